What follows belongs to an exercise in optimizing a design on an open flow for small area and a short achievable clock period; a production flow would make more cautious choices. Where RTL was checked, it was by simulation tests only, not by an equivalence proof against the original. Order is by start time. A run may have started before the one above it ended, and the first run may already hold edits. Some runs may be left out. An edit can pass the tests and still lose a function that they never use. No functional check of the RTL was part of runs 1 to 6, 9, 10, 14 to 20, 23, 25, 27, 30, 31, 37 and 38.

===== flow/run.sh =====
#!/bin/bash
# synth_recipe.tcl (not shown) runs the flow's synth.tcl, then flattens the netlist and writes it again
# the make line also repeats each setting of config.mk as NAME=value (left out here)
make -C /OpenROAD-flow-scripts/flow DESIGN_CONFIG=/design/flow/config.mk WORK_HOME=/design/flow/orfs CLKGATE_MAP_FILE= SYNTH_SCRIPT=/design/flow/synth_recipe.tcl finish

===== flow/config.mk =====
export PLATFORM = sky130hd
export DESIGN_NAME = compute_array
export DESIGN_NICKNAME = compute_array
export VERILOG_FILES = /design/flow/design.v
export SDC_FILE = /design/flow/constraint.sdc
export NUM_CORES = 4
export LEC_CHECK = 0
export CAP_MARGIN = 20
export CORE_MARGIN = 2
export CORE_UTILIZATION = 40
export SLEW_MARGIN = 20

===== flow/constraint.sdc =====
create_clock -name core_clock -period 16.0 [get_ports {clk}]
set_input_delay 3.2000 -clock core_clock [delete_from_list [all_inputs] [get_ports {clk}]]
set_output_delay 3.2000 -clock core_clock [all_outputs]
set_load 0.01 [all_outputs]

===== flow/design.v =====
module mux2 (
input in0, in1,
input s,
output out
);
assign out = s ? in1 : in0;
endmodule 
module mux2x16 (
input [15:0] in0, in1,
input s,
output [15:0] out
);
mux2 m0(in0[0], in1[0], s, out[0]);
mux2 m1(in0[1], in1[1], s, out[1]);
mux2 m2(in0[2], in1[2], s, out[2]);
mux2 m3(in0[3], in1[3], s, out[3]);
mux2 m4(in0[4], in1[4], s, out[4]);
mux2 m5(in0[5], in1[5], s, out[5]);
mux2 m6(in0[6], in1[6], s, out[6]);
mux2 m7(in0[7], in1[7], s, out[7]);
mux2 m8(in0[8], in1[8], s, out[8]);
mux2 m9(in0[9], in1[9], s, out[9]);
mux2 m10(in0[10], in1[10], s, out[10]);
mux2 m11(in0[11], in1[11], s, out[11]);
mux2 m12(in0[12], in1[12], s, out[12]);
mux2 m13(in0[13], in1[13], s, out[13]);
mux2 m14(in0[14], in1[14], s, out[14]);
mux2 m15(in0[15], in1[15], s, out[15]);
endmodule 
module mux4x16 (
input [15:0] in0, in1, in2, in3,
input [1:0] s,
output [15:0] out
);
wire [15:0] muxOut0, muxOut1;
mux2x16 m0(in0, in1, s[0], muxOut0);
mux2x16 m1(in2, in3, s[0], muxOut1);
mux2x16 m2(muxOut0, muxOut1, s[1], out);
endmodule 
module mux8x16 (
input [15:0] in0, in1, in2, in3, in4, in5, in6, in7,
input [2:0] s,
output [15:0] out
);
wire [15:0] muxOut0, muxOut1;
mux4x16 m0(in0, in1, in2, in3, s[1:0], muxOut0);
mux4x16 m1(in4, in5, in6, in7, s[1:0], muxOut1);
mux2x16 m2(muxOut0, muxOut1, s[2], out);
endmodule 
module reg16 (
input enable, clear, clk,
input [15:0] dataIn,
output [15:0] dataOut
);
reg [15:0] regValue;
assign dataOut = regValue;
always @(posedge clk)
if (~clear) begin
  regValue <= 16'b0;
end else if (enable) begin
  regValue <= dataIn;
end
endmodule 
module adder (
input [15:0] a, b,
output [15:0] out
);
assign out = a+b;
endmodule 
module multiplier (
input [15:0] a, b,
output [15:0] out
);
wire signed [15:0] signed_a, signed_b;
assign signed_a = a;
assign signed_b = b;
assign out = signed_a*signed_b;
endmodule 
module accumulator (
input enable, clear, clk,
input [15:0] dataIn,
output [15:0] dataOut
);
wire [15:0] regOut, adderOut;
assign dataOut = adderOut;
adder a0(dataIn, regOut, adderOut);
reg16 r0(enable, clear, clk, adderOut, regOut);
endmodule
module lessThan(
input minMode,
input [15:0] a, b,
output [15:0] out
);
reg [15:0] compareOut;
wire signed [15:0] signed_a, signed_b;
assign signed_a = a;
assign signed_b = b;
assign out = minMode ? compareOut : {15'b0, a < b};
always@* begin
    if(signed_a < signed_b) begin
        compareOut <= a;
    end else begin
        compareOut <= b;
    end
end
endmodule
module greaterThan(
input maxMode,
input [15:0] a, b,
output [15:0] out
);
reg [15:0] compareOut;
wire signed [15:0] signed_a, signed_b;
assign signed_a = a;
assign signed_b = b;
assign out = maxMode ? compareOut : {15'b0, a < b};
always@* begin
    if(signed_a > signed_b) begin
        compareOut <= a;
    end else begin
        compareOut <= b;
    end
end
endmodule
module equalTo(
input [15:0] a, b,
output [15:0] out
);
wire signed [15:0] signed_a, signed_b;
assign signed_a = a;
assign signed_b = b;
assign out[15:1] = 15'b0;
assign out[0] = a == b;
endmodule
module computationTile (
input clk, clear,
input [3:0] opcode,
input [15:0] input0, input1_wire,
output [15:0] cellOut
);
wire accumulatorEnable, readCell;
wire [15:0] additionOut, multiplicationOut, accumulatorOut, lessThanWire, greaterThanWire, equalToWire, orWire, andWire, notWire, simpleMuxOut, accumulatorMuxOut, regOut, input1;
reg prepareCache;
wire cacheOperand;
assign readCell = opcode[3] & ~opcode[2] & ~opcode[1] & ~opcode[0];
assign cellOut = readCell ? regOut : simpleMuxOut;
assign accumulatorEnable = (opcode[3] & opcode[2] & opcode[1] & opcode[0]) & ~clear;
assign andWire = input0 & input1;
assign orWire = input0 | input1;
assign notWire = ~input0;
assign input1 = cacheOperand ? regOut : input1_wire;
multiplier x0(input0, input1, multiplicationOut);
adder p0(input0, input1, additionOut);
accumulator a0(accumulatorEnable, accumulatorEnable, clk, multiplicationOut, accumulatorOut);
lessThan l0(opcode[3], input0, input1, lessThanWire);
greaterThan g0(opcode[3], input0, input1, greaterThanWire);
equalTo e0(input0, input1, equalToWire);
mux2x16 m1(multiplicationOut, accumulatorOut, opcode[3], accumulatorMuxOut);
mux8x16 m0(notWire, andWire, orWire, additionOut, lessThanWire, greaterThanWire, equalToWire, accumulatorMuxOut, opcode[2:0], simpleMuxOut);
reg16 r0(~readCell, ~clear, clk, simpleMuxOut, regOut);
assign cacheOperand = ~clear & (opcode != 8) & (opcode != 15) & prepareCache;
always@(posedge clk)begin
    if(clear == 1)begin
        prepareCache <= 0;
    end else if(opcode == 8)begin
        prepareCache <= 0;
    end else begin
        prepareCache <= 1;
    end
end
endmodule
module compute_array (
    input clk, clear,
    input [3:0] tile_opcode,
    input [63:0] value_a, value_b,
    output [63:0] wire_out
);
    parameter WORD_BITS = 16;
    parameter TILES = 4;
    generate
        genvar i;
        for(i = 0; i < TILES; i = i+1) begin: ctl
            computationTile tile_i(clk, clear, tile_opcode,
                value_a[WORD_BITS*(i+1)-1:WORD_BITS*i],
                value_b[WORD_BITS*(i+1)-1:WORD_BITS*i],
                wire_out[WORD_BITS*(i+1)-1:WORD_BITS*i]
            );
        end
    endgenerate
endmodule

==> metrics.csv, run 1 <==
metric,value,unit
arrival,12.23,ns
async_flop_share,0,
max_slew_margin,0.212,
regToRegSetupSlack,7.40,ns
status,"complete, no violations",
num_vias,31100,
seq_area_frac_synth,0.0770,
drc,0,
slowest_delay,0.65,ns
cp-end-kind,output port,
fmax,64.8,MHz
die_h,294,um
routed_wirelength,123000,um
die_w,294,um
tightest_slew,1.18,ns
period_minus_slack,15.43,ns
grt_max_degree,98,
rsz0062_at_grt,no,
layout.nets,5413,
synth.most_common_cell,inv_1,
clock_latency,0.50,ns
drt_iter0_drc,2587,
num_rows,106,
synth_area_leaders,"fa_1 (19%), ha_1 (19%), inv_1 (7.8%), dfxtp_1 (7.7%), nor2_1 (5.7%)",
clk_path_buf_depth,2,
path_max_fanout,34,
ctsRootBufferMaster,clkbuf_16,
hold_violations,0,
synth_area,33500,sq um
synth_area_per_cell,7.68,sq um
path_clk_slew,0.07,ns
tns,0,ns
yosysTopAreaCell,fa_1,
drv_cap,0,
grt_overflow_total,0,
hold_class,reg2reg,
r2r-start,ctl[2].tile_i.prepareCache,
slowest_stage,or4b_1,
cts-buffers-inserted,17,
clkSinkCount,129,
cts_tree,done,
place_hpwl,96100,um
synth-main-ff-cell,dfxtp_1,
dieArea,86200,sq um
grt.total_usage,0.286,
syn_nets,5319,
pin_count,198,
utilization,0.447,
syn_inst,4365,
r2r_end,ctl[2].tile_i.r0.regValue[15],
synth_top_area_share,0.193,
ant_nets,0,
layout-drive-gt1-share,0.0456,
worstSetupPathType,in2out,
worst_slack,0.570,ns
first_global_vias,30700,
endpoint,wire_out[47],
ys_types,86,
first_pass_iters,6,
core_area,83300,sq um
timing.critical_path.mode_cell,fa_1,
synth_warnings,4,
start_util,0.403,
area_growth,11.1,%
setup_viol,0,
worstSetupStartpoint,tile_opcode[1],
synth-edff-count,0,
pre_cts_ws,0.499,ns
min-delay-start,ctl[3].tile_i.r0.regValue[11],
reg2reg_depth,31,
skew,0.0193,ns
htreeDepth,4,
critPathLaunchType,input port,
cts_hold_buf,0,
antenna_found_initial,0,
gp_congestion,0.959,
final.period_utilization,0.964,
critPathRequiredTime,12.80,ns
antenna_cells,0,
post_drt_wl_per_cell,22.2,um
port_buffers,197,
ys_seq_elements,129,
synthTopCellsByCount,"inv_1 (697), nor2_1 (506), ha_1 (496)",
slew_viol_final,0,
via_per_inst,5.59,
grt_pass1_wl,188000,um
## kinds of logic (layout without fill, tap and decap cells)
group | after synthesis | in the layout | share of synthesized area
AO/OA/AOI/OAI | 826 | 826 | 0.155
XOR/XNOR | 241 | 241 | 0.0685
adder cells (fa/ha/maj) | 820 | 820 | 0.378
buffers and inverters | 907 | 1014 | 0.103
flip-flops | 129 | 129 | 0.0770
multiplexers | 142 | 142 | 0.0470
AND/OR/NAND/NOR | 1300 | 1300 | 0.171
## worst max-delay path, delay by kind of cell
family	cells	cell delay, ns
buffers and inverters	8	1.32
AOI/OAI and AO/OA	7	1.69
and+or+nand+nor	5	1.15
muxes	2	0.66
xor gates and xnor gates	2	0.50
adders and majority gates	8	3.65
## how the worst min path moves through the flow
stage	to	slack [ns]	cells past startpoint
detailed placement	ctl[3].tile_i.r0.regValue[11]	0.53	2
floorplan	ctl[3].tile_i.r0.regValue[11]	0.51	2
finish	ctl[3].tile_i.r0.regValue[11]	0.54	2
CTS	ctl[3].tile_i.r0.regValue[11]	0.54	2
global placement	ctl[3].tile_i.r0.regValue[11]	0.53	2
global route	ctl[3].tile_i.r0.regValue[11]	0.57	2
## cell type report
type | count | area [sq um]
fill | 8543 | 46000
multi-input combinational | 3329 | 27500
inverter | 715 | 2680
sequential | 129 | 2580
timing repair buffer | 267 | 2530
tap | 1080 | 1350
clock buffer | 20 | 447
clock inverter | 12 | 136
## cells in the final DEF (no fill, tap or decap), drive strengths merged, types with 129 or more instances in the layout
cell type	netlist	routed
o21ai	191	191
dfxtp	129	129
xnor2	172	172
nand2	482	482
clkdlybuf4s50	0	192
inv	703	704
fa	324	324
a21oi	259	259
ha	496	496
nor2	507	507
## metal layers
| layer | routed length, um | part of all wire | vias to the layer above | GRT usage |
|---|---|---|---|---|
| li1 | - | - | 14500 | - |
| met1 | 54600 | 0.44 | 15100 | 0.390 |
| met2 | 55400 | 0.45 | 1255 | 0.461 |
| met3 | 8060 | 0.065 | 229 | 0.0328 |
| met4 | 5100 | 0.041 | 0 | 0.113 |
| met5 | 0 | 0 | - | 0 |
## flip-flops by register name (all words and copies together), names as in the netlist
register                   cells
ctl.tile_i.a0.r0.regValue     64
ctl.tile_i.r0.regValue        64
ctl.tile_i.prepareCache        1
## per-stage QoR
stage                     hold slack [ns]  instance area (sq um)  instances
after global placement              0.527                  36600       5512
after detailed placement            0.527                  36600       5512
after CTS                           0.542                  37200       5544
after global routing                0.572                  37300       5552
final                               0.541                  37300       5552
after floorplan                     0.507                  33500       4365
## what timing repair did
item,in CTS,in global routing
setup endpoints to repair,0,3
gates resized for setup,0,0
setup buffers,0,8
hold endpoints to repair,0,0
Power of run 1 is not shown: the default activity estimate is doubtful for this run.
==> run 2, diff against run 1 <==
==> flow/design.v (replaced) <==
module computationTile (
input clk, clear,
input [3:0] opcode,
input cache_ok, mac_last,
input [15:0] input0, input1_wire,
output [15:0] cellOut
);
reg [15:0] R;
wire mac = opcode == 4'd15;
wire cacheOperand = ~clear & (opcode != 4'd8) & ~mac & cache_ok;
wire [15:0] x = input0;
wire [15:0] y = cacheOperand ? R : input1_wire;
wire isadd = opcode[2:0] == 3'd3;
wire [15:0] xg = x & {16{~isadd}};
wire y0a = y[0] | isadd;
wire [15:0] z = ({16{isadd}} & y) | ({16{mac & mac_last}} & R);
wire [15:0] ca = {x[15] ^ opcode[3], x[14:0]};
wire [15:0] cb = {y[15] ^ opcode[3], y[14:0]};
wire [15:0] prod;
wire lt, eq;
wire p1;
wire p2;
wire p3;
wire p4;
wire p5;
wire p6;
wire p7;
wire p8;
wire p9;
wire p10;
wire p11;
wire p12;
wire p13;
wire p14;
wire p15;
wire p16;
wire p17;
wire p18;
wire p19;
wire p20;
wire p21;
wire p22;
wire p23;
wire p24;
wire p25;
wire p26;
wire p27;
wire p28;
wire p29;
wire p30;
wire p31;
wire p32;
wire p33;
wire p34;
wire p35;
wire p36;
wire p37;
wire p38;
wire p39;
wire p40;
wire p41;
wire p42;
wire p43;
wire p44;
wire p45;
wire p46;
wire p47;
wire p48;
wire p49;
wire p50;
wire p51;
wire p52;
wire p53;
wire p54;
wire p55;
wire p56;
wire p57;
wire p58;
wire p59;
wire p60;
wire p61;
wire p62;
wire p63;
wire p64;
wire p65;
wire p66;
wire p67;
wire p68;
wire p69;
wire p70;
wire p71;
wire p72;
wire p73;
wire p74;
wire p75;
wire p76;
wire p77;
wire p78;
wire p79;
wire p80;
wire p81;
wire p82;
wire p83;
wire p84;
wire p85;
wire p86;
wire p87;
wire p88;
wire p89;
wire p90;
wire p91;
wire p92;
wire p93;
wire p94;
wire p95;
wire p96;
wire p97;
wire p98;
wire p99;
wire p100;
wire p101;
wire p102;
wire p103;
wire p104;
wire p105;
wire p106;
wire p107;
wire p108;
wire p109;
wire p110;
wire p111;
wire p112;
wire p113;
wire p114;
wire p115;
wire p116;
wire p117;
wire p118;
wire p119;
wire p120;
wire p121;
wire p122;
wire p123;
wire p124;
wire p125;
wire p126;
wire p127;
wire p128;
wire p129;
wire p130;
wire p131;
wire p132;
wire p133;
wire p134;
wire p135;
wire p136;
wire p137;
wire p138;
wire p139;
wire p140;
wire p141;
wire p142;
wire p143;
wire p144;
wire p145;
wire p146;
wire p147;
wire p148;
wire p149;
wire p150;
wire p151;
wire p152;
wire s153;
wire c154;
wire s155;
wire c156;
wire s157;
wire c158;
wire s159;
wire c160;
wire s161;
wire c162;
wire s163;
wire c164;
wire s165;
wire c166;
wire s167;
wire c168;
wire s169;
wire c170;
wire s171;
wire c172;
wire s173;
wire c174;
wire s175;
wire c176;
wire s177;
wire c178;
wire s179;
wire c180;
wire s181;
wire c182;
wire s183;
wire c184;
wire s185;
wire c186;
wire s187;
wire c188;
wire s189;
wire c190;
wire s191;
wire c192;
wire s193;
wire c194;
wire s195;
wire c196;
wire s197;
wire c198;
wire s199;
wire c200;
wire s201;
wire c202;
wire s203;
wire c204;
wire s205;
wire c206;
wire s207;
wire c208;
wire s209;
wire c210;
wire s211;
wire c212;
wire s213;
wire c214;
wire s215;
wire c216;
wire s217;
wire c218;
wire s219;
wire c220;
wire s221;
wire c222;
wire s223;
wire c224;
wire s225;
wire c226;
wire s227;
wire c228;
wire s229;
wire c230;
wire s231;
wire c232;
wire s233;
wire c234;
wire s235;
wire c236;
wire s237;
wire c238;
wire s239;
wire c240;
wire s241;
wire c242;
wire s243;
wire c244;
wire s245;
wire c246;
wire s247;
wire c248;
wire s249;
wire c250;
wire s251;
wire c252;
wire s253;
wire c254;
wire s255;
wire c256;
wire s257;
wire c258;
wire s259;
wire c260;
wire s261;
wire c262;
wire s263;
wire c264;
wire s265;
wire c266;
wire s267;
wire c268;
wire s269;
wire c270;
wire s271;
wire c272;
wire s273;
wire c274;
wire s275;
wire c276;
wire s277;
wire c278;
wire s279;
wire c280;
wire s281;
wire c282;
wire s283;
wire c284;
wire s285;
wire c286;
wire s287;
wire c288;
wire s289;
wire c290;
wire s291;
wire c292;
wire s293;
wire c294;
wire s295;
wire c296;
wire s297;
wire c298;
wire s299;
wire c300;
wire s301;
wire c302;
wire s303;
wire c304;
wire s305;
wire c306;
wire s307;
wire c308;
wire s309;
wire c310;
wire s311;
wire c312;
wire s313;
wire c314;
wire s315;
wire c316;
wire s317;
wire c318;
wire s319;
wire c320;
wire s321;
wire c322;
wire s323;
wire c324;
wire s325;
wire c326;
wire s327;
wire c328;
wire s329;
wire c330;
wire s331;
wire c332;
wire s333;
wire c334;
wire s335;
wire c336;
wire s337;
wire c338;
wire s339;
wire c340;
wire s341;
wire c342;
wire s343;
wire c344;
wire s345;
wire c346;
wire s347;
wire c348;
wire s349;
wire c350;
wire s351;
wire c352;
wire s353;
wire c354;
wire s355;
wire c356;
wire s357;
wire c358;
wire s359;
wire c360;
wire s361;
wire c362;
wire s363;
wire c364;
wire s365;
wire c366;
wire s367;
wire c368;
wire s369;
wire c370;
wire s371;
wire c372;
wire s373;
wire c374;
wire s375;
wire c376;
wire s377;
wire c378;
wire s379;
wire c380;
wire s381;
wire c382;
wire s383;
wire c384;
wire s385;
wire c386;
wire s387;
wire c388;
wire s389;
wire c390;
wire s391;
wire c392;
wire g393;
wire t394;
wire g395;
wire t396;
wire g397;
wire t398;
wire g399;
wire t400;
wire g401;
wire t402;
wire g403;
wire t404;
wire g405;
wire t406;
wire g407;
wire t408;
wire g409;
wire t410;
wire g411;
wire t412;
wire g413;
wire t414;
wire g415;
wire t416;
wire g417;
wire t418;
wire g419;
wire t420;
wire g421;
wire t422;
wire g423;
wire t424;
wire G425;
wire P426;
wire G427;
wire P428;
wire G429;
wire P430;
wire G431;
wire P432;
wire G433;
wire P434;
wire G435;
wire P436;
wire G437;
wire P438;
wire G439;
wire P440;
wire G441;
wire P442;
wire G443;
wire P444;
wire G445;
wire P446;
wire G447;
wire P448;
wire G449;
wire P450;
wire G451;
wire P452;
wire G453;
wire P454;
wire G455;
wire P456;
wire G457;
wire P458;
wire G459;
wire P460;
wire G461;
wire P462;
wire G463;
wire P464;
wire G465;
wire P466;
wire G467;
wire P468;
wire G469;
wire P470;
wire G471;
wire P472;
wire G473;
wire P474;
wire G475;
wire P476;
wire G477;
wire P478;
wire G479;
wire P480;
wire G481;
wire P482;
wire G483;
wire P484;
wire G485;
wire P486;
wire G487;
wire P488;
wire l489;
wire e490;
wire l491;
wire e492;
wire l493;
wire e494;
wire l495;
wire e496;
wire l497;
wire e498;
wire l499;
wire e500;
wire l501;
wire e502;
wire l503;
wire e504;
wire l505;
wire e506;
wire l507;
wire e508;
wire l509;
wire e510;
wire l511;
wire e512;
wire l513;
wire e514;
wire l515;
wire e516;
wire l517;
wire e518;
wire l519;
wire e520;
wire l521;
wire e522;
wire l523;
wire e524;
wire l525;
wire e526;
wire l527;
wire e528;
wire l529;
wire e530;
wire l531;
wire e532;
wire l533;
wire e534;
wire l535;
wire e536;
wire l537;
wire e538;
wire l539;
wire e540;
wire l541;
wire e542;
wire l543;
wire e544;
wire l545;
wire e546;
wire l547;
wire e548;
wire l549;
wire e550;
assign p1 = (x[0] & y0a);
assign p2 = z[0];
assign p3 = (x[1] & y0a);
assign p4 = (xg[0] & y[1]);
assign p5 = z[1];
assign p6 = (x[2] & y0a);
assign p7 = (xg[1] & y[1]);
assign p8 = (xg[0] & y[2]);
assign p9 = z[2];
assign p10 = (x[3] & y0a);
assign p11 = (xg[2] & y[1]);
assign p12 = (xg[1] & y[2]);
assign p13 = (xg[0] & y[3]);
assign p14 = z[3];
assign p15 = (x[4] & y0a);
assign p16 = (xg[3] & y[1]);
assign p17 = (xg[2] & y[2]);
assign p18 = (xg[1] & y[3]);
assign p19 = (xg[0] & y[4]);
assign p20 = z[4];
assign p21 = (x[5] & y0a);
assign p22 = (xg[4] & y[1]);
assign p23 = (xg[3] & y[2]);
assign p24 = (xg[2] & y[3]);
assign p25 = (xg[1] & y[4]);
assign p26 = (xg[0] & y[5]);
assign p27 = z[5];
assign p28 = (x[6] & y0a);
assign p29 = (xg[5] & y[1]);
assign p30 = (xg[4] & y[2]);
assign p31 = (xg[3] & y[3]);
assign p32 = (xg[2] & y[4]);
assign p33 = (xg[1] & y[5]);
assign p34 = (xg[0] & y[6]);
assign p35 = z[6];
assign p36 = (x[7] & y0a);
assign p37 = (xg[6] & y[1]);
assign p38 = (xg[5] & y[2]);
assign p39 = (xg[4] & y[3]);
assign p40 = (xg[3] & y[4]);
assign p41 = (xg[2] & y[5]);
assign p42 = (xg[1] & y[6]);
assign p43 = (xg[0] & y[7]);
assign p44 = z[7];
assign p45 = (x[8] & y0a);
assign p46 = (xg[7] & y[1]);
assign p47 = (xg[6] & y[2]);
assign p48 = (xg[5] & y[3]);
assign p49 = (xg[4] & y[4]);
assign p50 = (xg[3] & y[5]);
assign p51 = (xg[2] & y[6]);
assign p52 = (xg[1] & y[7]);
assign p53 = (xg[0] & y[8]);
assign p54 = z[8];
assign p55 = (x[9] & y0a);
assign p56 = (xg[8] & y[1]);
assign p57 = (xg[7] & y[2]);
assign p58 = (xg[6] & y[3]);
assign p59 = (xg[5] & y[4]);
assign p60 = (xg[4] & y[5]);
assign p61 = (xg[3] & y[6]);
assign p62 = (xg[2] & y[7]);
assign p63 = (xg[1] & y[8]);
assign p64 = (xg[0] & y[9]);
assign p65 = z[9];
assign p66 = (x[10] & y0a);
assign p67 = (xg[9] & y[1]);
assign p68 = (xg[8] & y[2]);
assign p69 = (xg[7] & y[3]);
assign p70 = (xg[6] & y[4]);
assign p71 = (xg[5] & y[5]);
assign p72 = (xg[4] & y[6]);
assign p73 = (xg[3] & y[7]);
assign p74 = (xg[2] & y[8]);
assign p75 = (xg[1] & y[9]);
assign p76 = (xg[0] & y[10]);
assign p77 = z[10];
assign p78 = (x[11] & y0a);
assign p79 = (xg[10] & y[1]);
assign p80 = (xg[9] & y[2]);
assign p81 = (xg[8] & y[3]);
assign p82 = (xg[7] & y[4]);
assign p83 = (xg[6] & y[5]);
assign p84 = (xg[5] & y[6]);
assign p85 = (xg[4] & y[7]);
assign p86 = (xg[3] & y[8]);
assign p87 = (xg[2] & y[9]);
assign p88 = (xg[1] & y[10]);
assign p89 = (xg[0] & y[11]);
assign p90 = z[11];
assign p91 = (x[12] & y0a);
assign p92 = (xg[11] & y[1]);
assign p93 = (xg[10] & y[2]);
assign p94 = (xg[9] & y[3]);
assign p95 = (xg[8] & y[4]);
assign p96 = (xg[7] & y[5]);
assign p97 = (xg[6] & y[6]);
assign p98 = (xg[5] & y[7]);
assign p99 = (xg[4] & y[8]);
assign p100 = (xg[3] & y[9]);
assign p101 = (xg[2] & y[10]);
assign p102 = (xg[1] & y[11]);
assign p103 = (xg[0] & y[12]);
assign p104 = z[12];
assign p105 = (x[13] & y0a);
assign p106 = (xg[12] & y[1]);
assign p107 = (xg[11] & y[2]);
assign p108 = (xg[10] & y[3]);
assign p109 = (xg[9] & y[4]);
assign p110 = (xg[8] & y[5]);
assign p111 = (xg[7] & y[6]);
assign p112 = (xg[6] & y[7]);
assign p113 = (xg[5] & y[8]);
assign p114 = (xg[4] & y[9]);
assign p115 = (xg[3] & y[10]);
assign p116 = (xg[2] & y[11]);
assign p117 = (xg[1] & y[12]);
assign p118 = (xg[0] & y[13]);
assign p119 = z[13];
assign p120 = (x[14] & y0a);
assign p121 = (xg[13] & y[1]);
assign p122 = (xg[12] & y[2]);
assign p123 = (xg[11] & y[3]);
assign p124 = (xg[10] & y[4]);
assign p125 = (xg[9] & y[5]);
assign p126 = (xg[8] & y[6]);
assign p127 = (xg[7] & y[7]);
assign p128 = (xg[6] & y[8]);
assign p129 = (xg[5] & y[9]);
assign p130 = (xg[4] & y[10]);
assign p131 = (xg[3] & y[11]);
assign p132 = (xg[2] & y[12]);
assign p133 = (xg[1] & y[13]);
assign p134 = (xg[0] & y[14]);
assign p135 = z[14];
assign p136 = (x[15] & y0a);
assign p137 = (xg[14] & y[1]);
assign p138 = (xg[13] & y[2]);
assign p139 = (xg[12] & y[3]);
assign p140 = (xg[11] & y[4]);
assign p141 = (xg[10] & y[5]);
assign p142 = (xg[9] & y[6]);
assign p143 = (xg[8] & y[7]);
assign p144 = (xg[7] & y[8]);
assign p145 = (xg[6] & y[9]);
assign p146 = (xg[5] & y[10]);
assign p147 = (xg[4] & y[11]);
assign p148 = (xg[3] & y[12]);
assign p149 = (xg[2] & y[13]);
assign p150 = (xg[1] & y[14]);
assign p151 = (xg[0] & y[15]);
assign p152 = z[15];
assign s153 = p91 ^ p92;
assign c154 = p91 & p92;
assign s155 = p105 ^ p106 ^ p107;
assign c156 = (p105 & p106) | (p105 & p107) | (p106 & p107);
assign s157 = p108 ^ p109;
assign c158 = p108 & p109;
assign s159 = p120 ^ p121 ^ p122;
assign c160 = (p120 & p121) | (p120 & p122) | (p121 & p122);
assign s161 = p123 ^ p124 ^ p125;
assign c162 = (p123 & p124) | (p123 & p125) | (p124 & p125);
assign s163 = p126 ^ p127;
assign c164 = p126 & p127;
assign s165 = p136 ^ p137 ^ p138;
assign c166 = (p136 & p137) | (p136 & p138) | (p137 & p138);
assign s167 = p139 ^ p140 ^ p141;
assign c168 = (p139 & p140) | (p139 & p141) | (p140 & p141);
assign s169 = p142 ^ p143 ^ p144;
assign c170 = (p142 & p143) | (p142 & p144) | (p143 & p144);
assign s171 = p145 ^ p146;
assign c172 = p145 & p146;
assign s173 = p45 ^ p46;
assign c174 = p45 & p46;
assign s175 = p55 ^ p56 ^ p57;
assign c176 = (p55 & p56) | (p55 & p57) | (p56 & p57);
assign s177 = p58 ^ p59;
assign c178 = p58 & p59;
assign s179 = p66 ^ p67 ^ p68;
assign c180 = (p66 & p67) | (p66 & p68) | (p67 & p68);
assign s181 = p69 ^ p70 ^ p71;
assign c182 = (p69 & p70) | (p69 & p71) | (p70 & p71);
assign s183 = p72 ^ p73;
assign c184 = p72 & p73;
assign s185 = p78 ^ p79 ^ p80;
assign c186 = (p78 & p79) | (p78 & p80) | (p79 & p80);
assign s187 = p81 ^ p82 ^ p83;
assign c188 = (p81 & p82) | (p81 & p83) | (p82 & p83);
assign s189 = p84 ^ p85 ^ p86;
assign c190 = (p84 & p85) | (p84 & p86) | (p85 & p86);
assign s191 = p87 ^ p88;
assign c192 = p87 & p88;
assign s193 = p93 ^ p94 ^ p95;
assign c194 = (p93 & p94) | (p93 & p95) | (p94 & p95);
assign s195 = p96 ^ p97 ^ p98;
assign c196 = (p96 & p97) | (p96 & p98) | (p97 & p98);
assign s197 = p99 ^ p100 ^ p101;
assign c198 = (p99 & p100) | (p99 & p101) | (p100 & p101);
assign s199 = p102 ^ p103 ^ p104;
assign c200 = (p102 & p103) | (p102 & p104) | (p103 & p104);
assign s201 = p110 ^ p111 ^ p112;
assign c202 = (p110 & p111) | (p110 & p112) | (p111 & p112);
assign s203 = p113 ^ p114 ^ p115;
assign c204 = (p113 & p114) | (p113 & p115) | (p114 & p115);
assign s205 = p116 ^ p117 ^ p118;
assign c206 = (p116 & p117) | (p116 & p118) | (p117 & p118);
assign s207 = p119 ^ s155 ^ s157;
assign c208 = (p119 & s155) | (p119 & s157) | (s155 & s157);
assign s209 = p128 ^ p129 ^ p130;
assign c210 = (p128 & p129) | (p128 & p130) | (p129 & p130);
assign s211 = p131 ^ p132 ^ p133;
assign c212 = (p131 & p132) | (p131 & p133) | (p132 & p133);
assign s213 = p134 ^ p135 ^ s159;
assign c214 = (p134 & p135) | (p134 & s159) | (p135 & s159);
assign s215 = s161 ^ s163 ^ c156;
assign c216 = (s161 & s163) | (s161 & c156) | (s163 & c156);
assign s217 = p147 ^ p148 ^ p149;
assign c218 = (p147 & p148) | (p147 & p149) | (p148 & p149);
assign s219 = p150 ^ p151 ^ p152;
assign c220 = (p150 & p151) | (p150 & p152) | (p151 & p152);
assign s221 = s165 ^ s167 ^ s169;
assign c222 = (s165 & s167) | (s165 & s169) | (s167 & s169);
assign s223 = s171 ^ c160 ^ c162;
assign c224 = (s171 & c160) | (s171 & c162) | (c160 & c162);
assign s225 = p21 ^ p22;
assign c226 = p21 & p22;
assign s227 = p28 ^ p29 ^ p30;
assign c228 = (p28 & p29) | (p28 & p30) | (p29 & p30);
assign s229 = p31 ^ p32;
assign c230 = p31 & p32;
assign s231 = p36 ^ p37 ^ p38;
assign c232 = (p36 & p37) | (p36 & p38) | (p37 & p38);
assign s233 = p39 ^ p40 ^ p41;
assign c234 = (p39 & p40) | (p39 & p41) | (p40 & p41);
assign s235 = p42 ^ p43;
assign c236 = p42 & p43;
assign s237 = p47 ^ p48 ^ p49;
assign c238 = (p47 & p48) | (p47 & p49) | (p48 & p49);
assign s239 = p50 ^ p51 ^ p52;
assign c240 = (p50 & p51) | (p50 & p52) | (p51 & p52);
assign s241 = p53 ^ p54 ^ s173;
assign c242 = (p53 & p54) | (p53 & s173) | (p54 & s173);
assign s243 = p60 ^ p61 ^ p62;
assign c244 = (p60 & p61) | (p60 & p62) | (p61 & p62);
assign s245 = p63 ^ p64 ^ p65;
assign c246 = (p63 & p64) | (p63 & p65) | (p64 & p65);
assign s247 = s175 ^ s177 ^ c174;
assign c248 = (s175 & s177) | (s175 & c174) | (s177 & c174);
assign s249 = p74 ^ p75 ^ p76;
assign c250 = (p74 & p75) | (p74 & p76) | (p75 & p76);
assign s251 = p77 ^ s179 ^ s181;
assign c252 = (p77 & s179) | (p77 & s181) | (s179 & s181);
assign s253 = s183 ^ c176 ^ c178;
assign c254 = (s183 & c176) | (s183 & c178) | (c176 & c178);
assign s255 = p89 ^ p90 ^ s185;
assign c256 = (p89 & p90) | (p89 & s185) | (p90 & s185);
assign s257 = s187 ^ s189 ^ s191;
assign c258 = (s187 & s189) | (s187 & s191) | (s189 & s191);
assign s259 = c180 ^ c182 ^ c184;
assign c260 = (c180 & c182) | (c180 & c184) | (c182 & c184);
assign s261 = s153 ^ s193 ^ s195;
assign c262 = (s153 & s193) | (s153 & s195) | (s193 & s195);
assign s263 = s197 ^ s199 ^ c186;
assign c264 = (s197 & s199) | (s197 & c186) | (s199 & c186);
assign s265 = c188 ^ c190 ^ c192;
assign c266 = (c188 & c190) | (c188 & c192) | (c190 & c192);
assign s267 = c154 ^ s201 ^ s203;
assign c268 = (c154 & s201) | (c154 & s203) | (s201 & s203);
assign s269 = s205 ^ s207 ^ c194;
assign c270 = (s205 & s207) | (s205 & c194) | (s207 & c194);
assign s271 = c196 ^ c198 ^ c200;
assign c272 = (c196 & c198) | (c196 & c200) | (c198 & c200);
assign s273 = c158 ^ s209 ^ s211;
assign c274 = (c158 & s209) | (c158 & s211) | (s209 & s211);
assign s275 = s213 ^ s215 ^ c202;
assign c276 = (s213 & s215) | (s213 & c202) | (s215 & c202);
assign s277 = c204 ^ c206 ^ c208;
assign c278 = (c204 & c206) | (c204 & c208) | (c206 & c208);
assign s279 = c164 ^ s217 ^ s219;
assign c280 = (c164 & s217) | (c164 & s219) | (s217 & s219);
assign s281 = s221 ^ s223 ^ c210;
assign c282 = (s221 & s223) | (s221 & c210) | (s223 & c210);
assign s283 = c212 ^ c214 ^ c216;
assign c284 = (c212 & c214) | (c212 & c216) | (c214 & c216);
assign s285 = p10 ^ p11;
assign c286 = p10 & p11;
assign s287 = p15 ^ p16 ^ p17;
assign c288 = (p15 & p16) | (p15 & p17) | (p16 & p17);
assign s289 = p18 ^ p19;
assign c290 = p18 & p19;
assign s291 = p23 ^ p24 ^ p25;
assign c292 = (p23 & p24) | (p23 & p25) | (p24 & p25);
assign s293 = p26 ^ p27 ^ s225;
assign c294 = (p26 & p27) | (p26 & s225) | (p27 & s225);
assign s295 = p33 ^ p34 ^ p35;
assign c296 = (p33 & p34) | (p33 & p35) | (p34 & p35);
assign s297 = s227 ^ s229 ^ c226;
assign c298 = (s227 & s229) | (s227 & c226) | (s229 & c226);
assign s299 = p44 ^ s231 ^ s233;
assign c300 = (p44 & s231) | (p44 & s233) | (s231 & s233);
assign s301 = s235 ^ c228 ^ c230;
assign c302 = (s235 & c228) | (s235 & c230) | (c228 & c230);
assign s303 = s237 ^ s239 ^ s241;
assign c304 = (s237 & s239) | (s237 & s241) | (s239 & s241);
assign s305 = c232 ^ c234 ^ c236;
assign c306 = (c232 & c234) | (c232 & c236) | (c234 & c236);
assign s307 = s243 ^ s245 ^ s247;
assign c308 = (s243 & s245) | (s243 & s247) | (s245 & s247);
assign s309 = c238 ^ c240 ^ c242;
assign c310 = (c238 & c240) | (c238 & c242) | (c240 & c242);
assign s311 = s249 ^ s251 ^ s253;
assign c312 = (s249 & s251) | (s249 & s253) | (s251 & s253);
assign s313 = c244 ^ c246 ^ c248;
assign c314 = (c244 & c246) | (c244 & c248) | (c246 & c248);
assign s315 = s255 ^ s257 ^ s259;
assign c316 = (s255 & s257) | (s255 & s259) | (s257 & s259);
assign s317 = c250 ^ c252 ^ c254;
assign c318 = (c250 & c252) | (c250 & c254) | (c252 & c254);
assign s319 = s261 ^ s263 ^ s265;
assign c320 = (s261 & s263) | (s261 & s265) | (s263 & s265);
assign s321 = c256 ^ c258 ^ c260;
assign c322 = (c256 & c258) | (c256 & c260) | (c258 & c260);
assign s323 = s267 ^ s269 ^ s271;
assign c324 = (s267 & s269) | (s267 & s271) | (s269 & s271);
assign s325 = c262 ^ c264 ^ c266;
assign c326 = (c262 & c264) | (c262 & c266) | (c264 & c266);
assign s327 = s273 ^ s275 ^ s277;
assign c328 = (s273 & s275) | (s273 & s277) | (s275 & s277);
assign s329 = c268 ^ c270 ^ c272;
assign c330 = (c268 & c270) | (c268 & c272) | (c270 & c272);
assign s331 = s279 ^ s281 ^ s283;
assign c332 = (s279 & s281) | (s279 & s283) | (s281 & s283);
assign s333 = c274 ^ c276 ^ c278;
assign c334 = (c274 & c276) | (c274 & c278) | (c276 & c278);
assign s335 = p6 ^ p7;
assign c336 = p6 & p7;
assign s337 = p12 ^ p13 ^ p14;
assign c338 = (p12 & p13) | (p12 & p14) | (p13 & p14);
assign s339 = p20 ^ s287 ^ s289;
assign c340 = (p20 & s287) | (p20 & s289) | (s287 & s289);
assign s341 = s291 ^ s293 ^ c288;
assign c342 = (s291 & s293) | (s291 & c288) | (s293 & c288);
assign s343 = s295 ^ s297 ^ c292;
assign c344 = (s295 & s297) | (s295 & c292) | (s297 & c292);
assign s345 = s299 ^ s301 ^ c296;
assign c346 = (s299 & s301) | (s299 & c296) | (s301 & c296);
assign s347 = s303 ^ s305 ^ c300;
assign c348 = (s303 & s305) | (s303 & c300) | (s305 & c300);
assign s349 = s307 ^ s309 ^ c304;
assign c350 = (s307 & s309) | (s307 & c304) | (s309 & c304);
assign s351 = s311 ^ s313 ^ c308;
assign c352 = (s311 & s313) | (s311 & c308) | (s313 & c308);
assign s353 = s315 ^ s317 ^ c312;
assign c354 = (s315 & s317) | (s315 & c312) | (s317 & c312);
assign s355 = s319 ^ s321 ^ c316;
assign c356 = (s319 & s321) | (s319 & c316) | (s321 & c316);
assign s357 = s323 ^ s325 ^ c320;
assign c358 = (s323 & s325) | (s323 & c320) | (s325 & c320);
assign s359 = s327 ^ s329 ^ c324;
assign c360 = (s327 & s329) | (s327 & c324) | (s329 & c324);
assign s361 = s331 ^ s333 ^ c328;
assign c362 = (s331 & s333) | (s331 & c328) | (s333 & c328);
assign s363 = p3 ^ p4;
assign c364 = p3 & p4;
assign s365 = p8 ^ p9 ^ s335;
assign c366 = (p8 & p9) | (p8 & s335) | (p9 & s335);
assign s367 = s285 ^ s337 ^ c336;
assign c368 = (s285 & s337) | (s285 & c336) | (s337 & c336);
assign s369 = c286 ^ s339 ^ c338;
assign c370 = (c286 & s339) | (c286 & c338) | (s339 & c338);
assign s371 = c290 ^ s341 ^ c340;
assign c372 = (c290 & s341) | (c290 & c340) | (s341 & c340);
assign s373 = c294 ^ s343 ^ c342;
assign c374 = (c294 & s343) | (c294 & c342) | (s343 & c342);
assign s375 = c298 ^ s345 ^ c344;
assign c376 = (c298 & s345) | (c298 & c344) | (s345 & c344);
assign s377 = c302 ^ s347 ^ c346;
assign c378 = (c302 & s347) | (c302 & c346) | (s347 & c346);
assign s379 = c306 ^ s349 ^ c348;
assign c380 = (c306 & s349) | (c306 & c348) | (s349 & c348);
assign s381 = c310 ^ s351 ^ c350;
assign c382 = (c310 & s351) | (c310 & c350) | (s351 & c350);
assign s383 = c314 ^ s353 ^ c352;
assign c384 = (c314 & s353) | (c314 & c352) | (s353 & c352);
assign s385 = c318 ^ s355 ^ c354;
assign c386 = (c318 & s355) | (c318 & c354) | (s355 & c354);
assign s387 = c322 ^ s357 ^ c356;
assign c388 = (c322 & s357) | (c322 & c356) | (s357 & c356);
assign s389 = c326 ^ s359 ^ c358;
assign c390 = (c326 & s359) | (c326 & c358) | (s359 & c358);
assign s391 = c330 ^ s361 ^ c360;
assign c392 = (c330 & s361) | (c330 & c360) | (s361 & c360);
assign g393 = p1 & p2;
assign t394 = p1 ^ p2;
assign g395 = p5 & s363;
assign t396 = p5 ^ s363;
assign g397 = s365 & c364;
assign t398 = s365 ^ c364;
assign g399 = s367 & c366;
assign t400 = s367 ^ c366;
assign g401 = s369 & c368;
assign t402 = s369 ^ c368;
assign g403 = s371 & c370;
assign t404 = s371 ^ c370;
assign g405 = s373 & c372;
assign t406 = s373 ^ c372;
assign g407 = s375 & c374;
assign t408 = s375 ^ c374;
assign g409 = s377 & c376;
assign t410 = s377 ^ c376;
assign g411 = s379 & c378;
assign t412 = s379 ^ c378;
assign g413 = s381 & c380;
assign t414 = s381 ^ c380;
assign g415 = s383 & c382;
assign t416 = s383 ^ c382;
assign g417 = s385 & c384;
assign t418 = s385 ^ c384;
assign g419 = s387 & c386;
assign t420 = s387 ^ c386;
assign g421 = s389 & c388;
assign t422 = s389 ^ c388;
assign g423 = s391 & c390;
assign t424 = s391 ^ c390;
assign G425 = g395 | (t396 & g393);
assign P426 = t396 & t394;
assign G427 = g399 | (t400 & g397);
assign P428 = t400 & t398;
assign G429 = g403 | (t404 & g401);
assign P430 = t404 & t402;
assign G431 = g407 | (t408 & g405);
assign P432 = t408 & t406;
assign G433 = g411 | (t412 & g409);
assign P434 = t412 & t410;
assign G435 = g415 | (t416 & g413);
assign P436 = t416 & t414;
assign G437 = g419 | (t420 & g417);
assign P438 = t420 & t418;
assign G439 = g423 | (t424 & g421);
assign P440 = t424 & t422;
assign G441 = g397 | (t398 & G425);
assign P442 = t398 & P426;
assign G443 = G427 | (P428 & G425);
assign P444 = P428 & P426;
assign G445 = g405 | (t406 & G429);
assign P446 = t406 & P430;
assign G447 = G431 | (P432 & G429);
assign P448 = P432 & P430;
assign G449 = g413 | (t414 & G433);
assign P450 = t414 & P434;
assign G451 = G435 | (P436 & G433);
assign P452 = P436 & P434;
assign G453 = g421 | (t422 & G437);
assign P454 = t422 & P438;
assign G455 = G439 | (P440 & G437);
assign P456 = P440 & P438;
assign G457 = g401 | (t402 & G443);
assign P458 = t402 & P444;
assign G459 = G429 | (P430 & G443);
assign P460 = P430 & P444;
assign G461 = G445 | (P446 & G443);
assign P462 = P446 & P444;
assign G463 = G447 | (P448 & G443);
assign P464 = P448 & P444;
assign G465 = g417 | (t418 & G451);
assign P466 = t418 & P452;
assign G467 = G437 | (P438 & G451);
assign P468 = P438 & P452;
assign G469 = G453 | (P454 & G451);
assign P470 = P454 & P452;
assign G471 = G455 | (P456 & G451);
assign P472 = P456 & P452;
assign G473 = g409 | (t410 & G463);
assign P474 = t410 & P464;
assign G475 = G433 | (P434 & G463);
assign P476 = P434 & P464;
assign G477 = G449 | (P450 & G463);
assign P478 = P450 & P464;
assign G479 = G451 | (P452 & G463);
assign P480 = P452 & P464;
assign G481 = G465 | (P466 & G463);
assign P482 = P466 & P464;
assign G483 = G467 | (P468 & G463);
assign P484 = P468 & P464;
assign G485 = G469 | (P470 & G463);
assign P486 = P470 & P464;
assign G487 = G471 | (P472 & G463);
assign P488 = P472 & P464;
assign prod[0] = t394;
assign prod[1] = t396 ^ g393;
assign prod[2] = t398 ^ G425;
assign prod[3] = t400 ^ G441;
assign prod[4] = t402 ^ G443;
assign prod[5] = t404 ^ G457;
assign prod[6] = t406 ^ G459;
assign prod[7] = t408 ^ G461;
assign prod[8] = t410 ^ G463;
assign prod[9] = t412 ^ G473;
assign prod[10] = t414 ^ G475;
assign prod[11] = t416 ^ G477;
assign prod[12] = t418 ^ G479;
assign prod[13] = t420 ^ G481;
assign prod[14] = t422 ^ G483;
assign prod[15] = t424 ^ G485;
assign l489 = ~ca[0] & cb[0];
assign e490 = ~(ca[0] ^ cb[0]);
assign l491 = ~ca[1] & cb[1];
assign e492 = ~(ca[1] ^ cb[1]);
assign l493 = ~ca[2] & cb[2];
assign e494 = ~(ca[2] ^ cb[2]);
assign l495 = ~ca[3] & cb[3];
assign e496 = ~(ca[3] ^ cb[3]);
assign l497 = ~ca[4] & cb[4];
assign e498 = ~(ca[4] ^ cb[4]);
assign l499 = ~ca[5] & cb[5];
assign e500 = ~(ca[5] ^ cb[5]);
assign l501 = ~ca[6] & cb[6];
assign e502 = ~(ca[6] ^ cb[6]);
assign l503 = ~ca[7] & cb[7];
assign e504 = ~(ca[7] ^ cb[7]);
assign l505 = ~ca[8] & cb[8];
assign e506 = ~(ca[8] ^ cb[8]);
assign l507 = ~ca[9] & cb[9];
assign e508 = ~(ca[9] ^ cb[9]);
assign l509 = ~ca[10] & cb[10];
assign e510 = ~(ca[10] ^ cb[10]);
assign l511 = ~ca[11] & cb[11];
assign e512 = ~(ca[11] ^ cb[11]);
assign l513 = ~ca[12] & cb[12];
assign e514 = ~(ca[12] ^ cb[12]);
assign l515 = ~ca[13] & cb[13];
assign e516 = ~(ca[13] ^ cb[13]);
assign l517 = ~ca[14] & cb[14];
assign e518 = ~(ca[14] ^ cb[14]);
assign l519 = ~ca[15] & cb[15];
assign e520 = ~(ca[15] ^ cb[15]);
assign l521 = l491 | (e492 & l489);
assign e522 = e492 & e490;
assign l523 = l495 | (e496 & l493);
assign e524 = e496 & e494;
assign l525 = l499 | (e500 & l497);
assign e526 = e500 & e498;
assign l527 = l503 | (e504 & l501);
assign e528 = e504 & e502;
assign l529 = l507 | (e508 & l505);
assign e530 = e508 & e506;
assign l531 = l511 | (e512 & l509);
assign e532 = e512 & e510;
assign l533 = l515 | (e516 & l513);
assign e534 = e516 & e514;
assign l535 = l519 | (e520 & l517);
assign e536 = e520 & e518;
assign l537 = l523 | (e524 & l521);
assign e538 = e524 & e522;
assign l539 = l527 | (e528 & l525);
assign e540 = e528 & e526;
assign l541 = l531 | (e532 & l529);
assign e542 = e532 & e530;
assign l543 = l535 | (e536 & l533);
assign e544 = e536 & e534;
assign l545 = l539 | (e540 & l537);
assign e546 = e540 & e538;
assign l547 = l543 | (e544 & l541);
assign e548 = e544 & e542;
assign l549 = l547 | (e548 & l545);
assign e550 = e548 & e546;
assign lt = l549;
assign eq = e550;
reg [15:0] g;
always @* begin
    case (opcode[2:0])
    3'd0: g = opcode[3] ? R : ~x;
    3'd1: g = x & y;
    3'd2: g = x | y;
    3'd4: g = opcode[3] ? (lt ? x : y) : {15'b0, lt};
    3'd5: g = opcode[3] ? (lt ? y : x) : {15'b0, lt};
    3'd6: g = {15'b0, eq};
    default: g = 16'd0;
    endcase
end
wire [15:0] f = (opcode[1:0] == 2'd3) ? prod : g;
assign cellOut = f;
always @(posedge clk)
    R <= clear ? 16'd0 : f;
endmodule
module compute_array (
    input clk, clear,
    input [3:0] tile_opcode,
    input [63:0] value_a, value_b,
    output [63:0] wire_out
);
    parameter WORD_BITS = 16;
    parameter TILES = 4;
    reg cache_ok, mac_last;
    always @(posedge clk) begin
        cache_ok <= ~clear & (tile_opcode != 4'd8);
        mac_last <= ~clear & (tile_opcode == 4'd15);
    end
    generate
        genvar i;
        for(i = 0; i < TILES; i = i+1) begin: ctl
            computationTile tile_i(clk, clear, tile_opcode, cache_ok, mac_last,
                value_a[WORD_BITS*(i+1)-1:WORD_BITS*i],
                value_b[WORD_BITS*(i+1)-1:WORD_BITS*i],
                wire_out[WORD_BITS*(i+1)-1:WORD_BITS*i]
            );
        end
    endgenerate
endmodule
==> metrics.csv, run 2 <==
metric,value,unit,change
status,"complete, no violations",,
nFillCells,6584,,-23%
multi_input_area,21900,sq um,-20%
synth-edff-count,0,,unchanged
cts_hold_buf,0,,unchanged
grt_pass1_wl,146000,um,-23%
antenna_cells,0,,unchanged
synth-main-ff-cell,dfxtp_1,,
ys_types,79,,-8.1%
slowest_delay,0.62,ns,-0.03 ns
antenna_found_initial,3,,+3
tns,0,ns,unchanged
port_buffers,197,,unchanged
dp.cells,4267,,-23%
synth_top_area_share,0.291,,+0.0980
first_pass_iters,5,,-1
fmax,67.7,MHz,+4.4%
grt_max_degree,105,,+7.1%
htreeDepth,3,,-1
layout-drive-gt1-share,0.0382,,-0.00740
clock_latency,0.41,ns,-0.09 ns
core_area,64500,sq um,-23%
pre_cts_ws,1.34,ns,+0.836 ns
final_cell_mix,"inv_1 (541), nor2_1 (456), fa_1 (380)",,
hold_violations,0,,unchanged
syn_inst,3363,,-23%
hold_class,reg2reg,,
worst_slack,1.22,ns,+0.653 ns
gp_congestion,0.933,,-2.6%
die_h,259,um,-12%
layout.nets,4233,,-22%
cts-buffers-inserted,9,,-8
place_hpwl,72600,um,-25%
synth_area_per_cell,7.76,sq um,+1.0%
critPathRequiredTime,12.80,ns,about the same
worstSetupPathType,in2out,,
syn_nets,4173,,-22%
slowest_stage,or4b_1,,
synth_area,26100,sq um,-22%
period_minus_slack,14.78,ns,-0.653 ns
clkSinkCount,66,,-49%
post_cts_resize_count,0,,unchanged
skew,0.0202,ns,+0.000999 ns
yosysTopAreaCell,fa_1,,
crit_chain,buf_6 > or4b_1 > nand3_4 > nand2_1 > nand2_1 > clkinv_1 > nor2_1 > fa_1 > fa_1 > inv_1 > fa_1 > inv_1 > fa_1 > fa_1 > ha_1 > o21a_1 > o21a_1 > o21ai_0 > a31oi_1 > nor2_1 > xor3_1 > nor3_1 > a311o_1 > clkdlybuf4s50_1,,
routed_wirelength,95200,um,-23%
largest_reg_flops,64,,
postCtsSetupBuffers,0,,unchanged
drt_iter0_drc,2426,,-6.2%
grt.total_usage,0.285,,-0.00116
via_per_inst,5.63,,+0.59%
area_growth,11.2,%,
dieArea,67300,sq um,-22%
synth.most_common_cell,inv_1,,
ctsRootBufferMaster,clkbuf_16,,
path_clk_slew,0.07,ns,about the same
cp-end-kind,output port,,
path_max_fanout,83,,+140%
final.period_utilization,0.924,,-0.0408
post_drt_wl_per_cell,22.2,um,+0.17%
max_slew_margin,0.259,,+0.0468
tightest_slew,1.08,ns,-0.0968 ns
seq_area_frac_synth,0.0506,,-0.0264
synth_area_leaders,"fa_1 (29%), ha_1 (14%), inv_1 (7.8%), nor2_1 (6.6%), dfxtp_1 (5.1%)",,
drv_cap,0,,unchanged
reg.largest.list,"ctl.tile_i.R x64, cache_ok x1, mac_last x1",,
grt_overflow_total,0,,unchanged
num_vias,24100,,-22%
async_flop_share,0,,unchanged
num_rows,93,,-12%
final_common_cell,inv_1,,
regArea,1320,sq um,-49%
clk_path_buf_depth,2,,unchanged
start_util,0.405,,+0.00230
regMostFlops,ctl.tile_i.R,,
critPathLaunchType,input port,,
ys_seq_elements,66,,-49%
slew_viol_final,0,,unchanged
die_w,259,um,-12%
timing.critical_path.mode_cell,fa_1,,
pin_count,198,,unchanged
rsz0062_at_grt,no,,
finalNonFillerCells,4283,,-23%
cts_tree,done,,
synthTopCellsByCount,"inv_1 (541), nor2_1 (456), fa_1 (380)",,
synth_warnings,2,,-2
arrival,11.58,ns,-0.65 ns
setup_viol,0,,unchanged
drc,0,,unchanged
ant_nets,0,,unchanged
first_global_vias,23700,,-23%
-- run 2: cell count changes in the layout (fill, tap and decap cells not counted), moves of 63 or more --
cell / delta
inv_1: -156
nand3_1: +83
ha_1: -200
a21oi_1: -81
o21ai_0: -66
dfxtp_1: -63
nand2_1: -188
-- run 2: logic make-up after synthesis --
family / Yosys count / share of synthesized area
AO/OA/AOI/OAI: 581 / 0.145
XOR/XNOR: 156 / 0.0555
adder cells (fa/ha/maj): 676 / 0.433
buffers and inverters: 758 / 0.111
flip-flops: 66 / 0.0506
multiplexers: 71 / 0.0281
AND/OR/NAND/NOR: 1055 / 0.176
-- run 2: path summary, 6_finish.rpt --
path / start / end / slack (ns) / cells after the start
max: tile_opcode[3] / wire_out[15] / 1.22 / 24
min: ctl[3].tile_i.R[0] / ctl[3].tile_i.R[0] / 0.85 / 5
max reg2reg: cache_ok / ctl[1].tile_i.R[15] / 8.15 / 25
min reg2reg: ctl[3].tile_i.R[0] / ctl[3].tile_i.R[0] / 0.85 / 5
-- run 2: per-layer routing --
metal	global-route usage	vias up	part of all wire
met3	0.0474	158	0.090
met4	0.0950	6	0.032
met5	0	-	0.00042
met2	0.450	1170	0.46
met1	0.395	11800	0.42
li1	-	10900	-
-- run 2: metrics by stage --
stage                util  hold slack (ns)  cell area, sq um
floorplan               -            0.779             26100
global placement    0.446            0.832             28700
detailed placement  0.446            0.837             28700
CTS                 0.451            0.853             29000
global route        0.451            0.951             29000
finish              0.451            0.851             29000
-- run 2: final cells by class --
| cell class | instances | area share |
|---|---|---|
| multi-input combinational | 2539 | 0.755 |
| timing repair buffer | 236 | 0.0785 |
| inverter | 571 | 0.0738 |
| sequential | 66 | 0.0455 |
| tap | 855 | 0.0368 |
| clock buffer | 14 | 0.00909 |
| clock inverter | 2 | 0.00121 |
-- run 2: critical path: cells and delay by family --
family	cells	cell delay [ns]
XOR/XNOR	1	0.48
AND/OR/NAND/NOR	7	2.35
AO/OA/AOI/OAI	5	1.03
buffers and inverters	5	1.65
adder cells (fa/ha/maj)	6	2.78
Power of run 2 is not shown: the default activity estimate is doubtful for this run.
==> run 3, diff against run 2 <==
--- a/flow/design.v
+++ b/flow/design.v
@@ -443,131 +443,82 @@
 wire g423;
 wire t424;
 wire G425;
-wire P426;
+wire G426;
 wire G427;
-wire P428;
+wire G428;
 wire G429;
-wire P430;
+wire G430;
 wire G431;
-wire P432;
+wire G432;
 wire G433;
-wire P434;
+wire G434;
 wire G435;
-wire P436;
+wire G436;
 wire G437;
-wire P438;
+wire G438;
 wire G439;
-wire P440;
-wire G441;
-wire P442;
-wire G443;
-wire P444;
-wire G445;
-wire P446;
-wire G447;
-wire P448;
-wire G449;
-wire P450;
-wire G451;
-wire P452;
-wire G453;
-wire P454;
-wire G455;
-wire P456;
-wire G457;
-wire P458;
-wire G459;
-wire P460;
-wire G461;
-wire P462;
-wire G463;
-wire P464;
-wire G465;
-wire P466;
-wire G467;
-wire P468;
-wire G469;
-wire P470;
-wire G471;
-wire P472;
-wire G473;
-wire P474;
-wire G475;
-wire P476;
-wire G477;
-wire P478;
-wire G479;
-wire P480;
-wire G481;
-wire P482;
-wire G483;
-wire P484;
-wire G485;
-wire P486;
-wire G487;
-wire P488;
-wire l489;
-wire e490;
-wire l491;
-wire e492;
-wire l493;
-wire e494;
-wire l495;
-wire e496;
-wire l497;
-wire e498;
-wire l499;
-wire e500;
-wire l501;
-wire e502;
-wire l503;
-wire e504;
-wire l505;
-wire e506;
-wire l507;
-wire e508;
-wire l509;
-wire e510;
-wire l511;
-wire e512;
-wire l513;
-wire e514;
-wire l515;
-wire e516;
-wire l517;
-wire e518;
-wire l519;
-wire e520;
-wire l521;
-wire e522;
-wire l523;
-wire e524;
-wire l525;
-wire e526;
-wire l527;
-wire e528;
-wire l529;
-wire e530;
-wire l531;
-wire e532;
-wire l533;
-wire e534;
-wire l535;
-wire e536;
-wire l537;
-wire e538;
-wire l539;
-wire e540;
-wire l541;
-wire e542;
-wire l543;
-wire e544;
-wire l545;
-wire e546;
-wire l547;
-wire e548;
-wire l549;
-wire e550;
+wire l440;
+wire e441;
+wire l442;
+wire e443;
+wire l444;
+wire e445;
+wire l446;
+wire e447;
+wire l448;
+wire e449;
+wire l450;
+wire e451;
+wire l452;
+wire e453;
+wire l454;
+wire e455;
+wire l456;
+wire e457;
+wire l458;
+wire e459;
+wire l460;
+wire e461;
+wire l462;
+wire e463;
+wire l464;
+wire e465;
+wire l466;
+wire e467;
+wire l468;
+wire e469;
+wire l470;
+wire e471;
+wire l472;
+wire e473;
+wire l474;
+wire e475;
+wire l476;
+wire e477;
+wire l478;
+wire e479;
+wire l480;
+wire e481;
+wire l482;
+wire e483;
+wire l484;
+wire e485;
+wire l486;
+wire e487;
+wire l488;
+wire e489;
+wire l490;
+wire e491;
+wire l492;
+wire e493;
+wire l494;
+wire e495;
+wire l496;
+wire e497;
+wire l498;
+wire e499;
+wire l500;
+wire e501;
 assign p1 = (x[0] & y0a);
 assign p2 = z[0];
 assign p3 = (x[1] & y0a);
@@ -993,149 +944,100 @@
 assign g423 = s391 & c390;
 assign t424 = s391 ^ c390;
 assign G425 = g395 | (t396 & g393);
-assign P426 = t396 & t394;
-assign G427 = g399 | (t400 & g397);
-assign P428 = t400 & t398;
-assign G429 = g403 | (t404 & g401);
-assign P430 = t404 & t402;
-assign G431 = g407 | (t408 & g405);
-assign P432 = t408 & t406;
-assign G433 = g411 | (t412 & g409);
-assign P434 = t412 & t410;
-assign G435 = g415 | (t416 & g413);
-assign P436 = t416 & t414;
-assign G437 = g419 | (t420 & g417);
-assign P438 = t420 & t418;
-assign G439 = g423 | (t424 & g421);
-assign P440 = t424 & t422;
-assign G441 = g397 | (t398 & G425);
-assign P442 = t398 & P426;
-assign G443 = G427 | (P428 & G425);
-assign P444 = P428 & P426;
-assign G445 = g405 | (t406 & G429);
-assign P446 = t406 & P430;
-assign G447 = G431 | (P432 & G429);
-assign P448 = P432 & P430;
-assign G449 = g413 | (t414 & G433);
-assign P450 = t414 & P434;
-assign G451 = G435 | (P436 & G433);
-assign P452 = P436 & P434;
-assign G453 = g421 | (t422 & G437);
-assign P454 = t422 & P438;
-assign G455 = G439 | (P440 & G437);
-assign P456 = P440 & P438;
-assign G457 = g401 | (t402 & G443);
-assign P458 = t402 & P444;
-assign G459 = G429 | (P430 & G443);
-assign P460 = P430 & P444;
-assign G461 = G445 | (P446 & G443);
-assign P462 = P446 & P444;
-assign G463 = G447 | (P448 & G443);
-assign P464 = P448 & P444;
-assign G465 = g417 | (t418 & G451);
-assign P466 = t418 & P452;
-assign G467 = G437 | (P438 & G451);
-assign P468 = P438 & P452;
-assign G469 = G453 | (P454 & G451);
-assign P470 = P454 & P452;
-assign G471 = G455 | (P456 & G451);
-assign P472 = P456 & P452;
-assign G473 = g409 | (t410 & G463);
-assign P474 = t410 & P464;
-assign G475 = G433 | (P434 & G463);
-assign P476 = P434 & P464;
-assign G477 = G449 | (P450 & G463);
-assign P478 = P450 & P464;
-assign G479 = G451 | (P452 & G463);
-assign P480 = P452 & P464;
-assign G481 = G465 | (P466 & G463);
-assign P482 = P466 & P464;
-assign G483 = G467 | (P468 & G463);
-assign P484 = P468 & P464;
-assign G485 = G469 | (P470 & G463);
-assign P486 = P470 & P464;
-assign G487 = G471 | (P472 & G463);
-assign P488 = P472 & P464;
+assign G426 = g397 | (t398 & G425);
+assign G427 = g399 | (t400 & G426);
+assign G428 = g401 | (t402 & G427);
+assign G429 = g403 | (t404 & G428);
+assign G430 = g405 | (t406 & G429);
+assign G431 = g407 | (t408 & G430);
+assign G432 = g409 | (t410 & G431);
+assign G433 = g411 | (t412 & G432);
+assign G434 = g413 | (t414 & G433);
+assign G435 = g415 | (t416 & G434);
+assign G436 = g417 | (t418 & G435);
+assign G437 = g419 | (t420 & G436);
+assign G438 = g421 | (t422 & G437);
+assign G439 = g423 | (t424 & G438);
 assign prod[0] = t394;
 assign prod[1] = t396 ^ g393;
 assign prod[2] = t398 ^ G425;
-assign prod[3] = t400 ^ G441;
-assign prod[4] = t402 ^ G443;
-assign prod[5] = t404 ^ G457;
-assign prod[6] = t406 ^ G459;
-assign prod[7] = t408 ^ G461;
-assign prod[8] = t410 ^ G463;
-assign prod[9] = t412 ^ G473;
-assign prod[10] = t414 ^ G475;
-assign prod[11] = t416 ^ G477;
-assign prod[12] = t418 ^ G479;
-assign prod[13] = t420 ^ G481;
-assign prod[14] = t422 ^ G483;
-assign prod[15] = t424 ^ G485;
-assign l489 = ~ca[0] & cb[0];
-assign e490 = ~(ca[0] ^ cb[0]);
-assign l491 = ~ca[1] & cb[1];
-assign e492 = ~(ca[1] ^ cb[1]);
-assign l493 = ~ca[2] & cb[2];
-assign e494 = ~(ca[2] ^ cb[2]);
-assign l495 = ~ca[3] & cb[3];
-assign e496 = ~(ca[3] ^ cb[3]);
-assign l497 = ~ca[4] & cb[4];
-assign e498 = ~(ca[4] ^ cb[4]);
-assign l499 = ~ca[5] & cb[5];
-assign e500 = ~(ca[5] ^ cb[5]);
-assign l501 = ~ca[6] & cb[6];
-assign e502 = ~(ca[6] ^ cb[6]);
-assign l503 = ~ca[7] & cb[7];
-assign e504 = ~(ca[7] ^ cb[7]);
-assign l505 = ~ca[8] & cb[8];
-assign e506 = ~(ca[8] ^ cb[8]);
-assign l507 = ~ca[9] & cb[9];
-assign e508 = ~(ca[9] ^ cb[9]);
-assign l509 = ~ca[10] & cb[10];
-assign e510 = ~(ca[10] ^ cb[10]);
-assign l511 = ~ca[11] & cb[11];
-assign e512 = ~(ca[11] ^ cb[11]);
-assign l513 = ~ca[12] & cb[12];
-assign e514 = ~(ca[12] ^ cb[12]);
-assign l515 = ~ca[13] & cb[13];
-assign e516 = ~(ca[13] ^ cb[13]);
-assign l517 = ~ca[14] & cb[14];
-assign e518 = ~(ca[14] ^ cb[14]);
-assign l519 = ~ca[15] & cb[15];
-assign e520 = ~(ca[15] ^ cb[15]);
-assign l521 = l491 | (e492 & l489);
-assign e522 = e492 & e490;
-assign l523 = l495 | (e496 & l493);
-assign e524 = e496 & e494;
-assign l525 = l499 | (e500 & l497);
-assign e526 = e500 & e498;
-assign l527 = l503 | (e504 & l501);
-assign e528 = e504 & e502;
-assign l529 = l507 | (e508 & l505);
-assign e530 = e508 & e506;
-assign l531 = l511 | (e512 & l509);
-assign e532 = e512 & e510;
-assign l533 = l515 | (e516 & l513);
-assign e534 = e516 & e514;
-assign l535 = l519 | (e520 & l517);
-assign e536 = e520 & e518;
-assign l537 = l523 | (e524 & l521);
-assign e538 = e524 & e522;
-assign l539 = l527 | (e528 & l525);
-assign e540 = e528 & e526;
-assign l541 = l531 | (e532 & l529);
-assign e542 = e532 & e530;
-assign l543 = l535 | (e536 & l533);
-assign e544 = e536 & e534;
-assign l545 = l539 | (e540 & l537);
-assign e546 = e540 & e538;
-assign l547 = l543 | (e544 & l541);
-assign e548 = e544 & e542;
-assign l549 = l547 | (e548 & l545);
-assign e550 = e548 & e546;
-assign lt = l549;
-assign eq = e550;
+assign prod[3] = t400 ^ G426;
+assign prod[4] = t402 ^ G427;
+assign prod[5] = t404 ^ G428;
+assign prod[6] = t406 ^ G429;
+assign prod[7] = t408 ^ G430;
+assign prod[8] = t410 ^ G431;
+assign prod[9] = t412 ^ G432;
+assign prod[10] = t414 ^ G433;
+assign prod[11] = t416 ^ G434;
+assign prod[12] = t418 ^ G435;
+assign prod[13] = t420 ^ G436;
+assign prod[14] = t422 ^ G437;
+assign prod[15] = t424 ^ G438;
+assign l440 = ~ca[0] & cb[0];
+assign e441 = ~(ca[0] ^ cb[0]);
+assign l442 = ~ca[1] & cb[1];
+assign e443 = ~(ca[1] ^ cb[1]);
+assign l444 = ~ca[2] & cb[2];
+assign e445 = ~(ca[2] ^ cb[2]);
+assign l446 = ~ca[3] & cb[3];
+assign e447 = ~(ca[3] ^ cb[3]);
+assign l448 = ~ca[4] & cb[4];
+assign e449 = ~(ca[4] ^ cb[4]);
+assign l450 = ~ca[5] & cb[5];
+assign e451 = ~(ca[5] ^ cb[5]);
+assign l452 = ~ca[6] & cb[6];
+assign e453 = ~(ca[6] ^ cb[6]);
+assign l454 = ~ca[7] & cb[7];
+assign e455 = ~(ca[7] ^ cb[7]);
+assign l456 = ~ca[8] & cb[8];
+assign e457 = ~(ca[8] ^ cb[8]);
+assign l458 = ~ca[9] & cb[9];
+assign e459 = ~(ca[9] ^ cb[9]);
+assign l460 = ~ca[10] & cb[10];
+assign e461 = ~(ca[10] ^ cb[10]);
+assign l462 = ~ca[11] & cb[11];
+assign e463 = ~(ca[11] ^ cb[11]);
+assign l464 = ~ca[12] & cb[12];
+assign e465 = ~(ca[12] ^ cb[12]);
+assign l466 = ~ca[13] & cb[13];
+assign e467 = ~(ca[13] ^ cb[13]);
+assign l468 = ~ca[14] & cb[14];
+assign e469 = ~(ca[14] ^ cb[14]);
+assign l470 = ~ca[15] & cb[15];
+assign e471 = ~(ca[15] ^ cb[15]);
+assign l472 = l442 | (e443 & l440);
+assign e473 = e443 & e441;
+assign l474 = l446 | (e447 & l444);
+assign e475 = e447 & e445;
+assign l476 = l450 | (e451 & l448);
+assign e477 = e451 & e449;
+assign l478 = l454 | (e455 & l452);
+assign e479 = e455 & e453;
+assign l480 = l458 | (e459 & l456);
+assign e481 = e459 & e457;
+assign l482 = l462 | (e463 & l460);
+assign e483 = e463 & e461;
+assign l484 = l466 | (e467 & l464);
+assign e485 = e467 & e465;
+assign l486 = l470 | (e471 & l468);
+assign e487 = e471 & e469;
+assign l488 = l474 | (e475 & l472);
+assign e489 = e475 & e473;
+assign l490 = l478 | (e479 & l476);
+assign e491 = e479 & e477;
+assign l492 = l482 | (e483 & l480);
+assign e493 = e483 & e481;
+assign l494 = l486 | (e487 & l484);
+assign e495 = e487 & e485;
+assign l496 = l490 | (e491 & l488);
+assign e497 = e491 & e489;
+assign l498 = l494 | (e495 & l492);
+assign e499 = e495 & e493;
+assign l500 = l498 | (e499 & l496);
+assign e501 = e499 & e497;
+assign lt = l500;
+assign eq = e501;
 reg [15:0] g;
 always @* begin
     case (opcode[2:0])
==> metrics.csv, run 3 <==
metric,value,unit,change
arrival,12.52,ns,+0.94 ns
layout-drive-gt1-share,0.109,,+0.0710
hold_violations,0,,unchanged
grt_util_met2,0.473,,+0.0230
max_slew_margin,0.277,,+0.0174
start_util,0.403,,-0.00205
path_max_fanout,7,,-92%
htreeDepth,3,,unchanged
drv_cap,0,,unchanged
final_cell_mix,"inv_1 (495), nor2_1 (423), fa_1 (389)",,
path_clk_slew,0.07,ns,about the same
num_vias,24600,,+2.1%
pin_count,198,,unchanged
antenna_cells,0,,unchanged
grt_use_met3,0.0405,,-0.00682
synth_top_area_share,0.325,,+0.0341
reg.largest.list,"ctl.tile_i.R x64, cache_ok x1, mac_last x1",,
slowest_delay,0.54,ns,-0.08 ns
slowest_stage,or4b_4,,
antenna_found_initial,3,,unchanged
seq_area_frac_synth,0.0511,,+0.000534
num_rows,93,,unchanged
cts_hold_buf,0,,unchanged
final.period_utilization,0.982,,+0.0588
final_common_cell,inv_1,,
synth_warnings,2,,unchanged
slew_viol_final,0,,unchanged
routed_wirelength,96300,um,+1.2%
grt_overflow_total,0,,unchanged
grt_util_met1,0.398,,+0.00353
grt_max_degree,73,,-30%
critPathLaunchType,input port,,
port_buffers,197,,unchanged
area_growth,19.1,%,
ys_types,72,,-8.9%
post_drt_wl_per_cell,21.6,um,-2.9%
via_per_inst,5.51,,-2.0%
ys_seq_elements,66,,unchanged
place_hpwl,76100,um,+4.8%
core_area,64100,sq um,-0.54%
skew,0.0175,ns,-0.00278 ns
dieArea,66600,sq um,-1.0%
clk_path_buf_depth,2,,unchanged
async_flop_share,0,,unchanged
first_pass_iters,6,,+1
synth-main-ff-cell,dfxtp_1,,
ctsRootBufferMaster,clkbuf_16,,
top_usage_layer,met2,,
die_w,258,um,-0.52%
synth_area_per_cell,7.81,sq um,+0.57%
clkSinkCount,66,,unchanged
synth_area_leaders,"fa_1 (33%), ha_1 (12%), inv_1 (7.2%), nor2_1 (6.2%), dfxtp_1 (5.1%)",,
largest_reg_flops,64,,unchanged
tns,0,ns,unchanged
worstSetupPathType,in2out,,
synthTopCellsByCount,"inv_1 (496), nor2_1 (427), fa_1 (420)",,
rsz0062_at_grt,no,,
finalNonFillerCells,4463,,+4.2%
timing.critical_path.mode_cell,fa_2,,
dp.cells,4437,,+4.0%
syn_inst,3309,,-1.6%
gp_congestion,0.980,,+5.0%
synth_area,25800,sq um,-1.0%
clock_latency,0.41,ns,about the same
critPathRequiredTime,12.80,ns,about the same
die_h,258,um,-0.52%
cts-buffers-inserted,9,,unchanged
grt_pass1_wl,148000,um,+1.9%
layout.nets,4398,,+3.9%
status,"complete, no violations",,
fmax,63.6,MHz,-6.0%
regMostFlops,ctl.tile_i.R,,
cts_tree,done,,
utilization,0.480,,+0.0292
whs,0.853,ns,+0.00179 ns
synth-edff-count,0,,unchanged
drt_iter0_drc,2129,,-12%
synth.most_common_cell,inv_1,,
yosysTopAreaCell,fa_1,,
drc,0,,unchanged
ant_nets,0,,unchanged
hold_class,reg2reg,,
cp-end-kind,output port,,
period_minus_slack,15.72,ns,+0.941 ns
syn_nets,4104,,-1.7%
tightest_slew,1.09,ns,+0.00486 ns
first_global_vias,24600,,+3.8%
grt.total_usage,0.292,,+0.00706
setup_viol,0,,unchanged
[run 3: cell types whose count changed after synthesis, sizes merged, moves of 42 or more]
| cell | before | now |
|---|---|---|
| a22oi | 21 | 103 |
| ha | 296 | 241 |
| inv | 559 | 503 |
| nand2 | 299 | 357 |
| nand3 | 110 | 61 |
| nor2b | 65 | 3 |
| o211ai | 5 | 47 |
| o21ai | 126 | 231 |
[run 3: critical path: cells and delay by family]
kind,cells,cell delay (ns)
adders and majority gates,14,5.83
xor gates and xnor gates,8,1.41
and+or+nand+nor,4,0.83
buffers and inverters,5,0.61
muxes,1,0.32
AOI/OAI and AO/OA,1,0.30
[run 3: cells by family (layout without fill, tap and decap cells)]
group           count (synthesis)  in the layout  share of synthesized area
simple gates                 1014           1014                      0.166
mux                            68             68                     0.0288
fa+ha+maj                     661            661                      0.442
buf+inv                       699            998                      0.104
compound gates                689            689                      0.163
flops                          66             66                     0.0511
xor+xnor                      112            112                     0.0447
[run 3: final timing paths]
path	from	end	slack (ns)	cells after the start
max	tile_opcode[2]	wire_out[63]	0.28	33
min	ctl[3].tile_i.R[13]	ctl[3].tile_i.R[13]	0.85	4
max reg2reg	cache_ok	ctl[0].tile_i.R[15]	6.80	29
min reg2reg	ctl[3].tile_i.R[13]	ctl[3].tile_i.R[13]	0.85	4
[run 3: metal layers]
metal	vias up	wire length, um
met4	6	3520
met1	12200	41100
met5	-	34
li1	11200	-
met2	1024	44600
met3	176	7000
[run 3: what timing repair did]
action | CTS | global route
setup buffers | 4 | 5
pin swaps | 9 | 30
cloned | 1 | 0
gates resized for setup | 40 | 30
setup endpoints to repair | 4 | 4
[run 3: final cells by class]
| cell class | count | area (sq um) |
|---|---|---|
| Fill cell | 6415 | 33400 |
| Multi-Input combinational cell | 2544 | 22000 |
| Timing Repair Buffer | 469 | 4120 |
| Inverter | 513 | 1930 |
| Sequential cell | 66 | 1320 |
| Tap cell | 855 | 1070 |
| Clock buffer | 11 | 253 |
| Clock inverter | 5 | 52.6 |
[run 3: per-stage QoR]
stage	worst slack (ns)	cell area, sq um
2_1_floorplan	0.00142	25900
5_1_grt	0.000131	30800
3_3_place_gp	-0.787	30200
4_1_cts	0.00312	30600
6_report	0.282	30800
3_5_place_dp	-0.871	30200
Power of run 3 is not shown: the default activity estimate is doubtful for this run.
==> run 4, diff against run 3 <==
==> flow/design.v: back to that of run 2 <==
--- a/flow/config.mk
+++ b/flow/config.mk
@@ -8,4 +8,5 @@
 export CAP_MARGIN = 20
 export CORE_MARGIN = 2
 export CORE_UTILIZATION = 40
+export SETUP_SLACK_MARGIN = 2
 export SLEW_MARGIN = 20
==> metrics.csv, run 4 <==
metric,value,unit,change
status,"complete, no violations",,
reg.largest.list,"ctl.tile_i.R x64, cache_ok x1, mac_last x1",,
cts_tree,done,,
setup_viol,0,,unchanged
post_drt_wl_per_cell,22.5,um,+4.3%
path_max_fanout,28,,+21
start_util,0.405,,+0.00205
layout-drive-gt1-share,0.0554,,-0.0538
tns,0,ns,unchanged
syn_inst,3363,,+1.6%
slowest_stage,or4b_4,,
dieArea,67300,sq um,+1.0%
synth_warnings,2,,unchanged
critPathRequiredTime,12.80,ns,about the same
clock_latency,0.41,ns,about the same
synth_top_area_share,0.291,,-0.0341
clkSinkCount,66,,unchanged
via_per_inst,5.62,,+1.9%
synth_area_per_cell,7.76,sq um,-0.57%
synth_area_leaders,"fa_1 (29%), ha_1 (14%), inv_1 (7.8%), nor2_1 (6.6%), dfxtp_1 (5.1%)",,
first_global_vias,23800,,-3.2%
tightest_slew,1.09,ns,+0.00632 ns
arrival,10.48,ns,-2.04 ns
drt_iter0_drc,2314,,+8.7%
skew,0.0213,ns,+0.00384 ns
synth.area.mux_share,0.0281,,-0.000684
die_w,259,um,+0.52%
slowest_delay,0.64,ns,+0.10 ns
rsz0062_at_grt,yes,,
yosys.area_share.simple,0.176,,+0.00986
critPathLaunchType,input port,,
antenna_found_initial,2,,-1
layout.nets,4268,,-3.0%
routed_wirelength,97200,um,+0.93%
area_growth,13.2,%,
htreeDepth,3,,unchanged
slew_viol_final,0,,unchanged
first_pass_iters,6,,unchanged
grt_overflow_total,0,,unchanged
period_minus_slack,13.68,ns,-2.04 ns
drc,0,,unchanged
hold_class,reg2reg,,
ctsRootBufferMaster,clkbuf_16,,
cp-end-kind,output port,,
ys_types,79,,+9.7%
synthXorXnorAreaFrac,0.0555,,+0.0109
seq_area_frac_synth,0.0506,,-0.000534
num_vias,24300,,-1.4%
cts_hold_buf,0,,unchanged
grt_pass1_wl,146000,um,-1.5%
num_rows,93,,unchanged
syn_nets,4173,,+1.7%
synthTopCellsByCount,"inv_1 (541), nor2_1 (456), fa_1 (380)",,
worstSetupPathType,in2out,,
path_clk_slew,0.07,ns,about the same
pin_count,198,,unchanged
synth_top_family_by_area,adder cells,,
synth_compound_area_frac,0.145,,-0.0176
drv_cap,0,,unchanged
place_hpwl,72600,um,-4.6%
largest_reg_flops,64,,unchanged
clk_path_buf_depth,2,,unchanged
regMostFlops,ctl.tile_i.R,,
synthAdderAreaFrac,0.433,,-0.00893
regToRegSetupSlack,8.81,ns,+2.01 ns
synth-main-ff-cell,dfxtp_1,,
utilization,0.458,,-0.0213
final_common_cell,inv_1,,
crit_buf_inv,9,,+4
yosysTopAreaCell,fa_1,,
core_area,64500,sq um,+0.54%
grt.total_usage,0.286,,-0.00568
die_h,259,um,+0.52%
final_cell_mix,"inv_1 (538), nor2_1 (455), fa_1 (380)",,
grt_max_degree,105,,+44%
crit_family,adder cells,,
synth.most_common_cell,inv_1,,
synth-edff-count,0,,unchanged
port_buffers,197,,unchanged
async_flop_share,0,,unchanged
cts-buffers-inserted,9,,unchanged
ys_seq_elements,66,,unchanged
final.period_utilization,0.855,,-0.127
synth_area,26100,sq um,+1.1%
max_slew_margin,0.252,,-0.0250
hold_violations,0,,unchanged
gp_congestion,0.933,,-4.8%
fmax,73.1,MHz,+15%
ant_nets,0,,unchanged
## run 4: changes by cell type in the layout (fill, tap and decap cells not counted), sizes merged, moves of 38 or more
cell,before,now
nand2,357,299
inv,504,556
nor2b,3,65
o211ai,47,5
ha,241,296
buf,279,75
a22oi,103,21
o21ai,231,126
a221oi,3,41
nand3,61,111
fa,420,380
## run 4: path summary, 6_finish.rpt
check / startpoint / endpoint / cells after the start
worst max-delay path: tile_opcode[0] / wire_out[63] / 30
worst min-delay path: ctl[3].tile_i.R[0] / ctl[3].tile_i.R[0] / 5
worst max register to register: cache_ok / ctl[0].tile_i.R[15] / 24
worst min register to register: ctl[3].tile_i.R[0] / ctl[3].tile_i.R[0] / 5
## run 4: worst reg2reg max path: stages, from the launching register on
cell,delay [ns]
dfxtp_1,0.34
nor2b_2,0.45
nand3_4,0.16
buf_4,0.22
nand2_1,0.08
nand2_1,0.25
inv_1,0.50
nor3_1,0.14
fa_1,0.56
inv_1,0.05
fa_1,0.59
fa_1,0.45
fa_1,0.50
fa_1,0.51
fa_1,0.42
xnor2_1,0.21
xnor2_1,0.16
xnor2_1,0.10
xnor2_1,0.26
xnor2_1,0.17
xnor2_1,0.15
xnor2_1,0.16
nor3_1,0.07
a311o_1,0.39
nor2b_1,0.18
## run 4: what timing repair did
action                                  CTS  global route
cloned                                    1             3
setup buffers                             9            22
endpoints found under the setup margin   15            12
pin swaps                                 3             6
resized for setup                        13            41
## run 4: stage by stage
stage	cells	worst slack, ns	instance area, sq um	hold slack [ns]
after floorplan	3363	2.88	26100	0.779
after global placement	4267	1.53	28700	0.832
after detailed placement	4267	1.34	28700	0.837
after CTS	4293	2.00	29200	0.853
after global routing	4318	1.96	29600	0.951
final	4319	2.32	29600	0.876
## run 4: cells by family after synthesis
| group | count (synthesis) |
|---|---|
| adders and majority gates | 676 |
| xor gates and xnor gates | 156 |
| DFF | 66 |
| and+or+nand+nor | 1055 |
| AOI/OAI and AO/OA | 581 |
| muxes | 71 |
| buffers and inverters | 758 |
## run 4: final cells by class
type	count	area [sq um]
clock buffer	14	264
antenna	1	2.50
multi-input combinational	2541	22000
fill	6547	34900
tap	855	1070
clock inverter	2	35.0
sequential	66	1320
timing repair buffer	269	2650
inverter	571	2160
## run 4: metal layers
| metal | global-route usage | wire length (um) | part of all wire |
|---|---|---|---|
| met5 | 0 | 30 | 0.00031 |
| met4 | 0.0985 | 3440 | 0.035 |
| met3 | 0.0500 | 8760 | 0.090 |
| met2 | 0.451 | 44100 | 0.45 |
| met1 | 0.395 | 40900 | 0.42 |
Power of run 4 is not shown: the default activity estimate is doubtful for this run.
==> run 5, diff against run 4 <==
--- a/flow/config.mk
+++ b/flow/config.mk
@@ -8,5 +8,5 @@
 export CAP_MARGIN = 20
 export CORE_MARGIN = 2
 export CORE_UTILIZATION = 40
-export SETUP_SLACK_MARGIN = 2
+export SETUP_SLACK_MARGIN = 4
 export SLEW_MARGIN = 20
==> metrics.csv, run 5 <==
metric,value,unit,change
largest_reg_flops,64,,unchanged
yosys.area_share.simple,0.176,,unchanged
timing.critical_path.mode_cell,fa_1,,
period_minus_slack,12.82,ns,-0.864 ns
synth_compound_area_frac,0.145,,unchanged
skew,0.0169,ns,-0.00444 ns
antenna_found_initial,3,,+1
dieArea,67300,sq um,unchanged
max_slew_margin,0.231,,-0.0207
ant_nets,0,,unchanged
path_clk_slew,0.07,ns,about the same
grt_overflow_total,0,,unchanged
final.period_utilization,0.801,,-0.0540
synthTopCellsByCount,"inv_1 (541), nor2_1 (456), fa_1 (380)",,
place_hpwl,72400,um,-0.21%
whs,0.908,ns,+0.0314 ns
cts_hold_buf,0,,unchanged
synth-edff-count,0,,unchanged
seq_area_frac_synth,0.0506,,unchanged
synthAdderAreaFrac,0.433,,unchanged
synth-main-ff-cell,dfxtp_1,,
synthXorXnorAreaFrac,0.0555,,unchanged
synth_area,26100,sq um,unchanged
layout-drive-gt1-share,0.153,,+0.0978
first_pass_iters,6,,unchanged
port_buffers,197,,unchanged
rsz0062_at_grt,yes,,
layout.nets,4394,,+3.0%
core_area,64500,sq um,unchanged
path_max_fanout,9,,-68%
tightest_slew,1.15,ns,+0.0622 ns
fmax,78.0,MHz,+6.7%
setup_viol,0,,unchanged
place_area,29100,sq um,+1.4%
synth_area_leaders,"fa_1 (29%), ha_1 (14%), inv_1 (7.8%), nor2_1 (6.6%), dfxtp_1 (5.1%)",,
drv_cap,0,,unchanged
routed_wirelength,101000,um,+4.1%
syn_nets,4173,,unchanged
grt.total_usage,0.299,,+0.0131
critPathRequiredTime,12.80,ns,about the same
fin_area,32200,sq um,+8.8%
synth_area_per_cell,7.76,sq um,unchanged
synth.most_common_cell,inv_1,,
hold_violations,0,,unchanged
num_vias,25000,,+3.2%
clk_path_buf_depth,2,,unchanged
drc,0,,unchanged
tns,0,ns,unchanged
cts_tree,done,,
cp-end-kind,output port,,
arrival,9.62,ns,-0.86 ns
reg.largest.list,"ctl.tile_i.R x64, cache_ok x1, mac_last x1",,
ys_types,79,,unchanged
clock_latency,0.40,ns,about the same
yosysTopAreaCell,fa_1,,
worstSetupPathType,in2out,,
slew_viol_final,0,,unchanged
syn_inst,3363,,unchanged
final_common_cell,inv_1,,
die_h,259,um,unchanged
die_w,259,um,unchanged
start_util,0.405,,unchanged
slowest_delay,0.55,ns,-0.09 ns
pin_count,198,,unchanged
final_cell_mix,"inv_1 (514), nor2_1 (441), fa_1 (368)",,
area_growth,23.2,%,
via_per_inst,5.63,,+0.24%
gp_congestion,0.943,,+1.1%
status,"complete, no violations",,
num_rows,93,,unchanged
post_drt_wl_per_cell,22.8,um,+1.1%
grt_max_degree,69,,-34%
critPathLaunchType,input port,,
htreeDepth,3,,unchanged
synth_warnings,2,,unchanged
first_global_vias,25200,,+5.6%
ctsRootBufferMaster,clkbuf_16,,
synth.area.mux_share,0.0281,,unchanged
slowest_stage,or4b_4,,
grt_pass1_wl,153000,um,+5.0%
crit_buf_inv,10,,+1
async_flop_share,0,,unchanged
synth_top_family_by_area,adder cells,,
hold_class,reg2reg,,
crit_family,adder cells,,
synth_top_area_share,0.291,,unchanged
clkSinkCount,66,,unchanged
cts-buffers-inserted,9,,unchanged
drt_iter0_drc,2229,,-3.7%
regMostFlops,ctl.tile_i.R,,
ys_seq_elements,66,,unchanged
## run 5: worst paths after layout
| check | startpoint | end | slack (ns) | cells past startpoint |
|---|---|---|---|---|
| hold reg to reg | ctl[2].tile_i.R[1] | ctl[2].tile_i.R[1] | 0.91 | 3 |
| setup / recovery | tile_opcode[0] | wire_out[63] | 3.18 | 28 |
| hold / removal | ctl[2].tile_i.R[1] | ctl[2].tile_i.R[1] | 0.91 | 3 |
| setup reg to reg | cache_ok | ctl[1].tile_i.R[15] | 9.37 | 26 |
## run 5: final cells by class
class / instances / area [sq um]
repair buffers: 395 / 3810
fillers: 6392 / 32300
inverters: 571 / 2230
diodes: 2 / 5.00
clock buffers: 13 / 270
well taps: 855 / 1070
multi-input cells: 2541 / 23400
flip-flops and latches: 66 / 1320
clock inverters: 2 / 35.0
## run 5: worst register-to-register path, cell delays in order (launching register included)
cell and delay (ns):
dfxtp_1 0.38, nand2b_4 0.09, nor3_4 0.18, buf_4 0.15, buf_4 0.14, buf_8 0.18
mux2_4 0.39, clkinv_4 0.13, nor2_1 0.08, fa_1 0.48, inv_1 0.06, fa_1 0.56
fa_1 0.43, fa_1 0.52, fa_1 0.43, fa_2 0.37, xnor2_2 0.15, xnor2_1 0.13
xnor2_1 0.19, xnor2_1 0.15, xnor2_1 0.15, xnor2_1 0.14, xnor3_1 0.28, xnor2_2 0.15
xnor2_1 0.14, o21ai_2 0.17, nor2b_1 0.28
## run 5: repair_timing
action / in CTS / in global routing
gates cloned: 6 / 1
setup endpoints to repair: 57 / 43
setup buffers: 106 / 51
pin swaps: 97 / 113
endpoints found under the hold margin: 0 / 0
resized for setup: 284 / 162
## run 5: kinds of logic (layout without fill, tap and decap cells)
group	after synthesis	in the layout
and+or+nand+nor	1055	1057
buffers and inverters	758	981
adders and majority gates	676	676
AOI/OAI and AO/OA	581	581
xor gates and xnor gates	156	156
muxes	71	71
DFF	66	66
other	0	2
## run 5: through the flow
stage | util | setup WS, ns | instances
after floorplan | - | 3.64 | 3363
after global placement | 0.452 | 1.84 | 4264
after detailed placement | 0.452 | 1.73 | 4264
after CTS | 0.483 | 3.09 | 4391
after global routing | 0.499 | 2.96 | 4444
final | 0.499 | 3.18 | 4445
## run 5: metal layers
| layer | up-vias | track usage | wire, um |
|---|---|---|---|
| met3 | 219 | 0.0554 | 9020 |
| met5 | - | 0 | 26 |
| met2 | 1273 | 0.479 | 46200 |
| met1 | 12300 | 0.404 | 42400 |
| li1 | 11300 | - | - |
| met4 | 4 | 0.106 | 3570 |
Power of run 5 is not shown: the default activity estimate is doubtful for this run.
==> run 6, diff against run 5 <==
--- a/flow/design.v
+++ b/flow/design.v
@@ -7,12 +7,20 @@
 );
 reg [15:0] R;
 wire mac = opcode == 4'd15;
-wire cacheOperand = ~clear & (opcode != 4'd8) & ~mac & cache_ok;
+wire read = opcode == 4'd8;
+wire arith = opcode[1:0] == 2'd3;           
+wire isadd = opcode[2:0] == 3'd3;           
+wire flagop = ~opcode[3] & (opcode[2:0] == 3'd4 | opcode[2:0] == 3'd5)
+            | opcode[2:0] == 3'd6;           
+wire eqop = opcode[2:0] == 3'd6;
+wire minop = opcode == 4'd12;
+wire maxop = opcode == 4'd13;
+wire cacheOperand = ~clear & ~read & ~mac & cache_ok;
 wire [15:0] x = input0;
-wire [15:0] y = cacheOperand ? R : input1_wire;
-wire isadd = opcode[2:0] == 3'd3;
-wire [15:0] xg = x & {16{~isadd}};
-wire y0a = y[0] | isadd;
+wire [15:0] y = (cacheOperand | read) ? R : input1_wire;
+wire rowsel = arith & ~isadd;
+wire [15:0] xg = x & {16{rowsel}};
+wire y0a = (y[0] | isadd) & arith;
 wire [15:0] z = ({16{isadd}} & y) | ({16{mac & mac_last}} & R);
 wire [15:0] ca = {x[15] ^ opcode[3], x[14:0]};
 wire [15:0] cb = {y[15] ^ opcode[3], y[14:0]};
@@ -1136,19 +1144,14 @@
 assign e550 = e548 & e546;
 assign lt = l549;
 assign eq = e550;
-reg [15:0] g;
-always @* begin
-    case (opcode[2:0])
-    3'd0: g = opcode[3] ? R : ~x;
-    3'd1: g = x & y;
-    3'd2: g = x | y;
-    3'd4: g = opcode[3] ? (lt ? x : y) : {15'b0, lt};
-    3'd5: g = opcode[3] ? (lt ? y : x) : {15'b0, lt};
-    3'd6: g = {15'b0, eq};
-    default: g = 16'd0;
-    endcase
-end
-wire [15:0] f = (opcode[1:0] == 2'd3) ? prod : g;
+wire t_and = opcode[2:0] == 3'd1;
+wire t_x = opcode[2:0] == 3'd2 | (minop & lt) | (maxop & ~lt);
+wire t_y = opcode[2:0] == 3'd2 | (minop & ~lt) | (maxop & lt) | read;
+wire t_nx = opcode == 4'd0;
+wire [15:0] g = (x & y & {16{t_and}}) | (x & {16{t_x}}) | (y & {16{t_y}})
+              | (~x & {16{t_nx}});
+wire bit0 = flagop & (eqop ? eq : lt);
+wire [15:0] f = prod | g | {15'b0, bit0};
 assign cellOut = f;
 always @(posedge clk)
     R <= clear ? 16'd0 : f;
--- a/flow/config.mk
+++ b/flow/config.mk
@@ -8,5 +8,5 @@
 export CAP_MARGIN = 20
 export CORE_MARGIN = 2
 export CORE_UTILIZATION = 40
-export SETUP_SLACK_MARGIN = 4
+export SETUP_SLACK_MARGIN = 2
 export SLEW_MARGIN = 20
==> metrics.csv, run 6 <==
metric,value,unit,change
port_buffers,197,,unchanged
ys_seq_elements,66,,unchanged
place_hpwl,66700,um,-7.9%
timing.critical_path.mode_cell,xnor2_1,,
regMostFlops,ctl.tile_i.R,,
first_pass_iters,6,,unchanged
final_cell_mix,"inv_1 (525), nor2_1 (387), fa_1 (380)",,
synth_compound_area_frac,0.109,,-0.0360
synthXorXnorAreaFrac,0.0601,,+0.00451
syn_inst,2832,,-16%
arrival,10.56,ns,+0.94 ns
hold_class,reg2reg,,
min-delay-start,ctl[2].tile_i.R[15],,
layout.nets,3741,,-15%
synth_area,23200,sq um,-11%
htreeDepth,3,,unchanged
clk_path_buf_depth,2,,unchanged
critPathRequiredTime,12.80,ns,about the same
hold_end,ctl[2].tile_i.R[15],,
synthAdderAreaFrac,0.455,,+0.0218
cts_hold_buf,0,,unchanged
r2r-start,cache_ok,,
yosysTopAreaCell,fa_1,,
regArea,1320,sq um,unchanged
slowest_delay,0.57,ns,+0.02 ns
nFillCells,5731,,-10%
pin_count,198,,unchanged
cp.depth,23,,-18%
multi_input_area,19600,sq um,-17%
grt_pass1_wl,131000,um,-15%
crit_family,adder cells,,
layout-drive-gt1-share,0.0441,,-0.109
cts-buffers-inserted,9,,unchanged
synth-main-ff-cell,dfxtp_1,,
slew_viol_final,0,,unchanged
gp_congestion,0.972,,+3.0%
synth_area_leaders,"fa_1 (33%), ha_1 (13%), inv_1 (8.5%), nor2_1 (6.3%), dfxtp_1 (5.7%)",,
cts_tree,done,,
fmax,72.7,MHz,-6.9%
die_h,245,um,-5.6%
ant_nets,0,,unchanged
status,"complete, no violations",,
synth-edff-count,0,,unchanged
first_global_vias,22300,,-12%
crit_chain,clkbuf_4 > buf_4 > nand3_1 > buf_4 > nor3_1 > fa_1 > fa_1 > inv_1 > fa_1 > fa_1 > fa_1 > fa_1 > xnor2_1 > xnor2_1 > xnor2_1 > xnor2_1 > xnor2_1 > xnor2_1 > xnor2_1 > xnor2_2 > xnor3_1 > nand2_1 > clkdlybuf4s50_1,,
synth_top_area_share,0.328,,+0.0364
critPathLaunchType,input port,,
routed_wirelength,85200,um,-16%
pre_cts_ws,0.715,ns,-1.02 ns
cp-end-kind,output port,,
whs,0.778,ns,-0.130 ns
r2r_end,ctl[1].tile_i.R[15],,
die_w,245,um,-5.6%
final_common_cell,inv_1,,
ctsRootBufferMaster,clkbuf_16,,
synth.area.mux_share,0.0366,,+0.00852
max_slew_margin,0.297,,+0.0657
regToRegSetupSlack,8.73,ns,-0.64 ns
skew,0.0188,ns,+0.00191 ns
ys_types,65,,-18%
dieArea,60000,sq um,-11%
drc,0,,unchanged
grt.total_usage,0.287,,-0.0123
syn_nets,3582,,-14%
holdPathStages,3,,unchanged
post_drt_wl_per_cell,22.7,um,-0.45%
setup_viol,0,,unchanged
yosys.area_share.simple,0.175,,-0.000449
path_clk_slew,0.06,ns,about the same
antenna_cells,0,,-2
synth_warnings,2,,unchanged
period_minus_slack,13.76,ns,+0.943 ns
grt_overflow_total,0,,unchanged
worstSetupPathType,in2out,,
antenna_found_initial,3,,unchanged
path_max_fanout,20,,+11
seq_area_frac_synth,0.0569,,+0.00632
via_per_inst,5.58,,-0.91%
largest_reg_flops,64,,unchanged
area_growth,14.9,%,
clkSinkCount,66,,unchanged
crit_buf_inv,5,,-5
synth_top_family_by_area,adder cells,,
final.period_utilization,0.860,,+0.0590
rsz0062_at_grt,yes,,
core_area,57500,sq um,-11%
drt_iter0_drc,1963,,-12%
hold_violations,0,,unchanged
tns,0,ns,unchanged
grt_max_degree,79,,+14%
num_rows,88,,-5.4%
synth.most_common_cell,inv_1,,
synthTopCellsByCount,"inv_1 (525), nor2_1 (388), fa_1 (380)",,
slowest_stage,fa_1,,
synth_area_per_cell,8.20,sq um,+5.6%
async_flop_share,0,,unchanged
drv_cap,0,,unchanged
reg.largest.list,"ctl.tile_i.R x64, cache_ok x1, mac_last x1",,
tightest_slew,1.05,ns,-0.104 ns
clock_latency,0.40,ns,about the same
start_util,0.404,,-0.00121
worst_slack,2.24,ns,-0.943 ns
reg2reg_depth,23,,-12%
num_vias,21000,,-16%
run 6: changes by cell type after synthesis, moves of 18 or more:
cell / previous run / this run
a221oi_1: 41 / 19
and3_1: 3 / 22
o22a_1: 31 / 0
and2_1: 4 / 55
nor2_1: 456 / 388
o211ai_1: 5 / 31
ha_1: 296 / 236
a21oi_1: 178 / 82
clkbuf_1: 157 / 97
o21ai_0: 124 / 66
a211oi_1: 41 / 15
a22oi_1: 21 / 39
nor3_1: 61 / 28
nand2_1: 291 / 200
run 6: worst max-delay path by stage:
stage / startpoint / to / slack, ns
2_1_floorplan: tile_opcode[3] / wire_out[47] / 2.87
3_3_place_gp: tile_opcode[3] / wire_out[31] / 0.86
3_5_place_dp: tile_opcode[3] / wire_out[31] / 0.71
4_1_cts: tile_opcode[0] / wire_out[31] / 2.00
5_1_grt: clear / wire_out[63] / 1.99
6_report: tile_opcode[2] / wire_out[63] / 2.24
run 6: area by class of cell:
type	count	area share
clock inverter	5	0.00479
clock buffer	10	0.00859
inverter	528	0.0743
tap	765	0.0359
timing repair buffer	259	0.0932
multi-input combinational	2127	0.734
sequential	66	0.0496
run 6: logic make-up after synthesis:
family,Yosys count
xor gates and xnor gates,145
AOI/OAI and AO/OA,373
muxes,83
adders and majority gates,616
buffers and inverters,640
and+or+nand+nor,909
DFF,66
run 6: routing by layer:
metal | vias up | share of wire | GRT usage
met5 | - | 0.00043 | 0
met4 | 6 | 0.040 | 0.114
met3 | 194 | 0.083 | 0.0473
met2 | 1037 | 0.46 | 0.460
met1 | 10400 | 0.42 | 0.386
li1 | 9316 | - | -
run 6: stage by stage:
stage                     utilization  cells  instance area (sq um)
after global placement          0.454   3740                  26100
after global routing            0.464   3760                  26700
final                           0.464   3760                  26700
after detailed placement        0.454   3740                  26100
after floorplan                     -   2832                  23200
after CTS                       0.463   3757                  26600
run 6: repair_timing:
action / 4_1_cts / 5_1_grt
setup endpoints to repair: 21 / 5
buffers inserted: 1 / 3
cloned: 1 / 0
hold endpoints to repair: 0 / 0
gates resized for setup: 36 / 20
pin swaps: 1 / 2
run 6: worst min-delay path, cell delays in order, from the launching register on:
cell and delay (ns):
dfxtp_1 0.35, mux2_2 0.17, a221oi_1 0.09, a21oi_1 0.13
Power of run 6 is not shown: the default activity estimate is doubtful for this run.
==> run 7, diff against run 6 <==
--- a/flow/design.v
+++ b/flow/design.v
@@ -1,3 +1,17 @@
+module adder (
+input [15:0] a, b,
+output [15:0] out
+);
+assign out = a+b;
+endmodule
+module fullAdder (input a, b, c, output s, co);
+assign s = a ^ b ^ c;
+assign co = (a & b) | (a & c) | (b & c);
+endmodule
+module halfAdder (input a, b, output s, co);
+assign s = a ^ b;
+assign co = a & b;
+endmodule
 module computationTile (
 input clk, clear,
 input [3:0] opcode,
@@ -728,246 +742,126 @@
 assign p150 = (xg[1] & y[14]);
 assign p151 = (xg[0] & y[15]);
 assign p152 = z[15];
-assign s153 = p91 ^ p92;
-assign c154 = p91 & p92;
-assign s155 = p105 ^ p106 ^ p107;
-assign c156 = (p105 & p106) | (p105 & p107) | (p106 & p107);
-assign s157 = p108 ^ p109;
-assign c158 = p108 & p109;
-assign s159 = p120 ^ p121 ^ p122;
-assign c160 = (p120 & p121) | (p120 & p122) | (p121 & p122);
-assign s161 = p123 ^ p124 ^ p125;
-assign c162 = (p123 & p124) | (p123 & p125) | (p124 & p125);
-assign s163 = p126 ^ p127;
-assign c164 = p126 & p127;
-assign s165 = p136 ^ p137 ^ p138;
-assign c166 = (p136 & p137) | (p136 & p138) | (p137 & p138);
-assign s167 = p139 ^ p140 ^ p141;
-assign c168 = (p139 & p140) | (p139 & p141) | (p140 & p141);
-assign s169 = p142 ^ p143 ^ p144;
-assign c170 = (p142 & p143) | (p142 & p144) | (p143 & p144);
-assign s171 = p145 ^ p146;
-assign c172 = p145 & p146;
-assign s173 = p45 ^ p46;
-assign c174 = p45 & p46;
-assign s175 = p55 ^ p56 ^ p57;
-assign c176 = (p55 & p56) | (p55 & p57) | (p56 & p57);
-assign s177 = p58 ^ p59;
-assign c178 = p58 & p59;
-assign s179 = p66 ^ p67 ^ p68;
-assign c180 = (p66 & p67) | (p66 & p68) | (p67 & p68);
-assign s181 = p69 ^ p70 ^ p71;
-assign c182 = (p69 & p70) | (p69 & p71) | (p70 & p71);
-assign s183 = p72 ^ p73;
-assign c184 = p72 & p73;
-assign s185 = p78 ^ p79 ^ p80;
-assign c186 = (p78 & p79) | (p78 & p80) | (p79 & p80);
-assign s187 = p81 ^ p82 ^ p83;
-assign c188 = (p81 & p82) | (p81 & p83) | (p82 & p83);
-assign s189 = p84 ^ p85 ^ p86;
-assign c190 = (p84 & p85) | (p84 & p86) | (p85 & p86);
-assign s191 = p87 ^ p88;
-assign c192 = p87 & p88;
-assign s193 = p93 ^ p94 ^ p95;
-assign c194 = (p93 & p94) | (p93 & p95) | (p94 & p95);
-assign s195 = p96 ^ p97 ^ p98;
-assign c196 = (p96 & p97) | (p96 & p98) | (p97 & p98);
-assign s197 = p99 ^ p100 ^ p101;
-assign c198 = (p99 & p100) | (p99 & p101) | (p100 & p101);
-assign s199 = p102 ^ p103 ^ p104;
-assign c200 = (p102 & p103) | (p102 & p104) | (p103 & p104);
-assign s201 = p110 ^ p111 ^ p112;
-assign c202 = (p110 & p111) | (p110 & p112) | (p111 & p112);
-assign s203 = p113 ^ p114 ^ p115;
-assign c204 = (p113 & p114) | (p113 & p115) | (p114 & p115);
-assign s205 = p116 ^ p117 ^ p118;
-assign c206 = (p116 & p117) | (p116 & p118) | (p117 & p118);
-assign s207 = p119 ^ s155 ^ s157;
-assign c208 = (p119 & s155) | (p119 & s157) | (s155 & s157);
-assign s209 = p128 ^ p129 ^ p130;
-assign c210 = (p128 & p129) | (p128 & p130) | (p129 & p130);
-assign s211 = p131 ^ p132 ^ p133;
-assign c212 = (p131 & p132) | (p131 & p133) | (p132 & p133);
-assign s213 = p134 ^ p135 ^ s159;
-assign c214 = (p134 & p135) | (p134 & s159) | (p135 & s159);
-assign s215 = s161 ^ s163 ^ c156;
-assign c216 = (s161 & s163) | (s161 & c156) | (s163 & c156);
-assign s217 = p147 ^ p148 ^ p149;
-assign c218 = (p147 & p148) | (p147 & p149) | (p148 & p149);
-assign s219 = p150 ^ p151 ^ p152;
-assign c220 = (p150 & p151) | (p150 & p152) | (p151 & p152);
-assign s221 = s165 ^ s167 ^ s169;
-assign c222 = (s165 & s167) | (s165 & s169) | (s167 & s169);
-assign s223 = s171 ^ c160 ^ c162;
-assign c224 = (s171 & c160) | (s171 & c162) | (c160 & c162);
-assign s225 = p21 ^ p22;
-assign c226 = p21 & p22;
-assign s227 = p28 ^ p29 ^ p30;
-assign c228 = (p28 & p29) | (p28 & p30) | (p29 & p30);
-assign s229 = p31 ^ p32;
-assign c230 = p31 & p32;
-assign s231 = p36 ^ p37 ^ p38;
-assign c232 = (p36 & p37) | (p36 & p38) | (p37 & p38);
-assign s233 = p39 ^ p40 ^ p41;
-assign c234 = (p39 & p40) | (p39 & p41) | (p40 & p41);
-assign s235 = p42 ^ p43;
-assign c236 = p42 & p43;
-assign s237 = p47 ^ p48 ^ p49;
-assign c238 = (p47 & p48) | (p47 & p49) | (p48 & p49);
-assign s239 = p50 ^ p51 ^ p52;
-assign c240 = (p50 & p51) | (p50 & p52) | (p51 & p52);
-assign s241 = p53 ^ p54 ^ s173;
-assign c242 = (p53 & p54) | (p53 & s173) | (p54 & s173);
-assign s243 = p60 ^ p61 ^ p62;
-assign c244 = (p60 & p61) | (p60 & p62) | (p61 & p62);
-assign s245 = p63 ^ p64 ^ p65;
-assign c246 = (p63 & p64) | (p63 & p65) | (p64 & p65);
-assign s247 = s175 ^ s177 ^ c174;
-assign c248 = (s175 & s177) | (s175 & c174) | (s177 & c174);
-assign s249 = p74 ^ p75 ^ p76;
-assign c250 = (p74 & p75) | (p74 & p76) | (p75 & p76);
-assign s251 = p77 ^ s179 ^ s181;
-assign c252 = (p77 & s179) | (p77 & s181) | (s179 & s181);
-assign s253 = s183 ^ c176 ^ c178;
-assign c254 = (s183 & c176) | (s183 & c178) | (c176 & c178);
-assign s255 = p89 ^ p90 ^ s185;
-assign c256 = (p89 & p90) | (p89 & s185) | (p90 & s185);
-assign s257 = s187 ^ s189 ^ s191;
-assign c258 = (s187 & s189) | (s187 & s191) | (s189 & s191);
-assign s259 = c180 ^ c182 ^ c184;
-assign c260 = (c180 & c182) | (c180 & c184) | (c182 & c184);
-assign s261 = s153 ^ s193 ^ s195;
-assign c262 = (s153 & s193) | (s153 & s195) | (s193 & s195);
-assign s263 = s197 ^ s199 ^ c186;
-assign c264 = (s197 & s199) | (s197 & c186) | (s199 & c186);
-assign s265 = c188 ^ c190 ^ c192;
-assign c266 = (c188 & c190) | (c188 & c192) | (c190 & c192);
-assign s267 = c154 ^ s201 ^ s203;
-assign c268 = (c154 & s201) | (c154 & s203) | (s201 & s203);
-assign s269 = s205 ^ s207 ^ c194;
-assign c270 = (s205 & s207) | (s205 & c194) | (s207 & c194);
-assign s271 = c196 ^ c198 ^ c200;
-assign c272 = (c196 & c198) | (c196 & c200) | (c198 & c200);
-assign s273 = c158 ^ s209 ^ s211;
-assign c274 = (c158 & s209) | (c158 & s211) | (s209 & s211);
-assign s275 = s213 ^ s215 ^ c202;
-assign c276 = (s213 & s215) | (s213 & c202) | (s215 & c202);
-assign s277 = c204 ^ c206 ^ c208;
-assign c278 = (c204 & c206) | (c204 & c208) | (c206 & c208);
-assign s279 = c164 ^ s217 ^ s219;
-assign c280 = (c164 & s217) | (c164 & s219) | (s217 & s219);
-assign s281 = s221 ^ s223 ^ c210;
-assign c282 = (s221 & s223) | (s221 & c210) | (s223 & c210);
-assign s283 = c212 ^ c214 ^ c216;
-assign c284 = (c212 & c214) | (c212 & c216) | (c214 & c216);
-assign s285 = p10 ^ p11;
-assign c286 = p10 & p11;
-assign s287 = p15 ^ p16 ^ p17;
-assign c288 = (p15 & p16) | (p15 & p17) | (p16 & p17);
-assign s289 = p18 ^ p19;
-assign c290 = p18 & p19;
-assign s291 = p23 ^ p24 ^ p25;
-assign c292 = (p23 & p24) | (p23 & p25) | (p24 & p25);
-assign s293 = p26 ^ p27 ^ s225;
-assign c294 = (p26 & p27) | (p26 & s225) | (p27 & s225);
-assign s295 = p33 ^ p34 ^ p35;
-assign c296 = (p33 & p34) | (p33 & p35) | (p34 & p35);
-assign s297 = s227 ^ s229 ^ c226;
-assign c298 = (s227 & s229) | (s227 & c226) | (s229 & c226);
-assign s299 = p44 ^ s231 ^ s233;
-assign c300 = (p44 & s231) | (p44 & s233) | (s231 & s233);
-assign s301 = s235 ^ c228 ^ c230;
-assign c302 = (s235 & c228) | (s235 & c230) | (c228 & c230);
-assign s303 = s237 ^ s239 ^ s241;
-assign c304 = (s237 & s239) | (s237 & s241) | (s239 & s241);
-assign s305 = c232 ^ c234 ^ c236;
-assign c306 = (c232 & c234) | (c232 & c236) | (c234 & c236);
-assign s307 = s243 ^ s245 ^ s247;
-assign c308 = (s243 & s245) | (s243 & s247) | (s245 & s247);
-assign s309 = c238 ^ c240 ^ c242;
-assign c310 = (c238 & c240) | (c238 & c242) | (c240 & c242);
-assign s311 = s249 ^ s251 ^ s253;
-assign c312 = (s249 & s251) | (s249 & s253) | (s251 & s253);
-assign s313 = c244 ^ c246 ^ c248;
-assign c314 = (c244 & c246) | (c244 & c248) | (c246 & c248);
-assign s315 = s255 ^ s257 ^ s259;
-assign c316 = (s255 & s257) | (s255 & s259) | (s257 & s259);
-assign s317 = c250 ^ c252 ^ c254;
-assign c318 = (c250 & c252) | (c250 & c254) | (c252 & c254);
-assign s319 = s261 ^ s263 ^ s265;
-assign c320 = (s261 & s263) | (s261 & s265) | (s263 & s265);
-assign s321 = c256 ^ c258 ^ c260;
-assign c322 = (c256 & c258) | (c256 & c260) | (c258 & c260);
-assign s323 = s267 ^ s269 ^ s271;
-assign c324 = (s267 & s269) | (s267 & s271) | (s269 & s271);
-assign s325 = c262 ^ c264 ^ c266;
-assign c326 = (c262 & c264) | (c262 & c266) | (c264 & c266);
-assign s327 = s273 ^ s275 ^ s277;
-assign c328 = (s273 & s275) | (s273 & s277) | (s275 & s277);
-assign s329 = c268 ^ c270 ^ c272;
-assign c330 = (c268 & c270) | (c268 & c272) | (c270 & c272);
-assign s331 = s279 ^ s281 ^ s283;
-assign c332 = (s279 & s281) | (s279 & s283) | (s281 & s283);
-assign s333 = c274 ^ c276 ^ c278;
-assign c334 = (c274 & c276) | (c274 & c278) | (c276 & c278);
-assign s335 = p6 ^ p7;
-assign c336 = p6 & p7;
-assign s337 = p12 ^ p13 ^ p14;
-assign c338 = (p12 & p13) | (p12 & p14) | (p13 & p14);
-assign s339 = p20 ^ s287 ^ s289;
-assign c340 = (p20 & s287) | (p20 & s289) | (s287 & s289);
-assign s341 = s291 ^ s293 ^ c288;
-assign c342 = (s291 & s293) | (s291 & c288) | (s293 & c288);
-assign s343 = s295 ^ s297 ^ c292;
-assign c344 = (s295 & s297) | (s295 & c292) | (s297 & c292);
-assign s345 = s299 ^ s301 ^ c296;
-assign c346 = (s299 & s301) | (s299 & c296) | (s301 & c296);
-assign s347 = s303 ^ s305 ^ c300;
-assign c348 = (s303 & s305) | (s303 & c300) | (s305 & c300);
-assign s349 = s307 ^ s309 ^ c304;
-assign c350 = (s307 & s309) | (s307 & c304) | (s309 & c304);
-assign s351 = s311 ^ s313 ^ c308;
-assign c352 = (s311 & s313) | (s311 & c308) | (s313 & c308);
-assign s353 = s315 ^ s317 ^ c312;
-assign c354 = (s315 & s317) | (s315 & c312) | (s317 & c312);
-assign s355 = s319 ^ s321 ^ c316;
-assign c356 = (s319 & s321) | (s319 & c316) | (s321 & c316);
-assign s357 = s323 ^ s325 ^ c320;
-assign c358 = (s323 & s325) | (s323 & c320) | (s325 & c320);
-assign s359 = s327 ^ s329 ^ c324;
-assign c360 = (s327 & s329) | (s327 & c324) | (s329 & c324);
-assign s361 = s331 ^ s333 ^ c328;
-assign c362 = (s331 & s333) | (s331 & c328) | (s333 & c328);
-assign s363 = p3 ^ p4;
-assign c364 = p3 & p4;
-assign s365 = p8 ^ p9 ^ s335;
-assign c366 = (p8 & p9) | (p8 & s335) | (p9 & s335);
-assign s367 = s285 ^ s337 ^ c336;
-assign c368 = (s285 & s337) | (s285 & c336) | (s337 & c336);
-assign s369 = c286 ^ s339 ^ c338;
-assign c370 = (c286 & s339) | (c286 & c338) | (s339 & c338);
-assign s371 = c290 ^ s341 ^ c340;
-assign c372 = (c290 & s341) | (c290 & c340) | (s341 & c340);
-assign s373 = c294 ^ s343 ^ c342;
-assign c374 = (c294 & s343) | (c294 & c342) | (s343 & c342);
-assign s375 = c298 ^ s345 ^ c344;
-assign c376 = (c298 & s345) | (c298 & c344) | (s345 & c344);
-assign s377 = c302 ^ s347 ^ c346;
-assign c378 = (c302 & s347) | (c302 & c346) | (s347 & c346);
-assign s379 = c306 ^ s349 ^ c348;
-assign c380 = (c306 & s349) | (c306 & c348) | (s349 & c348);
-assign s381 = c310 ^ s351 ^ c350;
-assign c382 = (c310 & s351) | (c310 & c350) | (s351 & c350);
-assign s383 = c314 ^ s353 ^ c352;
-assign c384 = (c314 & s353) | (c314 & c352) | (s353 & c352);
-assign s385 = c318 ^ s355 ^ c354;
-assign c386 = (c318 & s355) | (c318 & c354) | (s355 & c354);
-assign s387 = c322 ^ s357 ^ c356;
-assign c388 = (c322 & s357) | (c322 & c356) | (s357 & c356);
-assign s389 = c326 ^ s359 ^ c358;
-assign c390 = (c326 & s359) | (c326 & c358) | (s359 & c358);
-assign s391 = c330 ^ s361 ^ c360;
-assign c392 = (c330 & s361) | (c330 & c360) | (s361 & c360);
+halfAdder us153(p91, p92, s153, c154);
+fullAdder us155(p105, p106, p107, s155, c156);
+halfAdder us157(p108, p109, s157, c158);
+fullAdder us159(p120, p121, p122, s159, c160);
+fullAdder us161(p123, p124, p125, s161, c162);
+halfAdder us163(p126, p127, s163, c164);
+fullAdder us165(p136, p137, p138, s165, c166);
+fullAdder us167(p139, p140, p141, s167, c168);
+fullAdder us169(p142, p143, p144, s169, c170);
+halfAdder us171(p145, p146, s171, c172);
+halfAdder us173(p45, p46, s173, c174);
+fullAdder us175(p55, p56, p57, s175, c176);
+halfAdder us177(p58, p59, s177, c178);
+fullAdder us179(p66, p67, p68, s179, c180);
+fullAdder us181(p69, p70, p71, s181, c182);
+halfAdder us183(p72, p73, s183, c184);
+fullAdder us185(p78, p79, p80, s185, c186);
+fullAdder us187(p81, p82, p83, s187, c188);
+fullAdder us189(p84, p85, p86, s189, c190);
+halfAdder us191(p87, p88, s191, c192);
+fullAdder us193(p93, p94, p95, s193, c194);
+fullAdder us195(p96, p97, p98, s195, c196);
+fullAdder us197(p99, p100, p101, s197, c198);
+fullAdder us199(p102, p103, p104, s199, c200);
+fullAdder us201(p110, p111, p112, s201, c202);
+fullAdder us203(p113, p114, p115, s203, c204);
+fullAdder us205(p116, p117, p118, s205, c206);
+fullAdder us207(p119, s155, s157, s207, c208);
+fullAdder us209(p128, p129, p130, s209, c210);
+fullAdder us211(p131, p132, p133, s211, c212);
+fullAdder us213(p134, p135, s159, s213, c214);
+fullAdder us215(s161, s163, c156, s215, c216);
+fullAdder us217(p147, p148, p149, s217, c218);
+fullAdder us219(p150, p151, p152, s219, c220);
+fullAdder us221(s165, s167, s169, s221, c222);
+fullAdder us223(s171, c160, c162, s223, c224);
+halfAdder us225(p21, p22, s225, c226);
+fullAdder us227(p28, p29, p30, s227, c228);
+halfAdder us229(p31, p32, s229, c230);
+fullAdder us231(p36, p37, p38, s231, c232);
+fullAdder us233(p39, p40, p41, s233, c234);
+halfAdder us235(p42, p43, s235, c236);
+fullAdder us237(p47, p48, p49, s237, c238);
+fullAdder us239(p50, p51, p52, s239, c240);
+fullAdder us241(p53, p54, s173, s241, c242);
+fullAdder us243(p60, p61, p62, s243, c244);
+fullAdder us245(p63, p64, p65, s245, c246);
+fullAdder us247(s175, s177, c174, s247, c248);
+fullAdder us249(p74, p75, p76, s249, c250);
+fullAdder us251(p77, s179, s181, s251, c252);
+fullAdder us253(s183, c176, c178, s253, c254);
+fullAdder us255(p89, p90, s185, s255, c256);
+fullAdder us257(s187, s189, s191, s257, c258);
+fullAdder us259(c180, c182, c184, s259, c260);
+fullAdder us261(s153, s193, s195, s261, c262);
+fullAdder us263(s197, s199, c186, s263, c264);
+fullAdder us265(c188, c190, c192, s265, c266);
+fullAdder us267(c154, s201, s203, s267, c268);
+fullAdder us269(s205, s207, c194, s269, c270);
+fullAdder us271(c196, c198, c200, s271, c272);
+fullAdder us273(c158, s209, s211, s273, c274);
+fullAdder us275(s213, s215, c202, s275, c276);
+fullAdder us277(c204, c206, c208, s277, c278);
+fullAdder us279(c164, s217, s219, s279, c280);
+fullAdder us281(s221, s223, c210, s281, c282);
+fullAdder us283(c212, c214, c216, s283, c284);
+halfAdder us285(p10, p11, s285, c286);
+fullAdder us287(p15, p16, p17, s287, c288);
+halfAdder us289(p18, p19, s289, c290);
+fullAdder us291(p23, p24, p25, s291, c292);
+fullAdder us293(p26, p27, s225, s293, c294);
+fullAdder us295(p33, p34, p35, s295, c296);
+fullAdder us297(s227, s229, c226, s297, c298);
+fullAdder us299(p44, s231, s233, s299, c300);
+fullAdder us301(s235, c228, c230, s301, c302);
+fullAdder us303(s237, s239, s241, s303, c304);
+fullAdder us305(c232, c234, c236, s305, c306);
+fullAdder us307(s243, s245, s247, s307, c308);
+fullAdder us309(c238, c240, c242, s309, c310);
+fullAdder us311(s249, s251, s253, s311, c312);
+fullAdder us313(c244, c246, c248, s313, c314);
+fullAdder us315(s255, s257, s259, s315, c316);
+fullAdder us317(c250, c252, c254, s317, c318);
+fullAdder us319(s261, s263, s265, s319, c320);
+fullAdder us321(c256, c258, c260, s321, c322);
+fullAdder us323(s267, s269, s271, s323, c324);
+fullAdder us325(c262, c264, c266, s325, c326);
+fullAdder us327(s273, s275, s277, s327, c328);
+fullAdder us329(c268, c270, c272, s329, c330);
+fullAdder us331(s279, s281, s283, s331, c332);
+fullAdder us333(c274, c276, c278, s333, c334);
+halfAdder us335(p6, p7, s335, c336);
+fullAdder us337(p12, p13, p14, s337, c338);
+fullAdder us339(p20, s287, s289, s339, c340);
+fullAdder us341(s291, s293, c288, s341, c342);
+fullAdder us343(s295, s297, c292, s343, c344);
+fullAdder us345(s299, s301, c296, s345, c346);
+fullAdder us347(s303, s305, c300, s347, c348);
+fullAdder us349(s307, s309, c304, s349, c350);
+fullAdder us351(s311, s313, c308, s351, c352);
+fullAdder us353(s315, s317, c312, s353, c354);
+fullAdder us355(s319, s321, c316, s355, c356);
+fullAdder us357(s323, s325, c320, s357, c358);
+fullAdder us359(s327, s329, c324, s359, c360);
+fullAdder us361(s331, s333, c328, s361, c362);
+halfAdder us363(p3, p4, s363, c364);
+fullAdder us365(p8, p9, s335, s365, c366);
+fullAdder us367(s285, s337, c336, s367, c368);
+fullAdder us369(c286, s339, c338, s369, c370);
+fullAdder us371(c290, s341, c340, s371, c372);
+fullAdder us373(c294, s343, c342, s373, c374);
+fullAdder us375(c298, s345, c344, s375, c376);
+fullAdder us377(c302, s347, c346, s377, c378);
+fullAdder us379(c306, s349, c348, s379, c380);
+fullAdder us381(c310, s351, c350, s381, c382);
+fullAdder us383(c314, s353, c352, s383, c384);
+fullAdder us385(c318, s355, c354, s385, c386);
+fullAdder us387(c322, s357, c356, s387, c388);
+fullAdder us389(c326, s359, c358, s389, c390);
+fullAdder us391(c330, s361, c360, s391, c392);
 assign g393 = p1 & p2;
 assign t394 = p1 ^ p2;
 assign g395 = p5 & s363;
--- a/flow/config.mk
+++ b/flow/config.mk
@@ -10,3 +10,5 @@
 export CORE_UTILIZATION = 40
 export SETUP_SLACK_MARGIN = 2
 export SLEW_MARGIN = 20
+export SYNTH_HIERARCHICAL = 1
+export SYNTH_MINIMUM_KEEP_SIZE = 0
==> metrics.csv, run 7 <==
metric,value,unit,change
layout-drive-gt1-share,0.0569,,+0.0128
final_common_cell,nor2_1,,
crit_chain,buf_2 > buf_8 > a31oi_1 > a311oi_4 > buf_6 > mux2_2 > and3_1 > fa_1 > fa_1 > fa_1 > fa_1 > fa_1 > ha_1 > nand2_1 > o21ai_0 > a21o_1 > a41o_1 > a41oi_1 > xnor2_1 > nand3_1 > clkdlybuf4s50_1,,
first_global_vias,21500,,-3.6%
synth-main-ff-cell,dfxtp_1,,
antenna_found_initial,1,,-2
synth-edff-count,0,,unchanged
reg.largest.list,"ctl.tile_i.R x64, cache_ok x1, mac_last x1",,
area_growth,14.0,%,
dieArea,59800,sq um,-0.27%
seq_area_frac_synth,0.0571,,+0.000154
grt_pass1_wl,124000,um,-5.5%
cts-buffers-inserted,9,,unchanged
post_drt_wl_per_cell,22.6,um,-0.11%
status,"complete, no violations",,
start_util,0.403,,-0.00109
antenna_cells,0,,unchanged
grt_overflow_total,0,,unchanged
crit_buf_inv,4,,-1
period_minus_slack,13.72,ns,-0.0404 ns
clkSinkCount,66,,unchanged
arrival,10.52,ns,-0.04 ns
via_per_inst,5.77,,+3.3%
first_pass_iters,6,,unchanged
yosysTopAreaCell,fa_1,,
ys_types,57,,-12%
crit_family,adder cells,,
synth_area_per_cell,8.84,sq um,+7.9%
pin_count,198,,unchanged
tns,0,ns,unchanged
syn_inst,2618,,-7.6%
slowest_delay,0.59,ns,+0.02 ns
drt_iter0_drc,1622,,-17%
synth.area.mux_share,0.0303,,-0.00633
synth_top_area_share,0.377,,+0.0493
grt.total_usage,0.269,,-0.0178
cp-end-kind,output port,,
num_vias,20300,,-3.2%
final.period_utilization,0.857,,-0.00253
synth.most_common_cell,nor2_1,,
tightest_slew,1.18,ns,+0.129 ns
synthTopCellsByCount,"nor2_1 (474), fa_1 (436), ha_1 (240)",,
clk_path_buf_depth,2,,unchanged
clock_latency,0.40,ns,about the same
ant_nets,0,,unchanged
synthAdderAreaFrac,0.507,,+0.0518
slew_viol_final,0,,unchanged
syn_nets,3428,,-4.3%
fmax,72.9,MHz,+0.29%
ys_seq_elements,66,,unchanged
hold_class,reg2reg,,
htreeDepth,3,,unchanged
synthXorXnorAreaFrac,0.0182,,-0.0419
drv_cap,0,,unchanged
worstSetupPathType,in2out,,
synth_top_family_by_area,adder cells,,
grt_max_degree,71,,-10%
skew,0.00779,ns,-0.0110 ns
regMostFlops,ctl.tile_i.R,,
setup_viol,0,,unchanged
synth_warnings,8,,+6
worst_slack,2.28,ns,+0.0404 ns
core_area,57500,sq um,unchanged
path_max_fanout,37,,+85%
synth_area,23100,sq um,-0.27%
num_rows,88,,unchanged
synth_area_leaders,"fa_1 (38%), ha_1 (13%), nor2_1 (7.7%), dfxtp_1 (5.7%), nand2_1 (3.7%)",,
pre_cts_ws,1.81,ns,+1.10 ns
path_clk_slew,0.08,ns,+0.02 ns
async_flop_share,0,,unchanged
slowest_stage,fa_1,,
gp_congestion,0.936,,-3.7%
port_buffers,197,,unchanged
nFillCells,5613,,-2.1%
critPathRequiredTime,12.80,ns,about the same
cts_tree,done,,
final_cell_mix,"nor2_1 (474), fa_1 (436), ha_1 (240)",,
max_slew_margin,0.211,,-0.0855
die_h,245,um,-0.13%
drc,0,,unchanged
fin_area,26400,sq um,-1.0%
critPathLaunchType,input port,,
place_area,26000,sq um,-0.37%
synth_compound_area_frac,0.132,,+0.0231
yosys.area_share.simple,0.206,,+0.0306
rsz0062_at_grt,yes,,
die_w,245,um,-0.13%
largest_reg_flops,64,,unchanged
ctsRootBufferMaster,clkbuf_16,,
layout.nets,3565,,-4.7%
routed_wirelength,79700,um,-6.4%
timing.critical_path.mode_cell,fa_1,,
place_hpwl,60800,um,-8.9%
hold_violations,0,,unchanged
-- run 7: worst paths after layout --
path / startpoint / to / slack, ns / cells after the start
max: tile_opcode[3] / wire_out[47] / 2.28 / 21
min: ctl[2].tile_i.R[0] / ctl[2].tile_i.R[0] / 0.80 / 4
max reg2reg: cache_ok / ctl[1].tile_i.R[9] / 9.27 / 22
min reg2reg: ctl[2].tile_i.R[0] / ctl[2].tile_i.R[0] / 0.80 / 4
-- run 7: metrics by stage --
step                hold WS (ns)  cells   util
floorplan                  0.707   2618      -
global placement           0.752   3507  0.453
detailed placement         0.785   3507  0.453
CTS                        0.804   3522  0.458
global route               0.879   3524  0.459
finish                     0.804   3524  0.459
-- run 7: per-layer routing --
metal	routed length (um)	up-vias	global-route usage	part of all wire
met4	3550	2	0.123	0.045
met3	5070	174	0.0396	0.064
met1	34100	10300	0.357	0.43
met5	9	-	0	0.00011
li1	-	9065	-	-
met2	37000	827	0.433	0.46
-- run 7: worst reg2reg max path, cell delays in order, from the launching register on --
cell	delay, ns
dfxtp_1	0.37
nand2b_1	0.11
nor2_1	0.07
a311oi_4	0.26
buf_4	0.40
mux2i_1	0.20
a21oi_2	0.59
and2_1	0.28
fa_1	0.44
fa_1	0.58
fa_1	0.47
fa_1	0.48
ha_1	0.32
o21a_1	0.12
nor2_1	0.03
a21oi_1	0.42
a21oi_1	0.24
fa_1	0.42
xnor2_1	0.14
a21oi_1	0.11
o211ai_1	0.09
a221o_2	0.34
nor2b_4	0.13
-- run 7: cell families (layout without fill, tap and decap cells) --
kind of cell | Yosys count | in the layout
buffers and inverters | 280 | 421
AO/OA/AOI/OAI | 444 | 444
flip-flops | 66 | 66
adder cells (fa/ha/maj) | 676 | 676
multiplexers | 68 | 68
AND/OR/NAND/NOR | 1036 | 1036
XOR/XNOR | 48 | 48
-- run 7: per-module statistics from Yosys (local to each module, per instance) --
module,times used,cell area (sq um),flops+latches,cells inside
fullAdder,420,20.0,0,1
computationTile,4,3480,16,533
halfAdder,60,12.5,0,1
compute_array,1,68.8,2,6
-- run 7: cell type report --
type,count,area [sq um],area share
repair buffers,254,2410,0.0912
multi-input cells,2272,20800,0.789
clock buffers,10,239,0.00906
clock inverters,5,78.8,0.00299
flip-flops and latches,66,1320,0.0501
inverters,152,571,0.0216
well taps,765,957,0.0363
-- run 7: timing repair --
| item | in CTS | in global routing |
|---|---|---|
| setup buffers | 0 | 2 |
| pin swaps | 0 | 1 |
| hold buffers | 0 | 0 |
| endpoints found under the setup margin | 7 | 19 |
| resized for setup | 2 | 10 |
Power of run 7 is not shown: the default activity estimate is doubtful for this run.
==> run 8, diff against run 7 <==
==> flow/flow/run.sh (new file) <==
#!/bin/bash
# The standard layout (standard.sh: standard synthesis, then ORFS to
# finish), with the port buffers made as sky130_fd_sc_hd__buf_1 cells in place
# of the delay buffers buffer_ports picks by default.
set -euo pipefail
bash standard.sh BUFFER_PORTS_ARGS="-buffer_cell sky130_fd_sc_hd__buf_1" finish > standard_flow.log 2>&1
==> flow/standard.sh (new file) <==
#!/bin/bash
# synth_recipe.tcl (not shown) runs the flow's synth.tcl, then flattens the netlist and writes it again
# the make line also repeats each setting of config.mk as NAME=value (left out here)
make -C /OpenROAD-flow-scripts/flow DESIGN_CONFIG=/design/flow/config.mk WORK_HOME=/design/flow/orfs CLKGATE_MAP_FILE= SYNTH_SCRIPT=/design/flow/synth_recipe.tcl "${@:-finish}"
removed: flow/run.sh
==> metrics.csv, run 8 <==
metric,value,unit,change
start_util,0.403,,unchanged
whs,0.796,ns,-0.00728 ns
slowest_stage,a311oi_4,,
cp-end-kind,output port,,
grt_max_degree,71,,unchanged
grt_pass1_wl,125000,um,+0.99%
port_buffers,197,,unchanged
area_growth,8.36,%,
synth-edff-count,0,,unchanged
largest_reg_flops,64,,unchanged
ys_types,57,,unchanged
synth.most_common_cell,nor2_1,,
synthTopCellsByCount,"nor2_1 (474), fa_1 (436), ha_1 (240)",,
seq_area_frac_synth,0.0571,,unchanged
tightest_slew,1.16,ns,-0.0170 ns
regMostFlops,ctl.tile_i.R,,
syn_inst,2618,,unchanged
crit_chain,clkbuf_4 > a31oi_1 > a311oi_4 > mux2i_1 > a21oi_1 > buf_4 > and2_1 > fa_1 > fa_1 > fa_1 > fa_1 > fa_1 > fa_1 > ha_1 > a21oi_1 > o21bai_1 > a41oi_1 > xnor2_1 > nand3_1 > buf_1,,
die_w,245,um,unchanged
layout-drive-gt1-share,0.0541,,-0.00280
final.period_utilization,0.853,,-0.00482
dieArea,59800,sq um,unchanged
rsz0062_at_grt,yes,,
grt.total_usage,0.270,,+0.000745
hold_class,reg2reg,,
clkSinkCount,66,,unchanged
critPathRequiredTime,12.80,ns,about the same
ant_nets,0,,unchanged
place_hpwl,59900,um,-1.4%
routed_wirelength,79100,um,-0.76%
grt_overflow_total,0,,unchanged
reg2reg_depth,19,,-14%
tns,0,ns,unchanged
synth_top_area_share,0.377,,unchanged
synth_area_per_cell,8.84,sq um,unchanged
arrival,10.44,ns,-0.08 ns
synth_area,23100,sq um,unchanged
yosysTopAreaCell,fa_1,,
layout.nets,3559,,-0.17%
holdPathStages,4,,unchanged
status,"complete, no violations",,
slowest_delay,0.91,ns,+0.32 ns
antenna_found_initial,6,,+5
dp.cells,3503,,-0.11%
final_cell_mix,"nor2_1 (474), fa_1 (436), ha_1 (240)",,
postCtsSetupBuffers,0,,unchanged
fmax,73.3,MHz,+0.56%
setup_viol,0,,unchanged
core_area,57500,sq um,unchanged
drv_cap,0,,unchanged
timing.critical_path.mode_cell,fa_1,,
gp_congestion,0.931,,-0.54%
reg.largest.list,"ctl.tile_i.R x64, cache_ok x1, mac_last x1",,
utilization,0.436,,-0.0227
die_h,245,um,unchanged
slew_viol_final,0,,unchanged
ctsRootBufferMaster,clkbuf_16,,
via_per_inst,5.81,,+0.74%
clk_path_buf_depth,2,,unchanged
ys_seq_elements,66,,unchanged
htreeDepth,3,,unchanged
cts_tree,done,,
critPathLaunchType,input port,,
finalNonFillerCells,3523,,-0.028%
syn_nets,3428,,unchanged
synth_area_leaders,"fa_1 (38%), ha_1 (13%), nor2_1 (7.7%), dfxtp_1 (5.7%), nand2_1 (3.7%)",,
clock_latency,0.40,ns,about the same
period_minus_slack,13.64,ns,-0.0770 ns
drt_iter0_drc,1743,,+7.5%
first_global_vias,21700,,+1.1%
cts-buffers-inserted,9,,unchanged
num_vias,20500,,+0.71%
final_common_cell,nor2_1,,
skew,0.0116,ns,+0.00382 ns
synth-main-ff-cell,dfxtp_1,,
hold_violations,0,,unchanged
first_pass_iters,5,,-1
max_slew_margin,0.222,,+0.0114
drc,0,,unchanged
synth_warnings,8,,unchanged
num_rows,88,,unchanged
async_flop_share,0,,unchanged
pin_count,198,,unchanged
post_drt_wl_per_cell,22.5,um,-0.73%
worstSetupPathType,in2out,,
path_clk_slew,0.07,ns,about the same
path_max_fanout,70,,+89%
## run 8: cell count changes in the layout (fill, tap and decap cells not counted), moves of 2 or more
cell	change
buf_4	-4
clkdlybuf4s50_1	-192
buf_1	+192
diode_2	+4
buf_6	-3
clkbuf_2	+3
bufinv_16	-2
## run 8: critical path, delay by kind of cell
family,cells,cell delay [ns]
compound gates,6,1.86
simple gates,2,0.33
xor+xnor,1,0.18
mux,1,0.35
fa+ha+maj,7,3.40
buf+inv,3,1.07
## run 8: kinds of logic after synthesis
kind of cell	Yosys count	synth area share
DFF	66	0.0571
muxes	68	0.0303
and+or+nand+nor	1036	0.206
buffers and inverters	280	0.0493
AOI/OAI and AO/OA	444	0.132
xor gates and xnor gates	48	0.0182
adders and majority gates	676	0.507
## run 8: final timing paths
check	start	end	slack [ns]
worst max-delay path	tile_opcode[0]	wire_out[47]	2.36
worst min-delay path	ctl[2].tile_i.R[0]	ctl[2].tile_i.R[0]	0.80
worst max register to register	cache_ok	ctl[2].tile_i.R[14]	9.03
worst min register to register	ctl[2].tile_i.R[0]	ctl[2].tile_i.R[0]	0.80
## run 8: stage by stage
stage	worst slack (ns)	instance area, sq um
2_1_floorplan	4.12	23100
6_report	2.36	25100
3_5_place_dp	2.27	24800
3_3_place_gp	2.42	24800
4_1_cts	2.25	25100
5_1_grt	1.92	25100
## run 8: final cells by class
cell class | instances | area, sq um
Fill cell | 5757 | 32400
Timing Repair Buffer | 248 | 1140
Sequential cell | 66 | 1320
Antenna cell | 4 | 10.0
Tap cell | 765 | 957
Inverter | 152 | 571
Clock buffer | 12 | 256
Clock inverter | 4 | 26.3
Multi-Input combinational cell | 2272 | 20800
## run 8: routing by layer
layer / global-route usage / part of all wire / up-vias
li1: - / - / 9051
met1: 0.356 / 0.42 / 10300
met2: 0.443 / 0.47 / 892
met3: 0.0419 / 0.072 / 182
met4: 0.109 / 0.038 / 4
met5: 0 / 0.00034 / -
## run 8: per-module statistics from Yosys (local to each module, per instance)
module,flip-flops and latches,copies in the design
fullAdder,0,420
halfAdder,0,60
compute_array,2,1
computationTile,16,4
## run 8: timing repair
item                       in CTS  in global routing
setup endpoints to repair       0                  7
hold endpoints to repair        0                  0
gates resized for setup         0                  1
hold buffers                    0                  0
Power of run 8 is not shown: the default activity estimate is doubtful for this run.
==> run 9, diff against run 8 <==
--- a/flow/design.v
+++ b/flow/design.v
@@ -1,3 +1,17 @@
+module mux2 (
+input in0, in1,
+input s,
+output out
+);
+assign out = s ? in1 : in0;
+endmodule
+module resultBit (
+input x, y, prod,
+input t_x, t_xy, t_y, t_nx,
+output f
+);
+assign f = prod | (x ? (t_x | (y & t_xy)) : (t_nx | (y & t_y)));
+endmodule
 module adder (
 input [15:0] a, b,
 output [15:0] out
@@ -1041,11 +1055,17 @@
 wire t_and = opcode[2:0] == 3'd1;
 wire t_x = opcode[2:0] == 3'd2 | (minop & lt) | (maxop & ~lt);
 wire t_y = opcode[2:0] == 3'd2 | (minop & ~lt) | (maxop & lt) | read;
+wire t_xy = t_and | t_y;
 wire t_nx = opcode == 4'd0;
-wire [15:0] g = (x & y & {16{t_and}}) | (x & {16{t_x}}) | (y & {16{t_y}})
-              | (~x & {16{t_nx}});
 wire bit0 = flagop & (eqop ? eq : lt);
-wire [15:0] f = prod | g | {15'b0, bit0};
+wire [15:0] f;
+resultBit rb0(x[0], y[0], prod[0] | bit0, t_x, t_xy, t_y, t_nx, f[0]);
+genvar i;
+generate
+    for (i = 1; i < 16; i = i + 1) begin: rbits
+        resultBit rb(x[i], y[i], prod[i], t_x, t_xy, t_y, t_nx, f[i]);
+    end
+endgenerate
 assign cellOut = f;
 always @(posedge clk)
     R <= clear ? 16'd0 : f;
--- a/flow/config.mk
+++ b/flow/config.mk
@@ -8,7 +8,7 @@
 export CAP_MARGIN = 20
 export CORE_MARGIN = 2
 export CORE_UTILIZATION = 40
-export SETUP_SLACK_MARGIN = 2
+export SETUP_SLACK_MARGIN = 2.5
 export SLEW_MARGIN = 20
 export SYNTH_HIERARCHICAL = 1
 export SYNTH_MINIMUM_KEEP_SIZE = 0
==> metrics.csv, run 9 <==
metric,value,unit,change
status,"complete, no violations",,
via_per_inst,5.54,,-4.7%
r2r_end,ctl[2].tile_i.R[15],,
critPathRequiredTime,12.80,ns,about the same
layout-drive-gt1-share,0.0687,,+0.0146
core_area,56200,sq um,-2.3%
ys_seq_elements,66,,unchanged
drc,0,,unchanged
final_common_cell,nor2_1,,
ys_types,55,,-3.5%
cts-buffers-inserted,9,,unchanged
first_pass_iters,5,,unchanged
yosysTopAreaCell,fa_1,,
synthTopCellsByCount,"nor2_1 (454), fa_1 (436), ha_1 (180)",,
ctsRootBufferMaster,clkbuf_16,,
regToRegSetupSlack,9.41,ns,+0.38 ns
path_max_fanout,27,,-61%
worstSetupStartpoint,tile_opcode[1],,
drt_iter0_drc,1132,,-35%
max_slew_margin,0.385,,+0.162
htreeDepth,3,,unchanged
synth-main-ff-cell,dfxtp_1,,
synth_area_leaders,"fa_1 (39%), ha_1 (10%), nor2_1 (7.5%), dfxtp_1 (5.8%), and2_1 (3.4%)",,
pre_cts_ws,2.42,ns,+0.153 ns
synth.most_common_cell,nor2_1,,
place_hpwl,54700,um,-8.7%
skew,0.0103,ns,-0.00128 ns
pin_count,198,,unchanged
critPathLaunchType,input port,,
r2r-start,cache_ok,,
endpoint,wire_out[63],,
num_rows,87,,-1.1%
grt_max_degree,48,,-32%
antenna_found_initial,6,,unchanged
regMostFlops,ctl.tile_i.R,,
gp_congestion,0.922,,-0.99%
setup_viol,0,,unchanged
hold_class,reg2reg,,
reg2reg_depth,17,,-2
grt_overflow_total,0,,unchanged
reg.largest.list,"ctl.tile_i.R x64, cache_ok x1, mac_last x1",,
ant_nets,0,,unchanged
arrival,9.91,ns,-0.53 ns
start_util,0.403,,about the same
first_global_vias,20000,,-7.7%
cts_tree,done,,
async_flop_share,0,,unchanged
layout.nets,3335,,-6.3%
worstSetupPathType,in2out,,
grt_pass1_wl,111000,um,-11%
tightest_slew,0.923,ns,-0.238 ns
port_buffers,197,,unchanged
tns,0,ns,unchanged
synth_area_per_cell,9.30,sq um,+5.2%
hold_violations,0,,unchanged
final_cell_mix,"nor2_1 (454), fa_1 (436), buf_1 (192)",,
clock_latency,0.40,ns,about the same
synth_area,22600,sq um,-2.3%
clk_path_buf_depth,2,,unchanged
routed_wirelength,69800,um,-12%
largest_reg_flops,64,,unchanged
post_drt_wl_per_cell,20.9,um,-7.2%
clkSinkCount,66,,unchanged
worst_slack,2.89,ns,+0.527 ns
period_minus_slack,13.11,ns,-0.527 ns
area_growth,8.16,%,
fmax,76.3,MHz,+4.0%
grt.total_usage,0.244,,-0.0261
seq_area_frac_synth,0.0584,,+0.00135
die_h,242,um,-1.1%
slew_viol_final,0,,unchanged
drv_cap,0,,unchanged
synth-edff-count,0,,unchanged
final.period_utilization,0.820,,-0.0330
synth_top_area_share,0.386,,+0.00893
cp-end-kind,output port,,
place_area,24100,sq um,-2.8%
fin_area,24500,sq um,-2.5%
rsz0062_at_grt,no,,
synth_warnings,8,,unchanged
syn_inst,2430,,-7.2%
die_w,242,um,-1.1%
num_vias,18500,,-9.4%
whs,0.798,ns,+0.00212 ns
dieArea,58400,sq um,-2.3%
path_clk_slew,0.07,ns,about the same
syn_nets,3180,,-7.2%
-- run 9: cell count changes after synthesis, sizes merged, moves of 20 or more --
cell	change
a211o	+64
and3	-76
nand2	-76
mux2	+124
a21oi	-64
and2	+64
ha	-60
nor3	-24
nor2b	+32
a221o	-28
a31oi	-40
clkbuf	-48
o211ai	-20
-- run 9: repair_timing --
item                                    CTS  global route
endpoints found under the setup margin    1             4
buffers inserted                          0             0
gates resized for setup                   1            14
hold buffers                              0             0
-- run 9: how the worst min path moves through the flow --
| stage | startpoint | to | depth (start not counted) |
|---|---|---|---|
| after floorplan | ctl[0].tile_i.R[15] | ctl[0].tile_i.R[15] | 4 |
| after global placement | ctl[3].tile_i.R[15] | ctl[3].tile_i.R[15] | 4 |
| after global routing | ctl[1].tile_i.R[15] | ctl[1].tile_i.R[15] | 4 |
| after CTS | ctl[1].tile_i.R[15] | ctl[1].tile_i.R[15] | 4 |
| after detailed placement | ctl[1].tile_i.R[15] | ctl[1].tile_i.R[15] | 4 |
| final | ctl[1].tile_i.R[15] | ctl[1].tile_i.R[15] | 4 |
-- run 9: per-module statistics from Yosys, one instance, submodules excluded --
module / flip-flops and latches / times used / cells
compute_array: 2 / 1 / 6
computationTile: 16 / 4 / 438
resultBit: 0 / 64 / 3
fullAdder: 0 / 420 / 1
halfAdder: 0 / 60 / 1
-- run 9: cell type report --
class                      instances  area [sq um]
sequential                        66          1320
timing repair buffer             236          1050
tap                              756           946
antenna                            3          7.51
clock buffer                      14           274
clock inverter                     2          10.0
inverter                         164           616
fill                            5562         31700
multi-input combinational       2108         20200
-- run 9: routing by layer --
layer,vias up,global-route usage,routed length [um]
met5,-,0,30
met4,4,0.106,2750
met3,145,0.0351,3630
met2,601,0.404,33200
met1,9448,0.318,30200
li1,8342,-,-
-- run 9: cells by family (layout without fill, tap and decap cells) --
family          Yosys count  count (layout)  synth area share
simple gates            932             932             0.191
buf+inv                 256             416            0.0505
fa+ha+maj               616             616             0.486
compound gates          324             324            0.0981
xor+xnor                 52              52            0.0201
other cells               0               3                 0
mux                     184             184            0.0963
flops                    66              66            0.0584
-- run 9: critical path, cell delays in order --
cell and delay [ns]:
clkbuf_4 0.31, buf_4 0.33, nand3_1 0.12, and2_2 0.27, o21ai_0 0.45, a31oi_4 0.33, and2_1 0.29, fa_1 0.51
fa_1 0.53, fa_1 0.60, fa_1 0.48, fa_1 0.55, fa_1 0.56, xor2_1 0.37, nor4_1 0.08, a2111oi_0 0.37
o211a_1 0.26, a211o_1 0.13, buf_1 0.16
-- run 9: per-stage QoR --
stage | instances | util
floorplan | 2430 | -
global placement | 3330 | 0.429
detailed placement | 3330 | 0.429
CTS | 3346 | 0.434
global route | 3349 | 0.435
finish | 3349 | 0.435
Power of run 9 is not shown: the default activity estimate is doubtful for this run.
==> run 10, diff against run 9 <==
--- a/flow/config.mk
+++ b/flow/config.mk
@@ -8,7 +8,7 @@
 export CAP_MARGIN = 20
 export CORE_MARGIN = 2
 export CORE_UTILIZATION = 40
-export SETUP_SLACK_MARGIN = 2.5
+export SETUP_SLACK_MARGIN = 3.5
 export SLEW_MARGIN = 20
 export SYNTH_HIERARCHICAL = 1
 export SYNTH_MINIMUM_KEEP_SIZE = 0
==> metrics.csv, run 10 <==
metric,value,unit,change
status,"complete, no violations",,
tightest_slew,0.880,ns,-0.0427 ns
grt_pass1_wl,112000,um,+0.84%
clkSinkCount,66,,unchanged
gp_congestion,0.922,,unchanged
die_w,242,um,unchanged
slowest_delay,0.57,ns,-0.03 ns
holdPathStages,4,,unchanged
grt_max_degree,48,,unchanged
slowest_stage,fa_1,,
synth_area_leaders,"fa_1 (39%), ha_1 (10%), nor2_1 (7.5%), dfxtp_1 (5.8%), and2_1 (3.4%)",,
multi_input_area,20500,sq um,+1.2%
place_hpwl,54700,um,unchanged
first_pass_iters,5,,unchanged
worstSetupPathType,in2out,,
port_buffers,197,,unchanged
num_rows,87,,unchanged
dieArea,58400,sq um,unchanged
final_common_cell,nor2_1,,
reg2reg_depth,19,,+2
layout-drive-gt1-share,0.105,,+0.0365
critPathLaunchType,input port,,
period_minus_slack,12.32,ns,-0.794 ns
largest_reg_flops,64,,unchanged
drc,0,,unchanged
final_cell_mix,"nor2_1 (454), fa_1 (435), buf_1 (189)",,
antenna_found_initial,5,,-1
max_slew_margin,0.413,,+0.0285
seq_area_frac_synth,0.0584,,unchanged
rsz0062_at_grt,no,,
arrival,9.12,ns,-0.79 ns
synth_warnings,8,,unchanged
ant_nets,0,,unchanged
syn_nets,3180,,unchanged
path_clk_slew,0.07,ns,about the same
via_per_inst,5.52,,-0.20%
critPathRequiredTime,12.80,ns,about the same
skew,0.00896,ns,-0.00137 ns
synth-edff-count,0,,unchanged
clk_path_buf_depth,2,,unchanged
drt_iter0_drc,1197,,+5.7%
htreeDepth,3,,unchanged
synth.most_common_cell,nor2_1,,
crit_chain,buf_12 > buf_12 > nor3b_1 > o21a_2 > o21ai_1 > a31oi_4 > buf_4 > and2_1 > fa_1 > fa_1 > fa_1 > fa_1 > fa_1 > ha_1 > a21o_1 > a21oi_1 > o211ai_1 > a2111o_1 > o211a_1 > a211o_1 > clkbuf_2,,
cp-end-kind,output port,,
cts_tree,done,,
grt.total_usage,0.246,,+0.00267
tns,0,ns,unchanged
reg.largest.list,"ctl.tile_i.R x64, cache_ok x1, mac_last x1",,
fmax,81.2,MHz,+6.4%
nFillCells,5507,,-0.99%
setup_viol,0,,unchanged
pin_count,198,,unchanged
synth_area_per_cell,9.30,sq um,unchanged
die_h,242,um,unchanged
slew_viol_final,0,,unchanged
final.period_utilization,0.770,,-0.0496
layout.nets,3407,,+2.2%
ctsRootBufferMaster,clkbuf_16,,
num_vias,18900,,+1.9%
synth_area,22600,sq um,unchanged
regToRegSetupSlack,9.76,ns,+0.35 ns
cts_hold_buf,0,,unchanged
path_max_fanout,28,,+3.7%
grt_overflow_total,0,,unchanged
regArea,1320,sq um,unchanged
hold_class,reg2reg,,
yosysTopAreaCell,fa_1,,
syn_inst,2430,,unchanged
core_area,56200,sq um,unchanged
area_growth,12.5,%,
cts-buffers-inserted,9,,unchanged
regMostFlops,ctl.tile_i.R,,
routed_wirelength,71300,um,+2.1%
ys_types,55,,unchanged
timing.critical_path.mode_cell,fa_1,,
first_global_vias,20200,,+0.71%
clock_latency,0.39,ns,about the same
post_drt_wl_per_cell,20.9,um,about the same
hold_violations,0,,unchanged
drv_cap,0,,unchanged
ys_seq_elements,66,,unchanged
start_util,0.403,,unchanged
synth-main-ff-cell,dfxtp_1,,
synthTopCellsByCount,"nor2_1 (454), fa_1 (436), ha_1 (180)",,
async_flop_share,0,,unchanged
synth_top_area_share,0.386,,unchanged
-- run 10: cell counts after synthesis --
No cell type changed its count.
-- run 10: worst paths after layout --
check | to | startpoint
hold / removal | ctl[1].tile_i.R[15] | ctl[1].tile_i.R[15]
setup reg to reg | ctl[3].tile_i.R[15] | cache_ok
setup / recovery | wire_out[31] | tile_opcode[1]
hold reg to reg | ctl[1].tile_i.R[15] | ctl[1].tile_i.R[15]
-- run 10: what timing repair did --
action	4_1_cts	5_1_grt
buffers inserted	21	48
pin swaps	7	15
gates cloned	0	3
setup endpoints to repair	25	14
resized for setup	44	57
-- run 10: area by class of cell --
type	count	area share
Clock inverter	2	0.000393
Inverter	164	0.0242
Tap cell	756	0.0372
Clock buffer	14	0.0108
Multi-Input combinational cell	2108	0.805
Sequential cell	66	0.0519
Antenna cell	3	0.000295
Timing Repair Buffer	308	0.0704
-- run 10: metrics by stage --
stage               utilization  cell area [sq um]  std cells  worst slack, ns  hold WS (ns)
finish                    0.453              25400       3421             3.68         0.797
global route              0.453              25400       3421             3.46         0.857
CTS                       0.442              24800       3367             3.48         0.802
detailed placement        0.429              24100       3330             2.42         0.783
global placement          0.429              24100       3330             2.66         0.767
floorplan                     -              22600       2430             4.32         0.784
-- run 10: Yosys stat by module (local to each module, per instance) --
module | area, sq um | cells | flip-flops and latches
computationTile | 2850 | 438 | 16
compute_array | 68.8 | 6 | 2
resultBit | 31.3 | 3 | 0
fullAdder | 20.0 | 1 | 0
halfAdder | 12.5 | 1 | 0
-- run 10: critical path, delay by kind of cell --
family                   cells  cell delay (ns)
AO/OA/AOI/OAI                9             2.10
adder cells (fa/ha/maj)      6             2.78
buffers and inverters        4             0.60
AND/OR/NAND/NOR              2             0.42
-- run 10: kinds of logic after synthesis --
family | synth area share
AOI/OAI and AO/OA | 0.0981
xor gates and xnor gates | 0.0201
muxes | 0.0963
adders and majority gates | 0.486
DFF | 0.0584
and+or+nand+nor | 0.191
buffers and inverters | 0.0505
-- run 10: routing by layer --
layer | vias to the layer above | share of wire | track usage | routed length, um
met5 | - | 0.00022 | 0 | 16
met4 | 2 | 0.041 | 0.113 | 2930
met3 | 150 | 0.056 | 0.0377 | 4030
met2 | 694 | 0.48 | 0.405 | 34000
met1 | 9567 | 0.43 | 0.320 | 30400
li1 | 8488 | - | - | -
Power of run 10 is not shown: the default activity estimate is doubtful for this run.
## Run 11: large edit since run 10, in outline
flow/design.v: 1096 -> 1124 lines; modules unchanged: 5
  cellMux2i: new, 3 lines
  cellNor2: new, 3 lines
  cellAnd2: new, 3 lines
  resultBit: edited, 7 -> 13 lines
  cellO21ai: new, 3 lines
  cellA21oi: new, 3 lines
  cellNand2: new, 3 lines
  prefixAdder: new, 213 lines, not shown
  lessThan: new, 18 lines
  compare16: new, 132 lines
  computationTile: edited, 1044 -> 685 lines, shown in part
==> module cellMux2i as of run 11 <==
module cellMux2i (input a0, a1, s, output y);
assign y = ~(s ? a1 : a0);
endmodule
==> module cellNor2 as of run 11 <==
module cellNor2 (input a, b, output y);
assign y = ~(a | b);
endmodule
==> module cellAnd2 as of run 11 <==
module cellAnd2 (input a, b, output y);
assign y = a & b;
endmodule
==> module resultBit as of run 11 <==
module resultBit (
input x, yn, prod_n,
input t_x_n, t_xy_n, t_y_n, t_nx_n,
input clear,
output f, d
);
wire p1, p0, gn;
cellO21ai o1(yn, t_xy_n, t_x_n, p1);      
cellO21ai o0(yn, t_y_n, t_nx_n, p0);      
cellMux2i m(p0, p1, x, gn);
cellNand2 n(prod_n, gn, f);
cellA21oi a(prod_n, gn, clear, d);
endmodule
==> module cellO21ai as of run 11 <==
module cellO21ai (input a1, a2, b1, output y);
assign y = ~((a1 | a2) & b1);
endmodule
==> module cellA21oi as of run 11 <==
module cellA21oi (input a1, a2, b1, output y);
assign y = ~((a1 & a2) | b1);
endmodule
==> module cellNand2 as of run 11 <==
module cellNand2 (input a, b, output y);
assign y = ~(a & b);
endmodule
==> module lessThan as of run 11 <==
module lessThan(
input minMode,
input [15:0] a, b,
output [15:0] out
);
reg [15:0] compareOut;
wire signed [15:0] signed_a, signed_b;
assign signed_a = a;
assign signed_b = b;
assign out = minMode ? compareOut : {15'b0, a < b};
always@* begin
    if(signed_a < signed_b) begin
        compareOut <= a;
    end else begin
        compareOut <= b;
    end
end
endmodule
==> module compare16 as of run 11 <==
module compare16 (
input [15:0] x, yn,
input s,
output lt, eq
);
wire gt1;
wire e2;
wire gt3;
wire e4;
wire gt5;
wire e6;
wire gt7;
wire e8;
wire gt9;
wire e10;
wire gt11;
wire e12;
wire gt13;
wire e14;
wire gt15;
wire e16;
wire gt17;
wire e18;
wire gt19;
wire e20;
wire gt21;
wire e22;
wire gt23;
wire e24;
wire gt25;
wire e26;
wire gt27;
wire e28;
wire gt29;
wire e30;
wire gt31;
wire e32;
wire gt33;
wire e34;
wire gt35;
wire e36;
wire gt37;
wire e38;
wire gt39;
wire e40;
wire gt41;
wire e42;
wire gt43;
wire e44;
wire gt45;
wire e46;
wire gt47;
wire e48;
wire gt49;
wire e50;
wire gt51;
wire e52;
wire gt53;
wire e54;
wire gt55;
wire e56;
wire gt57;
wire e58;
wire gt59;
wire e60;
wire gt61;
wire e62;
assign gt1 = x[0] & yn[0];
assign e2 = x[0] ^ yn[0];
assign gt3 = x[1] & yn[1];
assign e4 = x[1] ^ yn[1];
assign gt5 = x[2] & yn[2];
assign e6 = x[2] ^ yn[2];
assign gt7 = x[3] & yn[3];
assign e8 = x[3] ^ yn[3];
assign gt9 = x[4] & yn[4];
assign e10 = x[4] ^ yn[4];
assign gt11 = x[5] & yn[5];
assign e12 = x[5] ^ yn[5];
assign gt13 = x[6] & yn[6];
assign e14 = x[6] ^ yn[6];
assign gt15 = x[7] & yn[7];
assign e16 = x[7] ^ yn[7];
assign gt17 = x[8] & yn[8];
assign e18 = x[8] ^ yn[8];
assign gt19 = x[9] & yn[9];
assign e20 = x[9] ^ yn[9];
assign gt21 = x[10] & yn[10];
assign e22 = x[10] ^ yn[10];
assign gt23 = x[11] & yn[11];
assign e24 = x[11] ^ yn[11];
assign gt25 = x[12] & yn[12];
assign e26 = x[12] ^ yn[12];
assign gt27 = x[13] & yn[13];
assign e28 = x[13] ^ yn[13];
assign gt29 = x[14] & yn[14];
assign e30 = x[14] ^ yn[14];
assign gt31 = s ? (~x[15] & ~yn[15]) : (x[15] & yn[15]);
assign e32 = x[15] ^ yn[15];
assign gt33 = gt3 | (e4 & gt1);
assign e34 = e4 & e2;
assign gt35 = gt7 | (e8 & gt5);
assign e36 = e8 & e6;
assign gt37 = gt11 | (e12 & gt9);
assign e38 = e12 & e10;
assign gt39 = gt15 | (e16 & gt13);
assign e40 = e16 & e14;
assign gt41 = gt19 | (e20 & gt17);
assign e42 = e20 & e18;
assign gt43 = gt23 | (e24 & gt21);
assign e44 = e24 & e22;
assign gt45 = gt27 | (e28 & gt25);
assign e46 = e28 & e26;
assign gt47 = gt31 | (e32 & gt29);
assign e48 = e32 & e30;
assign gt49 = gt35 | (e36 & gt33);
assign e50 = e36 & e34;
assign gt51 = gt39 | (e40 & gt37);
assign e52 = e40 & e38;
assign gt53 = gt43 | (e44 & gt41);
assign e54 = e44 & e42;
assign gt55 = gt47 | (e48 & gt45);
assign e56 = e48 & e46;
assign gt57 = gt51 | (e52 & gt49);
assign e58 = e52 & e50;
assign gt59 = gt55 | (e56 & gt53);
assign e60 = e56 & e54;
assign gt61 = gt59 | (e60 & gt57);
assign e62 = e60 & e58;
assign lt = ~(gt61 | e62);
assign eq = e62;
endmodule
==> module computationTile, changes in run 11, first 98 of 1577 lines <==
@@ -6,6 +6,7 @@
 output [15:0] cellOut
 );
 reg [15:0] R;
+wire [15:0] x = input0;
 wire mac = opcode == 4'd15;
 wire read = opcode == 4'd8;
 wire arith = opcode[1:0] == 2'd3;           
@@ -15,1030 +16,670 @@
 wire eqop = opcode[2:0] == 3'd6;
 wire minop = opcode == 4'd12;
 wire maxop = opcode == 4'd13;
-wire cacheOperand = ~clear & ~read & ~mac & cache_ok;
-wire [15:0] x = input0;
-wire [15:0] y = (cacheOperand | read) ? R : input1_wire;
+wire cy = read | (cache_ok & ~clear & ~mac);
+wire [15:0] yn;
+genvar i;
+generate
+    for (i = 0; i < 16; i = i + 1) begin: opnd
+        cellMux2i ym(input1_wire[i], R[i], cy, yn[i]);
+    end
+endgenerate
 wire rowsel = arith & ~isadd;
-wire [15:0] xg = x & {16{rowsel}};
-wire y0a = (y[0] | isadd) & arith;
-wire [15:0] z = ({16{isadd}} & y) | ({16{mac & mac_last}} & R);
-wire [15:0] ca = {x[15] ^ opcode[3], x[14:0]};
-wire [15:0] cb = {y[15] ^ opcode[3], y[14:0]};
-wire [15:0] prod;
-wire lt, eq;
+wire y0a = (~yn[0] | isadd) & arith;
+wire [15:0] xgn = ~(x & {16{rowsel}});
+wire macm = mac & mac_last;
+wire [15:0] z = ({16{isadd}} & ~yn) | ({16{macm}} & R);
 wire p1;
-wire p2;
 wire p3;
-wire p4;
 wire p5;
-wire p6;
 wire p7;
-wire p8;
 wire p9;
-wire p10;
 wire p11;
-wire p12;
 wire p13;
-wire p14;
 wire p15;
-wire p16;
 wire p17;
-wire p18;
 wire p19;
-wire p20;
 wire p21;
-wire p22;
 wire p23;
-wire p24;
 wire p25;
-wire p26;
 wire p27;
-wire p28;
 wire p29;
-wire p30;
 wire p31;
-wire p32;
 wire p33;
-wire p34;
 wire p35;
-wire p36;
 wire p37;
-wire p38;
 wire p39;
-wire p40;
 wire p41;
-wire p42;
 wire p43;
-wire p44;
 wire p45;
-wire p46;
 wire p47;
-wire p48;
 wire p49;
-wire p50;
 wire p51;
-wire p52;
 wire p53;
-wire p54;
 wire p55;
-wire p56;
 wire p57;
-wire p58;
 wire p59;
-wire p60;
 wire p61;
-wire p62;
 wire p63;
==> flow/flow/run.sh (replaced) <==
#!/bin/bash
# The standard layout (standard.sh: standard synthesis, then ORFS to
# finish) with two changes:
# - the port buffers are sky130_fd_sc_hd__buf_1 cells in place of the delay
#   buffers buffer_ports picks by default;
# - before floorplanning, flow/downsize.tcl sets the combinational cells that
#   synthesis sized up back to drive strength 1 (repair sizes up again).
set -euo pipefail
here=$(pwd)
bash standard.sh synth > synth_flow.log 2>&1
bash standard.sh BUFFER_PORTS_ARGS="-buffer_cell sky130_fd_sc_hd__buf_1" \
    PRE_FLOORPLAN_TCL="$here/flow/downsize.tcl" finish > layout_flow.log 2>&1
==> flow/flow/downsize.tcl (new file) <==
# Before floorplanning: put every combinational cell that synthesis sized up
# back to its drive-strength-1 variant of the same function. The resizer's
# repair steps later size up again what slew, capacitance or timing need.
set db [ord::get_db]
set block [ord::get_db_block]
set n 0
foreach inst [$block getInsts] {
  set name [[$inst getMaster] getName]
  if { [regexp {^(sky130_fd_sc_hd__[a-z0-9]+)_([0-9]+)$} $name -> base drv] && $drv > 1 } {
    if { [string match "*__df*" $base] || [string match "*__sdf*" $base] || [string match "*__edf*" $base] } {
      continue
    }
    set master [$db findMaster ${base}_1]
    if { $master != "NULL" } {
      $inst swapMaster $master
      incr n
    }
  }
}
puts "downsize.tcl: $n instances set to drive strength 1"
--- a/flow/config.mk
+++ b/flow/config.mk
@@ -8,7 +8,7 @@
 export CAP_MARGIN = 20
 export CORE_MARGIN = 2
 export CORE_UTILIZATION = 40
-export SETUP_SLACK_MARGIN = 3.5
+export SETUP_SLACK_MARGIN = 4.5
 export SLEW_MARGIN = 20
 export SYNTH_HIERARCHICAL = 1
 export SYNTH_MINIMUM_KEEP_SIZE = 0
==> metrics.csv, run 11 <==
metric,value,unit,change
status,"complete, no violations",,
cts-buffers-inserted,9,,unchanged
reg.largest.list,"ctl.tile_i.R x64, cache_ok x1, mac_last x1",,
holdPathStages,4,,unchanged
tns,0,ns,unchanged
skew,0.0101,ns,+0.00110 ns
rsz0062_at_grt,yes,,
post_drt_wl_per_cell,22.9,um,+9.6%
ctsRootBufferMaster,clkbuf_16,,
clkSinkCount,66,,unchanged
port_buffers,197,,unchanged
setup_viol,0,,unchanged
largest_reg_flops,64,,unchanged
via_per_inst,5.75,,+4.1%
ant_nets,0,,unchanged
tightest_slew,0.836,ns,-0.0446 ns
core_area,51100,sq um,-9.0%
gp_congestion,0.897,,-2.7%
finalNonFillerCells,3373,,-1.4%
final_cell_mix,"nor2_1 (476), fa_1 (426), buf_4 (207)",,
clock_latency,0.40,ns,about the same
critPathLaunchType,input port,,
num_vias,19400,,+2.7%
routed_wirelength,77100,um,+8.1%
worst_slack,4.01,ns,+0.333 ns
die_h,231,um,-4.6%
slew_viol_final,0,,unchanged
grt_max_degree,39,,-19%
num_rows,83,,-4.6%
layout.nets,3439,,+0.94%
dieArea,53200,sq um,-9.0%
final_common_cell,nor2_1,,
first_global_vias,20800,,+3.0%
path_max_fanout,11,,-61%
pre_cts_ws,2.69,ns,+0.263 ns
grt.total_usage,0.291,,+0.0443
drt_iter0_drc,1490,,+24%
regToRegSetupSlack,9.77,ns,about the same
critPathRequiredTime,12.80,ns,about the same
antenna_found_initial,3,,-2
syn_nets,2972,,-6.5%
hold_end,ctl[3].tile_i.R[1],,
r2r-start,cache_ok,,
arrival,8.79,ns,-0.33 ns
final.period_utilization,0.749,,-0.0208
regMostFlops,ctl.tile_i.R,,
syn_inst,2218,,-8.7%
cts_hold_buf,0,,unchanged
hold_violations,0,,unchanged
nFillCells,4538,,-18%
start_util,0.402,,about the same
worstSetupPathType,in2out,,
dp.cells,3100,,-6.9%
layout-drive-gt1-share,0.237,,+0.132
max_slew_margin,0.441,,+0.0277
htreeDepth,3,,unchanged
grt_pass1_wl,118000,um,+5.4%
grt_overflow_total,0,,unchanged
cts_tree,done,,
die_w,231,um,-4.6%
r2r_end,ctl[3].tile_i.R[10],,
period_minus_slack,11.99,ns,-0.333 ns
reg2reg_depth,29,,+10
drc,0,,unchanged
clk_path_buf_depth,2,,unchanged
hold_class,reg2reg,,
first_pass_iters,7,,+2
fmax,83.4,MHz,+2.8%
place_hpwl,52700,um,-3.7%
synth_warnings,8,,unchanged
pin_count,198,,unchanged
path_clk_slew,0.07,ns,about the same
min-delay-start,ctl[3].tile_i.R[1],,
drv_cap,0,,unchanged
cp-end-kind,output port,,
run 11: cell count changes in the layout (fill, tap and decap cells not counted), sizes merged, moves of 64 or more:
cell   previous run  this run
inv             164        56
buf             302       473
mux2i            56       128
a21oi            56       120
mux2            128         0
and2            128        64
run 11: worst max path at each step:
stage                         startpoint           end  slack, ns  cells past startpoint
after floorplan           tile_opcode[1]  wire_out[15]       4.18                     18
after global placement    tile_opcode[0]  wire_out[60]       2.72                     21
after detailed placement  tile_opcode[0]  wire_out[28]       2.69                     22
after CTS                 tile_opcode[1]  wire_out[62]       4.02                     25
after global routing      tile_opcode[1]  wire_out[46]       3.87                     25
final                              clear  wire_out[31]       4.01                     21
run 11: routing by layer:
layer | vias to the layer above | wire (um) | track usage
met5 | - | 0 | 0
met4 | 0 | 2400 | 0.101
met1 | 9935 | 32000 | 0.383
met2 | 826 | 37600 | 0.489
li1 | 8481 | - | -
met3 | 160 | 5090 | 0.0430
run 11: per-stage QoR:
step           utilization  hold slack [ns]  area [sq um]
6_report             0.541            0.831         27600
2_1_floorplan            -            0.783         21400
4_1_cts              0.527            0.838         26900
5_1_grt              0.541            0.896         27600
3_3_place_gp         0.452            0.812         23100
3_5_place_dp         0.453            0.827         23100
run 11: critical path, cell delays in order:
cell and delay [ns]:
clkbuf_16 0.17, nor2b_4 0.18, a21oi_2 0.06, o21ai_4 0.16
buf_12 0.16, mux2i_4 0.28, a21oi_4 0.11, buf_4 0.17
and2_4 0.16, fa_1 0.46, fa_1 0.51, fa_1 0.44
fa_1 0.54, fa_1 0.45, fa_1 0.54, ha_4 0.23
a21o_1 0.19, a221oi_2 0.34, xnor2_1 0.18, nand2_1 0.08
buf_2 0.14
run 11: layout make-up:
cell class | instances | area (sq um) | share of cell area
repair buffers | 488 | 3820 | 0.138
inverters | 56 | 210 | 0.00760
clock inverters | 2 | 35.0 | 0.00127
clock buffers | 14 | 264 | 0.00955
flip-flops and latches | 66 | 1320 | 0.0478
diodes | 3 | 7.51 | 0.000272
well taps | 680 | 851 | 0.0308
multi-input cells | 2064 | 21100 | 0.764
run 11: timing repair:
item,4_1_cts,5_1_grt
pin swaps,153,88
buffers inserted,206,43
setup endpoints to repair,64,56
gates resized for setup,266,96
gates cloned,4,1
Power of run 11 is not shown: the default activity estimate is doubtful for this run.
==> run 12, diff against run 11 <==
--- a/flow/config.mk
+++ b/flow/config.mk
@@ -8,7 +8,7 @@
 export CAP_MARGIN = 20
 export CORE_MARGIN = 2
 export CORE_UTILIZATION = 40
-export SETUP_SLACK_MARGIN = 4.5
+export SETUP_SLACK_MARGIN = 3.5
 export SLEW_MARGIN = 20
 export SYNTH_HIERARCHICAL = 1
 export SYNTH_MINIMUM_KEEP_SIZE = 0
==> metrics.csv, run 12 <==
metric,value,unit,change
status,"complete, no violations",,
rsz0062_at_grt,yes,,
routed_wirelength,69000,um,-10%
skew,0.00614,ns,-0.00393 ns
layout-drive-gt1-share,0.0613,,-0.176
hold_violations,0,,unchanged
worst_slack,3.73,ns,-0.282 ns
nFillCells,4974,,+9.6%
finalNonFillerCells,3163,,-6.2%
syn_inst,2218,,unchanged
crit_family,adder cells,,
period_minus_slack,12.27,ns,+0.282 ns
post_drt_wl_per_cell,21.8,um,-4.5%
slowest_stage,fa_1,,
clkSinkCount,66,,unchanged
worstSetupPathType,in2out,,
die_h,231,um,unchanged
critPathLaunchType,input port,,
crit_chain,clkbuf_16 > nor2b_1 > a21oi_1 > o21ai_2 > buf_12 > mux2i_4 > a21oi_4 > buf_12 > and2_1 > fa_1 > fa_1 > fa_1 > fa_1 > fa_1 > ha_1 > a21o_1 > a21oi_2 > o21a_1 > o311ai_2 > a21oi_1 > xor2_1 > nand2_1 > buf_1,,
num_vias,18300,,-5.8%
dieArea,53200,sq um,unchanged
fmax,81.5,MHz,-2.3%
drt_iter0_drc,1630,,+9.4%
clk_path_buf_depth,2,,unchanged
cp-end-kind,output port,,
gp_congestion,0.942,,+5.1%
fin_area,23400,sq um,-15%
ant_nets,0,,unchanged
clock_latency,0.39,ns,about the same
place_hpwl,51400,um,-2.6%
tns,0,ns,unchanged
pre_cts_ws,2.19,ns,-0.497 ns
die_w,231,um,unchanged
slowest_delay,0.58,ns,+0.04 ns
first_pass_iters,6,,-1
antenna_found_initial,3,,unchanged
grt_overflow_total,0,,unchanged
final_cell_mix,"nor2_1 (518), fa_1 (435), buf_1 (192)",,
place_area,22500,sq um,-2.8%
grt_max_degree,71,,+82%
timing.critical_path.mode_cell,fa_1,,
path_clk_slew,0.07,ns,about the same
pin_count,198,,unchanged
cts_tree,done,,
cts-buffers-inserted,9,,unchanged
grt.total_usage,0.259,,-0.0314
hold_class,reg2reg,,
final_common_cell,nor2_1,,
dp.cells,3122,,+0.71%
layout.nets,3230,,-6.1%
synth_warnings,8,,unchanged
tightest_slew,0.940,ns,+0.104 ns
ctsRootBufferMaster,clkbuf_16,,
num_rows,83,,unchanged
drv_cap,0,,unchanged
core_area,51100,sq um,unchanged
syn_nets,2972,,unchanged
first_global_vias,19100,,-8.3%
largest_reg_flops,64,,unchanged
reg.largest.list,"ctl.tile_i.R x64, cache_ok x1, mac_last x1",,
critPathRequiredTime,12.80,ns,about the same
drc,0,,unchanged
crit_buf_inv,4,,unchanged
htreeDepth,3,,unchanged
final.period_utilization,0.767,,+0.0176
path_max_fanout,35,,+24
port_buffers,197,,unchanged
slew_viol_final,0,,unchanged
arrival,9.07,ns,+0.28 ns
start_util,0.402,,unchanged
via_per_inst,5.78,,+0.43%
max_slew_margin,0.356,,-0.0853
regMostFlops,ctl.tile_i.R,,
grt_pass1_wl,107000,um,-9.6%
setup_viol,0,,unchanged
==> run 12: cell type report <==
| type | count | area, sq um | area share |
|---|---|---|---|
| well taps | 680 | 851 | 0.0363 |
| multi-input cells | 2064 | 19200 | 0.821 |
| diodes | 2 | 5.00 | 0.000214 |
| repair buffers | 279 | 1510 | 0.0646 |
| inverters | 56 | 210 | 0.00898 |
| clock buffers | 14 | 264 | 0.0113 |
| clock inverters | 2 | 35.0 | 0.00150 |
| flip-flops and latches | 66 | 1320 | 0.0564 |
==> run 12: final timing paths <==
kind              slack, ns  cells after the start                from                  end
setup / recovery       3.73                     23               clear         wire_out[46]
hold / removal         0.82                      4  ctl[3].tile_i.R[1]   ctl[3].tile_i.R[1]
hold reg to reg        0.82                      4  ctl[3].tile_i.R[1]   ctl[3].tile_i.R[1]
setup reg to reg       9.82                     19            cache_ok  ctl[3].tile_i.R[14]
==> run 12: routing by layer <==
layer	part of all wire	track usage	vias to the layer above
met2	0.47	0.423	778
met3	0.073	0.0394	138
met4	0.032	0.0980	2
met1	0.42	0.349	9304
li1	-	-	8051
met5	0.00019	0	-
==> run 12: timing repair <==
action	in CTS	in global routing
gates resized for setup	40	42
pin swaps	2	8
hold buffers	0	0
endpoints found under the setup margin	35	20
cloned	0	1
setup buffers	7	15
==> run 12: stage by stage <==
stage	hold slack (ns)	utilization
6_report	0.817	0.458
4_1_cts	0.813	0.451
3_5_place_dp	0.801	0.440
5_1_grt	0.883	0.458
3_3_place_gp	0.794	0.440
2_1_floorplan	0.761	-
==> run 12: worst reg2reg max path, cell delays in order, from the launching register on <==
cell	delay [ns]
dfxtp_1	0.43
nor2b_2	0.19
a21oi_1	0.06
o21ai_2	0.17
buf_12	0.16
mux2i_1	0.79
nor2_1	0.18
fa_1	0.61
fa_1	0.45
fa_1	0.51
fa_1	0.60
fa_1	0.44
ha_1	0.35
nand2_1	0.16
o21a_1	0.17
o311ai_2	0.14
a21oi_1	0.18
xor2_1	0.26
buf_4	0.16
a21oi_1	0.05
Power of run 12 is not shown: the default activity estimate is doubtful for this run.
==> run 13, diff against run 12 <==
--- a/flow/config.mk
+++ b/flow/config.mk
@@ -8,7 +8,7 @@
 export CAP_MARGIN = 20
 export CORE_MARGIN = 2
 export CORE_UTILIZATION = 40
-export SETUP_SLACK_MARGIN = 3.5
+export SETUP_SLACK_MARGIN = 4.0
 export SLEW_MARGIN = 20
 export SYNTH_HIERARCHICAL = 1
 export SYNTH_MINIMUM_KEEP_SIZE = 0
==> metrics.csv, run 13 <==
metric,value,unit,change
first_global_vias,19600,,+2.6%
core_area,51100,sq um,unchanged
grt_overflow_total,0,,unchanged
num_rows,83,,unchanged
r2r-start,cache_ok,,
pin_count,198,,unchanged
htreeDepth,3,,unchanged
worstSetupStartpoint,tile_opcode[1],,
dieArea,53200,sq um,unchanged
cp-end-kind,output port,,
setup_viol,0,,unchanged
path_max_fanout,14,,-60%
nFillCells,4878,,-1.9%
clk_path_buf_depth,2,,unchanged
grt_max_degree,47,,-34%
syn_inst,2218,,unchanged
reg2reg_depth,21,,+2
final.period_utilization,0.744,,-0.0227
drv_cap,0,,unchanged
crit_chain,clkbuf_16 > nor2_4 > a21oi_2 > o21ai_4 > buf_6 > mux2i_4 > a21oi_4 > buf_12 > and2_4 > fa_1 > fa_1 > fa_1 > fa_1 > fa_1 > ha_4 > a21o_1 > a21oi_4 > o21a_1 > o311ai_4 > a21oi_2 > xor2_1 > nand2_1 > buf_1,,
syn_nets,2972,,unchanged
gp_congestion,0.941,,-0.14%
drc,0,,unchanged
synth_warnings,8,,unchanged
cts-buffers-inserted,9,,unchanged
critPathLaunchType,input port,,
die_w,231,um,unchanged
holdPathStages,4,,unchanged
worstSetupPathType,in2out,,
hold_class,reg2reg,,
slew_viol_final,0,,unchanged
critPathRequiredTime,12.80,ns,about the same
fmax,84.0,MHz,+3.1%
timing.critical_path.mode_cell,fa_1,,
hold_violations,0,,unchanged
crit_buf_inv,4,,unchanged
layout-drive-gt1-share,0.135,,+0.0735
pre_cts_ws,2.27,ns,+0.0844 ns
regArea,1320,sq um,unchanged
die_h,231,um,unchanged
port_buffers,197,,unchanged
ctsRootBufferMaster,clkbuf_16,,
arrival,8.71,ns,-0.36 ns
tns,0,ns,unchanged
crit_family,adder cells,,
max_slew_margin,0.374,,+0.0182
antenna_found_initial,0,,-3
start_util,0.402,,unchanged
slowest_stage,fa_1,,
clock_latency,0.39,ns,about the same
post_drt_wl_per_cell,22.1,um,+1.4%
clkSinkCount,66,,unchanged
path_clk_slew,0.06,ns,about the same
final_common_cell,nor2_1,,
cts_tree,done,,
largest_reg_flops,64,,unchanged
antenna_cells,0,,-2
slowest_delay,0.57,ns,about the same
rsz0062_at_grt,yes,,
regMostFlops,ctl.tile_i.R,,
layout.nets,3327,,+3.0%
period_minus_slack,11.91,ns,-0.364 ns
num_vias,18700,,+2.4%
final_cell_mix,"nor2_1 (506), fa_1 (435), buf_1 (191)",,
grt_pass1_wl,111000,um,+4.1%
first_pass_iters,6,,unchanged
drt_iter0_drc,1460,,-10%
worst_slack,4.09,ns,+0.364 ns
reg.largest.list,"ctl.tile_i.R x64, cache_ok x1, mac_last x1",,
via_per_inst,5.75,,-0.45%
skew,0.0124,ns,+0.00626 ns
cp.depth,23,,unchanged
routed_wirelength,72000,um,+4.4%
tightest_slew,0.938,ns,-0.00167 ns
min-delay-start,ctl[0].tile_i.R[1],,
place_hpwl,51500,um,+0.32%
grt.total_usage,0.270,,+0.0109
multi_input_area,20000,sq um,+4.3%
ant_nets,0,,unchanged
status,"complete, no violations",,
==> run 13: cell type report <==
cell class | instances | area share
multi-input combinational | 2065 | 0.797
timing repair buffer | 375 | 0.0978
sequential | 66 | 0.0526
tap | 680 | 0.0338
clock buffer | 13 | 0.0104
inverter | 56 | 0.00836
==> run 13: per-stage QoR <==
step / cells / hold WS, ns / utilization / instance area (sq um)
floorplan: 2218 / 0.783 / - / 21000
detailed placement: 3109 / 0.800 / 0.446 / 22800
global route: 3255 / 0.886 / 0.492 / 25100
global placement: 3109 / 0.767 / 0.446 / 22800
CTS: 3203 / 0.816 / 0.474 / 24200
finish: 3255 / 0.827 / 0.492 / 25100
==> run 13: worst paths after layout <==
check / end / slack, ns
min reg2reg: ctl[0].tile_i.R[1] / 0.83
max: wire_out[62] / 4.09
min: ctl[0].tile_i.R[1] / 0.83
max reg2reg: ctl[3].tile_i.R[14] / 10.16
==> run 13: worst reg2reg max path: cells and delay by family, from the launching register on <==
family | cells | cell delay, ns
and+or+nand+nor | 2 | 0.36
DFF | 1 | 0.44
AOI/OAI and AO/OA | 9 | 1.36
adders and majority gates | 6 | 2.82
muxes | 1 | 0.26
xor gates and xnor gates | 1 | 0.21
buffers and inverters | 2 | 0.29
==> run 13: routing by layer <==
metal,part of all wire,global-route usage
met5,0,0
met4,0.034,0.110
met3,0.064,0.0431
met2,0.47,0.439
met1,0.43,0.360
==> run 13: repair_timing <==
item,in CTS,in global routing
endpoints found under the setup margin,53,28
buffers inserted,80,47
pin swaps,16,69
gates cloned,1,5
hold endpoints to repair,0,0
hold buffers,0,0
resized for setup,93,92
Power of run 13 is not shown: the default activity estimate is doubtful for this run.
==> run 14: too many edits to list; what changed since run 13 <==
flow/design.v: 1124 -> 991 lines; modules unchanged: 14
  cellO22ai: new, 3 lines
  cellXor2: new, 3 lines
  compare16: edited, 132 -> 117 lines
  computationTile: edited, 685 -> 561 lines, shown in part
==> module cellO22ai as of run 14 <==
module cellO22ai (input a1, a2, b1, b2, output y);
assign y = ~((a1 | a2) & (b1 | b2));
endmodule
==> module cellXor2 as of run 14 <==
module cellXor2 (input a, b, output y);
assign y = a ^ b;
endmodule
==> module compare16 as of run 14 <==
module compare16 (
input [15:0] x, yn,
input s,
output lt, eq
);
wire gt1;
wire e2;
wire gt3;
wire e4;
wire gt5;
wire e6;
wire gt7;
wire e8;
wire gt9;
wire e10;
wire gt11;
wire e12;
wire gt13;
wire e14;
wire gt15;
wire e16;
wire gt17;
wire e18;
wire gt19;
wire e20;
wire gt21;
wire e22;
wire gt23;
wire e24;
wire gt25;
wire e26;
wire gt27;
wire e28;
wire gt29;
wire e30;
wire gt31;
wire e32;
wire gt33;
wire e34;
wire gt35;
wire e36;
wire gt37;
wire e38;
wire gt39;
wire e40;
wire gt41;
wire e42;
wire gt43;
wire e44;
wire gt45;
wire e46;
wire gt47;
wire e48;
wire gt49;
wire e50;
wire gt51;
wire e52;
wire gt53;
wire e54;
wire gt55;
wire e56;
wire gt57;
wire e58;
wire gt59;
wire e60;
wire gt61;
wire e62;
halfAdder h0(x[0], yn[0], e2, gt1);
halfAdder h1(x[1], yn[1], e4, gt3);
halfAdder h2(x[2], yn[2], e6, gt5);
halfAdder h3(x[3], yn[3], e8, gt7);
halfAdder h4(x[4], yn[4], e10, gt9);
halfAdder h5(x[5], yn[5], e12, gt11);
halfAdder h6(x[6], yn[6], e14, gt13);
halfAdder h7(x[7], yn[7], e16, gt15);
halfAdder h8(x[8], yn[8], e18, gt17);
halfAdder h9(x[9], yn[9], e20, gt19);
halfAdder h10(x[10], yn[10], e22, gt21);
halfAdder h11(x[11], yn[11], e24, gt23);
halfAdder h12(x[12], yn[12], e26, gt25);
halfAdder h13(x[13], yn[13], e28, gt27);
halfAdder h14(x[14], yn[14], e30, gt29);
assign gt31 = s ? (~x[15] & ~yn[15]) : (x[15] & yn[15]);
assign e32 = x[15] ^ yn[15];
cellA21oi agt33(e4, gt1, gt3, gt33);
cellNand2 ne34(e4, e2, e34);
cellA21oi agt35(e8, gt5, gt7, gt35);
cellNand2 ne36(e8, e6, e36);
cellA21oi agt37(e12, gt9, gt11, gt37);
cellNand2 ne38(e12, e10, e38);
cellA21oi agt39(e16, gt13, gt15, gt39);
cellNand2 ne40(e16, e14, e40);
cellA21oi agt41(e20, gt17, gt19, gt41);
cellNand2 ne42(e20, e18, e42);
cellA21oi agt43(e24, gt21, gt23, gt43);
cellNand2 ne44(e24, e22, e44);
cellA21oi agt45(e28, gt25, gt27, gt45);
cellNand2 ne46(e28, e26, e46);
cellA21oi agt47(e32, gt29, gt31, gt47);
cellNand2 ne48(e32, e30, e48);
cellO21ai ogt49(e36, gt33, gt35, gt49);
cellNor2 re50(e36, e34, e50);
cellO21ai ogt51(e40, gt37, gt39, gt51);
cellNor2 re52(e40, e38, e52);
cellO21ai ogt53(e44, gt41, gt43, gt53);
cellNor2 re54(e44, e42, e54);
cellO21ai ogt55(e48, gt45, gt47, gt55);
cellNor2 re56(e48, e46, e56);
cellA21oi agt57(e52, gt49, gt51, gt57);
cellNand2 ne58(e52, e50, e58);
cellA21oi agt59(e56, gt53, gt55, gt59);
cellNand2 ne60(e56, e54, e60);
cellO21ai ogt61(e60, gt57, gt59, gt61);
cellNor2 re62(e60, e58, e62);
assign lt = ~(gt61 | e62);
assign eq = e62;
endmodule
==> module computationTile, changes in run 14, first 102 of 1088 lines <==
@@ -25,644 +25,520 @@
     end
 endgenerate
 wire rowsel = arith & ~isadd;
-wire y0a = (~yn[0] | isadd) & arith;
-wire [15:0] xgn = ~(x & {16{rowsel}});
+wire [16:0] xe = {x, 1'b0};
+wire [7:0] one, two, neg, a1n, a2n, b1n, b2n, ng;
+genvar k;
+generate
+    for (k = 0; k < 8; k = k + 1) begin: benc
+        assign one[k] = xe[2*k+1] ^ xe[2*k];
+        assign two[k] = (xe[2*k+2] & ~xe[2*k+1] & ~xe[2*k])
+                      | (~xe[2*k+2] & xe[2*k+1] & xe[2*k]);
+        assign neg[k] = xe[2*k+2];
+        assign a1n[k] = ~(one[k] & arith);
+        assign a2n[k] = ~(two[k] & arith);
+        assign b1n[k] = ~(one[k] & rowsel);
+        assign b2n[k] = ~(two[k] & rowsel);
+        assign ng[k] = neg[k] & arith;
+    end
+endgenerate
+wire yp0n = yn[0] & ~isadd;                  
+wire r7b1 = (~b1n[7] & ~yn[1]) ^ (~a1n[7] & ng[7] & ~yp0n) | (~a2n[7] & ~yp0n);
 wire macm = mac & mac_last;
 wire [15:0] z = ({16{isadd}} & ~yn) | ({16{macm}} & R);
-wire p1;
+wire q1;
 wire p3;
-wire p5;
+wire q5;
 wire p7;
-wire p9;
+wire q9;
 wire p11;
-wire p13;
+wire q13;
 wire p15;
-wire p17;
+wire q17;
 wire p19;
-wire p21;
+wire q21;
 wire p23;
-wire p25;
+wire q25;
 wire p27;
-wire p29;
+wire q29;
 wire p31;
-wire p33;
+wire q33;
 wire p35;
-wire p37;
+wire q37;
 wire p39;
-wire p41;
+wire q41;
 wire p43;
-wire p45;
+wire q45;
 wire p47;
-wire p49;
+wire q49;
 wire p51;
-wire p53;
+wire q53;
 wire p55;
-wire p57;
+wire q57;
 wire p59;
-wire p61;
+wire q61;
 wire p63;
-wire p65;
+wire q65;
 wire p67;
-wire p69;
+wire q69;
 wire p71;
-wire p73;
+wire q73;
 wire p75;
-wire p77;
+wire q77;
 wire p79;
-wire p81;
+wire q81;
 wire p83;
-wire p85;
+wire q85;
 wire p87;
-wire p89;
+wire q89;
 wire p91;
-wire p93;
+wire q93;
 wire p95;
-wire p97;
+wire q97;
 wire p99;
-wire p101;
--- a/flow/config.mk
+++ b/flow/config.mk
@@ -8,7 +8,7 @@
 export CAP_MARGIN = 20
 export CORE_MARGIN = 2
 export CORE_UTILIZATION = 40
-export SETUP_SLACK_MARGIN = 4.0
+export SETUP_SLACK_MARGIN = 3.5
 export SLEW_MARGIN = 20
 export SYNTH_HIERARCHICAL = 1
 export SYNTH_MINIMUM_KEEP_SIZE = 0
==> metrics.csv, run 14 <==
metric,value,unit,change
status,"complete, no violations",,
drc,0,,unchanged
slew_viol_final,0,,unchanged
holdPathStages,4,,unchanged
regMostFlops,ctl.tile_i.R,,
critPathRequiredTime,12.80,ns,about the same
clock_latency,0.39,ns,about the same
antenna_found_initial,4,,+4
drt_iter0_drc,1688,,+16%
hold_violations,0,,unchanged
dieArea,51500,sq um,-3.2%
grt_overflow_total,0,,unchanged
grt_pass1_wl,108000,um,-2.6%
die_h,227,um,-1.6%
reg.largest.list,"ctl.tile_i.R x64, cache_ok x1, mac_last x1",,
tightest_slew,1.09,ns,+0.148 ns
cts_hold_buf,0,,unchanged
cp-end-kind,output port,,
drv_cap,0,,unchanged
max_slew_margin,0.276,,-0.0981
layout.nets,3083,,-7.3%
reg2reg_depth,19,,-9.5%
critPathLaunchType,input port,,
final_common_cell,xor2_1,,
fmax,81.6,MHz,-2.9%
path_max_fanout,46,,+32
largest_reg_flops,64,,unchanged
grt.total_usage,0.273,,+0.00345
arrival,9.06,ns,+0.35 ns
setup_viol,0,,unchanged
rsz0062_at_grt,no,,
grt_max_degree,47,,unchanged
via_per_inst,5.98,,+3.9%
start_util,0.405,,+0.00317
first_global_vias,19000,,-2.7%
synth_warnings,8,,unchanged
layout-drive-gt1-share,0.0612,,-0.0736
clk_path_buf_depth,2,,unchanged
ctsRootBufferMaster,clkbuf_16,,
syn_inst,2290,,+3.2%
pin_count,198,,unchanged
post_drt_wl_per_cell,22.1,um,about the same
path_clk_slew,0.06,ns,about the same
ant_nets,0,,unchanged
final.period_utilization,0.766,,+0.0221
num_rows,81,,-2.4%
port_buffers,197,,unchanged
first_pass_iters,6,,unchanged
clkSinkCount,66,,unchanged
core_area,49100,sq um,-4.0%
final_cell_mix,"xor2_1 (324), o22ai_1 (256), nand2_1 (255)",,
skew,0.0147,ns,+0.00226 ns
routed_wirelength,70900,um,-1.6%
tns,0,ns,unchanged
die_w,227,um,-1.6%
worstSetupPathType,in2out,,
cts-buffers-inserted,9,,unchanged
period_minus_slack,12.26,ns,+0.354 ns
hold_class,reg2reg,,
gp_congestion,0.977,,+3.9%
htreeDepth,3,,unchanged
syn_nets,2844,,-4.3%
num_vias,19100,,+2.2%
place_hpwl,53200,um,+3.2%
cts_tree,done,,
## run 14: path summary, 6_finish.rpt
| path | start | to | slack [ns] |
|---|---|---|---|
| worst max register to register | cache_ok | ctl[0].tile_i.R[15] | 10.14 |
| worst max-delay path | tile_opcode[2] | wire_out[30] | 3.74 |
| worst min-delay path | ctl[0].tile_i.R[3] | ctl[0].tile_i.R[3] | 0.87 |
| worst min register to register | ctl[0].tile_i.R[3] | ctl[0].tile_i.R[3] | 0.87 |
## run 14: per-layer routing
metal / share of wire / up-vias / global-route usage / wire length, um
met5: 0 / - / 0 / 0
met2: 0.46 / 775 / 0.439 / 32900
met1: 0.43 / 9384 / 0.363 / 30300
met3: 0.072 / 141 / 0.0447 / 5110
li1: - / 8833 / - / -
met4: 0.037 / 0 / 0.120 / 2610
## run 14: area by class of cell
| class | instances | area [sq um] |
|---|---|---|
| Antenna cell | 4 | 10.0 |
| Clock buffer | 13 | 250 |
| Clock inverter | 3 | 15.0 |
| Fill cell | 4974 | 26500 |
| Inverter | 56 | 210 |
| Multi-Input combinational cell | 2124 | 18600 |
| Sequential cell | 66 | 1320 |
| Tap cell | 664 | 831 |
| Timing Repair Buffer | 272 | 1360 |
## run 14: through the flow
stage | instances | utilization | hold slack [ns] | setup WS [ns] | area, sq um
finish | 3202 | 0.460 | 0.868 | 3.74 | 22600
global route | 3202 | 0.460 | 0.927 | 3.48 | 22600
CTS | 3181 | 0.453 | 0.859 | 3.49 | 22200
detailed placement | 3155 | 0.442 | 0.902 | 2.39 | 21700
global placement | 3155 | 0.442 | 0.849 | 2.60 | 21700
floorplan | 2290 | - | 0.800 | 3.67 | 19900
## run 14: what timing repair did
action                                  4_1_cts  5_1_grt
endpoints found under the setup margin       56       34
cloned                                        0        0
pin swaps                                     0        2
buffers inserted                             10       17
resized for setup                            53       46
## run 14: worst max-delay path, stage by stage
cell      delay [ns]
clkbuf_2        0.07
buf_4           0.42
and3_2          0.50
nand2_1         0.41
o22ai_1         0.28
xor2_1          0.21
fa_1            0.47
fa_1            0.58
fa_1            0.46
fa_1            0.49
ha_1            0.35
a21oi_1         0.33
o21a_1          0.22
o311ai_2        0.13
a21oi_1         0.22
xor2_1          0.30
nand2_1         0.21
buf_1           0.17
Power of run 14 is not shown: the default activity estimate is doubtful for this run.
==> run 15, diff against run 14 <==
--- a/flow/config.mk
+++ b/flow/config.mk
@@ -8,7 +8,7 @@
 export CAP_MARGIN = 20
 export CORE_MARGIN = 2
 export CORE_UTILIZATION = 40
-export SETUP_SLACK_MARGIN = 3.5
+export SETUP_SLACK_MARGIN = 4.5
 export SLEW_MARGIN = 20
 export SYNTH_HIERARCHICAL = 1
 export SYNTH_MINIMUM_KEEP_SIZE = 0
==> metrics.csv, run 15 <==
metric,value,unit,change
status,"complete, no violations",,
r2r-start,cache_ok,,
timing.critical_path.mode_cell,fa_1,,
slew_viol_final,0,,unchanged
drv_cap,0,,unchanged
first_pass_iters,6,,unchanged
skew,0.0150,ns,+0.000389 ns
crit_buf_inv,7,,+4
grt_overflow_total,0,,unchanged
period_minus_slack,11.70,ns,-0.564 ns
setup_viol,0,,unchanged
hold_class,reg2reg,,
synth_warnings,8,,unchanged
ant_nets,0,,unchanged
grt_pass1_wl,118000,um,+8.5%
critPathRequiredTime,12.80,ns,about the same
htreeDepth,3,,unchanged
dieArea,51500,sq um,unchanged
syn_inst,2290,,unchanged
path_max_fanout,7,,-85%
arrival,8.50,ns,-0.56 ns
tns,0,ns,unchanged
syn_nets,2844,,unchanged
routed_wirelength,78800,um,+11%
port_buffers,197,,unchanged
tightest_slew,1.05,ns,-0.0353 ns
gp_congestion,0.941,,-3.7%
num_vias,20900,,+9.5%
path_clk_slew,0.07,ns,about the same
pin_count,198,,unchanged
crit_chain,clkbuf_16 > buf_16 > nor2_4 > a21oi_2 > o2bb2ai_4 > buf_12 > buf_12 > buf_12 > mux2i_4 > buf_4 > o22ai_1 > xor2_1 > fa_1 > fa_1 > fa_1 > fa_1 > ha_4 > nand2_1 > nor2_1 > a221oi_4 > xnor2_1 > nand2_1 > buf_2,,
post_drt_wl_per_cell,22.7,um,+2.6%
max_slew_margin,0.299,,+0.0236
worstSetupPathType,in2out,,
die_w,227,um,unchanged
core_area,49100,sq um,unchanged
final.period_utilization,0.731,,-0.0353
slowest_delay,0.58,ns,about the same
die_h,227,um,unchanged
start_util,0.405,,unchanged
largest_reg_flops,64,,unchanged
cts-buffers-inserted,9,,unchanged
nFillCells,4426,,-11%
crit_family,adder cells,,
worstSetupStartpoint,tile_opcode[1],,
layout.nets,3352,,+8.7%
cts_tree,done,,
grt.total_usage,0.298,,+0.0243
place_hpwl,51700,um,-2.9%
first_global_vias,20800,,+9.1%
clock_latency,0.41,ns,+0.02 ns
ctsRootBufferMaster,clkbuf_16,,
cp-end-kind,output port,,
antenna_found_initial,2,,-2
fmax,85.5,MHz,+4.8%
reg.largest.list,"ctl.tile_i.R x64, cache_ok x1, mac_last x1",,
critPathLaunchType,input port,,
clkSinkCount,66,,unchanged
regMostFlops,ctl.tile_i.R,,
slowest_stage,fa_1,,
rsz0062_at_grt,yes,,
drc,0,,unchanged
cts_hold_buf,0,,unchanged
grt_max_degree,35,,-26%
min-delay-start,ctl[3].tile_i.R[0],,
layout-drive-gt1-share,0.229,,+0.168
drt_iter0_drc,1846,,+9.4%
final_common_cell,xor2_1,,
final_cell_mix,"xor2_1 (315), buf_4 (240), o22ai_1 (232)",,
via_per_inst,6.04,,+1.1%
hold_violations,0,,unchanged
clk_path_buf_depth,2,,unchanged
num_rows,81,,unchanged
-- run 15: per-stage QoR --
step / std cells / util / setup slack, ns / hold WS (ns) / cell area (sq um)
6_report: 3468 / 0.558 / 4.30 / 0.866 / 27400
5_1_grt: 3467 / 0.558 / 4.14 / 0.940 / 27400
4_1_cts: 3376 / 0.524 / 4.41 / 0.865 / 25700
3_5_place_dp: 3134 / 0.442 / 2.11 / 0.889 / 21700
3_3_place_gp: 3134 / 0.442 / 2.28 / 0.863 / 21700
2_1_floorplan: 2290 / - / 4.52 / 0.800 / 20100
-- run 15: area by class of cell --
type	instances	area [sq um]	share of cell area
multi-input combinational	2125	20400	0.745
timing repair buffer	540	4310	0.158
sequential	66	1320	0.0483
tap	664	831	0.0304
clock buffer	11	233	0.00850
inverter	56	210	0.00768
clock inverter	5	55.1	0.00201
antenna	1	2.50	0.0000914
-- run 15: final timing paths --
path | endpoint | slack [ns] | cells past startpoint
worst min register to register | ctl[3].tile_i.R[0] | 0.87 | 4
worst max register to register | ctl[2].tile_i.R[14] | 10.47 | 21
worst min-delay path | ctl[3].tile_i.R[0] | 0.87 | 4
worst max-delay path | wire_out[47] | 4.30 | 23
-- run 15: repair_timing --
action / CTS / global route
setup buffers: 210 / 89
gates resized for setup: 289 / 176
pin swaps: 106 / 139
endpoints found under the setup margin: 64 / 63
gates cloned: 16 / 2
-- run 15: tightest hold or removal path: cells and delay by family, from the launching register on --
kind | cells | cell delay, ns
DFF | 1 | 0.38
AOI/OAI and AO/OA | 2 | 0.24
muxes | 2 | 0.21
-- run 15: metal layers --
metal	share of wire	up-vias	GRT usage	wire length (um)
li1	-	9387	-	-
met1	0.41	10300	0.388	32000
met2	0.47	1068	0.486	37300
met3	0.080	205	0.0501	6330
met4	0.040	2	0.132	3150
met5	0.00019	-	0	15
Power of run 15 is not shown: the default activity estimate is doubtful for this run.
==> run 16, diff against run 15 <==
--- a/flow/config.mk
+++ b/flow/config.mk
@@ -7,8 +7,8 @@
 export LEC_CHECK = 0
 export CAP_MARGIN = 20
 export CORE_MARGIN = 2
-export CORE_UTILIZATION = 40
-export SETUP_SLACK_MARGIN = 4.5
+export CORE_UTILIZATION = 60
+export SETUP_SLACK_MARGIN = 3.5
 export SLEW_MARGIN = 20
 export SYNTH_HIERARCHICAL = 1
 export SYNTH_MINIMUM_KEEP_SIZE = 0
==> metrics.csv, run 16 <==
metric,value,unit,change
grt_max_degree,47,,+34%
num_vias,19400,,-7.4%
grt_use_met3,0.0644,,+0.0143
pin_count,198,,unchanged
arrival,9.03,ns,+0.53 ns
clk_path_buf_depth,2,,unchanged
top_usage_layer,met2,,
dieArea,34600,sq um,-33%
slew_viol_final,0,,unchanged
path_max_fanout,42,,+35
period_minus_slack,12.23,ns,+0.533 ns
regMostFlops,ctl.tile_i.R,,
routed_wirelength,64500,um,-18%
grt_overflow_total,0,,unchanged
path_clk_slew,0.07,ns,about the same
grt_util_met2,0.589,,+0.102
critPathLaunchType,input port,,
port_buffers,197,,unchanged
synth_warnings,8,,unchanged
grt_util_met1,0.507,,+0.119
max_slew_margin,0.270,,-0.0296
ctsRootBufferMaster,clkbuf_16,,
drv_cap,0,,unchanged
start_util,0.610,,+0.204
first_global_vias,18700,,-10%
setup_viol,0,,unchanged
worstSetupPathType,in2out,,
skew,0.00834,ns,-0.00670 ns
num_rows,66,,-19%
htreeDepth,3,,unchanged
drc,0,,unchanged
core_area,32600,sq um,-34%
hold_class,reg2reg,,
syn_inst,2290,,unchanged
die_h,186,um,-18%
syn_nets,2844,,unchanged
die_w,186,um,-18%
cp-end-kind,output port,,
nFillCells,2754,,-38%
status,"complete, no violations",,
final.period_utilization,0.764,,+0.0333
grt_pass1_wl,101000,um,-14%
post_drt_wl_per_cell,21.7,um,-4.6%
reg.largest.list,"ctl.tile_i.R x64, cache_ok x1, mac_last x1",,
final_cell_mix,"xor2_1 (324), nand2_1 (258), o22ai_1 (256)",,
cts_tree,done,,
place_hpwl,47000,um,-8.9%
first_pass_iters,6,,unchanged
final_common_cell,xor2_1,,
clkSinkCount,66,,unchanged
tightest_slew,1.10,ns,+0.0444 ns
via_per_inst,6.51,,+7.9%
antenna_found_initial,1,,-1
gp_congestion,0.932,,-0.92%
layout-drive-gt1-share,0.0600,,-0.169
fmax,81.8,MHz,-4.4%
tns,0,ns,unchanged
ant_nets,0,,unchanged
layout.nets,3084,,-8.0%
largest_reg_flops,64,,unchanged
drt_iter0_drc,1692,,-8.3%
clock_latency,0.38,ns,-0.03 ns
rsz0062_at_grt,no,,
hold_violations,0,,unchanged
grt.total_usage,0.376,,+0.0779
critPathRequiredTime,12.80,ns,about the same
cts-buffers-inserted,9,,unchanged
run 16: area by class of cell:
type | count | area [sq um] | share of cell area
multi-input cells | 2124 | 18600 | 0.833
repair buffers | 273 | 1370 | 0.0611
flip-flops and latches | 66 | 1320 | 0.0591
well taps | 442 | 553 | 0.0247
clock buffers | 14 | 274 | 0.0123
inverters | 56 | 210 | 0.00940
clock inverters | 2 | 10.0 | 0.000448
diodes | 2 | 5.00 | 0.000224
run 16: through the flow:
| step | utilization | worst slack (ns) | area [sq um] | hold WS (ns) | cells |
|---|---|---|---|---|---|
| 3_5_place_dp | 0.655 | 2.50 | 21400 | 0.882 | 2928 |
| 3_3_place_gp | 0.655 | 2.72 | 21400 | 0.870 | 2928 |
| 5_1_grt | 0.686 | 3.47 | 22400 | 0.932 | 2978 |
| 6_report | 0.686 | 3.77 | 22400 | 0.857 | 2979 |
| 4_1_cts | 0.670 | 3.49 | 21900 | 0.852 | 2944 |
| 2_1_floorplan | - | 3.67 | 19900 | 0.800 | 2290 |
run 16: worst paths after layout:
kind | startpoint | end | slack, ns | cells after the start
worst min-delay path | ctl[1].tile_i.R[0] | ctl[1].tile_i.R[0] | 0.86 | 4
worst min register to register | ctl[1].tile_i.R[0] | ctl[1].tile_i.R[0] | 0.86 | 4
worst max-delay path | tile_opcode[1] | wire_out[49] | 3.77 | 22
worst max register to register | cache_ok | ctl[2].tile_i.R[14] | 10.29 | 18
run 16: repair_timing:
action,in CTS,in global routing
setup endpoints to repair,64,38
hold endpoints to repair,0,0
resized for setup,48,51
hold buffers,0,0
setup buffers,0,33
run 16: routing by layer:
metal	routed length (um)	up-vias
met5	0	-
met3	5740	168
met4	2580	0
met2	29400	1012
li1	-	8848
met1	26800	9380
run 16: worst max-delay path, cell delays in order:
cell,delay [ns]
buf_6,0.26
buf_6,0.27
and2_4,0.30
nand2_1,0.10
o2bb2ai_2,0.14
buf_6,0.24
mux2i_1,0.46
inv_1,0.09
ha_1,0.19
mux2_1,0.29
a21oi_1,0.12
o21ai_1,0.09
a21oi_1,0.24
o21ai_1,0.12
nor2_1,0.27
o21a_1,0.15
o32a_1,0.83
o31a_1,0.88
o21ai_1,0.16
mux2i_1,0.27
nand2_1,0.15
buf_1,0.16
Power of run 16 is not shown: the default activity estimate is doubtful for this run.
==> run 17, diff against run 16 <==
--- a/flow/config.mk
+++ b/flow/config.mk
@@ -7,8 +7,8 @@
 export LEC_CHECK = 0
 export CAP_MARGIN = 20
 export CORE_MARGIN = 2
-export CORE_UTILIZATION = 60
-export SETUP_SLACK_MARGIN = 3.5
+export CORE_UTILIZATION = 40
+export SETUP_SLACK_MARGIN = 3.8
 export SLEW_MARGIN = 20
 export SYNTH_HIERARCHICAL = 1
 export SYNTH_MINIMUM_KEEP_SIZE = 0
==> metrics.csv, run 17 <==
metric,value,unit,change
multi_input_area,18700,sq um,+0.66%
worstSetupStartpoint,tile_opcode[1],,
rsz0062_at_grt,yes,,
layout-drive-gt1-share,0.0844,,+0.0244
via_per_inst,5.95,,-8.7%
reg.largest.list,"ctl.tile_i.R x64, cache_ok x1, mac_last x1",,
layout.nets,3120,,+1.2%
cts_tree,done,,
skew,0.0275,ns,+0.0192 ns
wl_met3,4070,um,-29%
slew_viol_final,0,,unchanged
clkSinkCount,66,,unchanged
hold_class,reg2reg,,
drc,0,,unchanged
die_w,227,um,+22%
reg2reg_depth,18,,unchanged
critPathRequiredTime,12.80,ns,about the same
antenna_found_initial,0,,-1
drv_cap,0,,unchanged
clock_latency,0.41,ns,+0.03 ns
nFillCells,4859,,+76%
period_minus_slack,12.04,ns,-0.192 ns
grt_max_degree,44,,-6.4%
highest_layer,met4,,
post_drt_wl_per_cell,21.1,um,-2.7%
syn_nets,2844,,unchanged
grt_pass1_wl,107000,um,+6.3%
port_buffers,197,,unchanged
drt_iter0_drc,1449,,-14%
r2r-start,cache_ok,,
path_max_fanout,38,,-9.5%
fmax,83.1,MHz,+1.6%
cp-end-kind,output port,,
start_util,0.405,,-0.204
clk_path_buf_depth,2,,unchanged
tightest_slew,1.07,ns,-0.0298 ns
final_common_cell,xor2_1,,
critPathLaunchType,input port,,
setup_viol,0,,unchanged
place_hpwl,50500,um,+7.4%
ant_nets,0,,unchanged
largest_reg_flops,64,,unchanged
holdPathStages,4,,unchanged
first_pass_iters,6,,unchanged
num_rows,81,,+23%
wl_met2,31900,um,+8.7%
tns,0,ns,unchanged
arrival,8.84,ns,-0.19 ns
first_global_vias,19200,,+2.7%
regMostFlops,ctl.tile_i.R,,
final_cell_mix,"xor2_1 (324), o22ai_1 (256), nand2_1 (248)",,
routed_wirelength,68200,um,+5.7%
grt.total_usage,0.266,,-0.110
max_slew_margin,0.289,,+0.0199
core_area,49100,sq um,+50%
cts-buffers-inserted,9,,unchanged
syn_inst,2290,,unchanged
htreeDepth,3,,unchanged
worstSetupPathType,in2out,,
synth_warnings,8,,unchanged
min-delay-start,ctl[0].tile_i.R[9],,
gp_congestion,0.932,,about the same
regArea,1320,sq um,unchanged
met1_length,30300,um,+13%
dieArea,51500,sq um,+49%
cts_hold_buf,0,,unchanged
path_clk_slew,0.07,ns,about the same
grt_overflow_total,0,,unchanged
hold_violations,0,,unchanged
pin_count,198,,unchanged
die_h,227,um,+22%
num_vias,19200,,-0.89%
ctsRootBufferMaster,clkbuf_16,,
final.period_utilization,0.752,,-0.0120
antenna_cells,0,,-2
status,"complete, no violations",,
run 17: area by class of cell:
type / count / area share
repair buffers: 309 / 0.0751
multi-input cells: 2124 / 0.810
well taps: 664 / 0.0359
clock buffers: 11 / 0.0105
clock inverters: 5 / 0.00232
inverters: 56 / 0.00908
flip-flops and latches: 66 / 0.0571
run 17: timing repair:
item / 4_1_cts / 5_1_grt
setup buffers: 29 / 34
cloned: 0 / 1
resized for setup: 82 / 67
pin swaps: 0 / 5
setup endpoints to repair: 64 / 49
run 17: worst max-delay path, stage by stage:
cell and delay [ns]:
clkbuf_8 0.20, buf_12 0.22, nor2_1 0.10, a21oi_1 0.08
o2bb2ai_2 0.21, buf_12 0.24, mux2i_1 0.64, inv_1 0.11
ha_1 0.20, mux2_1 0.28, a21oi_1 0.12, o21ai_1 0.12
a21oi_1 0.19, o21ai_1 0.09, nor2_1 0.26, o21a_1 0.16
o32a_1 0.79, o31a_1 0.90, o21ai_1 0.17, mux2i_1 0.25
nand2_1 0.09, buf_1 0.15
run 17: worst paths after layout:
check | slack (ns) | end
min reg2reg | 0.86 | ctl[0].tile_i.R[9]
max | 3.96 | wire_out[44]
min | 0.86 | ctl[0].tile_i.R[9]
max reg2reg | 10.22 | ctl[3].tile_i.R[15]
run 17: through the flow:
step	hold WS (ns)	utilization	instances	setup slack (ns)	instance area [sq um]
after floorplan	0.800	-	2290	4.14	19900
after global placement	0.861	0.442	3155	2.55	21700
after detailed placement	0.903	0.442	3155	2.41	21700
after CTS	0.880	0.460	3200	3.75	22600
after global routing	0.935	0.472	3235	3.77	23100
final	0.860	0.472	3235	3.96	23100
run 17: layer usage:
metal  global-route usage  vias up
li1                     -     8905
met1                0.364     9493
met2                0.431      727
met3               0.0319      111
met4               0.0985        0
met5                    0        -
Power of run 17 is not shown: the default activity estimate is doubtful for this run.
==> run 18, diff against run 17 <==
--- a/flow/design.v
+++ b/flow/design.v
@@ -432,7 +432,7 @@
 endgenerate
 wire rowsel = arith & ~isadd;
 wire [16:0] xe = {x, 1'b0};
-wire [7:0] one, two, neg, a1n, a2n, b1n, b2n, ng;
+wire [7:0] one, two, neg, on, tn, ng;
 genvar k;
 generate
     for (k = 0; k < 8; k = k + 1) begin: benc
@@ -440,17 +440,18 @@
         assign two[k] = (xe[2*k+2] & ~xe[2*k+1] & ~xe[2*k])
                       | (~xe[2*k+2] & xe[2*k+1] & xe[2*k]);
         assign neg[k] = xe[2*k+2];
-        assign a1n[k] = ~(one[k] & arith);
-        assign a2n[k] = ~(two[k] & arith);
-        assign b1n[k] = ~(one[k] & rowsel);
-        assign b2n[k] = ~(two[k] & rowsel);
-        assign ng[k] = neg[k] & arith;
+        if (k == 0) begin: d0
+            assign on[k] = ~(arith & (isadd | one[k]));
+        end else begin: dk
+            assign on[k] = ~(rowsel & one[k]);
+        end
+        assign tn[k] = ~(rowsel & two[k]);
+        assign ng[k] = rowsel & neg[k];
     end
 endgenerate
-wire yp0n = yn[0] & ~isadd;                  
-wire r7b1 = (~b1n[7] & ~yn[1]) ^ (~a1n[7] & ng[7] & ~yp0n) | (~a2n[7] & ~yp0n);
+wire r7b1 = (~on[7] & (~yn[1] ^ (ng[7] & ~yn[0]))) | (~tn[7] & ~yn[0]);
 wire macm = mac & mac_last;
-wire [15:0] z = ({16{isadd}} & ~yn) | ({16{macm}} & R);
+wire [15:0] z = ({16{isadd}} & x) | ({16{macm}} & R);
 wire q1;
 wire p3;
 wire q5;
@@ -732,180 +733,180 @@
 wire c488;
 wire s490;
 wire c491;
-cellNor2 u2(yp0n, a1n[0], q1);
+cellNor2 u2(yn[0], on[0], q1);
 cellXor2 u4(q1, ng[0], p3);
-cellO22ai u6(yn[1], b1n[0], yp0n, a2n[0], q5);
+cellO22ai u6(yn[1], on[0], yn[0], tn[0], q5);
 cellXor2 u8(q5, ng[0], p7);
-cellO22ai u10(yn[2], b1n[0], yn[1], b2n[0], q9);
+cellO22ai u10(yn[2], on[0], yn[1], tn[0], q9);
 cellXor2 u12(q9, ng[0], p11);
-cellO22ai u14(yn[3], b1n[0], yn[2], b2n[0], q13);
+cellO22ai u14(yn[3], on[0], yn[2], tn[0], q13);
 cellXor2 u16(q13, ng[0], p15);
-cellO22ai u18(yn[4], b1n[0], yn[3], b2n[0], q17);
+cellO22ai u18(yn[4], on[0], yn[3], tn[0], q17);
 cellXor2 u20(q17, ng[0], p19);
-cellO22ai u22(yn[5], b1n[0], yn[4], b2n[0], q21);
+cellO22ai u22(yn[5], on[0], yn[4], tn[0], q21);
 cellXor2 u24(q21, ng[0], p23);
-cellO22ai u26(yn[6], b1n[0], yn[5], b2n[0], q25);
+cellO22ai u26(yn[6], on[0], yn[5], tn[0], q25);
 cellXor2 u28(q25, ng[0], p27);
-cellO22ai u30(yn[7], b1n[0], yn[6], b2n[0], q29);
+cellO22ai u30(yn[7], on[0], yn[6], tn[0], q29);
 cellXor2 u32(q29, ng[0], p31);
-cellO22ai u34(yn[8], b1n[0], yn[7], b2n[0], q33);
+cellO22ai u34(yn[8], on[0], yn[7], tn[0], q33);
 cellXor2 u36(q33, ng[0], p35);
-cellO22ai u38(yn[9], b1n[0], yn[8], b2n[0], q37);
+cellO22ai u38(yn[9], on[0], yn[8], tn[0], q37);
 cellXor2 u40(q37, ng[0], p39);
-cellO22ai u42(yn[10], b1n[0], yn[9], b2n[0], q41);
+cellO22ai u42(yn[10], on[0], yn[9], tn[0], q41);
 cellXor2 u44(q41, ng[0], p43);
-cellO22ai u46(yn[11], b1n[0], yn[10], b2n[0], q45);
+cellO22ai u46(yn[11], on[0], yn[10], tn[0], q45);
 cellXor2 u48(q45, ng[0], p47);
-cellO22ai u50(yn[12], b1n[0], yn[11], b2n[0], q49);
+cellO22ai u50(yn[12], on[0], yn[11], tn[0], q49);
 cellXor2 u52(q49, ng[0], p51);
-cellO22ai u54(yn[13], b1n[0], yn[12], b2n[0], q53);
+cellO22ai u54(yn[13], on[0], yn[12], tn[0], q53);
 cellXor2 u56(q53, ng[0], p55);
-cellO22ai u58(yn[14], b1n[0], yn[13], b2n[0], q57);
+cellO22ai u58(yn[14], on[0], yn[13], tn[0], q57);
 cellXor2 u60(q57, ng[0], p59);
-cellO22ai u62(yn[15], b1n[0], yn[14], b2n[0], q61);
+cellO22ai u62(yn[15], on[0], yn[14], tn[0], q61);
 cellXor2 u64(q61, ng[0], p63);
-cellNor2 u66(yp0n, a1n[1], q65);
+cellNor2 u66(yn[0], on[1], q65);
 cellXor2 u68(q65, ng[1], p67);
-cellO22ai u70(yn[1], b1n[1], yp0n, a2n[1], q69);
+cellO22ai u70(yn[1], on[1], yn[0], tn[1], q69);
 cellXor2 u72(q69, ng[1], p71);
-cellO22ai u74(yn[2], b1n[1], yn[1], b2n[1], q73);
+cellO22ai u74(yn[2], on[1], yn[1], tn[1], q73);
 cellXor2 u76(q73, ng[1], p75);
-cellO22ai u78(yn[3], b1n[1], yn[2], b2n[1], q77);
+cellO22ai u78(yn[3], on[1], yn[2], tn[1], q77);
 cellXor2 u80(q77, ng[1], p79);
-cellO22ai u82(yn[4], b1n[1], yn[3], b2n[1], q81);
+cellO22ai u82(yn[4], on[1], yn[3], tn[1], q81);
 cellXor2 u84(q81, ng[1], p83);
-cellO22ai u86(yn[5], b1n[1], yn[4], b2n[1], q85);
+cellO22ai u86(yn[5], on[1], yn[4], tn[1], q85);
 cellXor2 u88(q85, ng[1], p87);
-cellO22ai u90(yn[6], b1n[1], yn[5], b2n[1], q89);
+cellO22ai u90(yn[6], on[1], yn[5], tn[1], q89);
 cellXor2 u92(q89, ng[1], p91);
-cellO22ai u94(yn[7], b1n[1], yn[6], b2n[1], q93);
+cellO22ai u94(yn[7], on[1], yn[6], tn[1], q93);
 cellXor2 u96(q93, ng[1], p95);
-cellO22ai u98(yn[8], b1n[1], yn[7], b2n[1], q97);
+cellO22ai u98(yn[8], on[1], yn[7], tn[1], q97);
 cellXor2 u100(q97, ng[1], p99);
-cellO22ai u102(yn[9], b1n[1], yn[8], b2n[1], q101);
+cellO22ai u102(yn[9], on[1], yn[8], tn[1], q101);
 cellXor2 u104(q101, ng[1], p103);
-cellO22ai u106(yn[10], b1n[1], yn[9], b2n[1], q105);
+cellO22ai u106(yn[10], on[1], yn[9], tn[1], q105);
 cellXor2 u108(q105, ng[1], p107);
-cellO22ai u110(yn[11], b1n[1], yn[10], b2n[1], q109);
+cellO22ai u110(yn[11], on[1], yn[10], tn[1], q109);
 cellXor2 u112(q109, ng[1], p111);
-cellO22ai u114(yn[12], b1n[1], yn[11], b2n[1], q113);
+cellO22ai u114(yn[12], on[1], yn[11], tn[1], q113);
 cellXor2 u116(q113, ng[1], p115);
-cellO22ai u118(yn[13], b1n[1], yn[12], b2n[1], q117);
+cellO22ai u118(yn[13], on[1], yn[12], tn[1], q117);
 cellXor2 u120(q117, ng[1], p119);
-cellNor2 u122(yp0n, a1n[2], q121);
+cellNor2 u122(yn[0], on[2], q121);
 cellXor2 u124(q121, ng[2], p123);
-cellO22ai u126(yn[1], b1n[2], yp0n, a2n[2], q125);
+cellO22ai u126(yn[1], on[2], yn[0], tn[2], q125);
 cellXor2 u128(q125, ng[2], p127);
-cellO22ai u130(yn[2], b1n[2], yn[1], b2n[2], q129);
+cellO22ai u130(yn[2], on[2], yn[1], tn[2], q129);
 cellXor2 u132(q129, ng[2], p131);
-cellO22ai u134(yn[3], b1n[2], yn[2], b2n[2], q133);
+cellO22ai u134(yn[3], on[2], yn[2], tn[2], q133);
 cellXor2 u136(q133, ng[2], p135);
-cellO22ai u138(yn[4], b1n[2], yn[3], b2n[2], q137);
+cellO22ai u138(yn[4], on[2], yn[3], tn[2], q137);
 cellXor2 u140(q137, ng[2], p139);
-cellO22ai u142(yn[5], b1n[2], yn[4], b2n[2], q141);
+cellO22ai u142(yn[5], on[2], yn[4], tn[2], q141);
 cellXor2 u144(q141, ng[2], p143);
-cellO22ai u146(yn[6], b1n[2], yn[5], b2n[2], q145);
+cellO22ai u146(yn[6], on[2], yn[5], tn[2], q145);
 cellXor2 u148(q145, ng[2], p147);
-cellO22ai u150(yn[7], b1n[2], yn[6], b2n[2], q149);
+cellO22ai u150(yn[7], on[2], yn[6], tn[2], q149);
 cellXor2 u152(q149, ng[2], p151);
-cellO22ai u154(yn[8], b1n[2], yn[7], b2n[2], q153);
+cellO22ai u154(yn[8], on[2], yn[7], tn[2], q153);
 cellXor2 u156(q153, ng[2], p155);
-cellO22ai u158(yn[9], b1n[2], yn[8], b2n[2], q157);
+cellO22ai u158(yn[9], on[2], yn[8], tn[2], q157);
 cellXor2 u160(q157, ng[2], p159);
-cellO22ai u162(yn[10], b1n[2], yn[9], b2n[2], q161);
+cellO22ai u162(yn[10], on[2], yn[9], tn[2], q161);
 cellXor2 u164(q161, ng[2], p163);
-cellO22ai u166(yn[11], b1n[2], yn[10], b2n[2], q165);
+cellO22ai u166(yn[11], on[2], yn[10], tn[2], q165);
 cellXor2 u168(q165, ng[2], p167);
-cellNor2 u170(yp0n, a1n[3], q169);
+cellNor2 u170(yn[0], on[3], q169);
 cellXor2 u172(q169, ng[3], p171);
-cellO22ai u174(yn[1], b1n[3], yp0n, a2n[3], q173);
+cellO22ai u174(yn[1], on[3], yn[0], tn[3], q173);
 cellXor2 u176(q173, ng[3], p175);
-cellO22ai u178(yn[2], b1n[3], yn[1], b2n[3], q177);
+cellO22ai u178(yn[2], on[3], yn[1], tn[3], q177);
 cellXor2 u180(q177, ng[3], p179);
-cellO22ai u182(yn[3], b1n[3], yn[2], b2n[3], q181);
+cellO22ai u182(yn[3], on[3], yn[2], tn[3], q181);
 cellXor2 u184(q181, ng[3], p183);
-cellO22ai u186(yn[4], b1n[3], yn[3], b2n[3], q185);
+cellO22ai u186(yn[4], on[3], yn[3], tn[3], q185);
 cellXor2 u188(q185, ng[3], p187);
-cellO22ai u190(yn[5], b1n[3], yn[4], b2n[3], q189);
+cellO22ai u190(yn[5], on[3], yn[4], tn[3], q189);
 cellXor2 u192(q189, ng[3], p191);
-cellO22ai u194(yn[6], b1n[3], yn[5], b2n[3], q193);
+cellO22ai u194(yn[6], on[3], yn[5], tn[3], q193);
 cellXor2 u196(q193, ng[3], p195);
-cellO22ai u198(yn[7], b1n[3], yn[6], b2n[3], q197);
+cellO22ai u198(yn[7], on[3], yn[6], tn[3], q197);
 cellXor2 u200(q197, ng[3], p199);
-cellO22ai u202(yn[8], b1n[3], yn[7], b2n[3], q201);
+cellO22ai u202(yn[8], on[3], yn[7], tn[3], q201);
 cellXor2 u204(q201, ng[3], p203);
-cellO22ai u206(yn[9], b1n[3], yn[8], b2n[3], q205);
+cellO22ai u206(yn[9], on[3], yn[8], tn[3], q205);
 cellXor2 u208(q205, ng[3], p207);
-cellNor2 u210(yp0n, a1n[4], q209);
+cellNor2 u210(yn[0], on[4], q209);
 cellXor2 u212(q209, ng[4], p211);
-cellO22ai u214(yn[1], b1n[4], yp0n, a2n[4], q213);
+cellO22ai u214(yn[1], on[4], yn[0], tn[4], q213);
 cellXor2 u216(q213, ng[4], p215);
-cellO22ai u218(yn[2], b1n[4], yn[1], b2n[4], q217);
+cellO22ai u218(yn[2], on[4], yn[1], tn[4], q217);
 cellXor2 u220(q217, ng[4], p219);
-cellO22ai u222(yn[3], b1n[4], yn[2], b2n[4], q221);
+cellO22ai u222(yn[3], on[4], yn[2], tn[4], q221);
 cellXor2 u224(q221, ng[4], p223);
-cellO22ai u226(yn[4], b1n[4], yn[3], b2n[4], q225);
+cellO22ai u226(yn[4], on[4], yn[3], tn[4], q225);
 cellXor2 u228(q225, ng[4], p227);
-cellO22ai u230(yn[5], b1n[4], yn[4], b2n[4], q229);
+cellO22ai u230(yn[5], on[4], yn[4], tn[4], q229);
 cellXor2 u232(q229, ng[4], p231);
-cellO22ai u234(yn[6], b1n[4], yn[5], b2n[4], q233);
+cellO22ai u234(yn[6], on[4], yn[5], tn[4], q233);
 cellXor2 u236(q233, ng[4], p235);
-cellO22ai u238(yn[7], b1n[4], yn[6], b2n[4], q237);
+cellO22ai u238(yn[7], on[4], yn[6], tn[4], q237);
 cellXor2 u240(q237, ng[4], p239);
-cellNor2 u242(yp0n, a1n[5], q241);
+cellNor2 u242(yn[0], on[5], q241);
 cellXor2 u244(q241, ng[5], p243);
-cellO22ai u246(yn[1], b1n[5], yp0n, a2n[5], q245);
+cellO22ai u246(yn[1], on[5], yn[0], tn[5], q245);
 cellXor2 u248(q245, ng[5], p247);
-cellO22ai u250(yn[2], b1n[5], yn[1], b2n[5], q249);
+cellO22ai u250(yn[2], on[5], yn[1], tn[5], q249);
 cellXor2 u252(q249, ng[5], p251);
-cellO22ai u254(yn[3], b1n[5], yn[2], b2n[5], q253);
+cellO22ai u254(yn[3], on[5], yn[2], tn[5], q253);
 cellXor2 u256(q253, ng[5], p255);
-cellO22ai u258(yn[4], b1n[5], yn[3], b2n[5], q257);
+cellO22ai u258(yn[4], on[5], yn[3], tn[5], q257);
 cellXor2 u260(q257, ng[5], p259);
-cellO22ai u262(yn[5], b1n[5], yn[4], b2n[5], q261);
+cellO22ai u262(yn[5], on[5], yn[4], tn[5], q261);
 cellXor2 u264(q261, ng[5], p263);
-cellNor2 u266(yp0n, a1n[6], q265);
+cellNor2 u266(yn[0], on[6], q265);
 cellXor2 u268(q265, ng[6], p267);
-cellO22ai u270(yn[1], b1n[6], yp0n, a2n[6], q269);
+cellO22ai u270(yn[1], on[6], yn[0], tn[6], q269);
 cellXor2 u272(q269, ng[6], p271);
-cellO22ai u274(yn[2], b1n[6], yn[1], b2n[6], q273);
+cellO22ai u274(yn[2], on[6], yn[1], tn[6], q273);
 cellXor2 u276(q273, ng[6], p275);
-cellO22ai u278(yn[3], b1n[6], yn[2], b2n[6], q277);
+cellO22ai u278(yn[3], on[6], yn[2], tn[6], q277);
 cellXor2 u280(q277, ng[6], p279);
-cellNor2 u282(yp0n, a1n[7], p281);
-halfAdder u285(p35, p91, s283, c284);
-halfAdder u288(p39, p95, s286, c287);
-fullAdder u291(p43, p99, p147, s289, c290);
-halfAdder u294(p187, p219, s292, c293);
-fullAdder u297(p47, p103, p151, s295, c296);
-halfAdder u300(p191, p223, s298, c299);
-fullAdder u303(p51, p107, p155, s301, c302);
-fullAdder u306(p195, p227, p251, s304, c305);
-halfAdder u309(p267, ng[6], s307, c308);
-fullAdder u312(p55, p111, p159, s310, c311);
-fullAdder u315(p199, p231, p255, s313, c314);
-halfAdder u318(p271, z[13], s316, c317);
-fullAdder u321(p59, p115, p163, s319, c320);
-fullAdder u324(p203, p235, p259, s322, c323);
-fullAdder u327(p275, p281, z[14], s325, c326);
-fullAdder u330(p63, p119, p167, s328, c329);
-fullAdder u333(p207, p239, p263, s331, c332);
-fullAdder u336(p279, r7b1, z[15], s334, c335);
-halfAdder u339(p19, p75, s337, c338);
-halfAdder u342(p23, p79, s340, c341);
-fullAdder u345(p27, p83, p131, s343, c344);
-halfAdder u348(p171, ng[3], s346, c347);
-fullAdder u351(p31, p87, p135, s349, c350);
-halfAdder u354(p175, z[7], s352, c353);
-fullAdder u357(p139, p179, p211, s355, c356);
-fullAdder u360(ng[4], z[8], s283, s358, c359);
-fullAdder u363(p143, p183, p215, s361, c362);
-fullAdder u366(z[9], s286, c284, s364, c365);
-fullAdder u369(p243, ng[5], z[10], s367, c368);
+cellNor2 u282(yn[0], on[7], p281);
+halfAdder u285(ng[4], z[8], s283, c284);
+halfAdder u288(z[9], p39, s286, c287);
+fullAdder u291(ng[5], z[10], p43, s289, c290);
+halfAdder u294(p99, p147, s292, c293);
+fullAdder u297(z[11], p47, p103, s295, c296);
+halfAdder u300(p151, p191, s298, c299);
+fullAdder u303(ng[6], z[12], p51, s301, c302);
+fullAdder u306(p107, p155, p195, s304, c305);
+halfAdder u309(p227, p251, s307, c308);
+fullAdder u312(z[13], p55, p111, s310, c311);
+fullAdder u315(p159, p199, p231, s313, c314);
+halfAdder u318(p255, p271, s316, c317);
+fullAdder u321(z[14], p59, p115, s319, c320);
+fullAdder u324(p163, p203, p235, s322, c323);
+fullAdder u327(p259, p275, p281, s325, c326);
+fullAdder u330(z[15], p63, p119, s328, c329);
+fullAdder u333(p167, p207, p239, s331, c332);
+fullAdder u336(p263, p279, r7b1, s334, c335);
+halfAdder u339(ng[2], z[4], s337, c338);
+halfAdder u342(z[5], p23, s340, c341);
+fullAdder u345(ng[3], z[6], p27, s343, c344);
+halfAdder u348(p83, p131, s346, c347);
+fullAdder u351(z[7], p31, p87, s349, c350);
+halfAdder u354(p135, p175, s352, c353);
+fullAdder u357(p35, p91, p139, s355, c356);
+fullAdder u360(p179, p211, s283, s358, c359);
+fullAdder u363(p95, p143, p183, s361, c362);
+fullAdder u366(p215, s286, c284, s364, c365);
+fullAdder u369(p187, p219, p243, s367, c368);
 fullAdder u372(s289, s292, c287, s370, c371);
-fullAdder u375(p247, z[11], s295, s373, c374);
+fullAdder u375(p223, p247, s295, s373, c374);
 fullAdder u378(s298, c290, c293, s376, c377);
-fullAdder u381(z[12], s301, s304, s379, c380);
+fullAdder u381(p267, s301, s304, s379, c380);
 fullAdder u384(s307, c296, c299, s382, c383);
 fullAdder u387(s310, s313, s316, s385, c386);
 fullAdder u390(c302, c305, c308, s388, c389);
@@ -913,11 +914,11 @@
 fullAdder u396(c311, c314, c317, s394, c395);
 fullAdder u399(s328, s331, s334, s397, c398);
 fullAdder u402(c320, c323, c326, s400, c401);
-halfAdder u405(p11, p67, s403, c404);
-halfAdder u408(p15, p71, s406, c407);
-fullAdder u411(p123, ng[2], z[4], s409, c410);
-fullAdder u414(p127, z[5], s340, s412, c413);
-fullAdder u417(z[6], s343, s346, s415, c416);
+halfAdder u405(ng[1], z[2], s403, c404);
+halfAdder u408(z[3], p15, s406, c407);
+fullAdder u411(p19, p75, p123, s409, c410);
+fullAdder u414(p79, p127, s340, s412, c413);
+fullAdder u417(p171, s343, s346, s415, c416);
 fullAdder u420(s349, s352, c344, s418, c419);
 fullAdder u423(s355, s358, c350, s421, c422);
 fullAdder u426(s361, s364, c356, s424, c425);
@@ -927,10 +928,10 @@
 fullAdder u438(s385, s388, c380, s436, c437);
 fullAdder u441(s391, s394, c386, s439, c440);
 fullAdder u444(s397, s400, c392, s442, c443);
-halfAdder u447(p3, ng[0], s445, c446);
-halfAdder u450(p7, z[1], s448, c449);
-fullAdder u453(ng[1], z[2], s403, s451, c452);
-fullAdder u456(z[3], s406, c404, s454, c455);
+halfAdder u447(ng[0], z[0], s445, c446);
+halfAdder u450(z[1], p7, s448, c449);
+fullAdder u453(p11, p67, s403, s451, c452);
+fullAdder u456(p71, s406, c404, s454, c455);
 fullAdder u459(s337, s409, c407, s457, c458);
 fullAdder u462(c338, s412, c410, s460, c461);
 fullAdder u465(c341, s415, c413, s463, c464);
@@ -944,7 +945,7 @@
 fullAdder u489(c389, s439, c437, s487, c488);
 fullAdder u492(c395, s442, c440, s490, c491);
 wire [15:0] prod_n;
-prefixAdder cpa({s490, s487, s484, s481, s478, s475, s472, s469, s466, s463, s460, s457, s454, s451, s448, z[0]}, {c488, c485, c482, c479, c476, c473, c470, c467, c464, c461, c458, c455, c452, c449, c446, s445}, prod_n);
+prefixAdder cpa({s490, s487, s484, s481, s478, s475, s472, s469, s466, s463, s460, s457, s454, s451, s448, p3}, {c488, c485, c482, c479, c476, c473, c470, c467, c464, c461, c458, c455, c452, c449, c446, s445}, prod_n);
 wire lt, eq;
 compare16 cmp(x, yn, opcode[3], lt, eq);
 wire t_and = opcode[2:0] == 3'd1;
--- a/flow/config.mk
+++ b/flow/config.mk
@@ -8,7 +8,7 @@
 export CAP_MARGIN = 20
 export CORE_MARGIN = 2
 export CORE_UTILIZATION = 40
-export SETUP_SLACK_MARGIN = 3.8
+export SETUP_SLACK_MARGIN = 3.5
 export SLEW_MARGIN = 20
 export SYNTH_HIERARCHICAL = 1
 export SYNTH_MINIMUM_KEEP_SIZE = 0
==> metrics.csv, run 18 <==
metric,value,unit,change
status,"complete, no violations",,
die_h,224,um,-1.1%
final_common_cell,xor2_1,,
clock_latency,0.39,ns,-0.02 ns
grt_pass1_wl,104000,um,-2.8%
grt_max_degree,52,,+18%
cts_hold_buf,0,,unchanged
cp-end-kind,output port,,
path_clk_slew,0.07,ns,about the same
r2r-start,cache_ok,,
regMostFlops,ctl.tile_i.R,,
pin_count,198,,unchanged
path_max_fanout,51,,+34%
worstSetupStartpoint,clear,,
reg2reg_depth,16,,-2
dieArea,50400,sq um,-2.2%
rsz0062_at_grt,yes,,
drt_iter0_drc,1336,,-7.8%
setup_viol,0,,unchanged
regToRegSetupSlack,10.22,ns,about the same
critPathRequiredTime,12.80,ns,about the same
hold_end,ctl[2].tile_i.R[8],,
clkSinkCount,66,,unchanged
reg.largest.list,"ctl.tile_i.R x64, cache_ok x1, mac_last x1",,
drv_cap,0,,unchanged
hold_violations,0,,unchanged
arrival,9.06,ns,+0.22 ns
holdPathStages,4,,unchanged
final.period_utilization,0.766,,+0.0138
place_hpwl,48500,um,-4.0%
gp_congestion,0.905,,-2.9%
cts_tree,done,,
htreeDepth,3,,unchanged
grt_util_met1,0.355,,-0.00890
antenna_found_initial,1,,+1
die_w,224,um,-1.1%
num_vias,18800,,-2.0%
via_per_inst,6.00,,+0.89%
largest_reg_flops,64,,unchanged
cts-buffers-inserted,9,,unchanged
num_rows,80,,-1.2%
ant_nets,0,,unchanged
post_drt_wl_per_cell,21.0,um,-0.47%
syn_nets,2784,,-2.1%
first_global_vias,18900,,-1.3%
tns,0,ns,unchanged
drc,0,,unchanged
routed_wirelength,65900,um,-3.3%
port_buffers,197,,unchanged
synth_warnings,8,,unchanged
final_cell_mix,"xor2_1 (324), o22ai_1 (256), fa_1 (240)",,
top_usage_layer,met2,,
period_minus_slack,12.26,ns,+0.220 ns
clk_path_buf_depth,2,,unchanged
finalNonFillerCells,3142,,-2.9%
first_pass_iters,6,,unchanged
r2r_end,ctl[2].tile_i.R[15],,
ctsRootBufferMaster,clkbuf_16,,
fmax,81.6,MHz,-1.8%
start_util,0.406,,+0.00112
core_area,47800,sq um,-2.5%
min-delay-start,ctl[2].tile_i.R[8],,
grt.total_usage,0.261,,-0.00459
grt_use_met3,0.0368,,+0.00496
worstSetupPathType,in2out,,
slew_viol_final,0,,unchanged
grt_util_met2,0.421,,-0.0106
grt_overflow_total,0,,unchanged
skew,0.0102,ns,-0.0173 ns
max_slew_margin,0.292,,+0.00255
layout-drive-gt1-share,0.0685,,-0.0159
hold_class,reg2reg,,
tightest_slew,1.06,ns,-0.00774 ns
syn_inst,2230,,-2.6%
layout.nets,3075,,-1.4%
dp.cells,3075,,-2.5%
critPathLaunchType,input port,,
[run 18: layout make-up]
class / count / area [sq um]
clock buffers: 12 / 256
fillers: 4665 / 25300
clock inverters: 4 / 97.6
multi-input cells: 2080 / 18200
repair buffers: 304 / 1620
inverters: 60 / 225
flip-flops and latches: 66 / 1320
diodes: 1 / 2.50
well taps: 615 / 769
[run 18: through the flow]
| step | cell area [sq um] | hold slack, ns | setup WS (ns) | util |
|---|---|---|---|---|
| 2_1_floorplan | 19400 | 0.780 | 3.96 | - |
| 3_3_place_gp | 21300 | 0.892 | 2.83 | 0.446 |
| 3_5_place_dp | 21300 | 0.918 | 2.80 | 0.446 |
| 4_1_cts | 22000 | 0.917 | 3.51 | 0.459 |
| 5_1_grt | 22500 | 0.909 | 3.40 | 0.470 |
| 6_report | 22500 | 0.860 | 3.74 | 0.470 |
[run 18: per-layer routing]
layer	routed length, um	share of wire
met5	0	0
met4	2200	0.033
met3	4220	0.064
met2	30400	0.46
met1	29200	0.44
[run 18: timing repair]
action,CTS,global route
setup buffers,13,37
setup endpoints to repair,25,22
gates resized for setup,32,35
endpoints found under the hold margin,0,0
pin swaps,1,0
[run 18: worst max-delay path by stage]
stage	depth (start not counted)	end	slack, ns
after CTS	21	wire_out[31]	3.51
after detailed placement	21	wire_out[62]	2.80
after floorplan	18	wire_out[14]	3.96
final	19	wire_out[47]	3.74
after global routing	21	wire_out[15]	3.40
after global placement	21	wire_out[14]	2.83
[run 18: worst max-delay path, cell delays in order]
cell and delay (ns):
clkbuf_4 0.24, buf_12 0.28, nor2b_1 0.18, a21oi_1 0.07, nor2_2 0.12, buf_4 0.41
mux2i_1 0.67, o22ai_1 0.19, xor2_1 0.19, fa_1 0.50, fa_1 0.52, fa_1 0.59
fa_1 0.45, ha_1 0.36, a21o_1 0.18, a221oi_1 0.44, xnor2_1 0.19, nand2_1 0.08
buf_1 0.14
Power of run 18 is not shown: the default activity estimate is doubtful for this run.
==> run 19, diff against run 18 <==
--- a/flow/config.mk
+++ b/flow/config.mk
@@ -8,7 +8,7 @@
 export CAP_MARGIN = 20
 export CORE_MARGIN = 2
 export CORE_UTILIZATION = 40
-export SETUP_SLACK_MARGIN = 3.5
+export SETUP_SLACK_MARGIN = 3.0
 export SLEW_MARGIN = 20
 export SYNTH_HIERARCHICAL = 1
 export SYNTH_MINIMUM_KEEP_SIZE = 0
==> metrics.csv, run 19 <==
metric,value,unit,change
place_hpwl,48500,um,unchanged
slowest_delay,0.65,ns,-0.02 ns
setup_viol,0,,unchanged
final_cell_mix,"xor2_1 (324), o22ai_1 (256), fa_1 (240)",,
fmax,79.0,MHz,-3.2%
layout.nets,3025,,-1.6%
num_vias,18500,,-1.9%
slew_viol_final,0,,unchanged
largest_reg_flops,64,,unchanged
cp-end-kind,output port,,
cts-buffers-inserted,9,,unchanged
path_max_fanout,51,,unchanged
timing.critical_path.mode_cell,fa_1,,
critPathRequiredTime,12.80,ns,about the same
drt_iter0_drc,1338,,+0.15%
htreeDepth,3,,unchanged
port_buffers,197,,unchanged
regMostFlops,ctl.tile_i.R,,
cts_hold_buf,0,,unchanged
dieArea,50400,sq um,unchanged
postCtsSetupBuffers,0,,-13
reg.largest.list,"ctl.tile_i.R x64, cache_ok x1, mac_last x1",,
slowest_stage,mux2i_2,,
synth_warnings,8,,unchanged
nFillCells,4707,,+0.90%
core_area,47800,sq um,unchanged
period_minus_slack,12.66,ns,+0.401 ns
max_slew_margin,0.290,,-0.00178
clk_path_buf_depth,2,,unchanged
met1_length,28700,um,-1.6%
via_per_inst,5.98,,-0.35%
hold_class,reg2reg,,
critPathLaunchType,input port,,
antenna_found_initial,1,,unchanged
start_util,0.406,,unchanged
syn_nets,2784,,unchanged
gp_congestion,0.905,,unchanged
first_global_vias,18800,,-0.85%
syn_inst,2230,,unchanged
drc,0,,unchanged
grt_pass1_wl,103000,um,-0.70%
hold_violations,0,,unchanged
wl_met3,4340,um,+2.8%
highest_layer,met4,,
first_pass_iters,7,,+1
grt_max_degree,52,,unchanged
clock_latency,0.39,ns,about the same
rsz0062_at_grt,yes,,
cts_tree,done,,
tns,0,ns,unchanged
routed_wirelength,65100,um,-1.3%
layout-drive-gt1-share,0.0420,,-0.0265
final.period_utilization,0.791,,+0.0251
worstSetupPathType,in2out,,
skew,0.0103,ns,+0.0000729 ns
status,"complete, no violations",,
wl_met2,29800,um,-1.8%
arrival,9.46,ns,+0.40 ns
grt.total_usage,0.259,,-0.00214
ctsRootBufferMaster,clkbuf_16,,
tightest_slew,1.06,ns,+0.000375 ns
die_h,224,um,unchanged
num_rows,80,,unchanged
clkSinkCount,66,,unchanged
ant_nets,0,,unchanged
path_clk_slew,0.07,ns,about the same
pin_count,198,,unchanged
grt_overflow_total,0,,unchanged
drv_cap,0,,unchanged
post_drt_wl_per_cell,21.0,um,+0.27%
crit_chain,clkbuf_4 > buf_6 > nor2b_1 > a21oi_1 > nor2_4 > buf_4 > mux2i_2 > o22ai_1 > xor2_1 > fa_1 > fa_1 > fa_1 > ha_1 > nand3_1 > a211oi_1 > nor2_1 > o311ai_1 > a21oi_1 > xor2_1 > nand2_1 > buf_1,,
final_common_cell,xor2_1,,
die_w,224,um,unchanged
run 19: worst max-delay path, delay by kind of cell:
family | cells | cell delay (ns)
AOI/OAI and AO/OA | 5 | 1.17
xor gates and xnor gates | 2 | 0.38
adders and majority gates | 4 | 1.92
buffers and inverters | 4 | 1.04
muxes | 1 | 0.65
and+or+nand+nor | 5 | 1.04
run 19: per-stage QoR:
step	std cells	setup WS, ns	util	area [sq um]	hold slack, ns
after floorplan	2230	3.96	-	19400	0.780
after global placement	3074	2.83	0.446	21300	0.892
after detailed placement	3075	2.80	0.446	21300	0.918
after CTS	3091	3.03	0.454	21700	0.942
after global routing	3092	2.93	0.456	21800	1.00
final	3092	3.34	0.456	21800	0.914
run 19: final timing paths:
path | slack, ns | depth (start not counted) | endpoint | from
hold / removal | 0.91 | 4 | ctl[0].tile_i.R[9] | ctl[0].tile_i.R[9]
setup / recovery | 3.34 | 21 | wire_out[62] | clear
hold reg to reg | 0.91 | 4 | ctl[0].tile_i.R[9] | ctl[0].tile_i.R[9]
setup reg to reg | 9.87 | 18 | ctl[3].tile_i.R[14] | cache_ok
run 19: cell type report:
type,count,area (sq um),share of cell area
flip-flops and latches,66,1320,0.0605
clock inverters,4,97.6,0.00447
multi-input cells,2080,18000,0.824
diodes,1,2.50,0.000115
clock buffers,12,256,0.0117
repair buffers,254,1180,0.0540
inverters,60,225,0.0103
well taps,615,769,0.0352
run 19: timing repair:
action | 4_1_cts | 5_1_grt
pin swaps | 0 | 0
endpoints found under the setup margin | 7 | 19
hold endpoints to repair | 0 | 0
gates resized for setup | 5 | 21
run 19: layer usage:
metal,global-route usage,up-vias
met2,0.417,746
met5,0,-
met3,0.0361,127
li1,-,8604
met1,0.354,9008
met4,0.0968,0
Power of run 19 is not shown: the default activity estimate is doubtful for this run.
==> run 20, diff against run 19 <==
--- a/flow/design.v
+++ b/flow/design.v
@@ -292,117 +292,132 @@
 input s,
 output lt, eq
 );
-wire gt1;
-wire e2;
-wire gt3;
-wire e4;
-wire gt5;
-wire e6;
-wire gt7;
-wire e8;
-wire gt9;
-wire e10;
-wire gt11;
-wire e12;
-wire gt13;
-wire e14;
-wire gt15;
-wire e16;
-wire gt17;
-wire e18;
-wire gt19;
-wire e20;
-wire gt21;
-wire e22;
-wire gt23;
-wire e24;
-wire gt25;
-wire e26;
-wire gt27;
-wire e28;
-wire gt29;
-wire e30;
-wire gt31;
-wire e32;
-wire gt33;
-wire e34;
-wire gt35;
-wire e36;
-wire gt37;
-wire e38;
-wire gt39;
-wire e40;
-wire gt41;
-wire e42;
-wire gt43;
-wire e44;
-wire gt45;
-wire e46;
-wire gt47;
-wire e48;
-wire gt49;
-wire e50;
-wire gt51;
-wire e52;
-wire gt53;
-wire e54;
-wire gt55;
-wire e56;
-wire gt57;
-wire e58;
-wire gt59;
-wire e60;
-wire gt61;
-wire e62;
-halfAdder h0(x[0], yn[0], e2, gt1);
-halfAdder h1(x[1], yn[1], e4, gt3);
-halfAdder h2(x[2], yn[2], e6, gt5);
-halfAdder h3(x[3], yn[3], e8, gt7);
-halfAdder h4(x[4], yn[4], e10, gt9);
-halfAdder h5(x[5], yn[5], e12, gt11);
-halfAdder h6(x[6], yn[6], e14, gt13);
-halfAdder h7(x[7], yn[7], e16, gt15);
-halfAdder h8(x[8], yn[8], e18, gt17);
-halfAdder h9(x[9], yn[9], e20, gt19);
-halfAdder h10(x[10], yn[10], e22, gt21);
-halfAdder h11(x[11], yn[11], e24, gt23);
-halfAdder h12(x[12], yn[12], e26, gt25);
-halfAdder h13(x[13], yn[13], e28, gt27);
-halfAdder h14(x[14], yn[14], e30, gt29);
-assign gt31 = s ? (~x[15] & ~yn[15]) : (x[15] & yn[15]);
-assign e32 = x[15] ^ yn[15];
-cellA21oi agt33(e4, gt1, gt3, gt33);
-cellNand2 ne34(e4, e2, e34);
-cellA21oi agt35(e8, gt5, gt7, gt35);
-cellNand2 ne36(e8, e6, e36);
-cellA21oi agt37(e12, gt9, gt11, gt37);
-cellNand2 ne38(e12, e10, e38);
-cellA21oi agt39(e16, gt13, gt15, gt39);
-cellNand2 ne40(e16, e14, e40);
-cellA21oi agt41(e20, gt17, gt19, gt41);
-cellNand2 ne42(e20, e18, e42);
-cellA21oi agt43(e24, gt21, gt23, gt43);
-cellNand2 ne44(e24, e22, e44);
-cellA21oi agt45(e28, gt25, gt27, gt45);
-cellNand2 ne46(e28, e26, e46);
-cellA21oi agt47(e32, gt29, gt31, gt47);
-cellNand2 ne48(e32, e30, e48);
-cellO21ai ogt49(e36, gt33, gt35, gt49);
-cellNor2 re50(e36, e34, e50);
-cellO21ai ogt51(e40, gt37, gt39, gt51);
-cellNor2 re52(e40, e38, e52);
-cellO21ai ogt53(e44, gt41, gt43, gt53);
-cellNor2 re54(e44, e42, e54);
-cellO21ai ogt55(e48, gt45, gt47, gt55);
-cellNor2 re56(e48, e46, e56);
-cellA21oi agt57(e52, gt49, gt51, gt57);
-cellNand2 ne58(e52, e50, e58);
-cellA21oi agt59(e56, gt53, gt55, gt59);
-cellNand2 ne60(e56, e54, e60);
-cellO21ai ogt61(e60, gt57, gt59, gt61);
-cellNor2 re62(e60, e58, e62);
-assign lt = ~(gt61 | e62);
-assign eq = e62;
+wire g1;
+wire l2;
+wire g3;
+wire l4;
+wire g5;
+wire l6;
+wire g7;
+wire l8;
+wire g9;
+wire l10;
+wire g11;
+wire l12;
+wire g13;
+wire l14;
+wire g15;
+wire l16;
+wire g17;
+wire l18;
+wire g19;
+wire l20;
+wire g21;
+wire l22;
+wire g23;
+wire l24;
+wire g25;
+wire l26;
+wire g27;
+wire l28;
+wire g29;
+wire l30;
+wire g31;
+wire l32;
+wire g33;
+wire l34;
+wire g35;
+wire l36;
+wire g37;
+wire l38;
+wire g39;
+wire l40;
+wire g41;
+wire l42;
+wire g43;
+wire l44;
+wire g45;
+wire l46;
+wire g47;
+wire l48;
+wire g49;
+wire l50;
+wire g51;
+wire l52;
+wire g53;
+wire l54;
+wire g55;
+wire l56;
+wire g57;
+wire l58;
+wire g59;
+wire l60;
+wire g61;
+wire l62;
+cellNand2 a0(x[0], yn[0], g1);
+cellNor2 b0(x[0], yn[0], l2);
+cellNand2 a1(x[1], yn[1], g3);
+cellNor2 b1(x[1], yn[1], l4);
+cellNand2 a2(x[2], yn[2], g5);
+cellNor2 b2(x[2], yn[2], l6);
+cellNand2 a3(x[3], yn[3], g7);
+cellNor2 b3(x[3], yn[3], l8);
+cellNand2 a4(x[4], yn[4], g9);
+cellNor2 b4(x[4], yn[4], l10);
+cellNand2 a5(x[5], yn[5], g11);
+cellNor2 b5(x[5], yn[5], l12);
+cellNand2 a6(x[6], yn[6], g13);
+cellNor2 b6(x[6], yn[6], l14);
+cellNand2 a7(x[7], yn[7], g15);
+cellNor2 b7(x[7], yn[7], l16);
+cellNand2 a8(x[8], yn[8], g17);
+cellNor2 b8(x[8], yn[8], l18);
+cellNand2 a9(x[9], yn[9], g19);
+cellNor2 b9(x[9], yn[9], l20);
+cellNand2 a10(x[10], yn[10], g21);
+cellNor2 b10(x[10], yn[10], l22);
+cellNand2 a11(x[11], yn[11], g23);
+cellNor2 b11(x[11], yn[11], l24);
+cellNand2 a12(x[12], yn[12], g25);
+cellNor2 b12(x[12], yn[12], l26);
+cellNand2 a13(x[13], yn[13], g27);
+cellNor2 b13(x[13], yn[13], l28);
+cellNand2 a14(x[14], yn[14], g29);
+cellNor2 b14(x[14], yn[14], l30);
+assign g31 = ~(s ? (~x[15] & ~yn[15]) : (x[15] & yn[15]));
+assign l32 = s ? (x[15] & yn[15]) : (~x[15] & ~yn[15]);
+cellO21ai og33(l4, g1, g3, g33);
+cellA21oi al34(g3, l2, l4, l34);
+cellO21ai og35(l8, g5, g7, g35);
+cellA21oi al36(g7, l6, l8, l36);
+cellO21ai og37(l12, g9, g11, g37);
+cellA21oi al38(g11, l10, l12, l38);
+cellO21ai og39(l16, g13, g15, g39);
+cellA21oi al40(g15, l14, l16, l40);
+cellO21ai og41(l20, g17, g19, g41);
+cellA21oi al42(g19, l18, l20, l42);
+cellO21ai og43(l24, g21, g23, g43);
+cellA21oi al44(g23, l22, l24, l44);
+cellO21ai og45(l28, g25, g27, g45);
+cellA21oi al46(g27, l26, l28, l46);
+cellO21ai og47(l32, g29, g31, g47);
+cellA21oi al48(g31, l30, l32, l48);
+cellA21oi ag49(l36, g33, g35, g49);
+cellO21ai ol50(g35, l34, l36, l50);
+cellA21oi ag51(l40, g37, g39, g51);
+cellO21ai ol52(g39, l38, l40, l52);
+cellA21oi ag53(l44, g41, g43, g53);
+cellO21ai ol54(g43, l42, l44, l54);
+cellA21oi ag55(l48, g45, g47, g55);
+cellO21ai ol56(g47, l46, l48, l56);
+cellO21ai og57(l52, g49, g51, g57);
+cellA21oi al58(g51, l50, l52, l58);
+cellO21ai og59(l56, g53, g55, g59);
+cellA21oi al60(g55, l54, l56, l60);
+cellA21oi ag61(l60, g57, g59, g61);
+cellO21ai ol62(g59, l58, l60, l62);
+assign lt = l62;
+assign eq = g61 & ~l62;
 endmodule
 module computationTile (
 input clk, clear,
--- a/flow/config.mk
+++ b/flow/config.mk
@@ -8,7 +8,7 @@
 export CAP_MARGIN = 20
 export CORE_MARGIN = 2
 export CORE_UTILIZATION = 40
-export SETUP_SLACK_MARGIN = 3.0
+export SETUP_SLACK_MARGIN = 3.5
 export SLEW_MARGIN = 20
 export SYNTH_HIERARCHICAL = 1
 export SYNTH_MINIMUM_KEEP_SIZE = 0
==> metrics.csv, run 20 <==
metric,value,unit,change
crit_chain,buf_4 > a21oi_1 > nor2_2 > buf_4 > mux2i_4 > buf_4 > o22ai_1 > xor2_1 > fa_1 > fa_1 > fa_1 > ha_1 > nand3_1 > a211oi_1 > nor2_1 > o311ai_1 > a21oi_1 > xor2_1 > nand2_1 > buf_1,,
ctsRootBufferMaster,clkbuf_16,,
path_max_fanout,42,,-18%
final_cell_mix,"xor2_1 (324), o22ai_1 (256), nand2_1 (251)",,
grt_overflow_total,0,,unchanged
arrival,9.10,ns,-0.36 ns
multi_input_area,17800,sq um,-0.81%
via_per_inst,6.00,,+0.31%
tightest_slew,1.13,ns,+0.0697 ns
hold_class,reg2reg,,
antenna_found_initial,3,,+2
core_area,47500,sq um,-0.63%
max_slew_margin,0.243,,-0.0474
place_hpwl,48400,um,-0.32%
path_clk_slew,0.08,ns,about the same
drv_cap,0,,unchanged
largest_reg_flops,64,,unchanged
grt.total_usage,0.264,,+0.00474
finalNonFillerCells,3171,,+2.6%
r2r-start,cache_ok,,
min-delay-start,ctl[3].tile_i.R[6],,
setup_viol,0,,unchanged
regMostFlops,ctl.tile_i.R,,
status,"complete, no violations",,
critPathLaunchType,input port,,
regArea,1320,sq um,unchanged
whs,0.878,ns,-0.0359 ns
dp.cells,3141,,+2.1%
die_w,223,um,-0.66%
cts-buffers-inserted,9,,unchanged
clk_path_buf_depth,2,,unchanged
nFillCells,4770,,+1.3%
post_drt_wl_per_cell,20.7,um,-1.7%
die_h,223,um,-0.66%
worstSetupPathType,in2out,,
tns,0,ns,unchanged
gp_congestion,0.932,,+3.0%
place_area,21100,sq um,-1.2%
num_vias,19000,,+2.9%
syn_inst,2294,,+2.9%
hold_violations,0,,unchanged
syn_nets,2780,,-0.14%
slowest_stage,fa_1,,
first_pass_iters,6,,-1
drc,0,,unchanged
slowest_delay,0.58,ns,-0.07 ns
rsz0062_at_grt,yes,,
fmax,81.3,MHz,+2.9%
pin_count,198,,unchanged
skew,0.0186,ns,+0.00831 ns
clkSinkCount,66,,unchanged
grt_max_degree,64,,+23%
clock_latency,0.40,ns,about the same
layout.nets,3034,,+0.30%
final.period_utilization,0.769,,-0.0222
cts_tree,done,,
fin_area,21700,sq um,-0.57%
reg.largest.list,"ctl.tile_i.R x64, cache_ok x1, mac_last x1",,
final_common_cell,xor2_1,,
worstSetupStartpoint,tile_opcode[3],,
drt_iter0_drc,1503,,+12%
slew_viol_final,0,,unchanged
grt_pass1_wl,104000,um,+1.2%
num_rows,80,,unchanged
first_global_vias,19000,,+1.1%
critPathRequiredTime,12.80,ns,about the same
layout-drive-gt1-share,0.0501,,+0.00813
period_minus_slack,12.30,ns,-0.356 ns
ant_nets,0,,unchanged
synth_warnings,8,,unchanged
cp-end-kind,output port,,
htreeDepth,3,,unchanged
start_util,0.404,,-0.00291
routed_wirelength,65600,um,+0.84%
port_buffers,197,,unchanged
dieArea,49700,sq um,-1.3%
[run 20: worst max-delay path, delay by kind of cell]
kind                       cells  cell delay [ns]
xor gates and xnor gates       2             0.43
buffers and inverters          4             1.13
AOI/OAI and AO/OA              5             1.41
adders and majority gates      4             1.93
muxes                          1             0.43
and+or+nand+nor                4             0.51
[run 20: stage by stage]
step | setup WS, ns | util
after floorplan | 3.93 | -
after global placement | 2.39 | 0.443
after detailed placement | 2.27 | 0.444
after CTS | 3.53 | 0.452
after global routing | 3.42 | 0.457
final | 3.70 | 0.457
[run 20: final timing paths]
path                                             to  slack [ns]  depth (start not counted)
worst max-delay path                   wire_out[62]        3.70                         20
worst min-delay path             ctl[3].tile_i.R[6]        0.88                          4
worst max register to register  ctl[3].tile_i.R[14]        9.94                         19
worst min register to register   ctl[3].tile_i.R[6]        0.88                          4
[run 20: final cells by class]
cell class | instances | share of cell area
clock inverters | 5 | 0.00277
diodes | 3 | 0.000346
repair buffers | 266 | 0.0583
inverters | 52 | 0.00899
multi-input cells | 2153 | 0.822
well taps | 615 | 0.0354
clock buffers | 11 | 0.0116
flip-flops and latches | 66 | 0.0609
[run 20: metal layers]
metal / track usage / share of wire
met1: 0.365 / 0.44
met3: 0.0340 / 0.068
met4: 0.0821 / 0.024
met2: 0.428 / 0.46
met5: 0 / 0.00020
[run 20: repair_timing]
action / 4_1_cts / 5_1_grt
cloned: 0 / 1
pin swaps: 0 / 2
setup endpoints to repair: 25 / 17
setup buffers: 0 / 10
hold endpoints to repair: 0 / 0
gates resized for setup: 20 / 26
hold buffers: 0 / 0
Power of run 20 is not shown: the default activity estimate is doubtful for this run.
==> run 21, diff against run 20 <==
--- a/flow/design.v
+++ b/flow/design.v
@@ -60,214 +60,176 @@
 input [15:0] a, b,
 output [15:0] sn
 );
-wire g1;
-wire t2;
-wire g3;
-wire t4;
-wire g5;
-wire t6;
-wire g7;
-wire t8;
-wire g9;
-wire t10;
-wire g11;
-wire t12;
-wire g13;
-wire t14;
-wire g15;
-wire t16;
-wire g17;
-wire t18;
-wire g19;
-wire t20;
-wire g21;
-wire t22;
-wire g23;
-wire t24;
-wire g25;
-wire t26;
-wire g27;
-wire t28;
-wire g29;
-wire t30;
-wire g31;
-wire t32;
-wire G33;
-wire P34;
-wire G35;
-wire P36;
-wire G37;
-wire P38;
-wire G39;
-wire P40;
-wire G41;
-wire P42;
-wire G43;
-wire P44;
-wire G45;
-wire P46;
-wire G47;
-wire P48;
-wire G49;
-wire P50;
-wire G51;
-wire P52;
-wire G53;
-wire P54;
-wire G55;
-wire P56;
-wire G57;
-wire P58;
-wire G59;
-wire P60;
-wire G61;
-wire P62;
-wire G63;
-wire P64;
-wire G65;
-wire P66;
-wire G67;
-wire P68;
-wire G69;
-wire P70;
-wire G71;
-wire P72;
-wire G73;
-wire P74;
-wire G75;
-wire P76;
-wire G77;
-wire P78;
-wire G79;
-wire P80;
-wire G81;
-wire P82;
-wire G83;
-wire P84;
-wire G85;
-wire P86;
-wire G87;
-wire P88;
-wire G89;
-wire P90;
-wire G91;
-wire P92;
-wire G93;
-wire P94;
-wire G95;
-wire P96;
-assign g1 = a[0] & b[0];
-assign t2 = a[0] ^ b[0];
-assign g3 = a[1] & b[1];
-assign t4 = a[1] ^ b[1];
-assign g5 = a[2] & b[2];
-assign t6 = a[2] ^ b[2];
-assign g7 = a[3] & b[3];
-assign t8 = a[3] ^ b[3];
-assign g9 = a[4] & b[4];
-assign t10 = a[4] ^ b[4];
-assign g11 = a[5] & b[5];
-assign t12 = a[5] ^ b[5];
-assign g13 = a[6] & b[6];
-assign t14 = a[6] ^ b[6];
-assign g15 = a[7] & b[7];
-assign t16 = a[7] ^ b[7];
-assign g17 = a[8] & b[8];
-assign t18 = a[8] ^ b[8];
-assign g19 = a[9] & b[9];
-assign t20 = a[9] ^ b[9];
-assign g21 = a[10] & b[10];
-assign t22 = a[10] ^ b[10];
-assign g23 = a[11] & b[11];
-assign t24 = a[11] ^ b[11];
-assign g25 = a[12] & b[12];
-assign t26 = a[12] ^ b[12];
-assign g27 = a[13] & b[13];
-assign t28 = a[13] ^ b[13];
-assign g29 = a[14] & b[14];
-assign t30 = a[14] ^ b[14];
-assign g31 = a[15] & b[15];
-assign t32 = a[15] ^ b[15];
-assign G33 = g3 | (t4 & g1);
-assign P34 = t4 & t2;
-assign G35 = g7 | (t8 & g5);
-assign P36 = t8 & t6;
-assign G37 = g11 | (t12 & g9);
-assign P38 = t12 & t10;
-assign G39 = g15 | (t16 & g13);
-assign P40 = t16 & t14;
-assign G41 = g19 | (t20 & g17);
-assign P42 = t20 & t18;
-assign G43 = g23 | (t24 & g21);
-assign P44 = t24 & t22;
-assign G45 = g27 | (t28 & g25);
-assign P46 = t28 & t26;
-assign G47 = g31 | (t32 & g29);
-assign P48 = t32 & t30;
-assign G49 = g5 | (t6 & G33);
-assign P50 = t6 & P34;
-assign G51 = G35 | (P36 & G33);
-assign P52 = P36 & P34;
-assign G53 = g13 | (t14 & G37);
-assign P54 = t14 & P38;
-assign G55 = G39 | (P40 & G37);
-assign P56 = P40 & P38;
-assign G57 = g21 | (t22 & G41);
-assign P58 = t22 & P42;
-assign G59 = G43 | (P44 & G41);
-assign P60 = P44 & P42;
-assign G61 = g29 | (t30 & G45);
-assign P62 = t30 & P46;
-assign G63 = G47 | (P48 & G45);
-assign P64 = P48 & P46;
-assign G65 = g9 | (t10 & G51);
-assign P66 = t10 & P52;
-assign G67 = G37 | (P38 & G51);
-assign P68 = P38 & P52;
-assign G69 = G53 | (P54 & G51);
-assign P70 = P54 & P52;
-assign G71 = G55 | (P56 & G51);
-assign P72 = P56 & P52;
-assign G73 = g25 | (t26 & G59);
-assign P74 = t26 & P60;
-assign G75 = G45 | (P46 & G59);
-assign P76 = P46 & P60;
-assign G77 = G61 | (P62 & G59);
-assign P78 = P62 & P60;
-assign G79 = G63 | (P64 & G59);
-assign P80 = P64 & P60;
-assign G81 = g17 | (t18 & G71);
-assign P82 = t18 & P72;
-assign G83 = G41 | (P42 & G71);
-assign P84 = P42 & P72;
-assign G85 = G57 | (P58 & G71);
-assign P86 = P58 & P72;
-assign G87 = G59 | (P60 & G71);
-assign P88 = P60 & P72;
-assign G89 = G73 | (P74 & G71);
-assign P90 = P74 & P72;
-assign G91 = G75 | (P76 & G71);
-assign P92 = P76 & P72;
-assign G93 = G77 | (P78 & G71);
-assign P94 = P78 & P72;
-assign G95 = G79 | (P80 & G71);
-assign P96 = P80 & P72;
-assign sn[0] = ~t2;
-assign sn[1] = ~(t4 ^ g1);
-assign sn[2] = ~(t6 ^ G33);
-assign sn[3] = ~(t8 ^ G49);
-assign sn[4] = ~(t10 ^ G51);
-assign sn[5] = ~(t12 ^ G65);
-assign sn[6] = ~(t14 ^ G67);
-assign sn[7] = ~(t16 ^ G69);
-assign sn[8] = ~(t18 ^ G71);
-assign sn[9] = ~(t20 ^ G81);
-assign sn[10] = ~(t22 ^ G83);
-assign sn[11] = ~(t24 ^ G85);
-assign sn[12] = ~(t26 ^ G87);
-assign sn[13] = ~(t28 ^ G89);
-assign sn[14] = ~(t30 ^ G91);
-assign sn[15] = ~(t32 ^ G93);
+wire g97;
+wire t98;
+wire g99;
+wire t100;
+wire g101;
+wire t102;
+wire g103;
+wire t104;
+wire g105;
+wire t106;
+wire g107;
+wire t108;
+wire g109;
+wire t110;
+wire g111;
+wire t112;
+wire g113;
+wire t114;
+wire g115;
+wire t116;
+wire g117;
+wire t118;
+wire g119;
+wire t120;
+wire g121;
+wire t122;
+wire g123;
+wire t124;
+wire g125;
+wire t126;
+wire g127;
+wire t128;
+wire G129;
+wire G131;
+wire P132;
+wire G133;
+wire P134;
+wire G135;
+wire P136;
+wire G137;
+wire P138;
+wire G139;
+wire P140;
+wire G141;
+wire P142;
+wire i145;
+wire G146;
+wire G149;
+wire i151;
+wire G152;
+wire i153;
+wire P154;
+wire G155;
+wire P156;
+wire i157;
+wire G158;
+wire i159;
+wire P160;
+wire G161;
+wire P162;
+wire i163;
+wire G164;
+wire i165;
+wire P166;
+wire G169;
+wire i171;
+wire G172;
+wire G175;
+wire G177;
+wire G179;
+wire P180;
+wire i181;
+wire G182;
+wire i183;
+wire P184;
+wire G185;
+wire P186;
+wire i189;
+wire G190;
+wire G191;
+wire G192;
+wire G193;
+wire G194;
+wire G195;
+wire G196;
+halfAdder h0(a[0], b[0], t98, g97);
+halfAdder h1(a[1], b[1], t100, g99);
+halfAdder h2(a[2], b[2], t102, g101);
+halfAdder h3(a[3], b[3], t104, g103);
+halfAdder h4(a[4], b[4], t106, g105);
+halfAdder h5(a[5], b[5], t108, g107);
+halfAdder h6(a[6], b[6], t110, g109);
+halfAdder h7(a[7], b[7], t112, g111);
+halfAdder h8(a[8], b[8], t114, g113);
+halfAdder h9(a[9], b[9], t116, g115);
+halfAdder h10(a[10], b[10], t118, g117);
+halfAdder h11(a[11], b[11], t120, g119);
+halfAdder h12(a[12], b[12], t122, g121);
+halfAdder h13(a[13], b[13], t124, g123);
+halfAdder h14(a[14], b[14], t126, g125);
+halfAdder h15(a[15], b[15], t128, g127);
+cellA21oi nG129(t100, g97, g99, G129);
+cellA21oi nG131(t104, g101, g103, G131);
+cellNand2 mP132(t104, t102, P132);
+cellA21oi nG133(t108, g105, g107, G133);
+cellNand2 mP134(t108, t106, P134);
+cellA21oi nG135(t112, g109, g111, G135);
+cellNand2 mP136(t112, t110, P136);
+cellA21oi nG137(t116, g113, g115, G137);
+cellNand2 mP138(t116, t114, P138);
+cellA21oi nG139(t120, g117, g119, G139);
+cellNand2 mP140(t120, t118, P140);
+cellA21oi nG141(t124, g121, g123, G141);
+cellNand2 mP142(t124, t122, P142);
+assign i145 = ~G129;
+cellA21oi nG146(t102, i145, g101, G146);
+cellO21ai nG149(P132, G129, G131, G149);
+assign i151 = ~G133;
+cellA21oi nG152(t110, i151, g109, G152);
+assign i153 = ~P134;
+cellNand2 mP154(t110, i153, P154);
+cellO21ai nG155(P136, G133, G135, G155);
+cellNor2 mP156(P136, P134, P156);
+assign i157 = ~G137;
+cellA21oi nG158(t118, i157, g117, G158);
+assign i159 = ~P138;
+cellNand2 mP160(t118, i159, P160);
+cellO21ai nG161(P140, G137, G139, G161);
+cellNor2 mP162(P140, P138, P162);
+assign i163 = ~G141;
+cellA21oi nG164(t126, i163, g125, G164);
+assign i165 = ~P142;
+cellNand2 mP166(t126, i165, P166);
+cellA21oi nG169(t106, G149, g105, G169);
+assign i171 = ~G149;
+cellO21ai nG172(P134, i171, G133, G172);
+cellO21ai nG175(P154, i171, G152, G175);
+cellA21oi nG177(P156, G149, G155, G177);
+cellA21oi nG179(t122, G161, g121, G179);
+cellNand2 mP180(t122, P162, P180);
+assign i181 = ~G161;
+cellO21ai nG182(P142, i181, G141, G182);
+assign i183 = ~P162;
+cellNor2 mP184(P142, i183, P184);
+cellO21ai nG185(P166, i181, G164, G185);
+cellNor2 mP186(P166, i183, P186);
+assign i189 = ~G177;
+cellA21oi nG190(t114, i189, g113, G190);
+cellO21ai nG191(P138, G177, G137, G191);
+cellO21ai nG192(P160, G177, G158, G192);
+cellA21oi nG193(P162, i189, G161, G193);
+cellO21ai nG194(P180, G177, G179, G194);
+cellA21oi nG195(P184, i189, G182, G195);
+cellA21oi nG196(P186, i189, G185, G196);
+assign sn[0] = ~t98;
+assign sn[1] = ~(t100 ^ g97);
+assign sn[2] = t102 ^ G129;
+assign sn[3] = t104 ^ G146;
+assign sn[4] = ~(t106 ^ G149);
+assign sn[5] = t108 ^ G169;
+assign sn[6] = ~(t110 ^ G172);
+assign sn[7] = ~(t112 ^ G175);
+assign sn[8] = t114 ^ G177;
+assign sn[9] = t116 ^ G190;
+assign sn[10] = ~(t118 ^ G191);
+assign sn[11] = ~(t120 ^ G192);
+assign sn[12] = t122 ^ G193;
+assign sn[13] = ~(t124 ^ G194);
+assign sn[14] = t126 ^ G195;
+assign sn[15] = t128 ^ G196;
 endmodule
 module lessThan(
 input minMode,
==> metrics.csv, run 21 <==
metric,value,unit,change
ctsRootBufferMaster,clkbuf_16,,
place_hpwl,49000,um,+1.3%
cts-buffers-inserted,9,,unchanged
critPathLaunchType,input port,,
pin_count,198,,unchanged
first_global_vias,19300,,+1.6%
clkSinkCount,66,,unchanged
slowest_stage,fa_1,,
clock_latency,0.40,ns,about the same
drc,0,,unchanged
cts_hold_buf,0,,unchanged
postCtsSetupBuffers,0,,unchanged
crit_chain,clkbuf_4 > nor2b_1 > a21oi_1 > nor2_4 > buf_4 > mux2i_2 > o22ai_1 > xor2_1 > fa_1 > fa_1 > fa_1 > fa_1 > ha_1 > a21oi_1 > inv_1 > a21oi_1 > o21ai_1 > a21oi_1 > xor2_1 > nand2_1 > buf_1,,
syn_inst,2338,,+1.9%
max_slew_margin,0.223,,-0.0194
antenna_found_initial,4,,+1
slowest_delay,0.58,ns,about the same
clk_path_buf_depth,2,,unchanged
cts_tree,done,,
layout.nets,3063,,+0.96%
drt_iter0_drc,1750,,+16%
gp_congestion,0.906,,-2.8%
final_cell_mix,"xor2_1 (340), nand2_1 (268), o22ai_1 (252)",,
skew,0.0164,ns,-0.00217 ns
num_vias,19400,,+2.0%
layout-drive-gt1-share,0.0459,,-0.00419
htreeDepth,3,,unchanged
slew_viol_final,0,,unchanged
cp-end-kind,output port,,
critPathRequiredTime,12.80,ns,about the same
rsz0062_at_grt,no,,
core_area,47400,sq um,-0.21%
num_rows,80,,unchanged
final.period_utilization,0.757,,-0.0123
tns,0,ns,unchanged
drv_cap,0,,unchanged
syn_nets,2816,,+1.3%
die_h,223,um,-0.21%
fin_area,21600,sq um,-0.46%
first_pass_iters,6,,unchanged
final_common_cell,xor2_1,,
path_max_fanout,28,,-33%
dieArea,49500,sq um,-0.41%
routed_wirelength,66800,um,+1.7%
hold_violations,0,,unchanged
hold_class,reg2reg,,
period_minus_slack,12.11,ns,-0.196 ns
ant_nets,0,,unchanged
die_w,223,um,-0.21%
fmax,82.6,MHz,+1.6%
setup_viol,0,,unchanged
arrival,8.91,ns,-0.19 ns
largest_reg_flops,64,,unchanged
worstSetupPathType,in2out,,
synth_warnings,8,,unchanged
path_clk_slew,0.07,ns,about the same
status,"complete, no violations",,
start_util,0.403,,-0.000836
grt_max_degree,44,,-31%
grt_pass1_wl,106000,um,+2.0%
post_drt_wl_per_cell,20.8,um,+0.59%
place_area,21000,sq um,-0.27%
regMostFlops,ctl.tile_i.R,,
tightest_slew,1.16,ns,+0.0299 ns
via_per_inst,6.05,,+0.90%
port_buffers,197,,unchanged
grt_overflow_total,0,,unchanged
reg.largest.list,"ctl.tile_i.R x64, cache_ok x1, mac_last x1",,
grt.total_usage,0.269,,+0.00564
## run 21: final cells by class
class                   count  area [sq um]
fillers                  4779         25800
multi-input cells        2188         17700
flip-flops and latches     66          1320
repair buffers            260          1230
well taps                 615           769
clock buffers              11           253
inverters                  60           225
clock inverters             5          85.1
diodes                      2          5.00
## run 21: per-layer routing
metal / part of all wire / vias to the layer above / global-route usage / routed length, um
met5: 0.00037 / - / 0 / 25
met4: 0.031 / 4 / 0.101 / 2080
met3: 0.072 / 114 / 0.0407 / 4830
met2: 0.46 / 799 / 0.431 / 30800
met1: 0.43 / 9536 / 0.368 / 29000
li1: - / 8952 / - / -
## run 21: worst paths after layout
check,from,endpoint,slack (ns),cells after the start
max,clear,wire_out[47],3.89,21
min,ctl[2].tile_i.R[13],ctl[2].tile_i.R[13],0.89,4
max reg2reg,cache_ok,ctl[2].tile_i.R[15],10.23,19
min reg2reg,ctl[2].tile_i.R[13],ctl[2].tile_i.R[13],0.89,4
## run 21: worst max-delay path: cells and delay by family
kind,cells,cell delay [ns]
adders and majority gates,5,2.39
buffers and inverters,4,0.84
AOI/OAI and AO/OA,6,0.80
and+or+nand+nor,3,0.69
muxes,1,0.53
xor gates and xnor gates,2,0.40
## run 21: per-stage QoR
step                      utilization  cells  setup slack (ns)  hold slack [ns]
after floorplan                     -   2338              4.01            0.795
after detailed placement        0.443   3189              3.12            0.932
after global routing            0.455   3207              3.50            0.958
after CTS                       0.451   3205              3.45            0.942
after global placement          0.443   3189              3.16            0.913
final                           0.455   3207              3.89            0.889
## run 21: timing repair
item	4_1_cts	5_1_grt
pin swaps	0	0
resized for setup	13	33
endpoints found under the setup margin	22	28
Power of run 21 is not shown: the default activity estimate is doubtful for this run.
==> run 22, diff against run 21 <==
--- a/flow/config.mk
+++ b/flow/config.mk
@@ -8,7 +8,7 @@
 export CAP_MARGIN = 20
 export CORE_MARGIN = 2
 export CORE_UTILIZATION = 40
-export SETUP_SLACK_MARGIN = 3.5
+export SETUP_SLACK_MARGIN = 3.9
 export SLEW_MARGIN = 20
 export SYNTH_HIERARCHICAL = 1
 export SYNTH_MINIMUM_KEEP_SIZE = 0
==> metrics.csv, run 22 <==
metric,value,unit,change
layout.nets,3107,,+1.4%
regArea,1320,sq um,unchanged
clk_path_buf_depth,2,,unchanged
worst_slack,4.19,ns,+0.297 ns
clock_latency,0.41,ns,about the same
critPathRequiredTime,12.80,ns,about the same
hold_violations,0,,unchanged
wl_met2,31300,um,+1.4%
critPathLaunchType,input port,,
min-delay-start,ctl[2].tile_i.R[13],,
gp_congestion,0.906,,unchanged
met1_length,29100,um,+0.43%
port_buffers,197,,unchanged
max_slew_margin,0.212,,-0.0111
clkSinkCount,66,,unchanged
first_global_vias,19400,,+0.47%
routed_wirelength,67400,um,+0.96%
post_drt_wl_per_cell,20.7,um,-0.40%
period_minus_slack,11.81,ns,-0.297 ns
fmax,84.7,MHz,+2.5%
final.period_utilization,0.738,,-0.0186
num_rows,80,,unchanged
antenna_found_initial,2,,-2
cp-end-kind,output port,,
arrival,8.61,ns,-0.30 ns
ant_nets,0,,unchanged
start_util,0.403,,unchanged
cts_tree,done,,
cts-buffers-inserted,9,,unchanged
tns,0,ns,unchanged
first_pass_iters,5,,-1
slew_viol_final,0,,unchanged
highest_layer,met4,,
dieArea,49500,sq um,unchanged
synth_warnings,8,,unchanged
drt_iter0_drc,1830,,+4.6%
hold_class,reg2reg,,
rsz0062_at_grt,yes,,
layout-drive-gt1-share,0.0668,,+0.0209
r2r-start,cache_ok,,
syn_nets,2816,,unchanged
syn_inst,2338,,unchanged
grt_pass1_wl,107000,um,+0.24%
final_cell_mix,"xor2_1 (340), nand2_1 (267), o22ai_1 (252)",,
core_area,47400,sq um,unchanged
path_max_fanout,28,,unchanged
status,"complete, no violations",,
pre_cts_ws,3.12,ns,unchanged
setup_viol,0,,unchanged
place_area,21000,sq um,unchanged
path_clk_slew,0.08,ns,about the same
place_hpwl,49000,um,unchanged
ctsRootBufferMaster,clkbuf_16,,
skew,0.0184,ns,+0.00204 ns
regMostFlops,ctl.tile_i.R,,
die_h,223,um,unchanged
htreeDepth,3,,unchanged
drv_cap,0,,unchanged
die_w,223,um,unchanged
worstSetupStartpoint,clear,,
via_per_inst,6.05,,about the same
num_vias,19700,,+1.4%
multi_input_area,17800,sq um,+0.69%
grt_max_degree,44,,unchanged
cts_hold_buf,0,,unchanged
holdPathStages,4,,unchanged
largest_reg_flops,64,,unchanged
grt.total_usage,0.270,,+0.000828
fin_area,22100,sq um,+2.4%
nFillCells,4757,,-0.46%
reg.largest.list,"ctl.tile_i.R x64, cache_ok x1, mac_last x1",,
final_common_cell,xor2_1,,
drc,0,,unchanged
worstSetupPathType,in2out,,
grt_overflow_total,0,,unchanged
reg2reg_depth,20,,+1
wl_met3,5030,um,+4.0%
pin_count,198,,unchanged
tightest_slew,1.17,ns,+0.0166 ns
==> run 22: cell count changes in the layout (fill, tap and decap cells not counted), sizes merged <==
| cell | delta |
|---|---|
| buf | +47 |
| clkbuf | -4 |
| nor2 | +1 |
==> run 22: final timing paths <==
| path | end | slack (ns) |
|---|---|---|
| setup reg to reg | ctl[0].tile_i.R[15] | 10.45 |
| hold reg to reg | ctl[2].tile_i.R[13] | 0.88 |
| setup / recovery | wire_out[63] | 4.19 |
| hold / removal | ctl[2].tile_i.R[13] | 0.88 |
==> run 22: area by class of cell <==
type	instances	share of cell area
Inverter	60	0.0102
Clock inverter	5	0.00385
Clock buffer	11	0.0114
Sequential cell	66	0.0597
Multi-Input combinational cell	2189	0.807
Tap cell	615	0.0348
Antenna cell	2	0.000226
Timing Repair Buffer	303	0.0731
==> run 22: per-stage QoR <==
| stage | cells | hold WS [ns] | utilization |
|---|---|---|---|
| after global routing | 3251 | 0.943 | 0.466 |
| after floorplan | 2338 | 0.795 | - |
| after CTS | 3210 | 0.885 | 0.456 |
| after detailed placement | 3189 | 0.932 | 0.443 |
| after global placement | 3189 | 0.913 | 0.443 |
| final | 3251 | 0.881 | 0.466 |
==> run 22: what timing repair did <==
| action | CTS | global route |
|---|---|---|
| buffers inserted | 5 | 38 |
| setup endpoints to repair | 32 | 27 |
| pin swaps | 1 | 1 |
| resized for setup | 43 | 39 |
| cloned | 0 | 1 |
==> run 22: layer usage <==
layer,global-route usage,vias to the layer above
met5,0,-
met4,0.101,0
met3,0.0407,110
met2,0.434,848
met1,0.368,9664
li1,-,9048
==> run 22: worst max-delay path: stages <==
cell and delay (ns):
buf_4 0.23, nor2b_1 0.20, a21oi_1 0.09, nor2_4 0.32, buf_6 0.29, mux2i_4 0.45
o22ai_1 0.15, xor2_1 0.18, fa_1 0.58, fa_1 0.45, fa_1 0.57, fa_1 0.42
ha_1 0.35, a21oi_1 0.21, inv_1 0.06, a21oi_1 0.12, o21ai_1 0.07, a21oi_1 0.16
xor2_1 0.21, nand2_1 0.09, buf_1 0.15
Power of run 22 is not shown: the default activity estimate is doubtful for this run.
==> run 23, diff against run 22 <==
--- a/flow/design.v
+++ b/flow/design.v
@@ -23,15 +23,13 @@
 module resultBit (
 input x, yn, prod_n,
 input t_x_n, t_xy_n, t_y_n, t_nx_n,
-input clear,
-output f, d
+output f
 );
 wire p1, p0, gn;
 cellO21ai o1(yn, t_xy_n, t_x_n, p1);      
 cellO21ai o0(yn, t_y_n, t_nx_n, p0);      
 cellMux2i m(p0, p1, x, gn);
 cellNand2 n(prod_n, gn, f);
-cellA21oi a(prod_n, gn, clear, d);
 endmodule
 module cellO21ai (input a1, a2, b1, output y);
 assign y = ~((a1 | a2) & b1);
@@ -385,6 +383,7 @@
 input clk, clear,
 input [3:0] opcode,
 input cache_ok, mac_last,
+input zeroed,
 input [15:0] input0, input1_wire,
 output [15:0] cellOut
 );
@@ -851,97 +850,96 @@
 cellO22ai u278(yn[3], on[6], yn[2], tn[6], q277);
 cellXor2 u280(q277, ng[6], p279);
 cellNor2 u282(yn[0], on[7], p281);
-halfAdder u285(ng[4], z[8], s283, c284);
-halfAdder u288(z[9], p39, s286, c287);
-fullAdder u291(ng[5], z[10], p43, s289, c290);
-halfAdder u294(p99, p147, s292, c293);
-fullAdder u297(z[11], p47, p103, s295, c296);
-halfAdder u300(p151, p191, s298, c299);
-fullAdder u303(ng[6], z[12], p51, s301, c302);
-fullAdder u306(p107, p155, p195, s304, c305);
-halfAdder u309(p227, p251, s307, c308);
-fullAdder u312(z[13], p55, p111, s310, c311);
-fullAdder u315(p159, p199, p231, s313, c314);
-halfAdder u318(p255, p271, s316, c317);
-fullAdder u321(z[14], p59, p115, s319, c320);
-fullAdder u324(p163, p203, p235, s322, c323);
-fullAdder u327(p259, p275, p281, s325, c326);
-fullAdder u330(z[15], p63, p119, s328, c329);
-fullAdder u333(p167, p207, p239, s331, c332);
-fullAdder u336(p263, p279, r7b1, s334, c335);
-halfAdder u339(ng[2], z[4], s337, c338);
-halfAdder u342(z[5], p23, s340, c341);
-fullAdder u345(ng[3], z[6], p27, s343, c344);
-halfAdder u348(p83, p131, s346, c347);
-fullAdder u351(z[7], p31, p87, s349, c350);
-halfAdder u354(p135, p175, s352, c353);
-fullAdder u357(p35, p91, p139, s355, c356);
-fullAdder u360(p179, p211, s283, s358, c359);
-fullAdder u363(p95, p143, p183, s361, c362);
-fullAdder u366(p215, s286, c284, s364, c365);
-fullAdder u369(p187, p219, p243, s367, c368);
-fullAdder u372(s289, s292, c287, s370, c371);
-fullAdder u375(p223, p247, s295, s373, c374);
-fullAdder u378(s298, c290, c293, s376, c377);
-fullAdder u381(p267, s301, s304, s379, c380);
-fullAdder u384(s307, c296, c299, s382, c383);
-fullAdder u387(s310, s313, s316, s385, c386);
-fullAdder u390(c302, c305, c308, s388, c389);
-fullAdder u393(s319, s322, s325, s391, c392);
-fullAdder u396(c311, c314, c317, s394, c395);
-fullAdder u399(s328, s331, s334, s397, c398);
-fullAdder u402(c320, c323, c326, s400, c401);
-halfAdder u405(ng[1], z[2], s403, c404);
-halfAdder u408(z[3], p15, s406, c407);
-fullAdder u411(p19, p75, p123, s409, c410);
-fullAdder u414(p79, p127, s340, s412, c413);
-fullAdder u417(p171, s343, s346, s415, c416);
-fullAdder u420(s349, s352, c344, s418, c419);
-fullAdder u423(s355, s358, c350, s421, c422);
-fullAdder u426(s361, s364, c356, s424, c425);
-fullAdder u429(s367, s370, c362, s427, c428);
-fullAdder u432(s373, s376, c368, s430, c431);
-fullAdder u435(s379, s382, c374, s433, c434);
-fullAdder u438(s385, s388, c380, s436, c437);
-fullAdder u441(s391, s394, c386, s439, c440);
-fullAdder u444(s397, s400, c392, s442, c443);
-halfAdder u447(ng[0], z[0], s445, c446);
-halfAdder u450(z[1], p7, s448, c449);
-fullAdder u453(p11, p67, s403, s451, c452);
-fullAdder u456(p71, s406, c404, s454, c455);
-fullAdder u459(s337, s409, c407, s457, c458);
-fullAdder u462(c338, s412, c410, s460, c461);
-fullAdder u465(c341, s415, c413, s463, c464);
-fullAdder u468(c347, s418, c416, s466, c467);
-fullAdder u471(c353, s421, c419, s469, c470);
-fullAdder u474(c359, s424, c422, s472, c473);
-fullAdder u477(c365, s427, c425, s475, c476);
-fullAdder u480(c371, s430, c428, s478, c479);
-fullAdder u483(c377, s433, c431, s481, c482);
-fullAdder u486(c383, s436, c434, s484, c485);
-fullAdder u489(c389, s439, c437, s487, c488);
-fullAdder u492(c395, s442, c440, s490, c491);
+halfAdder u285(ng[0], z[0], s283, c284);
+halfAdder u288(z[1], c284, s286, c287);
+fullAdder u291(ng[1], z[2], c287, s289, c290);
+halfAdder u294(p11, p67, s292, c293);
+fullAdder u297(z[3], p15, p71, s295, c296);
+halfAdder u300(c290, c293, s298, c299);
+fullAdder u303(ng[2], z[4], p19, s301, c302);
+fullAdder u306(p75, p123, c296, s304, c305);
+halfAdder u309(s301, c299, s307, c308);
+fullAdder u312(z[5], p23, p79, s310, c311);
+fullAdder u315(p127, c302, s310, s313, c314);
+halfAdder u318(c308, c305, s316, c317);
+fullAdder u321(ng[3], z[6], p27, s319, c320);
+fullAdder u324(p83, p131, p171, s322, c323);
+fullAdder u327(c311, s319, s322, s325, c326);
+halfAdder u330(c314, s325, s328, c329);
+fullAdder u333(z[7], p31, p87, s331, c332);
+fullAdder u336(p135, p175, c320, s334, c335);
+fullAdder u339(c323, s331, s334, s337, c338);
+halfAdder u342(c326, c329, s340, c341);
+fullAdder u345(ng[4], z[8], p35, s343, c344);
+fullAdder u348(p91, p139, p179, s346, c347);
+fullAdder u351(p211, c332, s343, s349, c350);
+fullAdder u354(s346, c335, s349, s352, c353);
+halfAdder u357(c338, s352, s355, c356);
+fullAdder u360(z[9], p39, p95, s358, c359);
+fullAdder u363(p143, p183, p215, s361, c362);
+fullAdder u366(c344, c347, s358, s364, c365);
+fullAdder u369(s361, c350, s364, s367, c368);
+halfAdder u372(c353, s367, s370, c371);
+fullAdder u375(ng[5], z[10], p43, s373, c374);
+fullAdder u378(p99, p147, p187, s376, c377);
+fullAdder u381(p219, p243, c359, s379, c380);
+fullAdder u384(c362, s373, s376, s382, c383);
+fullAdder u387(s379, c365, s382, s385, c386);
+halfAdder u390(c368, s385, s388, c389);
+fullAdder u393(z[11], p47, p103, s391, c392);
+fullAdder u396(p151, p191, p223, s394, c395);
+fullAdder u399(p247, c374, c377, s397, c398);
+fullAdder u402(s391, s394, c380, s400, c401);
+fullAdder u405(s397, c383, s400, s403, c404);
+halfAdder u408(c386, c389, s406, c407);
+fullAdder u411(ng[6], z[12], p51, s409, c410);
+fullAdder u414(p107, p155, p195, s412, c413);
+fullAdder u417(p227, p251, p267, s415, c416);
+fullAdder u420(c392, c395, s409, s418, c419);
+fullAdder u423(s412, s415, c398, s421, c422);
+fullAdder u426(s418, c401, s421, s424, c425);
+halfAdder u429(c404, s424, s427, c428);
+fullAdder u432(z[13], p55, p111, s430, c431);
+fullAdder u435(p159, p199, p231, s433, c434);
+fullAdder u438(p255, p271, c410, s436, c437);
+fullAdder u441(c413, c416, s430, s439, c440);
+fullAdder u444(s433, s436, c419, s442, c443);
+fullAdder u447(s439, c422, s442, s445, c446);
+halfAdder u450(c425, s445, s448, c449);
+fullAdder u453(z[14], p59, p115, s451, c452);
+fullAdder u456(p163, p203, p235, s454, c455);
+fullAdder u459(p259, p275, p281, s457, c458);
+fullAdder u462(c431, c434, s451, s460, c461);
+fullAdder u465(s454, s457, c437, s463, c464);
+fullAdder u468(c440, s460, c443, s466, c467);
+fullAdder u471(s463, s466, c446, s469, c470);
+fullAdder u474(z[15], p63, p119, s472, c473);
+fullAdder u477(p167, p207, p239, s475, c476);
+fullAdder u480(p263, p279, r7b1, s478, c479);
+fullAdder u483(c452, c455, c458, s481, c482);
+fullAdder u486(s472, s475, s478, s484, c485);
+fullAdder u489(c461, s481, s484, s487, c488);
+fullAdder u492(c464, s487, c467, s490, c491);
 wire [15:0] prod_n;
-prefixAdder cpa({s490, s487, s484, s481, s478, s475, s472, s469, s466, s463, s460, s457, s454, s451, s448, p3}, {c488, c485, c482, c479, c476, c473, c470, c467, c464, c461, c458, c455, c452, c449, c446, s445}, prod_n);
+prefixAdder cpa({s490, c449, c428, c407, s403, c371, c356, c341, s337, c317, s313, s304, s295, s289, s286, s283}, {c470, s469, s448, s427, s406, s388, s370, s355, s340, s328, s316, s307, s298, s292, p7, p3}, prod_n);
 wire lt, eq;
 compare16 cmp(x, yn, opcode[3], lt, eq);
 wire t_and = opcode[2:0] == 3'd1;
 wire t_x = opcode[2:0] == 3'd2 | (minop & lt) | (maxop & ~lt);
-wire t_y = opcode[2:0] == 3'd2 | (minop & ~lt) | (maxop & lt) | read;
+wire t_y = opcode[2:0] == 3'd2 | (minop & ~lt) | (maxop & lt) | (read & ~zeroed);
 wire t_xy = t_and | t_y;
 wire t_nx = opcode == 4'd0;
 wire bit0 = flagop & (eqop ? eq : lt);
 wire [15:0] pn = {prod_n[15:1], prod_n[0] & ~bit0};
-wire [15:0] f, d;
+wire [15:0] f;
 generate
     for (i = 0; i < 16; i = i + 1) begin: res
-        resultBit rb(x[i], yn[i], pn[i], ~t_x, ~t_xy, ~t_y, ~t_nx, clear,
-                     f[i], d[i]);
+        resultBit rb(x[i], yn[i], pn[i], ~t_x, ~t_xy, ~t_y, ~t_nx, f[i]);
     end
 endgenerate
 assign cellOut = f;
 always @(posedge clk)
-    R <= d;
+    R <= f;
 endmodule
 module compute_array (
     input clk, clear,
@@ -951,15 +949,16 @@
 );
     parameter WORD_BITS = 16;
     parameter TILES = 4;
-    reg cache_ok, mac_last;
+    reg cache_ok, mac_last, zeroed;
     always @(posedge clk) begin
         cache_ok <= ~clear & (tile_opcode != 4'd8);
         mac_last <= ~clear & (tile_opcode == 4'd15);
+        zeroed <= clear;
     end
     generate
         genvar i;
-        for(i = 0; i < TILES; i = i+1) begin: ctl
-            computationTile tile_i(clk, clear, tile_opcode, cache_ok, mac_last,
+        for(i = 0; i < TILES; i = i + 1) begin: ctl
+            computationTile tile_i(clk, clear, tile_opcode, cache_ok, mac_last, zeroed,
                 value_a[WORD_BITS*(i+1)-1:WORD_BITS*i],
                 value_b[WORD_BITS*(i+1)-1:WORD_BITS*i],
                 wire_out[WORD_BITS*(i+1)-1:WORD_BITS*i]
--- a/flow/config.mk
+++ b/flow/config.mk
@@ -8,7 +8,7 @@
 export CAP_MARGIN = 20
 export CORE_MARGIN = 2
 export CORE_UTILIZATION = 40
-export SETUP_SLACK_MARGIN = 3.9
+export SETUP_SLACK_MARGIN = 3.7
 export SLEW_MARGIN = 20
 export SYNTH_HIERARCHICAL = 1
 export SYNTH_MINIMUM_KEEP_SIZE = 0
==> metrics.csv, run 23 <==
metric,value,unit,change
status,"complete, no violations",,
post_drt_wl_per_cell,20.6,um,-0.49%
clock_latency,0.41,ns,about the same
path_max_fanout,30,,+7.1%
die_h,221,um,-0.83%
regToRegSetupSlack,10.54,ns,+0.09 ns
worstSetupPathType,in2out,,
hold_class,reg2reg,,
routed_wirelength,64800,um,-3.8%
cts_tree,done,,
synth_warnings,8,,unchanged
grt_max_degree,43,,-2.3%
slowest_delay,0.90,ns,+0.32 ns
critPathLaunchType,input port,,
ctsRootBufferMaster,clkbuf_16,,
holdPathStages,4,,unchanged
regMostFlops,ctl.tile_i.R,,
arrival,8.78,ns,+0.17 ns
crit_chain,clkbuf_4 > inv_1 > nor2_1 > buf_4 > and2_1 > xor2_1 > fa_1 > fa_1 > ha_1 > ha_1 > ha_1 > a21oi_1 > o21ai_1 > a21oi_1 > inv_1 > a21oi_1 > xor2_1 > nand2_1 > buf_1,,
drc,0,,unchanged
largest_reg_flops,64,,unchanged
min-delay-start,ctl[1].tile_i.R[12],,
num_rows,79,,-1.3%
syn_inst,2259,,-3.4%
slew_viol_final,0,,unchanged
fmax,83.5,MHz,-1.4%
critPathRequiredTime,12.80,ns,about the same
grt.total_usage,0.265,,-0.00496
skew,0.0176,ns,-0.000854 ns
final.period_utilization,0.749,,+0.0108
layout.nets,3006,,-3.3%
place_hpwl,47600,um,-2.9%
period_minus_slack,11.98,ns,+0.173 ns
clk_path_buf_depth,2,,unchanged
core_area,46500,sq um,-2.1%
layout-drive-gt1-share,0.0553,,-0.0115
pin_count,198,,unchanged
antenna_found_initial,2,,unchanged
num_vias,18700,,-5.1%
final_common_cell,xor2_1,,
dieArea,48700,sq um,-1.6%
ant_nets,0,,unchanged
setup_viol,0,,unchanged
clkSinkCount,67,,+1.5%
hold_violations,0,,unchanged
start_util,0.404,,+0.00167
r2r_end,ctl[3].tile_i.R[15],,
cp-end-kind,output port,,
via_per_inst,5.94,,-1.8%
path_clk_slew,0.07,ns,about the same
reg2reg_depth,19,,-5.0%
max_slew_margin,0.239,,+0.0263
drv_cap,0,,unchanged
slowest_stage,and2_1,,
syn_nets,2737,,-2.8%
first_global_vias,17900,,-7.3%
grt_pass1_wl,101000,um,-5.6%
r2r-start,cache_ok,,
port_buffers,197,,unchanged
first_pass_iters,6,,+1
cts-buffers-inserted,9,,unchanged
hold_end,ctl[1].tile_i.R[12],,
htreeDepth,3,,unchanged
tightest_slew,1.14,ns,-0.0361 ns
die_w,221,um,-0.83%
drt_iter0_drc,1440,,-21%
nFillCells,4553,,-4.3%
final_cell_mix,"xor2_1 (344), nand2_1 (260), o22ai_1 (252)",,
tns,0,ns,unchanged
rsz0062_at_grt,no,,
gp_congestion,0.889,,-1.8%
grt_overflow_total,0,,unchanged
==> run 23: final cells by class <==
| type | instances | area, sq um | area share |
|---|---|---|---|
| timing repair buffer | 282 | 1440 | 0.0666 |
| antenna | 2 | 5.00 | 0.000232 |
| sequential | 67 | 1340 | 0.0622 |
| tap | 607 | 759 | 0.0352 |
| inverter | 64 | 240 | 0.0111 |
| multi-input combinational | 2104 | 17500 | 0.809 |
| clock inverter | 5 | 100 | 0.00464 |
| clock buffer | 11 | 243 | 0.0112 |
==> run 23: metrics by stage <==
step                      hold WS [ns]  setup slack [ns]  instances  utilization  cell area, sq um
after CTS                        0.867              3.72       3113        0.455             21100
after floorplan                  0.793              3.82       2259            -             18800
after global placement           0.827              3.01       3097        0.445             20700
final                            0.826              4.02       3142        0.465             21600
after detailed placement         0.865              2.85       3097        0.445             20700
after global routing             0.861              3.72       3142        0.465             21600
==> run 23: worst max path at each step <==
stage | to | from | cells past startpoint
3_5_place_dp | wire_out[47] | tile_opcode[2] | 22
4_1_cts | wire_out[15] | tile_opcode[1] | 22
5_1_grt | wire_out[47] | tile_opcode[3] | 23
2_1_floorplan | wire_out[15] | tile_opcode[1] | 20
6_report | wire_out[44] | tile_opcode[2] | 19
3_3_place_gp | wire_out[47] | tile_opcode[2] | 22
==> run 23: what timing repair did <==
item / in CTS / in global routing
resized for setup: 29 / 32
endpoints found under the setup margin: 23 / 26
buffers inserted: 0 / 27
hold buffers: 0 / 0
==> run 23: critical path: cells and delay by family <==
family | cells | cell delay, ns
fa+ha+maj | 5 | 1.84
simple gates | 3 | 1.17
xor+xnor | 2 | 0.49
compound gates | 4 | 0.88
buf+inv | 5 | 1.16
==> run 23: per-layer routing <==
| layer | global-route usage | vias up | part of all wire |
|---|---|---|---|
| met5 | 0 | - | 0 |
| met4 | 0.0816 | 0 | 0.026 |
| met3 | 0.0403 | 101 | 0.072 |
| met2 | 0.435 | 808 | 0.47 |
| met1 | 0.359 | 9058 | 0.44 |
| li1 | - | 8705 | - |
Power of run 23 is not shown: the default activity estimate is doubtful for this run.
==> run 24, diff against run 23 <==
--- a/flow/design.v
+++ b/flow/design.v
@@ -850,78 +850,78 @@
 cellO22ai u278(yn[3], on[6], yn[2], tn[6], q277);
 cellXor2 u280(q277, ng[6], p279);
 cellNor2 u282(yn[0], on[7], p281);
-halfAdder u285(ng[0], z[0], s283, c284);
-halfAdder u288(z[1], c284, s286, c287);
-fullAdder u291(ng[1], z[2], c287, s289, c290);
-halfAdder u294(p11, p67, s292, c293);
-fullAdder u297(z[3], p15, p71, s295, c296);
-halfAdder u300(c290, c293, s298, c299);
-fullAdder u303(ng[2], z[4], p19, s301, c302);
-fullAdder u306(p75, p123, c296, s304, c305);
-halfAdder u309(s301, c299, s307, c308);
-fullAdder u312(z[5], p23, p79, s310, c311);
-fullAdder u315(p127, c302, s310, s313, c314);
-halfAdder u318(c308, c305, s316, c317);
-fullAdder u321(ng[3], z[6], p27, s319, c320);
-fullAdder u324(p83, p131, p171, s322, c323);
-fullAdder u327(c311, s319, s322, s325, c326);
-halfAdder u330(c314, s325, s328, c329);
-fullAdder u333(z[7], p31, p87, s331, c332);
-fullAdder u336(p135, p175, c320, s334, c335);
-fullAdder u339(c323, s331, s334, s337, c338);
-halfAdder u342(c326, c329, s340, c341);
-fullAdder u345(ng[4], z[8], p35, s343, c344);
-fullAdder u348(p91, p139, p179, s346, c347);
-fullAdder u351(p211, c332, s343, s349, c350);
-fullAdder u354(s346, c335, s349, s352, c353);
-halfAdder u357(c338, s352, s355, c356);
-fullAdder u360(z[9], p39, p95, s358, c359);
-fullAdder u363(p143, p183, p215, s361, c362);
-fullAdder u366(c344, c347, s358, s364, c365);
-fullAdder u369(s361, c350, s364, s367, c368);
-halfAdder u372(c353, s367, s370, c371);
-fullAdder u375(ng[5], z[10], p43, s373, c374);
-fullAdder u378(p99, p147, p187, s376, c377);
-fullAdder u381(p219, p243, c359, s379, c380);
-fullAdder u384(c362, s373, s376, s382, c383);
-fullAdder u387(s379, c365, s382, s385, c386);
-halfAdder u390(c368, s385, s388, c389);
-fullAdder u393(z[11], p47, p103, s391, c392);
-fullAdder u396(p151, p191, p223, s394, c395);
-fullAdder u399(p247, c374, c377, s397, c398);
-fullAdder u402(s391, s394, c380, s400, c401);
-fullAdder u405(s397, c383, s400, s403, c404);
-halfAdder u408(c386, c389, s406, c407);
-fullAdder u411(ng[6], z[12], p51, s409, c410);
-fullAdder u414(p107, p155, p195, s412, c413);
-fullAdder u417(p227, p251, p267, s415, c416);
-fullAdder u420(c392, c395, s409, s418, c419);
-fullAdder u423(s412, s415, c398, s421, c422);
-fullAdder u426(s418, c401, s421, s424, c425);
-halfAdder u429(c404, s424, s427, c428);
-fullAdder u432(z[13], p55, p111, s430, c431);
-fullAdder u435(p159, p199, p231, s433, c434);
-fullAdder u438(p255, p271, c410, s436, c437);
-fullAdder u441(c413, c416, s430, s439, c440);
-fullAdder u444(s433, s436, c419, s442, c443);
-fullAdder u447(s439, c422, s442, s445, c446);
-halfAdder u450(c425, s445, s448, c449);
-fullAdder u453(z[14], p59, p115, s451, c452);
-fullAdder u456(p163, p203, p235, s454, c455);
-fullAdder u459(p259, p275, p281, s457, c458);
-fullAdder u462(c431, c434, s451, s460, c461);
-fullAdder u465(s454, s457, c437, s463, c464);
-fullAdder u468(c440, s460, c443, s466, c467);
-fullAdder u471(s463, s466, c446, s469, c470);
-fullAdder u474(z[15], p63, p119, s472, c473);
-fullAdder u477(p167, p207, p239, s475, c476);
-fullAdder u480(p263, p279, r7b1, s478, c479);
-fullAdder u483(c452, c455, c458, s481, c482);
-fullAdder u486(s472, s475, s478, s484, c485);
-fullAdder u489(c461, s481, s484, s487, c488);
-fullAdder u492(c464, s487, c467, s490, c491);
+halfAdder u285(ng[4], z[8], s283, c284);
+halfAdder u288(z[9], p39, s286, c287);
+fullAdder u291(ng[5], z[10], p43, s289, c290);
+halfAdder u294(p99, p147, s292, c293);
+fullAdder u297(z[11], p47, p103, s295, c296);
+halfAdder u300(p151, p191, s298, c299);
+fullAdder u303(ng[6], z[12], p51, s301, c302);
+fullAdder u306(p107, p155, p195, s304, c305);
+halfAdder u309(p227, p251, s307, c308);
+fullAdder u312(z[13], p55, p111, s310, c311);
+fullAdder u315(p159, p199, p231, s313, c314);
+halfAdder u318(p255, p271, s316, c317);
+fullAdder u321(z[14], p59, p115, s319, c320);
+fullAdder u324(p163, p203, p235, s322, c323);
+fullAdder u327(p259, p275, p281, s325, c326);
+fullAdder u330(z[15], p63, p119, s328, c329);
+fullAdder u333(p167, p207, p239, s331, c332);
+fullAdder u336(p263, p279, r7b1, s334, c335);
+halfAdder u339(ng[2], z[4], s337, c338);
+halfAdder u342(z[5], p23, s340, c341);
+fullAdder u345(ng[3], z[6], p27, s343, c344);
+halfAdder u348(p83, p131, s346, c347);
+fullAdder u351(z[7], p31, p87, s349, c350);
+halfAdder u354(p135, p175, s352, c353);
+fullAdder u357(p35, p91, p139, s355, c356);
+fullAdder u360(p179, p211, s283, s358, c359);
+fullAdder u363(p95, p143, p183, s361, c362);
+fullAdder u366(p215, s286, c284, s364, c365);
+fullAdder u369(p187, p219, p243, s367, c368);
+fullAdder u372(s289, s292, c287, s370, c371);
+fullAdder u375(p223, p247, s295, s373, c374);
+fullAdder u378(s298, c290, c293, s376, c377);
+fullAdder u381(p267, s301, s304, s379, c380);
+fullAdder u384(s307, c296, c299, s382, c383);
+fullAdder u387(s310, s313, s316, s385, c386);
+fullAdder u390(c302, c305, c308, s388, c389);
+fullAdder u393(s319, s322, s325, s391, c392);
+fullAdder u396(c311, c314, c317, s394, c395);
+fullAdder u399(s328, s331, s334, s397, c398);
+fullAdder u402(c320, c323, c326, s400, c401);
+halfAdder u405(ng[1], z[2], s403, c404);
+halfAdder u408(z[3], p15, s406, c407);
+fullAdder u411(p19, p75, p123, s409, c410);
+fullAdder u414(p79, p127, s340, s412, c413);
+fullAdder u417(p171, s343, s346, s415, c416);
+fullAdder u420(s349, s352, c344, s418, c419);
+fullAdder u423(s355, s358, c350, s421, c422);
+fullAdder u426(s361, s364, c356, s424, c425);
+fullAdder u429(s367, s370, c362, s427, c428);
+fullAdder u432(s373, s376, c368, s430, c431);
+fullAdder u435(s379, s382, c374, s433, c434);
+fullAdder u438(s385, s388, c380, s436, c437);
+fullAdder u441(s391, s394, c386, s439, c440);
+fullAdder u444(s397, s400, c392, s442, c443);
+halfAdder u447(ng[0], z[0], s445, c446);
+halfAdder u450(z[1], p7, s448, c449);
+fullAdder u453(p11, p67, s403, s451, c452);
+fullAdder u456(p71, s406, c404, s454, c455);
+fullAdder u459(s337, s409, c407, s457, c458);
+fullAdder u462(c338, s412, c410, s460, c461);
+fullAdder u465(c341, s415, c413, s463, c464);
+fullAdder u468(c347, s418, c416, s466, c467);
+fullAdder u471(c353, s421, c419, s469, c470);
+fullAdder u474(c359, s424, c422, s472, c473);
+fullAdder u477(c365, s427, c425, s475, c476);
+fullAdder u480(c371, s430, c428, s478, c479);
+fullAdder u483(c377, s433, c431, s481, c482);
+fullAdder u486(c383, s436, c434, s484, c485);
+fullAdder u489(c389, s439, c437, s487, c488);
+fullAdder u492(c395, s442, c440, s490, c491);
 wire [15:0] prod_n;
-prefixAdder cpa({s490, c449, c428, c407, s403, c371, c356, c341, s337, c317, s313, s304, s295, s289, s286, s283}, {c470, s469, s448, s427, s406, s388, s370, s355, s340, s328, s316, s307, s298, s292, p7, p3}, prod_n);
+prefixAdder cpa({s490, s487, s484, s481, s478, s475, s472, s469, s466, s463, s460, s457, s454, s451, s448, p3}, {c488, c485, c482, c479, c476, c473, c470, c467, c464, c461, c458, c455, c452, c449, c446, s445}, prod_n);
 wire lt, eq;
 compare16 cmp(x, yn, opcode[3], lt, eq);
 wire t_and = opcode[2:0] == 3'd1;
==> metrics.csv, run 24 <==
metric,value,unit,change
status,"complete, no violations",,
dp.cells,3108,,+0.36%
finalNonFillerCells,3137,,-0.16%
r2r_end,ctl[2].tile_i.R[15],,
worstSetupStartpoint,tile_opcode[3],,
cp-end-kind,output port,,
final.period_utilization,0.750,,+0.000852
core_area,46500,sq um,unchanged
path_max_fanout,42,,+40%
num_vias,18700,,+0.091%
drt_iter0_drc,1433,,-0.49%
drv_cap,0,,unchanged
ant_nets,0,,unchanged
endpoint,wire_out[47],,
clkSinkCount,67,,unchanged
crit_chain,clkbuf_2 > buf_6 > nor2b_1 > a22oi_1 > o21ai_2 > buf_4 > mux2i_4 > o22ai_1 > xor2_1 > fa_1 > fa_1 > fa_1 > fa_1 > ha_1 > a21oi_1 > inv_1 > a21oi_1 > o21ai_1 > a21oi_1 > xor2_1 > nand2_1 > buf_1,,
regToRegSetupSlack,10.48,ns,-0.06 ns
whs,0.804,ns,-0.0224 ns
first_pass_iters,5,,-1
layout.nets,3001,,-0.17%
clk_path_buf_depth,2,,unchanged
cts-buffers-inserted,9,,unchanged
port_buffers,197,,unchanged
synth_warnings,8,,unchanged
die_w,221,um,unchanged
antenna_found_initial,2,,unchanged
cts_tree,done,,
clock_latency,0.40,ns,about the same
via_per_inst,5.96,,+0.25%
pin_count,198,,unchanged
slowest_stage,fa_1,,
ctsRootBufferMaster,clkbuf_16,,
final_cell_mix,"xor2_1 (344), nand2_1 (260), o22ai_1 (252)",,
regMostFlops,ctl.tile_i.R,,
skew,0.0133,ns,-0.00426 ns
first_global_vias,18500,,+3.3%
hold_class,reg2reg,,
grt_overflow_total,0,,unchanged
num_rows,79,,unchanged
dieArea,48700,sq um,unchanged
grt_pass1_wl,102000,um,+0.80%
htreeDepth,3,,unchanged
path_clk_slew,0.07,ns,about the same
grt_max_degree,43,,unchanged
tightest_slew,1.00,ns,-0.136 ns
routed_wirelength,64400,um,-0.67%
timing.critical_path.mode_cell,fa_1,,
utilization,0.461,,-0.00364
arrival,8.80,ns,+0.02 ns
post_drt_wl_per_cell,20.5,um,-0.52%
hold_violations,0,,unchanged
tns,0,ns,unchanged
r2r-start,cache_ok,,
slew_viol_final,0,,unchanged
setup_viol,0,,unchanged
critPathRequiredTime,12.80,ns,about the same
nFillCells,4625,,+1.6%
largest_reg_flops,64,,unchanged
die_h,221,um,unchanged
slowest_delay,0.58,ns,-0.32 ns
final_common_cell,xor2_1,,
period_minus_slack,12.00,ns,+0.0136 ns
reg2reg_depth,18,,-1
syn_inst,2259,,unchanged
cts_hold_buf,0,,unchanged
start_util,0.404,,unchanged
critPathLaunchType,input port,,
place_hpwl,47400,um,-0.31%
worstSetupPathType,in2out,,
gp_congestion,0.901,,+1.3%
max_slew_margin,0.330,,+0.0910
drc,0,,unchanged
layout-drive-gt1-share,0.0510,,-0.00424
fmax,83.4,MHz,-0.11%
rsz0062_at_grt,no,,
syn_nets,2737,,unchanged
grt.total_usage,0.266,,+0.000481
==> run 24: how the worst min path moves through the flow <==
stage                     slack (ns)  cells past startpoint                 from             endpoint
after floorplan                 0.79                      4  ctl[0].tile_i.R[14]  ctl[0].tile_i.R[14]
after global placement          0.85                      5   ctl[1].tile_i.R[9]   ctl[1].tile_i.R[9]
after detailed placement        0.83                      4   ctl[0].tile_i.R[5]   ctl[0].tile_i.R[5]
after CTS                       0.85                      4   ctl[0].tile_i.R[5]   ctl[0].tile_i.R[5]
after global routing            0.86                      4  ctl[0].tile_i.R[13]  ctl[0].tile_i.R[13]
final                           0.80                      4   ctl[0].tile_i.R[5]   ctl[0].tile_i.R[5]
==> run 24: critical path, delay by kind of cell <==
family | cells | cell delay, ns
adder cells (fa/ha/maj) | 5 | 2.39
AO/OA/AOI/OAI | 7 | 1.01
buffers and inverters | 5 | 0.97
multiplexers | 1 | 0.46
XOR/XNOR | 2 | 0.40
AND/OR/NAND/NOR | 2 | 0.34
==> run 24: metrics by stage <==
step | area, sq um | worst slack, ns
after detailed placement | 20700 | 3.48
final | 21400 | 4.00
after global routing | 21400 | 3.70
after global placement | 20700 | 3.57
after CTS | 21100 | 3.72
after floorplan | 18800 | 3.91
==> run 24: routing by layer <==
| layer | GRT usage | vias to the layer above | routed length, um | share of wire |
|---|---|---|---|---|
| li1 | - | 8696 | - | - |
| met4 | 0.0829 | 2 | 1680 | 0.026 |
| met2 | 0.427 | 768 | 29800 | 0.46 |
| met5 | 0 | - | 8 | 0.00012 |
| met3 | 0.0532 | 114 | 5120 | 0.079 |
| met1 | 0.359 | 9109 | 27800 | 0.43 |
==> run 24: layout make-up <==
class                           instances  area [sq um]  share of cell area
Tap cell                              607           759              0.0355
Antenna cell                            2          5.00            0.000234
Inverter                               64           240              0.0112
Multi-Input combinational cell       2104         17400               0.812
Timing Repair Buffer                  277          1360              0.0633
Sequential cell                        67          1340              0.0626
Clock buffer                           12           246              0.0115
Clock inverter                          4          73.8             0.00345
==> run 24: repair_timing <==
action                                  4_1_cts  5_1_grt
gates resized for setup                      14       34
buffers inserted                              0       11
endpoints found under the setup margin       16       22
Power of run 24 is not shown: the default activity estimate is doubtful for this run.
==> run 25, diff against run 24 <==
--- a/flow/design.v
+++ b/flow/design.v
@@ -14,6 +14,9 @@
 module cellO22ai (input a1, a2, b1, b2, output y);
 assign y = ~((a1 | a2) & (b1 | b2));
 endmodule
+module cellA22oi (input a1, a2, b1, b2, output y);
+assign y = ~((a1 & a2) | (b1 & b2));
+endmodule
 module cellXor2 (input a, b, output y);
 assign y = a ^ b;
 endmodule
@@ -403,7 +406,7 @@
 genvar i;
 generate
     for (i = 0; i < 16; i = i + 1) begin: opnd
-        cellMux2i ym(input1_wire[i], R[i], cy, yn[i]);
+        cellA22oi ym(cy, R[i], ~cy, input1_wire[i], yn[i]);
     end
 endgenerate
 wire rowsel = arith & ~isadd;
==> metrics.csv, run 25 <==
metric,value,unit,change
status,"complete, no violations",,
worstSetupStartpoint,tile_opcode[0],,
routed_wirelength,67200,um,+4.4%
grt_max_degree,47,,+9.3%
whs,0.746,ns,-0.0579 ns
drt_iter0_drc,1736,,+21%
core_area,46300,sq um,-0.43%
largest_reg_flops,64,,unchanged
period_minus_slack,12.03,ns,+0.0351 ns
port_buffers,197,,unchanged
die_w,220,um,-0.38%
tns,0,ns,unchanged
drc,0,,unchanged
hold_class,reg2reg,,
syn_inst,2263,,+0.18%
layout-drive-gt1-share,0.0813,,+0.0303
arrival,8.83,ns,+0.03 ns
post_drt_wl_per_cell,20.9,um,+2.0%
die_h,220,um,-0.38%
antenna_found_initial,5,,+3
clock_latency,0.39,ns,about the same
pin_count,198,,unchanged
path_clk_slew,0.07,ns,about the same
cts_tree,done,,
regMostFlops,ctl.tile_i.R,,
skew,0.0167,ns,+0.00337 ns
ant_nets,0,,unchanged
min-delay-start,ctl[2].tile_i.R[9],,
hold_violations,0,,unchanged
gp_congestion,0.918,,+1.9%
clk_path_buf_depth,2,,unchanged
clkSinkCount,67,,unchanged
cts_hold_buf,0,,unchanged
slew_viol_final,0,,unchanged
tightest_slew,1.07,ns,+0.0633 ns
path_max_fanout,30,,-29%
first_global_vias,18700,,+1.1%
first_pass_iters,6,,+1
setup_viol,0,,unchanged
grt_overflow_total,0,,unchanged
grt_pass1_wl,104000,um,+2.3%
num_rows,79,,unchanged
regToRegSetupSlack,10.29,ns,-0.19 ns
final_common_cell,xor2_1,,
final_cell_mix,"xor2_1 (344), nand2_1 (260), o22ai_1 (252)",,
cts-buffers-inserted,9,,unchanged
ctsRootBufferMaster,clkbuf_16,,
via_per_inst,6.00,,+0.65%
fmax,83.1,MHz,-0.29%
grt.total_usage,0.275,,+0.00973
num_vias,19200,,+2.9%
layout.nets,3069,,+2.3%
place_hpwl,48700,um,+2.6%
rsz0062_at_grt,yes,,
dieArea,48300,sq um,-0.76%
synth_warnings,8,,unchanged
max_slew_margin,0.289,,-0.0401
critPathLaunchType,input port,,
worst_slack,3.97,ns,-0.0351 ns
cp-end-kind,output port,,
drv_cap,0,,unchanged
syn_nets,2741,,+0.15%
pre_cts_ws,3.12,ns,-0.361 ns
worstSetupPathType,in2out,,
critPathRequiredTime,12.80,ns,about the same
start_util,0.403,,-0.00141
r2r-start,cache_ok,,
htreeDepth,3,,unchanged
final.period_utilization,0.752,,+0.00219
==> run 25: repair_timing <==
action / CTS / global route
setup buffers: 53 / 33
endpoints found under the setup margin: 30 / 32
gates resized for setup: 48 / 18
pin swaps: 21 / 11
==> run 25: layer usage <==
| layer | vias up | part of all wire | track usage | wire (um) |
|---|---|---|---|---|
| li1 | 8863 | - | - | - |
| met1 | 9364 | 0.44 | 0.383 | 29200 |
| met2 | 886 | 0.46 | 0.430 | 30800 |
| met3 | 121 | 0.078 | 0.0429 | 5270 |
| met4 | 2 | 0.028 | 0.104 | 1890 |
| met5 | - | 0.00018 | 0 | 12 |
==> run 25: path summary, 6_finish.rpt <==
path | depth (start not counted) | end
setup / recovery | 24 | wire_out[62]
setup reg to reg | 20 | ctl[3].tile_i.R[14]
hold / removal | 4 | ctl[2].tile_i.R[9]
hold reg to reg | 4 | ctl[2].tile_i.R[9]
==> run 25: per-stage QoR <==
stage               cell area, sq um  std cells  utilization
finish                         21800       3208        0.471
global route                   21800       3206        0.471
CTS                            21500       3170        0.464
detailed placement             20500       3101        0.443
global placement               20500       3099        0.443
floorplan                      18600       2263            -
==> run 25: worst max-delay path, cell delays in order <==
cell	delay, ns
buf_1	0.07
buf_4	0.23
inv_1	0.14
a32oi_1	0.10
o21ai_1	0.17
buf_6	0.26
clkinvlp_4	0.13
buf_4	0.17
a22oi_2	0.42
buf_4	0.29
o22ai_1	0.10
xor2_1	0.17
ha_1	0.35
fa_1	0.55
fa_1	0.43
ha_1	0.35
a21oi_1	0.15
o21ai_1	0.07
a21oi_1	0.52
inv_1	0.26
a21oi_1	0.22
xor2_1	0.21
nand2_1	0.10
buf_1	0.13
==> run 25: final cells by class <==
cell class | count | area (sq um)
Sequential cell | 67 | 1340
Inverter | 72 | 285
Multi-Input combinational cell | 2100 | 17200
Tap cell | 607 | 759
Clock buffer | 12 | 256
Fill cell | 4551 | 24500
Antenna cell | 5 | 12.5
Clock inverter | 4 | 72.6
Timing Repair Buffer | 341 | 1910
Power of run 25 is not shown: the default activity estimate is doubtful for this run.
==> run 26, diff against run 25 <==
--- a/flow/design.v
+++ b/flow/design.v
@@ -406,7 +406,7 @@
 genvar i;
 generate
     for (i = 0; i < 16; i = i + 1) begin: opnd
-        cellA22oi ym(cy, R[i], ~cy, input1_wire[i], yn[i]);
+        cellMux2i ym(input1_wire[i], R[i], cy, yn[i]);
     end
 endgenerate
 wire rowsel = arith & ~isadd;
--- a/flow/config.mk
+++ b/flow/config.mk
@@ -8,7 +8,7 @@
 export CAP_MARGIN = 20
 export CORE_MARGIN = 2
 export CORE_UTILIZATION = 40
-export SETUP_SLACK_MARGIN = 3.7
+export SETUP_SLACK_MARGIN = 4.0
 export SLEW_MARGIN = 20
 export SYNTH_HIERARCHICAL = 1
 export SYNTH_MINIMUM_KEEP_SIZE = 0
==> metrics.csv, run 26 <==
metric,value,unit,change
status,"complete, no violations",,
die_w,221,um,+0.38%
start_util,0.404,,+0.00141
drv_cap,0,,unchanged
multi_input_area,17600,sq um,+2.5%
via_per_inst,5.94,,-0.89%
top_usage_layer,met2,,
dieArea,48700,sq um,+0.77%
grt_util_met2,0.418,,-0.0123
gp_congestion,0.885,,-3.7%
grt_use_met3,0.0462,,+0.00326
clock_latency,0.39,ns,about the same
cts_tree,done,,
syn_inst,2259,,-0.18%
tightest_slew,1.01,ns,-0.0576 ns
grt_pass1_wl,99600,um,-4.2%
drc,0,,unchanged
path_max_fanout,11,,-63%
final.period_utilization,0.737,,-0.0145
regToRegSetupSlack,10.56,ns,+0.27 ns
ant_nets,0,,unchanged
clkSinkCount,67,,unchanged
layout-drive-gt1-share,0.0856,,+0.00428
synth_warnings,8,,unchanged
grt.total_usage,0.261,,-0.0140
htreeDepth,3,,unchanged
largest_reg_flops,64,,unchanged
num_vias,19000,,-1.4%
period_minus_slack,11.80,ns,-0.232 ns
drt_iter0_drc,1664,,-4.1%
grt_overflow_total,0,,unchanged
arrival,8.60,ns,-0.23 ns
port_buffers,197,,unchanged
grt_max_degree,43,,-8.5%
regArea,1340,sq um,unchanged
first_global_vias,18000,,-3.7%
cp-end-kind,output port,,
critPathLaunchType,input port,,
regMostFlops,ctl.tile_i.R,,
final_common_cell,xor2_1,,
rsz0062_at_grt,no,,
fmax,84.8,MHz,+2.0%
routed_wirelength,65700,um,-2.2%
die_h,221,um,+0.38%
clk_path_buf_depth,2,,unchanged
slew_viol_final,0,,unchanged
post_drt_wl_per_cell,20.6,um,-1.7%
grt_util_met1,0.363,,-0.0200
hold_class,reg2reg,,
num_rows,79,,unchanged
layout.nets,3057,,-0.39%
skew,0.0122,ns,-0.00455 ns
core_area,46500,sq um,+0.43%
path_clk_slew,0.07,ns,about the same
pin_count,198,,unchanged
worstSetupPathType,in2out,,
first_pass_iters,5,,-1
antenna_found_initial,4,,-1
tns,0,ns,unchanged
ctsRootBufferMaster,clkbuf_16,,
final_cell_mix,"xor2_1 (344), nand2_1 (255), o22ai_1 (252)",,
nFillCells,4587,,+0.79%
setup_viol,0,,unchanged
place_hpwl,47000,um,-3.4%
max_slew_margin,0.328,,+0.0384
critPathRequiredTime,12.80,ns,about the same
cts-buffers-inserted,9,,unchanged
hold_violations,0,,unchanged
syn_nets,2737,,-0.15%
-- run 26: cell count changes in the layout (fill, tap and decap cells not counted), moves of 5 or more --
cell,delta
buf_4,-19
nand2_2,+5
a22oi_2,-37
and2_1,-9
mux2i_1,+38
and2_2,+7
clkinvlp_4,-5
mux2i_2,+6
o21ai_2,+6
a22oi_1,-23
nand2_1,-5
mux2i_4,+22
o21ai_1,-7
-- run 26: worst paths after layout --
check	start	to	cells past startpoint
setup reg to reg	cache_ok	ctl[3].tile_i.R[14]	20
hold reg to reg	ctl[2].tile_i.R[10]	ctl[2].tile_i.R[10]	4
setup / recovery	tile_opcode[3]	wire_out[62]	24
hold / removal	ctl[2].tile_i.R[10]	ctl[2].tile_i.R[10]	4
-- run 26: cell type report --
cell class	instances	share of cell area
Antenna cell	2	0.000226
Clock buffer	13	0.0117
Timing Repair Buffer	330	0.0872
Sequential cell	67	0.0605
Tap cell	607	0.0343
Multi-Input combinational cell	2107	0.794
Inverter	64	0.0108
Clock inverter	2	0.00158
-- run 26: layer usage --
| metal | share of wire | wire length, um |
|---|---|---|
| met1 | 0.43 | 28500 |
| met3 | 0.076 | 4970 |
| met5 | 0.00041 | 27 |
| met2 | 0.46 | 30400 |
| met4 | 0.028 | 1850 |
-- run 26: repair_timing --
action | 4_1_cts | 5_1_grt
hold buffers | 0 | 0
gates cloned | 1 | 5
pin swaps | 2 | 4
endpoints found under the hold margin | 0 | 0
setup buffers | 8 | 60
endpoints found under the setup margin | 45 | 24
resized for setup | 57 | 62
-- run 26: stage by stage --
stage | worst slack [ns] | instances | util | cell area [sq um] | hold WS [ns]
after floorplan | 4.33 | 2259 | - | 18800 | 0.793
after global placement | 2.47 | 3101 | 0.445 | 20700 | 0.830
after detailed placement | 2.33 | 3101 | 0.445 | 20700 | 0.845
after CTS | 4.00 | 3125 | 0.459 | 21300 | 0.819
after global routing | 3.99 | 3191 | 0.477 | 22200 | 0.858
final | 4.20 | 3192 | 0.477 | 22200 | 0.804
-- run 26: critical path, cell delays in order --
cell      delay, ns
clkbuf_4       0.18
buf_12         0.17
nor2b_2        0.15
a22oi_1        0.27
o21ai_4        0.11
buf_12         0.16
buf_8          0.16
mux2i_4        0.19
buf_4          0.17
o22ai_1        0.15
xor2_1         0.23
fa_1           0.46
fa_1           0.49
fa_1           0.61
fa_1           0.48
ha_4           0.31
nand2_1        0.09
o21ai_2        0.25
inv_1          0.09
o21ai_1        0.14
a21oi_1        0.06
xor2_1         0.21
nand2_1        0.11
buf_1          0.14
Power of run 26 is not shown: the default activity estimate is doubtful for this run.
==> run 27, diff against run 26 <==
--- a/flow/design.v
+++ b/flow/design.v
@@ -401,7 +401,10 @@
 wire eqop = opcode[2:0] == 3'd6;
 wire minop = opcode == 4'd12;
 wire maxop = opcode == 4'd13;
-wire cy = read | (cache_ok & ~clear & ~mac);
+wire cy, cy_rn, cy_kn;
+assign cy_rn = ~read;
+assign cy_kn = ~(cache_ok & ~mac);
+cellO21ai cyg(cy_kn, clear, cy_rn, cy);
 wire [15:0] yn;
 genvar i;
 generate
--- a/flow/config.mk
+++ b/flow/config.mk
@@ -8,7 +8,7 @@
 export CAP_MARGIN = 20
 export CORE_MARGIN = 2
 export CORE_UTILIZATION = 40
-export SETUP_SLACK_MARGIN = 4.0
+export SETUP_SLACK_MARGIN = 3.7
 export SLEW_MARGIN = 20
 export SYNTH_HIERARCHICAL = 1
 export SYNTH_MINIMUM_KEEP_SIZE = 0
==> metrics.csv, run 27 <==
metric,value,unit,change
routed_wirelength,64300,um,-2.1%
slowest_delay,0.63,ns,+0.02 ns
tightest_slew,0.985,ns,-0.0232 ns
pre_cts_ws,2.21,ns,-0.115 ns
slowest_stage,fa_1,,
setup_viol,0,,unchanged
pin_count,198,,unchanged
htreeDepth,3,,unchanged
cts_hold_buf,0,,unchanged
hold_violations,0,,unchanged
hold_end,ctl[0].tile_i.R[12],,
crit_buf_inv,4,,-3
status,"complete, no violations",,
r2r-start,cache_ok,,
crit_family,adder cells,,
worst_slack,3.97,ns,-0.226 ns
fmax,83.2,MHz,-1.9%
finalNonFillerCells,3161,,-0.97%
gp_congestion,0.927,,+4.8%
final_common_cell,xor2_1,,
place_hpwl,47000,um,-0.10%
path_clk_slew,0.08,ns,about the same
ctsRootBufferMaster,clkbuf_16,,
dieArea,48600,sq um,-0.21%
final.period_utilization,0.752,,+0.0142
critPathRequiredTime,12.80,ns,about the same
max_slew_margin,0.343,,+0.0154
ant_nets,0,,unchanged
timing.critical_path.mode_cell,fa_1,,
antenna_found_initial,1,,-3
synth_warnings,8,,unchanged
skew,0.00946,ns,-0.00269 ns
layout.nets,3026,,-1.0%
syn_nets,2745,,+0.29%
core_area,46400,sq um,-0.21%
grt_max_degree,39,,-9.3%
dp.cells,3118,,+0.55%
cts-buffers-inserted,9,,unchanged
arrival,8.83,ns,+0.23 ns
regMostFlops,ctl.tile_i.R,,
syn_inst,2267,,+0.35%
drc,0,,unchanged
regToRegSetupSlack,10.52,ns,-0.04 ns
path_max_fanout,38,,+27
grt_overflow_total,0,,unchanged
min-delay-start,ctl[0].tile_i.R[12],,
clk_path_buf_depth,2,,unchanged
slew_viol_final,0,,unchanged
via_per_inst,5.94,,-0.12%
drt_iter0_drc,1606,,-3.5%
start_util,0.404,,about the same
num_vias,18800,,-1.1%
largest_reg_flops,64,,unchanged
critPathLaunchType,input port,,
clock_latency,0.39,ns,about the same
r2r_end,ctl[3].tile_i.R[15],,
grt.total_usage,0.265,,+0.00307
reg2reg_depth,18,,-10%
first_global_vias,18200,,+0.97%
grt_pass1_wl,101000,um,+1.5%
first_pass_iters,6,,+1
clkSinkCount,67,,unchanged
period_minus_slack,12.03,ns,+0.226 ns
layout-drive-gt1-share,0.0607,,-0.0248
die_w,220,um,-0.10%
tns,0,ns,unchanged
drv_cap,0,,unchanged
cp-end-kind,output port,,
rsz0062_at_grt,yes,,
worstSetupPathType,in2out,,
hold_class,reg2reg,,
cp.depth,21,,-13%
crit_chain,clkbuf_4 > nand2_1 > o21ai_0 > o21ai_2 > buf_4 > mux2i_4 > o22ai_1 > xor2_1 > fa_1 > fa_1 > fa_1 > fa_1 > ha_1 > a21oi_1 > inv_1 > a21oi_1 > o21ai_1 > a21oi_1 > xor2_1 > nand2_1 > buf_1,,
die_h,220,um,-0.10%
holdPathStages,4,,unchanged
post_drt_wl_per_cell,20.4,um,-1.2%
final_cell_mix,"xor2_1 (340), nand2_1 (280), o22ai_1 (252)",,
num_rows,79,,unchanged
port_buffers,197,,unchanged
cts_tree,done,,
run 27: metrics by stage:
stage               hold slack (ns)  utilization  instance area [sq um]
detailed placement            0.822        0.447                  20700
CTS                           0.823        0.457                  21200
global placement              0.803        0.447                  20700
floorplan                     0.793            -                  18700
finish                        0.815        0.465                  21600
global route                  0.874        0.465                  21600
run 27: area by class of cell:
type	count	area, sq um
tap	607	759
inverter	64	240
clock buffer	10	239
multi-input combinational	2117	17400
antenna	1	2.50
fill	4621	24800
clock inverter	6	88.8
timing repair buffer	289	1450
sequential	67	1340
run 27: layer usage:
metal / vias up / track usage / wire, um / share of wire
li1: 8705 / - / - / -
met1: 9182 / 0.365 / 28300 / 0.44
met2: 763 / 0.416 / 29400 / 0.46
met3: 113 / 0.0482 / 4840 / 0.075
met4: 0 / 0.0893 / 1880 / 0.029
met5: - / 0 / 0 / 0
run 27: worst register-to-register path, cell delays in order (launching register included):
cell	delay, ns
dfxtp_1	0.41
o21ai_0	0.13
o21ai_2	0.13
buf_4	0.41
mux2i_4	0.52
o22ai_1	0.16
xor2_1	0.27
fa_1	0.48
fa_1	0.52
fa_1	0.63
fa_1	0.44
ha_1	0.36
a21oi_1	0.21
inv_1	0.06
a21oi_1	0.11
o21ai_1	0.07
a21oi_1	0.15
xor2_1	0.21
nand2_1	0.09
run 27: timing repair:
item	4_1_cts	5_1_grt
gates cloned	0	1
resized for setup	23	32
setup buffers	0	25
endpoints found under the setup margin	26	26
pin swaps	0	1
run 27: worst max path at each step:
stage / startpoint / to / slack [ns]
final: tile_opcode[3] / wire_out[63] / 3.97
after global placement: tile_opcode[1] / wire_out[41] / 2.37
after CTS: tile_opcode[1] / wire_out[41] / 3.68
after floorplan: tile_opcode[1] / wire_out[15] / 3.92
after global routing: tile_opcode[3] / wire_out[30] / 3.69
after detailed placement: tile_opcode[1] / wire_out[41] / 2.21
Power of run 27 is not shown: the default activity estimate is doubtful for this run.
==> run 28, diff against run 27 <==
--- a/flow/design.v
+++ b/flow/design.v
@@ -401,10 +401,7 @@
 wire eqop = opcode[2:0] == 3'd6;
 wire minop = opcode == 4'd12;
 wire maxop = opcode == 4'd13;
-wire cy, cy_rn, cy_kn;
-assign cy_rn = ~read;
-assign cy_kn = ~(cache_ok & ~mac);
-cellO21ai cyg(cy_kn, clear, cy_rn, cy);
+wire cy = read | (cache_ok & ~clear & ~mac);
 wire [15:0] yn;
 genvar i;
 generate
--- a/flow/config.mk
+++ b/flow/config.mk
@@ -8,7 +8,8 @@
 export CAP_MARGIN = 20
 export CORE_MARGIN = 2
 export CORE_UTILIZATION = 40
-export SETUP_SLACK_MARGIN = 3.7
+export CTS_BUF_LIST = sky130_fd_sc_hd__clkbuf_8
+export SETUP_SLACK_MARGIN = 3.4
 export SLEW_MARGIN = 20
 export SYNTH_HIERARCHICAL = 1
 export SYNTH_MINIMUM_KEEP_SIZE = 0
==> metrics.csv, run 28 <==
metric,value,unit,change
status,"complete, no violations",,
post_cts_resize_count,0,,-100%
htreeDepth,3,,unchanged
start_util,0.404,,about the same
fmax,81.6,MHz,-1.9%
cts-buffers-inserted,9,,unchanged
nFillCells,4655,,+0.74%
drt_iter0_drc,1453,,-9.5%
arrival,9.06,ns,+0.23 ns
ant_nets,0,,unchanged
path_max_fanout,42,,+11%
port_buffers,197,,unchanged
regToRegSetupSlack,10.30,ns,-0.22 ns
num_rows,79,,unchanged
max_slew_margin,0.337,,-0.00642
path_clk_slew,0.09,ns,about the same
final.period_utilization,0.766,,+0.0148
first_global_vias,18500,,+1.8%
ctsRootBufferMaster,clkbuf_8,,
layout.nets,2990,,-1.2%
crit_buf_inv,5,,+1
slowest_delay,0.65,ns,+0.02 ns
layout-drive-gt1-share,0.0445,,-0.0162
final_common_cell,xor2_1,,
critPathRequiredTime,12.80,ns,about the same
syn_nets,2737,,-0.29%
multi_input_area,17300,sq um,-0.90%
postCtsSetupBuffers,0,,unchanged
tightest_slew,0.991,ns,+0.00649 ns
final_cell_mix,"xor2_1 (344), nand2_1 (260), o22ai_1 (252)",,
synth_warnings,8,,unchanged
rsz0062_at_grt,yes,,
via_per_inst,5.98,,+0.73%
worstSetupPathType,in2out,,
period_minus_slack,12.26,ns,+0.237 ns
min-delay-start,ctl[0].tile_i.R[7],,
dieArea,48700,sq um,+0.21%
cts_hold_buf,0,,unchanged
routed_wirelength,64200,um,-0.19%
hold_violations,0,,unchanged
cp-end-kind,output port,,
regArea,1340,sq um,unchanged
clkSinkCount,67,,unchanged
gp_congestion,0.901,,-2.9%
grt_overflow_total,0,,unchanged
die_h,221,um,+0.10%
critPathLaunchType,input port,,
tns,0,ns,unchanged
largest_reg_flops,64,,unchanged
grt.total_usage,0.265,,+0.000633
clock_latency,0.47,ns,+0.08 ns
antenna_found_initial,1,,unchanged
slowest_stage,mux2i_1,,
place_hpwl,47400,um,+1.0%
crit_family,adder cells,,
skew,0.0215,ns,+0.0120 ns
regMostFlops,ctl.tile_i.R,,
cts_tree,done,,
timing.critical_path.mode_cell,fa_1,,
setup_viol,0,,unchanged
first_pass_iters,5,,-1
hold_class,reg2reg,,
syn_inst,2259,,-0.35%
grt_pass1_wl,101000,um,+0.27%
slew_viol_final,0,,unchanged
die_w,221,um,+0.10%
r2r-start,cache_ok,,
core_area,46500,sq um,+0.21%
num_vias,18700,,-0.42%
crit_chain,clkbuf_2 > buf_4 > nor2b_1 > a22oi_1 > o21ai_2 > buf_4 > mux2i_1 > o22ai_1 > xor2_1 > fa_1 > fa_1 > fa_1 > fa_1 > ha_1 > a21oi_1 > inv_1 > a21oi_1 > o21ai_1 > a21oi_1 > xor2_1 > nand2_1 > buf_1,,
pin_count,198,,unchanged
drv_cap,0,,unchanged
worstSetupStartpoint,tile_opcode[3],,
drc,0,,unchanged
grt_max_degree,43,,+10%
post_drt_wl_per_cell,20.6,um,+0.96%
clk_path_buf_depth,2,,unchanged
run 28: layer usage:
metal  vias to the layer above  track usage  wire length (um)
li1                       8664            -                 -
met1                      9163        0.360             27700
met2                       740        0.425             29800
met3                       115       0.0525              5050
met4                         2       0.0822              1690
met5                         -            0                 8
run 28: per-stage QoR:
| step | instances | cell area (sq um) | utilization | setup WS (ns) | hold slack [ns] |
|---|---|---|---|---|---|
| 3_3_place_gp | 3107 | 20700 | 0.446 | 3.57 | 0.851 |
| 4_1_cts | 3124 | 21000 | 0.451 | 3.46 | 0.855 |
| 6_report | 3125 | 21100 | 0.454 | 3.74 | 0.847 |
| 3_5_place_dp | 3108 | 20700 | 0.447 | 3.48 | 0.831 |
| 5_1_grt | 3124 | 21100 | 0.454 | 3.34 | 0.908 |
| 2_1_floorplan | 2259 | 18800 | - | 3.91 | 0.793 |
run 28: tightest hold or removal path, delay by kind of cell, from the launching register on:
kind | cells | cell delay (ns)
AND/OR/NAND/NOR | 1 | 0.07
AO/OA/AOI/OAI | 1 | 0.14
flip-flops | 1 | 0.38
multiplexers | 2 | 0.23
run 28: area by class of cell:
cell class	count	share of cell area
inverter	64	0.0114
clock buffer	10	0.00652
multi-input combinational	2104	0.819
antenna	1	0.000119
timing repair buffer	266	0.0599
sequential	67	0.0636
tap	607	0.0360
clock inverter	6	0.00385
run 28: worst paths after layout:
check                                           end  depth (start not counted)
worst max-delay path                   wire_out[47]                         22
worst max register to register  ctl[2].tile_i.R[15]                         18
worst min register to register   ctl[0].tile_i.R[7]                          4
worst min-delay path             ctl[0].tile_i.R[7]                          4
Power of run 28 is not shown: the default activity estimate is doubtful for this run.
==> run 29, diff against run 28 <==
--- a/flow/config.mk
+++ b/flow/config.mk
@@ -9,7 +9,7 @@
 export CORE_MARGIN = 2
 export CORE_UTILIZATION = 40
 export CTS_BUF_LIST = sky130_fd_sc_hd__clkbuf_8
-export SETUP_SLACK_MARGIN = 3.4
+export SETUP_SLACK_MARGIN = 3.7
 export SLEW_MARGIN = 20
 export SYNTH_HIERARCHICAL = 1
 export SYNTH_MINIMUM_KEEP_SIZE = 0
==> metrics.csv, run 29 <==
metric,value,unit,change
critPathRequiredTime,12.80,ns,about the same
place_hpwl,47400,um,unchanged
cts_tree,done,,
layout.nets,3004,,+0.47%
num_vias,18600,,-0.21%
max_slew_margin,0.343,,+0.00584
clock_latency,0.47,ns,about the same
grt_pass1_wl,102000,um,+0.27%
pre_cts_ws,3.48,ns,unchanged
antenna_found_initial,1,,unchanged
ant_nets,0,,unchanged
cts-buffers-inserted,9,,unchanged
rsz0062_at_grt,no,,
worstSetupPathType,in2out,,
hold_class,reg2reg,,
routed_wirelength,64400,um,+0.25%
period_minus_slack,12.00,ns,-0.263 ns
die_h,221,um,unchanged
fmax,83.3,MHz,+2.2%
cp-end-kind,output port,,
worst_slack,4.00,ns,+0.263 ns
synth_warnings,8,,unchanged
syn_inst,2259,,unchanged
critPathLaunchType,input port,,
ctsRootBufferMaster,clkbuf_8,,
drv_cap,0,,unchanged
clkSinkCount,67,,unchanged
status,"complete, no violations",,
grt_overflow_total,0,,unchanged
start_util,0.404,,unchanged
slew_viol_final,0,,unchanged
first_global_vias,18500,,+0.032%
final_cell_mix,"xor2_1 (344), nand2_1 (260), o22ai_1 (252)",,
setup_viol,0,,unchanged
final_common_cell,xor2_1,,
grt.total_usage,0.266,,+0.000445
num_rows,79,,unchanged
drt_iter0_drc,1400,,-3.6%
cts_hold_buf,0,,unchanged
grt_max_degree,43,,unchanged
regMostFlops,ctl.tile_i.R,,
place_area,20700,sq um,unchanged
layout-drive-gt1-share,0.0522,,+0.00766
hold_violations,0,,unchanged
dieArea,48700,sq um,unchanged
htreeDepth,3,,unchanged
gp_congestion,0.901,,unchanged
syn_nets,2737,,unchanged
path_max_fanout,42,,unchanged
drc,0,,unchanged
skew,0.0200,ns,-0.00151 ns
tightest_slew,0.983,ns,-0.00874 ns
first_pass_iters,6,,+1
fin_area,21300,sq um,+1.1%
pin_count,198,,unchanged
post_drt_wl_per_cell,20.5,um,-0.20%
path_clk_slew,0.09,ns,about the same
die_w,221,um,unchanged
tns,0,ns,unchanged
clk_path_buf_depth,2,,unchanged
final.period_utilization,0.750,,-0.0164
via_per_inst,5.94,,-0.65%
arrival,8.80,ns,-0.26 ns
largest_reg_flops,64,,unchanged
port_buffers,197,,unchanged
core_area,46500,sq um,unchanged
==> run 29: cell type report <==
class / instances / area (sq um)
Fill cell: 4636 / 25100
Multi-Input combinational cell: 2104 / 17400
Timing Repair Buffer: 280 / 1380
Sequential cell: 67 / 1340
Tap cell: 607 / 759
Inverter: 64 / 240
Clock buffer: 10 / 138
Clock inverter: 6 / 81.3
Antenna cell: 1 / 2.50
==> run 29: worst paths after layout <==
kind / start / to / slack [ns] / cells past startpoint
worst min-delay path: ctl[0].tile_i.R[5] / ctl[0].tile_i.R[5] / 0.81 / 4
worst max-delay path: tile_opcode[3] / wire_out[47] / 4.00 / 22
worst max register to register: cache_ok / ctl[3].tile_i.R[14] / 10.46 / 18
worst min register to register: ctl[0].tile_i.R[5] / ctl[0].tile_i.R[5] / 0.81 / 4
==> run 29: metal layers <==
layer | global-route usage | vias to the layer above | wire [um]
met5 | 0 | - | 8
met3 | 0.0531 | 120 | 5020
li1 | - | 8689 | -
met1 | 0.360 | 9079 | 27800
met4 | 0.0818 | 2 | 1740
met2 | 0.427 | 755 | 29800
==> run 29: through the flow <==
step	util	std cells	hold slack [ns]
after global placement	0.446	3107	0.851
after floorplan	-	2259	0.793
after global routing	0.459	3138	0.871
after CTS	0.452	3124	0.855
after detailed placement	0.447	3108	0.831
final	0.459	3139	0.812
==> run 29: repair_timing <==
item,in CTS,in global routing
endpoints found under the hold margin,0,0
setup endpoints to repair,15,22
resized for setup,14,34
buffers inserted,0,14
==> run 29: critical path: stages <==
cell	delay [ns]
clkbuf_2	0.09
buf_6	0.27
nor2b_1	0.25
a22oi_1	0.11
o21ai_2	0.12
buf_4	0.40
mux2i_4	0.47
o22ai_1	0.15
xor2_1	0.20
fa_1	0.50
fa_1	0.53
fa_1	0.58
fa_1	0.43
ha_1	0.35
a21oi_1	0.22
inv_1	0.07
a21oi_1	0.15
o21ai_1	0.09
a21oi_1	0.17
xor2_1	0.20
nand2_1	0.09
buf_1	0.14
Power of run 29 is not shown: the default activity estimate is doubtful for this run.
==> run 30, diff against run 29 <==
--- a/flow/design.v
+++ b/flow/design.v
@@ -387,6 +387,7 @@
 input [3:0] opcode,
 input cache_ok, mac_last,
 input zeroed,
+input cy_in,
 input [15:0] input0, input1_wire,
 output [15:0] cellOut
 );
@@ -401,7 +402,7 @@
 wire eqop = opcode[2:0] == 3'd6;
 wire minop = opcode == 4'd12;
 wire maxop = opcode == 4'd13;
-wire cy = read | (cache_ok & ~clear & ~mac);
+wire cy = cy_in;
 wire [15:0] yn;
 genvar i;
 generate
@@ -958,10 +959,11 @@
         mac_last <= ~clear & (tile_opcode == 4'd15);
         zeroed <= clear;
     end
+    wire cy = (tile_opcode == 4'd8) | (cache_ok & ~clear & (tile_opcode != 4'd15));
     generate
         genvar i;
         for(i = 0; i < TILES; i = i + 1) begin: ctl
-            computationTile tile_i(clk, clear, tile_opcode, cache_ok, mac_last, zeroed,
+            computationTile tile_i(clk, clear, tile_opcode, cache_ok, mac_last, zeroed, cy,
                 value_a[WORD_BITS*(i+1)-1:WORD_BITS*i],
                 value_b[WORD_BITS*(i+1)-1:WORD_BITS*i],
                 wire_out[WORD_BITS*(i+1)-1:WORD_BITS*i]
--- a/flow/config.mk
+++ b/flow/config.mk
@@ -9,7 +9,7 @@
 export CORE_MARGIN = 2
 export CORE_UTILIZATION = 40
 export CTS_BUF_LIST = sky130_fd_sc_hd__clkbuf_8
-export SETUP_SLACK_MARGIN = 3.7
+export SETUP_SLACK_MARGIN = 4.0
 export SLEW_MARGIN = 20
 export SYNTH_HIERARCHICAL = 1
 export SYNTH_MINIMUM_KEEP_SIZE = 0
==> metrics.csv, run 30 <==
metric,value,unit,change
core_area,46400,sq um,-0.21%
start_util,0.403,,-0.00132
ant_nets,0,,unchanged
rsz0062_at_grt,yes,,
first_global_vias,18900,,+2.1%
holdPathStages,4,,unchanged
synth_warnings,8,,unchanged
final_cell_mix,"xor2_1 (339), nand2_1 (274), o22ai_1 (251)",,
syn_inst,2252,,-0.31%
multi_input_area,17800,sq um,+2.4%
regToRegSetupSlack,10.65,ns,+0.19 ns
cp-end-kind,output port,,
period_minus_slack,11.93,ns,-0.0724 ns
drv_cap,0,,unchanged
max_slew_margin,0.331,,-0.0115
status,"complete, no violations",,
place_hpwl,47200,um,-0.54%
setup_viol,0,,unchanged
cts-buffers-inserted,9,,unchanged
grt_max_degree,35,,-19%
via_per_inst,5.95,,+0.11%
clock_latency,0.46,ns,about the same
layout-drive-gt1-share,0.117,,+0.0648
timing.critical_path.mode_cell,fa_1,,
first_pass_iters,6,,unchanged
arrival,8.73,ns,-0.07 ns
htreeDepth,3,,unchanged
die_h,220,um,-0.27%
hold_class,reg2reg,,
final.period_utilization,0.745,,-0.00453
clk_path_buf_depth,2,,unchanged
antenna_found_initial,6,,+5
die_w,220,um,-0.27%
final_common_cell,xor2_1,,
grt.total_usage,0.277,,+0.0113
crit_chain,buf_4 > buf_12 > or3b_4 > nand2_4 > and3_4 > buf_16 > mux2i_4 > o22ai_1 > xor2_1 > fa_1 > fa_1 > fa_1 > fa_1 > ha_1 > a21oi_1 > o21ai_2 > a21oi_1 > o21ai_1 > xnor2_1 > nand2_1 > buf_1,,
reg2reg_depth,18,,unchanged
critPathRequiredTime,12.80,ns,about the same
regMostFlops,ctl.tile_i.R,,
ctsRootBufferMaster,clkbuf_8,,
hold_violations,0,,unchanged
slowest_stage,fa_1,,
grt_pass1_wl,105000,um,+2.9%
port_buffers,197,,unchanged
grt_overflow_total,0,,unchanged
slowest_delay,0.58,ns,about the same
gp_congestion,0.922,,+2.4%
largest_reg_flops,64,,unchanged
path_clk_slew,0.09,ns,about the same
regArea,1340,sq um,unchanged
num_rows,79,,unchanged
critPathLaunchType,input port,,
clkSinkCount,67,,unchanged
dieArea,48500,sq um,-0.53%
tightest_slew,1.00,ns,+0.0203 ns
slew_viol_final,0,,unchanged
skew,0.0259,ns,+0.00595 ns
post_drt_wl_per_cell,21.2,um,+3.4%
tns,0,ns,unchanged
cts_tree,done,,
layout.nets,3116,,+3.7%
num_vias,19300,,+3.8%
drt_iter0_drc,1667,,+19%
nFillCells,4427,,-4.5%
routed_wirelength,69000,um,+7.2%
syn_nets,2730,,-0.26%
worstSetupPathType,in2out,,
drc,0,,unchanged
path_max_fanout,13,,-69%
pin_count,198,,unchanged
fmax,83.8,MHz,+0.61%
## run 30: layer usage
metal	vias up	share of wire	track usage
met5	-	0.00032	0
met4	4	0.029	0.0872
met2	933	0.47	0.448
met3	145	0.085	0.0587
met1	9369	0.42	0.369
li1	8898	-	-
## run 30: layout make-up
cell class                 instances  area share
tap                              607      0.0332
clock inverter                     5    0.000929
multi-input combinational       2111       0.778
inverter                          60     0.00984
sequential                        67      0.0586
timing repair buffer             389       0.113
clock buffer                      11     0.00661
antenna                            4    0.000437
## run 30: final timing paths
check / endpoint / from
hold reg to reg: ctl[3].tile_i.R[12] / ctl[3].tile_i.R[12]
hold / removal: ctl[3].tile_i.R[12] / ctl[3].tile_i.R[12]
setup reg to reg: ctl[2].tile_i.R[13] / cache_ok
setup / recovery: wire_out[45] / tile_opcode[0]
## run 30: timing repair
| item | 4_1_cts | 5_1_grt |
|---|---|---|
| endpoints found under the setup margin | 48 | 22 |
| resized for setup | 75 | 95 |
| hold buffers | 0 | 0 |
| setup buffers | 64 | 62 |
| pin swaps | 7 | 45 |
| endpoints found under the hold margin | 0 | 0 |
| gates cloned | 4 | 3 |
## run 30: worst max-delay path: cells and delay by family
family | cells | cell delay [ns]
AOI/OAI and AO/OA | 5 | 0.72
adders and majority gates | 5 | 2.31
xor gates and xnor gates | 2 | 0.54
buffers and inverters | 4 | 0.65
and+or+nand+nor | 4 | 0.91
muxes | 1 | 0.34
## run 30: through the flow
stage          cells   util  setup WS, ns  hold WS (ns)  instance area (sq um)
2_1_floorplan   2252      -          4.16         0.793                  18700
3_3_place_gp    3101  0.445          2.76         0.806                  20600
3_5_place_dp    3101  0.445          2.65         0.847                  20600
4_1_cts         3185  0.471          4.00         0.805                  21900
5_1_grt         3253  0.494          3.88         0.843                  22900
6_report        3254  0.494          4.07         0.801                  22900
Power of run 30 is not shown: the default activity estimate is doubtful for this run.
==> run 31, diff against run 30 <==
--- a/flow/config.mk
+++ b/flow/config.mk
@@ -9,7 +9,7 @@
 export CORE_MARGIN = 2
 export CORE_UTILIZATION = 40
 export CTS_BUF_LIST = sky130_fd_sc_hd__clkbuf_8
-export SETUP_SLACK_MARGIN = 4.0
+export SETUP_SLACK_MARGIN = 3.7
 export SLEW_MARGIN = 20
 export SYNTH_HIERARCHICAL = 1
 export SYNTH_MINIMUM_KEEP_SIZE = 0
==> metrics.csv, run 31 <==
metric,value,unit,change
status,"complete, no violations",,
cts_tree,done,,
tightest_slew,0.972,ns,-0.0309 ns
ctsRootBufferMaster,clkbuf_8,,
slew_viol_final,0,,unchanged
via_per_inst,5.99,,+0.79%
syn_nets,2730,,unchanged
slowest_delay,0.63,ns,+0.05 ns
crit_chain,buf_1 > buf_6 > or3b_1 > nand2_2 > and3_4 > buf_4 > mux2i_2 > buf_4 > o22ai_1 > xor2_1 > fa_1 > fa_1 > fa_1 > fa_1 > ha_1 > a21oi_1 > inv_1 > a21oi_1 > o21ai_1 > a21oi_1 > xor2_1 > nand2_1 > buf_1,,
critPathRequiredTime,12.80,ns,about the same
cp-end-kind,output port,,
htreeDepth,3,,unchanged
syn_inst,2252,,unchanged
regMostFlops,ctl.tile_i.R,,
synth_warnings,8,,unchanged
antenna_found_initial,3,,-3
ant_nets,0,,unchanged
rsz0062_at_grt,yes,,
grt_overflow_total,0,,unchanged
drt_iter0_drc,1633,,-2.0%
start_util,0.403,,unchanged
pin_count,198,,unchanged
cts-buffers-inserted,9,,unchanged
die_h,220,um,unchanged
final_common_cell,xor2_1,,
place_area,20700,sq um,+0.11%
die_w,220,um,unchanged
port_buffers,197,,unchanged
max_slew_margin,0.351,,+0.0201
period_minus_slack,12.17,ns,+0.244 ns
fmax,82.2,MHz,-2.0%
hold_class,reg2reg,,
clkSinkCount,67,,unchanged
arrival,8.97,ns,+0.24 ns
place_hpwl,47600,um,+0.96%
fin_area,21500,sq um,-5.9%
tns,0,ns,unchanged
largest_reg_flops,64,,unchanged
crit_family,adder cells,,
dieArea,48500,sq um,unchanged
clk_path_buf_depth,2,,unchanged
crit_buf_inv,6,,+2
skew,0.0212,ns,-0.00471 ns
grt.total_usage,0.269,,-0.00778
layout-drive-gt1-share,0.0658,,-0.0511
cts_hold_buf,0,,unchanged
worstSetupPathType,in2out,,
final.period_utilization,0.761,,+0.0152
grt_max_degree,39,,+11%
core_area,46400,sq um,unchanged
setup_viol,0,,unchanged
layout.nets,3026,,-2.9%
hold_violations,0,,unchanged
path_max_fanout,34,,+21
grt_pass1_wl,101000,um,-3.0%
post_drt_wl_per_cell,20.9,um,-1.4%
drv_cap,0,,unchanged
num_vias,18900,,-2.1%
clock_latency,0.46,ns,about the same
drc,0,,unchanged
path_clk_slew,0.10,ns,about the same
timing.critical_path.mode_cell,fa_1,,
critPathLaunchType,input port,,
first_global_vias,18100,,-4.4%
final_cell_mix,"xor2_1 (340), nand2_1 (277), o22ai_1 (252)",,
slowest_stage,fa_1,,
num_rows,79,,unchanged
gp_congestion,0.897,,-2.7%
first_pass_iters,6,,unchanged
routed_wirelength,66100,um,-4.2%
## run 31: per-layer routing
metal  wire, um  track usage
met4       1970       0.0953
met2      29900        0.423
met1      29000        0.377
met5         13            0
met3       5230       0.0381
## run 31: through the flow
step                worst slack (ns)  hold WS [ns]  cells  utilization
detailed placement              2.71         0.722   3104        0.446
finish                          3.83         0.744   3161        0.465
global placement                2.88         0.705   3103        0.445
CTS                             3.70         0.757   3126        0.456
floorplan                       3.72         0.793   2252            -
global route                    3.56         0.793   3161        0.465
## run 31: repair_timing
| action | in CTS | in global routing |
|---|---|---|
| resized for setup | 41 | 26 |
| setup endpoints to repair | 33 | 25 |
| pin swaps | 1 | 3 |
| setup buffers | 5 | 32 |
| gates cloned | 2 | 1 |
## run 31: cell type report
type	instances	area [sq um]
inverters	60	225
clock inverters	5	22.5
fillers	4552	24800
flip-flops and latches	67	1340
well taps	607	759
multi-input cells	2110	17400
diodes	2	5.00
repair buffers	300	1620
clock buffers	10	138
## run 31: worst min-delay path, delay by kind of cell, from the launching register on
| family | cells | cell delay [ns] |
|---|---|---|
| flip-flops | 1 | 0.36 |
| AO/OA/AOI/OAI | 1 | 0.12 |
| AND/OR/NAND/NOR | 1 | 0.07 |
| multiplexers | 2 | 0.17 |
## run 31: final timing paths
check                                   startpoint                  end  slack [ns]  cells past startpoint
worst max register to register            cache_ok  ctl[1].tile_i.R[15]       10.49                     20
worst min-delay path            ctl[0].tile_i.R[7]   ctl[0].tile_i.R[7]        0.74                      4
worst max-delay path                tile_opcode[1]         wire_out[31]        3.83                     23
worst min register to register  ctl[0].tile_i.R[7]   ctl[0].tile_i.R[7]        0.74                      4
Power of run 31 is not shown: the default activity estimate is doubtful for this run.
==> run 32, diff against run 31 <==
--- a/flow/design.v
+++ b/flow/design.v
@@ -387,7 +387,6 @@
 input [3:0] opcode,
 input cache_ok, mac_last,
 input zeroed,
-input cy_in,
 input [15:0] input0, input1_wire,
 output [15:0] cellOut
 );
@@ -402,7 +401,7 @@
 wire eqop = opcode[2:0] == 3'd6;
 wire minop = opcode == 4'd12;
 wire maxop = opcode == 4'd13;
-wire cy = cy_in;
+wire cy = read | (cache_ok & ~clear & ~mac);
 wire [15:0] yn;
 genvar i;
 generate
@@ -959,11 +958,10 @@
         mac_last <= ~clear & (tile_opcode == 4'd15);
         zeroed <= clear;
     end
-    wire cy = (tile_opcode == 4'd8) | (cache_ok & ~clear & (tile_opcode != 4'd15));
     generate
         genvar i;
         for(i = 0; i < TILES; i = i + 1) begin: ctl
-            computationTile tile_i(clk, clear, tile_opcode, cache_ok, mac_last, zeroed, cy,
+            computationTile tile_i(clk, clear, tile_opcode, cache_ok, mac_last, zeroed,
                 value_a[WORD_BITS*(i+1)-1:WORD_BITS*i],
                 value_b[WORD_BITS*(i+1)-1:WORD_BITS*i],
                 wire_out[WORD_BITS*(i+1)-1:WORD_BITS*i]
--- a/flow/config.mk
+++ b/flow/config.mk
@@ -5,11 +5,11 @@
 export SDC_FILE = /design/flow/constraint.sdc
 export NUM_CORES = 4
 export LEC_CHECK = 0
-export CAP_MARGIN = 20
+export CAP_MARGIN = 0
 export CORE_MARGIN = 2
 export CORE_UTILIZATION = 40
 export CTS_BUF_LIST = sky130_fd_sc_hd__clkbuf_8
 export SETUP_SLACK_MARGIN = 3.7
-export SLEW_MARGIN = 20
+export SLEW_MARGIN = 0
 export SYNTH_HIERARCHICAL = 1
 export SYNTH_MINIMUM_KEEP_SIZE = 0
==> metrics.csv, run 32 <==
metric,value,unit,change
clock_latency,0.46,ns,about the same
period_minus_slack,12.01,ns,-0.160 ns
cp-end-kind,output port,,
slowest_stage,fa_1,,
fmax,83.3,MHz,+1.3%
largest_reg_flops,64,,unchanged
max_slew_margin,0.297,,-0.0543
grt_max_degree,43,,+10%
first_pass_iters,6,,unchanged
die_h,221,um,+0.27%
tns,0,ns,unchanged
regMostFlops,ctl.tile_i.R,,
start_util,0.404,,+0.00132
setup_viol,0,,unchanged
arrival,8.81,ns,-0.16 ns
port_buffers,197,,unchanged
critPathRequiredTime,12.80,ns,about the same
critPathLaunchType,input port,,
finalNonFillerCells,3131,,-0.95%
cts-buffers-inserted,9,,unchanged
first_global_vias,18600,,+2.9%
core_area,46500,sq um,+0.21%
post_drt_wl_per_cell,20.5,um,-1.8%
syn_inst,2259,,+0.31%
pin_count,198,,unchanged
skew,0.0255,ns,+0.00424 ns
crit_buf_inv,5,,-1
dieArea,48700,sq um,+0.53%
grt_overflow_total,0,,unchanged
path_clk_slew,0.09,ns,about the same
status,"complete, no violations",,
hold_violations,0,,unchanged
final.period_utilization,0.751,,-0.0100
nFillCells,4693,,+3.1%
worstSetupPathType,in2out,,
grt.total_usage,0.266,,-0.00345
rsz0062_at_grt,yes,,
ant_nets,0,,unchanged
via_per_inst,5.96,,-0.56%
layout.nets,2997,,-0.96%
slew_viol_final,0,,unchanged
grt_pass1_wl,101000,um,about the same
synth_warnings,8,,unchanged
cts_tree,done,,
ctsRootBufferMaster,clkbuf_8,,
routed_wirelength,64300,um,-2.7%
syn_nets,2737,,+0.26%
die_w,221,um,+0.27%
place_hpwl,47500,um,-0.23%
num_vias,18700,,-1.5%
timing.critical_path.mode_cell,fa_1,,
htreeDepth,3,,unchanged
drc,0,,unchanged
utilization,0.458,,-0.00702
drv_cap,0,,unchanged
worst_slack,3.99,ns,+0.160 ns
crit_family,adder cells,,
drt_iter0_drc,1372,,-16%
num_rows,79,,unchanged
dp.cells,3107,,+0.097%
gp_congestion,0.901,,+0.39%
path_max_fanout,42,,+24%
cts_hold_buf,0,,unchanged
hold_class,reg2reg,,
clk_path_buf_depth,2,,unchanged
final_cell_mix,"xor2_1 (344), nand2_1 (260), o22ai_1 (252)",,
layout-drive-gt1-share,0.0503,,-0.0155
tightest_slew,1.05,ns,+0.0787 ns
final_common_cell,xor2_1,,
antenna_found_initial,2,,-1
slowest_delay,0.58,ns,-0.05 ns
clkSinkCount,67,,unchanged
crit_chain,clkbuf_2 > buf_6 > nor2b_1 > a22oi_1 > o21ai_2 > buf_4 > mux2i_2 > o22ai_1 > xor2_1 > fa_1 > fa_1 > fa_1 > fa_1 > ha_1 > a21oi_1 > inv_1 > a21oi_1 > o21ai_1 > a21oi_1 > xor2_1 > nand2_1 > buf_1,,
pre_cts_ws,3.44,ns,+0.726 ns
## run 32: layout make-up
| cell class | instances | area, sq um | area share |
|---|---|---|---|
| clock buffer | 10 | 138 | 0.00647 |
| tap | 607 | 759 | 0.0357 |
| timing repair buffer | 273 | 1350 | 0.0633 |
| sequential | 67 | 1340 | 0.0631 |
| inverter | 64 | 240 | 0.0113 |
| multi-input combinational | 2104 | 17400 | 0.819 |
| clock inverter | 5 | 22.5 | 0.00106 |
| antenna | 1 | 2.50 | 0.000118 |
## run 32: through the flow
step / hold slack [ns] / instance area, sq um
finish: 0.820 / 21300
CTS: 0.881 / 20900
floorplan: 0.793 / 18800
global route: 0.853 / 21300
detailed placement: 0.866 / 20700
global placement: 0.851 / 20700
## run 32: repair_timing
action	4_1_cts	5_1_grt
resized for setup	14	40
setup buffers	0	8
hold endpoints to repair	0	0
endpoints found under the setup margin	14	23
## run 32: final timing paths
path / cells past startpoint / end / slack, ns / from
min reg2reg: 4 / ctl[3].tile_i.R[10] / 0.82 / ctl[3].tile_i.R[10]
max reg2reg: 18 / ctl[2].tile_i.R[15] / 10.47 / cache_ok
min: 4 / ctl[3].tile_i.R[10] / 0.82 / ctl[3].tile_i.R[10]
max: 22 / wire_out[47] / 3.99 / tile_opcode[3]
## run 32: tightest hold or removal path, cell delays in order (launching register included)
cell and delay [ns]:
dfxtp_1 0.39, mux2i_4 0.11, o21ai_1 0.12, mux2i_1 0.08
nand2_1 0.08
## run 32: metal layers
| metal | track usage | vias up | part of all wire |
|---|---|---|---|
| met1 | 0.360 | 9100 | 0.44 |
| met2 | 0.421 | 742 | 0.45 |
| met4 | 0.0964 | 2 | 0.030 |
| li1 | - | 8690 | - |
| met5 | 0 | - | 0.00020 |
| met3 | 0.0517 | 127 | 0.078 |
Power of run 32 is not shown: the default activity estimate is doubtful for this run.
==> run 33, diff against run 32 <==
--- a/flow/design.v
+++ b/flow/design.v
@@ -17,6 +17,9 @@
 module cellA22oi (input a1, a2, b1, b2, output y);
 assign y = ~((a1 & a2) | (b1 & b2));
 endmodule
+module cellXnor2 (input a, b, output y);
+assign y = ~(a ^ b);
+endmodule
 module cellXor2 (input a, b, output y);
 assign y = a ^ b;
 endmodule
@@ -91,7 +94,6 @@
 wire t124;
 wire g125;
 wire t126;
-wire g127;
 wire t128;
 wire G129;
 wire G131;
@@ -146,76 +148,91 @@
 wire G194;
 wire G195;
 wire G196;
-halfAdder h0(a[0], b[0], t98, g97);
-halfAdder h1(a[1], b[1], t100, g99);
-halfAdder h2(a[2], b[2], t102, g101);
-halfAdder h3(a[3], b[3], t104, g103);
-halfAdder h4(a[4], b[4], t106, g105);
-halfAdder h5(a[5], b[5], t108, g107);
-halfAdder h6(a[6], b[6], t110, g109);
-halfAdder h7(a[7], b[7], t112, g111);
-halfAdder h8(a[8], b[8], t114, g113);
-halfAdder h9(a[9], b[9], t116, g115);
-halfAdder h10(a[10], b[10], t118, g117);
-halfAdder h11(a[11], b[11], t120, g119);
-halfAdder h12(a[12], b[12], t122, g121);
-halfAdder h13(a[13], b[13], t124, g123);
-halfAdder h14(a[14], b[14], t126, g125);
-halfAdder h15(a[15], b[15], t128, g127);
-cellA21oi nG129(t100, g97, g99, G129);
-cellA21oi nG131(t104, g101, g103, G131);
-cellNand2 mP132(t104, t102, P132);
-cellA21oi nG133(t108, g105, g107, G133);
-cellNand2 mP134(t108, t106, P134);
-cellA21oi nG135(t112, g109, g111, G135);
-cellNand2 mP136(t112, t110, P136);
-cellA21oi nG137(t116, g113, g115, G137);
-cellNand2 mP138(t116, t114, P138);
-cellA21oi nG139(t120, g117, g119, G139);
-cellNand2 mP140(t120, t118, P140);
-cellA21oi nG141(t124, g121, g123, G141);
-cellNand2 mP142(t124, t122, P142);
+cellXnor2 h0(a[0], b[0], t98);
+cellNand2 k0(a[0], b[0], g97);
+cellXnor2 h1(a[1], b[1], t100);
+cellNand2 k1(a[1], b[1], g99);
+cellXnor2 h2(a[2], b[2], t102);
+cellNand2 k2(a[2], b[2], g101);
+cellXnor2 h3(a[3], b[3], t104);
+cellNand2 k3(a[3], b[3], g103);
+cellXnor2 h4(a[4], b[4], t106);
+cellNand2 k4(a[4], b[4], g105);
+cellXnor2 h5(a[5], b[5], t108);
+cellNand2 k5(a[5], b[5], g107);
+cellXnor2 h6(a[6], b[6], t110);
+cellNand2 k6(a[6], b[6], g109);
+cellXnor2 h7(a[7], b[7], t112);
+cellNand2 k7(a[7], b[7], g111);
+cellXnor2 h8(a[8], b[8], t114);
+cellNand2 k8(a[8], b[8], g113);
+cellXnor2 h9(a[9], b[9], t116);
+cellNand2 k9(a[9], b[9], g115);
+cellXnor2 h10(a[10], b[10], t118);
+cellNand2 k10(a[10], b[10], g117);
+cellXnor2 h11(a[11], b[11], t120);
+cellNand2 k11(a[11], b[11], g119);
+cellXnor2 h12(a[12], b[12], t122);
+cellNand2 k12(a[12], b[12], g121);
+cellXnor2 h13(a[13], b[13], t124);
+cellNand2 k13(a[13], b[13], g123);
+cellXnor2 h14(a[14], b[14], t126);
+cellNand2 k14(a[14], b[14], g125);
+cellXnor2 h15(a[15], b[15], t128);
+cellO21ai nG129(t100, g97, g99, G129);
+cellO21ai nG131(t104, g101, g103, G131);
+cellNor2 mP132(t104, t102, P132);
+cellO21ai nG133(t108, g105, g107, G133);
+cellNor2 mP134(t108, t106, P134);
+cellO21ai nG135(t112, g109, g111, G135);
+cellNor2 mP136(t112, t110, P136);
+cellO21ai nG137(t116, g113, g115, G137);
+cellNor2 mP138(t116, t114, P138);
+cellO21ai nG139(t120, g117, g119, G139);
+cellNor2 mP140(t120, t118, P140);
+cellO21ai nG141(t124, g121, g123, G141);
+cellNor2 mP142(t124, t122, P142);
 assign i145 = ~G129;
-cellA21oi nG146(t102, i145, g101, G146);
-cellO21ai nG149(P132, G129, G131, G149);
+cellO21ai nG146(t102, i145, g101, G146);
+cellA21oi nG149(P132, G129, G131, G149);
 assign i151 = ~G133;
-cellA21oi nG152(t110, i151, g109, G152);
+cellO21ai nG152(t110, i151, g109, G152);
 assign i153 = ~P134;
-cellNand2 mP154(t110, i153, P154);
-cellO21ai nG155(P136, G133, G135, G155);
-cellNor2 mP156(P136, P134, P156);
+cellNor2 mP154(t110, i153, P154);
+cellA21oi nG155(P136, G133, G135, G155);
+cellNand2 mP156(P136, P134, P156);
 assign i157 = ~G137;
-cellA21oi nG158(t118, i157, g117, G158);
+cellO21ai nG158(t118, i157, g117, G158);
 assign i159 = ~P138;
-cellNand2 mP160(t118, i159, P160);
-cellO21ai nG161(P140, G137, G139, G161);
-cellNor2 mP162(P140, P138, P162);
+cellNor2 mP160(t118, i159, P160);
+cellA21oi nG161(P140, G137, G139, G161);
+cellNand2 mP162(P140, P138, P162);
 assign i163 = ~G141;
-cellA21oi nG164(t126, i163, g125, G164);
+cellO21ai nG164(t126, i163, g125, G164);
 assign i165 = ~P142;
-cellNand2 mP166(t126, i165, P166);
-cellA21oi nG169(t106, G149, g105, G169);
+cellNor2 mP166(t126, i165, P166);
+cellO21ai nG169(t106, G149, g105, G169);
 assign i171 = ~G149;
-cellO21ai nG172(P134, i171, G133, G172);
-cellO21ai nG175(P154, i171, G152, G175);
-cellA21oi nG177(P156, G149, G155, G177);
-cellA21oi nG179(t122, G161, g121, G179);
-cellNand2 mP180(t122, P162, P180);
+cellA21oi nG172(P134, i171, G133, G172);
+cellA21oi nG175(P154, i171, G152, G175);
+cellO21ai nG177(P156, G149, G155, G177);
+cellO21ai nG179(t122, G161, g121, G179);
+cellNor2 mP180(t122, P162, P180);
 assign i181 = ~G161;
-cellO21ai nG182(P142, i181, G141, G182);
+cellA21oi nG182(P142, i181, G141, G182);
 assign i183 = ~P162;
-cellNor2 mP184(P142, i183, P184);
-cellO21ai nG185(P166, i181, G164, G185);
-cellNor2 mP186(P166, i183, P186);
+cellNand2 mP184(P142, i183, P184);
+cellA21oi nG185(P166, i181, G164, G185);
+cellNand2 mP186(P166, i183, P186);
 assign i189 = ~G177;
-cellA21oi nG190(t114, i189, g113, G190);
-cellO21ai nG191(P138, G177, G137, G191);
-cellO21ai nG192(P160, G177, G158, G192);
-cellA21oi nG193(P162, i189, G161, G193);
-cellO21ai nG194(P180, G177, G179, G194);
-cellA21oi nG195(P184, i189, G182, G195);
-cellA21oi nG196(P186, i189, G185, G196);
-assign sn[0] = ~t98;
+cellO21ai nG190(t114, i189, g113, G190);
+cellA21oi nG191(P138, G177, G137, G191);
+cellA21oi nG192(P160, G177, G158, G192);
+cellO21ai nG193(P162, i189, G161, G193);
+cellA21oi nG194(P180, G177, G179, G194);
+cellO21ai nG195(P184, i189, G182, G195);
+cellO21ai nG196(P186, i189, G185, G196);
+assign sn[0] = t98;
 assign sn[1] = ~(t100 ^ g97);
 assign sn[2] = t102 ^ G129;
 assign sn[3] = t104 ^ G146;
==> metrics.csv, run 33 <==
metric,value,unit,change
period_minus_slack,11.95,ns,-0.0588 ns
clk_path_buf_depth,2,,unchanged
drv_cap,0,,unchanged
final_common_cell,xor2_1,,
syn_nets,2733,,-0.15%
gp_congestion,0.891,,-1.1%
cts-buffers-inserted,9,,unchanged
max_slew_margin,0.169,,-0.128
via_per_inst,5.92,,-0.71%
num_rows,79,,unchanged
critPathLaunchType,input port,,
dieArea,48700,sq um,about the same
worstSetupPathType,in2out,,
die_h,221,um,about the same
drc,0,,unchanged
worst_slack,4.05,ns,+0.0588 ns
path_max_fanout,42,,unchanged
grt_overflow_total,0,,unchanged
start_util,0.404,,about the same
path_clk_slew,0.09,ns,about the same
status,"complete, no violations",,
core_area,46500,sq um,unchanged
layout-drive-gt1-share,0.0533,,+0.00297
skew,0.0105,ns,-0.0149 ns
antenna_found_initial,3,,+1
first_pass_iters,5,,-1
final_cell_mix,"xor2_1 (344), nand2_1 (296), o21ai_1 (260)",,
pre_cts_ws,3.23,ns,-0.204 ns
hold_class,reg2reg,,
cts_tree,done,,
grt_max_degree,43,,unchanged
cp-end-kind,output port,,
port_buffers,197,,unchanged
tns,0,ns,unchanged
routed_wirelength,64000,um,-0.54%
syn_inst,2319,,+2.7%
hold_violations,0,,unchanged
ant_nets,0,,unchanged
min-delay-start,ctl[1].tile_i.R[11],,
first_global_vias,18200,,-2.4%
clkSinkCount,67,,unchanged
rsz0062_at_grt,no,,
cts_hold_buf,0,,unchanged
ctsRootBufferMaster,clkbuf_8,,
tightest_slew,1.23,ns,+0.182 ns
r2r-start,cache_ok,,
htreeDepth,3,,unchanged
final.period_utilization,0.747,,-0.00367
fin_area,21400,sq um,+0.41%
pin_count,198,,unchanged
regMostFlops,ctl.tile_i.R,,
fmax,83.7,MHz,+0.49%
critPathRequiredTime,12.80,ns,about the same
slew_viol_final,0,,unchanged
die_w,221,um,about the same
worstSetupStartpoint,tile_opcode[3],,
largest_reg_flops,64,,unchanged
post_drt_wl_per_cell,20.0,um,-2.7%
arrival,8.75,ns,-0.06 ns
drt_iter0_drc,1592,,+16%
setup_viol,0,,unchanged
layout.nets,2998,,+0.033%
place_area,20700,sq um,-0.19%
clock_latency,0.44,ns,-0.02 ns
synth_warnings,8,,unchanged
place_hpwl,47200,um,-0.77%
num_vias,18900,,+1.5%
grt.total_usage,0.261,,-0.00500
grt_pass1_wl,100000,um,-1.4%
[run 33: changes by cell type in the layout (fill, tap and decap cells not counted), moves of 5 or more]
cell     previous run  this run
o21ai_1           228       260
xnor2_1            28        91
nand2_1           260       296
a21oi_1           137       106
nor2_1            150       174
inv_1              66        61
buf_4              71        83
ha_1              120        56
[run 33: routing by layer]
layer	vias to the layer above	track usage	wire (um)
met3	105	0.0434	4390
met4	2	0.0811	1720
met1	9255	0.364	28700
met2	754	0.412	29100
met5	-	0	13
li1	8821	-	-
[run 33: area by class of cell]
type	instances	area [sq um]
fillers	4637	25100
clock buffers	11	151
repair buffers	282	1400
diodes	4	10.0
clock inverters	5	76.3
flip-flops and latches	67	1340
inverters	60	225
multi-input cells	2164	17400
well taps	607	759
[run 33: worst max-delay path, cell delays in order]
cell	delay [ns]
clkbuf_2	0.09
buf_6	0.27
nor2b_1	0.22
a22oi_1	0.10
o21ai_2	0.15
buf_6	0.30
mux2i_4	0.49
o22ai_1	0.15
xor2_1	0.17
fa_1	0.53
fa_1	0.45
fa_1	0.60
fa_1	0.48
xnor2_1	0.31
nor2_1	0.12
a21oi_2	0.28
inv_1	0.09
a21oi_1	0.14
o21ai_1	0.09
xor2_1	0.18
nand2_1	0.11
buf_1	0.16
[run 33: worst paths after layout]
kind                                       endpoint  slack [ns]  depth (start not counted)
worst max-delay path                   wire_out[46]        4.05                         22
worst min-delay path            ctl[1].tile_i.R[11]        0.80                          4
worst max register to register  ctl[2].tile_i.R[14]       10.49                         18
worst min register to register  ctl[1].tile_i.R[11]        0.80                          4
[run 33: repair_timing]
action | in CTS | in global routing
pin swaps | 0 | 1
endpoints found under the hold margin | 0 | 0
gates resized for setup | 31 | 23
buffers inserted | 0 | 19
endpoints found under the setup margin | 18 | 31
[run 33: stage by stage]
stage          utilization  cells  hold slack, ns
3_5_place_dp         0.446   3161           0.864
2_1_floorplan            -   2319           0.793
3_3_place_gp         0.446   3161           0.831
5_1_grt              0.460   3198           0.858
6_report             0.460   3200           0.804
4_1_cts              0.454   3177           0.847
Power of run 33 is not shown: the default activity estimate is doubtful for this run.
==> run 34, diff against run 33 <==
--- a/flow/config.mk
+++ b/flow/config.mk
@@ -9,7 +9,7 @@
 export CORE_MARGIN = 2
 export CORE_UTILIZATION = 40
 export CTS_BUF_LIST = sky130_fd_sc_hd__clkbuf_8
-export SETUP_SLACK_MARGIN = 3.7
+export SETUP_SLACK_MARGIN = 3.9
 export SLEW_MARGIN = 0
 export SYNTH_HIERARCHICAL = 1
 export SYNTH_MINIMUM_KEEP_SIZE = 0
==> metrics.csv, run 34 <==
metric,value,unit,change
timing.critical_path.mode_cell,fa_1,,
hold_end,ctl[1].tile_i.R[11],,
core_area,46500,sq um,unchanged
clock_latency,0.44,ns,about the same
hold_violations,0,,unchanged
worstSetupPathType,in2out,,
grt_overflow_total,0,,unchanged
crit_chain,clkbuf_2 > buf_8 > nor2b_1 > a22oi_1 > o21ai_2 > buf_6 > mux2i_1 > buf_4 > o22ai_1 > xor2_1 > fa_1 > fa_1 > fa_1 > fa_1 > xnor2_2 > nor2_1 > a21oi_2 > inv_1 > a21oi_1 > o21ai_1 > xor2_1 > nand2_1 > buf_1,,
slowest_stage,fa_1,,
critPathRequiredTime,12.80,ns,about the same
num_vias,19100,,+0.85%
r2r-start,cache_ok,,
place_hpwl,47200,um,unchanged
dieArea,48700,sq um,unchanged
fmax,84.9,MHz,+1.5%
min-delay-start,ctl[1].tile_i.R[11],,
final.period_utilization,0.736,,-0.0109
grt.total_usage,0.262,,+0.000811
period_minus_slack,11.78,ns,-0.174 ns
setup_viol,0,,unchanged
grt_max_degree,43,,unchanged
antenna_found_initial,3,,unchanged
hold_class,reg2reg,,
path_clk_slew,0.09,ns,about the same
clk_path_buf_depth,2,,unchanged
cts_tree,done,,
slew_viol_final,0,,unchanged
ant_nets,0,,unchanged
die_w,221,um,unchanged
drc,0,,unchanged
critPathLaunchType,input port,,
largest_reg_flops,64,,unchanged
gp_congestion,0.891,,unchanged
tightest_slew,1.13,ns,-0.108 ns
first_pass_iters,5,,unchanged
port_buffers,197,,unchanged
status,"complete, no violations",,
slowest_delay,0.59,ns,about the same
syn_nets,2733,,unchanged
max_slew_margin,0.249,,+0.0804
arrival,8.58,ns,-0.17 ns
holdPathStages,4,,unchanged
layout-drive-gt1-share,0.0659,,+0.0126
skew,0.0121,ns,+0.00154 ns
r2r_end,ctl[2].tile_i.R[14],,
num_rows,79,,unchanged
first_global_vias,18200,,+0.34%
drv_cap,0,,unchanged
syn_inst,2319,,unchanged
htreeDepth,3,,unchanged
regMostFlops,ctl.tile_i.R,,
via_per_inst,5.93,,+0.25%
path_max_fanout,42,,unchanged
die_h,221,um,unchanged
finalNonFillerCells,3219,,+0.59%
tns,0,ns,unchanged
rsz0062_at_grt,no,,
layout.nets,3018,,+0.67%
post_drt_wl_per_cell,20.0,um,+0.11%
nFillCells,4611,,-0.56%
regToRegSetupSlack,10.63,ns,+0.14 ns
reg2reg_depth,19,,+1
clkSinkCount,67,,unchanged
final_cell_mix,"xor2_1 (344), nand2_1 (296), o21ai_1 (259)",,
start_util,0.404,,unchanged
drt_iter0_drc,1593,,+0.063%
routed_wirelength,64400,um,+0.70%
cts-buffers-inserted,9,,unchanged
utilization,0.466,,+0.00585
synth_warnings,8,,unchanged
pin_count,198,,unchanged
cp-end-kind,output port,,
ctsRootBufferMaster,clkbuf_8,,
grt_pass1_wl,100000,um,+0.31%
dp.cells,3161,,unchanged
final_common_cell,xor2_1,,
[run 34: through the flow]
| stage | setup slack, ns | hold WS [ns] | area, sq um |
|---|---|---|---|
| after global placement | 3.40 | 0.831 | 20700 |
| after CTS | 3.90 | 0.847 | 21200 |
| after detailed placement | 3.23 | 0.864 | 20700 |
| after floorplan | 4.06 | 0.793 | 18800 |
| final | 4.22 | 0.808 | 21600 |
| after global routing | 3.89 | 0.858 | 21600 |
[run 34: critical path, delay by kind of cell]
family / cells / cell delay [ns]
xor+xnor: 3 / 0.60
simple gates: 3 / 0.44
compound gates: 6 / 0.85
buf+inv: 6 / 1.12
mux: 1 / 0.23
fa+ha+maj: 4 / 2.09
[run 34: how the worst max path moves through the flow]
stage / start / to / slack (ns)
5_1_grt: tile_opcode[0] / wire_out[30] / 3.89
2_1_floorplan: tile_opcode[1] / wire_out[14] / 4.06
6_report: tile_opcode[3] / wire_out[46] / 4.22
3_3_place_gp: tile_opcode[3] / wire_out[15] / 3.40
4_1_cts: tile_opcode[3] / wire_out[30] / 3.90
3_5_place_dp: tile_opcode[3] / wire_out[14] / 3.23
[run 34: area by class of cell]
class | instances | area [sq um] | share of cell area
multi-input combinational | 2165 | 17500 | 0.809
timing repair buffer | 301 | 1580 | 0.0731
sequential | 67 | 1340 | 0.0620
tap | 607 | 759 | 0.0351
inverter | 60 | 225 | 0.0104
clock buffer | 11 | 151 | 0.00700
clock inverter | 5 | 76.3 | 0.00353
antenna | 3 | 7.51 | 0.000347
[run 34: routing by layer]
| layer | vias to the layer above | part of all wire | routed length [um] | GRT usage |
|---|---|---|---|---|
| li1 | 8849 | - | - | - |
| met1 | 9337 | 0.45 | 28800 | 0.364 |
| met2 | 804 | 0.46 | 29400 | 0.413 |
| met3 | 106 | 0.070 | 4480 | 0.0440 |
| met4 | 2 | 0.027 | 1750 | 0.0838 |
| met5 | - | 0.00020 | 13 | 0 |
[run 34: timing repair]
action,4_1_cts,5_1_grt
resized for setup,40,37
gates cloned,0,1
setup buffers,7,31
pin swaps,1,0
endpoints found under the setup margin,26,30
hold buffers,0,0
Power of run 34 is not shown: the default activity estimate is doubtful for this run.
==> run 35, diff against run 34 <==
==> flow/flow/run.sh (replaced) <==
#!/bin/bash
# The standard layout (standard.sh: standard synthesis, then ORFS to
# finish), with the port buffers made as sky130_fd_sc_hd__buf_1 cells in place
# of the delay buffers buffer_ports picks by default.
set -euo pipefail
bash standard.sh synth > synth_flow.log 2>&1
bash standard.sh BUFFER_PORTS_ARGS="-buffer_cell sky130_fd_sc_hd__buf_1" finish > layout_flow.log 2>&1
removed: flow/flow/downsize.tcl
==> metrics.csv, run 35 <==
metric,value,unit,change
layout.nets,3020,,+0.066%
antenna_found_initial,5,,+2
num_rows,80,,+1.3%
drv_cap,0,,unchanged
status,"complete, no violations",,
ys_types,42,,
start_util,0.405,,+0.000965
ys_seq_elements,67,,
syn_inst,2319,,unchanged
period_minus_slack,11.78,ns,+0.0000700 ns
fmax,84.9,MHz,about the same
tns,0,ns,unchanged
grt.total_usage,0.261,,about the same
path_max_fanout,22,,-48%
first_pass_iters,8,,+3
synth_area,19300,sq um,
seq_area_frac_synth,0.0694,,
grt_max_degree,39,,-9.3%
final_common_cell,xor2_1,,
arrival,8.58,ns,about the same
async_flop_share,0,,
skew,0.0239,ns,+0.0118 ns
worstSetupPathType,in2out,,
via_per_inst,5.93,,about the same
regArea,1340,sq um,unchanged
multi_input_area,18000,sq um,+2.7%
cts_tree,done,,
synth_warnings,8,,unchanged
synth_area_leaders,"fa_1 (23%), xor2_1 (16%), o22ai_1 (8.2%), dfxtp_1 (6.9%), o21ai_1 (6.7%)",,
dp.cells,3164,,+0.095%
hold_class,reg2reg,,
max_slew_margin,0.239,,-0.0103
clkSinkCount,67,,unchanged
synth_area_per_cell,8.34,sq um,
regMostFlops,ctl.tile_i.R,,
grt_pass1_wl,104000,um,+3.4%
tightest_slew,1.14,ns,+0.0118 ns
core_area,47700,sq um,+2.8%
path_clk_slew,0.11,ns,+0.02 ns
place_hpwl,47800,um,+1.5%
clk_path_buf_depth,2,,unchanged
gp_congestion,0.901,,+1.2%
ant_nets,0,,unchanged
grt_overflow_total,0,,unchanged
drt_iter0_drc,1437,,-9.8%
critPathLaunchType,input port,,
layout-drive-gt1-share,0.113,,+0.0471
critPathRequiredTime,12.80,ns,about the same
first_global_vias,18900,,+3.6%
clock_latency,0.47,ns,+0.03 ns
largest_reg_flops,64,,unchanged
syn_nets,2733,,unchanged
whs,0.806,ns,-0.00174 ns
num_vias,19100,,+0.23%
htreeDepth,3,,unchanged
cp-end-kind,output port,,
post_drt_wl_per_cell,20.5,um,+2.3%
yosysTopAreaCell,fa_1,,
synth-edff-count,0,,
ctsRootBufferMaster,clkbuf_8,,
hold_violations,0,,unchanged
slew_viol_final,0,,unchanged
dieArea,50100,sq um,+3.0%
synth.most_common_cell,xor2_1,,
cts-buffers-inserted,9,,unchanged
area_growth,14.6,%,
reg2reg_depth,19,,unchanged
rsz0062_at_grt,yes,,
finalNonFillerCells,3229,,+0.31%
final.period_utilization,0.736,,about the same
pin_count,198,,unchanged
synthTopCellsByCount,"xor2_1 (344), nand2_1 (292), o21ai_1 (260)",,
port_buffers,197,,unchanged
setup_viol,0,,unchanged
nFillCells,4715,,+2.3%
synth-main-ff-cell,dfxtp_1,,
final_cell_mix,"xor2_1 (344), nand2_1 (291), o21ai_1 (256)",,
routed_wirelength,66100,um,+2.6%
synth_top_area_share,0.232,,
drc,0,,unchanged
die_h,224,um,+1.5%
die_w,224,um,+1.5%
holdPathStages,4,,unchanged
## run 35: kinds of logic (layout without fill, tap and decap cells)
logic type | count (synthesis) | in the layout | synth area share
AND/OR/NAND/NOR | 572 | 574 | 0.128
AO/OA/AOI/OAI | 744 | 744 | 0.245
buffers and inverters | 88 | 378 | 0.0233
other | 0 | 3 | 0
adder cells (fa/ha/maj) | 284 | 284 | 0.270
flip-flops | 67 | 67 | 0.0694
multiplexers | 128 | 128 | 0.0663
XOR/XNOR | 436 | 436 | 0.197
## run 35: stage by stage
stage / cell area, sq um / setup WS (ns) / util
6_report: 22200 / 4.22 / 0.464
3_5_place_dp: 21100 / 2.89 / 0.442
5_1_grt: 22200 / 3.87 / 0.464
2_1_floorplan: 19300 / 4.03 / -
4_1_cts: 21900 / 3.92 / 0.458
3_3_place_gp: 21100 / 3.08 / 0.442
## run 35: routing by layer
metal  up-vias  track usage  wire (um)
met5         -            0         23
met4         4       0.0789       1710
met3       118       0.0458       4470
met2       775        0.431      31200
met1      9377        0.350      28700
li1       8868            -          -
## run 35: final cells by class
class                      instances  area share
antenna                            3    0.000339
clock buffer                      12     0.00746
clock inverter                     4     0.00429
inverter                          60      0.0102
multi-input combinational       2166       0.810
sequential                        67      0.0605
tap                              615      0.0347
timing repair buffer             302      0.0722
## run 35: critical path, cell delays in order
cell and delay (ns):
buf_4 0.21, buf_8 0.21, nor2b_1 0.19, a22oi_1 0.12
o21ai_4 0.23, buf_6 0.23, mux2i_1 0.22, buf_4 0.22
o22ai_1 0.11, xor2_1 0.21, fa_1 0.58, fa_1 0.46
fa_1 0.60, fa_1 0.46, xnor2_1 0.20, nor2_1 0.23
inv_1 0.07, nor2_1 0.18, nand2_1 0.07, o21ai_1 0.17
xor2_1 0.16, nand2_1 0.08, buf_1 0.13
## run 35: final timing paths
path	to	start	slack (ns)
setup / recovery	wire_out[15]	tile_opcode[3]	4.22
hold / removal	ctl[0].tile_i.R[13]	ctl[0].tile_i.R[13]	0.81
setup reg to reg	ctl[1].tile_i.R[14]	cache_ok	10.60
hold reg to reg	ctl[0].tile_i.R[13]	ctl[0].tile_i.R[13]	0.81
## run 35: repair_timing
item | 4_1_cts | 5_1_grt
hold endpoints to repair | 0 | 0
pin swaps | 2 | 2
setup buffers | 24 | 20
resized for setup | 58 | 30
setup endpoints to repair | 32 | 20
hold buffers | 0 | 0
cloned | 0 | 2
## run 35: Yosys stat by module, one instance, submodules excluded, excerpt
module | flip-flops and latches | area [sq um] | cells inside | times used
computationTile | 16 | 972 | 120 | 4
compute_array | 3 | 88.8 | 7 | 1
compare16 | 0 | 40.0 | 7 | 4
fullAdder | 0 | 20.0 | 1 | 224
halfAdder | 0 | 12.5 | 1 | 56
cellXor2 | 0 | 8.76 | 1 | 280
cellO21ai | 0 | 5.00 | 1 | 260
Power of run 35 is not shown: the default activity estimate is doubtful for this run.
==> run 36, diff against run 35 <==
==> flow/flow/run.sh (replaced) <==
#!/bin/bash
# The standard layout (standard.sh: standard synthesis, then ORFS to
# finish) with two changes:
# - the port buffers are sky130_fd_sc_hd__buf_1 cells in place of the delay
#   buffers buffer_ports picks by default;
# - before floorplanning, flow/downsize.tcl sets the combinational cells that
#   synthesis sized up back to drive strength 1 (repair sizes up again).
set -euo pipefail
here=$(pwd)
bash standard.sh synth > synth_flow.log 2>&1
bash standard.sh BUFFER_PORTS_ARGS="-buffer_cell sky130_fd_sc_hd__buf_1" \
    PRE_FLOORPLAN_TCL="$here/flow/downsize.tcl" finish > layout_flow.log 2>&1
==> flow/flow/downsize.tcl (new file) <==
# Before floorplanning: put every combinational cell that synthesis sized up
# back to its drive-strength-1 variant of the same function. The resizer's
# repair steps later size up again what slew, capacitance or timing need.
set db [ord::get_db]
set block [ord::get_db_block]
set n 0
foreach inst [$block getInsts] {
  set name [[$inst getMaster] getName]
  if { [regexp {^(sky130_fd_sc_hd__[a-z0-9]+)_([0-9]+)$} $name -> base drv] && $drv > 1 } {
    if { [string match "*__df*" $base] || [string match "*__sdf*" $base] || [string match "*__edf*" $base] } {
      continue
    }
    set master [$db findMaster ${base}_1]
    if { $master != "NULL" } {
      $inst swapMaster $master
      incr n
    }
  }
}
puts "downsize.tcl: $n instances set to drive strength 1"
--- a/flow/config.mk
+++ b/flow/config.mk
@@ -9,7 +9,7 @@
 export CORE_MARGIN = 2
 export CORE_UTILIZATION = 40
 export CTS_BUF_LIST = sky130_fd_sc_hd__clkbuf_8
-export SETUP_SLACK_MARGIN = 3.9
+export SETUP_SLACK_MARGIN = 4.2
 export SLEW_MARGIN = 0
 export SYNTH_HIERARCHICAL = 1
 export SYNTH_MINIMUM_KEEP_SIZE = 0
==> metrics.csv, run 36 <==
metric,value,unit,change
num_rows,79,,-1.3%
pin_count,198,,unchanged
regMostFlops,ctl.tile_i.R,,
grt_pass1_wl,101000,um,-2.6%
crit_buf_inv,7,,+1
syn_nets,2733,,unchanged
cts-buffers-inserted,9,,unchanged
rsz0062_at_grt,yes,,
tns,0,ns,unchanged
clock_latency,0.46,ns,about the same
syn_inst,2319,,unchanged
tightest_slew,1.14,ns,-0.00237 ns
worstSetupPathType,in2out,,
clk_path_buf_depth,2,,unchanged
drt_iter0_drc,1543,,+7.4%
final_cell_mix,"xor2_1 (344), nand2_1 (294), o21ai_1 (256)",,
whs,0.804,ns,-0.00247 ns
worstSetupStartpoint,tile_opcode[3],,
critPathLaunchType,input port,,
hold_class,reg2reg,,
finalNonFillerCells,3246,,+0.53%
final.period_utilization,0.722,,-0.0138
final_common_cell,xor2_1,,
grt_max_degree,43,,+10%
start_util,0.404,,-0.000965
cp-end-kind,output port,,
max_slew_margin,0.241,,+0.00159
drv_cap,0,,unchanged
grt.total_usage,0.265,,+0.00404
hold_violations,0,,unchanged
clkSinkCount,67,,unchanged
fmax,86.5,MHz,+1.9%
ant_nets,0,,unchanged
post_drt_wl_per_cell,20.4,um,-0.42%
via_per_inst,5.91,,-0.35%
r2r-start,cache_ok,,
cts_tree,done,,
period_minus_slack,11.56,ns,-0.221 ns
dieArea,48700,sq um,-2.9%
port_buffers,197,,unchanged
layout-drive-gt1-share,0.0820,,-0.0309
slew_viol_final,0,,unchanged
routed_wirelength,66200,um,+0.11%
skew,0.0101,ns,-0.0137 ns
num_vias,19200,,+0.18%
core_area,46500,sq um,-2.7%
setup_viol,0,,unchanged
synth_warnings,8,,unchanged
slowest_stage,fa_1,,
cts_hold_buf,0,,unchanged
slowest_delay,0.61,ns,about the same
place_hpwl,47100,um,-1.5%
die_h,221,um,-1.4%
crit_chain,clkbuf_4 > buf_12 > nor2b_2 > a22oi_1 > o21ai_2 > buf_4 > buf_12 > buf_4 > mux2i_1 > buf_4 > o22ai_1 > xor2_1 > fa_1 > fa_1 > fa_1 > fa_1 > xnor2_2 > nor2_1 > a21oi_1 > o21ai_1 > xor2_1 > nand2_1 > buf_1,,
first_pass_iters,7,,-1
antenna_found_initial,3,,-2
arrival,8.36,ns,-0.22 ns
dp.cells,3164,,unchanged
grt_overflow_total,0,,unchanged
timing.critical_path.mode_cell,fa_1,,
critPathRequiredTime,12.80,ns,about the same
min-delay-start,ctl[0].tile_i.R[9],,
drc,0,,unchanged
ctsRootBufferMaster,clkbuf_8,,
gp_congestion,0.881,,-2.2%
nFillCells,4551,,-3.5%
first_global_vias,18200,,-3.5%
path_max_fanout,17,,-23%
path_clk_slew,0.10,ns,about the same
htreeDepth,3,,unchanged
status,"complete, no violations",,
die_w,221,um,-1.4%
largest_reg_flops,64,,unchanged
crit_family,adder cells,,
layout.nets,3042,,+0.73%
-- run 36: repair_timing --
item / in CTS / in global routing
gates cloned: 0 / 4
buffers inserted: 21 / 35
endpoints found under the setup margin: 40 / 53
resized for setup: 53 / 63
pin swaps: 0 / 8
-- run 36: layer usage --
| metal | GRT usage | share of wire | routed length, um |
|---|---|---|---|
| met2 | 0.418 | 0.46 | 30200 |
| met3 | 0.0458 | 0.078 | 5160 |
| met4 | 0.0949 | 0.031 | 2040 |
| met5 | 0 | 0 | 0 |
| met1 | 0.366 | 0.43 | 28800 |
-- run 36: final timing paths --
| kind | end | slack (ns) | cells after the start |
|---|---|---|---|
| worst max-delay path | wire_out[15] | 4.44 | 23 |
| worst max register to register | ctl[0].tile_i.R[15] | 10.81 | 19 |
| worst min-delay path | ctl[0].tile_i.R[9] | 0.80 | 4 |
| worst min register to register | ctl[0].tile_i.R[9] | 0.80 | 4 |
-- run 36: worst reg2reg max path: stages, from the launching register on --
cell and delay (ns):
dfxtp_1 0.55, a22oi_1 0.17, o21ai_2 0.17, buf_4 0.14
buf_12 0.17, mux2i_4 0.46, o22ai_1 0.15, xor2_1 0.18
fa_1 0.57, fa_1 0.44, fa_1 0.57, fa_1 0.48
xnor2_2 0.21, nor2_2 0.17, inv_1 0.06, nor2_1 0.13
nand2_1 0.07, o21ai_1 0.14, xor2_1 0.17, nand2_1 0.09
-- run 36: cell type report --
| type | instances | area, sq um | share of cell area |
|---|---|---|---|
| clock inverter | 5 | 76.3 | 0.00345 |
| antenna | 6 | 15.0 | 0.000680 |
| inverter | 60 | 225 | 0.0102 |
| sequential | 67 | 1340 | 0.0607 |
| clock buffer | 11 | 151 | 0.00685 |
| multi-input combinational | 2165 | 17600 | 0.798 |
| timing repair buffer | 325 | 1900 | 0.0860 |
| tap | 607 | 759 | 0.0344 |
-- run 36: through the flow --
stage | util | worst slack (ns) | cell area (sq um)
5_1_grt | 0.475 | 4.11 | 22100
3_5_place_dp | 0.446 | 3.44 | 20700
3_3_place_gp | 0.446 | 3.64 | 20700
4_1_cts | 0.460 | 4.21 | 21400
6_report | 0.476 | 4.44 | 22100
2_1_floorplan | - | 4.48 | 18800
Power of run 36 is not shown: the default activity estimate is doubtful for this run.
==> run 37, diff against run 36 <==
--- a/flow/design.v
+++ b/flow/design.v
@@ -418,7 +418,8 @@
 wire eqop = opcode[2:0] == 3'd6;
 wire minop = opcode == 4'd12;
 wire maxop = opcode == 4'd13;
-wire cy = read | (cache_ok & ~clear & ~mac);
+wire cy = cache_ok & ~clear & ~mac;
+wire readr = read & ~zeroed;
 wire [15:0] yn;
 genvar i;
 generate
@@ -447,7 +448,7 @@
 endgenerate
 wire r7b1 = (~on[7] & (~yn[1] ^ (ng[7] & ~yn[0]))) | (~tn[7] & ~yn[0]);
 wire macm = mac & mac_last;
-wire [15:0] z = ({16{isadd}} & x) | ({16{macm}} & R);
+wire [15:0] z = ({16{isadd}} & x) | ({16{macm | readr}} & R);
 wire q1;
 wire p3;
 wire q5;
@@ -946,7 +947,7 @@
 compare16 cmp(x, yn, opcode[3], lt, eq);
 wire t_and = opcode[2:0] == 3'd1;
 wire t_x = opcode[2:0] == 3'd2 | (minop & lt) | (maxop & ~lt);
-wire t_y = opcode[2:0] == 3'd2 | (minop & ~lt) | (maxop & lt) | (read & ~zeroed);
+wire t_y = opcode[2:0] == 3'd2 | (minop & ~lt) | (maxop & lt);
 wire t_xy = t_and | t_y;
 wire t_nx = opcode == 4'd0;
 wire bit0 = flagop & (eqop ? eq : lt);
--- a/flow/config.mk
+++ b/flow/config.mk
@@ -9,7 +9,7 @@
 export CORE_MARGIN = 2
 export CORE_UTILIZATION = 40
 export CTS_BUF_LIST = sky130_fd_sc_hd__clkbuf_8
-export SETUP_SLACK_MARGIN = 4.2
+export SETUP_SLACK_MARGIN = 3.9
 export SLEW_MARGIN = 0
 export SYNTH_HIERARCHICAL = 1
 export SYNTH_MINIMUM_KEEP_SIZE = 0
==> metrics.csv, run 37 <==
metric,value,unit,change
slew_viol_final,0,,unchanged
final_cell_mix,"xor2_1 (343), nand2_1 (290), o21ai_1 (258)",,
path_max_fanout,35,,+18
pin_count,198,,unchanged
first_global_vias,18800,,+3.0%
clock_latency,0.46,ns,about the same
path_clk_slew,0.10,ns,about the same
regToRegSetupSlack,10.57,ns,-0.24 ns
gp_congestion,0.909,,+3.2%
die_w,221,um,about the same
fmax,84.0,MHz,-2.9%
post_drt_wl_per_cell,20.7,um,+1.3%
clk_path_buf_depth,2,,unchanged
status,"complete, no violations",,
num_rows,79,,unchanged
skew,0.0227,ns,+0.0125 ns
worst_slack,4.10,ns,-0.342 ns
grt_pass1_wl,103000,um,+2.3%
num_vias,19300,,+0.57%
grt_use_met3,0.0390,,-0.00674
grt_util_met1,0.368,,+0.00227
grt_util_met2,0.441,,+0.0229
routed_wirelength,66800,um,+0.92%
syn_nets,2737,,+0.15%
via_per_inst,5.97,,+0.98%
place_hpwl,48200,um,+2.4%
tns,0,ns,unchanged
period_minus_slack,11.90,ns,+0.342 ns
cts-buffers-inserted,9,,unchanged
grt.total_usage,0.272,,+0.00667
start_util,0.404,,about the same
worstSetupPathType,in2out,,
die_h,221,um,about the same
largest_reg_flops,64,,unchanged
clkSinkCount,67,,unchanged
final.period_utilization,0.744,,+0.0214
layout.nets,3035,,-0.23%
dieArea,48600,sq um,about the same
top_usage_layer,met2,,
syn_inst,2323,,+0.17%
antenna_found_initial,2,,-1
final_common_cell,xor2_1,,
critPathLaunchType,input port,,
r2r-start,cache_ok,,
cp-end-kind,output port,,
layout-drive-gt1-share,0.0834,,+0.00136
regMostFlops,ctl.tile_i.R,,
ant_nets,0,,unchanged
reg2reg_depth,20,,+1
synth_warnings,8,,unchanged
core_area,46500,sq um,unchanged
arrival,8.70,ns,+0.34 ns
tightest_slew,1.34,ns,+0.208 ns
drc,0,,unchanged
cts_tree,done,,
grt_overflow_total,0,,unchanged
first_pass_iters,6,,-1
setup_viol,0,,unchanged
port_buffers,197,,unchanged
critPathRequiredTime,12.80,ns,about the same
hold_violations,0,,unchanged
hold_class,reg2reg,,
min-delay-start,ctl[2].tile_i.R[11],,
grt_max_degree,39,,-9.3%
rsz0062_at_grt,yes,,
holdPathStages,4,,unchanged
r2r_end,ctl[1].tile_i.R[15],,
drt_iter0_drc,1489,,-3.5%
drv_cap,0,,unchanged
htreeDepth,3,,unchanged
ctsRootBufferMaster,clkbuf_8,,
max_slew_margin,0.104,,-0.137
hold_end,ctl[2].tile_i.R[11],,
antenna_cells,0,,-6
pre_cts_ws,2.71,ns,-0.734 ns
-- run 37: cell types whose count changed in the layout (fill, tap and decap cells not counted), sizes merged, moves of 5 or more --
cell    before  now
and3         8   32
and2        32    8
clkbuf      17   12
nand3       20   12
nor2       174  182
diode        6    0
-- run 37: critical path, cell delays in order --
cell	delay [ns]
clkbuf_4	0.27
buf_6	0.28
a311oi_4	0.30
buf_4	0.20
buf_12	0.16
mux2i_1	0.19
buf_4	0.20
o22ai_1	0.10
xor2_1	0.19
fa_1	0.63
fa_1	0.45
fa_1	0.58
fa_1	0.46
xnor2_1	0.21
nor2_1	0.19
inv_1	0.06
nor2_1	0.13
nand2_1	0.09
o21ai_2	0.20
xor2_2	0.25
nand2_1	0.14
buf_1	0.15
-- run 37: per-stage QoR --
stage / cell area [sq um] / hold WS [ns] / utilization / cells
2_1_floorplan: 18800 / 0.793 / - / 2323
3_3_place_gp: 20700 / 0.849 / 0.446 / 3159
6_report: 21900 / 0.807 / 0.472 / 3233
4_1_cts: 21400 / 0.813 / 0.461 / 3199
3_5_place_dp: 20700 / 0.864 / 0.446 / 3159
5_1_grt: 21900 / 0.839 / 0.472 / 3233
-- run 37: worst max path at each step --
| stage | startpoint | endpoint | slack (ns) |
|---|---|---|---|
| 2_1_floorplan | tile_opcode[1] | wire_out[14] | 4.16 |
| 5_1_grt | tile_opcode[2] | wire_out[31] | 3.87 |
| 3_3_place_gp | tile_opcode[0] | wire_out[31] | 2.88 |
| 3_5_place_dp | tile_opcode[0] | wire_out[46] | 2.71 |
| 6_report | tile_opcode[2] | wire_out[31] | 4.10 |
| 4_1_cts | tile_opcode[1] | wire_out[31] | 3.85 |
-- run 37: layout make-up --
cell class / count / area [sq um]
flip-flops and latches: 67 / 1340
clock inverters: 7 / 124
clock buffers: 9 / 124
inverters: 60 / 225
well taps: 607 / 759
multi-input cells: 2164 / 17600
fillers: 4574 / 24500
repair buffers: 319 / 1740
-- run 37: timing repair --
item	CTS	global route
hold buffers	0	0
gates resized for setup	66	53
pin swaps	3	5
gates cloned	0	1
setup buffers	24	33
setup endpoints to repair	41	38
-- run 37: layer usage --
layer,part of all wire,up-vias
li1,-,8901
met1,0.42,9397
met2,0.47,830
met3,0.076,154
met4,0.031,4
met5,0.00039,-
Power of run 37 is not shown: the default activity estimate is doubtful for this run.
==> run 38, diff against run 37 <==
--- a/flow/config.mk
+++ b/flow/config.mk
@@ -9,7 +9,7 @@
 export CORE_MARGIN = 2
 export CORE_UTILIZATION = 40
 export CTS_BUF_LIST = sky130_fd_sc_hd__clkbuf_8
-export SETUP_SLACK_MARGIN = 3.9
+export SETUP_SLACK_MARGIN = 3.7
 export SLEW_MARGIN = 0
 export SYNTH_HIERARCHICAL = 1
 export SYNTH_MINIMUM_KEEP_SIZE = 0
==> metrics.csv, run 38 <==
metric,value,unit,change
gp_congestion,0.954,,+5.0%
htreeDepth,3,,unchanged
critPathRequiredTime,12.80,ns,about the same
worstSetupPathType,in2out,,
crit_chain,buf_2 > buf_4 > and2_2 > a311oi_4 > clkbuf_16 > mux2i_1 > buf_4 > o22ai_1 > xor2_1 > fa_1 > fa_1 > fa_1 > fa_1 > xnor2_1 > nor2_1 > inv_1 > nor2_1 > nand2_1 > o21ai_2 > xor2_2 > nand2_1 > buf_1,,
hold_class,reg2reg,,
grt.total_usage,0.275,,+0.00335
syn_inst,2323,,unchanged
timing.critical_path.mode_cell,fa_1,,
ant_nets,0,,unchanged
tns,0,ns,unchanged
whs,0.838,ns,+0.0302 ns
start_util,0.404,,unchanged
slowest_stage,fa_1,,
skew,0.0149,ns,-0.00773 ns
drt_iter0_drc,1604,,+7.7%
final.period_utilization,0.756,,+0.0124
clk_path_buf_depth,2,,unchanged
clkSinkCount,67,,unchanged
syn_nets,2737,,unchanged
slew_viol_final,0,,unchanged
pin_count,198,,unchanged
dp.cells,3163,,+0.13%
routed_wirelength,67500,um,+1.1%
ctsRootBufferMaster,clkbuf_8,,
hold_violations,0,,unchanged
crit_family,adder cells,,
path_max_fanout,15,,-57%
max_slew_margin,0.299,,+0.195
post_drt_wl_per_cell,21.0,um,+1.6%
grt_overflow_total,0,,unchanged
grt_pass1_wl,104000,um,+0.91%
die_w,221,um,unchanged
drc,0,,unchanged
finalNonFillerCells,3218,,-0.46%
cts_tree,done,,
fmax,82.7,MHz,-1.6%
setup_viol,0,,unchanged
core_area,46500,sq um,unchanged
arrival,8.90,ns,+0.20 ns
via_per_inst,6.00,,+0.57%
num_vias,19300,,+0.099%
port_buffers,197,,unchanged
period_minus_slack,12.10,ns,+0.198 ns
synth_warnings,8,,unchanged
status,"complete, no violations",,
antenna_found_initial,3,,+1
tightest_slew,1.05,ns,-0.292 ns
num_rows,79,,unchanged
cts-buffers-inserted,9,,unchanged
crit_buf_inv,6,,-1
cp-end-kind,output port,,
place_hpwl,49100,um,+1.9%
final_cell_mix,"xor2_1 (343), nand2_1 (291), o21ai_1 (261)",,
clock_latency,0.44,ns,-0.02 ns
layout-drive-gt1-share,0.0698,,-0.0136
first_pass_iters,6,,unchanged
slowest_delay,0.59,ns,-0.04 ns
critPathLaunchType,input port,,
largest_reg_flops,64,,unchanged
die_h,221,um,unchanged
layout.nets,3018,,-0.56%
grt_max_degree,43,,+10%
first_global_vias,18900,,+0.83%
cts_hold_buf,0,,unchanged
drv_cap,0,,unchanged
regMostFlops,ctl.tile_i.R,,
final_common_cell,xor2_1,,
path_clk_slew,0.09,ns,about the same
rsz0062_at_grt,yes,,
dieArea,48600,sq um,unchanged
run 38: final cells by class:
type / count / area, sq um
Fill cell: 4605 / 24800
Multi-Input combinational cell: 2165 / 17500
Timing Repair Buffer: 301 / 1590
Sequential cell: 67 / 1340
Tap cell: 607 / 759
Inverter: 60 / 225
Clock buffer: 10 / 138
Clock inverter: 6 / 88.8
Antenna cell: 2 / 5.00
run 38: final timing paths:
path	from	end	slack, ns	cells after the start
worst max register to register	cache_ok	ctl[1].tile_i.R[15]	10.46	19
worst min-delay path	ctl[2].tile_i.R[8]	ctl[2].tile_i.R[8]	0.84	4
worst max-delay path	tile_opcode[0]	wire_out[31]	3.90	22
worst min register to register	ctl[2].tile_i.R[8]	ctl[2].tile_i.R[8]	0.84	4
run 38: repair_timing:
item,4_1_cts,5_1_grt
setup buffers,4,31
gates resized for setup,30,46
gates cloned,0,2
pin swaps,2,3
setup endpoints to repair,35,36
run 38: worst reg2reg max path, delay by kind of cell, from the launching register on:
family | cells | cell delay (ns)
AO/OA/AOI/OAI | 3 | 0.76
XOR/XNOR | 3 | 0.61
adder cells (fa/ha/maj) | 4 | 2.08
buffers and inverters | 4 | 0.67
flip-flops | 1 | 0.47
multiplexers | 1 | 0.21
AND/OR/NAND/NOR | 4 | 0.62
run 38: per-layer routing:
layer	GRT usage	routed length (um)	part of all wire	vias up
li1	-	-	-	8864
met1	0.372	28800	0.43	9377
met2	0.446	31300	0.46	911
met3	0.0455	5290	0.078	153
met4	0.0967	2170	0.032	0
met5	0	0	0	-
run 38: per-stage QoR:
stage | util | cell area [sq um] | setup slack [ns]
4_1_cts | 0.455 | 21100 | 3.70
5_1_grt | 0.465 | 21600 | 3.62
2_1_floorplan | - | 18800 | 3.86
3_3_place_gp | 0.446 | 20700 | 3.01
3_5_place_dp | 0.446 | 20700 | 2.85
6_report | 0.465 | 21600 | 3.90
Power of run 38 is not shown: the default activity estimate is doubtful for this run.

-- re-timing with driven ports --
In the flow no input, the clock included, has a driving cell. The finished layouts below were timed again as built, in two steps. Step 1 assumes that a clkbuf_16 drives the clock port and a buf_2 every other input. Step 2 adds t to the input delays and takes it off the output delays; t is the mean of the earliest and latest rising clock arrival at the registers after step 1. Input paths then give back, and output paths get back, about the clock's delay inside the block. Three values: ideal ports, drivers, drivers and shift; two values: the first two.
| run | t (ns) | setup slack, ns | worst slew at a driven data input, ns |
|---|---|---|---|
| run 1 | 0.551 | 0.570 / 0.544 / 0.544 | 0.17 |
| run 2 | 0.459 | 1.222 / 1.163 / 1.163 | 0.15 |
| run 3 | 0.459 | 0.282 / 0.222 / 0.222 | 0.16 |
| run 4 | 0.462 | 2.320 / 2.204 / 2.204 | 0.20 |
| run 5 | 0.451 | 3.184 / 2.942 / 2.942 | 0.27 |
| run 6 | 0.451 | 2.240 / 2.154 / 2.154 | 0.12 |
| run 7 | 0.450 | 2.281 / 2.194 / 2.194 | 0.09 |
| run 8 | 0.446 | 2.358 / 2.273 / 2.273 | 0.09 |
| run 9 | 0.449 | 2.885 / 2.811 / 2.811 | 0.09 |
| run 10 | 0.444 | 3.679 / 3.584 / 3.584 | 0.10 |
| run 11 | 0.444 | 4.012 / 3.821 / 3.821 | 0.29 |
| run 12 | 0.435 | 3.730 / 3.615 / 3.615 | 0.17 |
| run 13 | 0.441 | 4.094 / 3.962 / 3.962 | 0.22 |
| run 14 | 0.442 | 3.740 / 3.699 / 3.699 | 0.10 |
| run 15 | 0.456 | 4.304 / 4.171 / 4.171 | 0.21 |
| run 16 | 0.433 | 3.771 / 3.714 / 3.714 | 0.09 |
| run 17 | 0.452 | 3.963 / 3.923 / 3.923 | 0.08 |
| run 18 | 0.432 | 3.743 / 3.722 / 3.722 | 0.07 |
| run 19 | 0.435 | 3.342 / 3.321 / 3.321 | 0.07 |
| run 20 | 0.440 | 3.698 / 3.661 / 3.661 | 0.08 |
| run 21 | 0.446 | 3.894 / 3.875 / 3.875 | 0.10 |
| run 22 | 0.446 | 4.191 / 4.170 / 4.170 | 0.10 |
| run 23 | 0.446 | 4.018 / 3.986 / 3.986 | 0.09 |
| run 24 | 0.451 | 4.005 / 3.979 / 3.979 | 0.09 |
| run 25 | 0.437 | 3.970 / 3.907 / 3.907 | 0.10 |
| run 26 | 0.439 | 4.201 / 4.181 / 4.181 | 0.08 |
| run 27 | 0.434 | 3.975 / 3.927 / 3.927 | 0.09 |
| run 28 | 0.506 | 3.738 / 3.711 / 3.711 | 0.08 |
| run 29 | 0.506 | 4.001 / 3.975 / 3.975 | 0.08 |
| run 30 | 0.496 | 4.073 / 4.048 / 4.048 | 0.10 |
| run 31 | 0.504 | 3.830 / 3.808 / 3.808 | 0.08 |
| run 32 | 0.496 | 3.990 / 3.963 / 3.963 | 0.09 |
| run 33 | 0.482 | 4.049 / 4.025 / 4.025 | 0.09 |
| run 34 | 0.484 | 4.222 / 4.198 / 4.198 | 0.08 |
| run 35 | 0.508 | 4.222 / 4.178 / 4.178 | 0.09 |
| run 36 | 0.499 | 4.443 / 4.415 / 4.415 | 0.10 |
| run 37 | 0.498 | 4.102 / 4.080 / 4.080 | 0.09 |
| run 38 | 0.484 | 3.904 / 3.885 / 3.885 | 0.10 |
After both steps every run listed still meets setup and hold. For run 5, which loses most, drivers alone change the setup slack by -0.242 ns; drivers and shift together by -0.242 ns.
